This is an optimization exercise on Yosys and OpenROAD, whose aim is small area, a short achievable clock period and few clock cycles per item, not a production implementation.
At most, simulation tests tie the RTL to the original design; equivalence was not proved.
Order is by start time. A run may have started before the one above it ended, and the first run may already hold edits.
The series may have gaps, and a smaller design here may also do less where the tests do not look.
Function not checked in runs 6 to 9, 19, 20, 24, 25, 30, 36 and 37: the RTL went through the layout flow alone.
Power and IR drop assume default switching activity.

**design.v**
```verilog
`default_nettype none
`timescale 1 ns / 1 ps
module ll_udp_skidbuffer #(
    parameter   REG_OUTPUT = 1,
    parameter   DATA_WIDTH = 64
)(
    input   wire                       i_clk,
    input   wire                       i_reset,
    input   wire                       i_valid,
    output  reg                        o_ready,    
    input   wire      [DATA_WIDTH-1:0] i_data,
	input   wire  [(DATA_WIDTH/8)-1:0] i_keep,
	input   wire                       i_last,
	input   wire                       i_user,
    output  reg                        o_valid,
	input   wire                       i_ready,
    output  reg       [DATA_WIDTH-1:0] o_data,
	output  reg   [(DATA_WIDTH/8)-1:0] o_keep,
	output  reg                        o_last,
	output  reg                        o_user
);
logic                      r_valid;
logic     [DATA_WIDTH-1:0] r_data;
logic [(DATA_WIDTH/8)-1:0] r_keep;
logic                      r_last;
logic                      r_user;
always_ff @(posedge i_clk) begin
    if (i_reset) begin
        r_valid <= 0;
    end
    else if ((i_valid && o_ready) && (o_valid && !i_ready)) begin
        r_valid <= 1;
    end
    else if (i_ready) begin
        r_valid <= 0;
    end
end
always_ff @(posedge i_clk) begin
    if (i_reset) begin
        r_data <= '0;
		r_keep <= '0;
		r_last <= 1'b0;
		r_user <= 1'b0;
	end
    else if((!REG_OUTPUT || i_valid) && o_ready) begin
        r_data <= i_data;
		r_keep <= i_keep;
		r_last <= i_last;
		r_user <= i_user;
    end
end
always_comb begin
    o_ready = !r_valid;
end
if (!REG_OUTPUT) begin : NET_OUTPUT
    always_comb begin
        o_valid = !i_reset && (i_valid || r_valid);
    end
    always_comb begin
        if (r_valid) begin
            o_data = r_data;
			o_keep = r_keep;
			o_last = r_last;
			o_user = r_user;
        end
        else if (i_valid) begin
            o_data = i_data;
			o_keep = i_keep;
			o_last = i_last;
			o_user = i_user;
        end
        else begin
            o_data = '0;
			o_keep = '0;
			o_last = 1'b0;
			o_user = 1'b0;
        end
    end
end
else begin : REG_OUT
    always @(posedge i_clk) begin
        if (i_reset) begin
            o_valid <= 0;
        end
        else if (!o_valid || i_ready) begin
            o_valid <= (i_valid || r_valid);
        end
    end
    always @(posedge i_clk) begin
        if (i_reset) begin
            o_data <= '0;
			o_keep <= '0;
			o_last <= 1'b0;
			o_user <= 1'b0;
        end
        else if (!o_valid || i_ready) begin
            if (r_valid) begin
                o_data <= r_data;
				o_keep <= r_keep;
				o_last <= r_last;
				o_user <= r_user;
            end
            else if (i_valid) begin
                o_data <= i_data;
				o_keep <= i_keep;
				o_last <= i_last;
				o_user <= i_user;
            end
            else begin
                o_data <= '0;
				o_keep <= '0;
				o_last <= 1'b0;
				o_user <= 1'b0;
            end
        end
    end
end
endmodule
`timescale 1 ns / 1 ps
module udp_ll_axis_reg_slice_64 (
  input  wire          aclk,
  input  wire          aresetn,
  input  wire          s_axis_tvalid,
  output wire          s_axis_tready,
  input  wire  [63:0]  s_axis_tdata,
  input  wire   [7:0]  s_axis_tkeep,
  input  wire          s_axis_tlast,
  input  wire          s_axis_tuser,
  output wire          m_axis_tvalid,
  input  wire          m_axis_tready,
  output wire  [63:0]  m_axis_tdata,
  output wire   [7:0]  m_axis_tkeep,
  output wire          m_axis_tlast,
  output wire          m_axis_tuser
);
ll_udp_skidbuffer #(
    .REG_OUTPUT (1),
    .DATA_WIDTH (64)
) slice_i (
    .i_clk   (aclk),
    .i_reset (!aresetn),
    .i_valid (s_axis_tvalid),
    .o_ready (s_axis_tready),
    .i_data  (s_axis_tdata),
    .i_keep  (s_axis_tkeep),
    .i_last  (s_axis_tlast),
    .i_user  (s_axis_tuser),
    .o_valid (m_axis_tvalid),
    .i_ready (m_axis_tready),
    .o_data  (m_axis_tdata),
    .o_keep  (m_axis_tkeep),
    .o_last  (m_axis_tlast),
    .o_user  (m_axis_tuser)
);
endmodule
module udp_ll_reg_slice_256 (
  input  wire          aclk,
  input  wire          aresetn,
  input  wire          s_axis_tvalid,
  output wire          s_axis_tready,
  input  wire [255:0]  s_axis_tdata,
  input  wire  [31:0]  s_axis_tkeep,
  input  wire          s_axis_tlast,
  input  wire          s_axis_tuser,
  output wire          m_axis_tvalid,
  input  wire          m_axis_tready,
  output wire [255:0]  m_axis_tdata,
  output wire  [31:0]  m_axis_tkeep,
  output wire          m_axis_tlast,
  output wire          m_axis_tuser
);
wire [79:0] used_q;
wire  [9:0] unused_keep;
wire        unused_last;
wire        unused_user;
ll_udp_skidbuffer #(
    .REG_OUTPUT (1),
    .DATA_WIDTH (80)
) slice_i (
    .i_clk   (aclk),
    .i_reset (!aresetn),
    .i_valid (s_axis_tvalid),
    .o_ready (s_axis_tready),
    .i_data  ({s_axis_tdata[80+:32], s_axis_tdata[0+:48]}),
    .i_keep  (10'd0),
    .i_last  (1'b0),
    .i_user  (1'b0),
    .o_valid (m_axis_tvalid),
    .i_ready (m_axis_tready),
    .o_data  (used_q),
    .o_keep  (unused_keep),
    .o_last  (unused_last),
    .o_user  (unused_user)
);
assign m_axis_tdata = {144'd0, used_q[48+:32], 32'd0, used_q[0+:48]};
assign m_axis_tkeep = 32'd0;
assign m_axis_tlast = 1'b0;
assign m_axis_tuser = 1'b0;
endmodule
`default_nettype none
`timescale 1 ns / 1 ps
module udp_tx (
    input  wire           ap_clk,
    input  wire           ap_rst_n,
    input  wire           s_axis_tx_data_tvalid,
    output logic          s_axis_tx_data_tready,
    input  wire   [63:0]  s_axis_tx_data_tdata,
    input  wire    [7:0]  s_axis_tx_data_tkeep,
    input  wire    [7:0]  s_axis_tx_data_tstrb,
    input  wire           s_axis_tx_data_tlast,
    input  wire           s_axis_tx_meta_tvalid,
    output wire           s_axis_tx_meta_tready,
    input  wire  [255:0]  s_axis_tx_meta_tdata,
    input  wire   [31:0]  s_axis_tx_meta_tkeep,
    input  wire   [31:0]  s_axis_tx_meta_tstrb,
    input  wire           s_axis_tx_meta_tlast,
    output logic          m_axis_iph_data_tvalid,
    input  wire           m_axis_iph_data_tready,
    output logic  [63:0]  m_axis_iph_data_tdata,
    output logic   [7:0]  m_axis_iph_data_tkeep,
    output logic          m_axis_iph_data_tlast,
    output logic          m_axis_iph_meta_tvalid,
    input  wire           m_axis_iph_meta_tready,
    output logic  [63:0]  m_axis_iph_meta_tdata,  
    output logic  [31:0]  datagrams_transmitted
);
typedef enum logic[1:0] {IDLE           = 2'b00,
                         WAIT_RDY       = 2'b01,
                         PROCESS_DATA   = 2'b10} udp_stateCoding_t;
udp_stateCoding_t state;
udp_stateCoding_t next_state;
logic             eof;
logic  [31:0]     dst_addr;
logic  [15:0]     dst_port;
logic  [31:0]     src_addr;
logic  [15:0]     src_port;
logic  [15:0]     length;
logic  [63:0]     store_header;
logic             axis_data_tvalid;
logic             axis_data_tready;
logic  [63:0]     axis_data_tdata;
logic   [7:0]     axis_data_tkeep;
logic             axis_data_tlast;
logic             axis_tx_meta_tready;
logic             axis_tx_meta_tvalid;
logic [255:0]     axis_tx_meta_tdata;
udp_ll_axis_reg_slice_64 tx_data_reg_slice (
  .aclk          (ap_clk),                  
  .aresetn       (ap_rst_n),             
  .s_axis_tvalid (s_axis_tx_data_tvalid), 
  .s_axis_tready (s_axis_tx_data_tready),
  .s_axis_tdata  (s_axis_tx_data_tdata),
  .s_axis_tkeep  (s_axis_tx_data_tkeep),
  .s_axis_tlast  (s_axis_tx_data_tlast),
  .s_axis_tuser  (1'b0),
  .m_axis_tvalid (axis_data_tvalid),
  .m_axis_tready (axis_data_tready),
  .m_axis_tdata  (axis_data_tdata),
  .m_axis_tkeep  (axis_data_tkeep),
  .m_axis_tlast  (axis_data_tlast),
  .m_axis_tuser  ()
);
udp_ll_reg_slice_256 tx_meta_reg_slice (
  .aclk          (ap_clk),                  
  .aresetn       (ap_rst_n),             
  .s_axis_tvalid (s_axis_tx_meta_tvalid), 
  .s_axis_tready (s_axis_tx_meta_tready),
  .s_axis_tdata  (s_axis_tx_meta_tdata),
  .s_axis_tkeep  (s_axis_tx_meta_tkeep),
  .s_axis_tlast  (s_axis_tx_meta_tlast),
  .s_axis_tuser  (1'b0),
  .m_axis_tvalid (axis_tx_meta_tvalid),
  .m_axis_tready (axis_tx_meta_tready),
  .m_axis_tdata  (axis_tx_meta_tdata),
  .m_axis_tkeep  (),
  .m_axis_tlast  (),
  .m_axis_tuser  ()
);
assign eof = axis_data_tlast && axis_data_tvalid && m_axis_iph_data_tready;
assign axis_tx_meta_tready = (state == IDLE) && m_axis_iph_meta_tready;
always_comb begin
    if (state == PROCESS_DATA) begin
        axis_data_tready = m_axis_iph_data_tready;
    end    
    else begin
        axis_data_tready = 1'b0;
    end
end
always_comb
begin
    next_state = state;
    case(state)
        IDLE: begin
            if (axis_tx_meta_tvalid && m_axis_iph_meta_tready) begin
                if (m_axis_iph_data_tready) begin
                    next_state = PROCESS_DATA;
                end
                else begin
                    next_state = WAIT_RDY;
                end
            end
        end
        WAIT_RDY: begin
            if ((store_header[32+:16] == 16'h0800) && m_axis_iph_data_tready) begin
                next_state = IDLE;
            end            
            else if (m_axis_iph_data_tready) begin
                next_state = PROCESS_DATA;
            end
        end
        PROCESS_DATA: begin
            if (eof) begin
                next_state = IDLE;
            end
        end        
        default : next_state  = IDLE;
    endcase
end
always_ff @(posedge ap_clk) begin
    if(!ap_rst_n) begin
        state <= IDLE;
    end
    else begin
        state <= next_state;
    end
end
assign dst_addr = axis_tx_meta_tdata[0+:32];
assign dst_port = {axis_tx_meta_tdata[32+:8], axis_tx_meta_tdata[40+:8]};
assign src_addr = axis_tx_meta_tdata[48+:32];
assign src_port = {axis_tx_meta_tdata[80+:8], axis_tx_meta_tdata[88+:8]};
assign length   = axis_tx_meta_tdata[96+:16] + 8;
assign m_axis_iph_meta_tdata  = {length, dst_addr};
assign m_axis_iph_meta_tvalid = axis_tx_meta_tvalid;
always_ff @(posedge ap_clk) begin
    if (axis_tx_meta_tvalid && (state == IDLE)) begin
        store_header <= {16'h0000, length[0+:8], length[8+:8], dst_port, src_port};
    end
end
always_comb
begin
    m_axis_iph_data_tdata = 32'd0;
    case (state)
        IDLE: begin
            m_axis_iph_data_tdata = {16'h0000, length[0+:8], length[8+:8], dst_port, src_port};            
        end
        WAIT_RDY: begin
            m_axis_iph_data_tdata = store_header;        
        end
        PROCESS_DATA: begin
            m_axis_iph_data_tdata = axis_data_tdata;
        end
        default: m_axis_iph_data_tdata = 32'd0;
    endcase
end
always_comb begin
    if (state == IDLE && next_state == IDLE) begin
        m_axis_iph_data_tvalid = 1'b0;
        m_axis_iph_data_tkeep  = '0;        
    end
    else if (state == IDLE && (next_state == WAIT_RDY || next_state == PROCESS_DATA)) begin
        m_axis_iph_data_tvalid = 1'b1;
        m_axis_iph_data_tkeep  = '1;
    end
    else if (state == WAIT_RDY) begin
        m_axis_iph_data_tvalid = 1'b1;
        m_axis_iph_data_tkeep  = '1;
    end   
    else begin
        m_axis_iph_data_tvalid = axis_data_tvalid;
        m_axis_iph_data_tkeep  = axis_data_tkeep;
    end
end
always_comb begin
    if (state != IDLE && next_state == IDLE) begin
        m_axis_iph_data_tlast = 1'b1;
    end
    else begin
        m_axis_iph_data_tlast = 1'b0;
    end
end
always_ff @(posedge ap_clk) begin
    if(!ap_rst_n) begin
        datagrams_transmitted <= 32'd0;
    end
    else if (state != IDLE && next_state == IDLE) begin
        datagrams_transmitted <= datagrams_transmitted + 1;
    end
end
endmodule
`default_nettype none
`timescale 1 ns / 1 ps
module tx_ipv4 (
    input  wire             ap_clk,
    input  wire             ap_rst_n,
    input  wire  [31:0]     local_ipv4_addr,
    input  wire   [7:0]     protocol,
    input  wire             s_axis_udp_tvalid,
    output logic            s_axis_udp_tready,
    input  wire  [63:0]     s_axis_udp_tdata,
    input  wire   [7:0]     s_axis_udp_tkeep,
    input  wire             s_axis_udp_tlast,
    input wire              udp_meta_valid,
    output logic            udp_meta_ready,
    input wire   [47:0]     udp_meta_data,
    output logic            m_axis_ip_data_tvalid,
    input  wire             m_axis_ip_data_tready,
    output logic [63:0]     m_axis_ip_data_tdata,
    output logic  [7:0]     m_axis_ip_data_tkeep,
    output logic            m_axis_ip_data_tuser,
    output logic            m_axis_ip_data_tlast
);
localparam VERSION = 4'h4;
localparam IHL = 4'h5;  
localparam TTL = 8'h40;
localparam HEADER_W0 = 0;
localparam HEADER_W1 = 1;
localparam HEADER_W2 = 2;
typedef enum logic[2:0] {IDLE            = 3'b000,
                         WAIT_RDY        = 3'b001,
                         IP_HEADER       = 3'b010,
                         PAYLOAD         = 3'b011,
                         LOAD_LAST       = 3'b100} ip_stateCoding_t;
ip_stateCoding_t state;
ip_stateCoding_t next_state;
logic            axis_data_tvalid;
logic            axis_data_tready;
logic   [63:0]   axis_data_tdata;
logic    [7:0]   axis_data_tkeep;
logic            axis_data_tlast;
logic            udp_tvalid_r;
logic    [1:0]   hdr_cnt;
logic    [1:0]   hdr_cnt_next;
logic   [15:0]   ip_length;
logic   [15:0]   ip_length_r;
logic   [31:0]   dst_ip_addr_mangled;
logic   [95:0]   shift_ip_payload;
logic   [11:0]   shift_ip_keep;
logic   [95:0]   next_shift_ip_payload;
logic   [11:0]   next_shift_ip_keep;  
logic            eof;
logic            sop;
udp_ll_axis_reg_slice_64 tx_ipv4_reg_slice (
  .aclk          (ap_clk),                  
  .aresetn       (ap_rst_n),             
  .s_axis_tvalid (axis_data_tvalid), 
  .s_axis_tready (axis_data_tready),
  .s_axis_tdata  (axis_data_tdata),
  .s_axis_tkeep  (axis_data_tkeep),
  .s_axis_tlast  (axis_data_tlast),
  .s_axis_tuser  (1'b0),
  .m_axis_tvalid (m_axis_ip_data_tvalid),
  .m_axis_tready (m_axis_ip_data_tready),
  .m_axis_tdata  (m_axis_ip_data_tdata),
  .m_axis_tkeep  (m_axis_ip_data_tkeep),
  .m_axis_tlast  (m_axis_ip_data_tlast),
  .m_axis_tuser  (m_axis_ip_data_tuser)
);
always_ff @(posedge ap_clk) begin
    if ((state == IDLE) || (next_state == IDLE)) begin
        udp_meta_ready <= 1'b1;
    end
    else begin
        udp_meta_ready <= 1'b0;
    end
end
assign eof = s_axis_udp_tlast && s_axis_udp_tvalid && axis_data_tready;
assign ip_length = udp_meta_data[32+:16] + 20;
always_ff @(posedge ap_clk) begin
    if (udp_meta_valid && (state == IDLE)) begin
        ip_length_r <= ip_length;
        dst_ip_addr_mangled <= {udp_meta_data[0+:8], udp_meta_data[8+:8], udp_meta_data[16+:8], udp_meta_data[24+:8]};
    end
end
assign sop = (hdr_cnt == HEADER_W2) && (hdr_cnt_next == 2'h3);
always_comb
begin
    next_state = state;
    case(state)
        IDLE: begin
            if (udp_meta_valid) begin
                if (axis_data_tready) begin
                    next_state = IP_HEADER;
                end
                else begin
                    next_state = WAIT_RDY;
                end
            end
        end
        WAIT_RDY: begin
            if (axis_data_tready) begin
                next_state = IP_HEADER;
            end      
        end
        IP_HEADER: begin
            if (hdr_cnt_next == 2'h3 && s_axis_udp_tvalid && axis_data_tready) begin
                if (s_axis_udp_tlast) begin
                    next_state = LOAD_LAST;
                end
                else begin
                    next_state = PAYLOAD;
                end
            end
        end
        PAYLOAD: begin
            if (eof) begin
                if (s_axis_udp_tkeep[4] == 0) begin
                    next_state = IDLE;
                end
                else begin
                    next_state = LOAD_LAST;
                end
            end
        end
        LOAD_LAST: begin
            if (axis_data_tready) begin
                next_state = IDLE;
            end                   
        end
    default : next_state  = IDLE;
  endcase         
end
always_ff @(posedge ap_clk) begin
    if(!ap_rst_n) begin
        state <= IDLE;
    end
    else begin
        state <= next_state;
    end
end
always_ff @(posedge ap_clk) begin
    case (next_state)
        IDLE: begin
            hdr_cnt <= 2'b00;
        end    
        IP_HEADER: begin
            if (axis_data_tvalid && axis_data_tready) begin
                hdr_cnt <= hdr_cnt_next;
            end
        end
        PAYLOAD: begin
            hdr_cnt <= 2'b11;
        end
        LOAD_LAST: begin
            hdr_cnt <= 2'b11;
        end        
        default: hdr_cnt <= 2'b00;
    endcase    
end
assign hdr_cnt_next = hdr_cnt + 'd1;
always_ff @(posedge ap_clk) begin
    if (sop) begin
        shift_ip_payload[64+:32] <= s_axis_udp_tdata[32+:32];
        shift_ip_keep[8+:4]      <= s_axis_udp_tkeep[4+:4];
        udp_tvalid_r     <= s_axis_udp_tvalid;
    end
    else if (s_axis_udp_tvalid && axis_data_tready) begin
        shift_ip_payload[64+:32] <= next_shift_ip_payload[64+:32];
        shift_ip_keep[8+:4]      <= next_shift_ip_keep[8+:4];
        udp_tvalid_r     <= 1'b1;
    end
end
assign next_shift_ip_payload = {s_axis_udp_tdata, shift_ip_payload[64+:32]};
assign next_shift_ip_keep    = {s_axis_udp_tkeep, shift_ip_keep[8+:4]};
always_comb begin
    axis_data_tdata   = 32'd0;
    axis_data_tkeep   = 4'h0;
    s_axis_udp_tready = 1'b0;
    axis_data_tvalid  = 1'b0;       
    case (state)
        IDLE: begin
            axis_data_tdata   = {32'h00000000, ip_length[0+:8], ip_length[8+:8], 8'h00, VERSION, IHL};
            axis_data_tkeep   = 8'hFF;
            s_axis_udp_tready = 1'b0;
            axis_data_tvalid  =  udp_meta_valid;           
        end
        WAIT_RDY: begin
            axis_data_tdata   = {32'h00000000, ip_length_r[0+:8], ip_length_r[8+:8], 8'h00, VERSION, IHL};
            axis_data_tkeep   = 8'hFF;
            s_axis_udp_tready = 1'b0;
            axis_data_tvalid  =  1'b1;              
        end
        IP_HEADER: begin
            case (hdr_cnt)
                HEADER_W1: begin
                    axis_data_tdata   = {local_ipv4_addr, 16'h0000, protocol, TTL};
                    axis_data_tkeep   = 8'hFF;
                    s_axis_udp_tready = 1'b0;
                    axis_data_tvalid  =  1'b1;
                end
                HEADER_W2: begin
                    axis_data_tdata = {s_axis_udp_tdata[0+:32], dst_ip_addr_mangled};
                    axis_data_tkeep[0+:4] = 4'hF;
                    axis_data_tkeep[4+:4] = s_axis_udp_tkeep[0+:4];
                    s_axis_udp_tready     = axis_data_tready; 
                    axis_data_tvalid      = s_axis_udp_tvalid;
                end
            endcase
        end
        PAYLOAD: begin
            axis_data_tdata   = next_shift_ip_payload[0+:64];
            axis_data_tkeep   = next_shift_ip_keep[0+:8];
            s_axis_udp_tready = axis_data_tready;
            axis_data_tvalid  = udp_tvalid_r && s_axis_udp_tvalid;  
        end
        LOAD_LAST: begin
            axis_data_tdata[0+:32]  = shift_ip_payload[64+:32];
            axis_data_tdata[32+:32] = 32'h00000000;
            axis_data_tkeep[0+:4]   = shift_ip_keep[8+:4];
            axis_data_tkeep[4+:4]   = 4'h0;
            s_axis_udp_tready       = 1'b0;  
            axis_data_tvalid        = udp_tvalid_r;  
        end        
        default: begin
            axis_data_tdata   = 32'd0;
            axis_data_tkeep   = 4'h0;
            s_axis_udp_tready = 1'b0;
            axis_data_tvalid  = 1'b0;          
        end
    endcase
end
assign axis_data_tlast = (state != IDLE) && (next_state == IDLE);
endmodule
`default_nettype none
`timescale 1 ns / 1 ps
module udp_ipv4_tx (
    input  wire             ap_clk,
    input  wire             ap_rst_n,
    input  wire  [31:0]     my_ip_addr,
    input  wire   [7:0]     ip_protocol,
    input  wire             s_axis_tx_meta_tvalid,
    output wire             s_axis_tx_meta_tready,
    input  wire [255:0]     s_axis_tx_meta_tdata,
    input  wire             s_axis_tx_data_tvalid,
    output wire             s_axis_tx_data_tready,
    input  wire  [63:0]     s_axis_tx_data_tdata,
    input  wire   [7:0]     s_axis_tx_data_tkeep,
    input  wire             s_axis_tx_data_tlast,
    output wire             m_axis_tx_data_tvalid,
    input  wire             m_axis_tx_data_tready,
    output wire   [63:0]    m_axis_tx_data_tdata,
    output wire    [7:0]    m_axis_tx_data_tkeep,
    output wire             m_axis_tx_data_tlast,
    output wire   [31:0]    datagrams_transmitted
);
wire            tx_udp2ip_data_tvalid;
wire            tx_udp2ip_data_tready;
wire [63:0]     tx_udp2ip_data_tdata;
wire  [7:0]     tx_udp2ip_data_tkeep;
wire            tx_udp2ip_data_tlast;
wire            tx_udp2ip_meta_tvalid;
wire [63:0]     tx_udp2ip_meta_tdata;
wire            tx_udp2ip_meta_tready;
udp_tx udp_tx_i (
    .ap_clk                       (ap_clk),
    .ap_rst_n                     (ap_rst_n),
    .s_axis_tx_data_tvalid        (s_axis_tx_data_tvalid),
    .s_axis_tx_data_tready        (s_axis_tx_data_tready),
    .s_axis_tx_data_tdata         (s_axis_tx_data_tdata),
    .s_axis_tx_data_tkeep         (s_axis_tx_data_tkeep),
    .s_axis_tx_data_tstrb         (8'h00),
    .s_axis_tx_data_tlast         (s_axis_tx_data_tlast),
    .s_axis_tx_meta_tvalid        (s_axis_tx_meta_tvalid),
    .s_axis_tx_meta_tready        (s_axis_tx_meta_tready),
    .s_axis_tx_meta_tdata         (s_axis_tx_meta_tdata),
    .s_axis_tx_meta_tkeep         (32'h00000000),
    .s_axis_tx_meta_tstrb         (32'h00000000),
    .s_axis_tx_meta_tlast         (1'b0),
    .m_axis_iph_data_tvalid       (tx_udp2ip_data_tvalid),
    .m_axis_iph_data_tready       (tx_udp2ip_data_tready),
    .m_axis_iph_data_tdata        (tx_udp2ip_data_tdata),
    .m_axis_iph_data_tkeep        (tx_udp2ip_data_tkeep),
    .m_axis_iph_data_tlast        (tx_udp2ip_data_tlast),
    .m_axis_iph_meta_tvalid       (tx_udp2ip_meta_tvalid),
    .m_axis_iph_meta_tready       (tx_udp2ip_meta_tready),
    .m_axis_iph_meta_tdata        (tx_udp2ip_meta_tdata),
    .datagrams_transmitted        (datagrams_transmitted)
);
tx_ipv4 tx_ipv4_i (
    .ap_clk                  (ap_clk),
    .ap_rst_n                (ap_rst_n),
    .local_ipv4_addr         (my_ip_addr),
    .protocol                (ip_protocol),
    .s_axis_udp_tvalid       (tx_udp2ip_data_tvalid),
    .s_axis_udp_tready       (tx_udp2ip_data_tready),
    .s_axis_udp_tdata        (tx_udp2ip_data_tdata),
    .s_axis_udp_tkeep        (tx_udp2ip_data_tkeep),
    .s_axis_udp_tlast        (tx_udp2ip_data_tlast),
    .udp_meta_valid          (tx_udp2ip_meta_tvalid),
    .udp_meta_ready          (tx_udp2ip_meta_tready),
    .udp_meta_data           (tx_udp2ip_meta_tdata[47:0]),
    .m_axis_ip_data_tvalid   (m_axis_tx_data_tvalid),
    .m_axis_ip_data_tready   (m_axis_tx_data_tready),
    .m_axis_ip_data_tdata    (m_axis_tx_data_tdata),
    .m_axis_ip_data_tkeep    (m_axis_tx_data_tkeep),
    .m_axis_ip_data_tuser    (),
    .m_axis_ip_data_tlast    (m_axis_tx_data_tlast)
);
endmodule
```
**run.sh**
```bash
#!/bin/bash
# synth_recipe.tcl (not shown) runs the flow's synth.tcl, then flattens the netlist and writes it again
# the make line also repeats each setting of config.mk as NAME=value (left out here)
make -C /OpenROAD-flow-scripts/flow DESIGN_CONFIG=/design/flow/config.mk WORK_HOME=/design/flow/orfs CLKGATE_MAP_FILE= SYNTH_SCRIPT=/design/flow/synth_recipe.tcl finish
```
**config.mk**
```make
export PLATFORM = sky130hd
export DESIGN_NAME = udp_ipv4_tx
export DESIGN_NICKNAME = udp_ipv4_tx
export VERILOG_FILES = /design/flow/design.v
export SDC_FILE = /design/flow/constraint.sdc
export NUM_CORES = 4
export LEC_CHECK = 0
export CAP_MARGIN = 20
export CORE_MARGIN = 2
export CORE_UTILIZATION = 40
export PLACE_DENSITY = 0.6
export SLEW_MARGIN = 20
```
**constraint.sdc**
```tcl
create_clock -name core_clock -period 5.0 [get_ports {ap_clk}]
set_input_delay 1.0000 -clock core_clock [delete_from_list [all_inputs] [get_ports {ap_clk}]]
set_output_delay 1.0000 -clock core_clock [all_outputs]
set_load 0.01 [all_outputs]
```
==> results of run 1 <==
flip-flops by register name (all words and copies together) (netlist names), 3 cells and up:
name,count
tx_ipv4_i.state,3
udp_tx_i.tx_meta_reg_slice.slice_i.r_data,80
tx_ipv4_i.tx_ipv4_reg_slice.slice_i.r_keep,8
tx_ipv4_i.ip_length_r,16
tx_ipv4_i.shift_ip_payload,32
udp_tx_i.store_header,48
tx_ipv4_i.dst_ip_addr_mangled,32
tx_ipv4_i.shift_ip_keep,4
udp_tx_i.tx_data_reg_slice.slice_i.r_keep,8
udp_tx_i.datagrams_transmitted,32
tx_ipv4_i.tx_ipv4_reg_slice.slice_i.o_keep,8
udp_tx_i.tx_data_reg_slice.slice_i.r_data,64
udp_tx_i.tx_data_reg_slice.slice_i.o_keep,8
tx_ipv4_i.tx_ipv4_reg_slice.slice_i.o_data,64
tx_ipv4_i.tx_ipv4_reg_slice.slice_i.r_data,64
udp_tx_i.tx_meta_reg_slice.slice_i.o_data,80
udp_tx_i.tx_data_reg_slice.slice_i.o_data,64
worst max path at each step:
stage / cells after the start / startpoint / slack (ns) / end
6_report: 13 / tx_ipv4_i.state[2]$_SDFF_PN0_ / 0.77 / tx_ipv4_i.tx_ipv4_reg_slice.slice_i.r_data[45]$_SDFFE_PN0P_
5_1_grt: 13 / tx_ipv4_i.state[2]$_SDFF_PN0_ / 0.40 / tx_ipv4_i.tx_ipv4_reg_slice.slice_i.r_data[45]$_SDFFE_PN0P_
4_1_cts: 13 / udp_tx_i.store_header[39]$_DFFE_PP_ / 0.74 / tx_ipv4_i.tx_ipv4_reg_slice.slice_i.r_data[45]$_SDFFE_PN0P_
3_5_place_dp: 13 / udp_tx_i.store_header[39]$_DFFE_PP_ / 0.78 / tx_ipv4_i.tx_ipv4_reg_slice.slice_i.r_data[45]$_SDFFE_PN0P_
3_3_place_gp: 13 / udp_tx_i.store_header[39]$_DFFE_PP_ / 0.79 / tx_ipv4_i.tx_ipv4_reg_slice.slice_i.o_data[34]$_SDFFE_PN0P_
2_1_floorplan: 14 / tx_ipv4_i.hdr_cnt[0]$_DFFE_PP_ / 1.85 / tx_ipv4_i.hdr_cnt[0]$_DFFE_PP_
final cells by class:
cell class | count | area (sq um)
diodes | 8 | 20.0
clock buffers | 102 | 2030
clock inverters | 23 | 236
fillers | 5952 | 31700
inverters | 24 | 97.6
multi-input cells | 1956 | 10600
flip-flops and latches | 631 | 14000
well taps | 846 | 1060
repair buffers | 339 | 3390
power by group:
group / internal, W / switching (W) / total (W)
clock network: 0.00302 / 0.00206 / 0.00508
logic: 0.000662 / 0.00115 / 0.00181
registers: 0.00577 / 0.000286 / 0.00605
cells by family (layout without fill, tap and decap cells):
logic type	Yosys count	in the layout	synth area share
AO/OA/AOI/OAI	831	831	0.205
XOR/XNOR	44	44	0.0154
adder cells (fa/ha/maj)	8	8	0.00392
buffers and inverters	255	488	0.0405
flip-flops	631	631	0.548
multiplexers	49	49	0.0193
other	0	8	0
AND/OR/NAND/NOR	1024	1024	0.168
layer usage:
| metal | global-route usage | wire [um] | vias to the layer above |
|---|---|---|---|
| met5 | 0 | 0 | - |
| met4 | 0.0824 | 2020 | 0 |
| met3 | 0.0300 | 4460 | 107 |
| met2 | 0.353 | 35300 | 638 |
| met1 | 0.333 | 36800 | 10259 |
| li1 | - | - | 10432 |
critical path: cells and delay by family, from the launching register on:
kind            cells  cell delay, ns
simple gates        5            1.47
compound gates      6            1.34
buf+inv             1            0.46
flops               1            0.45
fa+ha+maj           1            0.38
synth_stat cells (all sizes together) (4+ instances only):
cell type	n	area, sq um
nand2b	7	43.8
o211ai	8	60.1
nor3b	33	248
mux2i	47	470
buf	51	267
nor4	5	37.5
nor2	285	1070
inv	24	90.1
nand2	586	2200
a21boi	7	52.6
a21oi	383	1940
and3	12	75.1
and2	23	144
a21o	6	45.0
o21ai	149	749
clkbuf	180	676
a31oi	6	37.5
or2	4	25.0
nor2b	7	43.8
xor2	18	165
a221oi	5	50.0
a211oi	15	113
dfxtp	496	9930
nand4	10	68.8
ha	8	100
a311oi	161	1410
a222oi	14	140
nand3	25	130
o22ai	6	37.5
edfxtp	135	4050
a22oi	41	308
nor3	6	46.3
or3	11	68.8
xnor2	26	228
a22o	6	52.6
metrics by stage:
stage                      util  std cells  total power (W)  worst slack (ns)
after floorplan               -       2842          0.00714              1.85
after global placement    0.461       3795          0.00791             0.791
after detailed placement  0.461       3795          0.00796             0.784
after CTS                 0.497       3920           0.0130             0.738
after global routing      0.498       3929           0.0134             0.402
final                     0.498       3929           0.0129             0.775
==> key figures, run 1 <==
Critical path
  – Reg-to-reg endpoint: tx_ipv4_i.tx_ipv4_reg_slice.slice_i.r_data[45]$_SDFFE_PN0P_
  – Endpoint required time on the critical path: 5.53 ns
  – CP Class: reg -> reg
  – Startpoint types: register
  – Worst path max stage delay: 0.53 ns
  – Cell mode on critical path: nor2_1
  – Crit Path Max Fanout: 37
  – Reg-to-Reg Start: tx_ipv4_i.state[2]$_SDFF_PN0_
  – CP max-delay cell: or3b_2
  – Critical Path End Type: register
  – Crit path DAT: 4.75 ns
  – Ordered list of cells on the worst path: nor2b_1, o21ai_0, nor2_1, nand3_1, a32oi_1, ha_1, or3b_2, o21ai_1, o32a_4, a21o_2, buf_4, a21oi_1, nor2_1
  – Worst R2R Path Depth: 13
  – R2R Setup Slk: 0.77 ns

Synth
  – Post-Syn Area: roughly 26000 sq um
  – Synth unique cells: 78
  – Ys flop type: dfxtp_1
  – Asr flop ratio synth: 0
  – Number of synthesized register bits: 631
  – Average size of a mapped cell: 8.98 sq um
  – Ys Warns: 4
  – Post-Syn Instances: ~2800
  – EDFF count, synth: 135
  – Seq/Total Area, Yosys: 0.548
  – Syn_nets: 3224

Clock tree
  – Clk buf depth: 3
  – H-tree depth: 3
  – Worst skew pair latency: between 0.6 and 0.7 ns
  – CTS tree: yes
  – Clock Pin Slew Worst Setup and Hold Paths: 0.06 ns
  – Hold_buf cts: 0
  – Clk root buf: clkbuf_16
  – CTS Sinks: 631
  – Post-CTS Setup Inserts: 0
  – Gates resized, CTS repair: 0
  – CTS Buf Count: roughly 70

Finish
  – Most frequent cells in the layout: nand2_1 (580), dfxtp_1 (492), a21oi_1 (380)
  – Share of cells above drive strength 1: 0.0579
  – Syn-to-layout area delta: 23.1%
  – Nets@finish: 3403
  – Fin area: 31400 sq um
  – Commonest non-fill, non-tap cell in the layout: nand2_1

Global routing
  – GRT Total Usage: 0.231
  – Wire length of the first global-routing pass: 119 mm
  – Maximum number of pins on one net before global-route repair: 136
  – Vias in the first global route: 19759
  – GRT overflow: 0
  – Initial antenna violation count: 9

STA
  – Slew Limit Fails: 0
  – FMAX: 237 MHz
  – Tmin final: 4.23 ns
  – Slew @ Worst Pin: between 1 and 1.5 ns
  – Slew margin rel.: 0.274
  – Setup Skew: 0.0190 ns
  – Period utilization: 0.845
  – Final Hold Fails: 0
  – Worst hold margin: 0.432 ns
  – Final setup vio count: 0
  – Setup Total Neg Slack: 0 ns
  – RSZ-0062 raised after global routing: false

Place
  – Port bufs: around 310
  – Final HPWL DP: 53.3 mm
  – Placed inst area: slightly below 30000 sq um
  – GPL Wtd Cong: 0.912

Floorplanning
  – Die width: 257 um
  – Die height: 257 um
  – Die area: 65800 sq um
  – I/O pin cnt: between 400 and 500
  – Core area: 63100 sq um
  – Initial core utilization: 0.404
  – Row count: 92

Power
  – VDD IR max: 0.000221 V
  – Pwr/cell area: 412 nW/um^2
  – Leakage power: ~11 nW

Min path
  – Hold endpoint: tx_ipv4_i.dst_ip_addr_mangled[25]$_DFFE_PP_
  – Hold_sp: udp_tx_i.tx_meta_reg_slice.slice_i.o_data[1]$_SDFFE_PN0P_
  – Hold Path Depth: 0
  – Worst min-delay path category: reg -> reg

Routing
  – WL final: 78.5 mm
  – Via density: 5.46
  – Routed Antenna Nets: 0
  – DR vias: 21436
  – DRC: 0
  – DR pass1 iterations: 7
  – WL/cell: 20.0 um
  – First DRT Iteration DRCs: roughly 2000

Run
  – Max-cap viol count: 0

Run status
  – Status: timing/DRC/antenna clean
Testbench counts, summed over its fixed seeds: cycles 92,928, packets 4,800.
==> inputs of run 2 (changes only) <==
==> design.v (replaced) <==
`default_nettype none
`timescale 1 ns / 1 ps
module udp_ipv4_tx (
    input  wire             ap_clk,
    input  wire             ap_rst_n,
    input  wire  [31:0]     my_ip_addr,
    input  wire   [7:0]     ip_protocol,
    input  wire             s_axis_tx_meta_tvalid,
    output wire             s_axis_tx_meta_tready,
    input  wire [255:0]     s_axis_tx_meta_tdata,
    input  wire             s_axis_tx_data_tvalid,
    output wire             s_axis_tx_data_tready,
    input  wire  [63:0]     s_axis_tx_data_tdata,
    input  wire   [7:0]     s_axis_tx_data_tkeep,
    input  wire             s_axis_tx_data_tlast,
    output wire             m_axis_tx_data_tvalid,
    input  wire             m_axis_tx_data_tready,
    output wire   [63:0]    m_axis_tx_data_tdata,
    output wire    [7:0]    m_axis_tx_data_tkeep,
    output wire             m_axis_tx_data_tlast,
    output reg    [31:0]    datagrams_transmitted
);
reg st_h0, st_h1, st_h2, st_h3, st_pay, st_ext;
reg  [31:0] prev_data;    
reg   [3:1] prev_keep;    
reg         len_zero;     
reg  [15:0] udp_len;      
wire [31:0] m_dst_ip   = s_axis_tx_meta_tdata[31:0];
wire [15:0] m_dst_port = s_axis_tx_meta_tdata[47:32];
wire [15:0] m_src_port = s_axis_tx_meta_tdata[95:80];
wire [15:0] m_len      = s_axis_tx_meta_tdata[111:96];
wire [15:0] tot_len    = m_len + 16'd28;
wire in_v    = s_axis_tx_data_tvalid;
wire in_last = s_axis_tx_data_tlast;
wire in_k4   = s_axis_tx_data_tkeep[4];
wire rdy     = m_axis_tx_data_tready;
wire data_beat = (st_h3 & ~len_zero) | st_pay;
assign m_axis_tx_data_tvalid = (st_h0 & s_axis_tx_meta_tvalid) | st_h1 | st_h2 |
                               (st_h3 & len_zero) | st_ext | (data_beat & in_v);
wire out_hs  = m_axis_tx_data_tvalid & rdy;
wire data_hs = data_beat & in_v & rdy;
assign s_axis_tx_data_tready = data_beat & rdy;
assign s_axis_tx_meta_tready = st_h3 & rdy & (len_zero | in_v);
assign m_axis_tx_data_tlast = st_ext | (st_h3 & len_zero) | (data_beat & in_last & ~in_k4);
assign m_axis_tx_data_tkeep[0]   = 1'b1;
assign m_axis_tx_data_tkeep[3:1] = st_ext ? prev_keep : 3'b111;
assign m_axis_tx_data_tkeep[7:4] = (st_h0 | st_h1 | st_h2) ? 4'hF :
                                   data_beat ? s_axis_tx_data_tkeep[3:0] : 4'h0;
assign m_axis_tx_data_tdata[31:0] =
      ({32{st_h0}} & {tot_len[7:0], tot_len[15:8], 8'h00, 8'h45})
    | ({32{st_h1}} & {16'h0000, ip_protocol, 8'h40})
    | ({32{st_h2}} & {m_dst_ip[7:0], m_dst_ip[15:8], m_dst_ip[23:16], m_dst_ip[31:24]})
    | ({32{st_h3}} & {16'h0000, udp_len[7:0], udp_len[15:8]})
    | ({32{st_pay | st_ext}} & prev_data);
assign m_axis_tx_data_tdata[63:32] =
      ({32{st_h1}} & my_ip_addr)
    | ({32{st_h2}} & {m_dst_port[7:0], m_dst_port[15:8], m_src_port[7:0], m_src_port[15:8]})
    | ({32{data_beat}} & s_axis_tx_data_tdata[31:0]);
wire last_hs = out_hs & m_axis_tx_data_tlast;
always @(posedge ap_clk) begin
    if (!ap_rst_n) begin
        st_h0  <= 1'b1;
        st_h1  <= 1'b0;
        st_h2  <= 1'b0;
        st_h3  <= 1'b0;
        st_pay <= 1'b0;
        st_ext <= 1'b0;
    end else if (out_hs) begin
        st_h0  <= m_axis_tx_data_tlast;
        st_h1  <= st_h0;
        st_h2  <= st_h1;
        st_h3  <= st_h2;
        st_pay <= data_beat & ~in_last;
        st_ext <= data_beat & in_last & in_k4;
    end
end
always @(posedge ap_clk) begin
    if (data_hs) begin
        prev_data <= s_axis_tx_data_tdata[63:32];
        prev_keep <= s_axis_tx_data_tkeep[7:5];
    end
end
always @(posedge ap_clk) begin
    len_zero <= (m_len == 16'd0);
    udp_len  <= m_len + 16'd8;
end
always @(posedge ap_clk) begin
    if (!ap_rst_n)
        datagrams_transmitted <= 32'd0;
    else if (last_hs)
        datagrams_transmitted <= datagrams_transmitted + 32'd1;
end
endmodule
==> run 2 against run 1 <==
  * The run now fails in 3_2_place_iop
  * Area after synthesis fell by 81%
  * Synthesized cell count fell by 82%
==> key figures, run 2 <==
Synth
  – Number of synthesized register bits: 90 (-86%)
  – EDFF count, synth: 35 (-74%)
  – Post-Syn Area: 4790 sq um (-81%)
  – Post-Synth Adder-Cell Area: 0.0157 (+0.0117)
  – Compound-Gate Fraction of Synth Area: 0.174 (-0.0308)
  – Post-Synth Simple-Gate Area: 0.192 (+0.0238)
  – Asr flop ratio synth: 0 (unchanged)
  – Seq/Total Area, Yosys: 0.449 (-0.0990)
  – Synth top area share: 0.230 (-0.159)
  – Average size of a mapped cell: 9.27 sq um (+3.3%)
  – Synth unique cells: 51 (-35%)
  – Post-synthesis mux area share: 0.00836 (-0.0110)
  – XOR/XNOR share of the synthesized area: 0.0841 (+0.0687)
  – Synth top cells by count: inv_1 (60), a222oi_1 (58), dfxtp_1 (55), nand2_1 (55), nor2_1 (39)
  – Yosys top cell by area: dfxtp_1
  – Post-Syn Instances: 517 (-82%)
  – Largest family of logic cells by synthesized area: simple AND/OR/NAND/NOR gates
  – Top-count cell post-synth: inv_1
  – Ys Warns: 1 (-3)
  – Ys flop type: dfxtp_1
  – Largest cells by area after synthesis: dfxtp_1 (23%), edfxtp_1 (22%), a222oi_1 (12%)
  – Syn_nets: 897 (-72%)

Run status
  – Status: stopped before the end
  – Tool error: [ERROR PPL-0024] Number of IO pins (482) exceeds maximum number of available positions (402). Increase the die perimeter from 453.82um to 655.52um.
  – Stop stage: 3_2_place_iop

Floorplanning
  – Row count: 39 (-58%)
  – Die width: 113 um (-56%)
  – Die height: 113 um (-56%)
  – Initial core utilization: 0.414 (+0.00993)
## run 2: cell count changes after synthesis, moves of 37 or more
| cell | delta |
|---|---|
| nor2_1 | -245 |
| mux2i_1 | -43 |
| a311oi_1 | -161 |
| o21ai_0 | -137 |
| clkbuf_1 | -156 |
| a22oi_1 | -39 |
| a222oi_1 | +44 |
| edfxtp_1 | -100 |
| inv_1 | +37 |
| nand2_1 | -530 |
| a21oi_1 | -372 |
| dfxtp_1 | -441 |
## run 2: cell families after synthesis
logic type                 count (synthesis)
buffers and inverters                     95
muxes                                      4
DFF                                       90
xor gates and xnor gates                  46
other                                      1
AOI/OAI and AO/OA                         96
adders and majority gates                  6
and+or+nand+nor                          179
Testbench counts for the RTL of run 2, summed over its fixed seeds: cycles 92,912, packets 4,800.
==> inputs of run 3 (changes only) <==
--- a/config.mk
+++ b/config.mk
@@ -6,7 +6,7 @@
 export NUM_CORES = 4
 export LEC_CHECK = 0
 export CAP_MARGIN = 20
-export CORE_MARGIN = 2
-export CORE_UTILIZATION = 40
+export CORE_AREA = 2.5 2.5 167.5 167.5
+export DIE_AREA = 0 0 170 170
 export PLACE_DENSITY = 0.6
 export SLEW_MARGIN = 20
==> run 3 against run 2 <==
  * The run now finishes clean
  * Area after synthesis unchanged
  * Synthesized cell count unchanged
==> key figures, run 3 <==
Clock tree
  – Gates resized, CTS repair: 0
  – CTS Sinks: 90
  – CTS tree: yes
  – Clk root buf: clkbuf_16
  – Hold_buf cts: 0
  – Clk buf depth: 2
  – Post-CTS Setup Inserts: 0
  – Worst skew pair latency: 0.35 ns
  – CTS Buf Count: 9
  – H-tree depth: 3
  – Clock Pin Slew Worst Setup and Hold Paths: ~0.080 ns

Place
  – GPL Wtd Cong: 0.746
  – Placed inst area: ~8200 sq um
  – Placed insts: approximately 1100
  – Port bufs: 304
  – Setup WS pre-CTS: 0.446 ns
  – Final HPWL DP: 15.4 mm

Critical path
  – Crit Path Max Fanout: 7
  – Startpoint types: input pin
  – Worst path max stage delay: 0.62 ns
  – R2R Setup Slk: 2.19 ns
  – CP Class: in -> out
  – Critical Path End Type: output port
  – Ordered list of cells on the worst path: clkdlybuf4s50_1, inv_1, ha_1, a21boi_0, or2_2, nor2_1, xnor2_1, o21ai_0, clkdlybuf4s50_1
  – Endpoint required time on the critical path: about 4.0 ns
  – CP max-delay cell: clkdlybuf4s50_1
  – Crit path DAT: 3.50 ns
  – Cell mode on critical path: clkdlybuf4s50_1

Routing
  – DR pass1 iterations: 7
  – Routed Antenna Nets: 0
  – WL/cell: 17.5 um
  – WL met1: 8.52 mm
  – First DRT Iteration DRCs: roughly 470
  – Met3 WL: 1.60 mm
  – Top sig layer: met4
  – DR vias: 5139
  – WL final: 20.2 mm
  – Via density: ~4.5
  – DRC: 0
  – Routed met2 length: 9.85 mm

Floorplanning
  – I/O pin cnt: 482
  – Core area: approximately 27000 sq um
  – Die width: 170 um (+50%)
  – Initial core utilization: 0.178 (-0.236)
  – Row count: 60 (+54%)
  – Die area: 28900 sq um
  – Die height: 170 um (+50%)

Finish
  – Nets@finish: 1186
  – Most frequent cells in the layout: clkdlybuf4s50_1 (304), inv_1 (60), a222oi_1 (58)
  – Commonest non-fill, non-tap cell in the layout: clkdlybuf4s50_1
  – Share of cells above drive strength 1: 0.0481
  – Syn-to-layout area delta: 77.7%
  – Filler cell count in the final layout: between 2000 and 3000
  – Biggest regs: datagrams_transmitted x32, prev_data x32, udp_len x16
  – Ant diodes: 0
  – Fin area: 8510 sq um
  – Final Non-Filler Cells: 1152

STA
  – Tmin final: 4.50 ns
  – RSZ-0062 raised after global routing: false
  – Period utilization: 0.900
  – Final setup vio count: 0
  – FMAX: 222 MHz
  – Slew margin rel.: 0.307
  – Setup Total Neg Slack: 0 ns
  – Final Hold Fails: 0
  – Slew Limit Fails: 0
  – Worst-case setup margin in the final layout: about 0.5 ns
  – Setup Skew: 0.0104 ns
  – Slew @ Worst Pin: 1.04 ns

Global routing
  – Maximum number of pins on one net before global-route repair: 47
  – GRT Total Usage: 0.133
  – GRT overflow: 0
  – Wire length of the first global-routing pass: between 20 and 30 mm
  – Vias in the first global route: 5158
  – Initial antenna violation count: 0

Power
  – Pwr/cell area: 233 nW/um^2
  – VDD IR max: 0.000191 V
  – Leakage power: 3.32 nW

Run status
  – Status: timing/DRC/antenna clean

Synth
  – EDFF count, synth: 35 (unchanged)
  – Largest cells by area after synthesis: dfxtp_1 (23%), edfxtp_1 (22%), a222oi_1 (12%)
  – Synth top cells by count: inv_1 (60), a222oi_1 (58), dfxtp_1 (55), nand2_1 (55), nor2_1 (39)
  – Synth unique cells: 51 (unchanged)
  – Seq/Total Area, Yosys: 0.449 (unchanged)
  – Synth top area share: 0.230 (unchanged)
  – Top-count cell post-synth: inv_1
  – Ys Warns: 1 (unchanged)
  – Average size of a mapped cell: 9.27 sq um (unchanged)
  – Ys flop type: dfxtp_1
  – Post-Syn Instances: 517 (unchanged)
  – Post-Syn Area: 4790 sq um (unchanged)
  – Yosys top cell by area: dfxtp_1
  – Asr flop ratio synth: 0 (unchanged)
  – Syn_nets: 897 (unchanged)
  – Number of synthesized register bits: 90 (unchanged)

Run
  – Max-cap viol count: 0

Min path
  – Worst min-delay path category: reg -> reg
==> run 3: cell families (layout without fill, tap and decap cells) <==
family          after synthesis  count (layout)  synth area share
buf+inv                      95             389            0.0762
other cells                   1               1          0.000783
mux                           4               4           0.00836
xor+xnor                     46              46            0.0841
compound gates               96              96             0.174
fa+ha+maj                     6               6            0.0157
simple gates                179             179             0.192
flops                        90              90             0.449
==> run 3: worst max-delay path, delay by kind of cell <==
| kind | cells | cell delay, ns |
|---|---|---|
| buffers and inverters | 3 | 1.31 |
| adder cells (fa/ha/maj) | 1 | 0.19 |
| AO/OA/AOI/OAI | 2 | 0.37 |
| AND/OR/NAND/NOR | 2 | 0.50 |
| XOR/XNOR | 1 | 0.13 |
==> run 3: path summary, 6_finish.rpt <==
path | endpoint | start | cells past startpoint
hold / removal | datagrams_transmitted[31]$_SDFFE_PN0P_ | datagrams_transmitted[31]$_SDFFE_PN0P_ | 2
hold reg to reg | datagrams_transmitted[31]$_SDFFE_PN0P_ | datagrams_transmitted[31]$_SDFFE_PN0P_ | 2
setup / recovery | m_axis_tx_data_tdata[23] | s_axis_tx_meta_tdata[100] | 9
setup reg to reg | datagrams_transmitted[31]$_SDFFE_PN0P_ | st_h2$_SDFFE_PN0P_ | 6
==> run 3: per-layer routing <==
layer / track usage / vias up
met5: 0 / -
met4: 0.0287 / 0
met3: 0.0374 / 14
met2: 0.231 / 209
met1: 0.164 / 2434
li1: - / 2482
==> run 3: final cells by class <==
cell class	count	area (sq um)	share of cell area
clock buffers	10	250	0.0294
clock inverters	6	51.3	0.00602
inverters	60	225	0.0265
multi-input cells	332	2280	0.267
flip-flops and latches	90	2150	0.253
well taps	341	427	0.0501
repair buffers	313	3130	0.368
==> run 3: report_power, final <==
group | switching, W | internal, W | total, W
Sequential | 0.0000285 | 0.000773 | 0.000802
Combinational | 0.000163 | 0.000292 | 0.000455
Clock | 0.000349 | 0.000379 | 0.000729
Total | 0.000541 | 0.00144 | 0.00199
==> run 3: per-stage QoR <==
stage	hold WS (ns)	power [W]	util
6_report	0.481	0.00199	0.317
5_1_grt	0.526	0.00208	0.317
4_1_cts	0.486	0.00203	0.317
3_5_place_dp	0.474	0.00128	0.306
3_3_place_gp	0.467	0.00127	0.305
2_1_floorplan	0.487	0.000953	-
==> inputs of run 4 (changes only) <==
==> flow/run.sh (new file) <==
#!/bin/bash
# Standard ORFS layout (standard.sh, unchanged synthesis), with the
# port buffers made from the smallest buffer instead of the default choice.
set -euo pipefail
export BUFFER_PORTS_ARGS="-buffer_cell sky130_fd_sc_hd__buf_1"
bash standard.sh synth > synth.log 2>&1
bash standard.sh finish > layout.log 2>&1
==> standard.sh (new file) <==
#!/bin/bash
# synth_recipe.tcl (not shown) runs the flow's synth.tcl, then flattens the netlist and writes it again
# the make line also repeats each setting of config.mk as NAME=value (left out here)
make -C /OpenROAD-flow-scripts/flow DESIGN_CONFIG=/design/flow/config.mk WORK_HOME=/design/flow/orfs CLKGATE_MAP_FILE= SYNTH_SCRIPT=/design/flow/synth_recipe.tcl "${@:-finish}"
removed: run.sh
==> run 4 against run 3 <==
  * Still clean
  * Clock skew is 0.0048 ns higher
  * Global-route usage is 1.5 points lower
  * Combinational power is 37% lower
  * Clock power is 9.9% lower
  * Final area is 23% lower
  * Sequential power is 1% lower
  * Total power is 13% lower
  * Core utilization is 7.3 points lower
  * Die area stayed put
==> key figures, run 4 <==
Floorplanning
  – I/O pin cnt: 482 (unchanged)
  – Row count: 60 (unchanged)
  – Die height: 170 um (unchanged)
  – Die width: 170 um (unchanged)
  – Die area: 28900 sq um (unchanged)
  – Core area: 26900 sq um (unchanged)
  – Initial core utilization: 0.178 (unchanged)

Critical path
  – Crit Path Max Fanout: 7 (unchanged)
  – Worst R2R Path Depth: 6 (unchanged)
  – Ordered list of cells on the worst path: buf_1, inv_1, ha_1, a21boi_0, or2_2, nor2_1, xnor2_1, a222oi_1, inv_1, buf_1
  – CP delay by family, top: compound AO/OA/AOI/OAI gates
  – Crit path DAT: 2.94 ns (-0.56 ns)
  – CP max-delay cell: a21boi_0
  – Crit path depth: 10 (+1)
  – Startpoint types: input pin
  – CP Class: in -> out
  – Critical Path End Type: output port
  – Worst path max stage delay: 0.43 ns (-0.19 ns)
  – Endpoint required time on the critical path: 4.00 ns (about the same)
  – Critical path buffer and inverter count: 4 (+1)

Synth
  – EDFF count, synth: 35 (unchanged)
  – Asr flop ratio synth: 0 (unchanged)
  – Seq/Total Area, Yosys: 0.449 (unchanged)
  – Top-count cell post-synth: inv_1
  – Ys Warns: 1 (unchanged)
  – Post-Syn Instances: 517 (unchanged)
  – Synth unique cells: 51 (unchanged)
  – Syn_nets: 897 (unchanged)
  – Average size of a mapped cell: 9.27 sq um (unchanged)
  – Yosys top cell by area: dfxtp_1
  – Largest cells by area after synthesis: dfxtp_1 (23%), edfxtp_1 (22%), a222oi_1 (12%)
  – Synth top area share: 0.230 (unchanged)
  – Number of synthesized register bits: 90 (unchanged)
  – Synth top cells by count: inv_1 (60), a222oi_1 (58), dfxtp_1 (55), nand2_1 (55), nor2_1 (39)
  – Ys flop type: dfxtp_1
  – Post-Syn Area: 4790 sq um (unchanged)

Clock tree
  – CTS tree: yes
  – Clk buf depth: 2 (unchanged)
  – Worst skew pair latency: 0.35 ns (about the same)
  – CTS Buf Count: 9 (unchanged)
  – Clock Pin Slew Worst Setup and Hold Paths: 0.07 ns (about the same)
  – H-tree depth: 3 (unchanged)
  – Gates resized, CTS repair: 0 (unchanged)
  – Hold_buf cts: 0 (unchanged)
  – Post-CTS Setup Inserts: 0 (unchanged)
  – CTS Sinks: 90 (unchanged)
  – Clk root buf: clkbuf_16

Routing
  – DR pass1 iterations: 8 (+1)
  – Routed Antenna Nets: 0 (unchanged)
  – WL final: 18.3 mm (-9.3%)
  – DRC: 0 (unchanged)
  – First DRT Iteration DRCs: 546 (+17%)
  – WL/cell: 16.0 um (-9.1%)
  – DR vias: 5188 (+0.95%)
  – Via density: 4.52 (+1.2%)

Power
  – Pwr/cell area: 265 nW/um^2 (+14%)
  – Leakage power: 2.47 nW (-26%)
  – VDD IR max: 0.000124 V (-35%)

Place
  – Port bufs: 304 (unchanged)
  – Final HPWL DP: 14.2 mm (-7.8%)
  – GPL Wtd Cong: 0.739 (-1.0%)

STA
  – Slew @ Worst Pin: 1.02 ns (-0.0200 ns)
  – Tmin final: 3.94 ns (-0.555 ns)
  – Final Hold Fails: 0 (unchanged)
  – Slew Limit Fails: 0 (unchanged)
  – Period utilization: 0.789 (-0.111)
  – Setup Skew: 0.0151 ns (+0.00475 ns)
  – FMAX: 254 MHz (+14%)
  – Slew margin rel.: 0.320 (+0.0126)
  – RSZ-0062 raised after global routing: false
  – Final setup vio count: 0 (unchanged)
  – Setup Total Neg Slack: 0 ns (unchanged)

Finish
  – Share of cells above drive strength 1: 0.0446 (-0.00353)
  – Nets@finish: 1183 (-0.25%)
  – Commonest non-fill, non-tap cell in the layout: buf_1
  – Ant diodes: 0 (unchanged)
  – Biggest regs: datagrams_transmitted x32, prev_data x32, udp_len x16
  – Filler cell count in the final layout: 2978 (+7.2%)
  – Syn-to-layout area delta: 36.7%
  – Most frequent cells in the layout: buf_1 (304), inv_1 (60), a222oi_1 (58)
  – Final core occ: 0.244 (-0.0731)

Global routing
  – Initial antenna violation count: 0 (unchanged)
  – Vias in the first global route: 4628 (-10%)
  – GRT overflow: 0 (unchanged)
  – GRT Total Usage: 0.118 (-0.0152)
  – Wire length of the first global-routing pass: 26.3 mm (-11%)
  – Maximum number of pins on one net before global-route repair: 52 (+11%)

Run
  – Max-cap viol count: 0 (unchanged)

Run status
  – Status: timing/DRC/antenna clean

Min path
  – Hold Path Depth: 2 (unchanged)
  – Worst min-delay path category: reg -> reg
-- run 4: cell counts after synthesis --
Identical to the previous run, type by type.
-- run 4: logic make-up (layout without fill, tap and decap cells) --
kind of cell               after synthesis  count (layout)  synth area share
other                                    1               1          0.000783
and+or+nand+nor                        179             179             0.192
DFF                                     90              90             0.449
xor gates and xnor gates                46              46            0.0841
AOI/OAI and AO/OA                       96              96             0.174
muxes                                    4               4           0.00836
buffers and inverters                   95             386            0.0762
adders and majority gates                6               6            0.0157
-- run 4: final timing paths --
check / startpoint / to / slack, ns
setup / recovery: s_axis_tx_meta_tdata[100] / m_axis_tx_data_tdata[21] / 1.06
hold reg to reg: datagrams_transmitted[31]$_SDFFE_PN0P_ / datagrams_transmitted[31]$_SDFFE_PN0P_ / 0.48
setup reg to reg: st_h1$_SDFFE_PN0P_ / datagrams_transmitted[31]$_SDFFE_PN0P_ / 2.22
hold / removal: datagrams_transmitted[31]$_SDFFE_PN0P_ / datagrams_transmitted[31]$_SDFFE_PN0P_ / 0.48
-- run 4: tightest hold or removal path: stages, from the launching register on --
cell and delay (ns):
dfxtp_1 0.32, nand2_1 0.05, o21ai_0 0.06
-- run 4: power by group --
group          leakage [nW]  switching (W)  internal, W
logic                  1.59       0.000169     0.000118
registers             0.765      0.0000196     0.000774
clock network         0.120       0.000317     0.000340
total                  2.47       0.000505      0.00123
-- run 4: area by class of cell --
| cell class | instances | area [sq um] | area share |
|---|---|---|---|
| multi-input cells | 332 | 2280 | 0.348 |
| clock inverters | 7 | 55.1 | 0.00841 |
| clock buffers | 9 | 225 | 0.0344 |
| repair buffers | 310 | 1190 | 0.181 |
| inverters | 60 | 225 | 0.0344 |
| flip-flops and latches | 90 | 2150 | 0.329 |
| well taps | 341 | 427 | 0.0652 |
-- run 4: metal layers --
| metal | part of all wire | GRT usage | wire, um |
|---|---|---|---|
| met3 | 0.089 | 0.0333 | 1640 |
| met2 | 0.49 | 0.203 | 9040 |
| met4 | 0.0077 | 0.0226 | 141 |
| met1 | 0.41 | 0.148 | 7510 |
| met5 | 0 | 0 | 0 |
-- run 4: through the flow --
stage	power, W	std cells	instance area [sq um]	hold slack [ns]	worst slack, ns
finish	0.00174	1149	6550	0.481	1.06
global placement	0.00110	1133	6270	0.462	1.07
detailed placement	0.00110	1133	6270	0.478	1.05
floorplan	0.000953	517	4790	0.487	1.70
CTS	0.00177	1149	6550	0.487	1.05
global route	0.00182	1149	6550	0.497	0.940
==> inputs of run 5 (changes only) <==
--- a/config.mk
+++ b/config.mk
@@ -6,7 +6,7 @@
 export NUM_CORES = 4
 export LEC_CHECK = 0
 export CAP_MARGIN = 20
-export CORE_AREA = 2.5 2.5 167.5 167.5
-export DIE_AREA = 0 0 170 170
+export CORE_AREA = 2.5 2.5 267.5 59.5
+export DIE_AREA = 0 0 270 62
 export PLACE_DENSITY = 0.6
 export SLEW_MARGIN = 20
==> run 5 against run 4 <==
  * Critical endpoint is now m_axis_tx_data_tdata[19]
  * Highest routed layer unchanged
  * Combinational power barely moved
  * Register-to-register slack got worse by 0.10 ns
  * Clock power is 7.2% higher
  * First-iteration DRC count is 69% higher
  * Die area is 42% lower
  * Global-route usage is 8.4 points higher
  * Core utilization up 20 points
==> key figures, run 5 <==
STA
  – Setup Total Neg Slack: 0 ns (unchanged)
  – Slew @ Worst Pin: 1.13 ns (+0.107 ns)
  – Final setup vio count: 0 (unchanged)
  – Tmin final: 3.86 ns (-0.0819 ns)
  – Period utilization: 0.772 (-0.0164)
  – Worst-case setup margin in the final layout: 1.14 ns (+0.0819 ns)
  – Final Hold Fails: 0 (unchanged)
  – Slew margin rel.: 0.249 (-0.0713)
  – Setup Skew: 0.00712 ns (-0.00801 ns)
  – RSZ-0062 raised after global routing: false
  – Slew Limit Fails: 0 (unchanged)
  – FMAX: 259 MHz (+2.1%)

Global routing
  – GRT overflow: 0 (unchanged)
  – Vias in the first global route: 4287 (-7.4%)
  – Maximum number of pins on one net before global-route repair: 46 (-12%)
  – GRT Total Usage: 0.202 (+0.0840)
  – Wire length of the first global-routing pass: 25.1 mm (-4.5%)
  – Initial antenna violation count: 0 (unchanged)

Critical path
  – CP delay by family, top: buffers and inverters
  – Crit Path Max Fanout: 7 (unchanged)
  – CP max-delay cell: or2_2
  – Critical Path End Type: output port
  – Startpoint types: input pin
  – Worst path max stage delay: 0.32 ns (-0.11 ns)
  – Critical path buffer and inverter count: 5 (+1)
  – Ordered list of cells on the worst path: buf_1, inv_1, ha_1, a21boi_0, buf_4, or2_2, nor2_1, xor2_1, a222oi_1, inv_1, buf_1
  – Endpoint required time on the critical path: 4.00 ns (about the same)
  – CP Class: in -> out
  – Crit path DAT: 2.86 ns (-0.08 ns)

Routing
  – WL/cell: 17.8 um (+11%)
  – Via density: 5.12 (+13%)
  – DR vias: 5221 (+0.64%)
  – DR pass1 iterations: 9 (+1)
  – DRC: 0 (unchanged)
  – First DRT Iteration DRCs: 921 (+69%)
  – Routed Antenna Nets: 0 (unchanged)
  – WL final: 18.1 mm (-1.1%)

Synth
  – Top-count cell post-synth: inv_1
  – Average size of a mapped cell: 9.27 sq um (unchanged)
  – Synth top area share: 0.230 (unchanged)
  – Synth top cells by count: inv_1 (60), a222oi_1 (58), dfxtp_1 (55), nand2_1 (55), nor2_1 (39)
  – Post-Syn Area: 4790 sq um (unchanged)
  – Number of synthesized register bits: 90 (unchanged)
  – Asr flop ratio synth: 0 (unchanged)
  – Largest cells by area after synthesis: dfxtp_1 (23%), edfxtp_1 (22%), a222oi_1 (12%)
  – EDFF count, synth: 35 (unchanged)
  – Synth unique cells: 51 (unchanged)
  – Ys Warns: 1 (unchanged)
  – Post-Syn Instances: 517 (unchanged)
  – Ys flop type: dfxtp_1
  – Seq/Total Area, Yosys: 0.449 (unchanged)
  – Yosys top cell by area: dfxtp_1
  – Syn_nets: 897 (unchanged)

Floorplanning
  – Die area: 16700 sq um (-42%)
  – Initial core utilization: 0.333 (+0.155)
  – Row count: 20 (-67%)
  – Die width: 270 um (+59%)
  – Die height: 62 um (-64%)
  – Core area: 14400 sq um (-46%)
  – I/O pin cnt: 482 (unchanged)

Place
  – Port bufs: 304 (unchanged)
  – GPL Wtd Cong: 0.825 (+12%)
  – Placed insts: 1004 (-11%)
  – Setup WS pre-CTS: 1.15 ns (+0.0964 ns)
  – Final HPWL DP: 14.2 mm (about the same)

Finish
  – Commonest non-fill, non-tap cell in the layout: buf_1
  – Syn-to-layout area delta: 34.2%
  – Biggest regs: datagrams_transmitted x32, prev_data x32, udp_len x16
  – Final Non-Filler Cells: 1020 (-11%)
  – Most frequent cells in the layout: buf_1 (304), inv_1 (60), a222oi_1 (58)
  – Final core occ: 0.447 (+0.203)
  – Nets@finish: 1186 (+0.25%)
  – Share of cells above drive strength 1: 0.0469 (+0.00230)
  – Ant diodes: 0 (unchanged)

Clock tree
  – Clk root buf: clkbuf_16
  – Post-CTS Setup Inserts: 0 (unchanged)
  – Gates resized, CTS repair: 0 (unchanged)
  – Worst skew pair latency: 0.36 ns (about the same)
  – H-tree depth: 3 (unchanged)
  – CTS Buf Count: 9 (unchanged)
  – CTS tree: yes
  – Hold_buf cts: 0 (unchanged)
  – Clock Pin Slew Worst Setup and Hold Paths: 0.06 ns (about the same)
  – Clk buf depth: 2 (unchanged)
  – CTS Sinks: 90 (unchanged)

Run status
  – Status: timing/DRC/antenna clean

Min path
  – Worst min-delay path category: reg -> reg

Power
  – VDD IR max: 0.000138 V (+11%)
  – Leakage power: 2.52 nW (+2.0%)
  – Pwr/cell area: 278 nW/um^2 (+5.0%)

Run
  – Max-cap viol count: 0 (unchanged)
-- run 5: through the flow --
stage          total power (W)  hold WS, ns  area, sq um
5_1_grt                0.00186        0.530         6430
6_report               0.00179        0.488         6430
3_5_place_dp           0.00110        0.481         6120
4_1_cts                0.00180        0.491         6430
3_3_place_gp           0.00110        0.464         6120
2_1_floorplan         0.000953        0.487         4790
-- run 5: routing by layer --
metal	vias up	GRT usage	wire [um]	part of all wire
met5	-	0	0	0
met4	0	0.0651	236	0.013
met3	24	0.0561	1520	0.084
met2	213	0.281	8060	0.44
met1	2509	0.299	8320	0.46
li1	2475	-	-	-
-- run 5: cells by family (layout without fill, tap and decap cells) --
group	count (synthesis)	in the layout	synth area share
DFF	90	90	0.449
AOI/OAI and AO/OA	96	96	0.174
buffers and inverters	95	389	0.0762
and+or+nand+nor	179	179	0.192
adders and majority gates	6	6	0.0157
other	1	1	0.000783
xor gates and xnor gates	46	46	0.0841
muxes	4	4	0.00836
-- run 5: path summary, 6_finish.rpt --
check,end,slack [ns],depth (start not counted),from
max,m_axis_tx_data_tdata[19],1.14,11,s_axis_tx_meta_tdata[100]
max reg2reg,datagrams_transmitted[31]$_SDFFE_PN0P_,2.12,6,st_h1$_SDFFE_PN0P_
min,datagrams_transmitted[31]$_SDFFE_PN0P_,0.49,2,datagrams_transmitted[31]$_SDFFE_PN0P_
min reg2reg,datagrams_transmitted[31]$_SDFFE_PN0P_,0.49,2,datagrams_transmitted[31]$_SDFFE_PN0P_
-- run 5: power by group --
| part | switching [W] | internal, W | leakage (nW) | total (W) |
|---|---|---|---|---|
| registers | 0.0000246 | 0.000774 | 0.765 | 0.000798 |
| logic | 0.000167 | 0.000120 | 1.60 | 0.000287 |
| clock network | 0.000302 | 0.000402 | 0.152 | 0.000704 |
| total | 0.000494 | 0.00130 | 2.52 | 0.00179 |
-- run 5: layout make-up --
type	instances	area [sq um]
clock inverters	6	66.3
clock buffers	10	239
multi-input cells	332	2280
well taps	209	262
fillers	1456	7960
inverters	60	225
repair buffers	313	1210
flip-flops and latches	90	2150
-- run 5: worst register-to-register path: stages, from the launching register on --
cell     delay (ns)
dfxtp_1        1.06
nor3_1         0.09
nand3_1        0.16
o21a_1         0.55
nand4_2        0.35
or4_1          0.53
o21ai_0        0.07
==> inputs of run 6 (changes only) <==
==> design.v (replaced) <==
`default_nettype none
`timescale 1 ns / 1 ps
module udp_ipv4_tx (
    input  wire             ap_clk,
    input  wire             ap_rst_n,
    input  wire  [31:0]     my_ip_addr,
    input  wire   [7:0]     ip_protocol,
    input  wire             s_axis_tx_meta_tvalid,
    output wire             s_axis_tx_meta_tready,
    input  wire [255:0]     s_axis_tx_meta_tdata,
    input  wire             s_axis_tx_data_tvalid,
    output wire             s_axis_tx_data_tready,
    input  wire  [63:0]     s_axis_tx_data_tdata,
    input  wire   [7:0]     s_axis_tx_data_tkeep,
    input  wire             s_axis_tx_data_tlast,
    output wire             m_axis_tx_data_tvalid,
    input  wire             m_axis_tx_data_tready,
    output wire   [63:0]    m_axis_tx_data_tdata,
    output wire    [7:0]    m_axis_tx_data_tkeep,
    output wire             m_axis_tx_data_tlast,
    output reg    [31:0]    datagrams_transmitted
);
reg st_h0, st_h1, st_h2, st_h3, st_dat, st_prv, st_ext;
reg  [31:0] prev_data;    
reg   [3:1] prev_keep;    
reg         len_zero;     
reg  [15:2] tot_len_r;    
reg  [15:3] udp_len_r;    
reg         meta_seen;    
wire [31:0] m_dst_ip   = s_axis_tx_meta_tdata[31:0];
wire [15:0] m_dst_port = s_axis_tx_meta_tdata[47:32];
wire [15:0] m_src_port = s_axis_tx_meta_tdata[95:80];
wire [15:0] m_len      = s_axis_tx_meta_tdata[111:96];
wire [15:0] tot_len    = {tot_len_r, m_len[1:0]};
wire [15:0] udp_len    = {udp_len_r, m_len[2:0]};
wire in_v    = s_axis_tx_data_tvalid;
wire in_last = s_axis_tx_data_tlast;
wire in_k4   = s_axis_tx_data_tkeep[4];
wire rdy     = m_axis_tx_data_tready;
assign m_axis_tx_data_tvalid = (st_h0 & s_axis_tx_meta_tvalid & meta_seen) | st_h1 | st_h2 |
                               (st_h3 & len_zero) | st_ext | (st_dat & in_v);
wire out_hs  = m_axis_tx_data_tvalid & rdy;
wire data_hs = st_dat & in_v & rdy;
assign s_axis_tx_data_tready = st_dat & rdy;
assign s_axis_tx_meta_tready = st_h3 & rdy & (len_zero | in_v);
assign m_axis_tx_data_tlast = st_ext | (st_h3 & len_zero) | (st_dat & in_last & ~in_k4);
assign m_axis_tx_data_tkeep[0]   = 1'b1;
assign m_axis_tx_data_tkeep[3:1] = st_ext ? prev_keep : 3'b111;
assign m_axis_tx_data_tkeep[7:4] = (st_h0 | st_h1 | st_h2) ? 4'hF :
                                   st_dat ? s_axis_tx_data_tkeep[3:0] : 4'h0;
assign m_axis_tx_data_tdata[31:0] =
      ({32{st_h0}} & {tot_len[7:0], tot_len[15:8], 8'h00, 8'h45})
    | ({32{st_h1}} & {16'h0000, ip_protocol, 8'h40})
    | ({32{st_h2}} & {m_dst_ip[7:0], m_dst_ip[15:8], m_dst_ip[23:16], m_dst_ip[31:24]})
    | ({32{st_h3}} & {16'h0000, udp_len[7:0], udp_len[15:8]})
    | ({32{st_prv}} & prev_data);
assign m_axis_tx_data_tdata[63:32] =
      ({32{st_h1}} & my_ip_addr)
    | ({32{st_h2}} & {m_dst_port[7:0], m_dst_port[15:8], m_src_port[7:0], m_src_port[15:8]})
    | ({32{st_dat}} & s_axis_tx_data_tdata[31:0]);
always @(posedge ap_clk) begin
    if (!ap_rst_n) begin
        st_h0  <= 1'b1;
        st_h1  <= 1'b0;
        st_h2  <= 1'b0;
        st_h3  <= 1'b0;
        st_dat <= 1'b0;
        st_prv <= 1'b0;
        st_ext <= 1'b0;
    end else if (out_hs) begin
        st_h0  <= m_axis_tx_data_tlast;
        st_h1  <= st_h0;
        st_h2  <= st_h1;
        st_h3  <= st_h2;
        st_dat <= (st_h2 & ~len_zero) | (st_dat & ~in_last);
        st_prv <= st_dat & (~in_last | in_k4);
        st_ext <= st_dat & in_last & in_k4;
    end
end
always @(posedge ap_clk) begin
    if (data_hs) begin
        prev_data <= s_axis_tx_data_tdata[63:32];
        prev_keep <= s_axis_tx_data_tkeep[7:5];
    end
end
always @(posedge ap_clk) begin
    len_zero  <= (m_len == 16'd0);
    tot_len_r <= m_len[15:2] + 14'd7;
    udp_len_r <= m_len[15:3] + 13'd1;
    meta_seen <= ap_rst_n & s_axis_tx_meta_tvalid & ~s_axis_tx_meta_tready;
end
always @(posedge ap_clk) begin
    if (!ap_rst_n)
        datagrams_transmitted <= 32'd0;
    else if (out_hs & m_axis_tx_data_tlast)
        datagrams_transmitted <= datagrams_transmitted + 32'd1;
end
endmodule
--- a/config.mk
+++ b/config.mk
@@ -6,7 +6,7 @@
 export NUM_CORES = 4
 export LEC_CHECK = 0
 export CAP_MARGIN = 20
-export CORE_AREA = 2.5 2.5 267.5 59.5
-export DIE_AREA = 0 0 270 62
+export CORE_AREA = 2.5 2.5 167.5 167.5
+export DIE_AREA = 0 0 170 170
 export PLACE_DENSITY = 0.6
 export SLEW_MARGIN = 20
==> run 6 against run 5 <==
  * Clock power rose by 4.0%
  * Fmax grew 19%
  * Critical path depth down 8
  * Sequential share of layout area rose by 1.5 points
==> key figures, run 6 <==
Run status
  – Status: timing/DRC/antenna clean

Synth
  – Top-count cell post-synth: dfxtp_1
  – Post-synthesis mux area share: 0.00778 (-0.000571)
  – EDFF count, synth: 35 (unchanged)
  – Ys Warns: 1 (unchanged)
  – Post-Synth Simple-Gate Area: 0.160 (-0.0318)
  – XOR/XNOR share of the synthesized area: 0.0613 (-0.0228)
  – Average size of a mapped cell: 9.46 sq um (+2.0%)
  – Synth unique cells: 46 (-9.8%)
  – Ys flop type: dfxtp_1
  – Synth top area share: 0.265 (+0.0349)
  – Synth top cells by count: dfxtp_1 (68), inv_1 (62), a222oi_1 (53), nand2_1 (44), edfxtp_1 (35)
  – Post-Synth Adder-Cell Area: 0.0122 (-0.00350)
  – Largest family of logic cells by synthesized area: compound AO/OA/AOI/OAI gates
  – Post-Syn Area: 5140 sq um (+7.3%)
  – Asr flop ratio synth: 0 (unchanged)
  – Number of synthesized register bits: 103 (+14%)
  – Syn_nets: 923 (+2.9%)
  – Seq/Total Area, Yosys: 0.469 (+0.0199)
  – Largest cells by area after synthesis: dfxtp_1 (26%), edfxtp_1 (20%), a222oi_1 (10%)
  – Post-Syn Instances: 544 (+5.2%)
  – Compound-Gate Fraction of Synth Area: 0.209 (+0.0353)
  – Yosys top cell by area: dfxtp_1

Routing
  – Routed met2 length: 8.52 mm (+5.7%)
  – Via density: 4.63 (-9.5%)
  – DRC: 0 (unchanged)
  – DR pass1 iterations: 6 (-3)
  – Top sig layer: met5
  – WL met1: 7.73 mm (-7.1%)
  – Met3 WL: 1.71 mm (+13%)
  – First DRT Iteration DRCs: 464 (-50%)
  – WL final: 18.3 mm (+1.0%)
  – DR vias: 5417 (+3.8%)
  – Routed Antenna Nets: 0 (unchanged)
  – WL/cell: 15.7 um (-12%)

Global routing
  – Wire length of the first global-routing pass: 27.3 mm (+8.8%)
  – Initial antenna violation count: 1 (+1)
  – GRT Total Usage: 0.120 (-0.0814)
  – GRT overflow: 0 (unchanged)
  – Maximum number of pins on one net before global-route repair: 46 (unchanged)
  – Vias in the first global route: 5217 (+22%)

Power
  – Int Power: 0.00134 W (+3.5%)
  – Pwr/cell area: 271 nW/um^2 (-2.5%)
  – VDD IR max: 0.000159 V (+16%)
  – Switching share of total power: 0.284 (+0.00776)
  – Power, Total: 0.00187 W (+4.7%)
  – Sequential power share: 0.482 (+0.036)
  – Switching power total: 0.000532 W (+7.6%)
  – Leakage power: 2.56 nW (+1.6%)
  – Logic gate share of total power: 0.127 (-0.034)
  – Clk pwr share: 0.391 (-0.002)

STA
  – Slew @ Worst Pin: 1.07 ns (-0.0563 ns)
  – Final setup vio count: 0 (unchanged)
  – Period utilization: 0.647 (-0.125)
  – FMAX: 309 MHz (+19%)
  – Final Hold Fails: 0 (unchanged)
  – Slew Limit Fails: 0 (unchanged)
  – Setup Skew: 0.0109 ns (+0.00376 ns)
  – Worst-case setup margin in the final layout: 1.77 ns (+0.627 ns)
  – RSZ-0062 raised after global routing: false
  – Worst hold margin: 0.484 ns (-0.00391 ns)
  – Setup Total Neg Slack: 0 ns (unchanged)
  – Tmin final: 3.23 ns (-0.627 ns)
  – Slew margin rel.: 0.287 (+0.0386)

Finish
  – Final Non-Filler Cells: 1169 (+15%)
  – Commonest non-fill, non-tap cell in the layout: buf_1
  – Syn-to-layout area delta: 34.2% (about the same)
  – Register area: 2410 sq um (+12%)
  – Most frequent cells in the layout: buf_1 (304), dfxtp_1 (66), inv_1 (62)
  – Filler cell count in the final layout: 2953 (+100%)
  – Share of cells above drive strength 1: 0.0423 (-0.00459)
  – Biggest regs: datagrams_transmitted x32, prev_data x32, tot_len_r x14
  – Ant diodes: 0 (unchanged)
  – Area of the multi-input gates: 2320 sq um (+2.0%)
  – Nets@finish: 1202 (+1.3%)

Clock tree
  – Clk buf depth: 2 (unchanged)
  – H-tree depth: 3 (unchanged)
  – CTS Sinks: 103 (+14%)
  – CTS tree: yes
  – Post-CTS Setup Inserts: 0 (unchanged)
  – Gates resized, CTS repair: 0 (unchanged)
  – Clk root buf: clkbuf_16
  – CTS Buf Count: 9 (unchanged)
  – Clock Pin Slew Worst Setup and Hold Paths: 0.09 ns (+0.03 ns)
  – Worst skew pair latency: 0.36 ns (about the same)
  – Hold_buf cts: 0 (unchanged)

Place
  – Port bufs: 304 (unchanged)
  – Setup WS pre-CTS: 1.81 ns (+0.660 ns)
  – Final HPWL DP: 13.7 mm (-3.2%)
  – Placed insts: 1152 (+15%)
  – GPL Wtd Cong: 0.795 (-3.7%)

Critical path
  – CP Class: reg -> out
  – Worst path max stage delay: 0.72 ns (+0.40 ns)
  – Crit Path Max Fanout: 45 (+38)
  – Ordered list of cells on the worst path: a211oi_1, nand3_1, buf_1
  – Crit path DAT: 2.23 ns (-0.63 ns)
  – Endpoint required time on the critical path: 4.00 ns (about the same)
  – Critical Path End Type: output port
  – CP max-delay cell: a211oi_1
  – Startpoint types: register

Floorplanning
  – Die height: 170 um (+170%)
  – Row count: 60 (+200%)
  – Core area: 26900 sq um (+87%)
  – Die area: 28900 sq um (+73%)
  – Initial core utilization: 0.191 (-0.142)
  – Die width: 170 um (-37%)
  – I/O pin cnt: 482 (unchanged)

Min path
  – Worst min-delay path category: reg -> reg

Run
  – Max-cap viol count: 0 (unchanged)
[run 6: cell count changes after synthesis, sizes merged, moves of 5 or more]
cell,previous run,this run
a222oi,58,53
or4,2,13
dfxtp,55,68
a21oi,8,24
nand2,55,44
xnor2,30,12
a22oi,2,19
nor2,39,32
o21ai,9,14
clkbuf,24,30
o31ai,2,13
xor2,16,24
[run 6: worst max-delay path, delay by kind of cell (launching register included)]
kind	cells	cell delay, ns
AO/OA/AOI/OAI	1	0.72
buffers and inverters	1	0.24
flip-flops	1	0.63
AND/OR/NAND/NOR	1	0.28
[run 6: cell families (layout without fill, tap and decap cells)]
| group | count (synthesis) | after routing |
|---|---|---|
| buf+inv | 105 | 389 |
| other cells | 1 | 1 |
| mux | 4 | 4 |
| fa+ha+maj | 5 | 5 |
| simple gates | 156 | 156 |
| compound gates | 134 | 134 |
| xor+xnor | 36 | 36 |
| flops | 103 | 103 |
[run 6: layout make-up]
type | count | area share
clock inverters | 7 | 0.0103
multi-input cells | 336 | 0.336
repair buffers | 310 | 0.175
well taps | 341 | 0.0618
inverters | 63 | 0.0343
flip-flops and latches | 103 | 0.350
clock buffers | 9 | 0.0326
[run 6: power by group through the flow]
stage	logic, W	registers [W]	clock network, W
floorplan	0.000130	0.000906	0
finish	0.000238	0.000903	0.000732
global placement	0.000234	0.000923	0
detailed placement	0.000236	0.000923	0
CTS	0.000238	0.000904	0.000764
global route	0.000266	0.000906	0.000791
[run 6: routing by layer]
layer / vias up / track usage
met3: 26 / 0.0386
met2: 270 / 0.202
met1: 2535 / 0.147
li1: 2584 / -
met4: 2 / 0.0384
met5: - / 0
[run 6: path summary, 6_finish.rpt]
kind	from	endpoint	slack, ns	depth (start not counted)
setup reg to reg	st_h1$_SDFFE_PN0P_	datagrams_transmitted[31]$_SDFFE_PN0P_	2.05	5
hold reg to reg	datagrams_transmitted[1]$_SDFFE_PN0P_	datagrams_transmitted[1]$_SDFFE_PN0P_	0.48	2
setup / recovery	st_h1$_SDFFE_PN0P_	m_axis_tx_data_tvalid	1.77	3
hold / removal	datagrams_transmitted[1]$_SDFFE_PN0P_	datagrams_transmitted[1]$_SDFFE_PN0P_	0.48	2
[run 6: per-stage QoR]
stage	area [sq um]	utilization
after floorplan	5140	-
after global placement	6580	0.245
after detailed placement	6580	0.245
after CTS	6880	0.256
after global routing	6900	0.257
final	6900	0.257
==> inputs of run 7 (changes only) <==
--- a/config.mk
+++ b/config.mk
@@ -9,4 +9,5 @@
 export CORE_AREA = 2.5 2.5 167.5 167.5
 export DIE_AREA = 0 0 170 170
 export PLACE_DENSITY = 0.6
+export SETUP_SLACK_MARGIN = 2.3
 export SLEW_MARGIN = 20
==> run 7 against run 6 <==
  * Total power grew 0.88%
  * Critical path depth grew 1
  * Critical endpoint is now m_axis_tx_data_tdata[51]
  * Synthesized cell count is the same
  * Core utilization grew 0.54 points
  * Sequential share of layout area shrank 0.57 points
  * Register-to-register slack gained 0.50 ns
  * Still clean on timing, DRC and antenna
  * Largest cell class unchanged
  * Clock skew is essentially flat
  * Count of clock-buffer cells in the layout is the same
  * Routed wire length grew 5.2%
  * Hold slack gained 0.0084 ns
  * Final area grew 2.1%
==> key figures, run 7 <==
Run status
  – Status: timing/DRC/antenna clean

Clock tree
  – Clk buf depth: 2 (unchanged)
  – CTS Sinks: 103 (unchanged)
  – Worst skew pair latency: 0.36 ns (about the same)
  – CTS tree: yes
  – H-tree depth: 3 (unchanged)
  – CTS Buf Count: 9 (unchanged)
  – Clock Pin Slew Worst Setup and Hold Paths: 0.08 ns (about the same)
  – Clk root buf: clkbuf_16

Routing
  – DRC: 0 (unchanged)
  – First DRT Iteration DRCs: 496 (+6.9%)
  – DR pass1 iterations: 9 (+3)
  – Routed Antenna Nets: 0 (unchanged)
  – DR vias: 5469 (+0.96%)
  – WL/cell: 16.4 um (+4.8%)
  – Via density: 4.66 (+0.53%)
  – WL final: 19.3 mm (+5.2%)

STA
  – Slew Limit Fails: 0 (unchanged)
  – Slew margin rel.: 0.377 (+0.0893)
  – Setup Total Neg Slack: 0 ns (unchanged)
  – Period utilization: 0.549 (-0.0979)
  – RSZ-0062 raised after global routing: true
  – Setup Skew: 0.0105 ns (-0.000407 ns)
  – Worst hold margin: 0.493 ns (+0.00841 ns)
  – Tmin final: 2.74 ns (-0.489 ns)
  – Slew @ Worst Pin: 0.935 ns (-0.134 ns)
  – FMAX: 364 MHz (+18%)
  – Final setup vio count: 0 (unchanged)
  – Final Hold Fails: 0 (unchanged)

Finish
  – Syn-to-layout area delta: 37.0%
  – Final core occ: 0.262 (+0.00535)
  – Commonest non-fill, non-tap cell in the layout: buf_1
  – Share of cells above drive strength 1: 0.0661 (+0.0238)
  – Filler cell count in the final layout: 2915 (-1.3%)
  – Most frequent cells in the layout: buf_1 (293), dfxtp_1 (64), inv_1 (62)
  – Biggest regs: datagrams_transmitted x32, prev_data x32, tot_len_r x14
  – Fin area: 7050 sq um (+2.1%)
  – Nets@finish: 1206 (+0.33%)

Synth
  – Yosys top cell by area: dfxtp_1
  – Synth top cells by count: dfxtp_1 (68), inv_1 (62), a222oi_1 (53), nand2_1 (44), edfxtp_1 (35)
  – Synth unique cells: 46 (unchanged)
  – Post-Syn Instances: 544 (unchanged)
  – Post-synthesis mux area share: 0.00778 (unchanged)
  – Synth top area share: 0.265 (unchanged)
  – Largest family of logic cells by synthesized area: compound AO/OA/AOI/OAI gates
  – XOR/XNOR share of the synthesized area: 0.0613 (unchanged)
  – Syn_nets: 923 (unchanged)
  – Number of synthesized register bits: 103 (unchanged)
  – Largest cells by area after synthesis: dfxtp_1 (26%), edfxtp_1 (20%), a222oi_1 (10%)
  – Asr flop ratio synth: 0 (unchanged)
  – Compound-Gate Fraction of Synth Area: 0.209 (unchanged)
  – Post-Synth Adder-Cell Area: 0.0122 (unchanged)
  – Post-Syn Area: 5140 sq um (unchanged)
  – Average size of a mapped cell: 9.46 sq um (unchanged)
  – Ys Warns: 1 (unchanged)
  – Seq/Total Area, Yosys: 0.469 (unchanged)
  – Ys flop type: dfxtp_1
  – Post-Synth Simple-Gate Area: 0.160 (unchanged)
  – Top-count cell post-synth: dfxtp_1
  – EDFF count, synth: 35 (unchanged)

Critical path
  – R2R Setup Slk: 2.55 ns (+0.50 ns)
  – CP max-delay cell: a222oi_1
  – CP Class: in -> out
  – Crit Path Max Fanout: 1 (-98%)
  – Critical path buffer and inverter count: 3 (+2)
  – Critical Path End Type: output port
  – Crit path DAT: 1.74 ns (-0.49 ns)
  – Ordered list of cells on the worst path: buf_1, a222oi_1, inv_1, clkbuf_2
  – Crit path depth: 4 (+1)
  – Worst R2R Path Depth: 5 (unchanged)
  – Endpoint required time on the critical path: 4.00 ns (about the same)
  – Worst path max stage delay: 0.46 ns (-0.26 ns)
  – CP delay by family, top: compound AO/OA/AOI/OAI gates
  – Startpoint types: input pin

Run
  – Max-cap viol count: 0 (unchanged)

Floorplanning
  – Die area: 28900 sq um (unchanged)
  – Die height: 170 um (unchanged)
  – Die width: 170 um (unchanged)
  – I/O pin cnt: 482 (unchanged)
  – Initial core utilization: 0.191 (unchanged)
  – Row count: 60 (unchanged)
  – Core area: 26900 sq um (unchanged)

Global routing
  – Maximum number of pins on one net before global-route repair: 46 (unchanged)
  – Wire length of the first global-routing pass: 27.0 mm (-1.1%)
  – GRT Total Usage: 0.121 (+0.000232)
  – Initial antenna violation count: 1 (unchanged)
  – Vias in the first global route: 4986 (-4.4%)
  – GRT overflow: 0 (unchanged)

Place
  – Placed inst area: 6580 sq um (about the same)
  – Port bufs: 304 (unchanged)
  – Final HPWL DP: 13.8 mm (+0.52%)
  – GPL Wtd Cong: 0.793 (-0.34%)

Power
  – Leakage power: 2.64 nW (+3.3%)
  – Pwr/cell area: 268 nW/um^2 (-1.2%)
  – Power, Total: 0.00189 W (+0.88%)
  – VDD IR max: 0.000143 V (-10%)

Min path
  – Worst min-delay path category: reg -> reg
  – Hold Path Depth: 2 (unchanged)
run 7: logic make-up (layout without fill, tap and decap cells):
kind of cell,Yosys count,in the layout
adders and majority gates,5,5
xor gates and xnor gates,36,36
DFF,103,103
other,1,2
and+or+nand+nor,156,156
AOI/OAI and AO/OA,134,134
muxes,4,4
buffers and inverters,105,393
run 7: stage by stage:
| stage | std cells | worst slack (ns) |
|---|---|---|
| after global placement | 1150 | 1.82 |
| after global routing | 1173 | 2.22 |
| after detailed placement | 1151 | 1.82 |
| final | 1174 | 2.26 |
| after CTS | 1171 | 2.30 |
| after floorplan | 544 | 2.36 |
run 7: area by class of cell:
| type | instances | area [sq um] | share of cell area |
|---|---|---|---|
| antenna | 1 | 2.50 | 0.000355 |
| clock buffer | 9 | 225 | 0.0320 |
| clock inverter | 7 | 73.8 | 0.0105 |
| inverter | 63 | 236 | 0.0336 |
| multi-input combinational | 336 | 2370 | 0.336 |
| sequential | 103 | 2420 | 0.344 |
| tap | 341 | 427 | 0.0605 |
| timing repair buffer | 314 | 1290 | 0.183 |
run 7: worst min-delay path, delay by kind of cell, from the launching register on:
| kind | cells | cell delay, ns |
|---|---|---|
| AO/OA/AOI/OAI | 2 | 0.12 |
| flip-flops | 1 | 0.33 |
run 7: worst paths after layout:
check,startpoint,endpoint
hold / removal,datagrams_transmitted[31]$_SDFFE_PN0P_,datagrams_transmitted[31]$_SDFFE_PN0P_
hold reg to reg,datagrams_transmitted[31]$_SDFFE_PN0P_,datagrams_transmitted[31]$_SDFFE_PN0P_
setup / recovery,my_ip_addr[19],m_axis_tx_data_tdata[51]
setup reg to reg,st_h3$_SDFFE_PN0P_,datagrams_transmitted[26]$_SDFFE_PN0P_
run 7: per-layer routing:
metal | vias up | global-route usage | wire length (um)
met5 | - | 0 | 13
met4 | 2 | 0.0269 | 229
met3 | 20 | 0.0358 | 1520
met2 | 274 | 0.200 | 9060
met1 | 2586 | 0.155 | 8460
li1 | 2587 | - | -
run 7: repair_timing:
item	in CTS	in global routing
setup buffers	4	2
pin swaps	4	9
endpoints found under the setup margin	90	32
hold endpoints to repair	0	0
hold buffers	0	0
resized for setup	13	22
run 7: power breakdown:
group / switching, W / internal, W / total (W)
Sequential: 0.0000210 / 0.000882 / 0.000903
Clock: 0.000377 / 0.000356 / 0.000733
Combinational: 0.000141 / 0.000112 / 0.000253
==> inputs of run 8 (changes only) <==
--- a/design.v
+++ b/design.v
@@ -25,14 +25,14 @@
 reg   [3:1] prev_keep;    
 reg         len_zero;     
 reg  [15:2] tot_len_r;    
-reg  [15:3] udp_len_r;    
 reg         meta_seen;    
 wire [31:0] m_dst_ip   = s_axis_tx_meta_tdata[31:0];
 wire [15:0] m_dst_port = s_axis_tx_meta_tdata[47:32];
 wire [15:0] m_src_port = s_axis_tx_meta_tdata[95:80];
 wire [15:0] m_len      = s_axis_tx_meta_tdata[111:96];
 wire [15:0] tot_len    = {tot_len_r, m_len[1:0]};
-wire [15:0] udp_len    = {udp_len_r, m_len[2:0]};
+wire [15:2] udp_len_q  = tot_len_r - 14'd5;      
+wire [15:0] udp_len    = {udp_len_q, m_len[1:0]};
 wire in_v    = s_axis_tx_data_tvalid;
 wire in_last = s_axis_tx_data_tlast;
 wire in_k4   = s_axis_tx_data_tkeep[4];
@@ -86,7 +86,6 @@
 always @(posedge ap_clk) begin
     len_zero  <= (m_len == 16'd0);
     tot_len_r <= m_len[15:2] + 14'd7;
-    udp_len_r <= m_len[15:3] + 13'd1;
     meta_seen <= ap_rst_n & s_axis_tx_meta_tvalid & ~s_axis_tx_meta_tready;
 end
 always @(posedge ap_clk) begin
==> run 8 against run 7 <==
  * Worst setup slack got worse by 0.31 ns
  * Core utilization is 0.99 points higher
  * Global-route usage up 4.4 points
  * First-iteration DRC count is 6.3% higher
  * Sequential share of layout area decreased by 4.6 points
  * Area after synthesis decreased by 1.4%
  * Non-clock buffer count rose by 16
  * Synthesized cell count down 3.3%
  * Largest cell class is now multi-input gates
  * Total power shrank 5.4%
  * Final cell count is 0.68% higher
==> key figures, run 8 <==
Run status
  – Status: timing/DRC/antenna clean

Floorplanning
  – Die height: 170 um (unchanged)
  – Die width: 170 um (unchanged)
  – Die area: 28900 sq um (unchanged)
  – I/O pin cnt: 482 (unchanged)
  – Initial core utilization: 0.189 (-0.00265)
  – Row count: 60 (unchanged)
  – Core area: 26900 sq um (unchanged)

Synth
  – Ys Warns: 1 (unchanged)
  – Post-Syn Instances: 526 (-3.3%)
  – Synth top cells by count: inv_1 (65), dfxtp_1 (55), a222oi_1 (54), nand2_1 (39), edfxtp_1 (35)
  – Syn_nets: 903 (-2.2%)
  – Top-count cell post-synth: inv_1
  – Largest cells by area after synthesis: dfxtp_1 (22%), edfxtp_1 (21%), a222oi_1 (11%)
  – Synth top area share: 0.217 (-0.0476)
  – Seq/Total Area, Yosys: 0.424 (-0.0447)
  – Post-Syn Area: 5070 sq um (-1.4%)
  – Synth unique cells: 48 (+4.3%)
  – Asr flop ratio synth: 0 (unchanged)
  – Ys flop type: dfxtp_1
  – Average size of a mapped cell: 9.64 sq um (+2.0%)
  – Yosys top cell by area: dfxtp_1
  – Number of synthesized register bits: 90 (-13%)
  – EDFF count, synth: 35 (unchanged)

Place
  – Placed inst area: 6530 sq um (-0.87%)
  – GPL Wtd Cong: 0.830 (+4.8%)
  – Setup WS pre-CTS: 1.90 ns (+0.0797 ns)
  – Final HPWL DP: 19.6 mm (+42%)
  – Port bufs: 304 (unchanged)

Routing
  – DR pass1 iterations: 5 (-4)
  – First DRT Iteration DRCs: 527 (+6.3%)
  – DR vias: 5620 (+2.8%)
  – DRC: 0 (unchanged)
  – Via density: 4.75 (+2.1%)
  – WL final: 25.3 mm (+31%)
  – WL/cell: 21.4 um (+30%)
  – Routed Antenna Nets: 0 (unchanged)

Global routing
  – Maximum number of pins on one net before global-route repair: 47 (+2.2%)
  – Initial antenna violation count: 27 (+26)
  – Wire length of the first global-routing pass: 33.8 mm (+25%)
  – GRT Total Usage: 0.165 (+0.0441)
  – Vias in the first global route: 5220 (+4.7%)
  – GRT overflow: 0 (unchanged)

Power
  – Switching power total: 0.000506 W (-6.2%)
  – VDD IR max: 0.000149 V (+4.8%)
  – Int Power: 0.00128 W (-5.0%)
  – Pwr/cell area: 245 nW/um^2 (-8.8%)
  – Clk pwr share: 0.384 (-0.004)
  – Logic gate share of total power: 0.169 (+0.035)
  – Sequential power share: 0.447 (-0.031)
  – Switching share of total power: 0.283 (-0.00248)
  – Leakage power: 2.72 nW (+2.7%)

Finish
  – Register area: 2180 sq um (-10%)
  – Syn-to-layout area delta: 44.2%
  – Most frequent cells in the layout: buf_1 (278), inv_1 (62), a222oi_1 (54)
  – Share of cells above drive strength 1: 0.132 (+0.0661)
  – Filler cell count in the final layout: 2944 (+0.99%)
  – Nets@finish: 1204 (-0.17%)
  – Biggest regs: datagrams_transmitted x32, prev_data x32, tot_len_r x14
  – Final core occ: 0.272 (+0.00987)
  – Fin area: 7310 sq um (+3.8%)
  – Commonest non-fill, non-tap cell in the layout: buf_1
  – Area of the multi-input gates: 2650 sq um (+12%)

STA
  – Worst-case setup margin in the final layout: 1.95 ns (-0.306 ns)
  – FMAX: 328 MHz (-10%)
  – Slew margin rel.: 0.380 (+0.00366)
  – Slew Limit Fails: 0 (unchanged)
  – Final setup vio count: 0 (unchanged)
  – RSZ-0062 raised after global routing: true
  – Setup Skew: 0.0112 ns (+0.000686 ns)
  – Final Hold Fails: 0 (unchanged)
  – Tmin final: 3.05 ns (+0.306 ns)
  – Period utilization: 0.610 (+0.0612)
  – Setup Total Neg Slack: 0 ns (unchanged)
  – Slew @ Worst Pin: 0.930 ns (-0.00548 ns)

Critical path
  – Reg-to-Reg Start: st_h0$_SDFFE_PN1P_
  – Startpoint types: register
  – CP Class: reg -> out
  – Critical path buffer and inverter count: 1 (-2)
  – Crit path DAT: 2.05 ns (+0.31 ns)
  – Worst path max stage delay: 0.44 ns (-0.02 ns)
  – Crit Path Max Fanout: 3 (+2)
  – R2R Setup Slk: 2.61 ns (+0.06 ns)
  – CP delay by family, top: simple AND/OR/NAND/NOR gates
  – Reg-to-reg endpoint: datagrams_transmitted[15]$_SDFFE_PN0P_
  – Worst R2R Path Depth: 7 (+2)
  – Crit path launch: tot_len_r[5]$_DFF_P_
  – CP max-delay cell: or4_4
  – Critical Path End Type: output port
  – Ordered list of cells on the worst path: nor4_4, nand2b_1, or4_4, xor2_2, o21ai_1, buf_2
  – Endpoint required time on the critical path: 4.00 ns (about the same)

Min path
  – Hold_sp: datagrams_transmitted[30]$_SDFFE_PN0P_
  – Worst min-delay path category: reg -> reg
  – Hold endpoint: datagrams_transmitted[30]$_SDFFE_PN0P_
  – Hold Path Depth: 2 (unchanged)

Clock tree
  – CTS Sinks: 90 (-13%)
  – Clk root buf: clkbuf_16
  – CTS tree: yes
  – H-tree depth: 3 (unchanged)
  – Clk buf depth: 2 (unchanged)
  – CTS Buf Count: 9 (unchanged)
  – Clock Pin Slew Worst Setup and Hold Paths: 0.07 ns (about the same)
  – Worst skew pair latency: 0.35 ns (about the same)
  – Hold_buf cts: 0 (unchanged)

Run
  – Max-cap viol count: 0 (unchanged)
-- run 8: repair_timing --
item / 4_1_cts / 5_1_grt
gates resized for setup: 46 / 60
setup endpoints to repair: 77 / 34
buffers inserted: 11 / 8
hold endpoints to repair: 0 / 0
pin swaps: 9 / 19
-- run 8: power groups by stage --
| stage | combinational [W] | clock [W] | sequential [W] |
|---|---|---|---|
| floorplan | 0.000133 | 0 | 0.000797 |
| global placement | 0.000246 | 0 | 0.000819 |
| detailed placement | 0.000249 | 0 | 0.000819 |
| CTS | 0.000276 | 0.000705 | 0.000801 |
| global route | 0.000331 | 0.000729 | 0.000801 |
| finish | 0.000302 | 0.000686 | 0.000799 |
-- run 8: final cells by class --
cell class                 instances  area share
tap                              341      0.0584
clock inverter                     5     0.00496
antenna                            9     0.00308
multi-input combinational        331       0.362
sequential                        90       0.299
timing repair buffer             330       0.204
clock buffer                      11      0.0347
inverter                          65      0.0339
-- run 8: logic make-up (layout without fill, tap and decap cells) --
group,count (synthesis),in the layout,share of synthesized area
other,1,10,0.000739
xor gates and xnor gates,48,48,0.0829
AOI/OAI and AO/OA,129,129,0.239
buffers and inverters,105,411,0.0816
and+or+nand+nor,147,147,0.158
DFF,90,90,0.424
adders and majority gates,3,3,0.00740
muxes,3,3,0.00592
-- run 8: worst reg2reg max path, stage by stage, from the launching register on --
cell and delay, ns:
dfxtp_1 0.31, buf_4 0.31, nand3_1 0.25, a211o_1 0.34, buf_4 0.23, a2111oi_0 0.56
xor2_1 0.12, and2_1 0.18
-- run 8: worst max-delay path by stage --
stage	endpoint	slack, ns	cells past startpoint
6_report	m_axis_tx_data_tdata[4]	1.95	6
5_1_grt	m_axis_tx_data_tdata[5]	1.85	7
4_1_cts	m_axis_tx_data_tdata[4]	1.96	8
3_5_place_dp	datagrams_transmitted[22]$_SDFFE_PN0P_	1.90	6
3_3_place_gp	datagrams_transmitted[31]$_SDFFE_PN0P_	1.96	7
2_1_floorplan	m_axis_tx_data_tdata[4]	2.30	5
-- run 8: routing by layer --
| layer | wire length [um] | global-route usage |
|---|---|---|
| met1 | 10200 | 0.185 |
| met2 | 10700 | 0.257 |
| met3 | 3690 | 0.110 |
| met4 | 583 | 0.0460 |
| met5 | 165 | 0 |
-- run 8: stage by stage --
stage	hold slack, ns	std cells	power (W)
floorplan	0.528	526	0.000931
global placement	0.518	1138	0.00106
detailed placement	0.538	1138	0.00107
CTS	0.548	1165	0.00178
global route	0.586	1173	0.00186
finish	0.542	1182	0.00179
==> inputs of run 9 (changes only) <==
--- a/config.mk
+++ b/config.mk
@@ -7,6 +7,7 @@
 export LEC_CHECK = 0
 export CAP_MARGIN = 20
 export CORE_AREA = 2.5 2.5 167.5 167.5
+export CTS_BUF_LIST = sky130_fd_sc_hd__clkbuf_8
 export DIE_AREA = 0 0 170 170
 export PLACE_DENSITY = 0.6
 export SETUP_SLACK_MARGIN = 2.3
==> run 9 against run 8 <==
  * Via count rose by 0.96%
  * Flip-flop and latch count did not move
  * Still clean
  * Combinational power is 7.0% higher
  * Synthesized cell count unchanged
  * Highest routed layer unchanged
  * Sequential power down 0.5%
  * Final cell count rose by 0.76%
  * Non-clock buffer count grew 8
  * Critical path depth increased by 1
==> key figures, run 9 <==
Run status
  – Status: timing/DRC/antenna clean

STA
  – Slew margin rel.: 0.383 (+0.00270)
  – Final setup vio count: 0 (unchanged)
  – Setup Skew: 0.0200 ns (+0.00883 ns)
  – Worst hold margin: 0.546 ns (+0.00441 ns)
  – Setup Total Neg Slack: 0 ns (unchanged)
  – FMAX: 317 MHz (-3.3%)
  – Tmin final: 3.16 ns (+0.106 ns)
  – RSZ-0062 raised after global routing: true
  – Period utilization: 0.631 (+0.0211)
  – Final Hold Fails: 0 (unchanged)
  – Slew @ Worst Pin: 0.926 ns (-0.00405 ns)
  – Slew Limit Fails: 0 (unchanged)

Finish
  – Syn-to-layout area delta: 44.9%
  – Share of cells above drive strength 1: 0.150 (+0.0178)
  – Nets@finish: 1212 (+0.66%)
  – Biggest regs: datagrams_transmitted x32, prev_data x32, tot_len_r x14
  – Commonest non-fill, non-tap cell in the layout: buf_1
  – Most frequent cells in the layout: buf_1 (271), inv_1 (63), a222oi_1 (54)

Min path
  – Worst min-delay path category: reg -> reg

Clock tree
  – Clk root buf: clkbuf_8
  – Worst skew pair latency: 0.40 ns (+0.05 ns)
  – Clk buf depth: 2 (unchanged)
  – CTS tree: yes
  – CTS Sinks: 90 (unchanged)
  – CTS Buf Count: 9 (unchanged)
  – H-tree depth: 3 (unchanged)
  – Clock Pin Slew Worst Setup and Hold Paths: 0.09 ns (+0.02 ns)

Synth
  – Yosys top cell by area: dfxtp_1
  – Top-count cell post-synth: inv_1
  – EDFF count, synth: 35 (unchanged)
  – Post-Syn Instances: 526 (unchanged)
  – Largest cells by area after synthesis: dfxtp_1 (22%), edfxtp_1 (21%), a222oi_1 (11%)
  – Ys flop type: dfxtp_1
  – Syn_nets: 903 (unchanged)
  – Synth top area share: 0.217 (unchanged)
  – Number of synthesized register bits: 90 (unchanged)
  – Seq/Total Area, Yosys: 0.424 (unchanged)
  – Post-Syn Area: 5070 sq um (unchanged)
  – Ys Warns: 1 (unchanged)
  – Synth unique cells: 48 (unchanged)
  – Asr flop ratio synth: 0 (unchanged)
  – Synth top cells by count: inv_1 (65), dfxtp_1 (55), a222oi_1 (54), nand2_1 (39), edfxtp_1 (35)
  – Average size of a mapped cell: 9.64 sq um (unchanged)

Critical path
  – CP max-delay cell: or4_4
  – Endpoint required time on the critical path: 4.00 ns (about the same)
  – Critical path buffer and inverter count: 2 (+1)
  – CP Class: reg -> out
  – Ordered list of cells on the worst path: nor4_4, buf_4, nand2b_4, or4_4, xor2_1, o21ai_1, buf_2
  – CP delay by family, top: simple AND/OR/NAND/NOR gates
  – Crit Path Max Fanout: 2 (-1)
  – R2R Setup Slk: 2.54 ns (-0.07 ns)
  – Critical Path End Type: output port
  – Worst path max stage delay: 0.42 ns (-0.02 ns)
  – Crit path DAT: 2.16 ns (+0.11 ns)
  – Startpoint types: register

Routing
  – Routed Antenna Nets: 0 (unchanged)
  – First DRT Iteration DRCs: 534 (+1.3%)
  – DRC: 0 (unchanged)
  – WL/cell: 21.8 um (+2.0%)
  – Via density: 4.76 (+0.20%)
  – DR vias: 5674 (+0.96%)
  – WL final: 26.0 mm (+2.8%)
  – DR pass1 iterations: 6 (+1)

Place
  – GPL Wtd Cong: 0.830 (unchanged)
  – Final HPWL DP: 19.6 mm (unchanged)
  – Port bufs: 304 (unchanged)

Power
  – VDD IR max: 0.000144 V (-3.3%)
  – Pwr/cell area: 224 nW/um^2 (-8.2%)
  – Int Power: 0.00115 W (-10%)
  – Switching power total: 0.000496 W (-1.9%)
  – Sequential power share: 0.482 (+0.035)
  – Leakage power: 2.76 nW (+1.5%)
  – Clk pwr share: 0.322 (-0.062)
  – Switching share of total power: 0.301 (+0.0179)
  – Logic gate share of total power: 0.196 (+0.027)

Global routing
  – M1 GR Usage: 0.192 (+0.00685)
  – GRT Total Usage: 0.168 (+0.00295)
  – Initial antenna violation count: 27 (unchanged)
  – Maximum number of pins on one net before global-route repair: 47 (unchanged)
  – GRT overflow: 0 (unchanged)
  – GR peak layer: met2
  – Global Route met2 Usage: 0.262 (+0.00581)
  – GR Util met3: 0.110 (unchanged)
  – Wire length of the first global-routing pass: 34.4 mm (+1.7%)
  – Vias in the first global route: 5253 (+0.63%)

Floorplanning
  – Die height: 170 um (unchanged)
  – I/O pin cnt: 482 (unchanged)
  – Die width: 170 um (unchanged)
  – Row count: 60 (unchanged)
  – Initial core utilization: 0.189 (unchanged)
  – Core area: 26900 sq um (unchanged)
  – Die area: 28900 sq um (unchanged)

Run
  – Max-cap viol count: 0 (unchanged)
run 9: final timing paths:
check	end	cells past startpoint	start
max	m_axis_tx_data_tdata[4]	7	tot_len_r[5]$_DFF_P_
min	datagrams_transmitted[30]$_SDFFE_PN0P_	2	datagrams_transmitted[30]$_SDFFE_PN0P_
max reg2reg	datagrams_transmitted[31]$_SDFFE_PN0P_	7	st_h0$_SDFFE_PN1P_
min reg2reg	datagrams_transmitted[30]$_SDFFE_PN0P_	2	datagrams_transmitted[30]$_SDFFE_PN0P_
run 9: final cells by class:
class                      count  area [sq um]
tap                          341           427
clock buffer                   9           124
inverter                      65           248
timing repair buffer         338          1610
antenna                       10          25.0
fill                        2943         19500
clock inverter                 7          70.1
multi-input combinational    331          2660
sequential                    90          2190
run 9: layer usage:
metal,routed length (um),vias up
li1,-,2614
met1,10400,2672
met2,11200,325
met3,3900,39
met4,342,24
met5,158,-
run 9: metrics by stage:
stage	instances	utilization	setup WS, ns	cell area [sq um]	power [W]
floorplan	526	-	2.30	5070	0.000931
global placement	1138	0.243	1.96	6530	0.00106
detailed placement	1138	0.243	1.90	6530	0.00107
CTS	1168	0.261	1.90	7010	0.00163
global route	1181	0.272	1.72	7320	0.00172
finish	1191	0.273	1.84	7350	0.00165
run 9: timing repair:
item | CTS | global route
cloned | 0 | 1
gates resized for setup | 50 | 71
setup buffers | 14 | 12
pin swaps | 9 | 33
hold buffers | 0 | 0
setup endpoints to repair | 77 | 48
run 9: power groups by stage:
stage	logic [W]	registers, W	clock network (W)
finish	0.000323	0.000795	0.000531
global route	0.000351	0.000796	0.000574
CTS	0.000290	0.000795	0.000545
detailed placement	0.000249	0.000819	0
global placement	0.000246	0.000819	0
floorplan	0.000133	0.000797	0
run 9: cells by family (layout without fill, tap and decap cells):
logic type / count (synthesis) / after routing / synth area share
adder cells (fa/ha/maj): 3 / 3 / 0.00740
other: 1 / 11 / 0.000739
multiplexers: 3 / 3 / 0.00592
flip-flops: 90 / 90 / 0.424
AO/OA/AOI/OAI: 129 / 129 / 0.239
buffers and inverters: 105 / 419 / 0.0816
XOR/XNOR: 48 / 48 / 0.0829
AND/OR/NAND/NOR: 147 / 147 / 0.158
run 9: worst min-delay path: cells and delay by family (launching register included):
| family | cells | cell delay [ns] |
|---|---|---|
| DFF | 1 | 0.34 |
| AOI/OAI and AO/OA | 2 | 0.17 |
==> inputs of run 10 (changes only) <==
--- a/design.v
+++ b/design.v
@@ -24,15 +24,14 @@
 reg  [31:0] prev_data;    
 reg   [3:1] prev_keep;    
 reg         len_zero;     
-reg  [15:2] tot_len_r;    
+reg  [15:2] len_r;        
 reg         meta_seen;    
 wire [31:0] m_dst_ip   = s_axis_tx_meta_tdata[31:0];
 wire [15:0] m_dst_port = s_axis_tx_meta_tdata[47:32];
 wire [15:0] m_src_port = s_axis_tx_meta_tdata[95:80];
 wire [15:0] m_len      = s_axis_tx_meta_tdata[111:96];
-wire [15:0] tot_len    = {tot_len_r, m_len[1:0]};
-wire [15:2] udp_len_q  = tot_len_r - 14'd5;      
-wire [15:0] udp_len    = {udp_len_q, m_len[1:0]};
+wire [15:0] tot_len    = {len_r, m_len[1:0]};
+wire [15:0] udp_len    = {len_r, m_len[1:0]};
 wire in_v    = s_axis_tx_data_tvalid;
 wire in_last = s_axis_tx_data_tlast;
 wire in_k4   = s_axis_tx_data_tkeep[4];
@@ -85,7 +84,7 @@
 end
 always @(posedge ap_clk) begin
     len_zero  <= (m_len == 16'd0);
-    tot_len_r <= m_len[15:2] + 14'd7;
+    len_r     <= m_len[15:2] + ((st_h2 | st_h3) ? 14'd2 : 14'd7);
     meta_seen <= ap_rst_n & s_axis_tx_meta_tvalid & ~s_axis_tx_meta_tready;
 end
 always @(posedge ap_clk) begin
--- a/config.mk
+++ b/config.mk
@@ -7,8 +7,7 @@
 export LEC_CHECK = 0
 export CAP_MARGIN = 20
 export CORE_AREA = 2.5 2.5 167.5 167.5
-export CTS_BUF_LIST = sky130_fd_sc_hd__clkbuf_8
 export DIE_AREA = 0 0 170 170
 export PLACE_DENSITY = 0.6
-export SETUP_SLACK_MARGIN = 2.3
+export SETUP_SLACK_MARGIN = 2.45
 export SLEW_MARGIN = 20
==> run 10 against run 9 <==
  * Sequential share of layout area is 2.0 points higher
  * First-iteration DRC count is 10% higher
  * Clock power is 32% higher
  * Via count is 6.8% lower
  * Synthesized cell count is 6.3% lower
  * Non-clock buffer count is 10 lower
  * Die area stayed put
  * Sequential power is 1% lower
  * Global-route usage is 4.6 points lower
  * Critical endpoint is now m_axis_tx_data_tdata[49]
  * Total power is 7.9% higher
  * Worst setup slack better by 0.40 ns
  * Core utilization is 2.1 points lower
==> key figures, run 10 <==
Routing
  – Via density: 4.63 (-2.9%)
  – DR vias: 5290 (-6.8%)
  – Routed Antenna Nets: 0 (unchanged)
  – WL met1: 8.45 mm (-19%)
  – Routed met2 length: 9.32 mm (-17%)
  – DRC: 0 (unchanged)
  – WL/cell: 17.0 um (-22%)
  – Met3 WL: 1.44 mm (-63%)
  – DR pass1 iterations: 6 (unchanged)
  – Top sig layer: met4
  – WL final: 19.5 mm (-25%)
  – First DRT Iteration DRCs: 588 (+10%)

Critical path
  – Crit Path Max Fanout: 1 (-1)
  – Crit path launch: s_axis_tx_meta_tdata[41]
  – Worst R2R Path Depth: 13 (+6)
  – CP Class: in -> out
  – Endpoint required time on the critical path: 4.00 ns (about the same)
  – Worst Setup EP: m_axis_tx_data_tdata[49]
  – Critical Path End Type: output port
  – Reg-to-Reg Start: st_h3$_SDFFE_PN0P_
  – R2R Setup Slk: 2.61 ns (+0.07 ns)
  – Crit path DAT: 1.76 ns (-0.40 ns)
  – Startpoint types: input pin
  – Reg-to-reg endpoint: st_h1$_SDFFE_PN0P_

Global routing
  – Maximum number of pins on one net before global-route repair: 70 (+49%)
  – GRT Total Usage: 0.122 (-0.0457)
  – Wire length of the first global-routing pass: 27.0 mm (-21%)
  – Initial antenna violation count: 1 (-96%)
  – Vias in the first global route: 4703 (-10%)
  – GRT overflow: 0 (unchanged)

Floorplanning
  – Initial core utilization: 0.173 (-0.0160)
  – Die width: 170 um (unchanged)
  – I/O pin cnt: 482 (unchanged)
  – Die height: 170 um (unchanged)
  – Row count: 60 (unchanged)
  – Die area: 28900 sq um (unchanged)
  – Core area: 26900 sq um (unchanged)

Synth
  – Syn_nets: 871 (-3.5%)
  – Asr flop ratio synth: 0 (unchanged)
  – Average size of a mapped cell: 9.42 sq um (-2.4%)
  – Ys flop type: dfxtp_1
  – Seq/Total Area, Yosys: 0.464 (+0.0393)
  – EDFF count, synth: 35 (unchanged)
  – Ys Warns: 1 (unchanged)
  – Yosys top cell by area: dfxtp_1
  – Top-count cell post-synth: inv_1
  – Post-Syn Area: 4640 sq um (-8.5%)
  – Synth top area share: 0.237 (+0.0201)
  – Synth top cells by count: inv_1 (63), dfxtp_1 (55), a222oi_1 (53), nand2_1 (36), edfxtp_1 (35)
  – Synth unique cells: 41 (-15%)
  – Largest cells by area after synthesis: dfxtp_1 (24%), edfxtp_1 (23%), a222oi_1 (11%)
  – Number of synthesized register bits: 90 (unchanged)
  – Post-Syn Instances: 493 (-6.3%)

Clock tree
  – CTS tree: yes
  – CTS Sinks: 90 (unchanged)
  – Clock Pin Slew Worst Setup and Hold Paths: 0.06 ns (-0.03 ns)
  – CTS Buf Count: 9 (unchanged)
  – Clk buf depth: 2 (unchanged)
  – Worst skew pair latency: 0.35 ns (-0.05 ns)
  – Clk root buf: clkbuf_16
  – H-tree depth: 3 (unchanged)

Finish
  – Biggest regs: datagrams_transmitted x32, prev_data x32, len_r x14
  – Most frequent cells in the layout: buf_1 (275), inv_1 (62), a222oi_1 (53)
  – Commonest non-fill, non-tap cell in the layout: buf_1
  – Syn-to-layout area delta: 46.4%
  – Share of cells above drive strength 1: 0.106 (-0.0439)
  – Nets@finish: 1174 (-3.1%)
  – Final core occ: 0.253 (-0.0205)

Power
  – VDD IR max: 0.000165 V (+14%)
  – Leakage power: 2.61 nW (-5.4%)
  – Pwr/cell area: 262 nW/um^2 (+17%)

STA
  – Tmin final: 2.76 ns (-0.396 ns)
  – RSZ-0062 raised after global routing: true
  – Final Hold Fails: 0 (unchanged)
  – Slew margin rel.: 0.430 (+0.0466)
  – Setup Skew: 0.0133 ns (-0.00665 ns)
  – Slew @ Worst Pin: 0.856 ns (-0.0698 ns)
  – FMAX: 362 MHz (+14%)
  – Worst-case setup margin in the final layout: 2.24 ns (+0.396 ns)
  – Period utilization: 0.552 (-0.0791)
  – Setup Total Neg Slack: 0 ns (unchanged)
  – Slew Limit Fails: 0 (unchanged)
  – Final setup vio count: 0 (unchanged)

Run
  – Max-cap viol count: 0 (unchanged)

Place
  – GPL Wtd Cong: 0.766 (-7.7%)
  – Setup WS pre-CTS: 1.56 ns (-0.347 ns)
  – Final HPWL DP: 13.9 mm (-29%)
  – Port bufs: 304 (unchanged)

Min path
  – Worst min-delay path category: reg -> reg

Run status
  – Status: timing/DRC/antenna clean
-- run 10: critical path, stage by stage --
cell,delay (ns)
buf_1,0.10
a222oi_1,0.44
inv_1,0.07
buf_1,0.14
-- run 10: how the worst min path moves through the flow --
stage / start / to / slack [ns] / cells past startpoint
after global routing: datagrams_transmitted[1]$_SDFFE_PN0P_ / datagrams_transmitted[1]$_SDFFE_PN0P_ / 0.53 / 2
after CTS: datagrams_transmitted[31]$_SDFFE_PN0P_ / datagrams_transmitted[31]$_SDFFE_PN0P_ / 0.49 / 2
after detailed placement: datagrams_transmitted[31]$_SDFFE_PN0P_ / datagrams_transmitted[31]$_SDFFE_PN0P_ / 0.48 / 2
final: datagrams_transmitted[1]$_SDFFE_PN0P_ / datagrams_transmitted[1]$_SDFFE_PN0P_ / 0.49 / 2
after global placement: datagrams_transmitted[1]$_SDFFE_PN0P_ / datagrams_transmitted[1]$_SDFFE_PN0P_ / 0.47 / 2
after floorplan: datagrams_transmitted[31]$_SDFFE_PN0P_ / datagrams_transmitted[31]$_SDFFE_PN0P_ / 0.50 / 2
-- run 10: where the power goes --
group | internal, W | total, W | switching, W
logic | 0.000135 | 0.000291 | 0.000156
registers | 0.000773 | 0.000786 | 0.0000130
clock network | 0.000389 | 0.000703 | 0.000314
total | 0.00130 | 0.00178 | 0.000483
-- run 10: cells by family after synthesis --
family          count (synthesis)  share of synthesized area
mux                             4                    0.00863
compound gates                132                      0.231
simple gates                  133                      0.146
flops                          90                      0.464
buf+inv                        99                     0.0827
other cells                     1                   0.000808
xor+xnor                       30                     0.0566
fa+ha+maj                       4                     0.0108
-- run 10: through the flow --
step	instances	hold WS, ns	total power [W]	instance area, sq um
2_1_floorplan	493	0.496	0.000919	4650
3_3_place_gp	1109	0.472	0.00104	6120
3_5_place_dp	1109	0.481	0.00105	6120
4_1_cts	1139	0.490	0.00180	6650
5_1_grt	1142	0.528	0.00187	6790
6_report	1143	0.486	0.00178	6800
-- run 10: layout make-up --
type	count	area (sq um)
antenna	1	2.50
inverter	63	236
tap	341	427
fill	2950	20100
timing repair buffer	328	1490
sequential	90	2160
clock buffer	10	229
multi-input combinational	304	2180
clock inverter	6	65.1
-- run 10: timing repair --
action                     4_1_cts  5_1_grt
buffers inserted                14        2
gates cloned                     0        1
pin swaps                       37        4
gates resized for setup         44       26
setup endpoints to repair      105       82
hold buffers                     0        0
-- run 10: layer usage --
metal	up-vias	GRT usage
met5	-	0
met4	0	0.0273
met3	21	0.0305
met2	263	0.199
met1	2528	0.164
li1	2478	-
Testbench counts for the RTL of run 10, summed over its fixed seeds: cycles 93,634, packets 4,800.
==> inputs of run 11 (changes only) <==
--- a/config.mk
+++ b/config.mk
@@ -9,5 +9,5 @@
 export CORE_AREA = 2.5 2.5 167.5 167.5
 export DIE_AREA = 0 0 170 170
 export PLACE_DENSITY = 0.6
-export SETUP_SLACK_MARGIN = 2.45
+export SETUP_SLACK_MARGIN = 2.3
 export SLEW_MARGIN = 20
==> run 11 against run 10 <==
  * Fmax shrank 0.15%
  * Core utilization decreased by 0.96 points
  * Flip-flop and latch count unchanged
  * Non-clock buffer count fell by 9
  * Sequential share of layout area increased by 1.3 points
  * Register-to-register slack worse by 0.07 ns
==> key figures, run 11 <==
Synth
  – Seq/Total Area, Yosys: 0.464 (unchanged)
  – Syn_nets: 871 (unchanged)
  – Ys flop type: dfxtp_1
  – Synth top area share: 0.237 (unchanged)
  – Top-count cell post-synth: inv_1
  – Yosys top cell by area: dfxtp_1
  – EDFF count, synth: 35 (unchanged)
  – Post-Syn Instances: 493 (unchanged)
  – Average size of a mapped cell: 9.42 sq um (unchanged)
  – Asr flop ratio synth: 0 (unchanged)
  – Synth unique cells: 41 (unchanged)
  – Largest cells by area after synthesis: dfxtp_1 (24%), edfxtp_1 (23%), a222oi_1 (11%)
  – Ys Warns: 1 (unchanged)
  – Number of synthesized register bits: 90 (unchanged)
  – Synth top cells by count: inv_1 (63), dfxtp_1 (55), a222oi_1 (53), nand2_1 (36), edfxtp_1 (35)
  – Post-Syn Area: 4640 sq um (unchanged)

Floorplanning
  – Die area: 28900 sq um (unchanged)
  – Die width: 170 um (unchanged)
  – Row count: 60 (unchanged)
  – I/O pin cnt: 482 (unchanged)
  – Core area: 26900 sq um (unchanged)
  – Initial core utilization: 0.173 (unchanged)
  – Die height: 170 um (unchanged)

Clock tree
  – CTS Sinks: 90 (unchanged)
  – CTS tree: yes
  – H-tree depth: 3 (unchanged)
  – CTS Buf Count: 9 (unchanged)
  – Clock Pin Slew Worst Setup and Hold Paths: 0.06 ns (about the same)
  – Clk root buf: clkbuf_16
  – Worst skew pair latency: 0.34 ns (about the same)
  – Clk buf depth: 2 (unchanged)

Critical path
  – Crit Path Max Fanout: 1 (unchanged)
  – Crit path DAT: 1.76 ns (about the same)
  – CP max-delay cell: a222oi_1
  – Ordered list of cells on the worst path: buf_1, a222oi_1, inv_1, buf_1
  – Startpoint types: input pin
  – CP Class: in -> out
  – Cell mode on critical path: buf_1
  – Critical Path End Type: output port
  – Critical path buffer and inverter count: 3 (unchanged)
  – CP delay by family, top: compound AO/OA/AOI/OAI gates
  – Worst path max stage delay: 0.47 ns (+0.03 ns)
  – Endpoint required time on the critical path: 4.00 ns (about the same)

Global routing
  – Initial antenna violation count: 0 (-1)
  – Vias in the first global route: 4711 (+0.17%)
  – GRT Total Usage: 0.119 (-0.00272)
  – M1 GR Usage: 0.160 (-0.00364)
  – GR peak layer: met2
  – GR Util met3: 0.0281 (-0.00233)
  – Wire length of the first global-routing pass: 26.7 mm (-1.0%)
  – Maximum number of pins on one net before global-route repair: 46 (-34%)
  – GRT overflow: 0 (unchanged)
  – Global Route met2 Usage: 0.198 (-0.000528)

Min path
  – Worst min-delay path category: reg -> reg

Finish
  – Most frequent cells in the layout: buf_1 (294), inv_1 (63), a222oi_1 (53)
  – Biggest regs: datagrams_transmitted x32, prev_data x32, len_r x14
  – Register area: 2160 sq um (+0.12%)
  – Syn-to-layout area delta: 40.8%
  – Filler cell count in the final layout: 2958 (+0.27%)
  – Area of the multi-input gates: 2120 sq um (-2.8%)
  – Share of cells above drive strength 1: 0.0644 (-0.0417)
  – Final Non-Filler Cells: 1133 (-0.87%)
  – Ant diodes: 0 (-1)
  – Commonest non-fill, non-tap cell in the layout: buf_1
  – Nets@finish: 1165 (-0.77%)

Run
  – Max-cap viol count: 0 (unchanged)

STA
  – Slew @ Worst Pin: 0.908 ns (+0.0520 ns)
  – RSZ-0062 raised after global routing: true
  – FMAX: 362 MHz (-0.15%)
  – Final Hold Fails: 0 (unchanged)
  – Slew margin rel.: 0.395 (-0.0347)
  – Setup Skew: 0.0110 ns (-0.00231 ns)
  – Slew Limit Fails: 0 (unchanged)
  – Setup Total Neg Slack: 0 ns (unchanged)
  – Period utilization: 0.553 (+0.000840)
  – Tmin final: 2.76 ns (+0.00420 ns)
  – Final setup vio count: 0 (unchanged)

Place
  – Final HPWL DP: 13.8 mm (-1.3%)
  – Placed insts: 1109 (unchanged)
  – Port bufs: 304 (unchanged)
  – GPL Wtd Cong: 0.736 (-4.0%)

Routing
  – Via density: 4.60 (-0.70%)
  – WL/cell: 16.2 um (-4.9%)
  – DR vias: 5207 (-1.6%)
  – DRC: 0 (unchanged)
  – WL final: 18.3 mm (-5.7%)
  – Routed Antenna Nets: 0 (unchanged)
  – DR pass1 iterations: 7 (+1)
  – First DRT Iteration DRCs: 652 (+11%)

Power
  – VDD IR max: 0.000120 V (-27%)
  – Leakage power: 2.47 nW (-5.4%)
  – Pwr/cell area: 261 nW/um^2 (-0.33%)

Run status
  – Status: timing/DRC/antenna clean
-- run 11: cell counts after synthesis --
No cell type changed its count.
-- run 11: final cells by class --
cell class,instances,share of cell area
flip-flops and latches,90,0.331
multi-input cells,304,0.325
repair buffers,319,0.200
well taps,341,0.0653
clock buffers,11,0.0377
inverters,63,0.0362
clock inverters,5,0.00536
-- run 11: cell families after synthesis --
group / after synthesis / share of synthesized area
other: 1 / 0.000808
xor gates and xnor gates: 30 / 0.0566
muxes: 4 / 0.00863
DFF: 90 / 0.464
and+or+nand+nor: 133 / 0.146
AOI/OAI and AO/OA: 132 / 0.231
buffers and inverters: 99 / 0.0827
adders and majority gates: 4 / 0.0108
-- run 11: path summary, 6_finish.rpt --
| check | start | end | slack (ns) | cells past startpoint |
|---|---|---|---|---|
| setup / recovery | my_ip_addr[14] | m_axis_tx_data_tdata[46] | 2.24 | 4 |
| hold / removal | st_prv$_SDFFE_PN0P_ | st_prv$_SDFFE_PN0P_ | 0.47 | 2 |
| setup reg to reg | st_dat$_SDFFE_PN0P_ | datagrams_transmitted[27]$_SDFFE_PN0P_ | 2.54 | 8 |
| hold reg to reg | st_prv$_SDFFE_PN0P_ | st_prv$_SDFFE_PN0P_ | 0.47 | 2 |
-- run 11: tightest hold or removal path, cell delays in order, from the launching register on --
cell	delay, ns
dfxtp_1	0.32
nand2_1	0.05
a21oi_1	0.05
-- run 11: where the power goes --
part	total (W)	switching, W	internal [W]
logic	0.000247	0.000136	0.000111
registers	0.000794	0.0000208	0.000773
clock network	0.000665	0.000306	0.000360
-- run 11: stage by stage --
step	util	area, sq um	hold WS, ns	total power [W]	setup slack (ns)
floorplan	-	4640	0.496	0.000918	2.37
global placement	0.227	6110	0.463	0.00104	1.61
detailed placement	0.228	6130	0.457	0.00105	1.60
CTS	0.241	6480	0.470	0.00174	2.28
global route	0.243	6540	0.488	0.00179	2.18
finish	0.243	6540	0.470	0.00171	2.24
-- run 11: routing by layer --
metal | vias to the layer above | share of wire
met5 | - | 0
met4 | 0 | 0.0085
met3 | 12 | 0.084
met2 | 284 | 0.48
met1 | 2455 | 0.43
li1 | 2456 | -
-- run 11: what timing repair did --
item,CTS,global route
resized for setup,8,18
endpoints found under the setup margin,101,24
hold buffers,0,0
setup buffers,7,1
pin swaps,5,8
==> inputs of run 12 (changes only) <==
--- a/design.v
+++ b/design.v
@@ -84,13 +84,28 @@
 end
 always @(posedge ap_clk) begin
     len_zero  <= (m_len == 16'd0);
-    len_r     <= m_len[15:2] + ((st_h2 | st_h3) ? 14'd2 : 14'd7);
+    len_r     <= {m_len[15:5] ^ len_inc, len_lo[2:0]};
     meta_seen <= ap_rst_n & s_axis_tx_meta_tvalid & ~s_axis_tx_meta_tready;
+end
+genvar i;
+wire        len_u = st_h2 | st_h3;
+wire  [3:0] len_lo = {1'b0, m_len[4:2]} + {1'b0, ~len_u, 1'b1, ~len_u};
+wire [10:0] len_ones;      
+assign len_ones[0] = 1'b1;
+for (i = 1; i < 11; i = i + 1) begin : g_len
+    assign len_ones[i] = len_ones[i-1] & m_len[4+i];
+end
+wire [10:0] len_inc = {11{len_lo[3]}} & len_ones;
+wire [31:0] cnt_ones;
+assign cnt_ones[0] = 1'b1;
+for (i = 1; i < 32; i = i + 1) begin : g_cnt
+    assign cnt_ones[i] = cnt_ones[i-1] & datagrams_transmitted[i-1];
 end
 always @(posedge ap_clk) begin
     if (!ap_rst_n)
         datagrams_transmitted <= 32'd0;
-    else if (out_hs & m_axis_tx_data_tlast)
-        datagrams_transmitted <= datagrams_transmitted + 32'd1;
+    else
+        datagrams_transmitted <= datagrams_transmitted ^
+                                 ({32{out_hs & m_axis_tx_data_tlast}} & cnt_ones);
 end
 endmodule
==> run 12 against run 11 <==
  * Sequential power barely moved
  * First-iteration DRC count shrank 24%
  * Register-to-register slack hardly changed
  * Routed wire length rose by 18%
  * Via count fell by 1.2%
  * Count of clock-buffer cells in the layout fell by 2
  * Global-route usage is 2.3 points higher
  * Die area did not move
  * Final cell count is 0.18% higher
  * Area after synthesis is 1.4% lower
  * Largest power group unchanged
==> key figures, run 12 <==
Run status
  – Status: timing/DRC/antenna clean

Finish
  – Most frequent cells in the layout: buf_1 (293), inv_1 (64), a222oi_1 (53)
  – Fin area: 6560 sq um (+0.33%)
  – Syn-to-layout area delta: 43.3%
  – Biggest regs: datagrams_transmitted x32, prev_data x32, len_r x14
  – Nets@finish: 1159 (-0.52%)
  – Share of cells above drive strength 1: 0.0764 (+0.0120)
  – Commonest non-fill, non-tap cell in the layout: buf_1

Routing
  – DR vias: 5145 (-1.2%)
  – Via density: 4.53 (-1.4%)
  – Routed Antenna Nets: 0 (unchanged)
  – First DRT Iteration DRCs: 497 (-24%)
  – DR pass1 iterations: 7 (unchanged)
  – DRC: 0 (unchanged)
  – WL/cell: 19.1 um (+18%)
  – WL final: 21.7 mm (+18%)

Critical path
  – Worst path max stage delay: 0.48 ns (about the same)
  – Crit path launch: my_ip_addr[0]
  – Reg-to-Reg Start: st_h3$_SDFFE_PN0P_
  – R2R Setup Slk: 2.54 ns (about the same)
  – Ordered list of cells on the worst path: buf_1, a222oi_1, inv_1, buf_1
  – Endpoint required time on the critical path: 4.00 ns (about the same)
  – Critical Path End Type: output port
  – CP delay by family, top: compound AO/OA/AOI/OAI gates
  – Cell mode on critical path: buf_1
  – CP max-delay cell: a222oi_1
  – Startpoint types: input pin
  – CP Class: in -> out
  – Critical path buffer and inverter count: 3 (unchanged)
  – Reg-to-reg endpoint: len_r[15]$_DFF_P_
  – Crit path depth: 4 (unchanged)
  – Crit path DAT: 1.77 ns (about the same)
  – Worst Setup EP: m_axis_tx_data_tdata[32]
  – Worst R2R Path Depth: 8 (unchanged)
  – Crit Path Max Fanout: 1 (unchanged)

Synth
  – Seq/Total Area, Yosys: 0.470 (+0.00672)
  – Syn_nets: 865 (-0.69%)
  – Ys Warns: 1 (unchanged)
  – Top-count cell post-synth: inv_1
  – Asr flop ratio synth: 0 (unchanged)
  – Post-Syn Area: 4580 sq um (-1.4%)
  – Number of synthesized register bits: 90 (unchanged)
  – Largest cells by area after synthesis: dfxtp_1 (24%), edfxtp_1 (23%), a222oi_1 (12%)
  – Synth top cells by count: inv_1 (64), dfxtp_1 (55), a222oi_1 (53), nand2_1 (41), edfxtp_1 (35)
  – Average size of a mapped cell: 9.41 sq um (about the same)
  – EDFF count, synth: 35 (unchanged)
  – Synth unique cells: 48 (+17%)
  – Synth top area share: 0.241 (+0.00344)
  – Post-Syn Instances: 486 (-1.4%)
  – Yosys top cell by area: dfxtp_1
  – Ys flop type: dfxtp_1

Power
  – Pwr/cell area: 267 nW/um^2 (+2.2%)
  – VDD IR max: 0.000128 V (+7.0%)
  – Power, Total: 0.00175 W (+2.6%)
  – Leakage power: 2.45 nW (-0.47%)

Clock tree
  – Clk buf depth: 2 (unchanged)
  – Worst skew pair latency: 0.34 ns (about the same)
  – CTS Buf Count: 9 (unchanged)
  – H-tree depth: 3 (unchanged)
  – Clk root buf: clkbuf_16
  – Clock Pin Slew Worst Setup and Hold Paths: 0.06 ns (about the same)
  – CTS Sinks: 90 (unchanged)
  – Hold_buf cts: 0 (unchanged)
  – CTS tree: yes

Global routing
  – Maximum number of pins on one net before global-route repair: 47 (+2.2%)
  – Vias in the first global route: 4836 (+2.7%)
  – Wire length of the first global-routing pass: 30.0 mm (+12%)
  – Initial antenna violation count: 13 (+13)
  – GRT Total Usage: 0.142 (+0.0230)
  – GRT overflow: 0 (unchanged)

Place
  – GPL Wtd Cong: 0.862 (+17%)
  – Final HPWL DP: 16.8 mm (+22%)
  – Setup WS pre-CTS: 1.84 ns (+0.247 ns)
  – Placed inst area: 6050 sq um (-1.2%)
  – Port bufs: 304 (unchanged)

STA
  – Period utilization: 0.553 (about the same)
  – Slew @ Worst Pin: 0.911 ns (+0.00297 ns)
  – FMAX: 362 MHz (about the same)
  – RSZ-0062 raised after global routing: true
  – Slew margin rel.: 0.393 (-0.00198)
  – Tmin final: 2.77 ns (+0.000100 ns)
  – Worst-case setup margin in the final layout: 2.23 ns (-0.000100 ns)
  – Final Hold Fails: 0 (unchanged)
  – Final setup vio count: 0 (unchanged)
  – Slew Limit Fails: 0 (unchanged)
  – Setup Skew: 0.00943 ns (-0.00160 ns)
  – Setup Total Neg Slack: 0 ns (unchanged)

Floorplanning
  – I/O pin cnt: 482 (unchanged)
  – Initial core utilization: 0.170 (-0.00247)
  – Core area: 26900 sq um (unchanged)
  – Die width: 170 um (unchanged)
  – Row count: 60 (unchanged)
  – Die area: 28900 sq um (unchanged)
  – Die height: 170 um (unchanged)

Run
  – Max-cap viol count: 0 (unchanged)

Min path
  – Worst min-delay path category: reg -> reg
## run 12: changes by cell type in the layout (fill, tap and decap cells not counted), moves of 6 or more
cell       previous run  this run
nor2_1               27        20
xor2_1               15         9
o2111ai_1            11         0
diode_2               0         9
a21oi_1              18        24
## run 12: where the power goes
| group | leakage, nW | switching [W] | internal, W |
|---|---|---|---|
| Combinational | 1.55 | 0.000165 | 0.000126 |
| Sequential | 0.765 | 0.0000225 | 0.000775 |
| Clock | 0.134 | 0.000321 | 0.000342 |
| Total | 2.45 | 0.000508 | 0.00124 |
## run 12: worst min-delay path, delay by kind of cell, from the launching register on
family / cells / cell delay [ns]
flip-flops: 1 / 0.32
AO/OA/AOI/OAI: 2 / 0.13
## run 12: cell type report
type                            count  area, sq um
Multi-Input combinational cell    294         2080
Tap cell                          341          427
Timing Repair Buffer              319         1340
Antenna cell                        9         22.5
Sequential cell                    90         2160
Clock buffer                        9          225
Fill cell                        2992        20300
Clock inverter                      7         51.3
Inverter                           66          250
## run 12: kinds of logic (layout without fill, tap and decap cells)
logic type / count (synthesis) / after routing / synth area share
simple gates: 135 / 136 / 0.160
compound gates: 127 / 127 / 0.218
buf+inv: 103 / 401 / 0.0880
flops: 90 / 90 / 0.470
xor+xnor: 23 / 23 / 0.0440
fa+ha+maj: 5 / 5 / 0.0137
mux: 2 / 2 / 0.00438
other cells: 1 / 10 / 0.000820
## run 12: worst min path at each step
stage | start | endpoint | slack (ns) | depth (start not counted)
2_1_floorplan | datagrams_transmitted[31]$_SDFF_PN0_ | datagrams_transmitted[31]$_SDFF_PN0_ | 0.50 | 2
3_3_place_gp | datagrams_transmitted[31]$_SDFF_PN0_ | datagrams_transmitted[31]$_SDFF_PN0_ | 0.47 | 2
3_5_place_dp | datagrams_transmitted[31]$_SDFF_PN0_ | datagrams_transmitted[31]$_SDFF_PN0_ | 0.49 | 2
4_1_cts | datagrams_transmitted[31]$_SDFF_PN0_ | datagrams_transmitted[31]$_SDFF_PN0_ | 0.50 | 2
5_1_grt | datagrams_transmitted[18]$_SDFF_PN0_ | datagrams_transmitted[18]$_SDFF_PN0_ | 0.52 | 2
6_report | datagrams_transmitted[31]$_SDFF_PN0_ | datagrams_transmitted[31]$_SDFF_PN0_ | 0.49 | 2
## run 12: what timing repair did
action	in CTS	in global routing
buffers inserted	2	7
pin swaps	4	10
endpoints found under the setup margin	72	21
gates resized for setup	14	29
cloned	0	1
## run 12: stage by stage
stage	utilization	hold WS, ns	cells
finish	0.244	0.492	1135
floorplan	-	0.502	486
global placement	0.225	0.468	1100
global route	0.243	0.524	1129
CTS	0.237	0.497	1118
detailed placement	0.225	0.487	1100
## run 12: layer usage
metal | global-route usage | share of wire | up-vias | wire length [um]
met1 | 0.168 | 0.41 | 2421 | 8880
met2 | 0.222 | 0.46 | 257 | 10000
met4 | 0.0517 | 0.016 | 8 | 357
met5 | 0 | 0.0023 | - | 50
met3 | 0.0721 | 0.11 | 29 | 2350
li1 | - | - | 2430 | -
Testbench counts for the RTL of run 12, summed over its fixed seeds: cycles 93,634, packets 4,800.
==> inputs of run 13 (changes only) <==
==> flow/run.sh (replaced) <==
#!/bin/bash
# Standard ORFS layout (standard.sh, unchanged synthesis), with the
# port buffers made from the smallest buffer instead of the default choice
# and the pins allowed on every routing track, so a smaller die fits them.
set -euo pipefail
export BUFFER_PORTS_ARGS="-buffer_cell sky130_fd_sc_hd__buf_1"
export PLACE_PINS_ARGS="-min_distance 1 -min_distance_in_tracks"
bash standard.sh synth > synth.log 2>&1
bash standard.sh finish > layout.log 2>&1
--- a/config.mk
+++ b/config.mk
@@ -6,8 +6,8 @@
 export NUM_CORES = 4
 export LEC_CHECK = 0
 export CAP_MARGIN = 20
-export CORE_AREA = 2.5 2.5 167.5 167.5
-export DIE_AREA = 0 0 170 170
+export CORE_AREA = 2.5 2.5 107.5 107.5
+export DIE_AREA = 0 0 110 110
 export PLACE_DENSITY = 0.6
 export SETUP_SLACK_MARGIN = 2.3
 export SLEW_MARGIN = 20
==> run 13 against run 12 <==
  * Register-to-register slack got worse by 0.05 ns
  * Clock power is 26% lower
  * Sequential power down 0.8%
  * Routed wire length shrank 28%
  * Total power shrank 11%
  * Worst setup slack worse by 0.075 ns
  * Die area down 58%
  * Via count is 0.19% higher
  * Critical endpoint is now m_axis_tx_data_tvalid
==> key figures, run 13 <==
Critical path
  – CP max-delay cell: a211oi_2
  – Crit path DAT: 1.84 ns (+0.07 ns)
  – Crit Path Max Fanout: 4 (+3)
  – Critical Path End Type: output port
  – Startpoint types: input pin
  – Worst path max stage delay: 0.28 ns (-0.20 ns)
  – Endpoint required time on the critical path: 4.00 ns (about the same)
  – Cell mode on critical path: buf_1
  – CP Class: in -> out
  – Ordered list of cells on the worst path: buf_1, a211oi_2, and3_4, inv_2, buf_1

Clock tree
  – H-tree depth: 3 (unchanged)
  – CTS tree: yes
  – Worst skew pair latency: 0.36 ns (+0.02 ns)
  – CTS Sinks: 90 (unchanged)
  – Clk buf depth: 2 (unchanged)
  – Clk root buf: clkbuf_8
  – CTS Buf Count: 9 (unchanged)
  – Hold_buf cts: 0 (unchanged)
  – Clock Pin Slew Worst Setup and Hold Paths: 0.08 ns (+0.02 ns)

Power
  – Switching share of total power: 0.270 (-0.0208)
  – Leakage power: 2.30 nW (-6.1%)
  – Clk pwr share: 0.318 (-0.061)
  – Logic gate share of total power: 0.171 (+0.005)
  – Sequential power share: 0.511 (+0.055)
  – VDD IR max: 0.000208 V (+62%)
  – Pwr/cell area: 257 nW/um^2 (-3.7%)
  – Int Power: 0.00113 W (-8.9%)
  – Switching power total: 0.000418 W (-18%)

Synth
  – Asr flop ratio synth: 0 (unchanged)
  – Ys Warns: 1 (unchanged)
  – Post-Syn Instances: 486 (unchanged)
  – Yosys top cell by area: dfxtp_1
  – Synth top area share: 0.241 (unchanged)
  – Average size of a mapped cell: 9.41 sq um (unchanged)
  – Post-Syn Area: 4580 sq um (unchanged)
  – Synth top cells by count: inv_1 (64), dfxtp_1 (55), a222oi_1 (53), nand2_1 (41), edfxtp_1 (35)
  – Number of synthesized register bits: 90 (unchanged)
  – Syn_nets: 865 (unchanged)
  – Largest cells by area after synthesis: dfxtp_1 (24%), edfxtp_1 (23%), a222oi_1 (12%)
  – Top-count cell post-synth: inv_1
  – Seq/Total Area, Yosys: 0.470 (unchanged)
  – EDFF count, synth: 35 (unchanged)
  – Synth unique cells: 48 (unchanged)
  – Ys flop type: dfxtp_1

Place
  – Port bufs: 304 (unchanged)
  – Placed insts: 896 (-19%)
  – Final HPWL DP: 11.6 mm (-31%)
  – Placed inst area: 5760 sq um (-4.8%)
  – GPL Wtd Cong: 0.910 (+5.5%)

Finish
  – Most frequent cells in the layout: buf_1 (303), inv_1 (64), a222oi_1 (53)
  – Fin area: 6030 sq um (-8.1%)
  – Commonest non-fill, non-tap cell in the layout: buf_1
  – Syn-to-layout area delta: 31.7%
  – Share of cells above drive strength 1: 0.0477 (-0.0288)
  – Final Non-Filler Cells: 916 (-19%)
  – Biggest regs: datagrams_transmitted x32, prev_data x32, len_r x14
  – Filler cell count in the final layout: 1057 (-65%)
  – Nets@finish: 1150 (-0.78%)
  – Ant diodes: 0 (-9)

STA
  – Slew @ Worst Pin: 0.825 ns (-0.0860 ns)
  – FMAX: 352 MHz (-2.6%)
  – Worst hold margin: 0.499 ns (+0.00747 ns)
  – Tmin final: 2.84 ns (+0.0748 ns)
  – Period utilization: 0.568 (+0.0150)
  – Final setup vio count: 0 (unchanged)
  – Setup Total Neg Slack: 0 ns (unchanged)
  – RSZ-0062 raised after global routing: true
  – Slew Limit Fails: 0 (unchanged)
  – Setup Skew: 0.00574 ns (-0.00370 ns)
  – Slew margin rel.: 0.450 (+0.0573)
  – Final Hold Fails: 0 (unchanged)

Floorplanning
  – Core area: 10800 sq um (-60%)
  – Initial core utilization: 0.424 (+0.254)
  – Die width: 110 um (-35%)
  – Die area: 12100 sq um (-58%)
  – Row count: 38 (-37%)
  – I/O pin cnt: 482 (unchanged)
  – Die height: 110 um (-35%)

Run
  – Max-cap viol count: 0 (unchanged)

Routing
  – WL/cell: 17.1 um (-10%)
  – DR vias: 5155 (+0.19%)
  – Routed Antenna Nets: 0 (unchanged)
  – First DRT Iteration DRCs: 582 (+17%)
  – Via density: 5.63 (+24%)
  – WL final: 15.7 mm (-28%)
  – DR pass1 iterations: 11 (+4)
  – DRC: 0 (unchanged)

Global routing
  – Vias in the first global route: 4729 (-2.2%)
  – Maximum number of pins on one net before global-route repair: 46 (-2.1%)
  – GRT Total Usage: 0.246 (+0.104)
  – Initial antenna violation count: 2 (-11)
  – Wire length of the first global-routing pass: 22.9 mm (-24%)
  – GRT overflow: 0 (unchanged)

Run status
  – Status: timing/DRC/antenna clean

Min path
  – Worst min-delay path category: reg -> reg
run 13: cell counts after synthesis:
No cell type changed its count.
run 13: cells by family after synthesis:
kind of cell,after synthesis,synth area share
xor+xnor,23,0.0440
buf+inv,103,0.0880
compound gates,127,0.218
flops,90,0.470
fa+ha+maj,5,0.0137
simple gates,135,0.160
mux,2,0.00438
other cells,1,0.000820
run 13: critical path: cells and delay by family:
| family | cells | cell delay, ns |
|---|---|---|
| compound gates | 1 | 0.28 |
| simple gates | 1 | 0.25 |
| buf+inv | 3 | 0.31 |
run 13: per-layer routing:
| layer | part of all wire | vias to the layer above | wire length, um | GRT usage |
|---|---|---|---|---|
| met5 | 0.0013 | - | 20 | 0 |
| li1 | - | 2394 | - | - |
| met3 | 0.13 | 58 | 2090 | 0.116 |
| met1 | 0.39 | 2396 | 6040 | 0.295 |
| met4 | 0.041 | 2 | 648 | 0.121 |
| met2 | 0.44 | 305 | 6880 | 0.370 |
run 13: stage by stage:
step,power (W),util,worst slack (ns)
final,0.00155,0.559,2.16
after global routing,0.00162,0.559,2.13
after CTS,0.00155,0.553,1.98
after detailed placement,0.00106,0.534,1.94
after global placement,0.00106,0.534,2.00
after floorplan,0.000938,-,2.34
run 13: worst paths after layout:
kind	from	endpoint	slack [ns]	depth (start not counted)
max	s_axis_tx_data_tvalid	m_axis_tx_data_tvalid	2.16	5
min	datagrams_transmitted[28]$_SDFF_PN0_	datagrams_transmitted[28]$_SDFF_PN0_	0.50	2
max reg2reg	st_h3$_SDFFE_PN0P_	len_r[15]$_DFF_P_	2.49	7
min reg2reg	datagrams_transmitted[28]$_SDFF_PN0_	datagrams_transmitted[28]$_SDFF_PN0_	0.50	2
run 13: what timing repair did:
item / 4_1_cts / 5_1_grt
resized for setup: 7 / 8
endpoints found under the setup margin: 82 / 30
setup buffers: 0 / 3
cloned: 0 / 0
pin swaps: 0 / 4
run 13: area by class of cell:
cell class / instances / area (sq um) / area share
flip-flops and latches: 90 / 2160 / 0.359
clock buffers: 13 / 149 / 0.0247
clock inverters: 3 / 38.8 / 0.00643
well taps: 140 / 175 / 0.0291
repair buffers: 311 / 1210 / 0.202
inverters: 66 / 248 / 0.0411
multi-input cells: 293 / 2040 / 0.339
run 13: power by group through the flow:
stage / sequential [W] / combinational [W] / clock [W]
2_1_floorplan: 0.000797 / 0.000141 / 0
6_report: 0.000791 / 0.000265 / 0.000492
3_3_place_gp: 0.000810 / 0.000248 / 0
5_1_grt: 0.000793 / 0.000292 / 0.000538
4_1_cts: 0.000793 / 0.000254 / 0.000503
3_5_place_dp: 0.000809 / 0.000252 / 0
==> inputs of run 14 (changes only) <==
==> config.mk (replaced) <==
export PLATFORM = sky130hd
export DESIGN_NAME = udp_ipv4_tx
export DESIGN_NICKNAME = udp_ipv4_tx
export VERILOG_FILES = /design/flow/design.v
export SDC_FILE = /design/flow/constraint.sdc
export NUM_CORES = 4
export LEC_CHECK = 0
export CAP_MARGIN = 20
export CORE_AREA = 2.5 2.5 117.5 117.5
export DIE_AREA = 0 0 120 120
export PLACE_DENSITY = 0.5
export SETUP_SLACK_MARGIN = 2.35
export SLEW_MARGIN = 20
==> run 14 against run 13 <==
  * Still clean on timing, DRC and antenna
  * Routed wire length up 11%
  * Hold slack worse by 0.017 ns
  * Critical path depth stayed put
  * Critical endpoint unchanged
  * Largest power group unchanged
==> key figures, run 14 <==
Floorplanning
  – Initial core utilization: 0.350 (-0.0743)
  – I/O pin cnt: 482 (unchanged)
  – Die width: 120 um (+9.1%)
  – Row count: 42 (+11%)
  – Core area: 13100 sq um (+21%)
  – Die area: 14400 sq um (+19%)
  – Die height: 120 um (+9.1%)

Critical path
  – CP delay by family, top: buffers and inverters
  – Crit Path Max Fanout: 3 (-1)
  – Reg-to-reg endpoint: datagrams_transmitted[23]$_SDFF_PN0_
  – Ordered list of cells on the worst path: clkbuf_2, a211oi_2, and3_4, inv_4, buf_6
  – R2R Setup Slk: 2.48 ns (about the same)
  – Crit path DAT: 1.76 ns (-0.08 ns)
  – Endpoint required time on the critical path: 4.00 ns (about the same)
  – Worst R2R Path Depth: 6 (-1)
  – CP max-delay cell: a211oi_2
  – Startpoint types: input pin
  – Critical Path End Type: output port
  – Crit path launch: s_axis_tx_data_tvalid
  – Crit path depth: 5 (unchanged)
  – Critical path buffer and inverter count: 3 (unchanged)
  – CP Class: in -> out
  – Worst path max stage delay: 0.24 ns (-0.04 ns)
  – Reg-to-Reg Start: st_dat$_SDFFE_PN0P_
  – Worst Setup EP: m_axis_tx_data_tvalid

Synth
  – Top-count cell post-synth: inv_1
  – Synth unique cells: 48 (unchanged)
  – EDFF count, synth: 35 (unchanged)
  – Post-Syn Instances: 486 (unchanged)
  – Post-Syn Area: 4580 sq um (unchanged)
  – Yosys top cell by area: dfxtp_1
  – Syn_nets: 865 (unchanged)
  – Seq/Total Area, Yosys: 0.470 (unchanged)
  – Synth top area share: 0.241 (unchanged)
  – Largest cells by area after synthesis: dfxtp_1 (24%), edfxtp_1 (23%), a222oi_1 (12%)
  – Number of synthesized register bits: 90 (unchanged)
  – Synth top cells by count: inv_1 (64), dfxtp_1 (55), a222oi_1 (53), nand2_1 (41), edfxtp_1 (35)
  – Ys flop type: dfxtp_1
  – Ys Warns: 1 (unchanged)
  – Asr flop ratio synth: 0 (unchanged)
  – Average size of a mapped cell: 9.41 sq um (unchanged)

Finish
  – Biggest regs: datagrams_transmitted x32, prev_data x32, len_r x14
  – Commonest non-fill, non-tap cell in the layout: buf_1
  – Nets@finish: 1155 (+0.43%)
  – Filler cell count in the final layout: 1334 (+26%)
  – Most frequent cells in the layout: buf_1 (284), inv_1 (64), a222oi_1 (53)
  – Syn-to-layout area delta: 37.9%
  – Ant diodes: 0 (unchanged)
  – Share of cells above drive strength 1: 0.0845 (+0.0368)

STA
  – Final Hold Fails: 0 (unchanged)
  – Final setup vio count: 0 (unchanged)
  – Tmin final: 2.76 ns (-0.0840 ns)
  – Setup Total Neg Slack: 0 ns (unchanged)
  – Worst-case setup margin in the final layout: 2.24 ns (+0.0840 ns)
  – Period utilization: 0.551 (-0.0168)
  – FMAX: 363 MHz (+3.0%)
  – Slew @ Worst Pin: 0.983 ns (+0.158 ns)
  – Setup Skew: 0.00574 ns (-0.00000350 ns)
  – Slew Limit Fails: 0 (unchanged)
  – Slew margin rel.: 0.342 (-0.109)
  – RSZ-0062 raised after global routing: true

Routing
  – Met3 WL: 1.87 mm (-10%)
  – DRC: 0 (unchanged)
  – WL met1: 7.18 mm (+19%)
  – DR pass1 iterations: 9 (-2)
  – First DRT Iteration DRCs: 527 (-9.5%)
  – Via density: 5.45 (-3.2%)
  – DR vias: 5212 (+1.1%)
  – WL final: 17.4 mm (+11%)
  – WL/cell: 18.2 um (+6.4%)
  – Routed met2 length: 7.65 mm (+11%)
  – Routed Antenna Nets: 0 (unchanged)
  – Top sig layer: met5

Run status
  – Status: timing/DRC/antenna clean

Power
  – VDD IR max: 0.000182 V (-12%)
  – Pwr/cell area: 285 nW/um^2 (+11%)
  – Leakage power: 2.46 nW (+6.9%)

Global routing
  – Initial antenna violation count: 3 (+1)
  – GRT Total Usage: 0.231 (-0.0147)
  – Wire length of the first global-routing pass: 26.0 mm (+13%)
  – Maximum number of pins on one net before global-route repair: 44 (-4.3%)
  – Vias in the first global route: 5015 (+6.0%)
  – GRT overflow: 0 (unchanged)

Place
  – Port bufs: 304 (unchanged)
  – GPL Wtd Cong: 0.975 (+7.2%)
  – Setup WS pre-CTS: 1.91 ns (-0.0268 ns)
  – Final HPWL DP: 12.9 mm (+12%)

Run
  – Max-cap viol count: 0 (unchanged)

Clock tree
  – CTS Sinks: 90 (unchanged)
  – Clock Pin Slew Worst Setup and Hold Paths: 0.06 ns (-0.02 ns)
  – Worst skew pair latency: 0.35 ns (about the same)
  – CTS tree: yes
  – Clk buf depth: 2 (unchanged)
  – Clk root buf: clkbuf_16
  – Hold_buf cts: 0 (unchanged)
  – H-tree depth: 3 (unchanged)
  – CTS Buf Count: 9 (unchanged)

Min path
  – Worst min-delay path category: reg -> reg
-- run 14: worst min path at each step --
stage | start | end | slack (ns) | depth (start not counted)
2_1_floorplan | datagrams_transmitted[31]$_SDFF_PN0_ | datagrams_transmitted[31]$_SDFF_PN0_ | 0.50 | 2
3_3_place_gp | datagrams_transmitted[31]$_SDFF_PN0_ | datagrams_transmitted[31]$_SDFF_PN0_ | 0.47 | 2
3_5_place_dp | datagrams_transmitted[31]$_SDFF_PN0_ | datagrams_transmitted[31]$_SDFF_PN0_ | 0.48 | 2
4_1_cts | datagrams_transmitted[31]$_SDFF_PN0_ | datagrams_transmitted[31]$_SDFF_PN0_ | 0.49 | 2
5_1_grt | datagrams_transmitted[22]$_SDFF_PN0_ | datagrams_transmitted[22]$_SDFF_PN0_ | 0.53 | 2
6_report | datagrams_transmitted[31]$_SDFF_PN0_ | datagrams_transmitted[31]$_SDFF_PN0_ | 0.48 | 2
-- run 14: power by group --
part,leakage [nW],total [W],internal [W],switching [W]
sequential,0.766,0.000797,0.000775,0.0000216
clock,0.156,0.000727,0.000437,0.000290
combinational,1.54,0.000275,0.000121,0.000154
-- run 14: layer usage --
layer	track usage	vias up
li1	-	2412
met1	0.295	2471
met2	0.341	267
met3	0.102	56
met4	0.0948	6
met5	0	-
-- run 14: cell type report --
cell class | instances | area [sq um] | share of cell area
Inverter | 66 | 250 | 0.0397
Sequential cell | 90 | 2170 | 0.343
Multi-Input combinational cell | 293 | 2050 | 0.325
Clock buffer | 9 | 225 | 0.0357
Timing Repair Buffer | 316 | 1310 | 0.207
Tap cell | 176 | 220 | 0.0349
Clock inverter | 7 | 92.6 | 0.0147
-- run 14: metrics by stage --
stage | hold slack, ns | util | total power [W] | std cells | area [sq um]
2_1_floorplan | 0.502 | - | 0.000938 | 486 | 4580
3_3_place_gp | 0.465 | 0.444 | 0.00107 | 933 | 5810
3_5_place_dp | 0.481 | 0.444 | 0.00107 | 933 | 5810
5_1_grt | 0.527 | 0.482 | 0.00187 | 957 | 6310
6_report | 0.483 | 0.482 | 0.00180 | 957 | 6310
4_1_cts | 0.490 | 0.473 | 0.00181 | 951 | 6190
-- run 14: kinds of logic (layout without fill, tap and decap cells) --
family,count (synthesis),after routing,synth area share
simple gates,135,135,0.160
mux,2,2,0.00438
xor+xnor,23,23,0.0440
fa+ha+maj,5,5,0.0137
compound gates,127,127,0.218
flops,90,90,0.470
buf+inv,103,398,0.0880
other cells,1,1,0.000820
-- run 14: repair_timing --
item | 4_1_cts | 5_1_grt
buffers inserted | 2 | 6
endpoints found under the setup margin | 93 | 56
pin swaps | 3 | 23
hold endpoints to repair | 0 | 0
resized for setup | 15 | 36
-- run 14: worst reg2reg max path, delay by kind of cell, from the launching register on --
| family | cells | cell delay, ns |
|---|---|---|
| and+or+nand+nor | 3 | 1.17 |
| DFF | 1 | 0.31 |
| buffers and inverters | 1 | 0.39 |
| AOI/OAI and AO/OA | 2 | 0.58 |
==> inputs of run 15 (changes only) <==
==> config.mk (replaced) <==
export PLATFORM = sky130hd
export DESIGN_NAME = udp_ipv4_tx
export DESIGN_NICKNAME = udp_ipv4_tx
export VERILOG_FILES = /design/flow/design.v
export SDC_FILE = /design/flow/constraint.sdc
export NUM_CORES = 4
export LEC_CHECK = 0
export CAP_MARGIN = 20
export CORE_AREA = 2.5 2.5 97.5 97.5
export DIE_AREA = 0 0 100 100
export PLACE_DENSITY = 0.7
export SETUP_SLACK_MARGIN = 2.4
export SLEW_MARGIN = 20
==> run 15 against run 14 <==
  * Flip-flop and latch count is the same
  * Sequential share of layout area grew 0.89 points
  * Final cell count shrank 7.0%
  * Total power shrank 14%
  * Clock power shrank 35%
  * Fmax grew 0.58%
  * Clock skew grew 0.0070 ns
  * First-iteration DRC count grew 4.2%
==> key figures, run 15 <==
STA
  – Tmin final: 2.74 ns (-0.0159 ns)
  – Slew margin rel.: 0.329 (-0.0124)
  – Final Hold Fails: 0 (unchanged)
  – Slew @ Worst Pin: 1.00 ns (+0.0186 ns)
  – Period utilization: 0.548 (-0.00319)
  – Slew Limit Fails: 0 (unchanged)
  – RSZ-0062 raised after global routing: true
  – Setup Skew: 0.0127 ns (+0.00700 ns)
  – FMAX: 365 MHz (+0.58%)
  – Final setup vio count: 0 (unchanged)
  – Setup Total Neg Slack: 0 ns (unchanged)
  – Worst hold margin: 0.504 ns (+0.0208 ns)

Finish
  – Most frequent cells in the layout: buf_1 (280), inv_1 (64), a222oi_1 (53)
  – Syn-to-layout area delta: 34.4%
  – Ant diodes: 0 (unchanged)
  – Biggest regs: datagrams_transmitted x32, prev_data x32, len_r x14
  – Commonest non-fill, non-tap cell in the layout: buf_1
  – Nets@finish: 1156 (+0.087%)
  – Share of cells above drive strength 1: 0.0908 (+0.00629)
  – Filler cell count in the final layout: 734 (-45%)
  – Fin area: 6150 sq um (-2.5%)

Clock tree
  – Clock Pin Slew Worst Setup and Hold Paths: 0.09 ns (+0.03 ns)
  – Hold_buf cts: 0 (unchanged)
  – CTS Buf Count: 9 (unchanged)
  – CTS Sinks: 90 (unchanged)
  – Clk root buf: clkbuf_8
  – Worst skew pair latency: 0.35 ns (about the same)
  – H-tree depth: 3 (unchanged)
  – CTS tree: yes
  – Clk buf depth: 2 (unchanged)

Synth
  – Post-Syn Instances: 486 (unchanged)
  – Largest cells by area after synthesis: dfxtp_1 (24%), edfxtp_1 (23%), a222oi_1 (12%)
  – Number of synthesized register bits: 90 (unchanged)
  – Post-Syn Area: 4580 sq um (unchanged)
  – EDFF count, synth: 35 (unchanged)
  – Ys Warns: 1 (unchanged)
  – Syn_nets: 865 (unchanged)
  – Synth top cells by count: inv_1 (64), dfxtp_1 (55), a222oi_1 (53), nand2_1 (41), edfxtp_1 (35)
  – Yosys top cell by area: dfxtp_1
  – Ys flop type: dfxtp_1
  – Synth unique cells: 48 (unchanged)
  – Average size of a mapped cell: 9.41 sq um (unchanged)
  – Asr flop ratio synth: 0 (unchanged)
  – Synth top area share: 0.241 (unchanged)
  – Top-count cell post-synth: inv_1
  – Seq/Total Area, Yosys: 0.470 (unchanged)

Critical path
  – CP Class: in -> out
  – R2R Setup Slk: 2.50 ns (+0.02 ns)
  – Crit path launch: s_axis_tx_data_tvalid
  – Reg-to-Reg Start: st_h3$_SDFFE_PN0P_
  – Endpoint required time on the critical path: 4.00 ns (about the same)
  – Crit Path Max Fanout: 3 (unchanged)
  – Reg-to-reg endpoint: len_r[15]$_DFF_P_
  – Crit path DAT: 1.74 ns (-0.02 ns)
  – Startpoint types: input pin
  – Critical Path End Type: output port
  – Worst Setup EP: m_axis_tx_data_tvalid
  – Worst R2R Path Depth: 7 (+1)

Place
  – GPL Wtd Cong: 1.01 (+3.6%)
  – Placed inst area: 5730 sq um (-1.5%)
  – Port bufs: 304 (unchanged)
  – Final HPWL DP: 11.3 mm (-13%)

Global routing
  – Wire length of the first global-routing pass: 23.6 mm (-9.1%)
  – Vias in the first global route: 4971 (-0.88%)
  – Maximum number of pins on one net before global-route repair: 45 (+2.3%)
  – GRT Total Usage: 0.294 (+0.0629)
  – GRT overflow: 0 (unchanged)
  – Initial antenna violation count: 0 (-3)

Min path
  – Hold Path Depth: 2 (unchanged)
  – Worst min-delay path category: reg -> reg

Routing
  – First DRT Iteration DRCs: 549 (+4.2%)
  – WL final: 15.6 mm (-11%)
  – DR pass1 iterations: 9 (unchanged)
  – Routed Antenna Nets: 0 (unchanged)
  – DRC: 0 (unchanged)
  – DR vias: 5186 (-0.50%)
  – WL/cell: 17.5 um (-3.8%)
  – Via density: 5.83 (+7.0%)

Floorplanning
  – Core area: 8720 sq um (-33%)
  – Die height: 100 um (-17%)
  – Die area: 10000 sq um (-31%)
  – Row count: 34 (-19%)
  – Initial core utilization: 0.525 (+0.175)
  – Die width: 100 um (-17%)
  – I/O pin cnt: 482 (unchanged)

Run
  – Max-cap viol count: 0 (unchanged)

Power
  – Clk pwr share: 0.307 (-0.097)
  – Int Power: 0.00113 W (-15%)
  – Power, Total: 0.00155 W (-14%)
  – Sequential power share: 0.514 (+0.071)
  – Switching share of total power: 0.271 (+0.0120)
  – Switching power total: 0.000419 W (-10%)
  – VDD IR max: 0.000191 V (+4.7%)
  – Leakage power: 2.44 nW (-0.87%)
  – Pwr/cell area: 252 nW/um^2 (-12%)
  – Logic gate share of total power: 0.179 (+0.026)

Run status
  – Status: timing/DRC/antenna clean
[run 15: cell types whose count changed in the layout (fill, tap and decap cells not counted), sizes merged]
cell,change
buf,-4
bufinv,-1
clkbuf,+6
inv,-1
nand3b,+1
[run 15: worst min path at each step]
| stage | start | end |
|---|---|---|
| floorplan | datagrams_transmitted[31]$_SDFF_PN0_ | datagrams_transmitted[31]$_SDFF_PN0_ |
| global placement | datagrams_transmitted[31]$_SDFF_PN0_ | datagrams_transmitted[31]$_SDFF_PN0_ |
| detailed placement | datagrams_transmitted[22]$_SDFF_PN0_ | datagrams_transmitted[22]$_SDFF_PN0_ |
| CTS | datagrams_transmitted[31]$_SDFF_PN0_ | datagrams_transmitted[31]$_SDFF_PN0_ |
| global route | datagrams_transmitted[22]$_SDFF_PN0_ | datagrams_transmitted[22]$_SDFF_PN0_ |
| finish | datagrams_transmitted[23]$_SDFF_PN0_ | datagrams_transmitted[23]$_SDFF_PN0_ |
[run 15: cell families (layout without fill, tap and decap cells)]
kind of cell	Yosys count	in the layout	synth area share
simple gates	135	136	0.160
buf+inv	103	398	0.0880
compound gates	127	127	0.218
other cells	1	1	0.000820
fa+ha+maj	5	5	0.0137
mux	2	2	0.00438
flops	90	90	0.470
xor+xnor	23	23	0.0440
[run 15: through the flow]
stage | utilization | setup slack, ns | cells
after global routing | 0.705 | 2.25 | 890
after CTS | 0.687 | 2.23 | 882
after detailed placement | 0.657 | 1.98 | 864
after floorplan | - | 2.42 | 486
after global placement | 0.657 | 2.02 | 864
final | 0.705 | 2.26 | 890
[run 15: area by class of cell]
type / instances / area (sq um) / share of cell area
flip-flops and latches: 90 / 2170 / 0.352
multi-input cells: 294 / 2080 / 0.339
repair buffers: 316 / 1330 / 0.216
inverters: 66 / 250 / 0.0407
well taps: 108 / 135 / 0.0220
clock buffers: 11 / 131 / 0.0214
clock inverters: 5 / 55.1 / 0.00895
[run 15: worst max-delay path: stages]
cell	delay (ns)
buf_8	0.10
a211oi_4	0.24
and3_4	0.23
inv_4	0.05
buf_6	0.11
[run 15: what timing repair did]
| action | CTS | global route |
|---|---|---|
| hold endpoints to repair | 0 | 0 |
| resized for setup | 24 | 37 |
| gates cloned | 0 | 1 |
| pin swaps | 17 | 22 |
| setup endpoints to repair | 91 | 76 |
| buffers inserted | 2 | 7 |
[run 15: power by group through the flow]
stage	clock network [W]	logic, W	registers (W)
CTS	0.000484	0.000258	0.000796
floorplan	0	0.000142	0.000797
finish	0.000474	0.000277	0.000796
global route	0.000511	0.000301	0.000798
detailed placement	0	0.000249	0.000813
global placement	0	0.000243	0.000813
[run 15: per-layer routing]
metal,track usage,share of wire
met5,0,0
met4,0.136,0.034
met3,0.114,0.13
met2,0.459,0.46
met1,0.361,0.38
==> inputs of run 16 (changes only) <==
--- a/config.mk
+++ b/config.mk
@@ -9,5 +9,5 @@
 export CORE_AREA = 2.5 2.5 97.5 97.5
 export DIE_AREA = 0 0 100 100
 export PLACE_DENSITY = 0.7
-export SETUP_SLACK_MARGIN = 2.4
+export SETUP_SLACK_MARGIN = 2.3
 export SLEW_MARGIN = 20
==> run 16 against run 15 <==
  * Still clean
  * Worst setup slack improved by 0.0083 ns
  * Sequential power barely moved
  * Sequential share of layout area rose by 0.48 points
  * Via count rose by 0.21%
  * First-iteration DRC count fell by 21%
  * Die area did not move
  * Global-route usage fell by 0.64 points
  * Area after synthesis did not move
  * Total power rose by 1.7%
  * Combinational power fell by 3%
  * Largest power group unchanged
==> key figures, run 16 <==
Finish
  – Biggest regs: datagrams_transmitted x32, prev_data x32, len_r x14
  – Fin area: 6070 sq um (-1.3%)
  – Ant diodes: 0 (unchanged)
  – Nets@finish: 1151 (-0.43%)
  – Commonest non-fill, non-tap cell in the layout: buf_1
  – Syn-to-layout area delta: 32.6%
  – Share of cells above drive strength 1: 0.0631 (-0.0277)
  – Most frequent cells in the layout: buf_1 (296), inv_1 (64), a222oi_1 (53)

Clock tree
  – Clk buf depth: 2 (unchanged)
  – CTS Buf Count: 9 (unchanged)
  – Worst skew pair latency: 0.35 ns (about the same)
  – Clk root buf: clkbuf_8
  – CTS Sinks: 90 (unchanged)
  – CTS tree: yes
  – H-tree depth: 3 (unchanged)
  – Clock Pin Slew Worst Setup and Hold Paths: 0.08 ns (about the same)

Floorplanning
  – Die height: 100 um (unchanged)
  – Die area: 10000 sq um (unchanged)
  – Core area: 8720 sq um (unchanged)
  – Die width: 100 um (unchanged)
  – I/O pin cnt: 482 (unchanged)
  – Row count: 34 (unchanged)
  – Initial core utilization: 0.525 (unchanged)

Global routing
  – Vias in the first global route: 4807 (-3.3%)
  – Wire length of the first global-routing pass: 23.1 mm (-2.2%)
  – Maximum number of pins on one net before global-route repair: 38 (-16%)
  – GRT Total Usage: 0.288 (-0.00637)
  – Initial antenna violation count: 0 (unchanged)
  – GRT overflow: 0 (unchanged)

Critical path
  – CP Class: in -> out
  – Crit path DAT: 1.73 ns (about the same)
  – Startpoint types: input pin
  – Critical Path End Type: output port
  – Crit Path Max Fanout: 3 (unchanged)
  – Endpoint required time on the critical path: 4.00 ns (about the same)

Routing
  – First DRT Iteration DRCs: 433 (-21%)
  – DR pass1 iterations: 7 (-2)
  – WL/cell: 17.1 um (-2.0%)
  – DRC: 0 (unchanged)
  – Routed Antenna Nets: 0 (unchanged)
  – WL final: 15.2 mm (-2.6%)
  – DR vias: 5197 (+0.21%)
  – Via density: 5.87 (+0.78%)

Synth
  – Synth top cells by count: inv_1 (64), dfxtp_1 (55), a222oi_1 (53), nand2_1 (41), edfxtp_1 (35)
  – Asr flop ratio synth: 0 (unchanged)
  – Top-count cell post-synth: inv_1
  – Ys flop type: dfxtp_1
  – Synth top area share: 0.241 (unchanged)
  – Yosys top cell by area: dfxtp_1
  – Syn_nets: 865 (unchanged)
  – Average size of a mapped cell: 9.41 sq um (unchanged)
  – Post-Syn Instances: 486 (unchanged)
  – Largest cells by area after synthesis: dfxtp_1 (24%), edfxtp_1 (23%), a222oi_1 (12%)
  – Synth unique cells: 48 (unchanged)
  – Seq/Total Area, Yosys: 0.470 (unchanged)
  – Post-Syn Area: 4580 sq um (unchanged)
  – Ys Warns: 1 (unchanged)
  – Number of synthesized register bits: 90 (unchanged)
  – EDFF count, synth: 35 (unchanged)

STA
  – Slew margin rel.: 0.289 (-0.0398)
  – Tmin final: 2.73 ns (-0.00832 ns)
  – Slew Limit Fails: 0 (unchanged)
  – Period utilization: 0.546 (-0.00166)
  – Final setup vio count: 0 (unchanged)
  – Final Hold Fails: 0 (unchanged)
  – RSZ-0062 raised after global routing: true
  – FMAX: 366 MHz (+0.30%)
  – Slew @ Worst Pin: 1.06 ns (+0.0594 ns)
  – Setup Total Neg Slack: 0 ns (unchanged)
  – Setup Skew: 0.0110 ns (-0.00172 ns)

Place
  – GPL Wtd Cong: 0.949 (-6.1%)
  – Final HPWL DP: 11.2 mm (-1.3%)
  – Port bufs: 304 (unchanged)
  – Placed inst area: 5720 sq um (about the same)

Power
  – Power, Total: 0.00157 W (+1.7%)
  – Pwr/cell area: 259 nW/um^2 (+3.1%)
  – VDD IR max: 0.000195 V (+2.3%)
  – Leakage power: 2.36 nW (-3.3%)

Run status
  – Status: timing/DRC/antenna clean

Min path
  – Worst min-delay path category: reg -> reg

Run
  – Max-cap viol count: 0 (unchanged)
## run 16: cell counts after synthesis
Identical to the previous run, type by type.
## run 16: where the power goes
group          switching, W  internal [W]
logic              0.000148      0.000119
registers         0.0000232      0.000775
clock network      0.000241      0.000267
total              0.000413       0.00116
## run 16: layout make-up
class	count	area, sq um
clock buffers	14	168
well taps	108	135
inverters	66	250
fillers	752	2650
clock inverters	2	35.0
multi-input cells	294	2060
flip-flops and latches	90	2170
repair buffers	311	1250
## run 16: path summary, 6_finish.rpt
path | startpoint | endpoint | slack [ns] | cells after the start
max | s_axis_tx_data_tvalid | m_axis_tx_data_tvalid | 2.27 | 5
min | datagrams_transmitted[31]$_SDFF_PN0_ | datagrams_transmitted[31]$_SDFF_PN0_ | 0.50 | 2
max reg2reg | st_h3$_SDFFE_PN0P_ | len_r[15]$_DFF_P_ | 2.49 | 7
min reg2reg | datagrams_transmitted[31]$_SDFF_PN0_ | datagrams_transmitted[31]$_SDFF_PN0_ | 0.50 | 2
## run 16: cell families (layout without fill, tap and decap cells)
kind of cell               Yosys count  count (layout)  share of synthesized area
other                                1               1                   0.000820
adders and majority gates            5               5                     0.0137
muxes                                2               2                    0.00438
and+or+nand+nor                    135             136                      0.160
AOI/OAI and AO/OA                  127             127                      0.218
buffers and inverters              103             393                     0.0880
xor gates and xnor gates            23              23                     0.0440
DFF                                 90              90                      0.470
## run 16: metal layers
metal	wire length, um	vias up	track usage
li1	-	2407	-
met1	5800	2379	0.361
met2	6770	342	0.433
met3	2080	69	0.136
met4	510	0	0.110
met5	0	-	0
## run 16: metrics by stage
step | std cells | worst slack [ns] | utilization | hold WS (ns)
global route | 885 | 2.25 | 0.696 | 0.522
floorplan | 486 | 2.34 | - | 0.502
global placement | 864 | 2.02 | 0.656 | 0.467
CTS | 881 | 2.04 | 0.683 | 0.499
detailed placement | 864 | 1.97 | 0.656 | 0.487
finish | 885 | 2.27 | 0.696 | 0.499
## run 16: timing repair
item,4_1_cts,5_1_grt
pin swaps,0,7
setup endpoints to repair,100,38
gates resized for setup,9,31
hold buffers,0,0
buffers inserted,1,3
cloned,0,1
## run 16: worst max-delay path, stage by stage
cell and delay, ns:
buf_4 0.13, a211oi_4 0.21, and3_4 0.24, inv_4 0.04
buf_6 0.11
==> inputs of run 17 (changes only) <==
--- a/design.v
+++ b/design.v
@@ -21,31 +21,31 @@
     output reg    [31:0]    datagrams_transmitted
 );
 reg st_h0, st_h1, st_h2, st_h3, st_dat, st_prv, st_ext;
+reg st_hdr, st_fix, st_lfix;
 reg  [31:0] prev_data;    
 reg   [3:1] prev_keep;    
 reg         len_zero;     
-reg  [15:2] len_r;        
+reg  [13:2] len_r;        
 reg         meta_seen;    
 wire [31:0] m_dst_ip   = s_axis_tx_meta_tdata[31:0];
 wire [15:0] m_dst_port = s_axis_tx_meta_tdata[47:32];
 wire [15:0] m_src_port = s_axis_tx_meta_tdata[95:80];
 wire [15:0] m_len      = s_axis_tx_meta_tdata[111:96];
-wire [15:0] tot_len    = {len_r, m_len[1:0]};
-wire [15:0] udp_len    = {len_r, m_len[1:0]};
+wire [15:0] tot_len    = {2'b00, len_r, m_len[1:0]};
+wire [15:0] udp_len    = {2'b00, len_r, m_len[1:0]};
 wire in_v    = s_axis_tx_data_tvalid;
 wire in_last = s_axis_tx_data_tlast;
 wire in_k4   = s_axis_tx_data_tkeep[4];
 wire rdy     = m_axis_tx_data_tready;
-assign m_axis_tx_data_tvalid = (st_h0 & s_axis_tx_meta_tvalid & meta_seen) | st_h1 | st_h2 |
-                               (st_h3 & len_zero) | st_ext | (st_dat & in_v);
+assign m_axis_tx_data_tvalid = (st_h0 & meta_seen) | st_fix | (st_dat & in_v);
 wire out_hs  = m_axis_tx_data_tvalid & rdy;
 wire data_hs = st_dat & in_v & rdy;
 assign s_axis_tx_data_tready = st_dat & rdy;
 assign s_axis_tx_meta_tready = st_h3 & rdy & (len_zero | in_v);
-assign m_axis_tx_data_tlast = st_ext | (st_h3 & len_zero) | (st_dat & in_last & ~in_k4);
+assign m_axis_tx_data_tlast = st_lfix | (st_dat & in_last & ~in_k4);
 assign m_axis_tx_data_tkeep[0]   = 1'b1;
 assign m_axis_tx_data_tkeep[3:1] = st_ext ? prev_keep : 3'b111;
-assign m_axis_tx_data_tkeep[7:4] = (st_h0 | st_h1 | st_h2) ? 4'hF :
+assign m_axis_tx_data_tkeep[7:4] = st_hdr ? 4'hF :
                                    st_dat ? s_axis_tx_data_tkeep[3:0] : 4'h0;
 assign m_axis_tx_data_tdata[31:0] =
       ({32{st_h0}} & {tot_len[7:0], tot_len[15:8], 8'h00, 8'h45})
@@ -57,23 +57,30 @@
       ({32{st_h1}} & my_ip_addr)
     | ({32{st_h2}} & {m_dst_port[7:0], m_dst_port[15:8], m_src_port[7:0], m_src_port[15:8]})
     | ({32{st_dat}} & s_axis_tx_data_tdata[31:0]);
+wire to_ext = st_dat & in_last & in_k4;
 always @(posedge ap_clk) begin
     if (!ap_rst_n) begin
-        st_h0  <= 1'b1;
-        st_h1  <= 1'b0;
-        st_h2  <= 1'b0;
-        st_h3  <= 1'b0;
-        st_dat <= 1'b0;
-        st_prv <= 1'b0;
-        st_ext <= 1'b0;
+        st_h0   <= 1'b1;
+        st_h1   <= 1'b0;
+        st_h2   <= 1'b0;
+        st_h3   <= 1'b0;
+        st_dat  <= 1'b0;
+        st_prv  <= 1'b0;
+        st_ext  <= 1'b0;
+        st_hdr  <= 1'b1;
+        st_fix  <= 1'b0;
+        st_lfix <= 1'b0;
     end else if (out_hs) begin
-        st_h0  <= m_axis_tx_data_tlast;
-        st_h1  <= st_h0;
-        st_h2  <= st_h1;
-        st_h3  <= st_h2;
-        st_dat <= (st_h2 & ~len_zero) | (st_dat & ~in_last);
-        st_prv <= st_dat & (~in_last | in_k4);
-        st_ext <= st_dat & in_last & in_k4;
+        st_h0   <= m_axis_tx_data_tlast;
+        st_h1   <= st_h0;
+        st_h2   <= st_h1;
+        st_h3   <= st_h2;
+        st_dat  <= (st_h2 & ~len_zero) | (st_dat & ~in_last);
+        st_prv  <= st_dat & (~in_last | in_k4);
+        st_ext  <= to_ext;
+        st_hdr  <= m_axis_tx_data_tlast | st_h0 | st_h1;
+        st_fix  <= st_h0 | st_h1 | (st_h2 & len_zero) | to_ext;
+        st_lfix <= (st_h2 & len_zero) | to_ext;
     end
 end
 always @(posedge ap_clk) begin
@@ -82,20 +89,20 @@
         prev_keep <= s_axis_tx_data_tkeep[7:5];
     end
 end
-always @(posedge ap_clk) begin
-    len_zero  <= (m_len == 16'd0);
-    len_r     <= {m_len[15:5] ^ len_inc, len_lo[2:0]};
-    meta_seen <= ap_rst_n & s_axis_tx_meta_tvalid & ~s_axis_tx_meta_tready;
-end
 genvar i;
 wire        len_u = st_h2 | st_h3;
 wire  [3:0] len_lo = {1'b0, m_len[4:2]} + {1'b0, ~len_u, 1'b1, ~len_u};
-wire [10:0] len_ones;      
+wire  [8:0] len_ones;      
 assign len_ones[0] = 1'b1;
-for (i = 1; i < 11; i = i + 1) begin : g_len
+for (i = 1; i < 9; i = i + 1) begin : g_len
     assign len_ones[i] = len_ones[i-1] & m_len[4+i];
 end
-wire [10:0] len_inc = {11{len_lo[3]}} & len_ones;
+wire  [8:0] len_inc = {9{len_lo[3]}} & len_ones;
+always @(posedge ap_clk) begin
+    len_zero  <= (m_len[13:0] == 14'd0);
+    len_r     <= {m_len[13:5] ^ len_inc, len_lo[2:0]};
+    meta_seen <= ap_rst_n & s_axis_tx_meta_tvalid & ~s_axis_tx_meta_tready;
+end
 wire [31:0] cnt_ones;
 assign cnt_ones[0] = 1'b1;
 for (i = 1; i < 32; i = i + 1) begin : g_cnt
==> run 17 against run 16 <==
  * Area after synthesis increased by 1.7%
  * Sequential power about the same
  * Count of clock-buffer cells in the layout unchanged
  * Combinational power fell by 19%
  * Clock power is 14% lower
  * Final area decreased by 0.68%
  * Highest routed layer unchanged
  * Fmax is 2.5% higher
  * Critical endpoint is now m_axis_tx_data_tdata[36]
  * Critical path depth decreased by 1
  * Register-to-register slack improved by 0.07 ns
==> key figures, run 17 <==
Synth
  – Synth top area share: 0.241 (about the same)
  – Yosys top cell by area: dfxtp_1
  – Largest cells by area after synthesis: dfxtp_1 (24%), edfxtp_1 (23%), a222oi_1 (11%)
  – Number of synthesized register bits: 91 (+1.1%)
  – Ys Warns: 1 (unchanged)
  – EDFF count, synth: 35 (unchanged)
  – Asr flop ratio synth: 0 (unchanged)
  – Post-Syn Area: 4650 sq um (+1.7%)
  – Synth unique cells: 45 (-6.3%)
  – Syn_nets: 854 (-1.3%)
  – Synth top cells by count: inv_1 (59), dfxtp_1 (56), a222oi_1 (50), nand2_1 (39)
  – Seq/Total Area, Yosys: 0.467 (-0.00366)
  – Ys flop type: dfxtp_1
  – Average size of a mapped cell: 9.80 sq um (+4.1%)
  – Post-Syn Instances: 475 (-2.3%)
  – Top-count cell post-synth: inv_1

Clock tree
  – CTS tree: yes
  – CTS Sinks: 91 (+1.1%)
  – CTS Buf Count: 9 (unchanged)
  – Clk buf depth: 2 (unchanged)
  – Hold_buf cts: 0 (unchanged)
  – Clock Pin Slew Worst Setup and Hold Paths: 0.08 ns (about the same)
  – Worst skew pair latency: 0.35 ns (about the same)
  – H-tree depth: 3 (unchanged)
  – Clk root buf: clkbuf_8

Critical path
  – Reg-to-Reg Start: st_dat$_SDFFE_PN0P_
  – Crit Path Max Fanout: 1 (-2)
  – Crit path DAT: 1.67 ns (-0.06 ns)
  – R2R Setup Slk: 2.56 ns (+0.07 ns)
  – Worst R2R Path Depth: 7 (unchanged)
  – CP Class: in -> out
  – Reg-to-reg endpoint: datagrams_transmitted[24]$_SDFF_PN0_
  – Critical Path End Type: output port
  – Startpoint types: input pin
  – Endpoint required time on the critical path: 4.00 ns (about the same)

Min path
  – Hold Path Depth: 2 (unchanged)
  – Hold endpoint: st_ext$_SDFFE_PN0P_
  – Hold_sp: st_ext$_SDFFE_PN0P_
  – Worst min-delay path category: reg -> reg

STA
  – Setup Skew: 0.00809 ns (-0.00293 ns)
  – FMAX: 375 MHz (+2.5%)
  – Final Hold Fails: 0 (unchanged)
  – Final setup vio count: 0 (unchanged)
  – Tmin final: 2.67 ns (-0.0659 ns)
  – RSZ-0062 raised after global routing: true
  – Period utilization: 0.533 (-0.0132)
  – Slew margin rel.: 0.498 (+0.209)
  – Slew Limit Fails: 0 (unchanged)
  – Slew @ Worst Pin: 0.750 ns (-0.310 ns)
  – Setup Total Neg Slack: 0 ns (unchanged)

Place
  – Port bufs: 302 (-0.66%)
  – Final HPWL DP: 11.0 mm (-1.5%)
  – Placed insts: 854 (-1.2%)
  – GPL Wtd Cong: 0.917 (-3.3%)

Power
  – Int Power: 0.00107 W (-7.6%)
  – Leakage power: 2.33 nW (-1.2%)
  – Sequential power share: 0.549 (+0.042)
  – Logic gate share of total power: 0.150 (-0.020)
  – VDD IR max: 0.000195 V (about the same)
  – Switching share of total power: 0.259 (-0.00292)
  – Clk pwr share: 0.301 (-0.022)
  – Switching power total: 0.000376 W (-9.0%)
  – Pwr/cell area: 240 nW/um^2 (-7.3%)

Finish
  – Filler cell count in the final layout: 752 (unchanged)
  – Syn-to-layout area delta: 29.5%
  – Final Non-Filler Cells: 872 (-1.5%)
  – Commonest non-fill, non-tap cell in the layout: buf_1
  – Biggest regs: datagrams_transmitted x32, prev_data x32, len_r x12
  – Most frequent cells in the layout: buf_1 (295), inv_1 (58), dfxtp_1 (52)
  – Ant diodes: 0 (unchanged)
  – Share of cells above drive strength 1: 0.0668 (+0.00369)
  – Nets@finish: 1138 (-1.1%)

Routing
  – WL final: 14.7 mm (-3.4%)
  – DR pass1 iterations: 9 (+2)
  – Routed Antenna Nets: 0 (unchanged)
  – Via density: 5.72 (-2.7%)
  – DR vias: 4984 (-4.1%)
  – WL/cell: 16.8 um (-1.9%)
  – First DRT Iteration DRCs: 449 (+3.7%)
  – DRC: 0 (unchanged)

Floorplanning
  – Initial core utilization: 0.534 (+0.00904)
  – Die area: 10000 sq um (unchanged)
  – Die height: 100 um (unchanged)
  – Core area: 8720 sq um (unchanged)
  – Row count: 34 (unchanged)
  – Die width: 100 um (unchanged)
  – I/O pin cnt: 482 (unchanged)

Global routing
  – Initial antenna violation count: 0 (unchanged)
  – GRT Total Usage: 0.282 (-0.00625)
  – GRT overflow: 0 (unchanged)
  – Wire length of the first global-routing pass: 22.3 mm (-3.3%)
  – Vias in the first global route: 4692 (-2.4%)
  – Maximum number of pins on one net before global-route repair: 44 (+16%)

Run
  – Max-cap viol count: 0 (unchanged)

Run status
  – Status: timing/DRC/antenna clean
-- run 17: changes by cell type after synthesis, moves of 9 or more --
cell / delta
a21oi_1: -13
nor2_1: +15
o21ai_0: -13
or3_1: -9
xor2_1: +9
-- run 17: cells by family after synthesis --
family / count (synthesis) / share of synthesized area
compound gates: 102 / 0.198
flops: 91 / 0.467
other cells: 1 / 0.000806
xor+xnor: 37 / 0.0696
fa+ha+maj: 5 / 0.0134
simple gates: 143 / 0.170
buf+inv: 96 / 0.0812
-- run 17: power groups by stage --
| stage | sequential [W] | combinational (W) | clock [W] |
|---|---|---|---|
| floorplan | 0.000804 | 0.000111 | 0 |
| global placement | 0.000813 | 0.000205 | 0 |
| detailed placement | 0.000813 | 0.000210 | 0 |
| CTS | 0.000796 | 0.000212 | 0.000445 |
| global route | 0.000797 | 0.000238 | 0.000476 |
| finish | 0.000796 | 0.000218 | 0.000436 |
-- run 17: layout make-up --
type | instances | area, sq um | area share
clock buffer | 14 | 154 | 0.0255
clock inverter | 2 | 11.3 | 0.00187
inverter | 60 | 225 | 0.0374
multi-input combinational | 288 | 2100 | 0.349
sequential | 91 | 2180 | 0.362
tap | 108 | 135 | 0.0224
timing repair buffer | 309 | 1220 | 0.202
-- run 17: timing repair --
item	CTS	global route
pin swaps	1	5
resized for setup	5	12
setup buffers	1	1
endpoints found under the setup margin	66	53
-- run 17: worst max-delay path by stage --
stage | endpoint | start | cells past startpoint
after floorplan | m_axis_tx_data_tvalid | s_axis_tx_data_tvalid | 2
after global placement | datagrams_transmitted[24]$_SDFF_PN0_ | s_axis_tx_data_tlast | 6
after detailed placement | datagrams_transmitted[24]$_SDFF_PN0_ | s_axis_tx_data_tlast | 6
after CTS | m_axis_tx_data_tlast | st_dat$_SDFFE_PN0P_ | 4
after global routing | m_axis_tx_data_tdata[26] | s_axis_tx_meta_tdata[2] | 4
final | m_axis_tx_data_tdata[36] | my_ip_addr[4] | 4
-- run 17: routing by layer --
layer	track usage	up-vias	part of all wire
met4	0.0821	0	0.017
met2	0.428	312	0.44
met5	0	-	0
li1	-	2329	-
met3	0.127	31	0.15
met1	0.364	2312	0.39
-- run 17: metrics by stage --
step / area [sq um] / hold slack [ns] / setup slack, ns / util / power [W]
global placement: 5810 / 0.476 / 2.20 / 0.666 / 0.00102
floorplan: 4650 / 0.464 / 2.51 / - / 0.000915
finish: 6030 / 0.509 / 2.33 / 0.691 / 0.00145
detailed placement: 5810 / 0.488 / 2.17 / 0.666 / 0.00102
CTS: 5990 / 0.503 / 2.30 / 0.687 / 0.00145
global route: 6030 / 0.547 / 2.26 / 0.691 / 0.00151
-- run 17: worst max-delay path, stage by stage --
cell and delay [ns]:
buf_1 0.07, a222oi_1 0.36, inv_1 0.09, clkbuf_2 0.14
Testbench counts for the RTL of run 17, summed over its fixed seeds: cycles 93,634, packets 4,800.
==> inputs of run 18 (changes only) <==
--- a/config.mk
+++ b/config.mk
@@ -7,6 +7,7 @@
 export LEC_CHECK = 0
 export CAP_MARGIN = 20
 export CORE_AREA = 2.5 2.5 97.5 97.5
+export CTS_BUF_LIST = sky130_fd_sc_hd__clkbuf_8
 export DIE_AREA = 0 0 100 100
 export PLACE_DENSITY = 0.7
 export SETUP_SLACK_MARGIN = 2.3
==> run 18 against run 17 <==
  * Register-to-register slack hardly changed
  * Worst setup slack better by 0.0080 ns
  * Non-clock buffer count stayed put
  * First-iteration DRC count is 0.67% higher
  * Die area stayed put
  * Critical endpoint is now m_axis_tx_data_tlast
  * Still clean on timing, DRC and antenna
  * Hold slack worse by 0.0017 ns
  * Critical path depth stayed put
  * Critical path type unchanged
  * Sequential power hardly changed
  * Synthesized cell count stayed put
==> key figures, run 18 <==
Run status
  – Status: timing/DRC/antenna clean

Clock tree
  – Clock Pin Slew Worst Setup and Hold Paths: 0.08 ns (about the same)
  – H-tree depth: 3 (unchanged)
  – Clk root buf: clkbuf_8
  – CTS tree: yes
  – Clk buf depth: 2 (unchanged)
  – CTS Sinks: 91 (unchanged)
  – CTS Buf Count: 9 (unchanged)
  – Hold_buf cts: 0 (unchanged)
  – Worst skew pair latency: 0.35 ns (about the same)

STA
  – Period utilization: 0.532 (-0.00161)
  – Final setup vio count: 0 (unchanged)
  – RSZ-0062 raised after global routing: true
  – Setup Skew: 0.00824 ns (+0.000151 ns)
  – Worst hold margin: 0.507 ns (-0.00171 ns)
  – Final Hold Fails: 0 (unchanged)
  – Tmin final: 2.66 ns (-0.00804 ns)
  – Setup Total Neg Slack: 0 ns (unchanged)
  – Slew Limit Fails: 0 (unchanged)
  – Slew margin rel.: 0.499 (about the same)
  – Slew @ Worst Pin: 0.750 ns (-0.000535 ns)
  – FMAX: 376 MHz (+0.30%)

Critical path
  – Startpoint types: input pin
  – Crit Path Max Fanout: 5 (+4)
  – CP Class: in -> out
  – Critical Path End Type: output port
  – Crit path DAT: 1.66 ns (about the same)
  – Worst R2R Path Depth: 7 (unchanged)
  – Endpoint required time on the critical path: 4.00 ns (about the same)

Min path
  – Hold Path Depth: 2 (unchanged)
  – Worst min-delay path category: reg -> reg

Finish
  – Commonest non-fill, non-tap cell in the layout: buf_1
  – Most frequent cells in the layout: buf_1 (295), inv_1 (62), dfxtp_1 (52)
  – Share of cells above drive strength 1: 0.0654 (-0.00131)
  – Ant diodes: 0 (unchanged)
  – Fin area: 6020 sq um (about the same)
  – Biggest regs: datagrams_transmitted x32, prev_data x32, len_r x12
  – Nets@finish: 1138 (unchanged)
  – Syn-to-layout area delta: 29.4% (about the same)
  – Filler cell count in the final layout: 751 (-0.13%)

Power
  – Int Power: 0.00106 W (-0.93%)
  – Switching share of total power: 0.261 (+0.00194)
  – Power, Total: 0.00144 W (-0.67%)
  – Pwr/cell area: 239 nW/um^2 (-0.65%)
  – Switching power total: 0.000376 W (about the same)
  – Logic gate share of total power: 0.151 (about the same)
  – Sequential power share: 0.553 (+0.004)
  – Leakage power: 2.35 nW (+0.58%)
  – VDD IR max: 0.000190 V (-3.0%)
  – Clk pwr share: 0.296 (-0.005)

Routing
  – WL/cell: 16.7 um (-0.38%)
  – First DRT Iteration DRCs: 452 (+0.67%)
  – WL final: 14.6 mm (-0.38%)
  – Via density: 5.70 (-0.30%)
  – DR vias: 4969 (-0.30%)
  – DR pass1 iterations: 9 (unchanged)
  – Routed Antenna Nets: 0 (unchanged)
  – DRC: 0 (unchanged)

Synth
  – Largest family of logic cells by synthesized area: compound AO/OA/AOI/OAI gates
  – Post-Syn Area: 4650 sq um (unchanged)
  – Yosys top cell by area: dfxtp_1
  – Largest cells by area after synthesis: dfxtp_1 (24%), edfxtp_1 (23%), a222oi_1 (11%)
  – Post-Synth Simple-Gate Area: 0.170 (unchanged)
  – Synth top cells by count: inv_1 (59), dfxtp_1 (56), a222oi_1 (50), nand2_1 (39)
  – Post-Syn Instances: 475 (unchanged)
  – Seq/Total Area, Yosys: 0.467 (unchanged)
  – Ys flop type: dfxtp_1
  – Asr flop ratio synth: 0 (unchanged)
  – Ys Warns: 1 (unchanged)
  – Number of synthesized register bits: 91 (unchanged)
  – Post-Synth Adder-Cell Area: 0.0134 (unchanged)
  – EDFF count, synth: 35 (unchanged)
  – Synth top area share: 0.241 (unchanged)
  – Syn_nets: 854 (unchanged)
  – XOR/XNOR share of the synthesized area: 0.0696 (unchanged)
  – Top-count cell post-synth: inv_1
  – Synth unique cells: 45 (unchanged)
  – Average size of a mapped cell: 9.80 sq um (unchanged)
  – Compound-Gate Fraction of Synth Area: 0.198 (unchanged)
  – Post-synthesis mux area share: 0 (unchanged)

Global routing
  – Vias in the first global route: 4692 (unchanged)
  – Wire length of the first global-routing pass: 22.3 mm (unchanged)
  – GRT Total Usage: 0.282 (unchanged)
  – Initial antenna violation count: 0 (unchanged)
  – GRT overflow: 0 (unchanged)
  – Maximum number of pins on one net before global-route repair: 44 (unchanged)

Floorplanning
  – Die height: 100 um (unchanged)
  – Core area: 8720 sq um (unchanged)
  – Row count: 34 (unchanged)
  – I/O pin cnt: 482 (unchanged)
  – Die width: 100 um (unchanged)
  – Die area: 10000 sq um (unchanged)
  – Initial core utilization: 0.534 (unchanged)

Place
  – Placed inst area: 5810 sq um (unchanged)
  – GPL Wtd Cong: 0.917 (unchanged)
  – Final HPWL DP: 11.0 mm (unchanged)
  – Port bufs: 302 (unchanged)

Run
  – Max-cap viol count: 0 (unchanged)
==> run 18: kinds of logic after synthesis <==
group / after synthesis
xor+xnor: 37
compound gates: 102
other cells: 1
simple gates: 143
fa+ha+maj: 5
flops: 91
buf+inv: 96
==> run 18: per-layer routing <==
metal  share of wire  vias up  track usage  wire, um
met4           0.019        0       0.0821       273
met3            0.15       31        0.127      2160
met5               0        -            0         0
met2            0.45      307        0.428      6510
met1            0.39     2302        0.364      5660
li1                -     2329            -         -
==> run 18: power by group through the flow <==
stage	clock network, W	logic [W]	registers (W)
floorplan	0	0.000111	0.000804
finish	0.000426	0.000218	0.000796
global route	0.000467	0.000238	0.000797
global placement	0	0.000205	0.000813
detailed placement	0	0.000210	0.000813
CTS	0.000435	0.000212	0.000796
==> run 18: path summary, 6_finish.rpt <==
check / to / slack [ns] / start
setup reg to reg: datagrams_transmitted[24]$_SDFF_PN0_ / 2.56 / st_dat$_SDFFE_PN0P_
hold / removal: st_ext$_SDFFE_PN0P_ / 0.51 / st_ext$_SDFFE_PN0P_
hold reg to reg: st_ext$_SDFFE_PN0P_ / 0.51 / st_ext$_SDFFE_PN0P_
setup / recovery: m_axis_tx_data_tlast / 2.34 / s_axis_tx_data_tkeep[4]
==> run 18: layout make-up <==
type / instances / area, sq um / share of cell area
Multi-Input combinational cell: 288 / 2100 / 0.349
Tap cell: 108 / 135 / 0.0224
Sequential cell: 91 / 2180 / 0.362
Inverter: 60 / 225 / 0.0374
Clock buffer: 10 / 138 / 0.0228
Timing Repair Buffer: 309 / 1220 / 0.202
Clock inverter: 6 / 26.3 / 0.00436
==> run 18: stage by stage <==
stage | util | cells | setup slack [ns]
2_1_floorplan | - | 475 | 2.51
6_report | 0.691 | 872 | 2.34
3_5_place_dp | 0.666 | 854 | 2.17
5_1_grt | 0.691 | 872 | 2.26
3_3_place_gp | 0.666 | 854 | 2.20
4_1_cts | 0.687 | 871 | 2.30
==> run 18: repair_timing <==
item	CTS	global route
pin swaps	1	5
endpoints found under the setup margin	66	53
buffers inserted	1	1
endpoints found under the hold margin	0	0
resized for setup	5	12
==> run 18: critical path, cell delays in order <==
cell and delay, ns:
buf_1 0.11, nand3b_4 0.22, nand2_1 0.13, buf_1 0.20
==> inputs of run 19 (changes only) <==
--- a/design.v
+++ b/design.v
@@ -53,10 +53,15 @@
     | ({32{st_h2}} & {m_dst_ip[7:0], m_dst_ip[15:8], m_dst_ip[23:16], m_dst_ip[31:24]})
     | ({32{st_h3}} & {16'h0000, udp_len[7:0], udp_len[15:8]})
     | ({32{st_prv}} & prev_data);
-assign m_axis_tx_data_tdata[63:32] =
-      ({32{st_h1}} & my_ip_addr)
-    | ({32{st_h2}} & {m_dst_port[7:0], m_dst_port[15:8], m_src_port[7:0], m_src_port[15:8]})
-    | ({32{st_dat}} & s_axis_tx_data_tdata[31:0]);
+wire [31:0] hi_ports = {m_dst_port[7:0], m_dst_port[15:8], m_src_port[7:0], m_src_port[15:8]};
+genvar i;
+for (i = 0; i < 32; i = i + 1) begin : g_hi
+    wire n_ip, n_pt, n_dat;
+    udp_nand2 u_ip  (.a(st_h1),  .b(my_ip_addr[i]),             .y(n_ip));
+    udp_nand2 u_pt  (.a(st_h2),  .b(hi_ports[i]),               .y(n_pt));
+    udp_nand2 u_dat (.a(st_dat), .b(s_axis_tx_data_tdata[i]),   .y(n_dat));
+    udp_nand3 u_out (.a(n_ip),   .b(n_pt), .c(n_dat),           .y(m_axis_tx_data_tdata[32+i]));
+end
 wire to_ext = st_dat & in_last & in_k4;
 always @(posedge ap_clk) begin
     if (!ap_rst_n) begin
@@ -89,7 +94,6 @@
         prev_keep <= s_axis_tx_data_tkeep[7:5];
     end
 end
-genvar i;
 wire        len_u = st_h2 | st_h3;
 wire  [3:0] len_lo = {1'b0, m_len[4:2]} + {1'b0, ~len_u, 1'b1, ~len_u};
 wire  [8:0] len_ones;      
@@ -116,3 +120,9 @@
                                  ({32{out_hs & m_axis_tx_data_tlast}} & cnt_ones);
 end
 endmodule
+module udp_nand2 (input wire a, input wire b, output wire y);
+assign y = ~(a & b);
+endmodule
+module udp_nand3 (input wire a, input wire b, input wire c, output wire y);
+assign y = ~(a & b & c);
+endmodule
--- a/config.mk
+++ b/config.mk
@@ -7,8 +7,8 @@
 export LEC_CHECK = 0
 export CAP_MARGIN = 20
 export CORE_AREA = 2.5 2.5 97.5 97.5
-export CTS_BUF_LIST = sky130_fd_sc_hd__clkbuf_8
 export DIE_AREA = 0 0 100 100
 export PLACE_DENSITY = 0.7
 export SETUP_SLACK_MARGIN = 2.3
 export SLEW_MARGIN = 20
+export SYNTH_HIERARCHICAL = 1
==> run 19 against run 18 <==
  * Count of clock-buffer cells in the layout unchanged
  * Routed wire length increased by 4.6%
  * Critical path depth unchanged
  * Critical endpoint is now m_axis_tx_data_tdata[25]
  * Critical path type unchanged
  * First-iteration DRC count decreased by 47%
  * Area after synthesis increased by 0.65%
  * Largest cell class is now multi-input gates
  * Still clean
  * Final cell count increased by 7.7%
  * Non-clock buffer count unchanged
  * Die area unchanged
  * Total power increased by 5.8%
  * Hold slack got worse by 0.0082 ns
  * Clock skew increased by 0.011 ns
==> key figures, run 19 <==
Run status
  – Status: timing/DRC/antenna clean

Min path
  – Hold_sp: datagrams_transmitted[31]$_SDFF_PN0_
  – Hold endpoint: datagrams_transmitted[31]$_SDFF_PN0_
  – Worst min-delay path category: reg -> reg
  – Hold Path Depth: 2 (unchanged)

Clock tree
  – CTS tree: yes
  – Hold_buf cts: 0 (unchanged)
  – Clk root buf: clkbuf_8
  – Worst skew pair latency: 0.37 ns (+0.02 ns)
  – CTS Buf Count: 9 (unchanged)
  – H-tree depth: 3 (unchanged)
  – Clock Pin Slew Worst Setup and Hold Paths: 0.10 ns (+0.02 ns)
  – Clk buf depth: 2 (unchanged)
  – CTS Sinks: 91 (unchanged)

STA
  – Setup Total Neg Slack: 0 ns (unchanged)
  – Final Hold Fails: 0 (unchanged)
  – Period utilization: 0.529 (-0.00273)
  – Tmin final: 2.64 ns (-0.0136 ns)
  – RSZ-0062 raised after global routing: false
  – FMAX: 378 MHz (+0.52%)
  – Setup Skew: 0.0192 ns (+0.0110 ns)
  – Slew @ Worst Pin: 0.831 ns (+0.0809 ns)
  – Final setup vio count: 0 (unchanged)
  – Worst hold margin: 0.499 ns (-0.00815 ns)
  – Slew margin rel.: 0.446 (-0.0524)
  – Slew Limit Fails: 0 (unchanged)

Critical path
  – Endpoint required time on the critical path: 4.00 ns (about the same)
  – Startpoint types: input pin
  – CP max-delay cell: a222oi_1
  – Worst path max stage delay: 0.31 ns (+0.09 ns)
  – Reg-to-reg endpoint: datagrams_transmitted[24]$_SDFF_PN0_
  – Worst R2R Path Depth: 7 (unchanged)
  – Crit Path Max Fanout: 3 (-2)
  – Crit path DAT: 1.64 ns (-0.02 ns)
  – R2R Setup Slk: 2.57 ns (about the same)
  – Critical path buffer and inverter count: 3 (+1)
  – Ordered list of cells on the worst path: buf_1, a222oi_1, inv_1, clkbuf_2
  – CP Class: in -> out
  – CP delay by family, top: buffers and inverters
  – Critical Path End Type: output port
  – Reg-to-Reg Start: st_dat$_SDFFE_PN0P_

Power
  – Leakage power: 2.22 nW (-5.4%)
  – Logic gate share of total power: 0.136 (-0.015)
  – Int Power: 0.00111 W (+4.2%)
  – Switching share of total power: 0.272 (+0.0111)
  – Switching power total: 0.000415 W (+10%)
  – Sequential power share: 0.523 (-0.030)
  – Clk pwr share: 0.340 (+0.044)
  – Pwr/cell area: 248 nW/um^2 (+3.9%)
  – VDD IR max: 0.000171 V (-9.6%)

Synth
  – Asr flop ratio synth: 0 (unchanged)
  – Largest cells by area after synthesis: dfxtp_1 (24%), edfxtp_1 (22%), nand2_1 (11%)
  – Syn_nets: 906 (+6.1%)
  – Seq/Total Area, Yosys: 0.464 (-0.00299)
  – Ys Warns: 7 (+6)
  – Synth top cells by count: nand2_1 (135), dfxtp_1 (56), nand3_1 (49), edfxtp_1 (35), nor2_1 (35)
  – Synth top area share: 0.239 (-0.00154)
  – Post-Syn Instances: 527 (+11%)
  – Yosys top cell by area: dfxtp_1
  – Average size of a mapped cell: 8.89 sq um (-9.3%)
  – Ys flop type: dfxtp_1
  – Post-Syn Area: 4680 sq um (+0.65%)
  – EDFF count, synth: 35 (unchanged)
  – Synth unique cells: 44 (-2.2%)
  – Top-count cell post-synth: nand2_1
  – Number of synthesized register bits: 91 (unchanged)

Routing
  – DR vias: 5098 (+2.6%)
  – DRC: 0 (unchanged)
  – Via density: 5.43 (-4.7%)
  – WL/cell: 16.3 um (-2.9%)
  – Routed Antenna Nets: 0 (unchanged)
  – WL final: 15.3 mm (+4.6%)
  – First DRT Iteration DRCs: 239 (-47%)
  – DR pass1 iterations: 5 (-4)

Floorplanning
  – I/O pin cnt: 482 (unchanged)
  – Die width: 100 um (unchanged)
  – Die height: 100 um (unchanged)
  – Die area: 10000 sq um (unchanged)
  – Initial core utilization: 0.537 (+0.00344)
  – Row count: 34 (unchanged)
  – Core area: 8720 sq um (unchanged)

Place
  – Placed inst area: 5890 sq um (+1.4%)
  – GPL Wtd Cong: 0.995 (+8.5%)
  – Final HPWL DP: 11.6 mm (+5.4%)
  – Port bufs: 302 (unchanged)

Finish
  – Area of the multi-input gates: 2300 sq um (+9.5%)
  – Commonest non-fill, non-tap cell in the layout: buf_1
  – Share of cells above drive strength 1: 0.0628 (-0.00264)
  – Fin area: 6140 sq um (+1.9%)
  – Syn-to-layout area delta: 31.0%
  – Nets@finish: 1202 (+5.6%)
  – Most frequent cells in the layout: buf_1 (298), nand2_1 (135), dfxtp_1 (52)
  – Biggest regs: datagrams_transmitted x32, prev_data x32, len_r x12
  – Filler cell count in the final layout: 744 (-0.93%)
  – Register area: 2180 sq um (unchanged)

Global routing
  – Maximum number of pins on one net before global-route repair: 42 (-4.5%)
  – Wire length of the first global-routing pass: 23.2 mm (+3.7%)
  – Initial antenna violation count: 1 (+1)
  – Vias in the first global route: 4845 (+3.3%)
  – GRT Total Usage: 0.294 (+0.0126)
  – GRT overflow: 0 (unchanged)

Run
  – Max-cap viol count: 0 (unchanged)
[run 19: cell types whose count changed in the layout (fill, tap and decap cells not counted), sizes merged, moves of 3 or more]
cell / previous run / this run
a222oi: 50 / 18
nand2: 39 / 135
inv: 65 / 30
nand3: 17 / 49
diode: 0 / 3
[run 19: metrics by stage]
| step | power [W] | util | instances | setup slack [ns] |
|---|---|---|---|---|
| after floorplan | 0.000909 | - | 527 | 2.42 |
| after global placement | 0.00101 | 0.675 | 918 | 2.21 |
| after detailed placement | 0.00102 | 0.675 | 918 | 2.17 |
| after CTS | 0.00153 | 0.700 | 935 | 2.32 |
| after global routing | 0.00158 | 0.703 | 937 | 2.30 |
| final | 0.00152 | 0.704 | 939 | 2.36 |
[run 19: final cells by class]
class	instances	share of cell area
antenna	3	0.00122
clock inverter	6	0.0116
clock buffer	10	0.0208
tap	108	0.0220
multi-input combinational	384	0.376
inverter	28	0.0171
sequential	91	0.355
timing repair buffer	309	0.197
[run 19: worst max path at each step]
stage	startpoint	end	slack [ns]	cells after the start
detailed placement	s_axis_tx_data_tvalid	m_axis_tx_data_tvalid	2.17	4
global placement	s_axis_tx_data_tvalid	m_axis_tx_data_tvalid	2.21	4
CTS	m_axis_tx_data_tready	s_axis_tx_meta_tready	2.32	3
finish	s_axis_tx_meta_tdata[97]	m_axis_tx_data_tdata[25]	2.36	4
floorplan	st_dat$_SDFFE_PN0P_	prev_data[0]$_DFFE_PP_	2.42	2
global route	s_axis_tx_meta_tdata[97]	m_axis_tx_data_tdata[25]	2.30	4
[run 19: timing repair]
action                     4_1_cts  5_1_grt
setup endpoints to repair       56       37
setup buffers                    1        1
gates resized for setup          6        5
pin swaps                        1        1
gates cloned                     0        0
[run 19: power groups by stage]
| stage | Sequential (W) | Combinational, W | Clock (W) |
|---|---|---|---|
| after floorplan | 0.000810 | 0.0000995 | 0 |
| after global placement | 0.000815 | 0.000199 | 0 |
| after detailed placement | 0.000815 | 0.000204 | 0 |
| after CTS | 0.000798 | 0.000206 | 0.000525 |
| after global routing | 0.000799 | 0.000229 | 0.000551 |
| final | 0.000797 | 0.000208 | 0.000518 |
[run 19: logic make-up (layout without fill, tap and decap cells)]
logic type	count (synthesis)	after routing	share of synthesized area
AND/OR/NAND/NOR	271	271	0.280
XOR/XNOR	37	37	0.0692
adder cells (fa/ha/maj)	5	5	0.0134
buffers and inverters	52	353	0.0446
flip-flops	91	91	0.464
AO/OA/AOI/OAI	70	70	0.128
other	1	4	0.000801
[run 19: modules after synthesis (local to each module, per instance)]
module / times used / area, sq um / flops+latches
udp_ipv4_tx: 1 / 4160 / 91
udp_nand2: 96 / 3.75 / 0
udp_nand3: 32 / 5.00 / 0
[run 19: worst reg2reg max path: cells and delay by family (launching register included)]
family                 cells  cell delay (ns)
AND/OR/NAND/NOR            2             0.42
buffers and inverters      2             0.51
AO/OA/AOI/OAI              2             0.74
flip-flops                 1             0.49
XOR/XNOR                   1             0.16
[run 19: routing by layer]
| metal | global-route usage | wire, um |
|---|---|---|
| met1 | 0.337 | 5580 |
| met5 | 0 | 0 |
| met4 | 0.137 | 580 |
| met2 | 0.491 | 7420 |
| met3 | 0.107 | 1700 |
==> inputs of run 20 (changes only) <==
--- a/design.v
+++ b/design.v
@@ -47,14 +47,52 @@
 assign m_axis_tx_data_tkeep[3:1] = st_ext ? prev_keep : 3'b111;
 assign m_axis_tx_data_tkeep[7:4] = st_hdr ? 4'hF :
                                    st_dat ? s_axis_tx_data_tkeep[3:0] : 4'h0;
-assign m_axis_tx_data_tdata[31:0] =
-      ({32{st_h0}} & {tot_len[7:0], tot_len[15:8], 8'h00, 8'h45})
-    | ({32{st_h1}} & {16'h0000, ip_protocol, 8'h40})
-    | ({32{st_h2}} & {m_dst_ip[7:0], m_dst_ip[15:8], m_dst_ip[23:16], m_dst_ip[31:24]})
-    | ({32{st_h3}} & {16'h0000, udp_len[7:0], udp_len[15:8]})
-    | ({32{st_prv}} & prev_data);
+wire [31:0] lo_dst = {m_dst_ip[7:0], m_dst_ip[15:8], m_dst_ip[23:16], m_dst_ip[31:24]};
+wire        n_h0;         
+wire        n_h01;        
+udp_inv  u_n_h0  (.a(st_h0), .y(n_h0));
+udp_nor2 u_n_h01 (.a(st_h0), .b(st_h1), .y(n_h01));
+genvar i;
+for (i = 0; i < 32; i = i + 1) begin : g_lo
+    wire n_dst, n_prv;
+    udp_nand2 u_dst (.a(st_h2),  .b(lo_dst[i]),    .y(n_dst));
+    udp_nand2 u_prv (.a(st_prv), .b(prev_data[i]), .y(n_prv));
+    if (i < 8) begin : b0
+        if (i < 6) begin : u
+            wire n_udp;
+            udp_nand2 u_udp (.a(st_h3), .b(udp_len[8+i]), .y(n_udp));
+            if (i == 0 || i == 2) begin : c
+                udp_nand4 u_out (.a(n_dst), .b(n_prv), .c(n_udp), .d(n_h0),
+                                 .y(m_axis_tx_data_tdata[i]));
+            end else begin : nc
+                udp_nand3 u_out (.a(n_dst), .b(n_prv), .c(n_udp),
+                                 .y(m_axis_tx_data_tdata[i]));
+            end
+        end else if (i == 6) begin : c6
+            udp_nand3 u_out (.a(n_dst), .b(n_prv), .c(n_h01),
+                             .y(m_axis_tx_data_tdata[i]));
+        end else begin : c7
+            udp_nand2 u_out (.a(n_dst), .b(n_prv), .y(m_axis_tx_data_tdata[i]));
+        end
+    end else if (i < 16) begin : b1
+        wire n_pro, n_udp;
+        udp_nand2 u_pro (.a(st_h1), .b(ip_protocol[i-8]), .y(n_pro));
+        udp_nand2 u_udp (.a(st_h3), .b(udp_len[i-8]),     .y(n_udp));
+        udp_nand4 u_out (.a(n_dst), .b(n_prv), .c(n_pro), .d(n_udp),
+                         .y(m_axis_tx_data_tdata[i]));
+    end else if (i < 22) begin : b2
+        wire n_tot;
+        udp_nand2 u_tot (.a(st_h0), .b(tot_len[i-8]), .y(n_tot));
+        udp_nand3 u_out (.a(n_dst), .b(n_prv), .c(n_tot), .y(m_axis_tx_data_tdata[i]));
+    end else if (i < 24) begin : b2z
+        udp_nand2 u_out (.a(n_dst), .b(n_prv), .y(m_axis_tx_data_tdata[i]));
+    end else begin : b3
+        wire n_tot;
+        udp_nand2 u_tot (.a(st_h0), .b(tot_len[i-24]), .y(n_tot));
+        udp_nand3 u_out (.a(n_dst), .b(n_prv), .c(n_tot), .y(m_axis_tx_data_tdata[i]));
+    end
+end
 wire [31:0] hi_ports = {m_dst_port[7:0], m_dst_port[15:8], m_src_port[7:0], m_src_port[15:8]};
-genvar i;
 for (i = 0; i < 32; i = i + 1) begin : g_hi
     wire n_ip, n_pt, n_dat;
     udp_nand2 u_ip  (.a(st_h1),  .b(my_ip_addr[i]),             .y(n_ip));
@@ -126,3 +164,12 @@
 module udp_nand3 (input wire a, input wire b, input wire c, output wire y);
 assign y = ~(a & b & c);
 endmodule
+module udp_nand4 (input wire a, input wire b, input wire c, input wire d, output wire y);
+assign y = ~(a & b & c & d);
+endmodule
+module udp_inv (input wire a, output wire y);
+assign y = ~a;
+endmodule
+module udp_nor2 (input wire a, input wire b, output wire y);
+assign y = ~(a | b);
+endmodule
==> run 20 against run 19 <==
  * Combinational power fell by 5%
  * Synthesized cell count rose by 12%
  * Final area rose by 0.77%
  * Critical path type unchanged
  * Clock skew fell by 0.0011 ns
  * Total power fell by 4.0%
  * Final cell count rose by 7.9%
  * Routed wire length rose by 3.0%
  * Non-clock buffer count fell by 2
  * Core utilization rose by 0.55 points
  * Register-to-register slack barely moved
  * Sequential power barely moved
  * Die area did not move
==> key figures, run 20 <==
Synth
  – EDFF count, synth: 35 (unchanged)
  – Asr flop ratio synth: 0 (unchanged)
  – Post-Syn Area: 4710 sq um (+0.53%)
  – Ys flop type: dfxtp_1
  – Number of synthesized register bits: 91 (unchanged)
  – Average size of a mapped cell: 7.98 sq um (-10%)
  – Seq/Total Area, Yosys: 0.461 (-0.00246)
  – Largest cells by area after synthesis: dfxtp_1 (24%), edfxtp_1 (22%), nand2_1 (18%)
  – Synth top area share: 0.238 (-0.00127)
  – Syn_nets: 969 (+7.0%)
  – Post-Syn Instances: 590 (+12%)
  – Synth unique cells: 48 (+9.1%)
  – Yosys top cell by area: dfxtp_1
  – Ys Warns: 7 (unchanged)
  – Synth top cells by count: nand2_1 (230), nand3_1 (60), dfxtp_1 (56), edfxtp_1 (35), nor2_1 (30)
  – Top-count cell post-synth: nand2_1

Floorplanning
  – Row count: 34 (unchanged)
  – Die width: 100 um (unchanged)
  – Die height: 100 um (unchanged)
  – Die area: 10000 sq um (unchanged)
  – Initial core utilization: 0.540 (+0.00287)
  – I/O pin cnt: 482 (unchanged)
  – Core area: 8720 sq um (unchanged)

Critical path
  – CP Class: in -> out
  – Critical Path End Type: output port
  – Crit Path Max Fanout: 5 (+2)
  – Endpoint required time on the critical path: 4.00 ns (about the same)
  – Startpoint types: input pin
  – Reg-to-Reg Start: datagrams_transmitted[1]$_SDFF_PN0_
  – Crit path DAT: 1.67 ns (+0.03 ns)
  – Worst R2R Path Depth: 5 (-2)
  – R2R Setup Slk: 2.58 ns (about the same)
  – Reg-to-reg endpoint: datagrams_transmitted[25]$_SDFF_PN0_

STA
  – Tmin final: 2.67 ns (+0.0229 ns)
  – Slew Limit Fails: 0 (unchanged)
  – Slew margin rel.: 0.433 (-0.0135)
  – RSZ-0062 raised after global routing: false
  – Final setup vio count: 0 (unchanged)
  – Period utilization: 0.533 (+0.00459)
  – Setup Skew: 0.0182 ns (-0.00106 ns)
  – Setup Total Neg Slack: 0 ns (unchanged)
  – Final Hold Fails: 0 (unchanged)
  – Worst hold margin: 0.504 ns (+0.00520 ns)
  – FMAX: 375 MHz (-0.86%)
  – Slew @ Worst Pin: 0.851 ns (+0.0203 ns)

Routing
  – WL/cell: 15.5 um (-4.6%)
  – DR pass1 iterations: 5 (unchanged)
  – Via density: 5.31 (-2.2%)
  – DRC: 0 (unchanged)
  – Routed Antenna Nets: 0 (unchanged)
  – DR vias: 5381 (+5.6%)
  – WL final: 15.7 mm (+3.0%)
  – First DRT Iteration DRCs: 237 (-0.84%)

Global routing
  – Maximum number of pins on one net before global-route repair: 42 (unchanged)
  – Initial antenna violation count: 3 (+2)
  – GRT overflow: 0 (unchanged)
  – GRT Total Usage: 0.295 (+0.00114)
  – Vias in the first global route: 5000 (+3.2%)
  – Wire length of the first global-routing pass: 23.2 mm (+0.36%)

Clock tree
  – Clock Pin Slew Worst Setup and Hold Paths: 0.09 ns (about the same)
  – CTS Buf Count: 9 (unchanged)
  – Clk root buf: clkbuf_8
  – H-tree depth: 3 (unchanged)
  – Clk buf depth: 2 (unchanged)
  – CTS Sinks: 91 (unchanged)
  – Worst skew pair latency: 0.37 ns (about the same)
  – CTS tree: yes
  – Hold_buf cts: 0 (unchanged)

Power
  – Pwr/cell area: 236 nW/um^2 (-4.7%)
  – Leakage power: 2.18 nW (-1.6%)
  – VDD IR max: 0.000147 V (-14%)

Place
  – Placed inst area: 5950 sq um (+1.0%)
  – GPL Wtd Cong: 0.900 (-9.6%)
  – Final HPWL DP: 12.0 mm (+3.6%)
  – Port bufs: 302 (unchanged)
  – Placed insts: 992 (+8.1%)

Min path
  – Hold Path Depth: 2 (unchanged)
  – Hold endpoint: datagrams_transmitted[27]$_SDFF_PN0_
  – Worst min-delay path category: reg -> reg
  – Hold_sp: datagrams_transmitted[27]$_SDFF_PN0_

Finish
  – Filler cell count in the final layout: 775 (+4.2%)
  – Commonest non-fill, non-tap cell in the layout: buf_1
  – Share of cells above drive strength 1: 0.0511 (-0.0117)
  – Final Non-Filler Cells: 1013 (+7.9%)
  – Most frequent cells in the layout: buf_1 (299), nand2_1 (230), nand3_1 (60)
  – Nets@finish: 1275 (+6.1%)
  – Biggest regs: datagrams_transmitted x32, prev_data x32, len_r x12
  – Syn-to-layout area delta: 31.3%
  – Fin area: 6180 sq um (+0.77%)

Run status
  – Status: timing/DRC/antenna clean

Run
  – Max-cap viol count: 0 (unchanged)
[run 20: changes by cell type after synthesis, sizes merged, moves of 5 or more]
cell / before / now
a21oi: 12 / 17
a222oi: 18 / 0
a22oi: 18 / 0
and4: 5 / 0
clkbuf: 19 / 7
inv: 28 / 16
nand2: 135 / 230
nand3: 49 / 62
nand4: 12 / 20
nor2: 35 / 30
o31ai: 0 / 5
or4: 1 / 7
xor2: 18 / 3
[run 20: per-layer routing]
layer	up-vias	routed length, um	GRT usage
met5	-	0	0
met4	0	835	0.193
met3	60	1270	0.0557
met2	239	7560	0.491
met1	2444	6050	0.349
li1	2638	-	-
[run 20: how the worst max path moves through the flow]
stage                               start                                   to  depth (start not counted)
floorplan           s_axis_tx_data_tvalid  datagrams_transmitted[0]$_SDFF_PN0_                          7
global placement                 ap_rst_n                  st_fix$_SDFFE_PN0P_                          3
detailed placement               ap_rst_n                  st_fix$_SDFFE_PN0P_                          3
CTS                   st_dat$_SDFFE_PN0P_             m_axis_tx_data_tdata[49]                          4
global route         s_axis_tx_data_tlast                 m_axis_tx_data_tlast                          5
finish               s_axis_tx_data_tlast                 m_axis_tx_data_tlast                          5
[run 20: cells by family after synthesis]
family          after synthesis  synth area share
mux                           3           0.00638
compound gates               42            0.0577
flops                        91             0.461
other cells                   1          0.000796
simple gates                393             0.386
fa+ha+maj                     5            0.0133
xor+xnor                     26            0.0484
buf+inv                      29            0.0263
[run 20: cell type report]
cell class	instances	area, sq um	area share
Timing Repair Buffer	307	1200	0.193
Inverter	17	67.6	0.0109
Clock inverter	6	48.8	0.00789
Multi-Input combinational cell	470	2420	0.391
Tap cell	108	135	0.0218
Sequential cell	91	2180	0.353
Antenna cell	4	10.0	0.00162
Clock buffer	10	128	0.0206
[run 20: repair_timing]
action                     4_1_cts  5_1_grt
setup buffers                    0        1
setup endpoints to repair       65       47
resized for setup                8        8
[run 20: modules after synthesis (local to each module, per instance)]
module	copies in the design	flops+latches	cells	cell area, sq um
udp_nand4	10	0	1	6.26
udp_nand3	51	0	1	5.00
udp_inv	1	0	1	3.75
udp_nand2	199	0	1	3.75
udp_nor2	1	0	1	3.75
udp_ipv4_tx	1	91	328	3640
[run 20: worst max-delay path, stage by stage]
cell and delay [ns]:
buf_2 0.13, and3b_2 0.22, nor2_2 0.11, inv_2 0.07, buf_2 0.14
[run 20: through the flow]
step / worst slack (ns) / util / total power [W]
2_1_floorplan: 2.49 / - / 0.000900
3_3_place_gp: 2.02 / 0.682 / 0.00100
3_5_place_dp: 1.97 / 0.682 / 0.00101
4_1_cts: 2.30 / 0.704 / 0.00146
5_1_grt: 2.30 / 0.709 / 0.00152
6_report: 2.33 / 0.709 / 0.00146
[run 20: power breakdown]
part	internal (W)	leakage [nW]	total (W)	switching, W
combinational	0.0000835	1.33	0.000197	0.000114
sequential	0.000781	0.773	0.000796	0.0000152
clock	0.000187	0.0852	0.000468	0.000281
==> inputs of run 21 (changes only) <==
--- a/design.v
+++ b/design.v
@@ -37,22 +37,33 @@
 wire in_last = s_axis_tx_data_tlast;
 wire in_k4   = s_axis_tx_data_tkeep[4];
 wire rdy     = m_axis_tx_data_tready;
-assign m_axis_tx_data_tvalid = (st_h0 & meta_seen) | st_fix | (st_dat & in_v);
+wire n_vreg, n_vdat;
+udp_aoi21 u_vreg (.a(st_h0), .b(meta_seen), .c(st_fix), .y(n_vreg));
+udp_nand2 u_vdat (.a(st_dat), .b(in_v), .y(n_vdat));
+udp_nand2 u_vout (.a(n_vreg), .b(n_vdat), .y(m_axis_tx_data_tvalid));
 wire out_hs  = m_axis_tx_data_tvalid & rdy;
 wire data_hs = st_dat & in_v & rdy;
 assign s_axis_tx_data_tready = st_dat & rdy;
 assign s_axis_tx_meta_tready = st_h3 & rdy & (len_zero | in_v);
-assign m_axis_tx_data_tlast = st_lfix | (st_dat & in_last & ~in_k4);
+wire n_lfix, n_ldat;
+udp_inv    u_lfix (.a(st_lfix), .y(n_lfix));
+udp_nand3b u_ldat (.a_n(in_k4), .b(st_dat), .c(in_last), .y(n_ldat));
+udp_nand2  u_lout (.a(n_lfix), .b(n_ldat), .y(m_axis_tx_data_tlast));
 assign m_axis_tx_data_tkeep[0]   = 1'b1;
 assign m_axis_tx_data_tkeep[3:1] = st_ext ? prev_keep : 3'b111;
-assign m_axis_tx_data_tkeep[7:4] = st_hdr ? 4'hF :
-                                   st_dat ? s_axis_tx_data_tkeep[3:0] : 4'h0;
+wire n_hdr;
+udp_inv u_hdr (.a(st_hdr), .y(n_hdr));
+genvar i;
+for (i = 0; i < 4; i = i + 1) begin : g_keep
+    wire n_k;
+    udp_nand2 u_k   (.a(st_dat), .b(s_axis_tx_data_tkeep[i]), .y(n_k));
+    udp_nand2 u_out (.a(n_hdr), .b(n_k), .y(m_axis_tx_data_tkeep[4+i]));
+end
 wire [31:0] lo_dst = {m_dst_ip[7:0], m_dst_ip[15:8], m_dst_ip[23:16], m_dst_ip[31:24]};
 wire        n_h0;         
 wire        n_h01;        
 udp_inv  u_n_h0  (.a(st_h0), .y(n_h0));
 udp_nor2 u_n_h01 (.a(st_h0), .b(st_h1), .y(n_h01));
-genvar i;
 for (i = 0; i < 32; i = i + 1) begin : g_lo
     wire n_dst, n_prv;
     udp_nand2 u_dst (.a(st_h2),  .b(lo_dst[i]),    .y(n_dst));
@@ -173,3 +184,9 @@
 module udp_nor2 (input wire a, input wire b, output wire y);
 assign y = ~(a | b);
 endmodule
+module udp_nand3b (input wire a_n, input wire b, input wire c, output wire y);
+assign y = ~(~a_n & b & c);
+endmodule
+module udp_aoi21 (input wire a, input wire b, input wire c, output wire y);
+assign y = ~((a & b) | c);
+endmodule
==> run 21 against run 20 <==
  * Routed wire length decreased by 4.5%
  * Largest cell class unchanged
  * Sequential power about the same
  * Critical path depth increased by 3
  * Flip-flop and latch count unchanged
  * Core utilization decreased by 0.55 points
==> key figures, run 21 <==
Synth
  – Compound-Gate Fraction of Synth Area: 0.0459 (-0.0117)
  – Ys flop type: dfxtp_1
  – Yosys top cell by area: dfxtp_1
  – Ys Warns: 7 (unchanged)
  – Top-count cell post-synth: nand2_1
  – XOR/XNOR share of the synthesized area: 0.0583 (+0.00992)
  – Largest cells by area after synthesis: dfxtp_1 (24%), edfxtp_1 (23%), nand2_1 (20%)
  – Seq/Total Area, Yosys: 0.466 (+0.00495)
  – Synth top cells by count: nand2_1 (243), nand3_1 (65), dfxtp_1 (56), edfxtp_1 (35), and2_1 (26)
  – Asr flop ratio synth: 0 (unchanged)
  – EDFF count, synth: 35 (unchanged)
  – Largest family of logic cells by synthesized area: simple AND/OR/NAND/NOR gates
  – Post-Synth Simple-Gate Area: 0.398 (+0.0119)
  – Post-Synth Adder-Cell Area: 0.0134 (+0.000143)
  – Average size of a mapped cell: 8.02 sq um (+0.47%)
  – Synth unique cells: 37 (-23%)
  – Number of synthesized register bits: 91 (unchanged)
  – Post-synthesis mux area share: 0 (-0.00638)
  – Synth top area share: 0.241 (+0.00256)
  – Post-Syn Area: 4660 sq um (-1.1%)
  – Syn_nets: 960 (-0.93%)
  – Post-Syn Instances: 581 (-1.5%)

Finish
  – Register area: 2180 sq um (-0.17%)
  – Filler cell count in the final layout: 790 (+1.9%)
  – Commonest non-fill, non-tap cell in the layout: buf_1
  – Most frequent cells in the layout: buf_1 (302), nand2_1 (243), nand3_1 (65)
  – Area of the multi-input gates: 2410 sq um (-0.16%)
  – Final core occ: 0.704 (-0.00545)
  – Syn-to-layout area delta: 31.7%
  – Share of cells above drive strength 1: 0.0335 (-0.0176)
  – Ant diodes: 0 (-4)
  – Final Non-Filler Cells: 1004 (-0.89%)
  – Biggest regs: datagrams_transmitted x32, prev_data x32, len_r x12
  – Nets@finish: 1270 (-0.39%)

Floorplanning
  – Row count: 34 (unchanged)
  – Die area: 10000 sq um (unchanged)
  – Core area: 8720 sq um (unchanged)
  – Die width: 100 um (unchanged)
  – Initial core utilization: 0.534 (-0.00574)
  – Die height: 100 um (unchanged)
  – I/O pin cnt: 482 (unchanged)

Global routing
  – Wire length of the first global-routing pass: 22.4 mm (-3.7%)
  – Maximum number of pins on one net before global-route repair: 51 (+21%)
  – Vias in the first global route: 4778 (-4.4%)
  – Initial antenna violation count: 0 (-3)
  – GRT overflow: 0 (unchanged)
  – GRT Total Usage: 0.281 (-0.0140)

Min path
  – Worst min-delay path category: reg -> reg
  – Hold_sp: st_fix$_SDFFE_PN0P_
  – Hold Path Depth: 2 (unchanged)
  – Hold endpoint: st_fix$_SDFFE_PN0P_

Routing
  – DR pass1 iterations: 5 (unchanged)
  – WL final: 15.0 mm (-4.5%)
  – DR vias: 5210 (-3.2%)
  – WL/cell: 15.0 um (-3.7%)
  – Routed Antenna Nets: 0 (unchanged)
  – DRC: 0 (unchanged)
  – First DRT Iteration DRCs: 262 (+11%)
  – Via density: 5.19 (-2.3%)

STA
  – FMAX: 372 MHz (-0.82%)
  – Tmin final: 2.69 ns (+0.0222 ns)
  – Final Hold Fails: 0 (unchanged)
  – Period utilization: 0.538 (+0.00443)
  – RSZ-0062 raised after global routing: true
  – Setup Total Neg Slack: 0 ns (unchanged)
  – Slew Limit Fails: 0 (unchanged)
  – Slew @ Worst Pin: 0.756 ns (-0.0948 ns)
  – Final setup vio count: 0 (unchanged)
  – Worst-case setup margin in the final layout: 2.31 ns (-0.0222 ns)
  – Slew margin rel.: 0.491 (+0.0585)
  – Setup Skew: 0.0104 ns (-0.00776 ns)

Place
  – Final HPWL DP: 11.5 mm (-4.1%)
  – GPL Wtd Cong: 0.911 (+1.2%)
  – Setup WS pre-CTS: 1.95 ns (-0.0165 ns)
  – Port bufs: 302 (unchanged)
  – Placed insts: 987 (-0.50%)

Power
  – Logic gate share of total power: 0.137 (+0.002)
  – Leakage power: 2.24 nW (+2.4%)
  – Power, Total: 0.00143 W (-2.2%)
  – Sequential power share: 0.555 (+0.010)
  – Switching share of total power: 0.272 (-0.00847)
  – Switching power total: 0.000389 W (-5.2%)
  – VDD IR max: 0.000202 V (+38%)
  – Int Power: 0.00104 W (-1.1%)
  – Pwr/cell area: 233 nW/um^2 (-1.5%)
  – Clk pwr share: 0.308 (-0.012)

Clock tree
  – Clk buf depth: 2 (unchanged)
  – CTS tree: yes
  – Clock Pin Slew Worst Setup and Hold Paths: 0.09 ns (about the same)
  – CTS Buf Count: 9 (unchanged)
  – Worst skew pair latency: 0.35 ns (-0.02 ns)
  – H-tree depth: 3 (unchanged)
  – Clk root buf: clkbuf_8
  – CTS Sinks: 91 (unchanged)

Critical path
  – Crit path DAT: 2.95 ns (+1.28 ns)
  – Crit Path Max Fanout: 14 (+9)
  – R2R Setup Slk: 2.40 ns (-0.18 ns)
  – Worst R2R Path Depth: 7 (+2)
  – Reg-to-reg endpoint: datagrams_transmitted[11]$_SDFF_PN0_
  – Startpoint types: input pin
  – CP Class: in -> reg
  – Reg-to-Reg Start: st_h0$_SDFFE_PN1P_
  – Endpoint required time on the critical path: 5.26 ns (+1.26 ns)
  – Critical Path End Type: register

Run status
  – Status: timing/DRC/antenna clean

Run
  – Max-cap viol count: 0 (unchanged)
==> run 21: worst max path at each step <==
stage	slack (ns)	start	to
global placement	2.05	s_axis_tx_data_tvalid	datagrams_transmitted[31]$_SDFF_PN0_
global route	2.19	s_axis_tx_data_tvalid	datagrams_transmitted[11]$_SDFF_PN0_
detailed placement	1.95	s_axis_tx_data_tvalid	datagrams_transmitted[31]$_SDFF_PN0_
finish	2.31	s_axis_tx_data_tvalid	datagrams_transmitted[11]$_SDFF_PN0_
floorplan	2.50	s_axis_tx_data_tkeep[4]	datagrams_transmitted[11]$_SDFF_PN0_
CTS	2.30	st_h2$_SDFFE_PN0P_	m_axis_tx_data_tdata[31]
==> run 21: what timing repair did <==
action / 4_1_cts / 5_1_grt
setup endpoints to repair: 53 / 21
endpoints found under the hold margin: 0 / 0
hold buffers: 0 / 0
gates resized for setup: 3 / 3
setup buffers: 0 / 1
==> run 21: cells by family after synthesis <==
logic type | after synthesis
compound gates | 32
xor+xnor | 31
fa+ha+maj | 5
buf+inv | 20
flops | 91
other cells | 1
simple gates | 401
==> run 21: area by class of cell <==
| class | instances | area share |
|---|---|---|
| Timing Repair Buffer | 310 | 0.197 |
| Clock inverter | 7 | 0.00714 |
| Sequential cell | 91 | 0.355 |
| Multi-Input combinational cell | 470 | 0.393 |
| Clock buffer | 9 | 0.0202 |
| Tap cell | 108 | 0.0220 |
| Inverter | 9 | 0.00550 |
==> run 21: power by group through the flow <==
stage	sequential (W)	clock (W)	combinational, W
final	0.000793	0.000440	0.000196
after CTS	0.000793	0.000446	0.000194
after global placement	0.000810	0	0.000190
after detailed placement	0.000811	0	0.000193
after floorplan	0.000813	0	0.0000837
after global routing	0.000795	0.000477	0.000217
==> run 21: per-module statistics from Yosys (local to each module, per instance) <==
module | cells inside | flip-flops and latches | copies in the design | cell area, sq um
udp_nand3 | 1 | 0 | 51 | 5.00
udp_ipv4_tx | 304 | 91 | 1 | 3520
udp_inv | 1 | 0 | 3 | 3.75
udp_nand3b | 1 | 0 | 1 | 7.51
udp_aoi21 | 1 | 0 | 1 | 8.76
udp_nand4 | 1 | 0 | 10 | 6.26
udp_nor2 | 1 | 0 | 1 | 3.75
udp_nand2 | 1 | 0 | 210 | 3.75
==> run 21: per-stage QoR <==
stage	instance area (sq um)	hold slack [ns]
4_1_cts	6110	0.489
3_5_place_dp	5930	0.477
3_3_place_gp	5930	0.465
6_report	6140	0.495
2_1_floorplan	4660	0.455
5_1_grt	6140	0.523
==> run 21: layer usage <==
layer / part of all wire / track usage / vias up
met5: 0 / 0 / -
met4: 0.033 / 0.106 / 0
met1: 0.40 / 0.340 / 2313
li1: - / - / 2588
met3: 0.12 / 0.0864 / 32
met2: 0.45 / 0.473 / 277
==> run 21: critical path: stages <==
cell and delay [ns]:
buf_1 0.11, nand2_1 0.06, nand2_1 0.13, nand2_1 0.33, nor4_1 0.77, nand4_1 0.21, xnor2_1 0.17, and2_1 0.16
Testbench counts for the RTL of run 21, summed over its fixed seeds: cycles 93,634, packets 4,800.
==> inputs of run 22 (changes only) <==
--- a/config.mk
+++ b/config.mk
@@ -9,6 +9,6 @@
 export CORE_AREA = 2.5 2.5 97.5 97.5
 export DIE_AREA = 0 0 100 100
 export PLACE_DENSITY = 0.7
-export SETUP_SLACK_MARGIN = 2.3
+export SETUP_SLACK_MARGIN = 2.45
 export SLEW_MARGIN = 20
 export SYNTH_HIERARCHICAL = 1
==> run 22 against run 21 <==
  * Core utilization is 0.92 points higher
  * Area after synthesis stayed put
  * Fmax rose by 5.5%
  * Sequential power about the same
  * Total power rose by 0.40%
  * Critical path type is now in -> out
  * Routed wire length increased by 1.1%
  * Register-to-register slack gained 0.39 ns
  * Clock skew about the same
  * Flip-flop and latch count did not move
  * Critical endpoint is now m_axis_tx_data_tlast
  * Still clean
  * Worst setup slack better by 0.14 ns
==> key figures, run 22 <==
Global routing
  – Initial antenna violation count: 0 (unchanged)
  – Maximum number of pins on one net before global-route repair: 51 (unchanged)
  – Vias in the first global route: 4808 (+0.63%)
  – M1 GR Usage: 0.350 (+0.00984)
  – GRT overflow: 0 (unchanged)
  – GRT Total Usage: 0.285 (+0.00414)
  – Wire length of the first global-routing pass: 22.7 mm (+1.4%)
  – GR peak layer: met2
  – Global Route met2 Usage: 0.478 (+0.00465)
  – GR Util met3: 0.0850 (-0.00139)

Synth
  – Ys flop type: dfxtp_1
  – Seq/Total Area, Yosys: 0.466 (unchanged)
  – Average size of a mapped cell: 8.02 sq um (unchanged)
  – Post-Syn Instances: 581 (unchanged)
  – Largest cells by area after synthesis: dfxtp_1 (24%), edfxtp_1 (23%), nand2_1 (20%)
  – EDFF count, synth: 35 (unchanged)
  – Ys Warns: 7 (unchanged)
  – Post-Synth Simple-Gate Area: 0.398 (unchanged)
  – Largest family of logic cells by synthesized area: simple AND/OR/NAND/NOR gates
  – Post-synthesis mux area share: 0 (unchanged)
  – Post-Synth Adder-Cell Area: 0.0134 (unchanged)
  – Number of synthesized register bits: 91 (unchanged)
  – Synth top cells by count: nand2_1 (243), nand3_1 (65), dfxtp_1 (56), edfxtp_1 (35), and2_1 (26)
  – Post-Syn Area: 4660 sq um (unchanged)
  – Asr flop ratio synth: 0 (unchanged)
  – XOR/XNOR share of the synthesized area: 0.0583 (unchanged)
  – Yosys top cell by area: dfxtp_1
  – Compound-Gate Fraction of Synth Area: 0.0459 (unchanged)
  – Top-count cell post-synth: nand2_1
  – Synth top area share: 0.241 (unchanged)
  – Syn_nets: 960 (unchanged)
  – Synth unique cells: 37 (unchanged)

Critical path
  – Crit path DAT: 1.55 ns (-1.40 ns)
  – Endpoint required time on the critical path: 4.00 ns (-1.26 ns)
  – CP Class: in -> out
  – Startpoint types: input pin
  – R2R Setup Slk: 2.79 ns (+0.39 ns)
  – Crit Path Max Fanout: 4 (-10)
  – Critical Path End Type: output port
  – Worst R2R Path Depth: 7 (unchanged)

Floorplanning
  – Core area: 8720 sq um (unchanged)
  – Die height: 100 um (unchanged)
  – Initial core utilization: 0.534 (unchanged)
  – Die width: 100 um (unchanged)
  – Row count: 34 (unchanged)
  – I/O pin cnt: 482 (unchanged)
  – Die area: 10000 sq um (unchanged)

Finish
  – Most frequent cells in the layout: buf_1 (299), nand2_1 (240), nand3_1 (65)
  – Biggest regs: datagrams_transmitted x32, prev_data x32, len_r x12
  – Share of cells above drive strength 1: 0.0467 (+0.0132)
  – Ant diodes: 0 (unchanged)
  – Filler cell count in the final layout: 782 (-1.0%)
  – Syn-to-layout area delta: 33.4%
  – Nets@finish: 1273 (+0.24%)
  – Area of the multi-input gates: 2440 sq um (+1.1%)
  – Commonest non-fill, non-tap cell in the layout: buf_1
  – Register area: 2180 sq um (+0.11%)
  – Final core occ: 0.713 (+0.00918)

Routing
  – First DRT Iteration DRCs: 289 (+10%)
  – WL/cell: 15.1 um (+0.80%)
  – DRC: 0 (unchanged)
  – DR vias: 5248 (+0.73%)
  – WL final: 15.2 mm (+1.1%)
  – DR pass1 iterations: 5 (unchanged)
  – Via density: 5.21 (+0.43%)
  – Routed Antenna Nets: 0 (unchanged)

STA
  – Slew @ Worst Pin: 0.510 ns (-0.246 ns)
  – Final Hold Fails: 0 (unchanged)
  – Slew margin rel.: 0.657 (+0.166)
  – Tmin final: 2.55 ns (-0.139 ns)
  – Worst hold margin: 0.495 ns (+0.000432 ns)
  – FMAX: 392 MHz (+5.5%)
  – Setup Skew: 0.00996 ns (-0.000426 ns)
  – Period utilization: 0.510 (-0.0279)
  – Slew Limit Fails: 0 (unchanged)
  – Setup Total Neg Slack: 0 ns (unchanged)
  – RSZ-0062 raised after global routing: true
  – Final setup vio count: 0 (unchanged)

Clock tree
  – Clock Pin Slew Worst Setup and Hold Paths: 0.08 ns (about the same)
  – CTS Sinks: 91 (unchanged)
  – H-tree depth: 3 (unchanged)
  – Clk buf depth: 2 (unchanged)
  – Clk root buf: clkbuf_8
  – Hold_buf cts: 0 (unchanged)
  – CTS tree: yes
  – Worst skew pair latency: 0.35 ns (about the same)
  – CTS Buf Count: 9 (unchanged)

Min path
  – Worst min-delay path category: reg -> reg
  – Hold Path Depth: 2 (unchanged)

Place
  – Port bufs: 302 (unchanged)
  – Final HPWL DP: 11.5 mm (unchanged)
  – GPL Wtd Cong: 0.911 (unchanged)

Power
  – VDD IR max: 0.000202 V (+0.16%)
  – Clk pwr share: 0.307 (about the same)
  – Sequential power share: 0.552 (-0.003)
  – Logic gate share of total power: 0.141 (+0.004)
  – Leakage power: 2.28 nW (+1.7%)
  – Int Power: 0.00104 W (+0.34%)
  – Switching power total: 0.000391 W (+0.57%)
  – Pwr/cell area: 231 nW/um^2 (-0.89%)
  – Switching share of total power: 0.273 (+0.000458)

Run status
  – Status: timing/DRC/antenna clean

Run
  – Max-cap viol count: 0 (unchanged)
run 22: Yosys stat by module, one instance, submodules excluded:
module,flops+latches,area [sq um],cells inside,times used
udp_nand2,0,3.75,1,210
udp_nor2,0,3.75,1,1
udp_nand4,0,6.26,1,10
udp_nand3b,0,7.51,1,1
udp_inv,0,3.75,1,3
udp_ipv4_tx,91,3520,304,1
udp_nand3,0,5.00,1,51
udp_aoi21,0,8.76,1,1
run 22: power by group through the flow:
| stage | registers, W | logic [W] | clock network, W |
|---|---|---|---|
| global placement | 0.000810 | 0.000190 | 0 |
| finish | 0.000793 | 0.000202 | 0.000440 |
| floorplan | 0.000813 | 0.0000837 | 0 |
| CTS | 0.000793 | 0.000197 | 0.000446 |
| global route | 0.000795 | 0.000223 | 0.000477 |
| detailed placement | 0.000811 | 0.000193 | 0 |
run 22: final cells by class:
type / count / share of cell area
timing repair buffer: 313 / 0.203
sequential: 91 / 0.351
tap: 108 / 0.0217
clock inverter: 7 / 0.00704
clock buffer: 9 / 0.0199
inverter: 9 / 0.00543
multi-input combinational: 470 / 0.393
run 22: stage by stage:
step	cells	power [W]	setup slack, ns	cell area, sq um
global route	1007	0.00149	2.43	6220
detailed placement	987	0.00100	1.95	5930
finish	1007	0.00144	2.45	6220
global placement	987	0.00100	2.05	5930
floorplan	581	0.000897	2.50	4660
CTS	1004	0.00144	2.44	6160
run 22: worst max-delay path, stage by stage:
cell and delay, ns:
buf_1 0.09, nand3b_1 0.18, nand2_2 0.13, buf_2 0.14
run 22: timing repair:
action                                  CTS  global route
buffers inserted                          1             3
pin swaps                                 0             2
cloned                                    0             0
resized for setup                        14            11
endpoints found under the setup margin   76            61
run 22: layer usage:
metal	routed length, um	vias to the layer above
met2	6970	273
met1	5970	2355
met3	1760	31
li1	-	2589
met4	481	0
met5	0	-
run 22: cells by family (layout without fill, tap and decap cells):
kind of cell / Yosys count / after routing
simple gates: 401 / 401
flops: 91 / 91
compound gates: 32 / 32
xor+xnor: 31 / 31
buf+inv: 20 / 338
other cells: 1 / 1
fa+ha+maj: 5 / 5
run 22: worst paths after layout:
kind                            from                                   end
min              st_fix$_SDFFE_PN0P_                   st_fix$_SDFFE_PN0P_
min reg2reg      st_fix$_SDFFE_PN0P_                   st_fix$_SDFFE_PN0P_
max          s_axis_tx_data_tkeep[4]                  m_axis_tx_data_tlast
max reg2reg       st_h0$_SDFFE_PN1P_  datagrams_transmitted[31]$_SDFF_PN0_
==> inputs of run 23 (changes only) <==
--- a/config.mk
+++ b/config.mk
@@ -9,6 +9,6 @@
 export CORE_AREA = 2.5 2.5 97.5 97.5
 export DIE_AREA = 0 0 100 100
 export PLACE_DENSITY = 0.7
-export SETUP_SLACK_MARGIN = 2.45
+export SETUP_SLACK_MARGIN = 2.65
 export SLEW_MARGIN = 20
 export SYNTH_HIERARCHICAL = 1
==> run 23 against run 22 <==
  * Worst setup slack better by 0.060 ns
  * Critical path depth stayed put
  * Sequential share of layout area is 2.8 points lower
  * Die area stayed put
  * Clock power is 4% higher
  * Total power is 3.4% higher
  * First-iteration DRC count is 11% higher
  * Register-to-register slack better by 0.02 ns
  * Combinational power is 16% higher
  * Area after synthesis stayed put
  * Final area is 9.3% higher
  * Critical path type unchanged
  * Largest power group unchanged
==> key figures, run 23 <==
STA
  – Setup Total Neg Slack: 0 ns (unchanged)
  – Tmin final: 2.49 ns (-0.0598 ns)
  – Final setup vio count: 0 (unchanged)
  – Slew Limit Fails: 0 (unchanged)
  – Final Hold Fails: 0 (unchanged)
  – Period utilization: 0.498 (-0.0120)
  – Setup Skew: 0.0196 ns (+0.00961 ns)
  – Slew @ Worst Pin: 0.846 ns (+0.335 ns)
  – FMAX: 402 MHz (+2.4%)
  – Slew margin rel.: 0.436 (-0.221)
  – RSZ-0062 raised after global routing: true
  – Worst-case setup margin in the final layout: 2.51 ns (+0.0598 ns)

Floorplanning
  – Core area: 8720 sq um (unchanged)
  – Initial core utilization: 0.534 (unchanged)
  – Die width: 100 um (unchanged)
  – I/O pin cnt: 482 (unchanged)
  – Row count: 34 (unchanged)
  – Die height: 100 um (unchanged)
  – Die area: 10000 sq um (unchanged)

Place
  – Port bufs: 302 (unchanged)
  – GPL Wtd Cong: 0.894 (-1.9%)
  – Placed inst area: 5920 sq um (-0.21%)
  – Final HPWL DP: 11.5 mm (about the same)
  – Setup WS pre-CTS: 1.78 ns (-0.170 ns)
  – Placed insts: 983 (-0.41%)

Critical path
  – Reg-to-reg endpoint: datagrams_transmitted[21]$_SDFF_PN0_
  – Crit Path Max Fanout: 3 (-1)
  – CP delay by family, top: simple AND/OR/NAND/NOR gates
  – Critical path buffer and inverter count: 2 (unchanged)
  – Critical Path End Type: output port
  – Worst R2R Path Depth: 11 (+4)
  – Reg-to-Reg Start: st_dat$_SDFFE_PN0P_
  – Crit path launch: s_axis_tx_data_tkeep[4]
  – Worst Setup EP: m_axis_tx_data_tlast
  – Endpoint required time on the critical path: 4.00 ns (about the same)
  – Worst path max stage delay: 0.15 ns (-0.03 ns)
  – Crit path DAT: 1.49 ns (-0.06 ns)
  – CP max-delay cell: nand3b_1
  – Cell mode on critical path: buf_6
  – R2R Setup Slk: 2.81 ns (+0.02 ns)
  – Crit path depth: 4 (unchanged)
  – Startpoint types: input pin
  – CP Class: in -> out
  – Ordered list of cells on the worst path: buf_6, nand3b_1, nand2_2, buf_6

Run
  – Max-cap viol count: 0 (unchanged)

Power
  – Power, Total: 0.00148 W (+3.4%)
  – Leakage power: 2.79 nW (+23%)
  – VDD IR max: 0.000204 V (+0.99%)
  – Pwr/cell area: 218 nW/um^2 (-5.4%)

Synth
  – Compound-Gate Fraction of Synth Area: 0.0459 (unchanged)
  – EDFF count, synth: 35 (unchanged)
  – Post-Synth Simple-Gate Area: 0.398 (unchanged)
  – Number of synthesized register bits: 91 (unchanged)
  – Largest cells by area after synthesis: dfxtp_1 (24%), edfxtp_1 (23%), nand2_1 (20%)
  – Syn_nets: 960 (unchanged)
  – Post-Syn Area: 4660 sq um (unchanged)
  – Seq/Total Area, Yosys: 0.466 (unchanged)
  – Average size of a mapped cell: 8.02 sq um (unchanged)
  – Largest family of logic cells by synthesized area: simple AND/OR/NAND/NOR gates
  – Synth top area share: 0.241 (unchanged)
  – Post-synthesis mux area share: 0 (unchanged)
  – Ys flop type: dfxtp_1
  – Synth unique cells: 37 (unchanged)
  – Ys Warns: 7 (unchanged)
  – Asr flop ratio synth: 0 (unchanged)
  – Synth top cells by count: nand2_1 (243), nand3_1 (65), dfxtp_1 (56), edfxtp_1 (35), and2_1 (26)
  – Post-Syn Instances: 581 (unchanged)
  – Top-count cell post-synth: nand2_1
  – Yosys top cell by area: dfxtp_1
  – XOR/XNOR share of the synthesized area: 0.0583 (unchanged)
  – Post-Synth Adder-Cell Area: 0.0134 (unchanged)

Clock tree
  – CTS Sinks: 91 (unchanged)
  – CTS tree: yes
  – Worst skew pair latency: 0.37 ns (+0.02 ns)
  – Clk buf depth: 2 (unchanged)
  – Clock Pin Slew Worst Setup and Hold Paths: 0.09 ns (about the same)
  – H-tree depth: 3 (unchanged)
  – Hold_buf cts: 0 (unchanged)
  – Clk root buf: clkbuf_8
  – CTS Buf Count: 9 (unchanged)

Global routing
  – GRT overflow: 0 (unchanged)
  – Initial antenna violation count: 0 (unchanged)
  – GRT Total Usage: 0.306 (+0.0204)
  – Maximum number of pins on one net before global-route repair: 51 (unchanged)
  – Wire length of the first global-routing pass: 24.1 mm (+6.3%)
  – Vias in the first global route: 5027 (+4.6%)

Routing
  – Via density: 5.37 (+3.0%)
  – First DRT Iteration DRCs: 322 (+11%)
  – DR vias: 5503 (+4.9%)
  – DRC: 0 (unchanged)
  – DR pass1 iterations: 6 (+1)
  – Routed Antenna Nets: 0 (unchanged)
  – WL final: 16.6 mm (+9.5%)
  – WL/cell: 16.2 um (+7.6%)

Run status
  – Status: timing/DRC/antenna clean

Finish
  – Commonest non-fill, non-tap cell in the layout: nand2_1
  – Syn-to-layout area delta: 45.9%
  – Biggest regs: datagrams_transmitted x32, prev_data x32, len_r x12
  – Fin area: 6800 sq um (+9.3%)
  – Most frequent cells in the layout: nand2_1 (230), buf_1 (225), buf_2 (53)
  – Filler cell count in the final layout: 632 (-19%)
  – Final Non-Filler Cells: 1025 (+1.8%)
  – Nets@finish: 1289 (+1.3%)
  – Share of cells above drive strength 1: 0.176 (+0.129)

Min path
  – Worst min-delay path category: reg -> reg
-- run 23: cell counts after synthesis --
No cell type changed its count.
-- run 23: final cells by class --
class	instances	area, sq um	area share
Clock inverter	6	47.5	0.00699
Multi-Input combinational cell	470	2580	0.380
Inverter	9	33.8	0.00497
Timing Repair Buffer	329	1670	0.246
Sequential cell	91	2190	0.322
Tap cell	108	135	0.0199
Clock buffer	10	128	0.0188
Antenna cell	2	5.00	0.000736
-- run 23: Yosys stat by module (local to each module, per instance) --
module | cells | copies in the design | flip-flops and latches
udp_aoi21 | 1 | 1 | 0
udp_nand3 | 1 | 51 | 0
udp_nand2 | 1 | 210 | 0
udp_nand3b | 1 | 1 | 0
udp_nor2 | 1 | 1 | 0
udp_ipv4_tx | 304 | 1 | 91
udp_nand4 | 1 | 10 | 0
udp_inv | 1 | 3 | 0
-- run 23: what timing repair did --
item,CTS,global route
buffers inserted,17,5
cloned,0,2
endpoints found under the setup margin,103,96
pin swaps,21,47
resized for setup,104,69
-- run 23: worst min-delay path by stage --
stage | startpoint | endpoint | depth (start not counted)
floorplan | st_fix$_SDFFE_PN0P_ | st_fix$_SDFFE_PN0P_ | 2
global placement | st_fix$_SDFFE_PN0P_ | st_fix$_SDFFE_PN0P_ | 2
detailed placement | datagrams_transmitted[31]$_SDFF_PN0_ | datagrams_transmitted[31]$_SDFF_PN0_ | 2
CTS | datagrams_transmitted[31]$_SDFF_PN0_ | datagrams_transmitted[31]$_SDFF_PN0_ | 2
global route | st_fix$_SDFFE_PN0P_ | st_fix$_SDFFE_PN0P_ | 2
finish | datagrams_transmitted[27]$_SDFF_PN0_ | datagrams_transmitted[27]$_SDFF_PN0_ | 2
-- run 23: logic make-up after synthesis --
family / Yosys count
AND/OR/NAND/NOR: 401
flip-flops: 91
AO/OA/AOI/OAI: 32
XOR/XNOR: 31
buffers and inverters: 20
adder cells (fa/ha/maj): 5
other: 1
-- run 23: worst reg2reg max path, stage by stage, from the launching register on --
cell and delay [ns]:
dfxtp_1 0.37, buf_12 0.21, nand3b_1 0.12, nand2_2 0.13
nand4_1 0.15, buf_4 0.18, buf_6 0.12, nor3_4 0.21
buf_6 0.18, nand4_1 0.12, xnor2_1 0.16, and2_1 0.15
-- run 23: metal layers --
| metal | part of all wire | wire [um] | global-route usage | up-vias |
|---|---|---|---|---|
| met1 | 0.38 | 6250 | 0.365 | 2522 |
| met3 | 0.11 | 1830 | 0.0850 | 41 |
| met5 | 0 | 0 | 0 | - |
| li1 | - | - | - | 2631 |
| met2 | 0.49 | 8080 | 0.521 | 309 |
| met4 | 0.027 | 456 | 0.126 | 0 |
-- run 23: power breakdown --
part | internal (W) | total (W) | switching (W)
clock | 0.000186 | 0.000457 | 0.000271
combinational | 0.000113 | 0.000234 | 0.000121
sequential | 0.000779 | 0.000793 | 0.0000142
-- run 23: stage by stage --
step,utilization,hold WS [ns]
detailed placement,0.679,0.475
CTS,0.746,0.488
floorplan,-,0.455
global route,0.779,0.521
finish,0.779,0.475
global placement,0.679,0.465
==> inputs of run 24 (changes only) <==
--- a/design.v
+++ b/design.v
@@ -41,10 +41,13 @@
 udp_aoi21 u_vreg (.a(st_h0), .b(meta_seen), .c(st_fix), .y(n_vreg));
 udp_nand2 u_vdat (.a(st_dat), .b(in_v), .y(n_vdat));
 udp_nand2 u_vout (.a(n_vreg), .b(n_vdat), .y(m_axis_tx_data_tvalid));
-wire out_hs  = m_axis_tx_data_tvalid & rdy;
-wire data_hs = st_dat & in_v & rdy;
-assign s_axis_tx_data_tready = st_dat & rdy;
-assign s_axis_tx_meta_tready = st_h3 & rdy & (len_zero | in_v);
+wire beat_valid = (st_h0 & meta_seen) | st_fix | (st_dat & in_v);
+wire beat_last  = st_lfix | (st_dat & in_last & ~in_k4);
+wire meta_take  = st_h3 & rdy & (len_zero | in_v);
+wire out_hs     = beat_valid & rdy;
+wire data_hs    = st_dat & in_v & rdy;
+udp_and2  u_drdy (.a(st_dat), .b(rdy), .y(s_axis_tx_data_tready));
+udp_o211a u_mrdy (.a(len_zero), .b(in_v), .c(st_h3), .d(rdy), .y(s_axis_tx_meta_tready));
 wire n_lfix, n_ldat;
 udp_inv    u_lfix (.a(st_lfix), .y(n_lfix));
 udp_nand3b u_ldat (.a_n(in_k4), .b(st_dat), .c(in_last), .y(n_ldat));
@@ -125,14 +128,14 @@
         st_fix  <= 1'b0;
         st_lfix <= 1'b0;
     end else if (out_hs) begin
-        st_h0   <= m_axis_tx_data_tlast;
+        st_h0   <= beat_last;
         st_h1   <= st_h0;
         st_h2   <= st_h1;
         st_h3   <= st_h2;
         st_dat  <= (st_h2 & ~len_zero) | (st_dat & ~in_last);
         st_prv  <= st_dat & (~in_last | in_k4);
         st_ext  <= to_ext;
-        st_hdr  <= m_axis_tx_data_tlast | st_h0 | st_h1;
+        st_hdr  <= beat_last | st_h0 | st_h1;
         st_fix  <= st_h0 | st_h1 | (st_h2 & len_zero) | to_ext;
         st_lfix <= (st_h2 & len_zero) | to_ext;
     end
@@ -154,7 +157,7 @@
 always @(posedge ap_clk) begin
     len_zero  <= (m_len[13:0] == 14'd0);
     len_r     <= {m_len[13:5] ^ len_inc, len_lo[2:0]};
-    meta_seen <= ap_rst_n & s_axis_tx_meta_tvalid & ~s_axis_tx_meta_tready;
+    meta_seen <= ap_rst_n & s_axis_tx_meta_tvalid & ~meta_take;
 end
 wire [31:0] cnt_ones;
 assign cnt_ones[0] = 1'b1;
@@ -166,7 +169,7 @@
         datagrams_transmitted <= 32'd0;
     else
         datagrams_transmitted <= datagrams_transmitted ^
-                                 ({32{out_hs & m_axis_tx_data_tlast}} & cnt_ones);
+                                 ({32{out_hs & beat_last}} & cnt_ones);
 end
 endmodule
 module udp_nand2 (input wire a, input wire b, output wire y);
@@ -190,3 +193,9 @@
 module udp_aoi21 (input wire a, input wire b, input wire c, output wire y);
 assign y = ~((a & b) | c);
 endmodule
+module udp_and2 (input wire a, input wire b, output wire y);
+assign y = a & b;
+endmodule
+module udp_o211a (input wire a, input wire b, input wire c, input wire d, output wire y);
+assign y = (a | b) & c & d;
+endmodule
--- a/config.mk
+++ b/config.mk
@@ -9,6 +9,6 @@
 export CORE_AREA = 2.5 2.5 97.5 97.5
 export DIE_AREA = 0 0 100 100
 export PLACE_DENSITY = 0.7
-export SETUP_SLACK_MARGIN = 2.65
+export SETUP_SLACK_MARGIN = 2.55
 export SLEW_MARGIN = 20
 export SYNTH_HIERARCHICAL = 1
==> run 24 against run 23 <==
  * Via count grew 0.29%
  * Synthesized cell count rose by 3.3%
  * Count of clock-buffer cells in the layout is 2 higher
  * Final cell count grew 0.98%
  * Fmax grew 1.2%
  * Die area unchanged
  * Clock skew decreased by 0.011 ns
  * Register-to-register slack worse by 0.11 ns
  * Final area is 5.7% lower
  * Worst setup slack gained 0.029 ns
  * Global-route usage is 0.48 points higher
  * Flip-flop and latch count unchanged
  * Critical path type unchanged
  * Highest routed layer unchanged
==> key figures, run 24 <==
Global routing
  – Maximum number of pins on one net before global-route repair: 47 (-7.8%)
  – Initial antenna violation count: 0 (unchanged)
  – Vias in the first global route: 5173 (+2.9%)
  – GRT overflow: 0 (unchanged)
  – GRT Total Usage: 0.311 (+0.00482)
  – Wire length of the first global-routing pass: 24.6 mm (+1.8%)

Critical path
  – CP Class: in -> out
  – Endpoint required time on the critical path: 4.00 ns (about the same)
  – Crit path DAT: 1.46 ns (-0.03 ns)
  – Crit Path Max Fanout: 1 (-2)
  – Startpoint types: input pin
  – Critical Path End Type: output port

Synth
  – Synth top area share: 0.240 (-0.000258)
  – Asr flop ratio synth: 0 (unchanged)
  – Syn_nets: 979 (+2.0%)
  – Synth unique cells: 49 (+32%)
  – Synth top cells by count: nand2_1 (242), nand3_1 (63), dfxtp_1 (56), edfxtp_1 (35), nor2_1 (23)
  – Number of synthesized register bits: 91 (unchanged)
  – Average size of a mapped cell: 7.77 sq um (-3.1%)
  – EDFF count, synth: 35 (unchanged)
  – Seq/Total Area, Yosys: 0.466 (-0.000500)
  – Post-Syn Area: 4660 sq um (+0.11%)
  – Ys flop type: dfxtp_1
  – Post-Syn Instances: 600 (+3.3%)
  – Largest cells by area after synthesis: dfxtp_1 (24%), edfxtp_1 (23%), nand2_1 (19%)
  – Top-count cell post-synth: nand2_1
  – Ys Warns: 7 (unchanged)
  – Yosys top cell by area: dfxtp_1

Finish
  – Filler cell count in the final layout: 753 (+19%)
  – Ant diodes: 0 (-2)
  – Biggest regs: datagrams_transmitted x32, prev_data x32, len_r x12
  – Most frequent cells in the layout: buf_1 (272), nand2_1 (242), nand3_1 (63)
  – Share of cells above drive strength 1: 0.0895 (-0.0864)
  – Fin area: 6410 sq um (-5.7%)
  – Commonest non-fill, non-tap cell in the layout: buf_1
  – Nets@finish: 1301 (+0.93%)
  – Syn-to-layout area delta: 37.5%
  – Register area: 2190 sq um (unchanged)
  – Area of the multi-input gates: 2390 sq um (-7.6%)

Power
  – Switching power total: 0.000401 W (-1.2%)
  – Logic gate share of total power: 0.145 (-0.012)
  – Power, Total: 0.00151 W (+1.6%)
  – Pwr/cell area: 235 nW/um^2 (+7.7%)
  – VDD IR max: 0.000169 V (-17%)
  – Sequential power share: 0.526 (-0.009)
  – Clk pwr share: 0.330 (+0.022)
  – Leakage power: 2.37 nW (-15%)
  – Switching share of total power: 0.266 (-0.00742)
  – Int Power: 0.00111 W (+2.6%)

Clock tree
  – Clk root buf: clkbuf_8
  – Hold_buf cts: 0 (unchanged)
  – CTS Sinks: 91 (unchanged)
  – CTS tree: yes
  – Clk buf depth: 2 (unchanged)
  – CTS Buf Count: 9 (unchanged)
  – H-tree depth: 3 (unchanged)
  – Worst skew pair latency: 0.36 ns (about the same)
  – Clock Pin Slew Worst Setup and Hold Paths: 0.09 ns (about the same)

Floorplanning
  – Core area: 8720 sq um (unchanged)
  – Die width: 100 um (unchanged)
  – Die area: 10000 sq um (unchanged)
  – Row count: 34 (unchanged)
  – Initial core utilization: 0.535 (+0.000574)
  – Die height: 100 um (unchanged)
  – I/O pin cnt: 482 (unchanged)

Routing
  – Via density: 5.33 (-0.68%)
  – WL final: 16.6 mm (-0.42%)
  – Routed Antenna Nets: 0 (unchanged)
  – DRC: 0 (unchanged)
  – DR pass1 iterations: 5 (-1)
  – WL/cell: 16.0 um (-1.4%)
  – First DRT Iteration DRCs: 336 (+4.3%)
  – DR vias: 5519 (+0.29%)

STA
  – Worst hold margin: 0.498 ns (+0.0227 ns)
  – RSZ-0062 raised after global routing: true
  – FMAX: 406 MHz (+1.2%)
  – Tmin final: 2.46 ns (-0.0294 ns)
  – Slew Limit Fails: 0 (unchanged)
  – Final setup vio count: 0 (unchanged)
  – Period utilization: 0.492 (-0.00588)
  – Setup Total Neg Slack: 0 ns (unchanged)
  – Setup Skew: 0.00893 ns (-0.0106 ns)
  – Final Hold Fails: 0 (unchanged)
  – Worst-case setup margin in the final layout: 2.54 ns (+0.0294 ns)

Run
  – Max-cap viol count: 0 (unchanged)

Run status
  – Status: timing/DRC/antenna clean

Place
  – Placed inst area: 5920 sq um (about the same)
  – Setup WS pre-CTS: 2.03 ns (+0.249 ns)
  – Port bufs: 302 (unchanged)
  – GPL Wtd Cong: 0.826 (-7.6%)
  – Final HPWL DP: 12.0 mm (+4.4%)

Min path
  – Worst min-delay path category: reg -> reg
-- run 24: cell types whose count changed after synthesis, moves of 5 or more --
cell	change
o31ai_1	-6
nand4_1	-5
or3_1	+9
o21ai_0	+7
and2_1	-23
inv_1	+10
a21oi_1	+18
a21boi_0	-5
xor2_1	-7
nor2_1	+16
-- run 24: worst paths after layout --
path                                                to                                 start  slack, ns  cells past startpoint
setup / recovery              m_axis_tx_data_tdata[33]              s_axis_tx_meta_tdata[89]       2.54                      4
hold / removal    datagrams_transmitted[31]$_SDFF_PN0_  datagrams_transmitted[31]$_SDFF_PN0_       0.50                      2
setup reg to reg  datagrams_transmitted[26]$_SDFF_PN0_                   st_dat$_SDFFE_PN0P_       2.70                      8
hold reg to reg   datagrams_transmitted[31]$_SDFF_PN0_  datagrams_transmitted[31]$_SDFF_PN0_       0.50                      2
-- run 24: final cells by class --
cell class,instances,area share
well taps,108,0.0211
flip-flops and latches,91,0.342
multi-input cells,478,0.372
clock buffers,12,0.0265
inverters,20,0.0119
clock inverters,4,0.00488
repair buffers,322,0.222
-- run 24: critical path: stages --
cell,delay [ns]
buf_1,0.17
nand2_1,0.08
nand3_1,0.08
buf_2,0.13
-- run 24: metal layers --
metal,share of wire,GRT usage,vias to the layer above
met3,0.12,0.0905,42
met1,0.37,0.354,2478
met2,0.47,0.536,304
met5,0,0,-
met4,0.042,0.147,0
li1,-,-,2695
-- run 24: what timing repair did --
action / CTS / global route
pin swaps: 7 / 2
endpoints found under the setup margin: 90 / 76
resized for setup: 38 / 22
gates cloned: 1 / 0
setup buffers: 11 / 4
-- run 24: metrics by stage --
step | cells | utilization
final | 1035 | 0.735
after global routing | 1035 | 0.735
after CTS | 1031 | 0.724
after detailed placement | 1003 | 0.679
after global placement | 1003 | 0.679
after floorplan | 600 | -
-- run 24: power by group through the flow --
stage	combinational (W)	sequential [W]	clock (W)
final	0.000218	0.000793	0.000497
after global routing	0.000239	0.000794	0.000531
after CTS	0.000209	0.000794	0.000501
after detailed placement	0.000197	0.000814	0
after global placement	0.000193	0.000813	0
after floorplan	0.0000863	0.000814	0
-- run 24: logic make-up (layout without fill, tap and decap cells) --
| logic type | Yosys count | after routing | synth area share |
|---|---|---|---|
| simple gates | 398 | 398 | 0.384 |
| flops | 91 | 91 | 0.466 |
| fa+ha+maj | 5 | 5 | 0.0134 |
| mux | 2 | 2 | 0.00429 |
| xor+xnor | 21 | 21 | 0.0394 |
| other cells | 1 | 1 | 0.000804 |
| buf+inv | 31 | 358 | 0.0276 |
| compound gates | 51 | 51 | 0.0649 |
-- run 24: modules after synthesis (local to each module, per instance) --
module | area [sq um] | flip-flops and latches | cells inside
udp_and2 | 6.26 | 0 | 1
udp_aoi21 | 8.76 | 0 | 1
udp_inv | 3.75 | 0 | 1
udp_ipv4_tx | 3510 | 91 | 321
udp_nand2 | 3.75 | 0 | 1
udp_nand3 | 5.00 | 0 | 1
udp_nand3b | 7.51 | 0 | 1
udp_nand4 | 6.26 | 0 | 1
udp_nor2 | 3.75 | 0 | 1
udp_o211a | 10.0 | 0 | 1
==> inputs of run 25 (changes only) <==
--- a/config.mk
+++ b/config.mk
@@ -9,6 +9,6 @@
 export CORE_AREA = 2.5 2.5 97.5 97.5
 export DIE_AREA = 0 0 100 100
 export PLACE_DENSITY = 0.7
-export SETUP_SLACK_MARGIN = 2.55
+export SETUP_SLACK_MARGIN = 2.6
 export SLEW_MARGIN = 20
 export SYNTH_HIERARCHICAL = 1
==> run 25 against run 24 <==
  * Fmax increased by 0.52%
  * Combinational power up 7%
  * Count of clock-buffer cells in the layout shrank 2
  * Final cell count up 0.19%
  * Total power rose by 0.37%
  * Critical path type unchanged
  * Register-to-register slack about the same
  * Critical endpoint is now s_axis_tx_meta_tready
  * Sequential power barely moved
==> key figures, run 25 <==
STA
  – Tmin final: 2.45 ns (-0.0126 ns)
  – RSZ-0062 raised after global routing: true
  – Final setup vio count: 0 (unchanged)
  – Slew margin rel.: 0.440
  – Setup Total Neg Slack: 0 ns (unchanged)
  – Final Hold Fails: 0 (unchanged)
  – FMAX: 409 MHz (+0.52%)
  – Period utilization: 0.490 (-0.00253)
  – Slew Limit Fails: 0 (unchanged)
  – Setup Skew: 0.0113 ns (+0.00240 ns)
  – Worst hold margin: 0.502 ns (+0.00458 ns)
  – Slew @ Worst Pin: 0.841 ns

Critical path
  – Crit path launch: s_axis_tx_data_tvalid
  – Crit path DAT: 1.45 ns (about the same)
  – Reg-to-reg endpoint: datagrams_transmitted[20]$_SDFF_PN0_
  – CP Class: in -> out
  – Worst R2R Path Depth: 9 (+1)
  – Endpoint required time on the critical path: 4.00 ns (about the same)
  – Reg-to-Reg Start: st_dat$_SDFFE_PN0P_
  – Crit Path Max Fanout: 5 (+4)
  – Critical Path End Type: output port
  – Startpoint types: input pin
  – R2R Setup Slk: 2.70 ns (about the same)

Routing
  – DR pass1 iterations: 5 (unchanged)
  – WL final: 16.8 mm (+1.7%)
  – Via density: 5.49 (+3.0%)
  – DRC: 0 (unchanged)
  – First DRT Iteration DRCs: 364 (+8.3%)
  – Routed Antenna Nets: 0 (unchanged)
  – DR vias: 5696 (+3.2%)
  – WL/cell: 16.2 um (+1.5%)

Global routing
  – Initial antenna violation count: 0 (unchanged)
  – GRT overflow: 0 (unchanged)
  – Wire length of the first global-routing pass: 25.0 mm (+1.9%)
  – Maximum number of pins on one net before global-route repair: 47 (unchanged)
  – Vias in the first global route: 5350 (+3.4%)
  – GRT Total Usage: 0.314 (+0.00292)

Power
  – Power, Total: 0.00151 W (+0.37%)
  – Clk pwr share: 0.322 (-0.008)
  – Pwr/cell area: 229 nW/um^2 (-2.5%)
  – Switching power total: 0.000414 W (+3.1%)
  – Leakage power: 2.55 nW (+7.6%)
  – Sequential power share: 0.524 (-0.002)
  – Switching share of total power: 0.273 (+0.00735)
  – Int Power: 0.00110 W (-0.64%)
  – VDD IR max: 0.000197 V (+17%)
  – Logic gate share of total power: 0.154 (+0.009)

Synth
  – Yosys top cell by area: dfxtp_1
  – Number of synthesized register bits: 91 (unchanged)
  – EDFF count, synth: 35 (unchanged)
  – Average size of a mapped cell: 7.77 sq um (unchanged)
  – Post-Syn Area: 4660 sq um (unchanged)
  – Synth unique cells: 49 (unchanged)
  – Ys flop type: dfxtp_1
  – Largest cells by area after synthesis: dfxtp_1 (24%), edfxtp_1 (23%), nand2_1 (19%)
  – Synth top area share: 0.240 (unchanged)
  – Syn_nets: 979 (unchanged)
  – Seq/Total Area, Yosys: 0.466 (unchanged)
  – Top-count cell post-synth: nand2_1
  – Ys Warns: 7 (unchanged)
  – Post-Syn Instances: 600 (unchanged)
  – Asr flop ratio synth: 0 (unchanged)
  – Synth top cells by count: nand2_1 (242), nand3_1 (63), dfxtp_1 (56), edfxtp_1 (35), nor2_1 (23)

Finish
  – Ant diodes: 0 (unchanged)
  – Fin area: 6600 sq um (+2.9%)
  – Nets@finish: 1303 (+0.15%)
  – Most frequent cells in the layout: buf_1 (239), nand2_1 (235), nand3_1 (58)
  – Biggest regs: datagrams_transmitted x32, prev_data x32, len_r x12
  – Commonest non-fill, non-tap cell in the layout: buf_1
  – Final core occ: 0.757 (+0.0214)
  – Share of cells above drive strength 1: 0.145 (+0.0558)
  – Syn-to-layout area delta: 41.5%

Run
  – Max-cap viol count: 0 (unchanged)

Clock tree
  – H-tree depth: 3 (unchanged)
  – Clk root buf: clkbuf_8
  – Worst skew pair latency: 0.36 ns (about the same)
  – Clock Pin Slew Worst Setup and Hold Paths: 0.09 ns (about the same)
  – CTS Sinks: 91 (unchanged)
  – Clk buf depth: 2 (unchanged)
  – CTS tree: yes
  – CTS Buf Count: 9 (unchanged)

Place
  – GPL Wtd Cong: 0.846 (+2.5%)
  – Placed inst area: 5910 sq um (-0.11%)
  – Final HPWL DP: 11.7 mm (-2.7%)
  – Port bufs: 302 (unchanged)

Floorplanning
  – Initial core utilization: 0.535 (unchanged)
  – Core area: 8720 sq um (unchanged)
  – Die width: 100 um (unchanged)
  – Row count: 34 (unchanged)
  – Die height: 100 um (unchanged)
  – I/O pin cnt: 482 (unchanged)
  – Die area: 10000 sq um (unchanged)

Min path
  – Hold_sp: datagrams_transmitted[31]$_SDFF_PN0_
  – Worst min-delay path category: reg -> reg
  – Hold Path Depth: 2 (unchanged)
  – Hold endpoint: datagrams_transmitted[31]$_SDFF_PN0_

Run status
  – Status: timing/DRC/antenna clean
run 25: cell counts after synthesis:
Identical to the previous run, type by type.
run 25: per-stage QoR:
| stage | std cells | worst slack (ns) |
|---|---|---|
| finish | 1037 | 2.55 |
| global route | 1037 | 2.53 |
| CTS | 1032 | 2.55 |
| detailed placement | 1002 | 2.04 |
| global placement | 1002 | 2.15 |
| floorplan | 600 | 2.50 |
run 25: Yosys stat by module (local to each module, per instance):
module	cells inside	area (sq um)
udp_o211a	1	10.0
udp_and2	1	6.26
udp_nand3	1	5.00
udp_inv	1	3.75
udp_aoi21	1	8.76
udp_nand2	1	3.75
udp_nand3b	1	7.51
udp_nor2	1	3.75
udp_ipv4_tx	321	3510
udp_nand4	1	6.26
run 25: layer usage:
layer,routed length [um],track usage,vias up
met2,7920,0.516,365
met1,6320,0.371,2576
met3,1930,0.0870,55
met5,0,0,-
met4,656,0.175,0
li1,-,-,2700
run 25: timing repair:
action                                  4_1_cts  5_1_grt
gates resized for setup                      63       75
endpoints found under the setup margin       91       74
hold buffers                                  0        0
cloned                                        1        0
pin swaps                                    11       12
setup buffers                                13        5
run 25: power groups by stage:
stage	clock (W)	combinational [W]	sequential, W
floorplan	0	0.0000863	0.000814
global placement	0	0.000193	0.000814
detailed placement	0	0.000196	0.000814
CTS	0.000492	0.000216	0.000794
global route	0.000520	0.000254	0.000795
finish	0.000487	0.000234	0.000793
run 25: how the worst max path moves through the flow:
stage                                                 to
CTS                                 m_axis_tx_data_tlast
global route                        m_axis_tx_data_tlast
finish                             s_axis_tx_meta_tready
detailed placement  datagrams_transmitted[16]$_SDFF_PN0_
global placement    datagrams_transmitted[16]$_SDFF_PN0_
floorplan           datagrams_transmitted[23]$_SDFF_PN0_
run 25: logic make-up after synthesis:
kind of cell	count (synthesis)	share of synthesized area
adders and majority gates	5	0.0134
DFF	91	0.466
muxes	2	0.00429
AOI/OAI and AO/OA	51	0.0649
xor gates and xnor gates	21	0.0394
other	1	0.000804
and+or+nand+nor	398	0.384
buffers and inverters	31	0.0276
run 25: final cells by class:
cell class                      instances  area [sq um]
Clock buffer                           10           149
Clock inverter                          6          42.5
Fill cell                             683          2120
Inverter                               20          76.3
Multi-Input combinational cell        478          2460
Sequential cell                        91          2190
Tap cell                              108           135
Timing Repair Buffer                  324          1540
run 25: critical path, cell delays in order:
cell and delay (ns):
buf_8 0.10, o211a_1 0.22, buf_6 0.13
==> inputs of run 26 (changes only) <==
==> design.v: back to that of run 21 <==
--- a/config.mk
+++ b/config.mk
@@ -9,6 +9,6 @@
 export CORE_AREA = 2.5 2.5 97.5 97.5
 export DIE_AREA = 0 0 100 100
 export PLACE_DENSITY = 0.7
-export SETUP_SLACK_MARGIN = 2.6
+export SETUP_SLACK_MARGIN = 2.55
 export SLEW_MARGIN = 20
 export SYNTH_HIERARCHICAL = 1
==> run 26 against run 25 <==
  * Still clean
  * Synthesized cell count shrank 3.2%
  * Area after synthesis shrank 0.11%
  * Flip-flop and latch count is the same
  * Fmax shrank 0.17%
  * Register-to-register slack gained 0.11 ns
  * Sequential power is essentially flat
  * Final cell count shrank 2.2%
  * Largest cell class unchanged
  * Largest power group unchanged
==> key figures, run 26 <==
Run status
  – Status: timing/DRC/antenna clean

Floorplanning
  – Die height: 100 um (unchanged)
  – Core area: 8720 sq um (unchanged)
  – I/O pin cnt: 482 (unchanged)
  – Die width: 100 um (unchanged)
  – Die area: 10000 sq um (unchanged)
  – Row count: 34 (unchanged)
  – Initial core utilization: 0.534 (-0.000574)

Routing
  – Routed Antenna Nets: 0 (unchanged)
  – DR pass1 iterations: 5 (unchanged)
  – Via density: 5.14 (-6.4%)
  – First DRT Iteration DRCs: 229 (-37%)
  – WL/cell: 15.3 um (-5.5%)
  – WL final: 15.6 mm (-7.6%)
  – DRC: 0 (unchanged)
  – DR vias: 5215 (-8.4%)

Clock tree
  – Worst skew pair latency: 0.36 ns (about the same)
  – CTS Sinks: 91 (unchanged)
  – Clk buf depth: 2 (unchanged)
  – CTS Buf Count: 9 (unchanged)
  – CTS tree: yes
  – H-tree depth: 3 (unchanged)
  – Clk root buf: clkbuf_8
  – Hold_buf cts: 0 (unchanged)
  – Clock Pin Slew Worst Setup and Hold Paths: 0.08 ns (about the same)

Min path
  – Worst min-delay path category: reg -> reg
  – Hold Path Depth: 2 (unchanged)
  – Hold_sp: datagrams_transmitted[31]$_SDFF_PN0_
  – Hold endpoint: datagrams_transmitted[31]$_SDFF_PN0_

Synth
  – Syn_nets: 960 (-1.9%)
  – Post-Syn Instances: 581 (-3.2%)
  – Average size of a mapped cell: 8.02 sq um (+3.2%)
  – Top-count cell post-synth: nand2_1
  – Post-Syn Area: 4660 sq um (-0.11%)
  – Asr flop ratio synth: 0 (unchanged)
  – Number of synthesized register bits: 91 (unchanged)
  – Largest cells by area after synthesis: dfxtp_1 (24%), edfxtp_1 (23%), nand2_1 (20%)
  – Synth unique cells: 37 (-24%)
  – Seq/Total Area, Yosys: 0.466 (+0.000500)
  – Synth top cells by count: nand2_1 (243), nand3_1 (65), dfxtp_1 (56), edfxtp_1 (35), and2_1 (26)
  – Ys flop type: dfxtp_1
  – Yosys top cell by area: dfxtp_1
  – Ys Warns: 7 (unchanged)
  – Synth top area share: 0.241 (+0.000258)
  – EDFF count, synth: 35 (unchanged)

Critical path
  – Crit Path Max Fanout: 3 (-2)
  – CP max-delay cell: o211a_4
  – Cell mode on critical path: buf_6
  – Reg-to-Reg Start: st_dat$_SDFFE_PN0P_
  – R2R Setup Slk: 2.81 ns (+0.11 ns)
  – Endpoint required time on the critical path: 4.00 ns (about the same)
  – CP Class: in -> out
  – Crit path DAT: 1.45 ns (about the same)
  – Startpoint types: input pin
  – Worst R2R Path Depth: 9 (unchanged)
  – Ordered list of cells on the worst path: buf_6, o211a_4, buf_6
  – Reg-to-reg endpoint: datagrams_transmitted[24]$_SDFF_PN0_
  – Critical Path End Type: output port
  – Worst path max stage delay: 0.23 ns (about the same)

Finish
  – Syn-to-layout area delta: 35.8%
  – Most frequent cells in the layout: buf_1 (283), nand2_1 (239), nand3_1 (64)
  – Nets@finish: 1278 (-1.9%)
  – Final Non-Filler Cells: 1014 (-2.2%)
  – Fin area: 6330 sq um (-4.1%)
  – Commonest non-fill, non-tap cell in the layout: buf_1
  – Biggest regs: datagrams_transmitted x32, prev_data x32, len_r x12
  – Share of cells above drive strength 1: 0.0741 (-0.0712)

STA
  – Slew @ Worst Pin: 0.831 ns (-0.00986 ns)
  – FMAX: 408 MHz (-0.17%)
  – Setup Skew: 0.0132 ns (+0.00185 ns)
  – Slew Limit Fails: 0 (unchanged)
  – Final Hold Fails: 0 (unchanged)
  – Slew margin rel.: 0.446 (+0.00657)
  – RSZ-0062 raised after global routing: true
  – Tmin final: 2.45 ns (+0.00409 ns)
  – Period utilization: 0.490 (+0.000818)
  – Worst-case setup margin in the final layout: 2.55 ns (-0.00409 ns)
  – Setup Total Neg Slack: 0 ns (unchanged)
  – Final setup vio count: 0 (unchanged)

Place
  – Port bufs: 302 (unchanged)
  – Setup WS pre-CTS: 1.80 ns (-0.243 ns)
  – GPL Wtd Cong: 0.896 (+5.8%)
  – Placed inst area: 5930 sq um (+0.19%)
  – Placed insts: 984 (-1.8%)
  – Final HPWL DP: 11.4 mm (-2.5%)

Global routing
  – Wire length of the first global-routing pass: 23.4 mm (-6.6%)
  – Vias in the first global route: 4776 (-11%)
  – GRT Total Usage: 0.296 (-0.0179)
  – Maximum number of pins on one net before global-route repair: 51 (+8.5%)
  – GRT overflow: 0 (unchanged)
  – Initial antenna violation count: 1 (+1)

Power
  – VDD IR max: 0.000163 V (-18%)
  – Pwr/cell area: 225 nW/um^2 (-1.7%)
  – Leakage power: 2.38 nW (-7.0%)

Run
  – Max-cap viol count: 0 (unchanged)
==> run 26: cell types whose count changed in the layout (fill, tap and decap cells not counted), sizes merged, moves of 6 or more <==
cell,previous run,this run
and2,3,26
a21oi,23,5
clkbuf,35,18
nor2,23,7
inv,23,9
buf,299,312
or3,12,2
a21boi,0,7
o21ai,15,8
xor2,3,10
o31ai,0,6
==> run 26: layout make-up <==
cell class              instances  area, sq um
multi-input cells             470         2460
fillers                       729         2390
flip-flops and latches         91         2190
repair buffers                318         1350
clock buffers                  12          135
well taps                     108          135
inverters                       9         33.8
clock inverters                 4         27.5
diodes                          2         5.00
==> run 26: worst max path at each step <==
stage / from / endpoint / slack [ns] / cells past startpoint
2_1_floorplan: s_axis_tx_data_tkeep[4] / datagrams_transmitted[29]$_SDFF_PN0_ / 2.53 / 8
3_3_place_gp: s_axis_tx_data_tvalid / datagrams_transmitted[20]$_SDFF_PN0_ / 1.89 / 8
3_5_place_dp: s_axis_tx_data_tvalid / datagrams_transmitted[20]$_SDFF_PN0_ / 1.80 / 8
4_1_cts: st_h2$_SDFFE_PN0P_ / m_axis_tx_data_tdata[30] / 2.52 / 4
5_1_grt: s_axis_tx_data_tkeep[4] / m_axis_tx_data_tlast / 2.51 / 4
6_report: s_axis_tx_data_tvalid / s_axis_tx_meta_tready / 2.55 / 3
==> run 26: Yosys stat by module (local to each module, per instance) <==
module,flip-flops and latches,copies in the design,cells inside
udp_ipv4_tx,91,1,304
udp_aoi21,0,1,1
udp_nand3b,0,1,1
udp_nand4,0,10,1
udp_nand3,0,51,1
udp_inv,0,3,1
udp_nand2,0,210,1
udp_nor2,0,1,1
==> run 26: stage by stage <==
step	hold WS [ns]	total power, W	util
6_report	0.486	0.00143	0.726
5_1_grt	0.512	0.00149	0.726
4_1_cts	0.494	0.00143	0.717
3_5_place_dp	0.482	0.00100	0.679
3_3_place_gp	0.466	0.000999	0.679
2_1_floorplan	0.455	0.000897	-
==> run 26: cells by family after synthesis <==
logic type / count (synthesis) / synth area share
AND/OR/NAND/NOR: 401 / 0.398
flip-flops: 91 / 0.466
AO/OA/AOI/OAI: 32 / 0.0459
XOR/XNOR: 31 / 0.0583
buffers and inverters: 20 / 0.0175
adder cells (fa/ha/maj): 5 / 0.0134
other: 1 / 0.000805
==> run 26: timing repair <==
action / in CTS / in global routing
gates resized for setup: 33 / 14
setup endpoints to repair: 97 / 49
buffers inserted: 8 / 4
pin swaps: 4 / 1
==> run 26: metal layers <==
metal,vias to the layer above,GRT usage,wire length [um]
met2,262,0.490,7260
met1,2319,0.350,6020
li1,2607,-,-
met4,0,0.123,334
met5,-,0,0
met3,27,0.104,1940
==> run 26: report_power, final <==
part	switching [W]	leakage (nW)	total [W]	internal [W]
combinational	0.000114	1.53	0.000206	0.0000919
clock	0.000246	0.0742	0.000427	0.000181
sequential	0.0000137	0.774	0.000793	0.000780
total	0.000374	2.38	0.00143	0.00105
==> run 26: critical path, delay by kind of cell <==
family                 cells  cell delay, ns
AOI/OAI and AO/OA          1            0.23
buffers and inverters      2            0.22
Testbench counts for the RTL of run 26, summed over its fixed seeds: cycles 93,634, packets 4,800.
==> inputs of run 27 (changes only) <==
--- a/config.mk
+++ b/config.mk
@@ -9,6 +9,6 @@
 export CORE_AREA = 2.5 2.5 97.5 97.5
 export DIE_AREA = 0 0 100 100
 export PLACE_DENSITY = 0.7
-export SETUP_SLACK_MARGIN = 2.55
+export SETUP_SLACK_MARGIN = 2.5
 export SLEW_MARGIN = 20
 export SYNTH_HIERARCHICAL = 1
==> run 27 against run 26 <==
  * Sequential share of layout area barely moved
  * Clock power rose by 4%
  * Count of clock-buffer cells in the layout fell by 3
  * Register-to-register slack got worse by 0.07 ns
  * Hold slack improved by 0.0074 ns
  * Non-clock buffer count rose by 4
  * Synthesized cell count did not move
  * First-iteration DRC count fell by 7.4%
  * Critical path type unchanged
  * Critical endpoint is now m_axis_tx_data_tlast
==> key figures, run 27 <==
Power
  – Sequential power share: 0.549 (-0.007)
  – Switching power total: 0.000396 W (+5.7%)
  – Logic gate share of total power: 0.143 (-0.002)
  – Power, Total: 0.00144 W (+1.2%)
  – Clk pwr share: 0.307 (+0.008)
  – VDD IR max: 0.000212 V (+30%)
  – Leakage power: 2.36 nW (-0.73%)
  – Int Power: 0.00105 W (-0.37%)
  – Pwr/cell area: 228 nW/um^2 (+1.4%)
  – Switching share of total power: 0.274 (+0.0116)

Critical path
  – Critical Path End Type: output port
  – Crit path launch: s_axis_tx_data_tkeep[4]
  – R2R Setup Slk: 2.74 ns (-0.07 ns)
  – Crit path depth: 4 (+1)
  – Reg-to-Reg Start: st_h0$_SDFFE_PN1P_
  – Endpoint required time on the critical path: 4.00 ns (about the same)
  – CP delay by family, top: simple AND/OR/NAND/NOR gates
  – Worst R2R Path Depth: 8 (-1)
  – Startpoint types: input pin
  – Worst path max stage delay: 0.16 ns (-0.07 ns)
  – Cell mode on critical path: buf_6
  – Critical path buffer and inverter count: 2 (unchanged)
  – Worst Setup EP: m_axis_tx_data_tlast
  – Reg-to-reg endpoint: datagrams_transmitted[24]$_SDFF_PN0_
  – Crit Path Max Fanout: 3 (unchanged)
  – CP max-delay cell: nand3b_1
  – Ordered list of cells on the worst path: buf_6, nand3b_1, nand2_2, buf_6
  – Crit path DAT: 1.50 ns (+0.05 ns)
  – CP Class: in -> out

Run status
  – Status: timing/DRC/antenna clean

STA
  – Final setup vio count: 0 (unchanged)
  – Final Hold Fails: 0 (unchanged)
  – Setup Total Neg Slack: 0 ns (unchanged)
  – Slew Limit Fails: 0 (unchanged)
  – Setup Skew: 0.0164 ns (+0.00325 ns)
  – Period utilization: 0.499 (+0.00899)
  – RSZ-0062 raised after global routing: true
  – Worst-case setup margin in the final layout: 2.50 ns (-0.0450 ns)
  – FMAX: 400 MHz (-1.8%)
  – Tmin final: 2.50 ns (+0.0450 ns)

Clock tree
  – Clk root buf: clkbuf_8
  – Clock Pin Slew Worst Setup and Hold Paths: 0.10 ns (+0.02 ns)
  – Clk buf depth: 2 (unchanged)
  – Worst skew pair latency: 0.36 ns (about the same)
  – H-tree depth: 3 (unchanged)
  – CTS Buf Count: 9 (unchanged)
  – CTS Sinks: 91 (unchanged)
  – CTS tree: yes
  – Hold_buf cts: 0 (unchanged)

Synth
  – Average size of a mapped cell: 8.02 sq um (unchanged)
  – Synth unique cells: 37 (unchanged)
  – Synth top area share: 0.241 (unchanged)
  – Synth top cells by count: nand2_1 (243), nand3_1 (65), dfxtp_1 (56), edfxtp_1 (35), and2_1 (26)
  – Number of synthesized register bits: 91 (unchanged)
  – EDFF count, synth: 35 (unchanged)
  – Largest cells by area after synthesis: dfxtp_1 (24%), edfxtp_1 (23%), nand2_1 (20%)
  – Ys flop type: dfxtp_1
  – Asr flop ratio synth: 0 (unchanged)
  – Ys Warns: 7 (unchanged)
  – Post-Syn Instances: 581 (unchanged)
  – Seq/Total Area, Yosys: 0.466 (unchanged)
  – Post-Syn Area: 4660 sq um (unchanged)
  – Syn_nets: 960 (unchanged)
  – Yosys top cell by area: dfxtp_1
  – Top-count cell post-synth: nand2_1

Floorplanning
  – Row count: 34 (unchanged)
  – Die height: 100 um (unchanged)
  – Die width: 100 um (unchanged)
  – Die area: 10000 sq um (unchanged)
  – I/O pin cnt: 482 (unchanged)
  – Core area: 8720 sq um (unchanged)
  – Initial core utilization: 0.534 (unchanged)

Finish
  – Nets@finish: 1282 (+0.31%)
  – Fin area: 6320 sq um (-0.16%)
  – Filler cell count in the final layout: 762 (+4.5%)
  – Commonest non-fill, non-tap cell in the layout: buf_1
  – Biggest regs: datagrams_transmitted x32, prev_data x32, len_r x12
  – Final core occ: 0.725 (-0.00115)
  – Syn-to-layout area delta: 35.6%
  – Share of cells above drive strength 1: 0.0672 (-0.00693)
  – Most frequent cells in the layout: buf_1 (291), nand2_1 (240), nand3_1 (65)

Place
  – Port bufs: 302 (unchanged)
  – Setup WS pre-CTS: 1.95 ns (+0.150 ns)
  – Final HPWL DP: 11.5 mm (+0.97%)
  – GPL Wtd Cong: 0.911 (+1.7%)
  – Placed inst area: 5930 sq um (+0.15%)

Run
  – Max-cap viol count: 0 (unchanged)

Routing
  – DR pass1 iterations: 4 (-1)
  – Routed Antenna Nets: 0 (unchanged)
  – DRC: 0 (unchanged)
  – WL final: 15.3 mm (-1.4%)
  – First DRT Iteration DRCs: 212 (-7.4%)
  – Via density: 5.17 (+0.55%)
  – WL/cell: 15.1 um (-1.7%)
  – DR vias: 5259 (+0.84%)

Global routing
  – Maximum number of pins on one net before global-route repair: 51 (unchanged)
  – Initial antenna violation count: 0 (-1)
  – GRT Total Usage: 0.285 (-0.0103)
  – Vias in the first global route: 4812 (+0.75%)
  – Wire length of the first global-routing pass: 22.7 mm (-2.9%)
  – GRT overflow: 0 (unchanged)

Min path
  – Worst min-delay path category: reg -> reg
  – Hold_sp: datagrams_transmitted[31]$_SDFF_PN0_
## run 27: cell counts after synthesis
No cell type changed its count.
## run 27: per-stage QoR
step	instances	hold slack (ns)
2_1_floorplan	581	0.455
3_3_place_gp	987	0.465
3_5_place_dp	987	0.477
4_1_cts	1007	0.489
5_1_grt	1016	0.523
6_report	1017	0.494
## run 27: power groups by stage
stage	combinational (W)	clock (W)	sequential, W
3_3_place_gp	0.000190	0	0.000810
3_5_place_dp	0.000193	0	0.000811
6_report	0.000207	0.000444	0.000793
2_1_floorplan	0.0000837	0	0.000813
5_1_grt	0.000228	0.000475	0.000795
4_1_cts	0.000201	0.000446	0.000793
## run 27: worst min-delay path by stage
stage | end | slack, ns | cells past startpoint
after CTS | st_fix$_SDFFE_PN0P_ | 0.49 | 2
final | datagrams_transmitted[31]$_SDFF_PN0_ | 0.49 | 2
after floorplan | st_fix$_SDFFE_PN0P_ | 0.45 | 2
after global placement | datagrams_transmitted[27]$_SDFF_PN0_ | 0.47 | 2
after global routing | datagrams_transmitted[27]$_SDFF_PN0_ | 0.52 | 2
after detailed placement | st_fix$_SDFFE_PN0P_ | 0.48 | 2
## run 27: area by class of cell
type / instances / area (sq um) / area share
repair buffers: 322 / 1350 / 0.214
clock inverters: 7 / 43.8 / 0.00693
clock buffers: 9 / 124 / 0.0196
inverters: 9 / 33.8 / 0.00535
diodes: 1 / 2.50 / 0.000396
flip-flops and latches: 91 / 2180 / 0.345
multi-input cells: 470 / 2440 / 0.387
well taps: 108 / 135 / 0.0214
## run 27: tightest hold or removal path, cell delays in order, from the launching register on
cell	delay, ns
dfxtp_1	0.33
o21ai_0	0.07
a21boi_1	0.06
## run 27: per-layer routing
layer,wire length [um],track usage,vias to the layer above
li1,-,-,2611
met1,6110,0.349,2363
met2,7040,0.476,259
met3,1760,0.0857,26
met4,421,0.111,0
met5,0,0,-
## run 27: cells by family (layout without fill, tap and decap cells)
family / after synthesis / in the layout / share of synthesized area
and+or+nand+nor: 401 / 401 / 0.398
DFF: 91 / 91 / 0.466
AOI/OAI and AO/OA: 32 / 32 / 0.0459
xor gates and xnor gates: 31 / 31 / 0.0583
buffers and inverters: 20 / 347 / 0.0175
adders and majority gates: 5 / 5 / 0.0134
other: 1 / 2 / 0.000805
## run 27: per-module statistics from Yosys, one instance, submodules excluded
| module | cells inside | flip-flops and latches | copies in the design |
|---|---|---|---|
| udp_inv | 1 | 0 | 3 |
| udp_nand3b | 1 | 0 | 1 |
| udp_nand2 | 1 | 0 | 210 |
| udp_nor2 | 1 | 0 | 1 |
| udp_nand3 | 1 | 0 | 51 |
| udp_ipv4_tx | 304 | 91 | 1 |
| udp_nand4 | 1 | 0 | 10 |
| udp_aoi21 | 1 | 0 | 1 |
## run 27: repair_timing
item / CTS / global route
setup endpoints to repair: 84 / 68
pin swaps: 2 / 5
gates cloned: 0 / 0
gates resized for setup: 20 / 18
setup buffers: 4 / 9
==> inputs of run 28 (changes only) <==
--- a/config.mk
+++ b/config.mk
@@ -8,7 +8,7 @@
 export CAP_MARGIN = 20
 export CORE_AREA = 2.5 2.5 97.5 97.5
 export DIE_AREA = 0 0 100 100
-export PLACE_DENSITY = 0.7
-export SETUP_SLACK_MARGIN = 2.5
+export PLACE_DENSITY = 0.8
+export SETUP_SLACK_MARGIN = 2.55
 export SLEW_MARGIN = 20
 export SYNTH_HIERARCHICAL = 1
==> run 28 against run 27 <==
  * Still clean on timing, DRC and antenna
  * Non-clock buffer count fell by 4
  * Core utilization increased by 0.47 points
  * Global-route usage grew 0.36 points
  * Clock skew hardly changed
  * Combinational power hardly changed
  * Worst setup slack worse by 0.012 ns
  * First-iteration DRC count fell by 2.8%
  * Flip-flop and latch count is the same
  * Register-to-register slack about the same
  * Critical path depth unchanged
  * Die area stayed put
  * Critical path type unchanged
  * Critical endpoint unchanged
  * Largest power group unchanged
==> key figures, run 28 <==
Synth
  – Number of synthesized register bits: 91 (unchanged)
  – EDFF count, synth: 35 (unchanged)
  – Synth top area share: 0.241 (unchanged)
  – Syn_nets: 960 (unchanged)
  – Ys Warns: 7 (unchanged)
  – Synth top cells by count: nand2_1 (243), nand3_1 (65), dfxtp_1 (56), edfxtp_1 (35), and2_1 (26)
  – Post-Syn Area: 4660 sq um (unchanged)
  – Asr flop ratio synth: 0 (unchanged)
  – Yosys top cell by area: dfxtp_1
  – Average size of a mapped cell: 8.02 sq um (unchanged)
  – Top-count cell post-synth: nand2_1
  – Ys flop type: dfxtp_1
  – Synth unique cells: 37 (unchanged)
  – Largest cells by area after synthesis: dfxtp_1 (24%), edfxtp_1 (23%), nand2_1 (20%)
  – Post-Syn Instances: 581 (unchanged)
  – Seq/Total Area, Yosys: 0.466 (unchanged)

Critical path
  – Ordered list of cells on the worst path: buf_6, nand3b_1, nand2_2, buf_6
  – CP max-delay cell: nand3b_1
  – Cell mode on critical path: buf_6
  – Worst path max stage delay: 0.16 ns (about the same)
  – Critical Path End Type: output port
  – Endpoint required time on the critical path: 4.00 ns (about the same)
  – Worst R2R Path Depth: 8 (unchanged)
  – Crit path DAT: 1.51 ns (about the same)
  – CP Class: in -> out
  – Reg-to-reg endpoint: datagrams_transmitted[31]$_SDFF_PN0_
  – Startpoint types: input pin
  – R2R Setup Slk: 2.73 ns (about the same)
  – Crit Path Max Fanout: 3 (unchanged)
  – Reg-to-Reg Start: st_dat$_SDFFE_PN0P_

Place
  – Placed inst area: 5920 sq um (-0.19%)
  – Final HPWL DP: 11.1 mm (-3.5%)
  – Port bufs: 302 (unchanged)
  – GPL Wtd Cong: 0.896 (-1.7%)
  – Setup WS pre-CTS: 1.82 ns (-0.131 ns)

STA
  – Final setup vio count: 0 (unchanged)
  – Tmin final: 2.51 ns (+0.0119 ns)
  – Period utilization: 0.502 (+0.00238)
  – Worst-case setup margin in the final layout: 2.49 ns (-0.0119 ns)
  – Final Hold Fails: 0 (unchanged)
  – FMAX: 399 MHz (-0.48%)
  – Slew @ Worst Pin: 0.492 ns
  – Slew Limit Fails: 0 (unchanged)
  – Setup Total Neg Slack: 0 ns (unchanged)
  – Slew margin rel.: 0.669
  – RSZ-0062 raised after global routing: true
  – Setup Skew: 0.0161 ns (-0.000329 ns)

Floorplanning
  – Initial core utilization: 0.534 (unchanged)
  – Die width: 100 um (unchanged)
  – Die area: 10000 sq um (unchanged)
  – I/O pin cnt: 482 (unchanged)
  – Die height: 100 um (unchanged)
  – Row count: 34 (unchanged)
  – Core area: 8720 sq um (unchanged)

Power
  – Leakage power: 2.39 nW (+1.5%)
  – Pwr/cell area: 236 nW/um^2 (+3.3%)
  – Clk pwr share: 0.333 (+0.026)
  – Int Power: 0.00111 W (+5.6%)
  – Logic gate share of total power: 0.139 (-0.004)
  – Switching share of total power: 0.263 (-0.0115)
  – Sequential power share: 0.529 (-0.020)
  – Switching power total: 0.000394 W (-0.40%)
  – VDD IR max: 0.000172 V (-19%)

Finish
  – Fin area: 6360 sq um (+0.65%)
  – Share of cells above drive strength 1: 0.0708 (+0.00362)
  – Ant diodes: 0 (-1)
  – Filler cell count in the final layout: 766 (+0.52%)
  – Commonest non-fill, non-tap cell in the layout: buf_1
  – Syn-to-layout area delta: 36.5%
  – Biggest regs: datagrams_transmitted x32, prev_data x32, len_r x12
  – Nets@finish: 1278 (-0.31%)
  – Most frequent cells in the layout: buf_1 (286), nand2_1 (239), nand3_1 (65)

Global routing
  – Maximum number of pins on one net before global-route repair: 51 (unchanged)
  – Initial antenna violation count: 0 (unchanged)
  – Vias in the first global route: 5041 (+4.8%)
  – Wire length of the first global-routing pass: 23.2 mm (+2.2%)
  – GRT overflow: 0 (unchanged)
  – GRT Total Usage: 0.289 (+0.00360)

Routing
  – Via density: 5.32 (+2.9%)
  – DRC: 0 (unchanged)
  – WL/cell: 15.0 um (-0.19%)
  – DR pass1 iterations: 5 (+1)
  – WL final: 15.2 mm (-0.68%)
  – DR vias: 5385 (+2.4%)
  – First DRT Iteration DRCs: 206 (-2.8%)
  – Routed Antenna Nets: 0 (unchanged)

Clock tree
  – Clk root buf: clkbuf_8
  – CTS tree: yes
  – CTS Sinks: 91 (unchanged)
  – Worst skew pair latency: 0.35 ns (about the same)
  – Clock Pin Slew Worst Setup and Hold Paths: 0.09 ns (about the same)
  – Clk buf depth: 2 (unchanged)
  – CTS Buf Count: 9 (unchanged)
  – H-tree depth: 3 (unchanged)

Min path
  – Hold endpoint: datagrams_transmitted[27]$_SDFF_PN0_
  – Worst min-delay path category: reg -> reg
  – Hold_sp: datagrams_transmitted[27]$_SDFF_PN0_
  – Hold Path Depth: 2 (unchanged)

Run status
  – Status: timing/DRC/antenna clean

Run
  – Max-cap viol count: 0 (unchanged)
[run 28: cell counts after synthesis]
Identical to the previous run, type by type.
[run 28: power groups by stage]
stage / Combinational (W) / Clock [W] / Sequential, W
after global routing: 0.000231 / 0.000538 / 0.000795
after detailed placement: 0.000187 / 0 / 0.000815
after CTS: 0.000198 / 0.000509 / 0.000796
final: 0.000208 / 0.000499 / 0.000793
after floorplan: 0.0000839 / 0 / 0.000813
after global placement: 0.000182 / 0 / 0.000814
[run 28: kinds of logic after synthesis]
kind of cell / Yosys count / synth area share
xor gates and xnor gates: 31 / 0.0583
AOI/OAI and AO/OA: 32 / 0.0459
and+or+nand+nor: 401 / 0.398
buffers and inverters: 20 / 0.0175
DFF: 91 / 0.466
other: 1 / 0.000805
adders and majority gates: 5 / 0.0134
[run 28: how the worst max path moves through the flow]
| stage | slack [ns] | end | cells after the start | from |
|---|---|---|---|---|
| 6_report | 2.49 | m_axis_tx_data_tlast | 4 | s_axis_tx_data_tkeep[4] |
| 5_1_grt | 2.49 | m_axis_tx_data_tlast | 4 | s_axis_tx_data_tkeep[4] |
| 4_1_cts | 2.48 | m_axis_tx_data_tlast | 4 | s_axis_tx_data_tkeep[4] |
| 3_5_place_dp | 1.82 | datagrams_transmitted[20]$_SDFF_PN0_ | 8 | s_axis_tx_data_tvalid |
| 2_1_floorplan | 2.53 | datagrams_transmitted[29]$_SDFF_PN0_ | 8 | s_axis_tx_data_tkeep[4] |
| 3_3_place_gp | 1.88 | datagrams_transmitted[20]$_SDFF_PN0_ | 8 | s_axis_tx_data_tvalid |
[run 28: layer usage]
layer,GRT usage,up-vias,share of wire
met4,0.144,0,0.035
li1,-,2601,-
met2,0.481,303,0.48
met3,0.0801,51,0.11
met1,0.345,2430,0.38
met5,0,-,0
[run 28: what timing repair did]
| action | 4_1_cts | 5_1_grt |
|---|---|---|
| setup buffers | 4 | 8 |
| setup endpoints to repair | 104 | 82 |
| pin swaps | 2 | 2 |
| hold buffers | 0 | 0 |
| gates resized for setup | 28 | 18 |
| gates cloned | 0 | 0 |
[run 28: modules after synthesis, one instance, submodules excluded]
module       times used  cells  cell area, sq um
udp_aoi21             1      1              8.76
udp_nand2           210      1              3.75
udp_nand4            10      1              6.26
udp_nand3b            1      1              7.51
udp_nor2              1      1              3.75
udp_ipv4_tx           1    304              3520
udp_nand3            51      1              5.00
udp_inv               3      1              3.75
[run 28: per-stage QoR]
step / power, W / util / hold WS, ns / instances
3_3_place_gp: 0.000996 / 0.679 / 0.467 / 984
2_1_floorplan: 0.000897 / - / 0.455 / 581
5_1_grt: 0.00156 / 0.729 / 0.552 / 1012
3_5_place_dp: 0.00100 / 0.679 / 0.491 / 984
6_report: 0.00150 / 0.729 / 0.500 / 1012
4_1_cts: 0.00150 / 0.716 / 0.506 / 1004
[run 28: critical path: cells and delay by family]
family / cells / cell delay, ns
AND/OR/NAND/NOR: 2 / 0.29
buffers and inverters: 2 / 0.21
[run 28: final cells by class]
type	instances	area [sq um]	share of cell area
sequential	91	2190	0.344
clock inverter	7	73.8	0.0116
timing repair buffer	318	1360	0.213
clock buffer	9	124	0.0195
multi-input combinational	470	2450	0.385
tap	108	135	0.0212
inverter	9	33.8	0.00531
==> inputs of run 29 (changes only) <==
--- a/config.mk
+++ b/config.mk
@@ -8,7 +8,7 @@
 export CAP_MARGIN = 20
 export CORE_AREA = 2.5 2.5 97.5 97.5
 export DIE_AREA = 0 0 100 100
-export PLACE_DENSITY = 0.8
+export PLACE_DENSITY = 0.6
 export SETUP_SLACK_MARGIN = 2.55
 export SLEW_MARGIN = 20
 export SYNTH_HIERARCHICAL = 1
==> run 29 against run 28 <==
  * Count of clock-buffer cells in the layout unchanged
  * Core utilization down 0.086 points
  * Flip-flop and latch count unchanged
  * Worst setup slack better by 0.016 ns
  * Die area unchanged
  * Final area down 0.12%
  * Largest power group unchanged
  * Sequential power about the same
==> key figures, run 29 <==
Run status
  – Status: timing/DRC/antenna clean

Synth
  – Ys flop type: dfxtp_1
  – Post-Syn Area: 4660 sq um (unchanged)
  – Number of synthesized register bits: 91 (unchanged)
  – Synth top area share: 0.241 (unchanged)
  – Yosys top cell by area: dfxtp_1
  – Asr flop ratio synth: 0 (unchanged)
  – Syn_nets: 960 (unchanged)
  – Ys Warns: 7 (unchanged)
  – Largest cells by area after synthesis: dfxtp_1 (24%), edfxtp_1 (23%), nand2_1 (20%)
  – Average size of a mapped cell: 8.02 sq um (unchanged)
  – Synth top cells by count: nand2_1 (243), nand3_1 (65), dfxtp_1 (56), edfxtp_1 (35), and2_1 (26)
  – Top-count cell post-synth: nand2_1
  – Synth unique cells: 37 (unchanged)
  – EDFF count, synth: 35 (unchanged)
  – Post-Syn Instances: 581 (unchanged)
  – Seq/Total Area, Yosys: 0.466 (unchanged)

Power
  – Logic gate share of total power: 0.133 (-0.006)
  – Sequential power share: 0.524 (-0.005)
  – Int Power: 0.00111 W (+0.24%)
  – Pwr/cell area: 238 nW/um^2 (+1.0%)
  – VDD IR max: 0.000183 V (+6.7%)
  – Clk pwr share: 0.342 (+0.009)
  – Leakage power: 2.39 nW (-0.17%)
  – Switching share of total power: 0.267 (+0.00467)
  – Switching power total: 0.000405 W (+2.7%)

STA
  – Tmin final: 2.49 ns (-0.0165 ns)
  – FMAX: 401 MHz (+0.66%)
  – Slew margin rel.: 0.461 (-0.208)
  – Final Hold Fails: 0 (unchanged)
  – Period utilization: 0.498 (-0.00329)
  – Worst hold margin: 0.499 ns (-0.00125 ns)
  – Final setup vio count: 0 (unchanged)
  – Worst-case setup margin in the final layout: 2.51 ns (+0.0165 ns)
  – Slew @ Worst Pin: 0.808 ns (+0.316 ns)
  – Setup Skew: 0.0170 ns (+0.000855 ns)
  – RSZ-0062 raised after global routing: true
  – Slew Limit Fails: 0 (unchanged)
  – Setup Total Neg Slack: 0 ns (unchanged)

Critical path
  – CP max-delay cell: nand3b_1
  – Crit Path Max Fanout: 4 (+1)
  – CP Class: in -> out
  – Endpoint required time on the critical path: 4.00 ns (about the same)
  – Worst path max stage delay: 0.16 ns (about the same)
  – Crit path DAT: 1.49 ns (-0.02 ns)
  – Critical path buffer and inverter count: 2 (unchanged)
  – Startpoint types: input pin
  – CP delay by family, top: simple AND/OR/NAND/NOR gates
  – Ordered list of cells on the worst path: buf_6, nand3b_1, nand2_2, buf_6
  – Cell mode on critical path: buf_6
  – Critical Path End Type: output port

Finish
  – Fin area: 6350 sq um (-0.12%)
  – Commonest non-fill, non-tap cell in the layout: buf_1
  – Most frequent cells in the layout: buf_1 (287), nand2_1 (240), nand3_1 (65)
  – Syn-to-layout area delta: 36.4%
  – Nets@finish: 1274 (-0.31%)
  – Biggest regs: datagrams_transmitted x32, prev_data x32, len_r x12
  – Share of cells above drive strength 1: 0.0678 (-0.00302)

Floorplanning
  – Initial core utilization: 0.534 (unchanged)
  – Row count: 34 (unchanged)
  – I/O pin cnt: 482 (unchanged)
  – Die height: 100 um (unchanged)
  – Die area: 10000 sq um (unchanged)
  – Die width: 100 um (unchanged)
  – Core area: 8720 sq um (unchanged)

Clock tree
  – Clock Pin Slew Worst Setup and Hold Paths: 0.09 ns (about the same)
  – Worst skew pair latency: 0.37 ns (+0.02 ns)
  – Clk buf depth: 2 (unchanged)
  – Clk root buf: clkbuf_8
  – Hold_buf cts: 0 (unchanged)
  – CTS Sinks: 91 (unchanged)
  – H-tree depth: 3 (unchanged)
  – CTS Buf Count: 9 (unchanged)
  – CTS tree: yes

Routing
  – First DRT Iteration DRCs: 233 (+13%)
  – DR pass1 iterations: 7 (+2)
  – Routed Antenna Nets: 0 (unchanged)
  – DRC: 0 (unchanged)
  – DR vias: 5336 (-0.91%)
  – WL final: 15.2 mm (-0.24%)
  – WL/cell: 15.0 um (-0.14%)
  – Via density: 5.28 (-0.81%)

Place
  – Port bufs: 302 (unchanged)
  – Final HPWL DP: 11.4 mm (+2.4%)
  – Placed inst area: 5920 sq um (about the same)
  – GPL Wtd Cong: 0.913 (+2.0%)
  – Setup WS pre-CTS: 1.82 ns (+0.00256 ns)

Run
  – Max-cap viol count: 0 (unchanged)

Global routing
  – Vias in the first global route: 4893 (-2.9%)
  – Initial antenna violation count: 3 (+3)
  – Wire length of the first global-routing pass: 23.3 mm (+0.18%)
  – Maximum number of pins on one net before global-route repair: 51 (unchanged)
  – GRT Total Usage: 0.290 (+0.000885)
  – GRT overflow: 0 (unchanged)

Min path
  – Worst min-delay path category: reg -> reg
## run 29: cell counts after synthesis
No cell type changed its count.
## run 29: area by class of cell
type | instances | area [sq um]
diodes | 3 | 7.51
clock buffers | 9 | 124
clock inverters | 7 | 81.3
fillers | 744 | 2370
inverters | 9 | 33.8
multi-input cells | 470 | 2460
flip-flops and latches | 91 | 2190
well taps | 108 | 135
repair buffers | 314 | 1330
## run 29: worst paths after layout
| path | slack, ns | from | cells after the start | end |
|---|---|---|---|---|
| setup / recovery | 2.51 | s_axis_tx_data_tkeep[4] | 4 | m_axis_tx_data_tlast |
| hold / removal | 0.50 | st_fix$_SDFFE_PN0P_ | 2 | st_fix$_SDFFE_PN0P_ |
| setup reg to reg | 2.81 | st_h2$_SDFFE_PN0P_ | 8 | len_r[13]$_DFF_P_ |
| hold reg to reg | 0.50 | st_fix$_SDFFE_PN0P_ | 2 | st_fix$_SDFFE_PN0P_ |
## run 29: cells by family (layout without fill, tap and decap cells)
logic type	after synthesis	after routing	synth area share
compound gates	32	32	0.0459
other cells	1	4	0.000805
simple gates	401	401	0.398
xor+xnor	31	31	0.0583
buf+inv	20	339	0.0175
fa+ha+maj	5	5	0.0134
flops	91	91	0.466
## run 29: tightest hold or removal path: cells and delay by family, from the launching register on
kind	cells	cell delay, ns
AND/OR/NAND/NOR	1	0.05
flip-flops	1	0.33
AO/OA/AOI/OAI	1	0.07
## run 29: through the flow
stage,power [W],instances,util
floorplan,0.000897,581,-
global placement,0.000997,984,0.679
detailed placement,0.00100,984,0.679
CTS,0.00152,1006,0.722
global route,0.00158,1011,0.729
finish,0.00151,1011,0.729
## run 29: Yosys stat by module, one instance, submodules excluded, excerpt
module       copies in the design  cell area, sq um  cells
udp_ipv4_tx                     1              3520    304
udp_aoi21                       1              8.76      1
udp_nand3b                      1              7.51      1
udp_nand4                      10              6.26      1
udp_nand2                     210              3.75      1
udp_nor2                        1              3.75      1
udp_inv                         3              3.75      1
## run 29: power by group through the flow
stage,logic [W],registers [W],clock network [W]
after CTS,0.000200,0.000794,0.000524
final,0.000202,0.000794,0.000519
after floorplan,0.0000839,0.000813,0
after detailed placement,0.000190,0.000811,0
after global placement,0.000186,0.000810,0
after global routing,0.000223,0.000796,0.000561
## run 29: what timing repair did
| item | CTS | global route |
|---|---|---|
| setup endpoints to repair | 102 | 69 |
| gates cloned | 1 | 0 |
| resized for setup | 30 | 15 |
| buffers inserted | 5 | 2 |
| pin swaps | 4 | 4 |
## run 29: metal layers
| metal | share of wire | up-vias | GRT usage |
|---|---|---|---|
| met3 | 0.11 | 55 | 0.0794 |
| met2 | 0.46 | 298 | 0.470 |
| li1 | - | 2593 | - |
| met1 | 0.37 | 2390 | 0.354 |
| met4 | 0.050 | 0 | 0.153 |
| met5 | 0 | - | 0 |
==> inputs of run 30 (changes only) <==
--- a/design.v
+++ b/design.v
@@ -105,11 +105,10 @@
 end
 wire [31:0] hi_ports = {m_dst_port[7:0], m_dst_port[15:8], m_src_port[7:0], m_src_port[15:8]};
 for (i = 0; i < 32; i = i + 1) begin : g_hi
-    wire n_ip, n_pt, n_dat;
-    udp_nand2 u_ip  (.a(st_h1),  .b(my_ip_addr[i]),             .y(n_ip));
-    udp_nand2 u_pt  (.a(st_h2),  .b(hi_ports[i]),               .y(n_pt));
-    udp_nand2 u_dat (.a(st_dat), .b(s_axis_tx_data_tdata[i]),   .y(n_dat));
-    udp_nand3 u_out (.a(n_ip),   .b(n_pt), .c(n_dat),           .y(m_axis_tx_data_tdata[32+i]));
+    wire n_hdr, n_dat;
+    udp_a22oi u_hdr (.a1(st_h1), .a2(my_ip_addr[i]), .b1(st_h2), .b2(hi_ports[i]), .y(n_hdr));
+    udp_nand2 u_dat (.a(st_dat), .b(s_axis_tx_data_tdata[i]), .y(n_dat));
+    udp_nand2 u_out (.a(n_hdr),  .b(n_dat), .y(m_axis_tx_data_tdata[32+i]));
 end
 wire to_ext = st_dat & in_last & in_k4;
 always @(posedge ap_clk) begin
@@ -190,3 +189,6 @@
 module udp_aoi21 (input wire a, input wire b, input wire c, output wire y);
 assign y = ~((a & b) | c);
 endmodule
+module udp_a22oi (input wire a1, input wire a2, input wire b1, input wire b2, output wire y);
+assign y = ~((a1 & a2) | (b1 & b2));
+endmodule
--- a/config.mk
+++ b/config.mk
@@ -8,7 +8,7 @@
 export CAP_MARGIN = 20
 export CORE_AREA = 2.5 2.5 97.5 97.5
 export DIE_AREA = 0 0 100 100
-export PLACE_DENSITY = 0.6
+export PLACE_DENSITY = 0.7
 export SETUP_SLACK_MARGIN = 2.55
 export SLEW_MARGIN = 20
 export SYNTH_HIERARCHICAL = 1
==> run 30 against run 29 <==
  * Still clean
  * Combinational power grew 18%
  * Final cell count shrank 2.8%
  * Flip-flop and latch count is the same
  * Final area grew 1.4%
  * Total power grew 1.2%
  * Via count shrank 2.3%
  * Hold slack lost 0.015 ns
  * Largest power group unchanged
==> key figures, run 30 <==
Synth
  – EDFF count, synth: 35 (unchanged)
  – Average size of a mapped cell: 8.51 sq um (+6.1%)
  – Number of synthesized register bits: 91 (unchanged)
  – XOR/XNOR share of the synthesized area: 0.0601 (+0.00185)
  – Ys flop type: dfxtp_1
  – Post-Synth Simple-Gate Area: 0.311 (-0.0866)
  – Post-Synth Adder-Cell Area: 0.0134 (about the same)
  – Synth unique cells: 35 (-5.4%)
  – Synth top cells by count: nand2_1 (206), dfxtp_1 (56), edfxtp_1 (35)
  – Yosys top cell by area: dfxtp_1
  – Synth top area share: 0.240 (about the same)
  – Ys Warns: 7 (unchanged)
  – Asr flop ratio synth: 0 (unchanged)
  – Post-Syn Instances: 548 (-5.7%)
  – Seq/Total Area, Yosys: 0.466 (about the same)
  – Post-Syn Area: 4660 sq um (about the same)
  – Top-count cell post-synth: nand2_1
  – Largest cells by area after synthesis: dfxtp_1 (24%), edfxtp_1 (23%), nand2_1 (17%)
  – Post-synthesis mux area share: 0 (unchanged)
  – Syn_nets: 927 (-3.4%)
  – Compound-Gate Fraction of Synth Area: 0.126 (+0.0797)
  – Largest family of logic cells by synthesized area: simple AND/OR/NAND/NOR gates

Critical path
  – Critical Path End Type: output port
  – Endpoint required time on the critical path: 4.00 ns (about the same)
  – Startpoint types: input pin
  – Crit Path Max Fanout: 3 (-1)
  – Worst R2R Path Depth: 6 (-2)
  – Crit path DAT: 1.48 ns (about the same)
  – CP Class: in -> out

Global routing
  – GRT Total Usage: 0.299 (+0.00875)
  – Initial antenna violation count: 2 (-1)
  – Wire length of the first global-routing pass: 23.7 mm (+1.8%)
  – Maximum number of pins on one net before global-route repair: 43 (-16%)
  – GRT overflow: 0 (unchanged)
  – Vias in the first global route: 4862 (-0.63%)

Min path
  – Hold Path Depth: 2 (unchanged)
  – Worst min-delay path category: reg -> reg

Clock tree
  – Clk buf depth: 2 (unchanged)
  – Hold_buf cts: 0 (unchanged)
  – CTS tree: yes
  – Clk root buf: clkbuf_8
  – Worst skew pair latency: 0.35 ns (-0.02 ns)
  – CTS Buf Count: 9 (unchanged)
  – CTS Sinks: 91 (unchanged)
  – H-tree depth: 3 (unchanged)
  – Clock Pin Slew Worst Setup and Hold Paths: 0.08 ns (about the same)

Floorplanning
  – I/O pin cnt: 482 (unchanged)
  – Row count: 34 (unchanged)
  – Die width: 100 um (unchanged)
  – Initial core utilization: 0.535 (about the same)
  – Core area: 8720 sq um (unchanged)
  – Die height: 100 um (unchanged)
  – Die area: 10000 sq um (unchanged)

Routing
  – DR pass1 iterations: 5 (-2)
  – DR vias: 5212 (-2.3%)
  – WL final: 15.5 mm (+1.9%)
  – Routed Antenna Nets: 0 (unchanged)
  – Via density: 5.30 (+0.46%)
  – DRC: 0 (unchanged)
  – WL/cell: 15.8 um (+4.8%)
  – First DRT Iteration DRCs: 218 (-6.4%)

Power
  – VDD IR max: 0.000164 V (-10%)
  – Pwr/cell area: 238 nW/um^2 (-0.15%)
  – Leakage power: 2.42 nW (+1.5%)

Finish
  – Share of cells above drive strength 1: 0.135 (+0.0677)
  – Syn-to-layout area delta: 38.1%
  – Biggest regs: datagrams_transmitted x32, prev_data x32, len_r x12
  – Final core occ: 0.738 (+0.00990)
  – Most frequent cells in the layout: buf_1 (265), nand2_1 (202), dfxtp_1 (51)
  – Nets@finish: 1245 (-2.3%)
  – Commonest non-fill, non-tap cell in the layout: buf_1

STA
  – Slew Limit Fails: 0 (unchanged)
  – Final setup vio count: 0 (unchanged)
  – Period utilization: 0.496 (-0.00240)
  – Final Hold Fails: 0 (unchanged)
  – Slew margin rel.: 0.526 (+0.0643)
  – Tmin final: 2.48 ns (-0.0120 ns)
  – Worst hold margin: 0.484 ns (-0.0152 ns)
  – FMAX: 403 MHz (+0.48%)
  – RSZ-0062 raised after global routing: true
  – Setup Skew: 0.0119 ns (-0.00511 ns)
  – Slew @ Worst Pin: 0.708 ns (-0.100 ns)
  – Setup Total Neg Slack: 0 ns (unchanged)

Place
  – Port bufs: 302 (unchanged)
  – GPL Wtd Cong: 0.861 (-5.7%)
  – Final HPWL DP: 11.1 mm (-2.5%)

Run status
  – Status: timing/DRC/antenna clean

Run
  – Max-cap viol count: 0 (unchanged)
-- run 30: changes by cell type after synthesis, moves of 4 or more --
| cell | before | now |
|---|---|---|
| a21boi_0 | 5 | 0 |
| a21oi_1 | 4 | 18 |
| a22oi_2 | 0 | 32 |
| and2_1 | 26 | 5 |
| nand2_1 | 243 | 206 |
| nand2b_1 | 9 | 4 |
| nand3_1 | 65 | 32 |
| nor2_1 | 7 | 32 |
| nor2b_1 | 4 | 0 |
| o211ai_1 | 5 | 0 |
| or3_1 | 2 | 6 |
| xnor2_1 | 21 | 11 |
| xor2_1 | 10 | 21 |
-- run 30: worst max-delay path, stage by stage --
cell and delay [ns]:
buf_6 0.10, nand3b_1 0.16, nand2_2 0.11, buf_6 0.11
-- run 30: worst paths after layout --
path / from / endpoint / slack (ns)
worst min-delay path: st_fix$_SDFFE_PN0P_ / st_fix$_SDFFE_PN0P_ / 0.48
worst max-delay path: s_axis_tx_data_tkeep[4] / m_axis_tx_data_tlast / 2.52
worst min register to register: st_fix$_SDFFE_PN0P_ / st_fix$_SDFFE_PN0P_ / 0.48
worst max register to register: datagrams_transmitted[8]$_SDFF_PN0_ / datagrams_transmitted[24]$_SDFF_PN0_ / 2.74
-- run 30: layer usage --
metal / global-route usage / routed length (um) / up-vias
li1: - / - / 2534
met3: 0.0801 / 1770 / 32
met5: 0 / 0 / -
met4: 0.136 / 418 / 0
met1: 0.359 / 6060 / 2367
met2: 0.502 / 7230 / 279
-- run 30: per-module statistics from Yosys (local to each module, per instance) --
module,flip-flops and latches,copies in the design
udp_ipv4_tx,91,1
udp_a22oi,0,32
udp_aoi21,0,1
udp_nand3b,0,1
udp_nand4,0,10
udp_nand3,0,19
udp_inv,0,3
udp_nand2,0,178
udp_nor2,0,1
-- run 30: logic make-up after synthesis --
group	count (synthesis)
simple gates	329
flops	91
compound gates	65
xor+xnor	32
buf+inv	25
fa+ha+maj	5
other cells	1
-- run 30: final cells by class --
class / count / area, sq um
inverter: 12 / 45.0
multi-input combinational: 432 / 2410
antenna: 4 / 10.0
clock buffer: 14 / 194
clock inverter: 2 / 12.5
timing repair buffer: 320 / 1440
tap: 108 / 135
fill: 695 / 2280
sequential: 91 / 2190
-- run 30: where the power goes --
| group | total (W) | switching, W | internal [W] |
|---|---|---|---|
| sequential | 0.000793 | 0.0000130 | 0.000780 |
| combinational | 0.000239 | 0.000129 | 0.000110 |
| clock | 0.000501 | 0.000248 | 0.000253 |
-- run 30: timing repair --
item,CTS,global route
pin swaps,3,5
cloned,0,0
endpoints found under the setup margin,85,47
buffers inserted,12,2
resized for setup,24,37
hold endpoints to repair,0,0
-- run 30: stage by stage --
step / cell area (sq um) / instances / setup WS [ns] / total power, W
floorplan: 4670 / 548 / 2.53 / 0.000909
global placement: 5900 / 948 / 1.82 / 0.00101
detailed placement: 5930 / 949 / 1.77 / 0.00102
CTS: 6340 / 977 / 2.49 / 0.00153
global route: 6430 / 981 / 2.51 / 0.00159
finish: 6440 / 983 / 2.52 / 0.00153
==> inputs of run 31 (changes only) <==
--- a/design.v
+++ b/design.v
@@ -105,10 +105,11 @@
 end
 wire [31:0] hi_ports = {m_dst_port[7:0], m_dst_port[15:8], m_src_port[7:0], m_src_port[15:8]};
 for (i = 0; i < 32; i = i + 1) begin : g_hi
-    wire n_hdr, n_dat;
-    udp_a22oi u_hdr (.a1(st_h1), .a2(my_ip_addr[i]), .b1(st_h2), .b2(hi_ports[i]), .y(n_hdr));
-    udp_nand2 u_dat (.a(st_dat), .b(s_axis_tx_data_tdata[i]), .y(n_dat));
-    udp_nand2 u_out (.a(n_hdr),  .b(n_dat), .y(m_axis_tx_data_tdata[32+i]));
+    wire n_ip, n_pt, n_dat;
+    udp_nand2 u_ip  (.a(st_h1),  .b(my_ip_addr[i]),             .y(n_ip));
+    udp_nand2 u_pt  (.a(st_h2),  .b(hi_ports[i]),               .y(n_pt));
+    udp_nand2 u_dat (.a(st_dat), .b(s_axis_tx_data_tdata[i]),   .y(n_dat));
+    udp_nand3 u_out (.a(n_ip),   .b(n_pt), .c(n_dat),           .y(m_axis_tx_data_tdata[32+i]));
 end
 wire to_ext = st_dat & in_last & in_k4;
 always @(posedge ap_clk) begin
@@ -189,6 +190,3 @@
 module udp_aoi21 (input wire a, input wire b, input wire c, output wire y);
 assign y = ~((a & b) | c);
 endmodule
-module udp_a22oi (input wire a1, input wire a2, input wire b1, input wire b2, output wire y);
-assign y = ~((a1 & a2) | (b1 & b2));
-endmodule
--- a/config.mk
+++ b/config.mk
@@ -6,8 +6,8 @@
 export NUM_CORES = 4
 export LEC_CHECK = 0
 export CAP_MARGIN = 20
-export CORE_AREA = 2.5 2.5 97.5 97.5
-export DIE_AREA = 0 0 100 100
+export CORE_AREA = 2.5 2.5 102.5 102.5
+export DIE_AREA = 0 0 105 105
 export PLACE_DENSITY = 0.7
 export SETUP_SLACK_MARGIN = 2.55
 export SLEW_MARGIN = 20
==> run 31 against run 30 <==
  * Still clean
  * Sequential share of layout area rose by 0.29 points
  * Final cell count rose by 5.3%
  * Fmax barely moved
==> key figures, run 31 <==
Min path
  – Worst min-delay path category: reg -> reg
  – Hold_sp: datagrams_transmitted[31]$_SDFF_PN0_

Critical path
  – Crit path DAT: 1.48 ns (about the same)
  – Ordered list of cells on the worst path: buf_1, nand3b_1, nand2_2, buf_6
  – Crit Path Max Fanout: 4 (+1)
  – Crit path launch: s_axis_tx_data_tkeep[4]
  – Critical Path End Type: output port
  – CP Class: in -> out
  – Reg-to-Reg Start: st_dat$_SDFFE_PN0P_
  – Endpoint required time on the critical path: 4.00 ns (about the same)
  – CP max-delay cell: nand3b_1
  – Worst path max stage delay: 0.16 ns (about the same)
  – Startpoint types: input pin

Synth
  – Number of synthesized register bits: 91 (unchanged)
  – Post-Syn Area: 4660 sq um (about the same)
  – Average size of a mapped cell: 8.02 sq um (-5.7%)
  – Synth top cells by count: nand2_1 (243), nand3_1 (65), dfxtp_1 (56), edfxtp_1 (35), and2_1 (26)
  – Largest family of logic cells by synthesized area: simple AND/OR/NAND/NOR gates
  – Ys flop type: dfxtp_1
  – Asr flop ratio synth: 0 (unchanged)
  – Compound-Gate Fraction of Synth Area: 0.0459 (-0.0797)
  – Synth unique cells: 37 (+5.7%)
  – Synth top area share: 0.241 (about the same)
  – Post-Synth Simple-Gate Area: 0.398 (+0.0866)
  – Syn_nets: 960 (+3.6%)
  – EDFF count, synth: 35 (unchanged)
  – Largest cells by area after synthesis: dfxtp_1 (24%), edfxtp_1 (23%), nand2_1 (20%)
  – Post-Syn Instances: 581 (+6.0%)
  – XOR/XNOR share of the synthesized area: 0.0583 (-0.00185)
  – Seq/Total Area, Yosys: 0.466 (about the same)
  – Ys Warns: 7 (unchanged)
  – Post-Synth Adder-Cell Area: 0.0134 (about the same)
  – Top-count cell post-synth: nand2_1
  – Yosys top cell by area: dfxtp_1
  – Post-synthesis mux area share: 0 (unchanged)

Routing
  – DR pass1 iterations: 8 (+3)
  – WL/cell: 15.1 um (-4.0%)
  – DR vias: 5411 (+3.8%)
  – First DRT Iteration DRCs: 631 (+190%)
  – Via density: 5.23 (-1.4%)
  – DRC: 0 (unchanged)
  – Routed Antenna Nets: 0 (unchanged)
  – WL final: 15.6 mm (+1.1%)

Clock tree
  – CTS tree: yes
  – Clk root buf: clkbuf_8
  – Clk buf depth: 2 (unchanged)
  – H-tree depth: 3 (unchanged)
  – Clock Pin Slew Worst Setup and Hold Paths: 0.08 ns (about the same)
  – CTS Buf Count: 9 (unchanged)
  – Hold_buf cts: 0 (unchanged)
  – CTS Sinks: 91 (unchanged)
  – Worst skew pair latency: 0.36 ns (about the same)

Floorplanning
  – Core area: 9730 sq um (+12%)
  – Die area: 11000 sq um (+10%)
  – Die height: 105 um (+5.0%)
  – Die width: 105 um (+5.0%)
  – Row count: 36 (+5.9%)
  – I/O pin cnt: 482 (unchanged)
  – Initial core utilization: 0.479 (-0.0557)

Power
  – Clk pwr share: 0.327 (about the same)
  – Logic gate share of total power: 0.142 (-0.014)
  – Switching power total: 0.000378 W (-3.0%)
  – Int Power: 0.00111 W (-2.4%)
  – Leakage power: 2.39 nW (-1.6%)
  – Switching share of total power: 0.253 (-0.00103)
  – VDD IR max: 0.000183 V (+11%)
  – Pwr/cell area: 234 nW/um^2 (-1.7%)
  – Sequential power share: 0.532 (+0.015)
  – Power, Total: 0.00149 W (-2.6%)

Finish
  – Biggest regs: datagrams_transmitted x32, prev_data x32, len_r x12
  – Nets@finish: 1277 (+2.6%)
  – Filler cell count in the final layout: 890 (+28%)
  – Syn-to-layout area delta: 37.0%
  – Ant diodes: 0 (-4)
  – Share of cells above drive strength 1: 0.0643 (-0.0712)
  – Commonest non-fill, non-tap cell in the layout: buf_1
  – Most frequent cells in the layout: buf_1 (288), nand2_1 (239), nand3_1 (65)
  – Final core occ: 0.656 (-0.0822)

STA
  – Setup Total Neg Slack: 0 ns (unchanged)
  – RSZ-0062 raised after global routing: true
  – FMAX: 403 MHz (about the same)
  – Final setup vio count: 0 (unchanged)
  – Setup Skew: 0.0142 ns (+0.00232 ns)
  – Final Hold Fails: 0 (unchanged)
  – Slew Limit Fails: 0 (unchanged)
  – Tmin final: 2.48 ns (-0.000820 ns)
  – Period utilization: 0.496 (about the same)

Global routing
  – Maximum number of pins on one net before global-route repair: 51 (+19%)
  – Initial antenna violation count: 0 (-2)
  – GR peak layer: met2
  – M1 GR Usage: 0.328 (-0.0303)
  – GR Util met3: 0.0693 (-0.0108)
  – Vias in the first global route: 5031 (+3.5%)
  – GRT Total Usage: 0.268 (-0.0311)
  – GRT overflow: 0 (unchanged)
  – Global Route met2 Usage: 0.435 (-0.0673)
  – Wire length of the first global-routing pass: 23.9 mm (+1.0%)

Run status
  – Status: timing/DRC/antenna clean

Place
  – Port bufs: 302 (unchanged)
  – GPL Wtd Cong: 0.857 (-0.52%)
  – Final HPWL DP: 11.2 mm (+1.4%)

Run
  – Max-cap viol count: 0 (unchanged)
==> run 31: changes by cell type after synthesis, moves of 10 or more <==
cell,previous run,this run
nand2_1,206,243
nand3_1,32,65
a22oi_2,32,0
nor2_1,32,7
and2_1,5,26
a21oi_1,18,4
xor2_1,21,10
xnor2_1,11,21
==> run 31: stage by stage <==
stage               hold slack [ns]  setup slack, ns  instances  instance area [sq um]
finish                        0.485             2.52       1035                   6380
global route                  0.521             2.50       1035                   6380
CTS                           0.492             2.51       1032                   6310
detailed placement            0.480             1.74       1009                   5960
global placement              0.467             1.87       1009                   5950
floorplan                     0.455             2.53        581                   4670
==> run 31: path summary, 6_finish.rpt <==
path | endpoint | slack [ns] | cells past startpoint
worst max-delay path | m_axis_tx_data_tlast | 2.52 | 4
worst max register to register | datagrams_transmitted[31]$_SDFF_PN0_ | 2.72 | 9
worst min register to register | datagrams_transmitted[31]$_SDFF_PN0_ | 0.49 | 2
worst min-delay path | datagrams_transmitted[31]$_SDFF_PN0_ | 0.49 | 2
==> run 31: modules after synthesis (local to each module, per instance) <==
module       cell area (sq um)  times used  cells inside  flip-flops and latches
udp_ipv4_tx               3520           1           304                      91
udp_nor2                  3.75           1             1                       0
udp_nand3                 5.00          51             1                       0
udp_nand4                 6.26          10             1                       0
udp_nand2                 3.75         210             1                       0
udp_aoi21                 8.76           1             1                       0
udp_inv                   3.75           3             1                       0
udp_nand3b                7.51           1             1                       0
==> run 31: cell type report <==
| type | instances | area [sq um] | area share |
|---|---|---|---|
| inverter | 9 | 33.8 | 0.00529 |
| tap | 133 | 166 | 0.0261 |
| timing repair buffer | 317 | 1350 | 0.212 |
| multi-input combinational | 470 | 2460 | 0.385 |
| clock inverter | 3 | 41.3 | 0.00647 |
| clock buffer | 12 | 145 | 0.0227 |
| sequential | 91 | 2190 | 0.343 |
==> run 31: worst max-delay path, delay by kind of cell <==
kind	cells	cell delay [ns]
simple gates	2	0.28
buf+inv	2	0.20
==> run 31: logic make-up (layout without fill, tap and decap cells) <==
group,Yosys count,after routing
other,1,1
buffers and inverters,20,341
AO/OA/AOI/OAI,32,32
XOR/XNOR,31,31
adder cells (fa/ha/maj),5,5
AND/OR/NAND/NOR,401,401
flip-flops,91,91
==> run 31: per-layer routing <==
layer  wire length [um]  up-vias  share of wire
li1                   -     2595              -
met1               6400     2437           0.41
met2               7230      302           0.46
met3               1360       77          0.087
met4                658        0          0.042
met5                  0        -              0
==> run 31: power groups by stage <==
stage | logic [W] | clock network [W] | registers [W]
after floorplan | 0.0000839 | 0 | 0.000813
after CTS | 0.000203 | 0.000501 | 0.000794
final | 0.000212 | 0.000488 | 0.000793
after global placement | 0.000185 | 0 | 0.000813
after detailed placement | 0.000189 | 0 | 0.000813
after global routing | 0.000233 | 0.000522 | 0.000795
==> run 31: what timing repair did <==
action / CTS / global route
setup buffers: 8 / 2
pin swaps: 6 / 4
gates resized for setup: 29 / 10
cloned: 0 / 1
setup endpoints to repair: 94 / 61
Testbench counts for the RTL of run 31, summed over its fixed seeds: cycles 93,634, packets 4,800.
==> inputs of run 32 (changes only) <==
--- a/config.mk
+++ b/config.mk
@@ -6,8 +6,9 @@
 export NUM_CORES = 4
 export LEC_CHECK = 0
 export CAP_MARGIN = 20
-export CORE_AREA = 2.5 2.5 102.5 102.5
-export DIE_AREA = 0 0 105 105
+export CORE_AREA = 2.5 2.5 97.5 97.5
+export DIE_AREA = 0 0 100 100
+export GPL_TIMING_DRIVEN = 0
 export PLACE_DENSITY = 0.7
 export SETUP_SLACK_MARGIN = 2.55
 export SLEW_MARGIN = 20
==> run 32 against run 31 <==
  * Combinational power hardly changed
  * Still clean
  * Final cell count down 1.2%
  * Sequential share of layout area decreased by 0.18 points
  * First-iteration DRC count down 56%
  * Hold slack improved by 0.0022 ns
  * Total power fell by 0.46%
  * Fmax grew 0.65%
  * Core utilization is 8.1 points higher
  * Highest routed layer unchanged
  * Final area grew 0.69%
==> key figures, run 32 <==
Global routing
  – GRT Total Usage: 0.316 (+0.0484)
  – Vias in the first global route: 5052 (+0.42%)
  – Maximum number of pins on one net before global-route repair: 44 (-14%)
  – Initial antenna violation count: 1 (+1)
  – Wire length of the first global-routing pass: 25.0 mm (+4.4%)
  – GRT overflow: 0 (unchanged)

STA
  – Final setup vio count: 0 (unchanged)
  – Setup Total Neg Slack: 0 ns (unchanged)
  – Tmin final: 2.46 ns (-0.0160 ns)
  – Worst-case setup margin in the final layout: 2.54 ns (+0.0160 ns)
  – RSZ-0062 raised after global routing: true
  – FMAX: 406 MHz (+0.65%)
  – Setup Skew: 0.0131 ns (-0.00111 ns)
  – Final Hold Fails: 0 (unchanged)
  – Worst hold margin: 0.487 ns (+0.00219 ns)
  – Period utilization: 0.493 (-0.00320)
  – Slew Limit Fails: 0 (unchanged)

Floorplanning
  – Die height: 100 um (-4.8%)
  – Die area: 10000 sq um (-9.3%)
  – Row count: 34 (-5.6%)
  – Die width: 100 um (-4.8%)
  – I/O pin cnt: 482 (unchanged)
  – Core area: 8720 sq um (-10%)
  – Initial core utilization: 0.534 (+0.0554)

Finish
  – Filler cell count in the final layout: 691 (-22%)
  – Commonest non-fill, non-tap cell in the layout: buf_1
  – Nets@finish: 1287 (+0.78%)
  – Syn-to-layout area delta: 38.0%
  – Fin area: 6430 sq um (+0.69%)
  – Most frequent cells in the layout: buf_1 (282), nand2_1 (241), nand3_1 (64)
  – Biggest regs: datagrams_transmitted x32, prev_data x32, len_r x12
  – Share of cells above drive strength 1: 0.0778 (+0.0135)

Place
  – Port bufs: 302 (unchanged)
  – Final HPWL DP: 11.8 mm (+5.2%)
  – Setup WS pre-CTS: 2.20 ns (+0.451 ns)
  – Placed inst area: 5980 sq um (+0.32%)
  – GPL Wtd Cong: 0.896 (+4.6%)

Clock tree
  – Clock Pin Slew Worst Setup and Hold Paths: 0.07 ns (about the same)
  – CTS Sinks: 91 (unchanged)
  – CTS tree: yes
  – CTS Buf Count: 9 (unchanged)
  – Clk buf depth: 2 (unchanged)
  – Hold_buf cts: 0 (unchanged)
  – Clk root buf: clkbuf_8
  – H-tree depth: 3 (unchanged)
  – Worst skew pair latency: 0.35 ns (about the same)

Routing
  – Via density: 5.32 (+1.8%)
  – Routed Antenna Nets: 0 (unchanged)
  – DRC: 0 (unchanged)
  – DR pass1 iterations: 5 (-3)
  – WL/cell: 16.4 um (+8.2%)
  – WL final: 16.7 mm (+6.9%)
  – First DRT Iteration DRCs: 276 (-56%)
  – DR vias: 5447 (+0.67%)

Synth
  – Average size of a mapped cell: 8.02 sq um (unchanged)
  – Seq/Total Area, Yosys: 0.466 (unchanged)
  – Post-Synth Simple-Gate Area: 0.398 (unchanged)
  – Synth unique cells: 37 (unchanged)
  – Post-Syn Instances: 581 (unchanged)
  – Synth top cells by count: nand2_1 (243), nand3_1 (65), dfxtp_1 (56), edfxtp_1 (35), and2_1 (26)
  – Post-Syn Area: 4660 sq um (unchanged)
  – Post-synthesis mux area share: 0 (unchanged)
  – XOR/XNOR share of the synthesized area: 0.0583 (unchanged)
  – Ys flop type: dfxtp_1
  – Largest family of logic cells by synthesized area: simple AND/OR/NAND/NOR gates
  – Largest cells by area after synthesis: dfxtp_1 (24%), edfxtp_1 (23%), nand2_1 (20%)
  – Asr flop ratio synth: 0 (unchanged)
  – Compound-Gate Fraction of Synth Area: 0.0459 (unchanged)
  – Yosys top cell by area: dfxtp_1
  – Post-Synth Adder-Cell Area: 0.0134 (unchanged)
  – Number of synthesized register bits: 91 (unchanged)
  – EDFF count, synth: 35 (unchanged)
  – Syn_nets: 960 (unchanged)
  – Ys Warns: 7 (unchanged)
  – Synth top area share: 0.241 (unchanged)
  – Top-count cell post-synth: nand2_1

Min path
  – Worst min-delay path category: reg -> reg

Power
  – VDD IR max: 0.000174 V (-5.0%)
  – Pwr/cell area: 231 nW/um^2 (-1.1%)
  – Leakage power: 2.42 nW (+1.5%)

Critical path
  – CP Class: in -> out
  – Crit path DAT: 1.46 ns (-0.02 ns)
  – Critical Path End Type: output port
  – Startpoint types: input pin
  – Crit Path Max Fanout: 3 (-1)
  – Endpoint required time on the critical path: 4.00 ns (about the same)

Run status
  – Status: timing/DRC/antenna clean

Run
  – Max-cap viol count: 0 (unchanged)
[run 32: cell count changes in the layout (fill, tap and decap cells not counted), sizes merged]
cell / previous run / this run
clkbuf: 16 / 27
diode: 0 / 2
bufinv: 1 / 0
inv: 9 / 12
clkinvlp: 1 / 0
buf: 313 / 312
[run 32: modules after synthesis (local to each module, per instance)]
module,flops+latches,cells,area [sq um]
udp_aoi21,0,1,8.76
udp_inv,0,1,3.75
udp_ipv4_tx,91,304,3520
udp_nand2,0,1,3.75
udp_nand3,0,1,5.00
udp_nand3b,0,1,7.51
udp_nand4,0,1,6.26
udp_nor2,0,1,3.75
[run 32: logic make-up (layout without fill, tap and decap cells)]
logic type               count (synthesis)  in the layout
AND/OR/NAND/NOR                        401            401
other                                    1              3
buffers and inverters                   20            352
flip-flops                              91             91
adder cells (fa/ha/maj)                  5              5
XOR/XNOR                                31             31
AO/OA/AOI/OAI                           32             32
[run 32: per-stage QoR]
step	cells	total power, W	util
final	1023	0.00149	0.737
after global routing	1022	0.00154	0.737
after CTS	1018	0.00149	0.729
after detailed placement	992	0.00100	0.685
after global placement	991	0.00100	0.681
after floorplan	581	0.000897	-
[run 32: worst paths after layout]
check	start	endpoint	slack, ns	cells after the start
setup / recovery	s_axis_tx_data_tkeep[4]	m_axis_tx_data_tlast	2.54	4
hold / removal	st_fix$_SDFFE_PN0P_	st_fix$_SDFFE_PN0P_	0.49	2
setup reg to reg	st_h2$_SDFFE_PN0P_	len_r[13]$_DFF_P_	2.71	9
hold reg to reg	st_fix$_SDFFE_PN0P_	st_fix$_SDFFE_PN0P_	0.49	2
[run 32: worst max-delay path: stages]
cell	delay, ns
buf_6	0.10
nand3b_1	0.17
nand2_2	0.09
buf_6	0.11
[run 32: metal layers]
| metal | global-route usage | part of all wire | up-vias |
|---|---|---|---|
| met1 | 0.367 | 0.37 | 2447 |
| met2 | 0.526 | 0.46 | 324 |
| met3 | 0.112 | 0.13 | 51 |
| met4 | 0.143 | 0.040 | 0 |
| met5 | 0 | 0 | - |
| li1 | - | - | 2625 |
[run 32: cell type report]
| class | count | area, sq um | share of cell area |
|---|---|---|---|
| tap | 108 | 135 | 0.0210 |
| clock buffer | 12 | 158 | 0.0245 |
| multi-input combinational | 470 | 2440 | 0.380 |
| timing repair buffer | 316 | 1390 | 0.215 |
| sequential | 91 | 2190 | 0.341 |
| clock inverter | 4 | 30.0 | 0.00467 |
| antenna | 2 | 5.00 | 0.000779 |
| inverter | 9 | 33.8 | 0.00525 |
| buffer | 11 | 50.0 | 0.00779 |
[run 32: repair_timing]
item / CTS / global route
pin swaps: 3 / 2
setup endpoints to repair: 85 / 34
setup buffers: 10 / 3
resized for setup: 25 / 14
[run 32: power by group]
group	switching (W)	internal [W]	leakage [nW]
sequential	0.0000152	0.000779	0.775
clock	0.000262	0.000217	0.100
combinational	0.000119	0.0000933	1.55
==> inputs of run 33 (changes only) <==
--- a/config.mk
+++ b/config.mk
@@ -8,7 +8,7 @@
 export CAP_MARGIN = 20
 export CORE_AREA = 2.5 2.5 97.5 97.5
 export DIE_AREA = 0 0 100 100
-export GPL_TIMING_DRIVEN = 0
+export GPL_ROUTABILITY_DRIVEN = 0
 export PLACE_DENSITY = 0.7
 export SETUP_SLACK_MARGIN = 2.55
 export SLEW_MARGIN = 20
==> run 33 against run 32 <==
  * Final cell count down 0.88%
  * Critical endpoint is now s_axis_tx_meta_tready
  * Clock power is 11% lower
  * Total power decreased by 4.0%
==> key figures, run 33 <==
Synth
  – Ys Warns: 7 (unchanged)
  – Compound-Gate Fraction of Synth Area: 0.0459 (unchanged)
  – Ys flop type: dfxtp_1
  – Synth unique cells: 37 (unchanged)
  – Largest cells by area after synthesis: dfxtp_1 (24%), edfxtp_1 (23%), nand2_1 (20%)
  – Top-count cell post-synth: nand2_1
  – Post-Syn Area: 4660 sq um (unchanged)
  – Yosys top cell by area: dfxtp_1
  – Post-synthesis mux area share: 0 (unchanged)
  – EDFF count, synth: 35 (unchanged)
  – Post-Syn Instances: 581 (unchanged)
  – Asr flop ratio synth: 0 (unchanged)
  – Synth top cells by count: nand2_1 (243), nand3_1 (65), dfxtp_1 (56), edfxtp_1 (35), and2_1 (26)
  – XOR/XNOR share of the synthesized area: 0.0583 (unchanged)
  – Post-Synth Simple-Gate Area: 0.398 (unchanged)
  – Syn_nets: 960 (unchanged)
  – Average size of a mapped cell: 8.02 sq um (unchanged)
  – Synth top area share: 0.241 (unchanged)
  – Largest family of logic cells by synthesized area: simple AND/OR/NAND/NOR gates
  – Number of synthesized register bits: 91 (unchanged)
  – Seq/Total Area, Yosys: 0.466 (unchanged)
  – Post-Synth Adder-Cell Area: 0.0134 (unchanged)

Global routing
  – Maximum number of pins on one net before global-route repair: 51 (+16%)
  – Vias in the first global route: 4776 (-5.5%)
  – GRT Total Usage: 0.296 (-0.0202)
  – Initial antenna violation count: 1 (unchanged)
  – Wire length of the first global-routing pass: 23.4 mm (-6.2%)
  – GRT overflow: 0 (unchanged)

Critical path
  – Crit path DAT: 1.45 ns (about the same)
  – Worst path max stage delay: 0.23 ns (+0.06 ns)
  – Worst Setup EP: s_axis_tx_meta_tready
  – Crit Path Max Fanout: 3 (unchanged)
  – Ordered list of cells on the worst path: buf_6, o211a_4, buf_6
  – CP max-delay cell: o211a_4
  – Startpoint types: input pin
  – Reg-to-Reg Start: st_dat$_SDFFE_PN0P_
  – R2R Setup Slk: 2.81 ns (+0.10 ns)
  – Critical Path End Type: output port
  – Reg-to-reg endpoint: datagrams_transmitted[24]$_SDFF_PN0_
  – Endpoint required time on the critical path: 4.00 ns (about the same)
  – Cell mode on critical path: buf_6
  – Worst R2R Path Depth: 9 (unchanged)
  – CP delay by family, top: compound AO/OA/AOI/OAI gates
  – CP Class: in -> out
  – Crit path depth: 3 (-1)
  – Critical path buffer and inverter count: 2 (unchanged)
  – Crit path launch: s_axis_tx_data_tvalid

Floorplanning
  – Die height: 100 um (unchanged)
  – Initial core utilization: 0.534 (unchanged)
  – Die area: 10000 sq um (unchanged)
  – Row count: 34 (unchanged)
  – I/O pin cnt: 482 (unchanged)
  – Die width: 100 um (unchanged)
  – Core area: 8720 sq um (unchanged)

STA
  – Slew @ Worst Pin: 0.831 ns
  – Setup Skew: 0.0132 ns (+0.000114 ns)
  – FMAX: 408 MHz (+0.47%)
  – Slew margin rel.: 0.446
  – Slew Limit Fails: 0 (unchanged)
  – Final setup vio count: 0 (unchanged)
  – Final Hold Fails: 0 (unchanged)
  – Tmin final: 2.45 ns (-0.0116 ns)
  – RSZ-0062 raised after global routing: true
  – Period utilization: 0.490 (-0.00232)
  – Setup Total Neg Slack: 0 ns (unchanged)

Finish
  – Register area: 2190 sq um (-0.17%)
  – Area of the multi-input gates: 2460 sq um (+0.67%)
  – Nets@finish: 1278 (-0.70%)
  – Filler cell count in the final layout: 729 (+5.5%)
  – Most frequent cells in the layout: buf_1 (283), nand2_1 (239), nand3_1 (64)
  – Share of cells above drive strength 1: 0.0741 (-0.00365)
  – Commonest non-fill, non-tap cell in the layout: buf_1
  – Final core occ: 0.726 (-0.0113)
  – Syn-to-layout area delta: 35.8%
  – Biggest regs: datagrams_transmitted x32, prev_data x32, len_r x12
  – Final Non-Filler Cells: 1014 (-0.88%)

Clock tree
  – Clk root buf: clkbuf_8
  – CTS tree: yes
  – H-tree depth: 3 (unchanged)
  – Clock Pin Slew Worst Setup and Hold Paths: 0.08 ns (about the same)
  – CTS Sinks: 91 (unchanged)
  – CTS Buf Count: 9 (unchanged)
  – Clk buf depth: 2 (unchanged)
  – Worst skew pair latency: 0.36 ns (about the same)
  – Hold_buf cts: 0 (unchanged)

Min path
  – Worst min-delay path category: reg -> reg

Place
  – Placed insts: 984 (-0.81%)
  – Port bufs: 302 (unchanged)
  – Final HPWL DP: 11.4 mm (-3.7%)

Routing
  – DR pass1 iterations: 5 (unchanged)
  – Via density: 5.14 (-3.4%)
  – Routed Antenna Nets: 0 (unchanged)
  – DR vias: 5215 (-4.3%)
  – First DRT Iteration DRCs: 229 (-17%)
  – WL/cell: 15.3 um (-6.2%)
  – DRC: 0 (unchanged)
  – WL final: 15.6 mm (-7.1%)

Run status
  – Status: timing/DRC/antenna clean

Power
  – Pwr/cell area: 225 nW/um^2 (-2.5%)
  – VDD IR max: 0.000163 V (-6.6%)
  – Leakage power: 2.38 nW (-1.9%)

Run
  – Max-cap viol count: 0 (unchanged)
[run 33: cell counts after synthesis]
Identical to the previous run, type by type.
[run 33: metal layers]
layer	GRT usage	wire length (um)
met4	0.123	334
met5	0	0
met3	0.104	1940
met1	0.350	6020
met2	0.490	7260
[run 33: cells by family after synthesis]
family	after synthesis
compound gates	32
flops	91
fa+ha+maj	5
xor+xnor	31
simple gates	401
buf+inv	20
other cells	1
[run 33: tightest hold or removal path, cell delays in order (launching register included)]
cell and delay (ns):
dfxtp_1 0.32, o21ai_0 0.07, a21boi_1 0.06
[run 33: what timing repair did]
item                       CTS  global route
setup endpoints to repair   97            49
pin swaps                    4             1
buffers inserted             8             4
resized for setup           33            14
[run 33: layout make-up]
type,instances,share of cell area
inverter,9,0.00534
tap,108,0.0213
antenna,2,0.000791
sequential,91,0.346
multi-input combinational,470,0.388
timing repair buffer,318,0.213
clock inverter,4,0.00435
clock buffer,12,0.0213
[run 33: modules after synthesis (local to each module, per instance)]
module,flip-flops and latches,cells inside,times used
udp_aoi21,0,1,1
udp_nand2,0,1,210
udp_nand3,0,1,51
udp_ipv4_tx,91,304,1
udp_inv,0,1,3
udp_nand3b,0,1,1
udp_nand4,0,1,10
udp_nor2,0,1,1
[run 33: metrics by stage]
step                cell area (sq um)  total power [W]  setup slack [ns]  hold WS, ns
finish                           6330          0.00143              2.55        0.486
floorplan                        4670         0.000897              2.53        0.455
detailed placement               5930          0.00100              1.80        0.482
CTS                              6250          0.00143              2.52        0.494
global placement                 5920         0.000999              1.89        0.466
global route                     6330          0.00149              2.51        0.512
[run 33: worst min-delay path by stage]
stage,startpoint,end,cells past startpoint
2_1_floorplan,st_fix$_SDFFE_PN0P_,st_fix$_SDFFE_PN0P_,2
3_3_place_gp,st_fix$_SDFFE_PN0P_,st_fix$_SDFFE_PN0P_,2
3_5_place_dp,datagrams_transmitted[31]$_SDFF_PN0_,datagrams_transmitted[31]$_SDFF_PN0_,2
4_1_cts,datagrams_transmitted[31]$_SDFF_PN0_,datagrams_transmitted[31]$_SDFF_PN0_,2
5_1_grt,st_fix$_SDFFE_PN0P_,st_fix$_SDFFE_PN0P_,2
6_report,datagrams_transmitted[31]$_SDFF_PN0_,datagrams_transmitted[31]$_SDFF_PN0_,2
[run 33: report_power, final]
group          switching, W  internal (W)
clock network      0.000246      0.000181
logic              0.000114     0.0000919
registers         0.0000137      0.000780
total              0.000374       0.00105
==> inputs of run 34 (changes only) <==
--- a/config.mk
+++ b/config.mk
@@ -8,8 +8,7 @@
 export CAP_MARGIN = 20
 export CORE_AREA = 2.5 2.5 97.5 97.5
 export DIE_AREA = 0 0 100 100
-export GPL_ROUTABILITY_DRIVEN = 0
 export PLACE_DENSITY = 0.7
-export SETUP_SLACK_MARGIN = 2.55
+export SETUP_SLACK_MARGIN = 2.58
 export SLEW_MARGIN = 20
 export SYNTH_HIERARCHICAL = 1
==> run 34 against run 33 <==
  * Still clean
  * Worst setup slack worse by 0.018 ns
  * Sequential power is essentially flat
  * Clock skew fell by 0.00070 ns
  * Critical endpoint is now m_axis_tx_data_tlast
  * Highest routed layer unchanged
==> key figures, run 34 <==
Clock tree
  – Clock Pin Slew Worst Setup and Hold Paths: 0.09 ns (about the same)
  – Clk buf depth: 2 (unchanged)
  – Worst skew pair latency: 0.35 ns (about the same)
  – Hold_buf cts: 0 (unchanged)
  – Clk root buf: clkbuf_8
  – CTS tree: yes
  – CTS Buf Count: 9 (unchanged)
  – H-tree depth: 3 (unchanged)
  – CTS Sinks: 91 (unchanged)

Routing
  – Via density: 5.28 (+2.7%)
  – Routed Antenna Nets: 0 (unchanged)
  – First DRT Iteration DRCs: 240 (+4.8%)
  – DR pass1 iterations: 4 (-1)
  – DRC: 0 (unchanged)
  – DR vias: 5362 (+2.8%)
  – WL/cell: 15.3 um (-0.27%)
  – WL final: 15.5 mm (-0.17%)

Power
  – Power, Total: 0.00148 W (+3.9%)
  – Leakage power: 2.48 nW (+4.3%)
  – VDD IR max: 0.000157 V (-3.2%)
  – Pwr/cell area: 231 nW/um^2 (+2.3%)

Run status
  – Status: timing/DRC/antenna clean

Global routing
  – GRT Total Usage: 0.289 (-0.00639)
  – GRT overflow: 0 (unchanged)
  – Vias in the first global route: 4777 (+0.021%)
  – Wire length of the first global-routing pass: 23.0 mm (-1.6%)
  – Initial antenna violation count: 0 (-1)
  – Maximum number of pins on one net before global-route repair: 51 (unchanged)

Finish
  – Share of cells above drive strength 1: 0.0972 (+0.0231)
  – Nets@finish: 1279 (+0.078%)
  – Area of the multi-input gates: 2470 sq um (+0.56%)
  – Most frequent cells in the layout: buf_1 (267), nand2_1 (237), nand3_1 (62)
  – Biggest regs: datagrams_transmitted x32, prev_data x32, len_r x12
  – Syn-to-layout area delta: 38.0%
  – Register area: 2190 sq um (unchanged)
  – Filler cell count in the final layout: 715 (-1.9%)
  – Commonest non-fill, non-tap cell in the layout: buf_1
  – Final core occ: 0.737 (+0.0113)

Synth
  – Syn_nets: 960 (unchanged)
  – EDFF count, synth: 35 (unchanged)
  – Largest cells by area after synthesis: dfxtp_1 (24%), edfxtp_1 (23%), nand2_1 (20%)
  – Asr flop ratio synth: 0 (unchanged)
  – Ys flop type: dfxtp_1
  – Yosys top cell by area: dfxtp_1
  – Synth unique cells: 37 (unchanged)
  – Ys Warns: 7 (unchanged)
  – Synth top area share: 0.241 (unchanged)
  – Seq/Total Area, Yosys: 0.466 (unchanged)
  – Average size of a mapped cell: 8.02 sq um (unchanged)
  – Post-Syn Area: 4660 sq um (unchanged)
  – Top-count cell post-synth: nand2_1
  – Number of synthesized register bits: 91 (unchanged)
  – Synth top cells by count: nand2_1 (243), nand3_1 (65), dfxtp_1 (56), edfxtp_1 (35), and2_1 (26)
  – Post-Syn Instances: 581 (unchanged)

Floorplanning
  – Die height: 100 um (unchanged)
  – Initial core utilization: 0.534 (unchanged)
  – Row count: 34 (unchanged)
  – Core area: 8720 sq um (unchanged)
  – Die area: 10000 sq um (unchanged)
  – Die width: 100 um (unchanged)
  – I/O pin cnt: 482 (unchanged)

Critical path
  – CP Class: in -> out
  – Endpoint required time on the critical path: 4.00 ns (about the same)
  – Critical Path End Type: output port
  – Startpoint types: input pin
  – Crit Path Max Fanout: 3 (unchanged)
  – Crit path DAT: 1.47 ns (+0.02 ns)

STA
  – Tmin final: 2.47 ns (+0.0176 ns)
  – Slew Limit Fails: 0 (unchanged)
  – FMAX: 405 MHz (-0.71%)
  – Setup Total Neg Slack: 0 ns (unchanged)
  – RSZ-0062 raised after global routing: true
  – Setup Skew: 0.0125 ns (-0.000704 ns)
  – Final setup vio count: 0 (unchanged)
  – Final Hold Fails: 0 (unchanged)
  – Period utilization: 0.494 (+0.00352)

Place
  – GPL Wtd Cong: 0.890
  – Final HPWL DP: 11.4 mm (+0.20%)
  – Port bufs: 302 (unchanged)

Run
  – Max-cap viol count: 0 (unchanged)

Min path
  – Worst min-delay path category: reg -> reg
==> run 34: per-layer routing <==
layer	GRT usage	up-vias	routed length, um
met5	0	-	0
met4	0.148	0	623
met3	0.0898	44	1920
met2	0.470	319	6950
met1	0.347	2401	6030
li1	-	2598	-
==> run 34: power breakdown <==
group | switching, W | leakage, nW | internal [W]
combinational | 0.000118 | 1.61 | 0.0000976
clock | 0.000246 | 0.0951 | 0.000227
sequential | 0.0000136 | 0.774 | 0.000780
==> run 34: worst max-delay path, stage by stage <==
cell      delay (ns)
buf_6           0.10
nand3b_1        0.16
nand2_2         0.10
buf_6           0.11
==> run 34: through the flow <==
stage               cells  cell area, sq um  setup slack (ns)  hold WS (ns)
finish               1015              6430              2.53         0.493
detailed placement    985              5930              1.79         0.485
CTS                  1008              6280              2.49         0.496
global placement      985              5930              1.86         0.466
global route         1013              6420              2.51         0.514
floorplan             581              4670              2.57         0.455
==> run 34: modules after synthesis, one instance, submodules excluded, excerpt <==
module | times used | area [sq um] | flops+latches | cells
udp_aoi21 | 1 | 8.76 | 0 | 1
udp_inv | 3 | 3.75 | 0 | 1
udp_ipv4_tx | 1 | 3520 | 91 | 304
udp_nand2 | 210 | 3.75 | 0 | 1
udp_nand3b | 1 | 7.51 | 0 | 1
udp_nand4 | 10 | 6.26 | 0 | 1
udp_nor2 | 1 | 3.75 | 0 | 1
==> run 34: final cells by class <==
class	instances	share of cell area
Antenna cell	2	0.000779
Clock buffer	10	0.0199
Clock inverter	6	0.00876
Inverter	9	0.00525
Multi-Input combinational cell	470	0.384
Sequential cell	91	0.340
Tap cell	108	0.0210
Timing Repair Buffer	319	0.220
==> run 34: path summary, 6_finish.rpt <==
check	from	endpoint	slack, ns	depth (start not counted)
setup / recovery	s_axis_tx_data_tkeep[4]	m_axis_tx_data_tlast	2.53	4
hold / removal	datagrams_transmitted[31]$_SDFF_PN0_	datagrams_transmitted[31]$_SDFF_PN0_	0.49	2
setup reg to reg	st_h2$_SDFFE_PN0P_	len_r[13]$_DFF_P_	2.85	8
hold reg to reg	datagrams_transmitted[31]$_SDFF_PN0_	datagrams_transmitted[31]$_SDFF_PN0_	0.49	2
==> run 34: kinds of logic after synthesis <==
family | synth area share
AND/OR/NAND/NOR | 0.398
flip-flops | 0.466
AO/OA/AOI/OAI | 0.0459
XOR/XNOR | 0.0583
buffers and inverters | 0.0175
adder cells (fa/ha/maj) | 0.0134
other | 0.000805
==> run 34: what timing repair did <==
item | in CTS | in global routing
pin swaps | 3 | 4
endpoints found under the setup margin | 94 | 63
buffers inserted | 6 | 5
cloned | 1 | 0
gates resized for setup | 33 | 42
==> inputs of run 35 (changes only) <==
--- a/config.mk
+++ b/config.mk
@@ -9,6 +9,6 @@
 export CORE_AREA = 2.5 2.5 97.5 97.5
 export DIE_AREA = 0 0 100 100
 export PLACE_DENSITY = 0.7
-export SETUP_SLACK_MARGIN = 2.58
+export SETUP_SLACK_MARGIN = 2.6
 export SLEW_MARGIN = 20
 export SYNTH_HIERARCHICAL = 1
==> run 35 against run 34 <==
  * Still clean
  * Hold slack better by 0.0022 ns
  * Routed wire length up 0.56%
  * Flip-flop and latch count unchanged
  * Clock skew down 0.00077 ns
  * Fmax down 0.13%
  * First-iteration DRC count up 16%
  * Total power up 0.62%
  * Core utilization up 0.90 points
  * Combinational power up 3%
  * Final area up 1.2%
  * Clock power about the same
  * Critical path type unchanged
==> key figures, run 35 <==
Run status
  – Status: timing/DRC/antenna clean

Synth
  – Ys Warns: 7 (unchanged)
  – Synth unique cells: 37 (unchanged)
  – EDFF count, synth: 35 (unchanged)
  – Syn_nets: 960 (unchanged)
  – Average size of a mapped cell: 8.02 sq um (unchanged)
  – Synth top area share: 0.241 (unchanged)
  – Post-Syn Instances: 581 (unchanged)
  – Largest cells by area after synthesis: dfxtp_1 (24%), edfxtp_1 (23%), nand2_1 (20%)
  – Top-count cell post-synth: nand2_1
  – Seq/Total Area, Yosys: 0.466 (unchanged)
  – Synth top cells by count: nand2_1 (243), nand3_1 (65), dfxtp_1 (56), edfxtp_1 (35), and2_1 (26)
  – Yosys top cell by area: dfxtp_1
  – Number of synthesized register bits: 91 (unchanged)
  – Asr flop ratio synth: 0 (unchanged)
  – Ys flop type: dfxtp_1
  – Post-Syn Area: 4660 sq um (unchanged)

STA
  – Setup Total Neg Slack: 0 ns (unchanged)
  – Slew Limit Fails: 0 (unchanged)
  – Period utilization: 0.495 (+0.000634)
  – RSZ-0062 raised after global routing: true
  – Final Hold Fails: 0 (unchanged)
  – Final setup vio count: 0 (unchanged)
  – Setup Skew: 0.0117 ns (-0.000775 ns)
  – Tmin final: 2.47 ns (+0.00317 ns)
  – FMAX: 404 MHz (-0.13%)

Finish
  – Syn-to-layout area delta: 39.7%
  – Nets@finish: 1279 (unchanged)
  – Most frequent cells in the layout: buf_1 (248), nand2_1 (235), nand3_1 (58)
  – Biggest regs: datagrams_transmitted x32, prev_data x32, len_r x12
  – Commonest non-fill, non-tap cell in the layout: buf_1
  – Share of cells above drive strength 1: 0.125 (+0.0276)
  – Final core occ: 0.746 (+0.00904)

Floorplanning
  – Row count: 34 (unchanged)
  – Die area: 10000 sq um (unchanged)
  – Die height: 100 um (unchanged)
  – Die width: 100 um (unchanged)
  – I/O pin cnt: 482 (unchanged)
  – Core area: 8720 sq um (unchanged)
  – Initial core utilization: 0.534 (unchanged)

Critical path
  – Cell mode on critical path: buf_6
  – Crit path DAT: 1.47 ns (about the same)
  – Crit Path Max Fanout: 3 (unchanged)
  – Worst Setup EP: m_axis_tx_data_tlast
  – Reg-to-Reg Start: st_h2$_SDFFE_PN0P_
  – Worst R2R Path Depth: 8 (unchanged)
  – Crit path launch: s_axis_tx_data_tkeep[4]
  – R2R Setup Slk: 2.84 ns (about the same)
  – Reg-to-reg endpoint: len_r[13]$_DFF_P_
  – Ordered list of cells on the worst path: buf_6, nand3b_1, nand2_2, buf_6
  – Worst path max stage delay: 0.16 ns (about the same)
  – CP Class: in -> out
  – Startpoint types: input pin
  – Critical Path End Type: output port
  – Endpoint required time on the critical path: 4.00 ns (about the same)
  – CP max-delay cell: nand3b_1

Power
  – Clk pwr share: 0.319 (about the same)
  – Sequential power share: 0.532 (-0.003)
  – Leakage power: 2.58 nW (+4.0%)
  – Pwr/cell area: 229 nW/um^2 (-0.60%)
  – VDD IR max: 0.000158 V (+0.23%)
  – Logic gate share of total power: 0.149 (+0.003)
  – Switching power total: 0.000381 W (+0.81%)
  – Int Power: 0.00111 W (+0.55%)
  – Switching share of total power: 0.255 (+0.000499)

Clock tree
  – Hold_buf cts: 0 (unchanged)
  – H-tree depth: 3 (unchanged)
  – CTS tree: yes
  – Clock Pin Slew Worst Setup and Hold Paths: 0.09 ns (about the same)
  – CTS Sinks: 91 (unchanged)
  – Clk buf depth: 2 (unchanged)
  – Worst skew pair latency: 0.35 ns (about the same)
  – CTS Buf Count: 9 (unchanged)
  – Clk root buf: clkbuf_8

Min path
  – Worst min-delay path category: reg -> reg
  – Hold_sp: datagrams_transmitted[31]$_SDFF_PN0_

Routing
  – Via density: 5.29 (about the same)
  – First DRT Iteration DRCs: 279 (+16%)
  – DR pass1 iterations: 5 (+1)
  – DR vias: 5367 (+0.093%)
  – Routed Antenna Nets: 0 (unchanged)
  – DRC: 0 (unchanged)
  – WL final: 15.6 mm (+0.56%)
  – WL/cell: 15.4 um (+0.56%)

Global routing
  – Vias in the first global route: 4796 (+0.40%)
  – Maximum number of pins on one net before global-route repair: 51 (unchanged)
  – GRT overflow: 0 (unchanged)
  – Initial antenna violation count: 0 (unchanged)
  – GRT Total Usage: 0.290 (+0.00104)
  – Wire length of the first global-routing pass: 23.1 mm (+0.54%)

Place
  – Final HPWL DP: 11.4 mm (unchanged)
  – GPL Wtd Cong: 0.890 (unchanged)
  – Port bufs: 302 (unchanged)

Run
  – Max-cap viol count: 0 (unchanged)
-- run 35: cell counts after synthesis --
Identical to the previous run, type by type.
-- run 35: metal layers --
metal  GRT usage  wire length, um
met1       0.348             6150
met2       0.472             7050
met3      0.0905             1790
met4       0.148              609
met5           0                0
-- run 35: through the flow --
stage | hold WS [ns] | setup slack (ns) | power (W) | instance area, sq um | std cells
after floorplan | 0.455 | 2.57 | 0.000897 | 4670 | 581
after global placement | 0.466 | 1.86 | 0.00100 | 5930 | 985
after detailed placement | 0.485 | 1.79 | 0.00100 | 5930 | 985
after CTS | 0.496 | 2.49 | 0.00149 | 6310 | 1008
after global routing | 0.514 | 2.51 | 0.00156 | 6500 | 1013
final | 0.495 | 2.53 | 0.00149 | 6510 | 1015
-- run 35: power groups by stage --
stage / Clock (W) / Sequential (W) / Combinational (W)
floorplan: 0 / 0.000813 / 0.0000841
finish: 0.000475 / 0.000793 / 0.000223
detailed placement: 0 / 0.000812 / 0.000193
CTS: 0.000485 / 0.000793 / 0.000208
global placement: 0 / 0.000812 / 0.000188
global route: 0.000517 / 0.000795 / 0.000243
-- run 35: Yosys stat by module, one instance, submodules excluded --
module	cell area [sq um]	cells inside	flops+latches	copies in the design
udp_ipv4_tx	3520	304	91	1
udp_aoi21	8.76	1	0	1
udp_nand3b	7.51	1	0	1
udp_nand4	6.26	1	0	10
udp_nand3	5.00	1	0	51
udp_inv	3.75	1	0	3
udp_nand2	3.75	1	0	210
udp_nor2	3.75	1	0	1
-- run 35: critical path, delay by kind of cell --
family,cells,cell delay (ns)
simple gates,2,0.27
buf+inv,2,0.21
-- run 35: layout make-up --
| cell class | instances | area (sq um) |
|---|---|---|
| clock inverters | 6 | 56.3 |
| fillers | 712 | 2210 |
| multi-input cells | 470 | 2490 |
| well taps | 108 | 135 |
| clock buffers | 10 | 128 |
| flip-flops and latches | 91 | 2190 |
| repair buffers | 319 | 1470 |
| diodes | 2 | 5.00 |
| inverters | 9 | 33.8 |
-- run 35: cell families after synthesis --
group,share of synthesized area
and+or+nand+nor,0.398
DFF,0.466
AOI/OAI and AO/OA,0.0459
xor gates and xnor gates,0.0583
buffers and inverters,0.0175
adders and majority gates,0.0134
other,0.000805
-- run 35: worst min path at each step --
stage	end	cells past startpoint	slack, ns
CTS	datagrams_transmitted[27]$_SDFF_PN0_	2	0.50
floorplan	st_fix$_SDFFE_PN0P_	2	0.45
detailed placement	datagrams_transmitted[27]$_SDFF_PN0_	2	0.48
global placement	st_fix$_SDFFE_PN0P_	2	0.47
global route	st_fix$_SDFFE_PN0P_	2	0.51
finish	datagrams_transmitted[31]$_SDFF_PN0_	2	0.50
-- run 35: repair_timing --
action                                  in CTS  in global routing
setup buffers                                6                  5
endpoints found under the setup margin      96                 83
resized for setup                           43                 67
cloned                                       1                  0
pin swaps                                    6                  9
==> inputs of run 36 (changes only) <==
--- a/design.v
+++ b/design.v
@@ -156,17 +156,34 @@
     len_r     <= {m_len[13:5] ^ len_inc, len_lo[2:0]};
     meta_seen <= ap_rst_n & s_axis_tx_meta_tvalid & ~s_axis_tx_meta_tready;
 end
-wire [31:0] cnt_ones;
-assign cnt_ones[0] = 1'b1;
-for (i = 1; i < 32; i = i + 1) begin : g_cnt
-    assign cnt_ones[i] = cnt_ones[i-1] & datagrams_transmitted[i-1];
+wire        cnt_inc = out_hs & m_axis_tx_data_tlast;
+wire  [7:0] cnt_grp_ones;     
+wire [32:0] cnt_c;            
+assign cnt_grp_ones[0] = 1'b1;
+for (i = 1; i < 8; i = i + 1) begin : g_cnt_grp
+    assign cnt_grp_ones[i] = cnt_grp_ones[i-1] & (&datagrams_transmitted[4*i-1 -: 4]);
+end
+for (i = 0; i < 32; i = i + 1) begin : g_cnt
+    if (i % 4 == 0) begin : grp
+        assign cnt_c[i+1] = (cnt_inc & cnt_grp_ones[i/4]) & datagrams_transmitted[i];
+    end else begin : rip
+        assign cnt_c[i+1] = cnt_c[i] & datagrams_transmitted[i];
+    end
+end
+assign cnt_c[0] = 1'b0;
+wire [31:0] cnt_t;            
+for (i = 0; i < 32; i = i + 1) begin : g_cnt_t
+    if (i % 4 == 0) begin : grp
+        assign cnt_t[i] = cnt_inc & cnt_grp_ones[i/4];
+    end else begin : rip
+        assign cnt_t[i] = cnt_c[i];
+    end
 end
 always @(posedge ap_clk) begin
     if (!ap_rst_n)
         datagrams_transmitted <= 32'd0;
     else
-        datagrams_transmitted <= datagrams_transmitted ^
-                                 ({32{out_hs & m_axis_tx_data_tlast}} & cnt_ones);
+        datagrams_transmitted <= datagrams_transmitted ^ cnt_t;
 end
 endmodule
 module udp_nand2 (input wire a, input wire b, output wire y);
--- a/config.mk
+++ b/config.mk
@@ -9,6 +9,6 @@
 export CORE_AREA = 2.5 2.5 97.5 97.5
 export DIE_AREA = 0 0 100 100
 export PLACE_DENSITY = 0.7
-export SETUP_SLACK_MARGIN = 2.6
+export SETUP_SLACK_MARGIN = 2.55
 export SLEW_MARGIN = 20
 export SYNTH_HIERARCHICAL = 1
==> run 36 against run 35 <==
  * Global-route usage down 1.4 points
  * Total power down 0.91%
  * Area after synthesis down 3.8%
  * Combinational power down 6%
  * Final cell count down 4.8%
  * Final area down 3.7%
  * Still clean
  * Worst setup slack worse by 0.18 ns
==> key figures, run 36 <==
Run status
  – Status: timing/DRC/antenna clean

Critical path
  – Critical Path End Type: register
  – CP Class: in -> reg
  – Crit path DAT: 2.89 ns (+1.42 ns)
  – Reg-to-reg endpoint: datagrams_transmitted[30]$_SDFF_PN0_
  – Crit Path Max Fanout: 5 (+2)
  – Reg-to-Reg Start: st_h0$_SDFFE_PN1P_
  – R2R Setup Slk: 2.60 ns (-0.24 ns)
  – Endpoint required time on the critical path: 5.25 ns (+1.25 ns)
  – Startpoint types: input pin
  – Worst R2R Path Depth: 11 (+3)
  – Crit path launch: s_axis_tx_data_tkeep[4]

Place
  – Final HPWL DP: 11.0 mm (-3.8%)
  – Placed inst area: 5860 sq um (-1.3%)
  – GPL Wtd Cong: 0.885 (-0.57%)
  – Port bufs: 302 (unchanged)

Synth
  – Ys Warns: 7 (unchanged)
  – Post-Syn Area: 4480 sq um (-3.8%)
  – Post-Synth Adder-Cell Area: 0.0782 (+0.0648)
  – Top-count cell post-synth: nand2_1
  – Asr flop ratio synth: 0 (unchanged)
  – XOR/XNOR share of the synthesized area: 0.0332 (-0.0250)
  – Post-Syn Instances: 534 (-8.1%)
  – Largest cells by area after synthesis: dfxtp_1 (25%), edfxtp_1 (23%), nand2_1 (19%)
  – Number of synthesized register bits: 91 (unchanged)
  – Yosys top cell by area: dfxtp_1
  – Compound-Gate Fraction of Synth Area: 0.0223 (-0.0236)
  – Largest family of logic cells by synthesized area: simple AND/OR/NAND/NOR gates
  – Post-synthesis mux area share: 0 (unchanged)
  – Synth top area share: 0.250 (+0.00961)
  – Post-Synth Simple-Gate Area: 0.366 (-0.0316)
  – Synth unique cells: 33 (-11%)
  – Ys flop type: dfxtp_1
  – Average size of a mapped cell: 8.39 sq um (+4.6%)
  – EDFF count, synth: 35 (unchanged)
  – Syn_nets: 936 (-2.5%)
  – Seq/Total Area, Yosys: 0.485 (+0.0186)
  – Synth top cells by count: nand2_1 (226), nand3_1 (57), dfxtp_1 (56), edfxtp_1 (35), and2_1 (34)

Floorplanning
  – Die area: 10000 sq um (unchanged)
  – Die width: 100 um (unchanged)
  – I/O pin cnt: 482 (unchanged)
  – Core area: 8720 sq um (unchanged)
  – Initial core utilization: 0.514 (-0.0205)
  – Row count: 34 (unchanged)
  – Die height: 100 um (unchanged)

STA
  – Tmin final: 2.65 ns (+0.175 ns)
  – RSZ-0062 raised after global routing: true
  – Setup Total Neg Slack: 0 ns (unchanged)
  – Setup Skew: 0.0130 ns (+0.00129 ns)
  – Slew margin rel.: 0.605
  – Period utilization: 0.530 (+0.0350)
  – Slew Limit Fails: 0 (unchanged)
  – Final Hold Fails: 0 (unchanged)
  – Final setup vio count: 0 (unchanged)
  – Slew @ Worst Pin: between 0.5 and 0.6 ns
  – FMAX: 378 MHz (-6.6%)

Finish
  – Register area: 2190 sq um (about the same)
  – Commonest non-fill, non-tap cell in the layout: buf_1
  – Most frequent cells in the layout: buf_1 (284), nand2_1 (222), nand3_1 (56)
  – Area of the multi-input gates: 2390 sq um (-4.2%)
  – Biggest regs: datagrams_transmitted x32, prev_data x32, len_r x12
  – Share of cells above drive strength 1: 0.0886 (-0.0363)
  – Final core occ: 0.719 (-0.0274)
  – Fin area: 6270 sq um (-3.7%)
  – Ant diodes: 0 (-2)
  – Nets@finish: 1255 (-1.9%)
  – Syn-to-layout area delta: 39.9%
  – Filler cell count in the final layout: 703 (-1.3%)

Clock tree
  – Clk buf depth: 2 (unchanged)
  – Worst skew pair latency: 0.35 ns (about the same)
  – H-tree depth: 3 (unchanged)
  – Clock Pin Slew Worst Setup and Hold Paths: 0.08 ns (about the same)
  – Clk root buf: clkbuf_8
  – CTS tree: yes
  – CTS Buf Count: 9 (unchanged)
  – CTS Sinks: 91 (unchanged)

Routing
  – WL/cell: 15.1 um (-1.7%)
  – Routed met2 length: 6.69 mm (-5.1%)
  – First DRT Iteration DRCs: 234 (-16%)
  – Routed Antenna Nets: 0 (unchanged)
  – WL final: 14.6 mm (-6.4%)
  – Top sig layer: met4
  – DRC: 0 (unchanged)
  – DR vias: 4981 (-7.2%)
  – Via density: 5.16 (-2.5%)
  – DR pass1 iterations: 4 (-1)
  – WL met1: 5.49 mm (-11%)
  – Met3 WL: 1.86 mm (+3.7%)

Global routing
  – GRT overflow: 0 (unchanged)
  – Wire length of the first global-routing pass: 21.9 mm (-5.3%)
  – Maximum number of pins on one net before global-route repair: 70 (+37%)
  – GRT Total Usage: 0.276 (-0.0144)
  – Vias in the first global route: 4690 (-2.2%)
  – Initial antenna violation count: 0 (unchanged)

Power
  – Pwr/cell area: 236 nW/um^2 (+2.9%)
  – Leakage power: 2.54 nW (-1.3%)
  – VDD IR max: 0.000195 V (+24%)

Run
  – Max-cap viol count: 0 (unchanged)

Min path
  – Hold_sp: st_hdr$_SDFFE_PN1P_
  – Hold endpoint: st_hdr$_SDFFE_PN1P_
  – Worst min-delay path category: reg -> reg
  – Hold Path Depth: 2 (unchanged)
## run 36: cell count changes after synthesis, sizes merged, moves of 4 or more
cell    previous run  this run
ha                 5        28
nand2            244       226
xnor2             21         7
nand3             66        57
and2              26        34
o31ai              6         0
nand2b             9         4
o211ai             5         0
and3               5         1
clkbuf             8         4
o21ai              8         4
## run 36: worst max path at each step
stage	endpoint	cells past startpoint	slack, ns
after global placement	datagrams_transmitted[26]$_SDFF_PN0_	11	1.91
after CTS	datagrams_transmitted[26]$_SDFF_PN0_	11	2.36
after global routing	datagrams_transmitted[31]$_SDFF_PN0_	13	2.27
after floorplan	datagrams_transmitted[26]$_SDFF_PN0_	10	2.10
final	datagrams_transmitted[30]$_SDFF_PN0_	12	2.35
after detailed placement	datagrams_transmitted[26]$_SDFF_PN0_	11	1.85
## run 36: logic make-up after synthesis
family          count (synthesis)
simple gates                  365
other cells                     1
flops                          91
xor+xnor                       17
buf+inv                        16
fa+ha+maj                      28
compound gates                 16
## run 36: cell type report
type | instances | area share
multi-input cells | 427 | 0.381
flip-flops and latches | 91 | 0.349
repair buffers | 314 | 0.211
clock buffers | 11 | 0.0250
well taps | 108 | 0.0216
inverters | 10 | 0.00599
clock inverters | 5 | 0.00579
## run 36: worst max-delay path, cell delays in order
cell and delay, ns:
buf_6 0.09, nand3b_1 0.15, nand2_2 0.10, nand3_2 0.08, or2_4 0.24, or3_4 0.38
buf_4 0.16, nor2_4 0.10, ha_4 0.14, ha_4 0.12, ha_4 0.18, and2_1 0.14
## run 36: repair_timing
item	CTS	global route
hold buffers	0	0
resized for setup	24	32
setup buffers	4	2
endpoints found under the setup margin	94	68
cloned	0	1
pin swaps	1	3
## run 36: per-stage QoR
stage / hold WS, ns / power, W / std cells / worst slack [ns]
3_3_place_gp: 0.514 / 0.00100 / 943 / 1.91
3_5_place_dp: 0.531 / 0.00101 / 943 / 1.85
2_1_floorplan: 0.498 / 0.000897 / 534 / 2.10
5_1_grt: 0.608 / 0.00154 / 966 / 2.27
6_report: 0.540 / 0.00148 / 966 / 2.35
4_1_cts: 0.545 / 0.00148 / 963 / 2.36
## run 36: metal layers
layer	GRT usage	up-vias
li1	-	2435
met1	0.321	2232
met2	0.467	276
met3	0.0912	38
met4	0.120	0
met5	0	-
## run 36: modules after synthesis, one instance, submodules excluded
module       cells inside  times used  area, sq um
udp_aoi21               1           1         8.76
udp_inv                 1           3         3.75
udp_nor2                1           1         3.75
udp_nand2               1         210         3.75
udp_nand3               1          51         5.00
udp_ipv4_tx           257           1         3340
udp_nand4               1          10         6.26
udp_nand3b              1           1         7.51
## run 36: power by group
part	internal (W)	switching (W)	leakage, nW	total [W]
Sequential	0.000780	0.0000125	0.774	0.000793
Clock	0.000218	0.000257	0.104	0.000475
Combinational	0.0000914	0.000118	1.67	0.000210
==> inputs of run 37 (changes only) <==
--- a/config.mk
+++ b/config.mk
@@ -9,6 +9,6 @@
 export CORE_AREA = 2.5 2.5 97.5 97.5
 export DIE_AREA = 0 0 100 100
 export PLACE_DENSITY = 0.7
-export SETUP_SLACK_MARGIN = 2.55
+export SETUP_SLACK_MARGIN = 2.5
 export SLEW_MARGIN = 20
 export SYNTH_HIERARCHICAL = 1
==> run 37 against run 36 <==
  * Highest routed layer unchanged
  * Total power up 1.2%
  * Largest power group unchanged
  * Worst setup slack lost 0.029 ns
  * Hold slack better by 0.0040 ns
  * First-iteration DRC count shrank 38%
  * Via count down 1.1%
  * Synthesized cell count unchanged
  * Global-route usage up 0.99 points
  * Fmax is 1.1% lower
==> key figures, run 37 <==
Clock tree
  – CTS tree: yes
  – Clk buf depth: 2 (unchanged)
  – H-tree depth: 3 (unchanged)
  – Clock Pin Slew Worst Setup and Hold Paths: 0.09 ns (about the same)
  – CTS Sinks: 91 (unchanged)
  – Clk root buf: clkbuf_8
  – CTS Buf Count: 9 (unchanged)
  – Worst skew pair latency: 0.35 ns (about the same)

Place
  – Final HPWL DP: 11.0 mm (+0.43%)
  – Port bufs: 302 (unchanged)
  – GPL Wtd Cong: 0.858 (-3.0%)

STA
  – Slew Limit Fails: 0 (unchanged)
  – Slew @ Worst Pin: 0.582 ns (-0.0113 ns)
  – Period utilization: 0.535 (+0.00585)
  – Setup Total Neg Slack: 0 ns (unchanged)
  – Setup Skew: 0.0107 ns (-0.00225 ns)
  – FMAX: 374 MHz (-1.1%)
  – Final Hold Fails: 0 (unchanged)
  – Slew margin rel.: 0.612 (+0.00756)
  – RSZ-0062 raised after global routing: true
  – Final setup vio count: 0 (unchanged)
  – Tmin final: 2.68 ns (+0.0292 ns)
  – Worst hold margin: 0.544 ns (+0.00400 ns)

Routing
  – Via density: 5.08 (-1.5%)
  – WL/cell: 14.9 um (-1.2%)
  – DR pass1 iterations: 4 (unchanged)
  – DR vias: 4925 (-1.1%)
  – First DRT Iteration DRCs: 146 (-38%)
  – Routed Antenna Nets: 0 (unchanged)
  – WL final: 14.5 mm (-0.78%)
  – DRC: 0 (unchanged)

Power
  – Pwr/cell area: 241 nW/um^2 (+2.2%)
  – Leakage power: 2.51 nW (-1.4%)
  – VDD IR max: 0.000244 V (+25%)

Synth
  – Yosys top cell by area: dfxtp_1
  – Ys Warns: 7 (unchanged)
  – EDFF count, synth: 35 (unchanged)
  – Post-Syn Area: 4480 sq um (unchanged)
  – Number of synthesized register bits: 91 (unchanged)
  – Ys flop type: dfxtp_1
  – Asr flop ratio synth: 0 (unchanged)
  – Synth unique cells: 33 (unchanged)
  – Synth top cells by count: nand2_1 (226), nand3_1 (57), dfxtp_1 (56), edfxtp_1 (35), and2_1 (34)
  – Post-Syn Instances: 534 (unchanged)
  – Synth top area share: 0.250 (unchanged)
  – Largest cells by area after synthesis: dfxtp_1 (25%), edfxtp_1 (23%), nand2_1 (19%)
  – Average size of a mapped cell: 8.39 sq um (unchanged)
  – Top-count cell post-synth: nand2_1
  – Syn_nets: 936 (unchanged)
  – Seq/Total Area, Yosys: 0.485 (unchanged)

Finish
  – Commonest non-fill, non-tap cell in the layout: buf_1
  – Filler cell count in the final layout: 739 (+5.1%)
  – Most frequent cells in the layout: buf_1 (292), nand2_1 (224), nand3_1 (56)
  – Biggest regs: datagrams_transmitted x32, prev_data x32, len_r x12
  – Share of cells above drive strength 1: 0.0733 (-0.0153)
  – Syn-to-layout area delta: 38.6%
  – Nets@finish: 1257 (+0.16%)

Floorplanning
  – I/O pin cnt: 482 (unchanged)
  – Die width: 100 um (unchanged)
  – Die area: 10000 sq um (unchanged)
  – Die height: 100 um (unchanged)
  – Core area: 8720 sq um (unchanged)
  – Initial core utilization: 0.514 (unchanged)
  – Row count: 34 (unchanged)

Critical path
  – Crit Path Max Fanout: 5 (unchanged)
  – R2R Setup Slk: 2.58 ns (-0.02 ns)
  – Endpoint required time on the critical path: 5.30 ns (+0.05 ns)
  – Critical Path End Type: register
  – Startpoint types: input pin
  – CP Class: in -> reg
  – Crit path DAT: 2.98 ns (+0.09 ns)

Global routing
  – GRT overflow: 0 (unchanged)
  – GRT Total Usage: 0.286 (+0.00992)
  – Initial antenna violation count: 0 (unchanged)
  – Wire length of the first global-routing pass: 22.7 mm (+3.7%)
  – Vias in the first global route: 4813 (+2.6%)
  – Maximum number of pins on one net before global-route repair: 41 (-41%)

Run status
  – Status: timing/DRC/antenna clean

Min path
  – Worst min-delay path category: reg -> reg

Run
  – Max-cap viol count: 0 (unchanged)
[run 37: cell counts after synthesis]
Identical to the previous run, type by type.
[run 37: logic make-up (layout without fill, tap and decap cells)]
| group | count (synthesis) | in the layout | share of synthesized area |
|---|---|---|---|
| XOR/XNOR | 17 | 17 | 0.0332 |
| AND/OR/NAND/NOR | 365 | 365 | 0.366 |
| AO/OA/AOI/OAI | 16 | 16 | 0.0223 |
| other | 1 | 3 | 0.000837 |
| flip-flops | 91 | 91 | 0.485 |
| buffers and inverters | 16 | 342 | 0.0142 |
| adder cells (fa/ha/maj) | 28 | 28 | 0.0782 |
[run 37: per-module statistics from Yosys, one instance, submodules excluded]
module	flops+latches	cells inside	times used
udp_nand2	0	1	210
udp_aoi21	0	1	1
udp_inv	0	1	3
udp_nor2	0	1	1
udp_ipv4_tx	91	257	1
udp_nand3	0	1	51
udp_nand3b	0	1	1
udp_nand4	0	1	10
[run 37: cell type report]
class                           count  area, sq um  share of cell area
Tap cell                          108          135              0.0218
Timing Repair Buffer              316         1290               0.207
Multi-Input combinational cell    427         2350               0.379
Clock inverter                      4         28.8             0.00464
Antenna cell                        2         5.00            0.000806
Inverter                           10         37.5             0.00605
Sequential cell                    91         2190               0.352
Clock buffer                       12          176              0.0284
[run 37: what timing repair did]
item                                    CTS  global route
endpoints found under the setup margin   91            64
resized for setup                        18             9
setup buffers                             5             4
endpoints found under the hold margin     0             0
hold buffers                              0             0
pin swaps                                 1             2
[run 37: routing by layer]
layer / up-vias / global-route usage / part of all wire
li1: 2441 / - / -
met1: 2174 / 0.329 / 0.38
met2: 274 / 0.498 / 0.47
met3: 36 / 0.0766 / 0.12
met4: 0 / 0.131 / 0.032
met5: - / 0 / 0
[run 37: per-stage QoR]
step	util	setup slack, ns	cell area (sq um)	total power [W]	cells
2_1_floorplan	-	2.10	4580	0.000897	534
3_3_place_gp	0.672	1.92	5860	0.00100	943
3_5_place_dp	0.672	1.83	5860	0.00100	943
4_1_cts	0.707	2.35	6160	0.00150	964
5_1_grt	0.711	2.24	6200	0.00156	968
6_report	0.712	2.32	6210	0.00150	970
[run 37: where the power goes]
part           switching [W]  internal, W  total [W]
combinational       0.000116    0.0000883   0.000204
clock               0.000258     0.000241   0.000498
sequential         0.0000135     0.000780   0.000794
total               0.000387      0.00111    0.00150
[run 37: final timing paths]
path                                               from                                   end  depth (start not counted)
worst max-delay path            s_axis_tx_data_tkeep[4]  datagrams_transmitted[27]$_SDFF_PN0_                         12
worst min register to register       st_h1$_SDFFE_PN0P_                    st_h1$_SDFFE_PN0P_                          2
worst max register to register       st_h0$_SDFFE_PN1P_  datagrams_transmitted[27]$_SDFF_PN0_                         11
worst min-delay path                 st_h1$_SDFFE_PN0P_                    st_h1$_SDFFE_PN0P_                          2
[run 37: worst max-delay path: stages]
cell      delay [ns]
buf_6           0.10
nand3b_1        0.15
nand2_2         0.10
nand3_2         0.08
or2_1           0.24
or3_4           0.39
nor4_4          0.18
ha_2            0.24
ha_4            0.13
ha_4            0.11
xor2_1          0.13
and2_1          0.13

static timing again, ports no longer ideal:
No port has a modelled driver above. Below, the same layouts with a new extraction and two added sets of constraints.
Step 1 assumes that a clkbuf_16 drives the clock port and a buf_2 every other input.
Step 2 moves the port delays by t, midway between the first and last clock arrival at a register: inputs arrive t later, outputs are due t later. That takes back most of the time a late clock gives input paths.
Slacks: ideal ports / drivers / drivers and shift; pairs: ideal ports / drivers.
run	t (ns)	slack for setup (ns)	clock arrival spread, ns
run 1	0.659	0.775 / 0.775 / 0.775	0.021 / 0.021
run 3	0.385	0.502 / 0.469 / 0.469	0.010 / 0.010
run 4	0.387	1.057 / 1.027 / 1.027	0.021 / 0.020
run 5	0.401	1.139 / 1.108 / 1.108	0.008 / 0.008
run 6	0.391	1.766 / 1.724 / 1.759	0.013 / 0.012
run 7	0.391	2.255 / 2.230 / 2.119	0.013 / 0.012
run 8	0.388	1.949 / 1.910 / 2.110	0.012 / 0.012
run 9	0.420	1.844 / 1.807 / 2.088	0.023 / 0.024
run 10	0.382	2.239 / 2.218 / 2.102	0.015 / 0.016
run 11	0.377	2.235 / 2.211 / 2.154	0.012 / 0.013
run 12	0.386	2.235 / 2.185 / 2.035	0.013 / 0.013
run 13	0.389	2.160 / 2.113 / 2.046	0.008 / 0.007
run 14	0.384	2.244 / 2.196 / 1.979	0.005 / 0.006
run 15	0.378	2.260 / 2.200 / 2.148	0.013 / 0.013
run 16	0.381	2.268 / 2.225 / 2.120	0.013 / 0.013
run 17	0.376	2.334 / 2.304 / 2.085	0.016 / 0.016
run 18	0.376	2.342 / 2.310 / 2.085	0.016 / 0.015
run 19	0.394	2.356 / 2.307 / 2.137	0.019 / 0.019
run 20	0.397	2.333 / 2.296 / 2.114	0.019 / 0.019
run 21	0.383	2.311 / 2.304 / 1.921	0.010 / 0.010
run 22	0.381	2.450 / 2.400 / 2.188	0.010 / 0.010
run 23	0.392	2.510 / 2.464 / 2.213	0.020 / 0.020
run 24	0.383	2.539 / 2.497 / 2.203	0.009 / 0.009
run 25	0.385	2.552 / 2.503 / 2.207	0.012 / 0.012
run 26	0.385	2.548 / 2.483 / 2.272	0.013 / 0.013
run 27	0.382	2.503 / 2.457 / 2.129	0.017 / 0.016
run 28	0.379	2.491 / 2.445 / 2.199	0.026 / 0.025
run 29	0.394	2.508 / 2.446 / 2.270	0.020 / 0.020
run 30	0.377	2.520 / 2.472 / 2.252	0.012 / 0.012
run 31	0.384	2.520 / 2.471 / 2.258	0.015 / 0.015
run 32	0.379	2.536 / 2.467 / 2.268	0.019 / 0.019
run 33	0.385	2.548 / 2.483 / 2.272	0.013 / 0.013
run 34	0.377	2.530 / 2.482 / 2.282	0.012 / 0.012
run 35	0.379	2.527 / 2.478 / 2.280	0.012 / 0.013
run 36	0.376	2.352 / 2.333 / 1.957	0.013 / 0.014
run 37	0.379	2.323 / 2.310 / 1.932	0.010 / 0.011
After both steps every run listed still meets setup and hold. For run 36, which loses most, drivers alone change the setup slack by -0.019 ns; drivers and shift together by -0.395 ns.
